Source: an optimization exercise on an open RTL-to-GDS flow (aim: small area and a short achievable clock period). Production flows keep margins and buffers that such runs may drop.
At most, simulation tests tie the RTL to the original design; equivalence was not proved.
Order is by start time. A run may have started before the one above it ended, and the first run may already hold edits.
Not every run is shown, and edits may drop behaviour that the tests do not exercise.
No functional check of the RTL was part of runs 1 to 10, 12, 15, 21, 22, 24, 25 and 27 to 33.
The flow treats the clock pin as an ideal source, which a real chip does not have.

==> flow/design.v <==
module HA(
input IN1,
input IN2,
output cout,
output sum    
               );
assign sum = IN1^IN2;
assign cout= IN1&IN2;
endmodule
module N_bit_adder_no_carry (IN1,IN2,S);
	parameter N = 4;
	input [N-1:0] IN1,IN2;
	output [N-1:0] S;
	assign S = IN1 + IN2;
endmodule
module Vedic_2bit_Mul(
input            [1:0]A,
input            [1:0]B,
output           [3:0]Res
                     );
wire [2:0] And_out;
wire        c_ha_1;
assign Res[0]        = A[0]&B[0];
assign And_out[0]    = A[0]&B[1];
assign And_out[1]    = A[1]&B[0];
HA ha_1(.sum(Res[1]),.cout(c_ha_1),.IN1(And_out[0]),.IN2(And_out[1]));
assign And_out[2]    = A[1]&B[1];
HA ha_2(.sum(Res[2]),.cout(Res[3]),.IN1(c_ha_1),.IN2(And_out[2]));
endmodule
module vedic_adder (q0,q1,q2,q3,Q);
	parameter MUL_Size 			=  4; 						 
	parameter Small_Adder_Size  =  MUL_Size;				 
	parameter Big_Adder_Size 	=  MUL_Size + MUL_Size/2;    
	parameter Added_Zeros 		=  MUL_Size/2;
	parameter Mul_Output_Size   =  2*MUL_Size;
	input  [MUL_Size-1:0] 		   q0,q1,q2,q3;
	output [Mul_Output_Size-1:0]   Q;
	wire [Small_Adder_Size-1:0]   Small_Adder_Sum;
	wire [Big_Adder_Size-1:0]     Big_Adder_Sum;
	N_bit_adder_no_carry #(.N(Small_Adder_Size)) FBA (.IN1({{Added_Zeros{1'b0}},q0[MUL_Size-1:Added_Zeros]}),.IN2(q1),.S(Small_Adder_Sum));
	N_bit_adder_no_carry #(.N(Big_Adder_Size))   SBA_0 (.IN1({{Added_Zeros{1'b0}},q2}),.IN2({q3,{Added_Zeros{1'b0}}}),.S(Big_Adder_Sum));
	N_bit_adder_no_carry #(.N(Big_Adder_Size))   SBA_1 (.IN1({{Added_Zeros{1'b0}},Small_Adder_Sum}),.IN2(Big_Adder_Sum),.S(Q[Mul_Output_Size-1:Added_Zeros]));
	assign Q[Added_Zeros-1:0] = q0[Added_Zeros-1:0];
endmodule
module Vedic4x4_Top(
input         [3:0] A_2,
input         [3:0] B_2,
output        [7:0] Q
);
wire  [3:0]      WM1;
wire  [3:0]      WM2;
wire  [3:0]      WM3;
wire  [3:0]      WM4;
Vedic_2bit_Mul M1                  (.A(A_2[1:0]),.B(B_2[1:0]),.Res(WM1));
Vedic_2bit_Mul M2                  (.A(A_2[3:2]),.B(B_2[1:0]),.Res(WM2));
Vedic_2bit_Mul M3                  (.A(A_2[1:0]),.B(B_2[3:2]),.Res(WM3));
Vedic_2bit_Mul M4                  (.A(A_2[3:2]),.B(B_2[3:2]),.Res(WM4));
vedic_adder #(.MUL_Size(4))  VA     (.q0(WM1),.q1(WM2),.q2(WM3),.q3(WM4),.Q(Q));
endmodule
module Vedic8x8_Top(
input         [7:0] A_3,
input         [7:0] B_3,
output        [15:0] Q
);
wire  [7:0]      WM1;
wire  [7:0]      WM2;
wire  [7:0]      WM3;
wire  [7:0]      WM4;
Vedic4x4_Top M1                  (.A_2(A_3[3:0]),.B_2(B_3[3:0]),.Q(WM1));
Vedic4x4_Top M2                  (.A_2(A_3[7:4]),.B_2(B_3[3:0]),.Q(WM2));
Vedic4x4_Top M3                  (.A_2(A_3[3:0]),.B_2(B_3[7:4]),.Q(WM3));
Vedic4x4_Top M4                  (.A_2(A_3[7:4]),.B_2(B_3[7:4]),.Q(WM4));
vedic_adder #(.MUL_Size(8))  VA     (.q0(WM1),.q1(WM2),.q2(WM3),.q3(WM4),.Q(Q));
endmodule
module Vedic16x16_Top(
input         [15:0] A_4,
input         [15:0] B_4,
output        [31:0] Q
);
wire  [15:0]      WM1;
wire  [15:0]      WM2;
wire  [15:0]      WM3;
wire  [15:0]      WM4;
Vedic8x8_Top M1                  (.A_3(A_4[7:0]),.B_3(B_4[7:0]),.Q(WM1));
Vedic8x8_Top M2                  (.A_3(A_4[15:8]),.B_3(B_4[7:0]),.Q(WM2));
Vedic8x8_Top M3                  (.A_3(A_4[7:0]),.B_3(B_4[15:8]),.Q(WM3));
Vedic8x8_Top M4                  (.A_3(A_4[15:8]),.B_3(B_4[15:8]),.Q(WM4));
vedic_adder #(.MUL_Size(16))  VA     (.q0(WM1),.q1(WM2),.q2(WM3),.q3(WM4),.Q(Q));
endmodule
module Vedic(
input                clk,
input                rst,
input         [31:0] A_5,
input         [31:0] B_5,
output  reg [63:0] Q_REG
);
wire [63:0]  Q;
reg  [31:0] A_5_reg;
reg  [31:0] B_5_reg;
always@(posedge clk or negedge rst)
begin
      if(~rst)
	  begin
        Q_REG   <=0;
		A_5_reg <=0;
		B_5_reg <=0;
  end
		else
begin
		  Q_REG <=Q;
		A_5_reg <=A_5;
		B_5_reg <=B_5;
		end
end
wire  [31:0]      WM1;
wire  [31:0]      WM2;
wire  [31:0]      WM3;
wire  [31:0]      WM4;
Vedic16x16_Top M1                  (.A_4(A_5_reg[15:0]),.B_4(B_5_reg[15:0]),.Q(WM1));
Vedic16x16_Top M2                  (.A_4(A_5_reg[31:16]),.B_4(B_5_reg[15:0]),.Q(WM2));
Vedic16x16_Top M3                  (.A_4(A_5_reg[15:0]),.B_4(B_5_reg[31:16]),.Q(WM3));
Vedic16x16_Top M4                  (.A_4(A_5_reg[31:16]),.B_4(B_5_reg[31:16]),.Q(WM4));
vedic_adder #(.MUL_Size(32))  VA     (.q0(WM1),.q1(WM2),.q2(WM3),.q3(WM4),.Q(Q));
endmodule
==> flow/run.sh <==
#!/bin/bash
# synth_recipe.tcl (not shown) runs the flow's synth.tcl, then flattens the netlist and writes it again
# the make line also repeats each setting of config.mk as NAME=value (left out here)
make -C /OpenROAD-flow-scripts/flow DESIGN_CONFIG=/design/flow/config.mk WORK_HOME=/design/flow/orfs CLKGATE_MAP_FILE= SYNTH_SCRIPT=/design/flow/synth_recipe.tcl finish
==> flow/config.mk <==
export PLATFORM = sky130hd
export DESIGN_NAME = Vedic
export DESIGN_NICKNAME = Vedic
export VERILOG_FILES = /design/flow/design.v
export SDC_FILE = /design/flow/constraint.sdc
export NUM_CORES = 4
export LEC_CHECK = 0
export CAP_MARGIN = 20
export CORE_MARGIN = 2
export CORE_UTILIZATION = 40
export SLEW_MARGIN = 20
==> flow/constraint.sdc <==
create_clock -name core_clock -period 14.0 [get_ports {clk}]
set_input_delay 2.8000 -clock core_clock [delete_from_list [all_inputs] [get_ports {clk}]]
set_output_delay 2.8000 -clock core_clock [all_outputs]
set_load 0.01 [all_outputs]
==> results of run 1 <==
## timing repair
| item | 4_1_cts | 5_1_grt |
|---|---|---|
| setup buffers | 0 | 11 |
| hold buffers | 0 | 0 |
| endpoints found under the setup margin | 15 | 32 |
| pin swaps | 2 | 63 |
| resized for setup | 16 | 122 |
## cell type report
| class | instances | area [um2] |
|---|---|---|
| Inverter | 723 | 2710 |
| Clock buffer | 17 | 425 |
| Sequential cell | 128 | 3200 |
| Clock inverter | 15 | 178 |
| Fill cell | 13400 | 76500 |
| Timing Repair Buffer | 314 | 2710 |
| Antenna cell | 11 | 27.5 |
| Tap cell | 1794 | 2240 |
| Multi-Input combinational cell | 5174 | 49200 |
## cells by family after synthesis
group | after synthesis
compound gates | 976
xor+xnor | 745
fa+ha+maj | 1882
buf+inv | 922
flops | 128
mux | 2
simple gates | 1569
## per-layer routing
metal | vias to the layer above | share of wire
met3 | 120 | 0.027
met1 | 20200 | 0.46
met5 | - | 0.00013
li1 | 21000 | -
met4 | 2 | 0.020
met2 | 443 | 0.49
## placed cells by master, fill, tap and decap left out, drive strengths merged, types with 143 or more instances in the layout
cell type     n
a21o        310
a21oi       349
and2        978
buf         186
fa          410
ha         1472
inv         735
nand2       196
nor2        143
xnor2       557
xor2        188
## tightest hold or removal path, delay by kind of cell, from the launching register on
| kind | cells | cell delay [ps] |
|---|---|---|
| flip-flops | 1 | 400 |
| AND/OR/NAND/NOR | 1 | 150 |
| adder cells (fa/ha/maj) | 1 | 130 |
## worst min path at each step
stage           startpoint   endpoint  slack, ps  cells after the start
3_3_place_gp    B_5_reg[0]   Q_REG[0]        720                      2
3_5_place_dp   B_5_reg[16]  Q_REG[16]        710                      2
4_1_cts        B_5_reg[16]  Q_REG[16]        730                      2
6_report       B_5_reg[16]  Q_REG[16]        720                      2
2_1_floorplan   A_5_reg[0]   Q_REG[0]        510                      1
5_1_grt         B_5_reg[0]   Q_REG[0]        760                      2
## stage by stage
stage	instances	utilization	hold WS [ps]	worst slack, ps
after floorplan	6224	-	510	404
after global placement	8122	0.432	724	-51.8
after detailed placement	8122	0.432	706	-254
after CTS	8154	0.437	728	-1.40
after global routing	8167	0.442	756	-179
final	8176	0.442	721	504
==> impl.org, run 1 <==
** Yosys
- Post-Synth Simple-Gate Area :: 0.163
- In this run, distinct cell masters in the synthesized netlist total 74.
- Parity-gate share of the synthesized area counting xor and xnor cells :: 0.119
- Most frequent cell after synthesis :: sky130_fd_sc_hd__ha_1
- Synth Area in Compound Gates :: 0.114
- For this run, the number of Yosys warnings is 1.
- For this run, asynchronously set or reset flops after synthesis account for 1.00.
- After technology mapping, the gate count stands at ~6.2k.
- Mapped Area :: between 50000 and 60000 um2
- By area the synthesized netlist is led by sky130_fd_sc_hd__ha_1 33%, sky130_fd_sc_hd__fa_1 15%, sky130_fd_sc_hd__and2_1 11%.
- Cell taking the most area after synthesis :: sky130_fd_sc_hd__ha_1
- Dominant combinational cell family by area after synthesis :: adder cells
- The share of synthesized area in the top cell type comes to 0.334.
- Counting flops with a built-in enable in the synthesized netlist gives 0.
- Share of synthesized cell area in full adder, half adder and majority cells :: 0.483
- Dividing the synthesized area by the synthesized cell count gives between 8 and 9 um2.
- FF+latch count, synth :: 128
- Most frequent cells after synthesis :: 1472 x sky130_fd_sc_hd__ha_1, 978 x sky130_fd_sc_hd__and2_1, 723 x sky130_fd_sc_hd__inv_1
- In the synthesized netlist the dominant register cell turns out to be sky130_fd_sc_hd__dfrtp_1.
- Of the post-synthesis cell area, the part taken by muxes is 0.000363.
- The share of the Yosys chip area taken by registers is 0.0581.

** Min path
- In this run the worst hold path is classified as register to register.

** Setup path
- Launch point of the worst path :: A_5_reg[0]
- Among the stages of the critical path, the cell type that occurs most often is sky130_fd_sc_hd__ha_1.
- The worst register-to-register path ends at Q_REG[53].
- The most critical setup path has its endpoint at Q_REG[53].
- CP max stage delay :: around 580 ps
- For the worst setup path, the data required time is 14420 ps.
- Internal reg-to-reg setup slack :: 500 ps
- Endpoint kind of the worst setup timing path :: register
- The slowest stage of the critical path belongs to the cell sky130_fd_sc_hd__fa_2.
- The number of buffers and inverters on the critical path is 8.
- The critical path is of the register to register type.
- Cell depth of the worst flop-to-flop path :: 62
- Biggest fanout along the worst timing path :: 5
- Data on the critical path arrives at its endpoint at around 14000 ps.
- Crit. path cell count :: 62
- Critical Path Start Type :: register
- The worst register-to-register path begins at A_5_reg[0].
- In this design, the largest share of critical-path delay is due to adder cells.

** Clock network
- Clock network latency to the later pin of the worst-skew pair :: between 500 and 600 ps
- CTS saw 128 sinks.
- The clock passes through at most 2 buffers.
- The number of clock buffers added by TritonCTS is 17.
- Clock-pin slew was measured on the worst setup and hold paths at ~80 ps.
- CTS root buf :: sky130_fd_sc_hd__clkbuf_16
- The clock tree synthesis step divided the H-tree into 4 levels.
- TritonCTS built the clock tree.

** Route
- Total number of vias :: about 42k
- The routed design has 144000 um of wire.
- The pre-antenna-repair detailed-routing pass consisted of 5 iterations.
- Iteration-0 DRC Markers :: around 1.5k
- Vias per Instance :: around 5.1
- For this run, design rule violations remaining after detail routing come to 0.
- Drt wl/cell :: approximately 18 um
- Post-DRT Antenna Nets :: 0

** Global route
- Initial antenna violation count :: 10
- In the global route stage, overall resource usage came out at 0.207.
- Largest net degree at the start of global routing :: just under 60
- Met3 Track Usage GR :: 0.0215
- Fraction of met2 tracks used by global routing :: 0.371
- For this run, global-route usage on met1 was measured as 0.267.
- Wire length of the first global-routing pass :: 231000 um
- The layer flagged by global routing as most heavily used is met2.
- The via count of the first global-routing pass came to around 43k.
- Final global-route overflow total :: 0

** Finish
- Fraction of final layout cells with drive strength greater than 1 :: 0.0542
- From synthesis to final layout, the design area changed by 10.1%.
- Max FFs per register :: 64
- Final design area excluding fillers :: roughly 61000 um2
- The net count of the finished layout is just over 8k.

** Floorplanning
- Pin placement for this block handled 130 I/O pins.
- The total area inside the core boundary comes to between 100000 and 150000 um2.
- Total Die Area :: between 100000 and 150000 um2
- Horiz. Die Dim :: around 380 um
- The initial utilization of the core area, before any placement, comes to 0.402.
- In this run the core area contains 136 standard-cell rows.
- Measured along the y axis, the die boundary spans 375 um.

** Placement
- Count of buffers from port buffering :: roughly 130
- In this run the cell area measured after placement is just under 60000 um2.
- Final estimated routing congestion in global placement :: between 0.8 and 0.9
- Post-DP HPWL :: around 120000 um

** Timing
- Setup clock skew after layout :: 26.0 ps
- The hold violation count in the final report is 0.
- Final setup TNS :: 0 ps
- Worst slew margin relative to its limit :: 0.316
- The number of slew-limit violations in the final report was 0.
- Setup violations remaining at the end of the flow were counted as 0.
- In the finished design, the share of the clock period the worst path needs comes to 0.964.
- Actual slew at the worst max-slew pin :: just over 1000 ps
- The worst path needs around 13000 ps of the cycle, external delays included.
- Top achievable clock speed :: approximately 74 MHz

** Outcome
- The flow ran to the end and the layout has no timing, DRC or antenna violations.

** Job
- Count of maximum capacitance violations :: 0
Power of run 1 is not shown: default switching activity piles up to over one toggle a cycle in this logic, so the estimate is an artifact.
--- run 2: outline of the changes from run 1 ---
flow/design.v: 124 -> 5530 lines; modules unchanged: 0
  Vedic: edited, 35 -> 24 lines
  mul32: new, 5494 lines, shown in part
  fa1: new, 4 lines
  ha1: new, 4 lines
  hai1: new, 4 lines
  removed: HA, N_bit_adder_no_carry, Vedic_2bit_Mul, vedic_adder, Vedic4x4_Top, Vedic8x8_Top, Vedic16x16_Top
==> module Vedic as of run 2 <==
module Vedic(
  input             clk,
  input             rst,
  input      [31:0] A_5,
  input      [31:0] B_5,
  output reg [63:0] Q_REG
);
reg  [31:0] A_5_reg;
reg  [31:0] B_5_reg;
wire [63:0] Q;
always @(posedge clk or negedge rst)
begin
  if (~rst) begin
    Q_REG   <= 0;
    A_5_reg <= 0;
    B_5_reg <= 0;
  end else begin
    Q_REG   <= Q;
    A_5_reg <= A_5;
    B_5_reg <= B_5;
  end
end
mul32 u_mul (.a(A_5_reg), .b(B_5_reg), .Q(Q));
endmodule
==> module mul32 as of run 2, first 156 of 5494 lines <==
module mul32(
  input  [31:0] a,
  input  [31:0] b,
  output [63:0] Q
);
wire [63:0] X, Y, xt, yt, g, pr;
wire pp1;
wire pp2;
wire pp3;
wire pp4;
wire pp5;
wire pp6;
wire pp7;
wire pp8;
wire pp9;
wire pp10;
wire pp11;
wire pp12;
wire pp13;
wire pp14;
wire pp15;
wire pp16;
wire pp17;
wire pp18;
wire pp19;
wire pp20;
wire pp21;
wire pp22;
wire pp23;
wire pp24;
wire pp25;
wire pp26;
wire pp27;
wire pp28;
wire pp29;
wire pp30;
wire pp31;
wire pp32;
wire pp33;
wire pp34;
wire pp35;
wire pp36;
wire pp37;
wire pp38;
wire pp39;
wire pp40;
wire pp41;
wire pp42;
wire pp43;
wire pp44;
wire pp45;
wire pp46;
wire pp47;
wire pp48;
wire pp49;
wire pp50;
wire pp51;
wire pp52;
wire pp53;
wire pp54;
wire pp55;
wire pp56;
wire pp57;
wire pp58;
wire pp59;
wire pp60;
wire pp61;
wire pp62;
wire pp63;
wire pp64;
wire pp65;
wire pp66;
wire pp67;
wire pp68;
wire pp69;
wire pp70;
wire pp71;
wire pp72;
wire pp73;
wire pp74;
wire pp75;
wire pp76;
wire pp77;
wire pp78;
wire pp79;
wire pp80;
wire pp81;
wire pp82;
wire pp83;
wire pp84;
wire pp85;
wire pp86;
wire pp87;
wire pp88;
wire pp89;
wire pp90;
wire pp91;
wire pp92;
wire pp93;
wire pp94;
wire pp95;
wire pp96;
wire pp97;
wire pp98;
wire pp99;
wire pp100;
wire pp101;
wire pp102;
wire pp103;
wire pp104;
wire pp105;
wire pp106;
wire pp107;
wire pp108;
wire pp109;
wire pp110;
wire pp111;
wire pp112;
wire pp113;
wire pp114;
wire pp115;
wire pp116;
wire pp117;
wire pp118;
wire pp119;
wire pp120;
wire pp121;
wire pp122;
wire pp123;
wire pp124;
wire pp125;
wire pp126;
wire pp127;
wire pp128;
wire pp129;
wire pp130;
wire pp131;
wire pp132;
wire pp133;
wire pp134;
wire pp135;
wire pp136;
wire pp137;
wire pp138;
wire pp139;
wire pp140;
wire pp141;
wire pp142;
wire pp143;
wire pp144;
wire pp145;
wire pp146;
wire pp147;
wire pp148;
wire pp149;
wire pp150;
==> module fa1 as of run 2 <==
module fa1(input a, input b, input ci, output s, output co);
assign s = a ^ b ^ ci;
assign co = (a & b) | (a & ci) | (b & ci);
endmodule
==> module ha1 as of run 2 <==
module ha1(input a, input b, output s, output co);
assign s = a ^ b;
assign co = a & b;
endmodule
==> module hai1 as of run 2 <==
module hai1(input a, input b, output s, output co);
assign s = ~(a ^ b);
assign co = a | b;
endmodule
--- a/flow/config.mk
+++ b/flow/config.mk
@@ -9,3 +9,5 @@
 export CORE_MARGIN = 2
 export CORE_UTILIZATION = 40
 export SLEW_MARGIN = 20
+export SYNTH_HIERARCHICAL = 1
+export SYNTH_MINIMUM_KEEP_SIZE = 0
==> impl.org, run 2 <==
** Yosys
- Of the synthesized area, sequential elements account for 0.109.
- Average instance area after synthesis :: around 11 um2
- Ranked by instance count, the synthesized netlist is headed by 1053 x sky130_fd_sc_hd__nand2_1, 904 x sky130_fd_sc_hd__fa_1, 192 x sky130_fd_sc_hd__clkbuf_1.
- By instance count, the leading cell after synthesis is sky130_fd_sc_hd__nand2_1.
- Primary flip-flop cell chosen by synthesis mapping :: sky130_fd_sc_hd__dfrtp_1
- Counting flops and latches in the post-synthesis netlist gives approximately 130.
- Sorting the synthesized cells by area gives the leading types as sky130_fd_sc_hd__fa_1 62%, sky130_fd_sc_hd__nand2_1 13%, sky130_fd_sc_hd__dfrtp_1 11%.
- In this run, synthesis inferred 0 flip-flops with an integrated enable.
- The Yosys step of the flow raised 7 warnings.
- In this run the cell area of the synthesized design comes to around 29000 um2.
- For this run, asynchronously set or reset flops after synthesis account for 1.00.
- Post-synth top area share :: 0.616
- The cell count after synthesis came out at 2758.
- Synthesis instantiated 59 different standard cells from the library.
- Cell taking the most area after synthesis :: sky130_fd_sc_hd__fa_1

** Clock network
- In this run the clock root is driven by a sky130_fd_sc_hd__clkbuf_16.
- CTS built an H-tree with a depth of 4.
- CTS Sinks :: about 130
- After clock tree synthesis, the repair step resized 0 gates.
- Clock network latency to the later pin of the worst-skew pair :: about 510 ps
- Clock tree synthesis inserted a total of 17 buffers.
- Post-CTS repair timing setup buffer count :: 0
- Maximum clock path buffer count :: 2
- After clock tree synthesis, the clock-pin slew on the worst setup and hold paths is approximately 70 ps.
- TritonCTS built the clock tree.
- Buffers inserted to repair hold after CTS numbered 0.

** Global route
- Across every metal layer, demand over resource in global routing totals 0.271.
- Entering global routing, the biggest net connects 57 pins.
- Vias in the first global route :: approximately 25k
- Wire length of the first global-routing pass :: ~150000 um
- Final global-route overflow total :: 0
- Initial antenna violation count :: 2

** Setup path
- Data on the critical path is required at its endpoint by between 10000 and 15000 ps.
- Critical Path Start Type :: register
- Across all register-to-register paths, the minimum setup slack is 5900 ps.
- Launch point of the worst path :: A_5_reg[18]
- In this run the critical register-to-register path is launched from A_5_reg[18].
- Endpoint kind of the worst setup timing path :: register
- The worst setup path is of the register to register kind.
- Endpoint arrival time on the critical path :: approximately 8400 ps
- Along the worst path, the maximum fanout reaches 32.

** Placement
- During placement, the flow inserted port buffers numbering approximately 130.
- Final estimated routing congestion in global placement :: between 0.9 and 1
- Detailed placement finished with a half-perimeter wire length of between 60000 and 70000 um.

** Floorplanning
- Core Region :: approximately 73000 um2
- Floorplan row count :: a little under 100
- Total Die Area :: 75700 um2
- Die Y-Extent :: around 280 um
- For this configuration, the core starts out at a cell density of 0.404.
- Measured along the x axis, the die boundary spans 275 um.
- 130 I/O pins were placed.

** Timing
- Final setup violation count :: 0
- The number of slew-limit violations in the final report was 0.
- Static timing analysis puts the maximum clock frequency at roughly 120 MHz.
- Hold is met by a little under 900 ps.
- The clock period could shrink to about 8000 ps.
- The hold violation count in the final report is 0.
- Worst slew margin relative to its limit :: 0.252
- For the final database, setup skew stands at 25.4 ps.
- At the pin with the least slew margin, the transition time is about 1100 ps.
- For the final routed database, the setup TNS stands at 0 ps.
- Dividing the final minimum period by the clock period gives 0.579.
- Setup repair after global routing left no endpoint under its margin.

** Outcome
- The run finished with no timing, DRC or antenna violations.

** Finish
- Storage element area :: between 3000 and 4000 um2
- Nets :: 3828
- Multi-input gate area in the final layout :: between 20000 and 25000 um2
- The register with the most flip-flops in the layout has 64 of them.
- The repair_antennas step left the layout with diodes totalling 0.
- Relative to the synthesized area, the layout overhead comes to 9.32%.
- Highest-count cells in the layout ignoring fill and taps :: 1053 x sky130_fd_sc_hd__nand2_1, 904 x sky130_fd_sc_hd__fa_1, 141 x sky130_fd_sc_hd__inv_1
- Counting the fill cells in the layout gives between 6k and 7k.
- Leading cell type in the layout, fill and taps excluded :: sky130_fd_sc_hd__nand2_1
- Of the cells placed in the final design, the portion with a size suffix greater than 1 is 0.0450.

** Route
- Total number of vias :: ~22k
- For this block, the initial DRC count from the detailed router was approximately 2.2k.
- Vias per Instance :: ~5.8
- Dividing the detail-routed wire length by the instance count gives 26.4 um.
- The pre-antenna-repair detailed-routing pass consisted of 8 iterations.
- Detailed-route DRC error count :: 0
- Post-DRT Antenna Nets :: 0
- Wire length after detailed routing :: about 100000 um

** Min path
- Type of the tightest min-delay check :: register to register
- Worst hold path startpoint :: A_5_reg[0]

** Job
- The tool flagged a number of max-cap violations equal to 0.
run 2: cell types whose count changed after synthesis, sizes merged, moves of 494 or more:
cell / before / now
ha: 1472 / 93
and2: 978 / 5
nand2: 196 / 1053
inv: 723 / 141
xnor2: 557 / 27
fa: 410 / 904
run 2: routing by layer:
| layer | vias to the layer above | GRT usage | part of all wire |
|---|---|---|---|
| li1 | 8309 | - | - |
| met1 | 11400 | 0.345 | 0.37 |
| met2 | 1687 | 0.431 | 0.47 |
| met3 | 331 | 0.0758 | 0.12 |
| met4 | 4 | 0.128 | 0.049 |
| met5 | - | 0 | 0.00032 |
run 2: Yosys stat by module, one instance, submodules excluded:
module,times used,cells inside,area (um2),flip-flops and latches
Vedic,1,128,3200,128
fa1,899,1,20.0,0
hai1,31,5,27.5,0
mul32,1,1576,7350,0
run 2: worst paths after layout:
check | to | depth (start not counted)
min in group asynchronous | A_5_reg[3] | 1
worst min-delay path | Q_REG[0] | 2
worst min register to register | Q_REG[0] | 2
max in group asynchronous | B_5_reg[17] | 3
worst max register to register | Q_REG[46] | 17
worst max-delay path | Q_REG[46] | 17
run 2: cell families (layout without fill, tap and decap cells):
logic type	Yosys count	count (layout)	synth area share
buffers and inverters	335	355	0.0432
AOI/OAI and AO/OA	117	117	0.0277
adders and majority gates	997	997	0.655
and+or+nand+nor	1136	1136	0.151
DFF	128	128	0.109
xor gates and xnor gates	45	45	0.0137
run 2: layout make-up:
class	instances	share of cell area
clock buffers	19	0.0138
multi-input cells	2295	0.776
repair buffers	182	0.0526
well taps	959	0.0373
clock inverters	13	0.00397
inverters	141	0.0165
flip-flops and latches	128	0.100
run 2: worst max-delay path, stage by stage (launching register included):
cell,delay (ps)
sky130_fd_sc_hd__dfrtp_2,1110
sky130_fd_sc_hd__nand2_1,180
sky130_fd_sc_hd__fa_1,590
sky130_fd_sc_hd__fa_1,440
sky130_fd_sc_hd__fa_1,610
sky130_fd_sc_hd__fa_1,470
sky130_fd_sc_hd__fa_1,400
sky130_fd_sc_hd__fa_1,510
sky130_fd_sc_hd__fa_1,470
sky130_fd_sc_hd__ha_1,470
sky130_fd_sc_hd__and4_1,310
sky130_fd_sc_hd__and4_2,250
sky130_fd_sc_hd__o21a_1,600
sky130_fd_sc_hd__o21bai_1,200
sky130_fd_sc_hd__a21boi_0,480
sky130_fd_sc_hd__o21ai_1,180
sky130_fd_sc_hd__nor4b_1,200
sky130_fd_sc_hd__a311oi_1,420
run 2: metrics by stage:
| step | util | std cells | instance area (um2) | setup WS (ps) |
|---|---|---|---|---|
| after floorplan | - | 2758 | 29400 | 7680 |
| after global placement | 0.433 | 3705 | 31600 | 6080 |
| after detailed placement | 0.433 | 3705 | 31600 | 6120 |
| after CTS | 0.441 | 3737 | 32100 | 6060 |
| after global routing | 0.441 | 3737 | 32100 | 5650 |
| final | 0.441 | 3737 | 32100 | 5900 |
Power of run 2 is left out for the same reason.
==> run 3: changes to the inputs <==
==> flow/flow/run.sh (new file) <==
#!/bin/bash
# Standard ORFS layout (standard.sh), with the resizer's setup
# repair aiming at a slack margin of 7 ns below the 14 ns clock.
set -euo pipefail
bash standard.sh SETUP_SLACK_MARGIN=7 finish > make_finish.log 2>&1
==> flow/standard.sh (new file) <==
#!/bin/bash
# synth_recipe.tcl (not shown) runs the flow's synth.tcl, then flattens the netlist and writes it again
# the make line also repeats each setting of config.mk as NAME=value (left out here)
make -C /OpenROAD-flow-scripts/flow DESIGN_CONFIG=/design/flow/config.mk WORK_HOME=/design/flow/orfs CLKGATE_MAP_FILE= SYNTH_SCRIPT=/design/flow/synth_recipe.tcl "${@:-finish}"
removed: flow/run.sh
==> impl.org, run 3 <==
** Outcome
- Run status :: finished clean

** Route
- Summed over all layers, the routed wires come to ~120000 um.
- In the routed design, unresolved DRC markers number 0.
- First-pass DRT Iterations :: 8
- Total number of vias :: 23.9k
- Post-DRT Antenna Nets :: 0
- In this run, the number of DRC markers left after iteration 0 of detailed routing was approximately 3.1k.
- Drt wl/cell :: between 20 and 30 um
- Vias per Instance :: between 6 and 7

** Global route
- Met3 Track Usage GR :: 0.0932
- The global routing stage identified its most utilized layer as met2.
- Largest net degree at the start of global routing :: 57
- In the global route stage, met1 resource usage came out at 0.350.
- The number of antenna violations at the first check in global routing came to 5.
- The total overflow left after global routing is 0.
- Tot GR Track Use :: 0.281
- In the global route stage, met2 resource usage came out at 0.437.
- Vias in the first global route :: roughly 26k
- The first global-routing pass estimated around 160000 um of wire.

** Floorplanning
- Measured along the y axis, the die boundary spans about 280 um.
- Horiz. Die Dim :: approximately 280 um
- The initial utilization of the core area, before any placement, comes to 0.404.
- Floorplan row count :: 99
- I/O Pins :: 130
- Core Region :: between 70000 and 80000 um2
- Total Die Area :: approximately 76000 um2

** Finish
- In the final layout, the share of cells above drive strength 1 is 0.137.
- Layout Area Growth over Synthesis :: 21.7%
- Nets :: slightly above 4k
- The library cell used most frequently in the layout, excluding fill and tap cells, is sky130_fd_sc_hd__nand2_1.
- Final design area excluding fillers :: ~36000 um2
- The register with the most flip-flops in the layout has between 60 and 70 of them.
- Highest-count cells in the layout ignoring fill and taps :: 1053 x sky130_fd_sc_hd__nand2_1, 896 x sky130_fd_sc_hd__fa_1, 141 x sky130_fd_sc_hd__inv_1

** Setup path
- Cell depth of the worst flop-to-flop path :: 20
- Endpoint arrival time on the critical path :: about 7400 ps
- Across all register-to-register paths, the minimum setup slack is 7010 ps.
- The worst setup path is of the register to register kind.
- STA classifies the critical path endpoint as a register.
- Biggest fanout along the worst timing path :: 16
- Launch point of the worst path :: B_5_reg[3]
- The endpoint identified for the worst register-to-register timing path is Q_REG[52].
- Data required, critical path :: between 10000 and 15000 ps
- Critical Path Start Type :: register
- R2r startpoint :: B_5_reg[3]

** Yosys
- Most frequent cells after synthesis :: 1053 x sky130_fd_sc_hd__nand2_1, 904 x sky130_fd_sc_hd__fa_1, 192 x sky130_fd_sc_hd__clkbuf_1
- The synthesized design contains around 130 register bits.
- Summing every instance area after synthesis gives around 29000 um2.
- Ranked by total cell area, the synthesized netlist is headed by sky130_fd_sc_hd__fa_1 62%, sky130_fd_sc_hd__nand2_1 13%, sky130_fd_sc_hd__dfrtp_1 11%.
- Yosys mapped the design onto between 50 and 60 distinct sky130hd cell types.
- In the synthesized netlist the dominant register cell turns out to be sky130_fd_sc_hd__dfrtp_1.
- Counting flops with a built-in enable in the synthesized netlist gives 0.
- Most frequent cell after synthesis :: sky130_fd_sc_hd__nand2_1
- Synth warnings :: 7
- Summed over all instances, the cell type with the most area after synthesis is sky130_fd_sc_hd__fa_1.
- Async set or reset register ratio after synthesis :: 1.00
- Post-Synthesis Cells :: about 2.8k
- Post-synth top area share :: 0.616
- Average instance area after synthesis :: between 10 and 15 um2
- For this run, the register share of the synthesized area comes to 0.109.

** Placement
- After legalization and detailed placement, the total HPWL measured ~66000 um.
- Summing all placed instances gives a cell area of between 30000 and 40000 um2.
- Buffers placed on the I/O ports in this run total 129.
- At the end of routability-driven placement, the weighted congestion stood at approximately 0.92.

** Timing
- Final setup TNS :: 0 ps
- Setup violations remaining at the end of the flow were counted as 0.
- The number of slew-limit violations in the final report is 0.
- Setup clock skew after layout :: between 20 and 30 ps
- Final-layout worst hold slack :: roughly 850 ps
- Dividing the final minimum period by the clock period gives 0.500.
- Top achievable clock speed :: about 140 MHz
- Setup repair after global routing left no endpoint under its margin.
- The worst path needs 6990 ps of the cycle, external delays included.
- Actual slew at the worst max-slew pin :: 746 ps
- In this run the tightest slew margin relative to its limit is 0.497.
- The hold violation count in the final report was 0.

** Clock network
- In this run, post-CTS hold repair placed 0 buffers.
- Clock network latency to the later pin of the worst-skew pair :: about 500 ps
- After clock tree synthesis, the clock-pin slew on the worst setup and hold paths is 80 ps.
- TritonCTS built the clock tree.
- Number of clock buffers inserted by TritonCTS :: 17
- Maximum clock path buffer count :: 2
- Maximum level of the CTS H-tree :: 4
- The clock net in this run drives a total of between 100 and 150 sinks.
- The root buffer cell chosen for the clock tree is sky130_fd_sc_hd__clkbuf_16.

** Min path
- The startpoint identified for the worst hold timing path is B_5_reg[0].
- Destination of the worst hold path :: Q_REG[0]
- Type of the tightest min-delay check :: register to register
- The worst hold path passes through 2 cells.

** Job
- Max-cap violations in this run came to 0.
-- run 3: metal layers --
metal | routed length, um | vias up
met2 | 50800 | 2367
li1 | - | 8736
met1 | 39600 | 12200
met3 | 18000 | 615
met5 | 15 | -
met4 | 8710 | 2
-- run 3: metrics by stage --
stage	utilization	setup slack (ps)	instances
3_3_place_gp	0.433	6080	3705
5_1_grt	0.491	6940	3940
3_5_place_dp	0.433	6120	3705
2_1_floorplan	-	7680	2758
6_report	0.491	7010	3941
4_1_cts	0.455	6990	3781
-- run 3: modules after synthesis (local to each module, per instance) --
module	cells	times used
fa1	1	899
hai1	5	31
mul32	1576	1
Vedic	128	1
-- run 3: final cells by class --
| cell class | count | area, um2 |
|---|---|---|
| diodes | 1 | 2.50 |
| clock buffers | 19 | 443 |
| clock inverters | 13 | 128 |
| fillers | 6350 | 37000 |
| inverters | 141 | 529 |
| multi-input cells | 2295 | 25100 |
| flip-flops and latches | 128 | 3310 |
| well taps | 959 | 1200 |
| repair buffers | 385 | 5030 |
-- run 3: how the worst max path moves through the flow --
stage	end	slack, ps	depth (start not counted)
after floorplan	Q_REG[37]	7680	19
after global placement	Q_REG[52]	6080	18
after detailed placement	Q_REG[52]	6120	18
after CTS	Q_REG[52]	6990	20
after global routing	Q_REG[52]	6940	20
final	Q_REG[52]	7010	20
-- run 3: critical path, stage by stage, from the launching register on --
cell and delay [ps]:
sky130_fd_sc_hd__dfrtp_2 440, sky130_fd_sc_hd__buf_12 210, sky130_fd_sc_hd__nand2_1 110, sky130_fd_sc_hd__fa_1 560, sky130_fd_sc_hd__fa_1 460, sky130_fd_sc_hd__fa_1 590
sky130_fd_sc_hd__fa_1 470, sky130_fd_sc_hd__fa_1 410, sky130_fd_sc_hd__fa_1 470, sky130_fd_sc_hd__fa_1 630, sky130_fd_sc_hd__ha_4 260, sky130_fd_sc_hd__a21o_1 180
sky130_fd_sc_hd__a211o_1 300, sky130_fd_sc_hd__o221ai_2 210, sky130_fd_sc_hd__nand3_4 280, sky130_fd_sc_hd__buf_4 240, sky130_fd_sc_hd__o21ai_2 310, sky130_fd_sc_hd__a21boi_2 150
sky130_fd_sc_hd__a31o_2 280, sky130_fd_sc_hd__a21oi_1 170, sky130_fd_sc_hd__xor2_1 170
-- run 3: cells by family after synthesis --
kind of cell / after synthesis / share of synthesized area
flops: 128 / 0.109
simple gates: 1136 / 0.151
buf+inv: 335 / 0.0432
compound gates: 117 / 0.0277
fa+ha+maj: 997 / 0.655
xor+xnor: 45 / 0.0137
-- run 3: timing repair --
action / CTS / global route
gates cloned: 0 / 45
setup buffers: 44 / 114
pin swaps: 4 / 15
resized for setup: 121 / 160
endpoints found under the setup margin: 31 / 26
Power of run 3 is left out for the same reason.
==> run 4: changes to the inputs <==
==> flow/flow/run.sh (replaced) <==
#!/bin/bash
# Standard ORFS layout (standard.sh), with the resizer's setup
# repair aiming at a slack margin of 8 ns below the 14 ns clock.
set -euo pipefail
bash standard.sh SETUP_SLACK_MARGIN=8 finish > make_finish.log 2>&1
==> impl.org, run 4 <==
** Yosys
- Among all cell types in the netlist, the one instantiated most often is sky130_fd_sc_hd__nand2_1.
- Synth warnings :: 7
- In the synthesized netlist the async set-or-reset flop fraction comes to 1.00.
- Post-synth top area share :: 0.616
- Post-Synthesis Cells :: 2758
- After synthesis the netlist holds a flip-flop and latch count of between 100 and 150.
- For this run, the leading register cell type out of synthesis is sky130_fd_sc_hd__dfrtp_1.
- Number of different library cells in the post-synthesis netlist :: 59
- Mapped Area :: 29400 um2
- Largest cells by area after synthesis :: sky130_fd_sc_hd__fa_1 62%, sky130_fd_sc_hd__nand2_1 13%, sky130_fd_sc_hd__dfrtp_1 11%
- Cell taking the most area after synthesis :: sky130_fd_sc_hd__fa_1
- Averaged over all synthesized cells, the footprint is between 10 and 15 um2.
- Share of synthesized area occupied by flip-flops and latches :: 0.109
- The commonest cells after synthesis are 1053 x sky130_fd_sc_hd__nand2_1, 904 x sky130_fd_sc_hd__fa_1, 192 x sky130_fd_sc_hd__clkbuf_1.
- Count of flip-flops with a built-in enable after synthesis :: 0

** Clock network
- Clock edge transition at the registers on the reported setup and hold paths :: about 80 ps
- The clock net in this run drives a total of around 130 sinks.
- In this run, CTS created clock tree buffers numbering 17.
- CTS root buf :: sky130_fd_sc_hd__clkbuf_16
- Maximum clock path buffer count :: 2
- Clock network latency to the later pin of the worst-skew pair :: about 520 ps
- TritonCTS clock tree :: yes
- The H-tree was split into 4 levels.

** Global route
- Initial antenna violation count :: 9
- The first global-routing pass estimated ~170000 um of wire.
- Entering global routing, the biggest net connects 52 pins.
- In the global route stage, overall resource usage came out at 0.320.
- Final global-route overflow total :: 0
- The via count of the first global-routing pass was between 20k and 30k.

** Finish
- Layout Area Growth over Synthesis :: 28.7%
- Leading cell type in the layout, fill and taps excluded :: sky130_fd_sc_hd__nand2_1
- Layout filler cell count :: between 6k and 7k
- Of the cells placed in the final design, the portion with a size suffix greater than 1 is 0.204.
- Highest-count cells in the layout ignoring fill and taps :: 1042 x sky130_fd_sc_hd__nand2_1, 839 x sky130_fd_sc_hd__fa_1, 201 x sky130_fd_sc_hd__buf_4
- Storage element area :: between 3000 and 4000 um2
- Nets :: just over 4k
- The register with the most flip-flops in the layout has 64 of them.
- Multi-input gate area in the final layout :: 25900 um2

** Route
- Wire length after detailed routing :: about 120000 um
- After detailed routing, the number of vias per cell comes to roughly 6.0.
- Total number of vias :: roughly 24k
- After detailed routing, the wire length on met1 is about 40000 um.
- Wire segments on met3 add up to about 17000 um in the final route.
- In this run, the number of DRC markers left after iteration 0 of detailed routing was ~3.2k.
- First-pass DRT Iterations :: 7
- The count of nets left with antenna violations once routing finished came out at 0.
- Drt wl/cell :: 29.3 um
- Top layer in use :: met5
- For this run, design rule violations remaining after detail routing come to 0.
- Summed over all nets, wire length on met2 after detailed routing comes to between 50000 and 60000 um.

** Floorplanning
- Total Die Area :: approximately 76000 um2
- The total area inside the core boundary comes to 72800 um2.
- Horiz. Die Dim :: 275 um
- Floorplan row count :: a little under 100
- I/O Pins :: 130
- In this run the vertical extent of the chip is ~280 um.
- Initial core utilization :: 0.404

** Setup path
- The number of buffers and inverters on the critical path is 2.
- Traced cell by cell, the critical path runs through buf_12 -> nand2_1 -> fa_1 -> fa_1 -> fa_2 -> fa_1 -> fa_2 -> fa_1 -> fa_2 -> ha_4 -> a21o_4 -> a211o_1 -> o221ai_4 -> nand3_4 -> buf_12 -> o21a_1 -> o21a_4 -> o21ba_4 -> or3_4 -> xnor2_2.
- Endpoint kind of the worst setup timing path :: register
- Highest-delay cell along the critical path :: sky130_fd_sc_hd__fa_2
- In this run the critical register-to-register path is captured at Q_REG[37].
- CP max stage delay :: 660 ps
- The most critical setup path has its startpoint at B_5_reg[14].
- The critical path in this run is classified as register to register.
- Critical Path Start Type :: register
- Along the worst path, the maximum fanout reaches 14.
- Endpoint arrival time on the critical path :: around 7200 ps
- Data on the critical path is required at its endpoint by 14390 ps.
- Among cell families on the critical path, the largest total delay comes from adder cells.
- Measured in cells, the most critical reg-to-reg path has a length of 20.
- Internal reg-to-reg setup slack :: 7170 ps
- The most numerous cell type found on the critical path is sky130_fd_sc_hd__fa_1.
- R2r startpoint :: B_5_reg[14]

** Min path
- Destination of the worst hold path :: Q_REG[0]
- The worst hold path was traced through 2 stages.
- The path class of the tightest hold or removal check is register to register.
- Worst hold path startpoint :: B_5_reg[0]

** Placement
- Once detailed placement completed, the half-perimeter wirelength came to about 67000 um.
- Final estimated routing congestion in global placement :: between 0.8 and 0.9
- During placement, the flow inserted port buffers numbering approximately 130.

** Timing
- Worst slew margin relative to its limit :: 0.458
- Clock period minus worst slack :: about 6800 ps
- Top achievable clock speed :: between 100 and 150 MHz
- Post-route fraction of the period consumed by the critical path :: 0.488
- Across the routed clock network, the largest skew measured is around 27 ps.
- Actual slew at the worst max-slew pin :: slightly above 800 ps
- After routing, the total negative slack on setup checks comes to 0 ps.
- The number of slew-limit violations in the final report is 0.
- Setup violations remaining at the end of the flow were counted as 0.
- Setup repair after global routing could not meet its margin everywhere.
- Hold Fails Final Rpt :: 0

** Job
- Count of maximum capacitance violations :: 0

** Outcome
- The run finished with no timing, DRC or antenna violations.
[run 4: changes by cell type in the layout (fill, tap and decap cells not counted), moves of 11 or more]
cell,delta
sky130_fd_sc_hd__bufbuf_16,+32
sky130_fd_sc_hd__buf_4,+75
sky130_fd_sc_hd__nand2_1,-11
sky130_fd_sc_hd__fa_1,-57
sky130_fd_sc_hd__buf_12,+24
sky130_fd_sc_hd__ha_4,+15
sky130_fd_sc_hd__ha_1,-14
sky130_fd_sc_hd__fa_2,+57
sky130_fd_sc_hd__clkbuf_16,-42
[run 4: worst max-delay path by stage]
stage                            to  slack (ps)  cells after the start
after CTS                 Q_REG[37]        7300                     20
after global routing      Q_REG[62]        7100                     20
final                     Q_REG[37]        7170                     20
after floorplan           Q_REG[37]        7930                     19
after detailed placement  Q_REG[61]        6040                     19
after global placement    Q_REG[61]        6120                     19
[run 4: kinds of logic (layout without fill, tap and decap cells)]
| kind of cell | Yosys count | after routing | synth area share |
|---|---|---|---|
| xor+xnor | 45 | 45 | 0.0137 |
| compound gates | 117 | 117 | 0.0277 |
| buf+inv | 335 | 661 | 0.0432 |
| flops | 128 | 128 | 0.109 |
| simple gates | 1136 | 1136 | 0.151 |
| other cells | 0 | 3 | 0 |
| fa+ha+maj | 997 | 997 | 0.655 |
[run 4: what timing repair did]
item                                   CTS  global route
setup endpoints to repair               41            40
cloned                                  41             3
endpoints found under the hold margin    0             0
pin swaps                               62            76
buffers inserted                       197            54
hold buffers                             0             0
resized for setup                      328           137
[run 4: layer usage]
metal | track usage | vias up
met4 | 0.226 | 10
met2 | 0.475 | 2222
li1 | - | 8959
met3 | 0.142 | 668
met1 | 0.370 | 12500
met5 | 0.00689 | -
[run 4: per-module statistics from Yosys, one instance, submodules excluded]
module | flops+latches | cells inside | copies in the design
mul32 | 0 | 1576 | 1
fa1 | 0 | 1 | 899
Vedic | 128 | 128 | 1
hai1 | 0 | 5 | 31
[run 4: layout make-up]
cell class / instances / share of cell area
inverter: 141 / 0.0140
clock inverter: 12 / 0.00423
sequential: 128 / 0.0870
timing repair buffer: 488 / 0.166
multi-input combinational: 2295 / 0.686
antenna: 3 / 0.000198
tap: 959 / 0.0317
clock buffer: 20 / 0.0115
[run 4: metrics by stage]
stage          cell area (um2)  instances  setup WS (ps)  hold WS [ps]  utilization
6_report                 37800       4046           7170           830        0.520
5_1_grt                  37800       4043           7100           853        0.519
4_1_cts                  36800       3986           7300           844        0.505
3_5_place_dp             31700       3716           6040           885        0.436
3_3_place_gp             31700       3716           6120           875        0.436
2_1_floorplan            29800       2758           7930           510            -
[run 4: worst reg2reg max path: stages (launching register included)]
cell	delay, ps
sky130_fd_sc_hd__dfrtp_2	420
sky130_fd_sc_hd__buf_12	190
sky130_fd_sc_hd__nand2_1	120
sky130_fd_sc_hd__fa_1	470
sky130_fd_sc_hd__fa_1	520
sky130_fd_sc_hd__fa_2	650
sky130_fd_sc_hd__fa_1	470
sky130_fd_sc_hd__fa_2	380
sky130_fd_sc_hd__fa_1	490
sky130_fd_sc_hd__fa_2	660
sky130_fd_sc_hd__ha_4	240
sky130_fd_sc_hd__a21o_4	240
sky130_fd_sc_hd__a211o_1	270
sky130_fd_sc_hd__o221ai_4	190
sky130_fd_sc_hd__nand3_4	100
sky130_fd_sc_hd__buf_12	180
sky130_fd_sc_hd__o21a_1	200
sky130_fd_sc_hd__o21a_4	240
sky130_fd_sc_hd__o21ba_4	200
sky130_fd_sc_hd__or3_4	340
sky130_fd_sc_hd__xnor2_2	130
Power of run 4 is left out for the same reason.
==> run 5: changes to the inputs <==
--- a/flow/design.v
+++ b/flow/design.v
@@ -2977,36 +2977,36 @@
 wire P3877;
 wire G3878;
 wire G3879;
-wire G3880;
-wire P3881;
-wire G3882;
-wire P3883;
-wire G3884;
-wire P3885;
-wire G3886;
-wire P3887;
-wire G3888;
-wire P3889;
-wire G3890;
-wire P3891;
-wire G3892;
-wire P3893;
-wire G3894;
-wire P3895;
-wire G3896;
-wire P3897;
-wire G3898;
-wire P3899;
-wire G3900;
-wire P3901;
-wire G3902;
-wire P3903;
-wire G3904;
-wire P3905;
-wire G3906;
-wire P3907;
-wire G3908;
-wire P3909;
+wire P3880;
+wire G3881;
+wire P3882;
+wire G3883;
+wire P3884;
+wire G3885;
+wire P3886;
+wire G3887;
+wire P3888;
+wire G3889;
+wire P3890;
+wire G3891;
+wire P3892;
+wire G3893;
+wire P3894;
+wire G3895;
+wire P3896;
+wire G3897;
+wire P3898;
+wire G3899;
+wire P3900;
+wire G3901;
+wire P3902;
+wire G3903;
+wire P3904;
+wire G3905;
+wire P3906;
+wire G3907;
+wire P3908;
+wire G3909;
 wire G3910;
 wire P3911;
 wire G3912;
@@ -3022,217 +3022,73 @@
 wire G3922;
 wire P3923;
 wire G3924;
-wire P3925;
-wire G3926;
-wire P3927;
-wire G3928;
-wire P3929;
-wire G3930;
-wire P3931;
+wire G3925;
+wire P3926;
+wire G3927;
+wire P3928;
+wire G3929;
+wire P3930;
+wire G3931;
 wire G3932;
 wire P3933;
 wire G3934;
-wire P3935;
+wire G3935;
 wire G3936;
-wire P3937;
+wire G3937;
 wire G3938;
-wire P3939;
+wire G3939;
 wire G3940;
 wire G3941;
 wire G3942;
 wire G3943;
 wire G3944;
-wire P3945;
+wire G3945;
 wire G3946;
-wire P3947;
+wire G3947;
 wire G3948;
-wire P3949;
+wire G3949;
 wire G3950;
-wire P3951;
+wire G3951;
 wire G3952;
-wire P3953;
+wire G3953;
 wire G3954;
-wire P3955;
+wire G3955;
 wire G3956;
-wire P3957;
+wire G3957;
 wire G3958;
-wire P3959;
+wire G3959;
 wire G3960;
-wire P3961;
+wire G3961;
 wire G3962;
-wire P3963;
+wire G3963;
 wire G3964;
-wire P3965;
+wire G3965;
 wire G3966;
-wire P3967;
+wire G3967;
 wire G3968;
-wire P3969;
+wire G3969;
 wire G3970;
-wire P3971;
+wire G3971;
 wire G3972;
-wire P3973;
+wire G3973;
 wire G3974;
-wire P3975;
+wire G3975;
 wire G3976;
-wire P3977;
+wire G3977;
 wire G3978;
-wire P3979;
+wire G3979;
 wire G3980;
-wire P3981;
+wire G3981;
 wire G3982;
-wire P3983;
+wire G3983;
 wire G3984;
-wire P3985;
+wire G3985;
 wire G3986;
-wire P3987;
+wire G3987;
 wire G3988;
-wire P3989;
+wire G3989;
 wire G3990;
-wire P3991;
-wire G3992;
-wire P3993;
-wire G3994;
-wire P3995;
-wire G3996;
-wire P3997;
-wire G3998;
-wire P3999;
-wire G4000;
-wire G4001;
-wire G4002;
-wire G4003;
-wire G4004;
-wire G4005;
-wire G4006;
-wire G4007;
-wire G4008;
-wire P4009;
-wire G4010;
-wire P4011;
-wire G4012;
-wire P4013;
-wire G4014;
-wire P4015;
-wire G4016;
-wire P4017;
-wire G4018;
-wire P4019;
-wire G4020;
-wire P4021;
-wire G4022;
-wire P4023;
-wire G4024;
-wire P4025;
-wire G4026;
-wire P4027;
-wire G4028;
-wire P4029;
-wire G4030;
-wire P4031;
-wire G4032;
-wire P4033;
-wire G4034;
-wire P4035;
-wire G4036;
-wire P4037;
-wire G4038;
-wire P4039;
-wire G4040;
-wire P4041;
-wire G4042;
-wire P4043;
-wire G4044;
-wire P4045;
-wire G4046;
-wire P4047;
-wire G4048;
-wire P4049;
-wire G4050;
-wire P4051;
-wire G4052;
-wire P4053;
-wire G4054;
-wire P4055;
-wire G4056;
-wire G4057;
-wire G4058;
-wire G4059;
-wire G4060;
-wire G4061;
-wire G4062;
-wire G4063;
-wire G4064;
-wire G4065;
-wire G4066;
-wire G4067;
-wire G4068;
-wire G4069;
-wire G4070;
-wire G4071;
-wire G4072;
-wire P4073;
-wire G4074;
-wire P4075;
-wire G4076;
-wire P4077;
-wire G4078;
-wire P4079;
-wire G4080;
-wire P4081;
-wire G4082;
-wire P4083;
-wire G4084;
-wire P4085;
-wire G4086;
-wire P4087;
-wire G4088;
-wire P4089;
-wire G4090;
-wire P4091;
-wire G4092;
-wire P4093;
-wire G4094;
-wire P4095;
-wire G4096;
-wire P4097;
-wire G4098;
-wire P4099;
-wire G4100;
-wire P4101;
-wire G4102;
-wire P4103;
-wire G4104;
-wire G4105;
-wire G4106;
-wire G4107;
-wire G4108;
-wire G4109;
-wire G4110;
-wire G4111;
-wire G4112;
-wire G4113;
-wire G4114;
-wire G4115;
-wire G4116;
-wire G4117;
-wire G4118;
-wire G4119;
-wire G4120;
-wire G4121;
-wire G4122;
-wire G4123;
-wire G4124;
-wire G4125;
-wire G4126;
-wire G4127;
-wire G4128;
-wire G4129;
-wire G4130;
-wire G4131;
-wire G4132;
-wire G4133;
-wire G4134;
-wire G4135;
+wire G3991;
 assign pp1 = ~(a[0] & b[0]);
 assign pp2 = ~(a[0] & b[1]);
 assign pp3 = ~(a[0] & b[2]);
@@ -5256,265 +5112,121 @@
 assign P3875 = pr[61] & pr[60];
 assign G3876 = g[63] | (pr[63] & g[62]);
 assign P3877 = pr[63] & pr[62];
-assign G3878 = g[2] | (pr[2] & G3815);
-assign G3879 = G3816 | (P3817 & G3815);
-assign G3880 = g[6] | (pr[6] & G3818);
-assign P3881 = pr[6] & P3819;
-assign G3882 = G3820 | (P3821 & G3818);
-assign P3883 = P3821 & P3819;
-assign G3884 = g[10] | (pr[10] & G3822);
-assign P3885 = pr[10] & P3823;
-assign G3886 = G3824 | (P3825 & G3822);
-assign P3887 = P3825 & P3823;
-assign G3888 = g[14] | (pr[14] & G3826);
-assign P3889 = pr[14] & P3827;
-assign G3890 = G3828 | (P3829 & G3826);
-assign P3891 = P3829 & P3827;
-assign G3892 = g[18] | (pr[18] & G3830);
-assign P3893 = pr[18] & P3831;
-assign G3894 = G3832 | (P3833 & G3830);
-assign P3895 = P3833 & P3831;
-assign G3896 = g[22] | (pr[22] & G3834);
-assign P3897 = pr[22] & P3835;
-assign G3898 = G3836 | (P3837 & G3834);
-assign P3899 = P3837 & P3835;
-assign G3900 = g[26] | (pr[26] & G3838);
-assign P3901 = pr[26] & P3839;
-assign G3902 = G3840 | (P3841 & G3838);
-assign P3903 = P3841 & P3839;
-assign G3904 = g[30] | (pr[30] & G3842);
-assign P3905 = pr[30] & P3843;
-assign G3906 = G3844 | (P3845 & G3842);
-assign P3907 = P3845 & P3843;
-assign G3908 = g[34] | (pr[34] & G3846);
-assign P3909 = pr[34] & P3847;
-assign G3910 = G3848 | (P3849 & G3846);
-assign P3911 = P3849 & P3847;
-assign G3912 = g[38] | (pr[38] & G3850);
-assign P3913 = pr[38] & P3851;
-assign G3914 = G3852 | (P3853 & G3850);
-assign P3915 = P3853 & P3851;
-assign G3916 = g[42] | (pr[42] & G3854);
-assign P3917 = pr[42] & P3855;
-assign G3918 = G3856 | (P3857 & G3854);
-assign P3919 = P3857 & P3855;
-assign G3920 = g[46] | (pr[46] & G3858);
-assign P3921 = pr[46] & P3859;
-assign G3922 = G3860 | (P3861 & G3858);
-assign P3923 = P3861 & P3859;
-assign G3924 = g[50] | (pr[50] & G3862);
-assign P3925 = pr[50] & P3863;
-assign G3926 = G3864 | (P3865 & G3862);
-assign P3927 = P3865 & P3863;
-assign G3928 = g[54] | (pr[54] & G3866);
-assign P3929 = pr[54] & P3867;
-assign G3930 = G3868 | (P3869 & G3866);
-assign P3931 = P3869 & P3867;
-assign G3932 = g[58] | (pr[58] & G3870);
-assign P3933 = pr[58] & P3871;
-assign G3934 = G3872 | (P3873 & G3870);
-assign P3935 = P3873 & P3871;
-assign G3936 = g[62] | (pr[62] & G3874);
-assign P3937 = pr[62] & P3875;
-assign G3938 = G3876 | (P3877 & G3874);
-assign P3939 = P3877 & P3875;
-assign G3940 = g[4] | (pr[4] & G3879);
-assign G3941 = G3818 | (P3819 & G3879);
-assign G3942 = G3880 | (P3881 & G3879);
-assign G3943 = G3882 | (P3883 & G3879);
-assign G3944 = g[12] | (pr[12] & G3886);
-assign P3945 = pr[12] & P3887;
-assign G3946 = G3826 | (P3827 & G3886);
-assign P3947 = P3827 & P3887;
-assign G3948 = G3888 | (P3889 & G3886);
-assign P3949 = P3889 & P3887;
-assign G3950 = G3890 | (P3891 & G3886);
-assign P3951 = P3891 & P3887;
-assign G3952 = g[20] | (pr[20] & G3894);
-assign P3953 = pr[20] & P3895;
-assign G3954 = G3834 | (P3835 & G3894);
-assign P3955 = P3835 & P3895;
-assign G3956 = G3896 | (P3897 & G3894);
-assign P3957 = P3897 & P3895;
-assign G3958 = G3898 | (P3899 & G3894);
-assign P3959 = P3899 & P3895;
-assign G3960 = g[28] | (pr[28] & G3902);
-assign P3961 = pr[28] & P3903;
-assign G3962 = G3842 | (P3843 & G3902);
-assign P3963 = P3843 & P3903;
-assign G3964 = G3904 | (P3905 & G3902);
-assign P3965 = P3905 & P3903;
-assign G3966 = G3906 | (P3907 & G3902);
-assign P3967 = P3907 & P3903;
-assign G3968 = g[36] | (pr[36] & G3910);
-assign P3969 = pr[36] & P3911;
-assign G3970 = G3850 | (P3851 & G3910);
-assign P3971 = P3851 & P3911;
-assign G3972 = G3912 | (P3913 & G3910);
-assign P3973 = P3913 & P3911;
-assign G3974 = G3914 | (P3915 & G3910);
-assign P3975 = P3915 & P3911;
-assign G3976 = g[44] | (pr[44] & G3918);
-assign P3977 = pr[44] & P3919;
-assign G3978 = G3858 | (P3859 & G3918);
-assign P3979 = P3859 & P3919;
-assign G3980 = G3920 | (P3921 & G3918);
-assign P3981 = P3921 & P3919;
-assign G3982 = G3922 | (P3923 & G3918);
-assign P3983 = P3923 & P3919;
-assign G3984 = g[52] | (pr[52] & G3926);
-assign P3985 = pr[52] & P3927;
-assign G3986 = G3866 | (P3867 & G3926);
-assign P3987 = P3867 & P3927;
-assign G3988 = G3928 | (P3929 & G3926);
-assign P3989 = P3929 & P3927;
-assign G3990 = G3930 | (P3931 & G3926);
-assign P3991 = P3931 & P3927;
-assign G3992 = g[60] | (pr[60] & G3934);
-assign P3993 = pr[60] & P3935;
-assign G3994 = G3874 | (P3875 & G3934);
-assign P3995 = P3875 & P3935;
-assign G3996 = G3936 | (P3937 & G3934);
-assign P3997 = P3937 & P3935;
-assign G3998 = G3938 | (P3939 & G3934);
-assign P3999 = P3939 & P3935;
-assign G4000 = g[8] | (pr[8] & G3943);
-assign G4001 = G3822 | (P3823 & G3943);
-assign G4002 = G3884 | (P3885 & G3943);
-assign G4003 = G3886 | (P3887 & G3943);
-assign G4004 = G3944 | (P3945 & G3943);
-assign G4005 = G3946 | (P3947 & G3943);
-assign G4006 = G3948 | (P3949 & G3943);
-assign G4007 = G3950 | (P3951 & G3943);
-assign G4008 = g[24] | (pr[24] & G3958);
-assign P4009 = pr[24] & P3959;
-assign G4010 = G3838 | (P3839 & G3958);
-assign P4011 = P3839 & P3959;
-assign G4012 = G3900 | (P3901 & G3958);
-assign P4013 = P3901 & P3959;
-assign G4014 = G3902 | (P3903 & G3958);
-assign P4015 = P3903 & P3959;
-assign G4016 = G3960 | (P3961 & G3958);
-assign P4017 = P3961 & P3959;
-assign G4018 = G3962 | (P3963 & G3958);
-assign P4019 = P3963 & P3959;
-assign G4020 = G3964 | (P3965 & G3958);
-assign P4021 = P3965 & P3959;
-assign G4022 = G3966 | (P3967 & G3958);
-assign P4023 = P3967 & P3959;
-assign G4024 = g[40] | (pr[40] & G3974);
-assign P4025 = pr[40] & P3975;
-assign G4026 = G3854 | (P3855 & G3974);
-assign P4027 = P3855 & P3975;
-assign G4028 = G3916 | (P3917 & G3974);
-assign P4029 = P3917 & P3975;
-assign G4030 = G3918 | (P3919 & G3974);
-assign P4031 = P3919 & P3975;
-assign G4032 = G3976 | (P3977 & G3974);
-assign P4033 = P3977 & P3975;
-assign G4034 = G3978 | (P3979 & G3974);
-assign P4035 = P3979 & P3975;
-assign G4036 = G3980 | (P3981 & G3974);
-assign P4037 = P3981 & P3975;
-assign G4038 = G3982 | (P3983 & G3974);
-assign P4039 = P3983 & P3975;
-assign G4040 = g[56] | (pr[56] & G3990);
-assign P4041 = pr[56] & P3991;
-assign G4042 = G3870 | (P3871 & G3990);
-assign P4043 = P3871 & P3991;
-assign G4044 = G3932 | (P3933 & G3990);
-assign P4045 = P3933 & P3991;
-assign G4046 = G3934 | (P3935 & G3990);
-assign P4047 = P3935 & P3991;
-assign G4048 = G3992 | (P3993 & G3990);
-assign P4049 = P3993 & P3991;
-assign G4050 = G3994 | (P3995 & G3990);
-assign P4051 = P3995 & P3991;
-assign G4052 = G3996 | (P3997 & G3990);
-assign P4053 = P3997 & P3991;
-assign G4054 = G3998 | (P3999 & G3990);
-assign P4055 = P3999 & P3991;
-assign G4056 = g[16] | (pr[16] & G4007);
-assign G4057 = G3830 | (P3831 & G4007);
-assign G4058 = G3892 | (P3893 & G4007);
-assign G4059 = G3894 | (P3895 & G4007);
-assign G4060 = G3952 | (P3953 & G4007);
-assign G4061 = G3954 | (P3955 & G4007);
-assign G4062 = G3956 | (P3957 & G4007);
-assign G4063 = G3958 | (P3959 & G4007);
-assign G4064 = G4008 | (P4009 & G4007);
-assign G4065 = G4010 | (P4011 & G4007);
-assign G4066 = G4012 | (P4013 & G4007);
-assign G4067 = G4014 | (P4015 & G4007);
-assign G4068 = G4016 | (P4017 & G4007);
-assign G4069 = G4018 | (P4019 & G4007);
-assign G4070 = G4020 | (P4021 & G4007);
-assign G4071 = G4022 | (P4023 & G4007);
-assign G4072 = g[48] | (pr[48] & G4038);
-assign P4073 = pr[48] & P4039;
-assign G4074 = G3862 | (P3863 & G4038);
-assign P4075 = P3863 & P4039;
-assign G4076 = G3924 | (P3925 & G4038);
-assign P4077 = P3925 & P4039;
-assign G4078 = G3926 | (P3927 & G4038);
-assign P4079 = P3927 & P4039;
-assign G4080 = G3984 | (P3985 & G4038);
-assign P4081 = P3985 & P4039;
-assign G4082 = G3986 | (P3987 & G4038);
-assign P4083 = P3987 & P4039;
-assign G4084 = G3988 | (P3989 & G4038);
-assign P4085 = P3989 & P4039;
-assign G4086 = G3990 | (P3991 & G4038);
-assign P4087 = P3991 & P4039;
-assign G4088 = G4040 | (P4041 & G4038);
-assign P4089 = P4041 & P4039;
-assign G4090 = G4042 | (P4043 & G4038);
-assign P4091 = P4043 & P4039;
-assign G4092 = G4044 | (P4045 & G4038);
-assign P4093 = P4045 & P4039;
-assign G4094 = G4046 | (P4047 & G4038);
-assign P4095 = P4047 & P4039;
-assign G4096 = G4048 | (P4049 & G4038);
-assign P4097 = P4049 & P4039;
-assign G4098 = G4050 | (P4051 & G4038);
-assign P4099 = P4051 & P4039;
-assign G4100 = G4052 | (P4053 & G4038);
-assign P4101 = P4053 & P4039;
-assign G4102 = G4054 | (P4055 & G4038);
-assign P4103 = P4055 & P4039;
-assign G4104 = g[32] | (pr[32] & G4071);
-assign G4105 = G3846 | (P3847 & G4071);
-assign G4106 = G3908 | (P3909 & G4071);
-assign G4107 = G3910 | (P3911 & G4071);
-assign G4108 = G3968 | (P3969 & G4071);
-assign G4109 = G3970 | (P3971 & G4071);
-assign G4110 = G3972 | (P3973 & G4071);
-assign G4111 = G3974 | (P3975 & G4071);
-assign G4112 = G4024 | (P4025 & G4071);
-assign G4113 = G4026 | (P4027 & G4071);
-assign G4114 = G4028 | (P4029 & G4071);
-assign G4115 = G4030 | (P4031 & G4071);
-assign G4116 = G4032 | (P4033 & G4071);
-assign G4117 = G4034 | (P4035 & G4071);
-assign G4118 = G4036 | (P4037 & G4071);
-assign G4119 = G4038 | (P4039 & G4071);
-assign G4120 = G4072 | (P4073 & G4071);
-assign G4121 = G4074 | (P4075 & G4071);
-assign G4122 = G4076 | (P4077 & G4071);
-assign G4123 = G4078 | (P4079 & G4071);
-assign G4124 = G4080 | (P4081 & G4071);
-assign G4125 = G4082 | (P4083 & G4071);
-assign G4126 = G4084 | (P4085 & G4071);
-assign G4127 = G4086 | (P4087 & G4071);
-assign G4128 = G4088 | (P4089 & G4071);
-assign G4129 = G4090 | (P4091 & G4071);
-assign G4130 = G4092 | (P4093 & G4071);
-assign G4131 = G4094 | (P4095 & G4071);
-assign G4132 = G4096 | (P4097 & G4071);
-assign G4133 = G4098 | (P4099 & G4071);
-assign G4134 = G4100 | (P4101 & G4071);
-assign G4135 = G4102 | (P4103 & G4071);
-assign Q = {~(pr[63] ^ G4134), ~(pr[62] ^ G4133), ~(pr[61] ^ G4132), ~(pr[60] ^ G4131), ~(pr[59] ^ G4130), ~(pr[58] ^ G4129), ~(pr[57] ^ G4128), ~(pr[56] ^ G4127), ~(pr[55] ^ G4126), ~(pr[54] ^ G4125), ~(pr[53] ^ G4124), ~(pr[52] ^ G4123), ~(pr[51] ^ G4122), ~(pr[50] ^ G4121), ~(pr[49] ^ G4120), ~(pr[48] ^ G4119), ~(pr[47] ^ G4118), ~(pr[46] ^ G4117), ~(pr[45] ^ G4116), ~(pr[44] ^ G4115), ~(pr[43] ^ G4114), ~(pr[42] ^ G4113), ~(pr[41] ^ G4112), ~(pr[40] ^ G4111), ~(pr[39] ^ G4110), ~(pr[38] ^ G4109), ~(pr[37] ^ G4108), ~(pr[36] ^ G4107), ~(pr[35] ^ G4106), ~(pr[34] ^ G4105), ~(pr[33] ^ G4104), ~(pr[32] ^ G4071), ~(pr[31] ^ G4070), ~(pr[30] ^ G4069), ~(pr[29] ^ G4068), ~(pr[28] ^ G4067), ~(pr[27] ^ G4066), ~(pr[26] ^ G4065), ~(pr[25] ^ G4064), ~(pr[24] ^ G4063), ~(pr[23] ^ G4062), ~(pr[22] ^ G4061), ~(pr[21] ^ G4060), ~(pr[20] ^ G4059), ~(pr[19] ^ G4058), ~(pr[18] ^ G4057), ~(pr[17] ^ G4056), ~(pr[16] ^ G4007), ~(pr[15] ^ G4006), ~(pr[14] ^ G4005), ~(pr[13] ^ G4004), ~(pr[12] ^ G4003), ~(pr[11] ^ G4002), ~(pr[10] ^ G4001), ~(pr[9] ^ G4000), ~(pr[8] ^ G3943), ~(pr[7] ^ G3942), ~(pr[6] ^ G3941), ~(pr[5] ^ G3940), ~(pr[4] ^ G3879), ~(pr[3] ^ G3878), ~(pr[2] ^ G3815), ~(pr[1] ^ (X[0] | Y[0])), pr[0]};
+assign G3878 = G3816 | (P3817 & G3815);
+assign G3879 = G3820 | (P3821 & G3818);
+assign P3880 = P3821 & P3819;
+assign G3881 = G3824 | (P3825 & G3822);
+assign P3882 = P3825 & P3823;
+assign G3883 = G3828 | (P3829 & G3826);
+assign P3884 = P3829 & P3827;
+assign G3885 = G3832 | (P3833 & G3830);
+assign P3886 = P3833 & P3831;
+assign G3887 = G3836 | (P3837 & G3834);
+assign P3888 = P3837 & P3835;
+assign G3889 = G3840 | (P3841 & G3838);
+assign P3890 = P3841 & P3839;
+assign G3891 = G3844 | (P3845 & G3842);
+assign P3892 = P3845 & P3843;
+assign G3893 = G3848 | (P3849 & G3846);
+assign P3894 = P3849 & P3847;
+assign G3895 = G3852 | (P3853 & G3850);
+assign P3896 = P3853 & P3851;
+assign G3897 = G3856 | (P3857 & G3854);
+assign P3898 = P3857 & P3855;
+assign G3899 = G3860 | (P3861 & G3858);
+assign P3900 = P3861 & P3859;
+assign G3901 = G3864 | (P3865 & G3862);
+assign P3902 = P3865 & P3863;
+assign G3903 = G3868 | (P3869 & G3866);
+assign P3904 = P3869 & P3867;
+assign G3905 = G3872 | (P3873 & G3870);
+assign P3906 = P3873 & P3871;
+assign G3907 = G3876 | (P3877 & G3874);
+assign P3908 = P3877 & P3875;
+assign G3909 = G3879 | (P3880 & G3878);
+assign G3910 = G3883 | (P3884 & G3881);
+assign P3911 = P3884 & P3882;
+assign G3912 = G3887 | (P3888 & G3885);
+assign P3913 = P3888 & P3886;
+assign G3914 = G3891 | (P3892 & G3889);
+assign P3915 = P3892 & P3890;
+assign G3916 = G3895 | (P3896 & G3893);
+assign P3917 = P3896 & P3894;
+assign G3918 = G3899 | (P3900 & G3897);
+assign P3919 = P3900 & P3898;
+assign G3920 = G3903 | (P3904 & G3901);
+assign P3921 = P3904 & P3902;
+assign G3922 = G3907 | (P3908 & G3905);
+assign P3923 = P3908 & P3906;
+assign G3924 = G3910 | (P3911 & G3909);
+assign G3925 = G3914 | (P3915 & G3912);
+assign P3926 = P3915 & P3913;
+assign G3927 = G3918 | (P3919 & G3916);
+assign P3928 = P3919 & P3917;
+assign G3929 = G3922 | (P3923 & G3920);
+assign P3930 = P3923 & P3921;
+assign G3931 = G3925 | (P3926 & G3924);
+assign G3932 = G3929 | (P3930 & G3927);
+assign P3933 = P3930 & P3928;
+assign G3934 = G3932 | (P3933 & G3931);
+assign G3935 = G3927 | (P3928 & G3931);
+assign G3936 = G3912 | (P3913 & G3924);
+assign G3937 = G3916 | (P3917 & G3931);
+assign G3938 = G3920 | (P3921 & G3935);
+assign G3939 = G3881 | (P3882 & G3909);
+assign G3940 = G3885 | (P3886 & G3924);
+assign G3941 = G3889 | (P3890 & G3936);
+assign G3942 = G3893 | (P3894 & G3931);
+assign G3943 = G3897 | (P3898 & G3937);
+assign G3944 = G3901 | (P3902 & G3935);
+assign G3945 = G3905 | (P3906 & G3938);
+assign G3946 = G3818 | (P3819 & G3878);
+assign G3947 = G3822 | (P3823 & G3909);
+assign G3948 = G3826 | (P3827 & G3939);
+assign G3949 = G3830 | (P3831 & G3924);
+assign G3950 = G3834 | (P3835 & G3940);
+assign G3951 = G3838 | (P3839 & G3936);
+assign G3952 = G3842 | (P3843 & G3941);
+assign G3953 = G3846 | (P3847 & G3931);
+assign G3954 = G3850 | (P3851 & G3942);
+assign G3955 = G3854 | (P3855 & G3937);
+assign G3956 = G3858 | (P3859 & G3943);
+assign G3957 = G3862 | (P3863 & G3935);
+assign G3958 = G3866 | (P3867 & G3944);
+assign G3959 = G3870 | (P3871 & G3938);
+assign G3960 = G3874 | (P3875 & G3945);
+assign G3961 = g[2] | (pr[2] & G3815);
+assign G3962 = g[4] | (pr[4] & G3878);
+assign G3963 = g[6] | (pr[6] & G3946);
+assign G3964 = g[8] | (pr[8] & G3909);
+assign G3965 = g[10] | (pr[10] & G3947);
+assign G3966 = g[12] | (pr[12] & G3939);
+assign G3967 = g[14] | (pr[14] & G3948);
+assign G3968 = g[16] | (pr[16] & G3924);
+assign G3969 = g[18] | (pr[18] & G3949);
+assign G3970 = g[20] | (pr[20] & G3940);
+assign G3971 = g[22] | (pr[22] & G3950);
+assign G3972 = g[24] | (pr[24] & G3936);
+assign G3973 = g[26] | (pr[26] & G3951);
+assign G3974 = g[28] | (pr[28] & G3941);
+assign G3975 = g[30] | (pr[30] & G3952);
+assign G3976 = g[32] | (pr[32] & G3931);
+assign G3977 = g[34] | (pr[34] & G3953);
+assign G3978 = g[36] | (pr[36] & G3942);
+assign G3979 = g[38] | (pr[38] & G3954);
+assign G3980 = g[40] | (pr[40] & G3937);
+assign G3981 = g[42] | (pr[42] & G3955);
+assign G3982 = g[44] | (pr[44] & G3943);
+assign G3983 = g[46] | (pr[46] & G3956);
+assign G3984 = g[48] | (pr[48] & G3935);
+assign G3985 = g[50] | (pr[50] & G3957);
+assign G3986 = g[52] | (pr[52] & G3944);
+assign G3987 = g[54] | (pr[54] & G3958);
+assign G3988 = g[56] | (pr[56] & G3938);
+assign G3989 = g[58] | (pr[58] & G3959);
+assign G3990 = g[60] | (pr[60] & G3945);
+assign G3991 = g[62] | (pr[62] & G3960);
+assign Q = {~(pr[63] ^ G3991), ~(pr[62] ^ G3960), ~(pr[61] ^ G3990), ~(pr[60] ^ G3945), ~(pr[59] ^ G3989), ~(pr[58] ^ G3959), ~(pr[57] ^ G3988), ~(pr[56] ^ G3938), ~(pr[55] ^ G3987), ~(pr[54] ^ G3958), ~(pr[53] ^ G3986), ~(pr[52] ^ G3944), ~(pr[51] ^ G3985), ~(pr[50] ^ G3957), ~(pr[49] ^ G3984), ~(pr[48] ^ G3935), ~(pr[47] ^ G3983), ~(pr[46] ^ G3956), ~(pr[45] ^ G3982), ~(pr[44] ^ G3943), ~(pr[43] ^ G3981), ~(pr[42] ^ G3955), ~(pr[41] ^ G3980), ~(pr[40] ^ G3937), ~(pr[39] ^ G3979), ~(pr[38] ^ G3954), ~(pr[37] ^ G3978), ~(pr[36] ^ G3942), ~(pr[35] ^ G3977), ~(pr[34] ^ G3953), ~(pr[33] ^ G3976), ~(pr[32] ^ G3931), ~(pr[31] ^ G3975), ~(pr[30] ^ G3952), ~(pr[29] ^ G3974), ~(pr[28] ^ G3941), ~(pr[27] ^ G3973), ~(pr[26] ^ G3951), ~(pr[25] ^ G3972), ~(pr[24] ^ G3936), ~(pr[23] ^ G3971), ~(pr[22] ^ G3950), ~(pr[21] ^ G3970), ~(pr[20] ^ G3940), ~(pr[19] ^ G3969), ~(pr[18] ^ G3949), ~(pr[17] ^ G3968), ~(pr[16] ^ G3924), ~(pr[15] ^ G3967), ~(pr[14] ^ G3948), ~(pr[13] ^ G3966), ~(pr[12] ^ G3939), ~(pr[11] ^ G3965), ~(pr[10] ^ G3947), ~(pr[9] ^ G3964), ~(pr[8] ^ G3909), ~(pr[7] ^ G3963), ~(pr[6] ^ G3946), ~(pr[5] ^ G3962), ~(pr[4] ^ G3878), ~(pr[3] ^ G3961), ~(pr[2] ^ G3815), ~(pr[1] ^ (X[0] | Y[0])), pr[0]};
 endmodule
 module fa1(input a, input b, input ci, output s, output co);
 assign s = a ^ b ^ ci;
@@ -5524,6 +5236,9 @@
 assign s = a ^ b;
 assign co = a & b;
 endmodule
+module bsel(input one, input two, input neg, input x1, input x0, output p);
+assign p = ((one & x1) | (two & x0)) ^ neg;
+endmodule
 module hai1(input a, input b, output s, output co);
 assign s = ~(a ^ b);
 assign co = a | b;
==> flow/run.sh (new file) <==
#!/bin/bash
# synth_recipe.tcl (not shown) runs the flow's synth.tcl, then flattens the netlist and writes it again
# the make line also repeats each setting of config.mk as NAME=value (left out here)
make -C /OpenROAD-flow-scripts/flow DESIGN_CONFIG=/design/flow/config.mk WORK_HOME=/design/flow/orfs CLKGATE_MAP_FILE= SYNTH_SCRIPT=/design/flow/synth_recipe.tcl finish
removed: flow/flow/run.sh
removed: flow/standard.sh
==> impl.org, run 5 <==
** Finish
- The layout has just under 7k filler cells.
- Leaving out fill and tap cells, the most frequent cells in the layout are 1044 x sky130_fd_sc_hd__nand2_1, 930 x sky130_fd_sc_hd__fa_1, 181 x sky130_fd_sc_hd__inv_1.
- Count of inserted antenna diode cells :: 0
- Fraction of final layout cells with drive strength greater than 1 :: 0.0424
- Max FFs per register :: 64
- Leading cell type in the layout, fill and taps excluded :: sky130_fd_sc_hd__nand2_1
- Compared with the post-synthesis result, the final layout area differs by 9.39%.
- Nets :: 3810

** Timing
- Setup repair after global routing left no endpoint under its margin.
- Top achievable clock speed :: 124 MHz
- In the finished design, the share of the clock period the worst path needs comes to 0.577.
- Worst slew margin relative to its limit :: 0.228
- For the final database, setup skew stands at roughly 27 ps.
- Setup violations remaining at the end of the flow were counted as 0.
- In the final timing run, aggregate negative setup slack is 0 ps.
- Count of final max-slew check failures :: 0
- Actual slew at the worst max-slew pin :: approximately 1100 ps
- The hold violation count in the final report was 0.
- Clock period minus worst slack :: ~8000 ps

** Yosys
- Post-synth top area share :: 0.635
- Most frequent cell after synthesis :: sky130_fd_sc_hd__nand2_1
- Most frequent cells after synthesis :: 1044 x sky130_fd_sc_hd__nand2_1, 930 x sky130_fd_sc_hd__fa_1, 192 x sky130_fd_sc_hd__clkbuf_1
- Async set or reset register ratio after synthesis :: 1.00
- The cell count after synthesis came out at about 2.7k.
- Largest cells by area after synthesis :: sky130_fd_sc_hd__fa_1 63%, sky130_fd_sc_hd__nand2_1 13%, sky130_fd_sc_hd__dfrtp_1 11%
- Number of different library cells in the post-synthesis netlist :: between 40 and 50
- Share of synthesized area occupied by flip-flops and latches :: 0.109
- FF+latch count, synth :: 128
- Cell taking the most area after synthesis :: sky130_fd_sc_hd__fa_1
- A synthesized cell averages approximately 11 um2.
- Among all flip-flop cells after synthesis, the most frequent one is sky130_fd_sc_hd__dfrtp_1.
- Mapped Area :: 29300 um2
- In this run, synthesis inferred 0 flip-flops with an integrated enable.
- The Yosys step of the flow raised 7 warnings.

** Setup path
- The worst setup path is launched from a register.
- Critical setup path kind :: register to register
- In this run the critical register-to-register path is captured at Q_REG[62].
- The setup check on the worst reg-to-reg path leaves a slack of 5920 ps.
- Endpoint kind of the worst setup timing path :: register
- The most critical setup path has its startpoint at A_5_reg[8].
- Data on the critical path arrives at its endpoint at 8540 ps.
- R2r startpoint :: A_5_reg[8]
- For the worst setup path, the data required time is around 14000 ps.
- Of all nets on the critical path, the largest fanout is 17.
- The most critical setup path has its endpoint at Q_REG[62].
- Measured in cells, the most critical reg-to-reg path has a length of 21.

** Min path
- The tightest min-delay check is of the register to register type.

** Route
- For this run, design rule violations remaining after detail routing come to 0.
- First-pass DRT Iterations :: 6
- In the routed layout, each cell is associated on average with a via count of 5.71.
- In the final routed layout, each cell accounts on average for approximately 26 um.
- For this block, the via count after detailed routing is ~21k.
- After detailed routing, the total wire length is 96400 um.
- After the first detailed-routing iteration, the DRC count stood at 2073.
- Post-DRT Antenna Nets :: 0

** Floorplanning
- The floorplan step defined a core boundary enclosing roughly 73000 um2.
- Total Die Area :: between 70000 and 80000 um2
- For this design the top-level I/O count stands at 130.
- Die Y-Extent :: ~270 um
- Horiz. Die Dim :: roughly 270 um
- The floorplan has 99 rows.
- For this configuration, the core starts out at a cell density of 0.403.

** Clock network
- Post-CTS repair timing setup buffer count :: 0
- No sink is reached through more buffers than the 2 on the longest clock path.
- Clock edge transition at the registers on the reported setup and hold paths :: about 90 ps
- The tree is rooted in a sky130_fd_sc_hd__clkbuf_16.
- TritonCTS clock tree :: yes
- The later pin in the worst-skew pair is clocked with a latency of between 500 and 600 ps.
- The number of hold buffers added after CTS was 0.
- The number of clock buffers added by TritonCTS is 17.
- For this design, the sink count on the clock tree is around 130.
- Maximum level of the CTS H-tree :: 4
- Once the clock tree was built, the resizer swapped 0 gates to a different size.

** Global route
- In the global route stage, overall resource usage came out at 0.268.
- Final global-route overflow total :: 0
- Wire length of the first global-routing pass :: between 100000 and 150000 um
- Vias in the first global route :: roughly 25k
- Entering global routing, the biggest net connects 75 pins.
- The number of antenna violations at the first check in global routing was 0.

** Outcome
- The flow ran to the end and the layout has no timing, DRC or antenna violations.

** Placement
- Final estimated routing congestion in global placement :: 0.915
- Post-DP HPWL :: about 66000 um
- In this run the tool buffered the top-level ports with roughly 130 buffer cells.

** Job
- Count of maximum capacitance violations :: 0
run 5: critical path: stages (launching register included):
cell and delay (ps):
sky130_fd_sc_hd__dfrtp_1 780, sky130_fd_sc_hd__buf_4 390, sky130_fd_sc_hd__nand2_1 120, sky130_fd_sc_hd__fa_1 440, sky130_fd_sc_hd__fa_1 460, sky130_fd_sc_hd__fa_1 460, sky130_fd_sc_hd__fa_1 520, sky130_fd_sc_hd__fa_1 430
sky130_fd_sc_hd__fa_1 390, sky130_fd_sc_hd__fa_1 510, sky130_fd_sc_hd__fa_1 440, sky130_fd_sc_hd__ha_1 380, sky130_fd_sc_hd__nand2_1 90, sky130_fd_sc_hd__nor3_1 880, sky130_fd_sc_hd__nand3_1 190, sky130_fd_sc_hd__inv_1 130
sky130_fd_sc_hd__o211ai_1 110, sky130_fd_sc_hd__a31oi_1 310, sky130_fd_sc_hd__nor4_1 110, sky130_fd_sc_hd__o31ai_1 330, sky130_fd_sc_hd__fa_1 460, sky130_fd_sc_hd__inv_1 60
run 5: cell families (layout without fill, tap and decap cells):
group / after synthesis / in the layout / synth area share
flops: 128 / 128 / 0.109
simple gates: 1083 / 1083 / 0.141
buf+inv: 373 / 389 / 0.0477
xor+xnor: 30 / 30 / 0.00896
compound gates: 83 / 83 / 0.0187
fa+ha+maj: 1022 / 1022 / 0.674
run 5: worst min path at each step:
stage,start,end,cells past startpoint
final,A_5_reg[0],Q_REG[0],2
after global routing,A_5_reg[0],Q_REG[0],2
after CTS,A_5_reg[0],Q_REG[0],2
after detailed placement,A_5_reg[0],Q_REG[0],2
after global placement,A_5_reg[0],Q_REG[0],2
after floorplan,A_5_reg[0],Q_REG[0],1
run 5: per-layer routing:
layer  wire, um  part of all wire  track usage
met5          0                 0            0
met4       4600             0.048        0.123
met3      11400              0.12       0.0779
met2      45800              0.47        0.431
met1      34600              0.36        0.337
run 5: area by class of cell:
cell class	count	area [um2]	area share
multi-input cells	2218	24700	0.771
flip-flops and latches	128	3230	0.101
repair buffers	176	1650	0.0513
well taps	959	1200	0.0374
inverters	181	679	0.0212
clock buffers	17	425	0.0133
clock inverters	15	169	0.00526
run 5: stage by stage:
stage                     cells  hold slack [ps]  instance area [um2]   util  setup WS (ps)
after CTS                  3694              874                32100  0.440           6040
after detailed placement   3662              865                31500  0.432           6090
final                      3694              876                32100  0.440           5920
after global routing       3694              901                32100  0.440           5720
after floorplan            2719              507                29300      -           7660
after global placement     3662              872                31500  0.432           6190
run 5: per-module statistics from Yosys, one instance, submodules excluded:
module,area (um2),flip-flops and latches,cells,copies in the design
fa1,20.0,0,1,899
Vedic,3200,128,128,1
hai1,27.5,0,5,31
mul32,7280,0,1537,1
Power of run 5 is left out for the same reason.
## Run 6: large edit since run 5, in outline
flow/design.v: 5245 -> 3519 lines; modules unchanged: 5
  mul32: edited, 5206 -> 3480 lines, shown in part
==> module mul32 as of run 6, first 151 of 3480 lines <==
module mul32(
  input  [31:0] a,
  input  [31:0] b,
  output [63:0] Q
);
wire [63:0] X, Y, xt, yt, g, pr;
wire one1;
wire two2;
wire neg3;
wire bp4;
wire bp5;
wire bp7;
wire bp9;
wire bp11;
wire bp13;
wire bp15;
wire bp17;
wire bp19;
wire bp21;
wire bp23;
wire bp25;
wire bp27;
wire bp29;
wire bp31;
wire bp33;
wire bp35;
wire bp37;
wire bp39;
wire bp41;
wire bp43;
wire bp45;
wire bp47;
wire bp49;
wire bp51;
wire bp53;
wire bp55;
wire bp57;
wire bp59;
wire bp61;
wire bp63;
wire bp65;
wire bp67;
wire sn68;
wire one69;
wire two70;
wire neg71;
wire bp72;
wire bp73;
wire bp75;
wire bp77;
wire bp79;
wire bp81;
wire bp83;
wire bp85;
wire bp87;
wire bp89;
wire bp91;
wire bp93;
wire bp95;
wire bp97;
wire bp99;
wire bp101;
wire bp103;
wire bp105;
wire bp107;
wire bp109;
wire bp111;
wire bp113;
wire bp115;
wire bp117;
wire bp119;
wire bp121;
wire bp123;
wire bp125;
wire bp127;
wire bp129;
wire bp131;
wire bp133;
wire bp135;
wire sn136;
wire one137;
wire two138;
wire neg139;
wire bp140;
wire bp141;
wire bp143;
wire bp145;
wire bp147;
wire bp149;
wire bp151;
wire bp153;
wire bp155;
wire bp157;
wire bp159;
wire bp161;
wire bp163;
wire bp165;
wire bp167;
wire bp169;
wire bp171;
wire bp173;
wire bp175;
wire bp177;
wire bp179;
wire bp181;
wire bp183;
wire bp185;
wire bp187;
wire bp189;
wire bp191;
wire bp193;
wire bp195;
wire bp197;
wire bp199;
wire bp201;
wire bp203;
wire sn204;
wire one205;
wire two206;
wire neg207;
wire bp208;
wire bp209;
wire bp211;
wire bp213;
wire bp215;
wire bp217;
wire bp219;
wire bp221;
wire bp223;
wire bp225;
wire bp227;
wire bp229;
wire bp231;
wire bp233;
wire bp235;
wire bp237;
wire bp239;
wire bp241;
wire bp243;
wire bp245;
wire bp247;
wire bp249;
wire bp251;
wire bp253;
wire bp255;
wire bp257;
wire bp259;
wire bp261;
wire bp263;
wire bp265;
wire bp267;
--- a/flow/config.mk
+++ b/flow/config.mk
@@ -5,6 +5,7 @@
 export SDC_FILE = /design/flow/constraint.sdc
 export NUM_CORES = 4
 export LEC_CHECK = 0
+export ABC_AREA = 1
 export CAP_MARGIN = 20
 export CORE_MARGIN = 2
 export CORE_UTILIZATION = 40
==> impl.org, run 6 <==
** Yosys
- The cell count after synthesis came out at between 5k and 6k.
- Async set or reset register ratio after synthesis :: 1.00
- FF+latch count, synth :: 128
- In this run, distinct cell masters in the synthesized netlist total 32.
- Mapped Area :: about 32000 um2
- Of the synthesized area, sequential elements account for 0.101.
- Primary flip-flop cell chosen by synthesis mapping :: sky130_fd_sc_hd__dfrtp_1
- Count of flip-flops with a built-in enable after synthesis :: 0
- Synth warnings :: 7
- The synthesized design spends more area on one cell type than any other, namely sky130_fd_sc_hd__nand2_1.
- The share of synthesized area in the top cell type comes to 0.333.
- Yosys attributes the largest share of cell area to sky130_fd_sc_hd__nand2_1 33%, sky130_fd_sc_hd__fa_1 31%, sky130_fd_sc_hd__dfrtp_1 10%.
- Most frequent cell after synthesis :: sky130_fd_sc_hd__nand2_1
- By count the netlist is led by 2821 x sky130_fd_sc_hd__nand2_1, 680 x sky130_fd_sc_hd__inv_1, 547 x sky130_fd_sc_hd__nand3_1.
- After synthesis, the mean cell area works out to 6.27 um2.

** Floorplanning
- Row generation in the floorplan step produced just over 100 rows.
- Total Die Area :: just over 80000 um2
- Die Y-Extent :: ~290 um
- The initial utilization of the core area, before any placement, comes to 0.404.
- The die is 286 um wide.
- For this design the top-level I/O count stands at 130.
- Core Region :: between 70000 and 80000 um2

** Setup path
- Data on the critical path is required at its endpoint by approximately 14000 ps.
- The critical path is of the register to register type.
- Critical Path Start Type :: register
- Of all nets on the critical path, the largest fanout is 67.
- Endpoint kind of the worst setup timing path :: register
- Endpoint arrival time on the critical path :: between 8000 and 9000 ps
- Internal reg-to-reg setup slack :: 6340 ps

** Global route
- Largest net degree at the start of global routing :: 70
- The first global-routing pass estimated about 190000 um of wire.
- For this run, the total global-route usage over all layers was measured as 0.308.
- For this run the aggregate overflow at the end of global routing stands at 0.
- The via count of the first global-routing pass came to approximately 33k.
- Initial antenna violation count :: 2

** Finish
- Nets :: around 6k
- The library cells used most frequently in the layout, excluding fill and tap cells, are 2821 x sky130_fd_sc_hd__nand2_1, 680 x sky130_fd_sc_hd__inv_1, 547 x sky130_fd_sc_hd__nand3_1.
- Leaving out fill and tap cells, the most frequent cell in the layout is sky130_fd_sc_hd__nand2_1.
- Fraction of final layout cells with drive strength greater than 1 :: 0.0399
- Max FFs per register :: 64
- Relative to the synthesized area, the layout overhead comes to 12.3%.

** Timing
- Headroom to the max-slew limit came out at 0.297.
- Post-route fraction of the period consumed by the critical path :: 0.547
- Setup clock skew after layout :: between 20 and 25 ps
- For this run, the top clock speed supported by timing is about 130 MHz.
- For the pin with the worst max-slew slack, the measured transition is 1050 ps.
- Clock period minus worst slack :: about 7700 ps
- The number of slew-limit violations in the final report came to 0.
- Final setup TNS :: 0 ps
- Unrepaired setup endpoints after global routing :: false
- Hold Fails Final Rpt :: 0
- In the post-route analysis, the smallest setup slack over all paths is roughly 6300 ps.
- Final setup violation count :: 0

** Route
- The routed layout has between 30k and 40k vias.
- Post-DRT Antenna Nets :: 0
- Iteration-0 DRC Markers :: around 3k
- In the routed design, unresolved DRC markers number 0.
- Drt wl/cell :: between 15 and 20 um
- First-pass DRT Iterations :: 9
- After detailed routing, the number of vias per cell comes to 5.27.
- After detailed routing, the total wire length is around 120000 um.

** Clock network
- TritonCTS built the clock tree.
- Clock network latency to the later pin of the worst-skew pair :: approximately 500 ps
- The H-tree generated during clock tree synthesis spans 4 levels.
- Post-CTS timing repair inserted 0 buffers for setup.
- TritonCTS created 17 clock buffers.
- CTS root buf :: sky130_fd_sc_hd__clkbuf_16
- Number of buffers inserted by hold repair at cts :: 0
- After clock tree synthesis, the clock-pin slew on the worst setup and hold paths is about 70 ps.
- Clock tree synthesis found a total of around 130 sinks.
- Post-CTS repair changed the size of 0 cells.
- Maximum clock path buffer count :: 2

** Min path
- In this run the worst hold path is classified as register to register.

** Placement
- After legalization and detailed placement, the total HPWL measured between 80000 and 90000 um.
- Pre-CTS setup slack :: 6470 ps
- Count of buffers from port buffering :: about 130
- Final estimated routing congestion in global placement :: just under 0.9

** Job
- Across the run, the number of max-cap violations was 0.

** Outcome
- The run finished with no timing, DRC or antenna violations.
==> run 6: changes by cell type in the layout (fill, tap and decap cells not counted), sizes merged, moves of 36 or more <==
cell,change
buf,+36
nand3,+546
inv,+510
nor2,+78
fa,-445
nand2,+1794
==> run 6: path summary, 6_finish.rpt <==
| check | from | endpoint | cells after the start |
|---|---|---|---|
| max | B_5_reg[9] | Q_REG[55] | 23 |
| min | B_5_reg[30] | Q_REG[63] | 8 |
| max reg2reg | B_5_reg[9] | Q_REG[55] | 23 |
| min reg2reg | B_5_reg[30] | Q_REG[63] | 8 |
| max in group asynchronous | rst | B_5_reg[31] | 2 |
| min in group asynchronous | rst | Q_REG[16] | 1 |
==> run 6: final cells by class <==
class,instances,area (um2)
antenna,1,2.50
tap,1050,1310
fill,8246,43100
inverter,689,2590
sequential,128,3230
multi-input combinational,4254,26100
clock inverter,12,134
timing repair buffer,212,1920
clock buffer,20,467
==> run 6: worst max-delay path: stages, from the launching register on <==
cell and delay [ps]:
sky130_fd_sc_hd__dfrtp_2 340, sky130_fd_sc_hd__buf_4 650, sky130_fd_sc_hd__nor2_1 170, sky130_fd_sc_hd__nor2_2 780, sky130_fd_sc_hd__buf_4 490, sky130_fd_sc_hd__nand2_1 120
sky130_fd_sc_hd__nand3_1 120, sky130_fd_sc_hd__nand2_1 100, sky130_fd_sc_hd__fa_1 490, sky130_fd_sc_hd__fa_1 590, sky130_fd_sc_hd__fa_1 460, sky130_fd_sc_hd__fa_1 420
sky130_fd_sc_hd__fa_1 510, sky130_fd_sc_hd__fa_1 410, sky130_fd_sc_hd__ha_1 370, sky130_fd_sc_hd__nand2_1 90, sky130_fd_sc_hd__inv_2 60, sky130_fd_sc_hd__nand2_1 110
sky130_fd_sc_hd__nor2_1 420, sky130_fd_sc_hd__nand4_4 310, sky130_fd_sc_hd__nor3_1 220, sky130_fd_sc_hd__nand2_1 90, sky130_fd_sc_hd__nand3_1 120, sky130_fd_sc_hd__nand2_1 60
==> run 6: Yosys stat by module (local to each module, per instance) <==
module  cells  area, um2  copies in the design
mul32     949       4810                     1
Vedic     128       3200                     1
bsel        7       27.5                   496
fa1         1       20.0                   480
ha1         1       12.5                    44
==> run 6: cell families (layout without fill, tap and decap cells) <==
logic type,Yosys count,after routing,share of synthesized area
fa+ha+maj,592,592,0.347
compound gates,121,121,0.0217
flops,128,128,0.101
simple gates,3492,3492,0.437
other cells,1,15,0.000118
buf+inv,704,933,0.0840
xor+xnor,35,35,0.00963
==> run 6: metal layers <==
metal / track usage / routed length, um
met5: 0 / 13
met4: 0.134 / 5730
met3: 0.0427 / 9690
met2: 0.517 / 57900
met1: 0.395 / 50000
==> run 6: per-stage QoR <==
step	cell area, um2	std cells	utilization	hold slack, ps
finish	35700	6366	0.453	1000
global route	35700	6365	0.453	1100
CTS	35700	6365	0.453	1010
detailed placement	35100	6333	0.446	1020
global placement	35100	6333	0.446	1000
floorplan	31900	5086	-	888
Power of run 6 is left out for the same reason.
==> run 7: changes to the inputs <==
==> flow/design.v: back to that of run 5 <==
==> flow/flow/run.sh (new file) <==
#!/bin/bash
# Standard ORFS layout (standard.sh); the port buffers are buf_1.
set -euo pipefail
bash standard.sh "BUFFER_PORTS_ARGS=-buffer_cell sky130_fd_sc_hd__buf_1" finish > make_finish.log 2>&1
==> flow/standard.sh (new file) <==
#!/bin/bash
# synth_recipe.tcl (not shown) runs the flow's synth.tcl, then flattens the netlist and writes it again
# the make line also repeats each setting of config.mk as NAME=value (left out here)
make -C /OpenROAD-flow-scripts/flow DESIGN_CONFIG=/design/flow/config.mk WORK_HOME=/design/flow/orfs CLKGATE_MAP_FILE= SYNTH_SCRIPT=/design/flow/synth_recipe.tcl "${@:-finish}"
--- a/flow/config.mk
+++ b/flow/config.mk
@@ -5,7 +5,6 @@
 export SDC_FILE = /design/flow/constraint.sdc
 export NUM_CORES = 4
 export LEC_CHECK = 0
-export ABC_AREA = 1
 export CAP_MARGIN = 20
 export CORE_MARGIN = 2
 export CORE_UTILIZATION = 40
removed: flow/run.sh
==> impl.org, run 7 <==
** Outcome
- Run status :: finished clean

** Route
- First-pass DRT Iterations :: 6
- Wire length after detailed routing :: between 90000 and 100000 um
- Vias per Instance :: 5.72
- Detailed-route DRC error count :: 0
- The detailed router placed around 21k vias in this run.
- Drt wl/cell :: 25.7 um
- Post-DRT Antenna Nets :: 0
- The detailed router finished its first iteration with 1949 violations.

** Placement
- Input and output buffers added on the ports amount to approximately 130.
- After legalization and detailed placement, the total HPWL measured around 64000 um.
- Final estimated routing congestion in global placement :: just under 0.9

** Clock network
- After clock tree synthesis, the setup repair step added 0 buffers.
- Clock tree synthesis found a total of around 130 sinks.
- In this run the clock root is driven by a sky130_fd_sc_hd__clkbuf_16.
- Clock latency on the worst-skew pair, taken at its later pin, is about 520 ps.
- Count of cells resized by post-cts repair :: 0
- The clock tree synthesis step divided the H-tree into 4 levels.
- Maximum clock path buffer count :: 2
- In this run, CTS created clock tree buffers numbering 17.
- Clock-pin slew was measured on the worst setup and hold paths at 90 ps.
- TritonCTS clock tree :: yes
- Number of buffers inserted by hold repair at cts :: 0

** Timing
- Final setup violation count :: 0
- Between clock sinks in the finished design, the worst skew comes to slightly above 30 ps.
- Measured against its own limit, the worst slew margin works out to 0.286.
- Top achievable clock speed :: roughly 120 MHz
- The hold violation count in the final report was 0.
- Actual slew at the worst max-slew pin :: about 1100 ps
- Post-route fraction of the period consumed by the critical path :: 0.575
- Unrepaired setup endpoints after global routing :: false
- Clock period minus worst slack :: 8050 ps
- For the final routed database, the setup TNS stands at 0 ps.
- The number of slew-limit violations in the final report was 0.

** Floorplanning
- Horiz. Die Dim :: between 200 and 300 um
- Total Die Area :: 75500 um2
- In this run the core area contains 99 standard-cell rows.
- 130 I/O pins were placed.
- Measured along the y axis, the die boundary spans 275 um.
- Core Region :: 72800 um2
- The initial utilization of the core area, before any placement, comes to 0.403.

** Finish
- In the final layout, the multi-input gates occupy approximately 25000 um2.
- Fraction of final layout cells with drive strength greater than 1 :: 0.0418
- Relative to the synthesized area, the layout overhead comes to 6.53%.
- Layout filler cell count :: 6822
- Leading cell type in the layout, fill and taps excluded :: sky130_fd_sc_hd__nand2_1
- Count of inserted antenna diode cells :: 0
- At the end of the flow, the number of nets in the layout was around 3.8k.
- Max FFs per register :: 64
- Summing all flip-flop and latch instances after layout gives around 3200 um2.
- Highest-count cells in the layout ignoring fill and taps :: 1044 x sky130_fd_sc_hd__nand2_1, 930 x sky130_fd_sc_hd__fa_1, 181 x sky130_fd_sc_hd__inv_1

** Yosys
- Most frequent cell after synthesis :: sky130_fd_sc_hd__nand2_1
- Synthesis inferred roughly 130 register bits.
- Share of synthesized area occupied by flip-flops and latches :: 0.109
- Average instance area after synthesis :: approximately 11 um2
- Post-Synthesis Cells :: approximately 2.7k
- Sorting the synthesized cells by how often they occur yields 1044 x sky130_fd_sc_hd__nand2_1, 930 x sky130_fd_sc_hd__fa_1, 192 x sky130_fd_sc_hd__clkbuf_1.
- After synthesis, the netlist uses 42 different library cells.
- Of the post-synthesis cell area, the dominant cell type holds 0.635.
- Yosys mapped a number of flops with a built-in enable equal to 0.
- After synthesis the cells add up to 29300 um2.
- Async set or reset register ratio after synthesis :: 1.00
- Synth warnings :: 7
- For this run, the leading register cell type out of synthesis is sky130_fd_sc_hd__dfrtp_1.
- Largest cells by area after synthesis :: sky130_fd_sc_hd__fa_1 63%, sky130_fd_sc_hd__nand2_1 13%, sky130_fd_sc_hd__dfrtp_1 11%
- Cell taking the most area after synthesis :: sky130_fd_sc_hd__fa_1

** Min path
- The worst hold path passes through 2 cells.
- The worst hold path belongs to the class register to register.
- Worst hold path startpoint :: A_5_reg[0]

** Global route
- For this run the aggregate overflow at the end of global routing stands at 0.
- Entering global routing, the biggest net connects between 50 and 60 pins.
- The first global-routing pass estimated 147000 um of wire.
- Tot GR Track Use :: 0.264
- The via count of the first global-routing pass was 24.8k.
- Initial antenna violation count :: 0

** Setup path
- Data on the critical path arrives at its endpoint at 8450 ps.
- Internal reg-to-reg setup slack :: roughly 6000 ps
- Data on the critical path is required at its endpoint by between 10000 and 15000 ps.
- Along the worst path, the maximum fanout reaches 18.
- Endpoint kind of the worst setup timing path :: register
- Critical Path Start Type :: register
- The startpoint identified for the worst register-to-register timing path is A_5_reg[9].
- The worst setup path is of the register to register kind.
- Tracing the worst setup path back leads to its startpoint at A_5_reg[9].
- Cell depth of the worst flop-to-flop path :: 23

** Job
- Count of maximum capacitance violations :: 0
run 7: cell types whose count changed after synthesis, sizes merged, moves of 6 or more:
cell and change:
a21o +6, inv -508, nor2 -78, xor2 -15
nand3 -546, fa +445, o21ai -28, nor3 -11
a21oi -27, xnor2 +10, nand2 -1794, ha -15
clkbuf +183, buf -6
run 7: per-module statistics from Yosys (local to each module, per instance):
| module | flip-flops and latches | cell area [um2] | cells | copies in the design |
|---|---|---|---|---|
| fa1 | 0 | 20.0 | 1 | 899 |
| Vedic | 128 | 3200 | 128 | 1 |
| hai1 | 0 | 27.5 | 5 | 31 |
| mul32 | 0 | 7280 | 1537 | 1 |
run 7: worst paths after layout:
check | end
min | Q_REG[0]
max | Q_REG[61]
min in group asynchronous | Q_REG[33]
max reg2reg | Q_REG[61]
min reg2reg | Q_REG[0]
max in group asynchronous | B_5_reg[11]
run 7: metrics by stage:
step                 util  setup WS, ps  cell area [um2]  hold slack [ps]  std cells
detailed placement  0.421          6130            30600              860       3655
global route        0.429          5770            31200              890       3687
finish              0.429          5950            31200              873       3687
CTS                 0.429          6090            31200              870       3687
global placement    0.421          6230            30600              856       3655
floorplan               -          7660            29300              507       2719
run 7: cell type report:
| type | instances | share of cell area |
|---|---|---|
| inverter | 181 | 0.0217 |
| timing repair buffer | 169 | 0.0252 |
| clock buffer | 18 | 0.0141 |
| tap | 959 | 0.0384 |
| clock inverter | 14 | 0.00549 |
| multi-input combinational | 2218 | 0.791 |
| sequential | 128 | 0.104 |
run 7: kinds of logic (layout without fill, tap and decap cells):
group / count (synthesis) / after routing / share of synthesized area
XOR/XNOR: 30 / 30 / 0.00896
AO/OA/AOI/OAI: 83 / 83 / 0.0187
adder cells (fa/ha/maj): 1022 / 1022 / 0.674
flip-flops: 128 / 128 / 0.109
AND/OR/NAND/NOR: 1083 / 1083 / 0.141
buffers and inverters: 373 / 382 / 0.0477
run 7: worst max-delay path: stages, from the launching register on:
cell	delay, ps
sky130_fd_sc_hd__dfrtp_1	820
sky130_fd_sc_hd__buf_4	430
sky130_fd_sc_hd__nand2_1	90
sky130_fd_sc_hd__inv_1	80
sky130_fd_sc_hd__ha_1	190
sky130_fd_sc_hd__inv_1	70
sky130_fd_sc_hd__fa_1	490
sky130_fd_sc_hd__fa_1	440
sky130_fd_sc_hd__fa_1	540
sky130_fd_sc_hd__fa_1	430
sky130_fd_sc_hd__fa_1	390
sky130_fd_sc_hd__fa_1	500
sky130_fd_sc_hd__fa_1	420
sky130_fd_sc_hd__ha_1	390
sky130_fd_sc_hd__a21oi_1	370
sky130_fd_sc_hd__nor2_1	100
sky130_fd_sc_hd__o211ai_1	220
sky130_fd_sc_hd__nand4b_1	360
sky130_fd_sc_hd__a21oi_1	360
sky130_fd_sc_hd__a31oi_1	240
sky130_fd_sc_hd__nor4_1	310
sky130_fd_sc_hd__nor2_1	130
sky130_fd_sc_hd__fa_1	390
sky130_fd_sc_hd__xnor2_1	140
run 7: routing by layer:
| metal | vias to the layer above | global-route usage | wire length, um |
|---|---|---|---|
| met3 | 352 | 0.0722 | 11000 |
| met4 | 0 | 0.135 | 4930 |
| met2 | 1507 | 0.418 | 44300 |
| met5 | - | 0 | 0 |
| li1 | 8032 | - | - |
| met1 | 11200 | 0.336 | 34600 |
Power of run 7 is left out for the same reason.
==> run 8: changes to the inputs <==
==> flow/design.v: back to that of run 6 <==
==> flow/run.sh (new file) <==
#!/bin/bash
# synth_recipe.tcl (not shown) runs the flow's synth.tcl, then flattens the netlist and writes it again
# the make line also repeats each setting of config.mk as NAME=value (left out here)
make -C /OpenROAD-flow-scripts/flow DESIGN_CONFIG=/design/flow/config.mk WORK_HOME=/design/flow/orfs CLKGATE_MAP_FILE= SYNTH_SCRIPT=/design/flow/synth_recipe.tcl finish
removed: flow/flow/run.sh
removed: flow/standard.sh
==> impl.org, run 8 <==
** Outcome
- The flow ran to the end and the layout has no timing, DRC or antenna violations.

** Setup path
- The most numerous cell type found on the critical path is sky130_fd_sc_hd__fa_1.
- The slowest stage of the critical path is the sky130_fd_sc_hd__a211oi_1 cell.
- Endpoint kind of the worst setup timing path :: register
- Endpoint arrival time on the critical path :: 8990 ps
- CP max stage delay :: around 870 ps
- In this run the worst path has a maximum fanout of 39.
- The signal on the critical path passes through buf_4 -> inv_1 -> nand3_1 -> o21ai_4 -> buf_4 -> a22oi_2 -> xnor2_1 -> fa_1 -> fa_1 -> fa_1 -> fa_1 -> fa_1 -> fa_1 -> ha_1 -> nand4_1 -> nor2_1 -> nand3_1 -> o211ai_1 -> o211ai_1 -> a211oi_1 -> o211ai_1 -> and2_4 -> o311ai_4.
- Critical setup path kind :: register to register
- Data required, critical path :: ~14000 ps
- The worst setup path is launched from a register.

** Finish
- The filler cells instantiated in the layout total between 6k and 7k.
- Highest-count cells in the layout ignoring fill and taps :: 540 x sky130_fd_sc_hd__xnor2_1, 496 x sky130_fd_sc_hd__a22oi_2, 485 x sky130_fd_sc_hd__fa_1
- Nets :: between 3k and 4k
- Leaving out fill and tap cells, the most frequent cell in the layout is sky130_fd_sc_hd__xnor2_1.
- The register with the most flip-flops in the layout has 64 of them.
- The count of cells in the finished layout, fillers not included, comes to roughly 3.4k.
- The number of antenna diodes in the final layout is 0.
- Fraction of final layout cells with drive strength greater than 1 :: 0.288
- Layout Area Growth over Synthesis :: 15.0%

** Route
- In the final routed layout, each cell accounts on average for ~29 um.
- Wires add up to ~97000 um.
- First-pass DRT Iterations :: 5
- The first routing iteration left between 1.5k and 2k violations.
- Total number of vias :: approximately 21k
- Detailed-route DRC error count :: 0
- Vias per Instance :: between 6 and 7
- The detail route stage leaves a number of antenna-violating nets equal to 0.

** Clock network
- Counting every sink on the clock net gives roughly 130.
- Clock latency on the worst-skew pair, taken at its later pin, is 530 ps.
- CTS root buf :: sky130_fd_sc_hd__clkbuf_16
- After clock tree synthesis, the setup repair step added 0 buffers.
- Count of cells resized by post-cts repair :: 0
- After clock tree synthesis, the clock-pin slew on the worst setup and hold paths is 70 ps.
- TritonCTS built the clock tree.
- Maximum clock path buffer count :: 2
- Buffers inserted to repair hold after CTS numbered 0.
- Clock tree synthesis inserted a total of 17 buffers.
- Maximum level of the CTS H-tree :: 4

** Timing
- Post-route fraction of the period consumed by the critical path :: 0.613
- Setup violations remaining at the end of the flow were counted as 0.
- Static timing analysis puts the maximum clock frequency at ~120 MHz.
- Hold timing on the final database bottoms out at a slack of between 1000 and 1500 ps.
- Clock period minus worst slack :: 8580 ps
- Unrepaired setup endpoints after global routing :: false
- The hold violation count in the final report came to 0.
- Adding up every negative setup slack in the final design gives 0 ps.
- The number of slew-limit violations in the final report came to 0.
- In this run the tightest slew margin relative to its limit is 0.344.
- Actual slew at the worst max-slew pin :: around 980 ps
- Setup clock skew after layout :: between 20 and 30 ps

** Placement
- Post-DP HPWL :: about 62000 um
- Cells after DPL :: ~3.3k
- Count of buffers from port buffering :: about 130
- Final estimated routing congestion in global placement :: around 0.9

** Yosys
- Average instance area after synthesis :: between 10 and 15 um2
- Dominant combinational cell family by area after synthesis :: adder cells
- By instance count, the leading cell after synthesis is sky130_fd_sc_hd__xnor2_1.
- Of the total synthesized cell area, the portion taken by XOR and XNOR cells is 0.181.
- Number of different library cells in the post-synthesis netlist :: 53
- Post-Synth Simple-Gate Area :: 0.0402
- Synth Area in Compound Gates :: 0.257
- After synthesis the cells add up to approximately 28000 um2.
- Synthesis produced a netlist whose cell count is around 2.2k.
- Count of flip-flops with a built-in enable after synthesis :: 0
- Share of synthesized cell area in full adder, half adder and majority cells :: 0.398
- Primary flip-flop cell chosen by synthesis mapping :: sky130_fd_sc_hd__dfrtp_1
- Share of synthesized area occupied by flip-flops and latches :: 0.115
- Mux share of post-synthesis cell area :: 0.000720
- After synthesis, the share of flip-flops with an asynchronous set or reset is 1.00.
- Synth warnings :: 7
- Largest cells by area after synthesis :: sky130_fd_sc_hd__fa_1 35%, sky130_fd_sc_hd__a22oi_2 22%, sky130_fd_sc_hd__xnor2_1 17%
- The share of synthesized area in the top cell type comes to 0.349.
- FF+latch count, synth :: approximately 130
- Most frequent cells after synthesis :: 540 x sky130_fd_sc_hd__xnor2_1, 496 x sky130_fd_sc_hd__a22oi_2, 485 x sky130_fd_sc_hd__fa_1
- Cell taking the most area after synthesis :: sky130_fd_sc_hd__fa_1

** Global route
- Entering global routing, the biggest net connects between 70 and 80 pins.
- After global routing the overflow that remains totals 0.
- The via count of the first global-routing pass is around 23k.
- The number of antenna violations at the first check in global routing was 0.
- Wire length of the first global-routing pass :: 146000 um
- In the global route stage, overall resource usage came out at 0.278.

** Min path
- Type of the tightest min-delay check :: register to register

** Job
- Across the run, the number of max-cap violations was 0.

** Floorplanning
- Initial core utilization :: 0.405
- Horiz. Die Dim :: 268 um
- Row generation in the floorplan step produced 96 rows.
- During I/O placement, the number of pins put on the boundary was 130.
- The die is 268 um tall.
- The die covers 71600 um2.
- After floorplanning, the core was sized to cover 68700 um2.
run 8: layer usage:
metal | up-vias | global-route usage | share of wire
met1 | 11000 | 0.344 | 0.39
met2 | 984 | 0.468 | 0.49
li1 | 8363 | - | -
met5 | - | 0 | 0
met4 | 0 | 0.122 | 0.042
met3 | 219 | 0.0565 | 0.076
run 8: path summary, 6_finish.rpt:
kind | start | endpoint | slack [ps] | cells after the start
worst max-delay path | B_5_reg[3] | Q_REG[62] | 5420 | 23
worst min-delay path | A_5_reg[0] | Q_REG[0] | 1040 | 4
worst max register to register | B_5_reg[3] | Q_REG[62] | 5420 | 23
worst min register to register | A_5_reg[0] | Q_REG[0] | 1040 | 4
max in group asynchronous | rst | A_5_reg[25] | 10300 | 2
min in group asynchronous | rst | Q_REG[5] | 2320 | 1
run 8: metrics by stage:
step,worst slack [ps],utilization,area [um2]
after global routing,5260,0.465,32000
after CTS,5530,0.465,32000
after detailed placement,5580,0.456,31300
after floorplan,4250,-,27800
after global placement,5650,0.455,31300
final,5420,0.465,32000
run 8: cells by family (layout without fill, tap and decap cells):
family,count (synthesis),after routing
XOR/XNOR,573,573
other,1,14
buffers and inverters,58,271
multiplexers,2,2
flip-flops,128,128
AO/OA/AOI/OAI,638,638
AND/OR/NAND/NOR,214,214
adder cells (fa/ha/maj),592,592
run 8: modules after synthesis (local to each module, per instance):
module / cells inside / flip-flops and latches / copies in the design / area, um2
Vedic: 128 / 128 / 1 / 3200
bsel: 2 / 0 / 496 / 21.3
fa1: 1 / 0 / 480 / 20.0
ha1: 1 / 0 / 44 / 12.5
mul32: 562 / 0 / 1 / 3880
run 8: cell type report:
class | instances | area [um2] | area share
inverters | 32 | 120 | 0.00376
clock inverters | 14 | 214 | 0.00669
flip-flops and latches | 128 | 3270 | 0.102
clock buffers | 18 | 439 | 0.0137
multi-input cells | 2033 | 24900 | 0.778
well taps | 931 | 1160 | 0.0364
repair buffers | 207 | 1890 | 0.0591
run 8: critical path: cells and delay by family (launching register included):
family                     cells  cell delay [ps]
AOI/OAI and AO/OA              7             2600
xor gates and xnor gates       1              160
adders and majority gates      7             3210
buffers and inverters          3             1250
DFF                            1              340
and+or+nand+nor                5              850
Power of run 8 is left out for the same reason.
==> run 9: changes to the inputs <==
==> flow/design.v: back to that of run 5 <==
==> flow/flow/run.sh (new file) <==
#!/bin/bash
# Standard ORFS layout (standard.sh); the port buffers are buf_1, and
# the resizer's setup repair aims at 7.5 ns of slack on the 14 ns clock,
# working on the worst paths only (TNS_END_PERCENT=0).
set -euo pipefail
bash standard.sh "BUFFER_PORTS_ARGS=-buffer_cell sky130_fd_sc_hd__buf_1" SETUP_SLACK_MARGIN=7.5 TNS_END_PERCENT=0 finish > make_finish.log 2>&1
==> flow/standard.sh (new file) <==
#!/bin/bash
# synth_recipe.tcl (not shown) runs the flow's synth.tcl, then flattens the netlist and writes it again
# the make line also repeats each setting of config.mk as NAME=value (left out here)
make -C /OpenROAD-flow-scripts/flow DESIGN_CONFIG=/design/flow/config.mk WORK_HOME=/design/flow/orfs CLKGATE_MAP_FILE= SYNTH_SCRIPT=/design/flow/synth_recipe.tcl "${@:-finish}"
removed: flow/run.sh
==> impl.org, run 9 <==
** Finish
- In the final layout, the share of cells above drive strength 1 is 0.118.
- Leading cell type in the layout, fill and taps excluded :: sky130_fd_sc_hd__nand2_1
- Compared with the post-synthesis result, the final layout area differs by 18.3%.
- Highest-count cells in the layout ignoring fill and taps :: 1043 x sky130_fd_sc_hd__nand2_1, 919 x sky130_fd_sc_hd__fa_1, 181 x sky130_fd_sc_hd__inv_1
- After the last flow step, the layout net total stands at about 4.0k.
- Max FFs per register :: 64

** Yosys
- Primary flip-flop cell chosen by synthesis mapping :: sky130_fd_sc_hd__dfrtp_1
- Count of flip-flops with a built-in enable after synthesis :: 0
- Dominant combinational cell family by area after synthesis :: adder cells
- Largest cells by area after synthesis :: sky130_fd_sc_hd__fa_1 63%, sky130_fd_sc_hd__nand2_1 13%, sky130_fd_sc_hd__dfrtp_1 11%
- The most common cell in the synthesized netlist is sky130_fd_sc_hd__nand2_1.
- Of the total synthesized cell area, the portion taken by AND, OR, NAND and NOR gates is 0.141.
- Of the total synthesized cell area, the portion taken by full adders, half adders and majority gates is 0.674.
- Synth Area in Compound Gates :: 0.0187
- The share of the Yosys chip area taken by registers is 0.109.
- Average instance area after synthesis :: around 11 um2
- Post-Synthesis Cells :: 2719
- Number of different library cells in the post-synthesis netlist :: 42
- During synthesis, Yosys emitted a total of 7 warnings.
- Counting flops with an async set or reset pin after synthesis yields a share of 1.00.
- Of the total synthesized cell area, the portion taken by XOR and XNOR cells is 0.00896.
- Most frequent cells after synthesis :: 1044 x sky130_fd_sc_hd__nand2_1, 930 x sky130_fd_sc_hd__fa_1, 192 x sky130_fd_sc_hd__clkbuf_1
- Counting flops and latches in the post-synthesis netlist gives between 100 and 150.
- Post-synth top area share :: 0.635
- Mapped Area :: between 20000 and 30000 um2
- Cell taking the most area after synthesis :: sky130_fd_sc_hd__fa_1
- Mux share of post-synthesis cell area :: 0

** Clock network
- The later pin in the worst-skew pair is clocked with a latency of roughly 520 ps.
- CTS Sinks :: roughly 130
- CTS root buf :: sky130_fd_sc_hd__clkbuf_16
- Clock edge transition at the registers on the reported setup and hold paths :: ~70 ps
- Maximum clock path buffer count :: 2
- The H-tree was split into 4 levels.
- TritonCTS clock tree :: yes
- The number of hold buffers added after CTS was 0.
- Clock tree synthesis inserted a total of 17 buffers.

** Global route
- In the global route stage, met3 resource usage came out at 0.111.
- For met2 alone, demand over resource in global routing was 0.460.
- Vias in the first global route :: about 26k
- The total overflow left after global routing is 0.
- For this run, global-route usage on met1 was measured as 0.358.
- Entering global routing, the biggest net connects 58 pins.
- The first global-routing pass estimated 162000 um of wire.
- Tot GR Track Use :: 0.298
- Global-route layer with the greatest usage :: met2
- Initial antenna violation count :: 6

** Timing
- Post-route fraction of the period consumed by the critical path :: 0.485
- Final setup violation count :: 0
- Summed over all failing endpoints, the final setup total negative slack is 0 ps.
- Unrepaired setup endpoints after global routing :: true
- Actual slew at the worst max-slew pin :: between 800 and 900 ps
- Worst slew margin relative to its limit :: 0.436
- The number of slew-limit violations in the final report was 0.
- Clock period minus worst slack :: 6790 ps
- Hold Fails Final Rpt :: 0
- Top achievable clock speed :: between 100 and 150 MHz
- Setup clock skew after layout :: 30.9 ps

** Placement
- Count of buffers from port buffering :: roughly 130
- Post-DP HPWL :: between 60000 and 70000 um
- Final estimated routing congestion in global placement :: just under 0.9

** Min path
- Type of the tightest min-delay check :: register to register

** Route
- Iteration-0 DRC Markers :: between 2k and 3k
- Wire length after detailed routing :: between 100000 and 150000 um
- After detailed routing, the average wire length per cell comes to 27.9 um.
- The routed layout has roughly 23k vias.
- For this run, design rule violations remaining after detail routing come to 0.
- The first detailed-routing pass took 6 iterations.
- Vias per Instance :: about 5.9
- The detail route stage leaves a number of antenna-violating nets equal to 0.

** Setup path
- Biggest fanout along the worst timing path :: 15
- At the worst endpoint, the required time is 14400 ps.
- Endpoint kind of the worst setup timing path :: register
- Critical Path Start Type :: register
- Endpoint arrival time on the critical path :: between 7000 and 8000 ps
- Critical setup path kind :: register to register

** Floorplanning
- From bottom edge to top edge, the die measures approximately 270 um.
- The die covers about 76000 um2.
- The initial utilization of the core area, before any placement, comes to 0.403.
- Core Region :: between 70000 and 80000 um2
- I/O Pins :: 130
- Floorplan row count :: between 90 and 100
- Measured along the x axis, the die boundary spans 275 um.

** Outcome
- The run finished with no timing, DRC or antenna violations.

** Job
- Max-cap violations in this run came to 0.
-- run 9: through the flow --
| stage | cells | hold WS, ps | cell area, um2 | util | worst slack, ps |
|---|---|---|---|---|---|
| after CTS | 3843 | 821 | 34400 | 0.472 | 7260 |
| after global routing | 3857 | 832 | 34700 | 0.476 | 7060 |
| after detailed placement | 3655 | 860 | 30600 | 0.421 | 6130 |
| after floorplan | 2719 | 507 | 29300 | - | 7660 |
| after global placement | 3655 | 856 | 30600 | 0.421 | 6230 |
| final | 3858 | 810 | 34700 | 0.476 | 7210 |
-- run 9: cells by family (layout without fill, tap and decap cells) --
group | count (synthesis) | in the layout
compound gates | 83 | 83
buf+inv | 373 | 552
other cells | 0 | 1
fa+ha+maj | 1022 | 1022
flops | 128 | 128
simple gates | 1083 | 1083
xor+xnor | 30 | 30
-- run 9: final timing paths --
| check | startpoint | end | slack [ps] | cells after the start |
|---|---|---|---|---|
| max in group asynchronous | rst | B_5_reg[19] | 10600 | 2 |
| min in group asynchronous | rst | Q_REG[33] | 2170 | 1 |
| worst max register to register | B_5_reg[19] | Q_REG[62] | 7210 | 21 |
| worst min register to register | B_5_reg[0] | Q_REG[0] | 810 | 2 |
| worst min-delay path | B_5_reg[0] | Q_REG[0] | 810 | 2 |
| worst max-delay path | B_5_reg[19] | Q_REG[62] | 7210 | 21 |
-- run 9: timing repair --
| item | CTS | global route |
|---|---|---|
| cloned | 16 | 1 |
| buffers inserted | 140 | 13 |
| pin swaps | 17 | 25 |
| gates resized for setup | 181 | 29 |
| setup endpoints to repair | 40 | 35 |
-- run 9: layer usage --
metal  share of wire  routed length, um
met5         0.00086                 93
met4           0.067               7240
met3            0.14              15100
met2            0.45              48800
met1            0.34              36600
-- run 9: modules after synthesis, one instance, submodules excluded --
module	flip-flops and latches	area (um2)	times used	cells
Vedic	128	3200	1	128
mul32	0	7280	1	1537
hai1	0	27.5	31	5
fa1	0	20.0	899	1
-- run 9: area by class of cell --
class                      instances  area (um2)
clock buffer                      18         439
timing repair buffer             339        3810
multi-input combinational       2218       25100
tap                              959        1200
inverter                         181         679
fill                            6470       38100
sequential                       128        3330
clock inverter                    14         171
antenna                            1        2.50
-- run 9: critical path: stages (launching register included) --
cell and delay (ps):
sky130_fd_sc_hd__dfrtp_4 560, sky130_fd_sc_hd__buf_16 200, sky130_fd_sc_hd__nand2_1 90, sky130_fd_sc_hd__fa_1 570, sky130_fd_sc_hd__fa_1 490, sky130_fd_sc_hd__fa_1 470, sky130_fd_sc_hd__fa_1 520, sky130_fd_sc_hd__fa_1 440
sky130_fd_sc_hd__fa_1 550, sky130_fd_sc_hd__fa_1 480, sky130_fd_sc_hd__ha_1 330, sky130_fd_sc_hd__nand2_2 120, sky130_fd_sc_hd__nor2_1 50, sky130_fd_sc_hd__o211ai_1 200, sky130_fd_sc_hd__nand4b_1 120, sky130_fd_sc_hd__buf_4 190
sky130_fd_sc_hd__a21oi_4 210, sky130_fd_sc_hd__a31oi_4 170, sky130_fd_sc_hd__nor4_4 260, sky130_fd_sc_hd__o31ai_2 110, sky130_fd_sc_hd__fa_1 480, sky130_fd_sc_hd__inv_1 40
Power of run 9 is left out for the same reason.
==> run 10: changes to the inputs <==
==> flow/flow/run.sh (replaced) <==
#!/bin/bash
# Standard ORFS layout (standard.sh); the port buffers are buf_1, and
# the resizer's setup repair aims at 8.5 ns of slack on the 14 ns clock,
# working on the worst paths only (TNS_END_PERCENT=0).
set -euo pipefail
bash standard.sh "BUFFER_PORTS_ARGS=-buffer_cell sky130_fd_sc_hd__buf_1" SETUP_SLACK_MARGIN=8.5 TNS_END_PERCENT=0 finish > make_finish.log 2>&1
==> impl.org, run 10 <==
** Outcome
- The run finished with no timing, DRC or antenna violations.

** Setup path
- Biggest fanout along the worst timing path :: 11
- For the worst setup path, the data required time is 14390 ps.
- The worst setup path is launched from a register.
- Launch point of the worst path :: A_5_reg[8]
- Endpoint kind of the worst setup timing path :: register
- R2r startpoint :: A_5_reg[8]
- At the worst endpoint, the arrival time is just over 7000 ps.
- Critical setup path kind :: register to register

** Route
- Met3 wire len :: between 15000 and 20000 um
- Total number of vias :: about 24k
- Detailed-route DRC error count :: 0
- Vias per Instance :: 5.96
- Iteration-0 DRC Markers :: ~2.8k
- Met2 routed wirelength :: around 50000 um
- The final layout contains routed wiring with a total length of roughly 110000 um.
- Once detail routing completed, the nets flagged for antenna violations numbered 0.
- In this run the top signal layer used is met5.
- After detailed routing, the average wire length per cell comes to 28.6 um.
- First-pass DRT Iterations :: 14
- After detailed routing, the wire length on met1 is 37500 um.

** Yosys
- The share of synthesized area in the top cell type comes to 0.635.
- Number of different library cells in the post-synthesis netlist :: 42
- Mapped Area :: 29300 um2
- Primary flip-flop cell chosen by synthesis mapping :: sky130_fd_sc_hd__dfrtp_1
- Among all cell types in the netlist, the one instantiated most often is sky130_fd_sc_hd__nand2_1.
- FF+latch count, synth :: 128
- Synth warnings :: 7
- Sorting the synthesized cells by area gives the leading types as sky130_fd_sc_hd__fa_1 63%, sky130_fd_sc_hd__nand2_1 13%, sky130_fd_sc_hd__dfrtp_1 11%.
- Post-Synthesis Cells :: around 2.7k
- Counting flops with a built-in enable in the synthesized netlist gives 0.
- sky130_fd_sc_hd__fa_1 takes more of the synthesized area than any other cell.
- Of the synthesized area, sequential elements account for 0.109.
- A synthesized cell averages between 10 and 15 um2.
- After synthesis, the share of flip-flops with an asynchronous set or reset is 1.00.
- Counting instances in the post-synthesis netlist gives the leading cell types as 1044 x sky130_fd_sc_hd__nand2_1, 930 x sky130_fd_sc_hd__fa_1, 192 x sky130_fd_sc_hd__clkbuf_1.

** Timing
- Setup slack closes at just over 7000 ps.
- For the pin with the worst max-slew slack, the measured transition is approximately 810 ps.
- The worst path in the final design needs a cycle of around 6800 ps, including I/O delays and setup.
- Worst slew margin relative to its limit :: 0.461
- Setup total negative slack on the finished layout was measured at 0 ps.
- Of the available clock period, the critical path in the final layout requires 0.484.
- Final-layout worst hold slack :: about 850 ps
- Setup violations remaining at the end of the flow were counted as 0.
- Clock skew on the completed layout was measured at 25.7 ps.
- Setup repair after global routing could not meet its margin everywhere.
- Hold Fails Final Rpt :: 0
- Top achievable clock speed :: 148 MHz
- Count of final max-slew check failures :: 0

** Global route
- Final global-route overflow total :: 0
- Initial antenna violation count :: 3
- Across every metal layer, demand over resource in global routing totals 0.308.
- The first global-routing pass estimated between 150000 and 200000 um of wire.
- The via count of the first global-routing pass came to between 20k and 30k.
- Largest net degree at the start of global routing :: between 50 and 60

** Finish
- The register with the most flip-flops in the layout has 64 of them.
- At the end of the flow, the number of nets in the layout was roughly 4.1k.
- Fraction of final layout cells with drive strength greater than 1 :: 0.170
- Highest-count cells in the layout ignoring fill and taps :: 1035 x sky130_fd_sc_hd__nand2_1, 867 x sky130_fd_sc_hd__fa_1, 180 x sky130_fd_sc_hd__inv_1
- Once layout is complete, the utilization of the core stands at 0.494.
- Leading cell type in the layout, fill and taps excluded :: sky130_fd_sc_hd__nand2_1
- Layout Area Growth over Synthesis :: 22.8%

** Clock network
- Clock latency on the worst-skew pair, taken at its later pin, is 510 ps.
- Clock edge transition at the registers on the reported setup and hold paths :: roughly 70 ps
- TritonCTS clock tree :: yes
- The clock passes through at most 2 buffers.
- CTS saw about 130 sinks.
- CTS root buf :: sky130_fd_sc_hd__clkbuf_16
- TritonCTS created 17 clock buffers.
- The H-tree was split into 4 levels.
- Hold repair after CTS inserted 0 buffers.

** Placement
- Pre-CTS setup slack :: 6420 ps
- Count of buffers from port buffering :: ~130
- The congestion estimate from routability-driven global placement came to 0.881.
- Detailed placement ended at an HPWL of 63000 um.

** Min path
- The startpoint identified for the worst hold timing path is B_5_reg[0].
- Type of the tightest min-delay check :: register to register

** Floorplanning
- Total Die Area :: 75500 um2
- Die Y-Extent :: between 200 and 300 um
- Core Region :: roughly 73000 um2
- In this run the horizontal extent of the chip is ~270 um.
- Floorplan row count :: 99
- Initial core utilization :: 0.403
- 130 I/O pins were placed.

** Job
- Across the run, the number of max-cap violations was 0.
[run 10: cell counts after synthesis]
No cell type changed its count.
[run 10: timing repair]
item | CTS | global route
endpoints found under the hold margin | 0 | 0
buffers inserted | 202 | 15
endpoints found under the setup margin | 47 | 48
pin swaps | 70 | 27
gates cloned | 31 | 2
resized for setup | 288 | 19
[run 10: worst max-delay path, stage by stage, from the launching register on]
cell and delay, ps:
sky130_fd_sc_hd__dfrtp_2 440, sky130_fd_sc_hd__buf_12 140, sky130_fd_sc_hd__buf_12 140, sky130_fd_sc_hd__nand2_1 90, sky130_fd_sc_hd__fa_1 590, sky130_fd_sc_hd__fa_1 440
sky130_fd_sc_hd__fa_1 470, sky130_fd_sc_hd__fa_1 540, sky130_fd_sc_hd__fa_2 400, sky130_fd_sc_hd__fa_1 510, sky130_fd_sc_hd__fa_2 660, sky130_fd_sc_hd__ha_4 240
sky130_fd_sc_hd__a21oi_2 130, sky130_fd_sc_hd__o21ai_2 100, sky130_fd_sc_hd__nor2_4 180, sky130_fd_sc_hd__nand2_4 90, sky130_fd_sc_hd__o211ai_1 390, sky130_fd_sc_hd__a31oi_2 190
sky130_fd_sc_hd__nor4_4 280, sky130_fd_sc_hd__o31ai_2 90, sky130_fd_sc_hd__fa_1 500, sky130_fd_sc_hd__inv_1 40
[run 10: metal layers]
metal,vias to the layer above,global-route usage
met4,8,0.201
met1,12200,0.365
met2,2159,0.463
met5,-,0
met3,631,0.130
li1,8571,-
[run 10: final timing paths]
check	endpoint	slack, ps	depth (start not counted)
max	Q_REG[62]	7230	21
max in group asynchronous	B_5_reg[17]	10580	2
max reg2reg	Q_REG[62]	7230	21
min	Q_REG[0]	850	2
min in group asynchronous	Q_REG[6]	2210	1
min reg2reg	Q_REG[0]	850	2
[run 10: layout make-up]
type | instances | area [um2]
diodes | 4 | 10.0
well taps | 959 | 1200
clock inverters | 14 | 171
fillers | 6336 | 36800
flip-flops and latches | 128 | 3330
inverters | 181 | 679
multi-input cells | 2218 | 25300
repair buffers | 424 | 4900
clock buffers | 18 | 439
[run 10: logic make-up after synthesis]
family                     Yosys count  share of synthesized area
xor gates and xnor gates            30                    0.00896
adders and majority gates         1022                      0.674
AOI/OAI and AO/OA                   83                     0.0187
DFF                                128                      0.109
and+or+nand+nor                   1083                      0.141
buffers and inverters              373                     0.0477
[run 10: Yosys stat by module, one instance, submodules excluded]
module / cells / area (um2) / times used / flip-flops and latches
Vedic: 128 / 3200 / 1 / 128
mul32: 1537 / 7280 / 1 / 0
fa1: 1 / 20.0 / 899 / 0
hai1: 5 / 27.5 / 31 / 0
[run 10: per-stage QoR]
stage | instances | area, um2
after global placement | 3660 | 30700
after floorplan | 2719 | 29600
after global routing | 3943 | 36000
after CTS | 3925 | 35700
final | 3946 | 36000
after detailed placement | 3660 | 30700
Power of run 10 is left out for the same reason.
==> run 11: too many edits to list; what changed since run 10 <==
flow/design.v: 5245 -> 3252 lines; modules unchanged: 5
  mul32: edited, 5206 -> 3192 lines, shown in part
  pc_aoi21: new, 3 lines
  pc_oai21: new, 3 lines
  pc_nand2: new, 3 lines
  pc_nor2: new, 3 lines
  pc_inv: new, 3 lines
  pc_xor2: new, 3 lines
  pc_xnor2: new, 3 lines
==> module mul32 as of run 11, first 117 of 3192 lines <==
module mul32(
  input  [31:0] a,
  input  [31:0] b,
  output [63:0] Q
);
wire [63:0] X, Y, xt, yt, g, pr;
wire one1;
wire two2;
wire neg3;
wire bp4;
wire bp5;
wire bp7;
wire bp9;
wire bp11;
wire bp13;
wire bp15;
wire bp17;
wire bp19;
wire bp21;
wire bp23;
wire bp25;
wire bp27;
wire bp29;
wire bp31;
wire bp33;
wire bp35;
wire bp37;
wire bp39;
wire bp41;
wire bp43;
wire bp45;
wire bp47;
wire bp49;
wire bp51;
wire bp53;
wire bp55;
wire bp57;
wire bp59;
wire bp61;
wire bp63;
wire bp65;
wire bp67;
wire sn68;
wire one69;
wire two70;
wire neg71;
wire bp72;
wire bp73;
wire bp75;
wire bp77;
wire bp79;
wire bp81;
wire bp83;
wire bp85;
wire bp87;
wire bp89;
wire bp91;
wire bp93;
wire bp95;
wire bp97;
wire bp99;
wire bp101;
wire bp103;
wire bp105;
wire bp107;
wire bp109;
wire bp111;
wire bp113;
wire bp115;
wire bp117;
wire bp119;
wire bp121;
wire bp123;
wire bp125;
wire bp127;
wire bp129;
wire bp131;
wire bp133;
wire bp135;
wire sn136;
wire one137;
wire two138;
wire neg139;
wire bp140;
wire bp141;
wire bp143;
wire bp145;
wire bp147;
wire bp149;
wire bp151;
wire bp153;
wire bp155;
wire bp157;
wire bp159;
wire bp161;
wire bp163;
wire bp165;
wire bp167;
wire bp169;
wire bp171;
wire bp173;
wire bp175;
wire bp177;
wire bp179;
wire bp181;
wire bp183;
wire bp185;
wire bp187;
wire bp189;
wire bp191;
wire bp193;
wire bp195;
wire bp197;
wire bp199;
wire bp201;
wire bp203;
wire sn204;
==> module pc_aoi21 as of run 11 <==
module pc_aoi21(input a1, input a2, input b1, output y);
assign y = ~((a1 & a2) | b1);
endmodule
==> module pc_oai21 as of run 11 <==
module pc_oai21(input a1, input a2, input b1, output y);
assign y = ~((a1 | a2) & b1);
endmodule
==> module pc_nand2 as of run 11 <==
module pc_nand2(input a, input b, output y);
assign y = ~(a & b);
endmodule
==> module pc_nor2 as of run 11 <==
module pc_nor2(input a, input b, output y);
assign y = ~(a | b);
endmodule
==> module pc_inv as of run 11 <==
module pc_inv(input a, output y);
assign y = ~a;
endmodule
==> module pc_xor2 as of run 11 <==
module pc_xor2(input a, input b, output y);
assign y = a ^ b;
endmodule
==> module pc_xnor2 as of run 11 <==
module pc_xnor2(input a, input b, output y);
assign y = ~(a ^ b);
endmodule
==> flow/flow/run.sh (replaced) <==
#!/bin/bash
# The standard layout (standard.sh, unchanged synthesis) with three changes:
#  - the port buffers are buf_1 (ORFS picks a larger delay buffer by default);
#  - after floorplan, ABC's buffers are removed and every combinational cell
#    is set to its smallest size (flow/downsize.tcl);
#  - the resizer's setup repair aims at 7.5 ns of slack on the 14 ns clock,
#    working on the worst paths (TNS_END_PERCENT=0), so it sizes up only
#    the cells that the critical paths need.
# The make output goes to make_finish.log; each ORFS step keeps its own log
# under orfs/logs.
set -euo pipefail
HERE=$(pwd)
bash standard.sh \
  "BUFFER_PORTS_ARGS=-buffer_cell sky130_fd_sc_hd__buf_1" \
  REMOVE_ABC_BUFFERS=1 \
  POST_FLOORPLAN_TCL=$HERE/flow/downsize.tcl \
  SETUP_SLACK_MARGIN=7.5 TNS_END_PERCENT=0 \
  finish > make_finish.log 2>&1
==> flow/flow/downsize.tcl (new file) <==
# Set every combinational cell to the smallest-area cell of the same function
# (same footprint family, e.g. a22oi_2 -> a22oi_1); the timing repair that
# follows sizes up only what the clock period needs.  Registers, clock cells,
# tie cells, tap cells and port buffers are left alone.
set ds_count 0
set ds_saved 0.0
foreach inst [get_cells *] {
  set ref [get_full_name [get_lib_cells -of_objects $inst]]
  set cell [get_property [get_lib_cells -of_objects $inst] name]
  if { ![regexp {^(sky130_fd_sc_hd__)([a-z0-9]+)_([0-9]+)$} $cell -> pre base drive] } { continue }
  if { [regexp {^(df|dl|sdf|edf|clk|conb|tap|fill|decap|diode|buf$|probe|lpflow)} $base] } { continue }
  set name [get_full_name $inst]
  if { [regexp {^(input|output)[0-9]+$} $name] } { continue }
  set best $cell
  set best_area [get_property [get_lib_cells $cell] area]
  foreach d {0 1 2} {
    set cand "${pre}${base}_$d"
    if { $cand eq $cell } { continue }
    set lc [get_lib_cells -quiet $cand]
    if { $lc eq "" } { continue }
    if { [get_property $lc dont_use] } { continue }
    set a [get_property $lc area]
    if { $a < $best_area } { set best $cand; set best_area $a }
  }
  if { $best ne $cell } {
    set ds_saved [expr { $ds_saved + [get_property [get_lib_cells $cell] area] - $best_area }]
    replace_cell $name $best
    incr ds_count
  }
}
puts "downsize: $ds_count cells set to their smallest size, [format %.1f $ds_saved] um2 saved"
==> impl.org, run 11 <==
** Timing
- Final setup violation count :: 0
- Worst path setup slack after routing :: 7130 ps
- The number of slew-limit violations in the final report was 0.
- Counting I/O delays and the setup requirement, the final critical path takes between 6000 and 7000 ps.
- Headroom to the max-slew limit came out at 0.230.
- Unrepaired setup endpoints after global routing :: true
- Actual slew at the worst max-slew pin :: between 1000 and 1500 ps
- Post-route fraction of the period consumed by the critical path :: 0.491
- Setup clock skew after layout :: roughly 27 ps
- Hold Fails Final Rpt :: 0
- For the final routed database, the setup TNS stands at 0 ps.
- Final-layout worst hold slack :: about 990 ps
- Top achievable clock speed :: roughly 150 MHz

** Global route
- Fraction of met2 tracks used by global routing :: 0.451
- The via count of the first global-routing pass came to roughly 24k.
- Global-route layer with the greatest usage :: met2
- GRT met1 Usage :: 0.360
- The first global-routing pass estimated about 150000 um of wire.
- After global routing the overflow that remains totals 0.
- Entering global routing, the biggest net connects 53 pins.
- Initial antenna violation count :: 0
- Met3 Track Usage GR :: 0.101
- Tot GR Track Use :: 0.295

** Floorplanning
- In this run the standard cell core region covers approximately 69000 um2.
- The die covers 71500 um2.
- Initial core utilization :: 0.404
- After floorplanning, the core was divided into between 90 and 100 placement rows.
- The die is around 270 um wide.
- Die Y-Extent :: approximately 270 um
- I/O Pins :: 130

** Setup path
- The worst setup path is of the register to register kind.
- Launch point of the worst path :: B_5_reg[6]
- At the worst endpoint, the required time is ~14000 ps.
- Internal reg-to-reg setup slack :: between 7000 and 8000 ps
- Endpoint of the lowest-slack register-to-register path :: Q_REG[47]
- The worst setup path is captured at a register.
- Endpoint arrival time on the critical path :: 7250 ps
- Cell depth of the worst flop-to-flop path :: 23
- Endpoint of the worst setup timing path :: Q_REG[47]
- STA classifies the critical path startpoint as a register.
- Along the worst path, the maximum fanout reaches 13.
- R2r startpoint :: B_5_reg[6]

** Route
- In the routed layout, each cell is associated on average with a via count of roughly 6.4.
- Wire length after detailed routing :: roughly 110000 um
- Detailed-route DRC error count :: 0
- The first detailed-routing pass ran for 7 iterations.
- In this run the remaining antenna-violating nets after routing total 0.
- For this block, the initial DRC count from the detailed router was about 2.9k.
- Total number of vias :: between 20k and 25k
- In the final routed layout, each cell accounts on average for a little over 30 um.

** Yosys
- Yosys instantiated no cell more often than sky130_fd_sc_hd__xnor2_1.
- The share of synthesized area in the top cell type comes to 0.369.
- Synth warnings :: 7
- Of the synthesized area, sequential elements account for 0.115.
- The commonest cells after synthesis are 521 x sky130_fd_sc_hd__xnor2_1, 511 x sky130_fd_sc_hd__fa_1, 496 x sky130_fd_sc_hd__a22oi_2.
- Largest cells by area after synthesis :: sky130_fd_sc_hd__fa_1 37%, sky130_fd_sc_hd__a22oi_2 22%, sky130_fd_sc_hd__xnor2_1 16%
- Async set or reset register ratio after synthesis :: 1.00
- In this run, synthesis produced a sequential element count of between 100 and 150.
- Synthesis produced a netlist whose cell count is between 2k and 2.5k.
- The synthesized design spends more area on one cell type than any other, namely sky130_fd_sc_hd__fa_1.
- The synthesized netlist occupies a cell area of about 28000 um2.
- In the synthesized netlist the dominant register cell turns out to be sky130_fd_sc_hd__dfrtp_1.
- In this run, synthesis inferred 0 flip-flops with an integrated enable.
- Counting distinct cell types in the post-synthesis netlist gives 37.
- In this run the mean area of a mapped cell was 12.9 um2.

** Finish
- Leaving out fill and tap cells, the most frequent cell in the layout is sky130_fd_sc_hd__xnor2_1.
- Layout Area Growth over Synthesis :: 14.2%
- The final layout contains around 3.2k nets.
- 0 antenna diodes ended up in the layout.
- Final core utilization :: 0.462
- In the final layout, the share of cells above drive strength 1 is 0.174.
- The top cell types in the final layout, fill and taps aside, are 518 x sky130_fd_sc_hd__xnor2_1, 482 x sky130_fd_sc_hd__a22oi_1, 470 x sky130_fd_sc_hd__fa_1.
- The register with the most flip-flops in the layout has 64 of them.

** Min path
- Type of the tightest min-delay check :: register to register

** Clock network
- The clock tree synthesis step divided the H-tree into 4 levels.
- Clock tree synthesis inserted a total of 17 buffers.
- After clock tree synthesis, the clock-pin slew on the worst setup and hold paths is around 80 ps.
- The tree is rooted in a sky130_fd_sc_hd__clkbuf_16.
- CTS Sinks :: 128
- Maximum clock path buffer count :: 2
- Clock network latency to the later pin of the worst-skew pair :: approximately 500 ps
- TritonCTS clock tree :: yes

** Placement
- Detailed placement finished with a half-perimeter wire length of 57500 um.
- Before CTS, the worst setup slack after placement is slightly above 5000 ps.
- Final estimated routing congestion in global placement :: roughly 0.91
- Buffers placed on the I/O ports in this run total between 100 and 150.

** Job
- Count of maximum capacitance violations :: 0

** Outcome
- The run finished with no timing, DRC or antenna violations.
## run 11: layout make-up
type	count	area, um2
timing repair buffer	346	3800
multi-input combinational	1967	22700
clock buffer	17	425
tap	931	1160
clock inverter	15	150
inverter	48	225
sequential	128	3250
fill	6114	36900
## run 11: through the flow
stage | cell area [um2] | cells
global route | 31700 | 3452
detailed placement | 27600 | 3277
CTS | 31000 | 3422
global placement | 27600 | 3277
finish | 31700 | 3452
floorplan | 27700 | 2143
## run 11: critical path: stages (launching register included)
cell and delay, ps:
sky130_fd_sc_hd__dfrtp_2 490, sky130_fd_sc_hd__nand2b_1 210, sky130_fd_sc_hd__o21ai_4 200, sky130_fd_sc_hd__buf_12 170
sky130_fd_sc_hd__a22oi_1 90, sky130_fd_sc_hd__xnor2_1 270, sky130_fd_sc_hd__fa_1 490, sky130_fd_sc_hd__fa_1 560
sky130_fd_sc_hd__fa_1 460, sky130_fd_sc_hd__fa_2 370, sky130_fd_sc_hd__fa_1 490, sky130_fd_sc_hd__fa_2 660
sky130_fd_sc_hd__ha_4 230, sky130_fd_sc_hd__a21oi_1 130, sky130_fd_sc_hd__o21ai_0 130, sky130_fd_sc_hd__nor2_1 150
sky130_fd_sc_hd__nand2_2 140, sky130_fd_sc_hd__o21ai_4 260, sky130_fd_sc_hd__o21ai_4 140, sky130_fd_sc_hd__buf_4 160
sky130_fd_sc_hd__a21o_1 180, sky130_fd_sc_hd__a21o_1 190, sky130_fd_sc_hd__fa_1 370, sky130_fd_sc_hd__xor2_1 170
## run 11: repair_timing
| item | CTS | global route |
|---|---|---|
| gates cloned | 35 | 8 |
| hold buffers | 0 | 0 |
| hold endpoints to repair | 0 | 0 |
| gates resized for setup | 226 | 73 |
| pin swaps | 59 | 51 |
| setup endpoints to repair | 43 | 38 |
| setup buffers | 78 | 22 |
## run 11: logic make-up (layout without fill, tap and decap cells)
logic type / after synthesis / in the layout / share of synthesized area
AOI/OAI and AO/OA: 630 / 630 / 0.254
adders and majority gates: 617 / 617 / 0.417
xor gates and xnor gates: 559 / 559 / 0.176
and+or+nand+nor: 147 / 147 / 0.0281
DFF: 128 / 128 / 0.115
buffers and inverters: 71 / 426 / 0.00961
other: 1 / 14 / 0.000135
## run 11: how the worst min path moves through the flow
stage / startpoint / end / slack (ps) / depth (start not counted)
2_1_floorplan: B_5_reg[30] / Q_REG[62] / 1000 / 4
3_3_place_gp: B_5_reg[0] / Q_REG[0] / 980 / 4
3_5_place_dp: B_5_reg[0] / Q_REG[0] / 960 / 4
4_1_cts: B_5_reg[0] / Q_REG[0] / 970 / 4
5_1_grt: B_5_reg[0] / Q_REG[0] / 1030 / 4
6_report: B_5_reg[0] / Q_REG[0] / 990 / 4
## run 11: layer usage
metal / part of all wire / up-vias
met2: 0.44 / 1930
met4: 0.074 / 0
met1: 0.35 / 11300
met5: 0 / -
met3: 0.14 / 565
li1: - / 8438
## run 11: per-module statistics from Yosys (local to each module, per instance)
module / area, um2 / times used / flip-flops and latches
fa1: 20.0 / 480 / 0
bsel: 21.3 / 496 / 0
Vedic: 3200 / 1 / 128
ha1: 12.5 / 44 / 0
mul32: 3830 / 1 / 0
Power of run 11 is left out for the same reason.
==> run 12: changes to the inputs <==
==> flow/design.v: back to that of run 5 <==
==> flow/flow/run.sh (replaced) <==
#!/bin/bash
set -euo pipefail
HERE=$(pwd)
export SKEW_CELLS="dlygate4sd3_1 dlygate4sd3_1"
bash standard.sh \
  "BUFFER_PORTS_ARGS=-buffer_cell sky130_fd_sc_hd__buf_1" \
  REMOVE_ABC_BUFFERS=1 \
  POST_FLOORPLAN_TCL=$HERE/flow/downsize.tcl \
  POST_CTS_TCL=$HERE/flow/skew.tcl \
  SETUP_SLACK_MARGIN=8.5 TNS_END_PERCENT=0 \
  finish > make_finish.log 2>&1
==> flow/flow/skew.tcl (new file) <==
set skew_cells [expr { [info exists ::env(SKEW_CELLS)] ? $::env(SKEW_CELLS) : "dlygate4sd3_1 dlygate4sd3_1" }]
set skew_n [llength $skew_cells]
set skew_buf sky130_fd_sc_hd__clkbuf_4
set block [ord::get_db_block]
set groups [dict create]
foreach inst [$block getInsts] {
  if { ![string match "Q_REG*" [$inst getName]] } { continue }
  set it [$inst findITerm CLK]
  set net [$it getNet]
  dict lappend groups [$net getName] $inst
}
set k 0
dict for {netname insts} $groups {
  # centroid of the group
  set sx 0; set sy 0
  set pins {}
  foreach inst $insts {
    set bb [$inst getBBox]
    set sx [expr { $sx + ([$bb xMin] + [$bb xMax]) / 2 }]
    set sy [expr { $sy + ([$bb yMin] + [$bb yMax]) / 2 }]
    lappend pins [get_pins -of_objects [get_cells [$inst getName]] -filter "name == CLK"]
  }
  set n [llength $insts]
  set dbu [$block getDbUnitsPerMicron]
  set cx [expr { double($sx) / $n / $dbu }]
  set cy [expr { double($sy) / $n / $dbu }]
  set b [insert_buffer -buffer_cell $skew_buf -net [get_nets $netname] -load_pins $pins \
           -location [list $cx $cy] -buffer_name skewbuf_$k -net_name skewnet_${k}_0]
  set load [get_pins [get_full_name $b]/A]
  for {set i 1} {$i <= $skew_n} {incr i} {
    set d [insert_buffer -buffer_cell sky130_fd_sc_hd__[lindex $skew_cells [expr { $i - 1 }]] -net [get_nets $netname] -load_pins $load \
             -location [list $cx $cy] -buffer_name skewdly_${k}_$i -net_name skewnet_${k}_$i]
    set load [get_pins [get_full_name $d]/A]
  }
  incr k
}
puts "skew: delayed the clock of [dict size $groups] Q_REG groups by $skew_cells"
foreach net [$block getNets] {
  if { [string match "skewnet_*" [$net getName]] } { $net setSigType CLOCK }
}
detailed_placement
estimate_parasitics -placement
==> impl.org, run 12 <==
** Global route
- The first global-routing pass estimated about 160000 um of wire.
- Tot GR Track Use :: 0.292
- The via count of the first global-routing pass was roughly 26k.
- Entering global routing, the biggest net connects between 60 and 70 pins.
- The number of antenna violations at the first check in global routing was 2.
- Final global-route overflow total :: 0

** Route
- The first detailed-routing pass ran for 6 iterations.
- Drt wl/cell :: 28.2 um
- Total number of vias :: 23.3k
- Post-DRT Antenna Nets :: 0
- Iteration-0 DRC Markers :: slightly above 3k
- The final layout contains routed wiring with a total length of 111000 um.
- For this run, design rule violations remaining after detail routing come to 0.
- Using the TritonRoute via totals, the vias-per-cell ratio works out to roughly 5.9.

** Yosys
- Most frequent cell after synthesis :: sky130_fd_sc_hd__nand2_1
- Count of flip-flops with a built-in enable after synthesis :: 0
- Share of synthesized cell area in full adder, half adder and majority cells :: 0.674
- A synthesized cell averages roughly 11 um2.
- After synthesis the cells add up to slightly below 30000 um2.
- Of the total synthesized cell area, the portion taken by XOR and XNOR cells is 0.00896.
- After technology mapping, the gate count stands at around 2.7k.
- The portion of synthesized area spent on multiplexers is 0.
- The most used flip-flop cell after synthesis is sky130_fd_sc_hd__dfrtp_1.
- Most frequent cells after synthesis :: 1044 x sky130_fd_sc_hd__nand2_1, 930 x sky130_fd_sc_hd__fa_1, 192 x sky130_fd_sc_hd__clkbuf_1
- Async set or reset register ratio after synthesis :: 1.00
- The Yosys step of the flow raised 7 warnings.
- Dominant combinational cell family by area after synthesis :: adder cells
- For this run, the register share of the synthesized area comes to 0.109.
- Counting flops and latches in the post-synthesis netlist gives around 130.
- The area fraction in compound gates after synthesis was 0.0187.
- Largest cells by area after synthesis :: sky130_fd_sc_hd__fa_1 63%, sky130_fd_sc_hd__nand2_1 13%, sky130_fd_sc_hd__dfrtp_1 11%
- The synthesized design spends more area on one cell type than any other, namely sky130_fd_sc_hd__fa_1.
- Of the total synthesized cell area, the portion taken by AND, OR, NAND and NOR gates is 0.141.
- Number of different library cells in the post-synthesis netlist :: between 40 and 50
- The share of synthesized area in the top cell type comes to 0.635.

** Timing
- Setup clock skew after layout :: 1310 ps
- Final setup TNS :: 0 ps
- The number of slew-limit violations in the final report is 0.
- At the pin with the least slew margin, the transition time is roughly 1000 ps.
- Top achievable clock speed :: roughly 180 MHz
- Post-route fraction of the period consumed by the critical path :: 0.402
- Setup violations remaining at the end of the flow were counted as 0.
- Unrepaired setup endpoints after global routing :: true
- Worst slew margin relative to its limit :: 0.342
- The clock period could shrink to about 5600 ps.
- Final-layout worst hold slack :: -34.4 ps
- The hold violation count in the final report was 3.

** Placement
- Input and output buffers added on the ports amount to between 100 and 150.
- Final estimated routing congestion in global placement :: ~0.9
- Post-DP HPWL :: ~63000 um

** Finish
- Leading cell type in the layout, fill and taps excluded :: sky130_fd_sc_hd__nand2_1
- In the final layout, the share of cells above drive strength 1 is 0.133.
- Relative to the synthesized area, the layout overhead comes to 20.7%.
- In the final design database the tool counted approximately 4.1k nets.
- Highest-count cells in the layout ignoring fill and taps :: 1039 x sky130_fd_sc_hd__nand2_1, 904 x sky130_fd_sc_hd__fa_1, 181 x sky130_fd_sc_hd__inv_1
- The register with the most flip-flops in the layout has 64 of them.

** Setup path
- Along the worst path, the maximum fanout reaches 6.
- The largest single stage delay on the critical path is 670 ps.
- Highest-delay cell along the critical path :: sky130_fd_sc_hd__fa_2
- Critical setup path kind :: register to register
- Internal reg-to-reg setup slack :: around 8400 ps
- Endpoint kind of the worst setup timing path :: register
- Data on the critical path arrives at its endpoint at roughly 7300 ps.
- The critical path goes through buf_12 -> nand2_1 -> fa_1 -> fa_1 -> fa_1 -> fa_1 -> fa_2 -> fa_1 -> fa_2 -> ha_4 -> a21oi_1 -> o21ai_1 -> nor2_2 -> nand2_4 -> o21ai_4 -> buf_4 -> o21bai_4 -> a21o_1 -> a21o_1 -> fa_1 -> inv_1.
- Critical Path Start Type :: register
- Worst path most repeated cell :: sky130_fd_sc_hd__fa_1
- The number of cells on the worst reg-to-reg path is 21.
- Data required, critical path :: around 16000 ps

** Clock network
- After clock tree synthesis, the clock-pin slew on the worst setup and hold paths is ~70 ps.
- Clock network latency to the later pin of the worst-skew pair :: 1790 ps
- TritonCTS clock tree :: yes
- CTS Sinks :: 128

** Floorplanning
- Total Die Area :: roughly 76000 um2
- For this design the top-level I/O count stands at 130.
- Floorplan row count :: 99
- For this configuration, the core starts out at a cell density of 0.403.
- The die is ~270 um tall.
- The region available for standard cell placement spans between 70000 and 80000 um2.
- Horiz. Die Dim :: 275 um

** Job
- Across the run, the number of max-cap violations was 0.

** Outcome
- The layout checks failed on negative hold slack.
- Run status :: complete, but fails checks

** Min path
- Type of the tightest min-delay check :: register to register
- Counting instances, the worst hold path has a depth of 5.
[run 12: final timing paths]
kind / from / end
max in group asynchronous: rst / A_5_reg[21]
min reg2reg: A_5_reg[30] / Q_REG[62]
max: A_5_reg[21] / Q_REG[46]
min in group asynchronous: rst / Q_REG[2]
max reg2reg: A_5_reg[21] / Q_REG[46]
min: A_5_reg[30] / Q_REG[62]
[run 12: through the flow]
step / setup slack (ps) / area, um2 / utilization / std cells
2_1_floorplan: 7460 / 28600 / - / 2527
3_3_place_gp: 5220 / 30700 / 0.421 / 3672
3_5_place_dp: 5420 / 30700 / 0.422 / 3673
5_1_grt: 8230 / 35400 / 0.486 / 3936
6_report: 8370 / 35400 / 0.486 / 3940
[run 12: critical path, delay by kind of cell (launching register included)]
kind            cells  cell delay (ps)
fa+ha+maj           9             4350
compound gates      6             1030
flops               1              530
simple gates        3              450
buf+inv             3              360
[run 12: per-layer routing]
metal | up-vias | track usage | part of all wire
li1 | 8555 | - | -
met1 | 12100 | 0.347 | 0.33
met2 | 2110 | 0.462 | 0.45
met4 | 2 | 0.173 | 0.072
met5 | - | 0 | 0.000081
met3 | 560 | 0.102 | 0.14
[run 12: kinds of logic (layout without fill, tap and decap cells)]
kind of cell | Yosys count | in the layout
AOI/OAI and AO/OA | 83 | 83
xor gates and xnor gates | 30 | 30
adders and majority gates | 1022 | 1022
buffers and inverters | 373 | 631
DFF | 128 | 128
other | 0 | 4
and+or+nand+nor | 1083 | 1083
[run 12: final cells by class, clock buffers not listed]
type / instances / area (um2)
Fill cell: 6406 / 37400
Tap cell: 959 / 1200
Antenna cell: 4 / 10.0
Timing Repair Buffer: 373 / 4190
Inverter: 181 / 679
Sequential cell: 128 / 3280
Clock inverter: 15 / 154
Multi-Input combinational cell: 2218 / 25000
[run 12: modules after synthesis (local to each module, per instance)]
| module | area, um2 | cells inside | copies in the design |
|---|---|---|---|
| hai1 | 27.5 | 5 | 31 |
| Vedic | 3200 | 128 | 1 |
| mul32 | 7280 | 1537 | 1 |
| fa1 | 20.0 | 1 | 899 |
Power of run 12 is left out for the same reason.
==> run 13: changes to the inputs <==
==> flow/design.v: back to that of run 11 <==
==> flow/flow/run.sh (replaced) <==
#!/bin/bash
set -euo pipefail
HERE=$(pwd)
export SKEW_CELLS="dlygate4sd3_1 dlygate4sd3_1 clkdlybuf4s25_1"
bash standard.sh \
  "BUFFER_PORTS_ARGS=-buffer_cell sky130_fd_sc_hd__buf_1" \
  REMOVE_ABC_BUFFERS=1 \
  POST_FLOORPLAN_TCL=$HERE/flow/downsize.tcl \
  POST_CTS_TCL=$HERE/flow/skew.tcl \
  SETUP_SLACK_MARGIN=8.7 TNS_END_PERCENT=0 HOLD_SLACK_MARGIN=0.15 \
  finish > make_finish.log 2>&1
--- a/flow/flow/skew.tcl
+++ b/flow/flow/skew.tcl
@@ -1,4 +1,4 @@
-set skew_cells [expr { [info exists ::env(SKEW_CELLS)] ? $::env(SKEW_CELLS) : "dlygate4sd3_1 dlygate4sd3_1" }]
+set skew_cells [expr { [info exists ::env(SKEW_CELLS)] ? $::env(SKEW_CELLS) : "dlygate4sd3_1 dlygate4sd3_1 clkdlybuf4s25_1" }]
 set skew_n [llength $skew_cells]
 set skew_buf sky130_fd_sc_hd__clkbuf_4
 set block [ord::get_db_block]
==> impl.org, run 13 <==
** Global route
- The number of antenna violations at the first check in global routing came to 0.
- Final global-route overflow total :: 0
- The via count of the first global-routing pass is roughly 25k.
- Across every metal layer, demand over resource in global routing totals 0.298.
- Largest net degree at the start of global routing :: 53
- The first global-routing pass estimated ~160000 um of wire.

** Yosys
- During synthesis, Yosys emitted a total of 7 warnings.
- Mapped Area :: about 28000 um2
- In the synthesized netlist the async set-or-reset flop fraction comes to 1.00.
- Post-synth top area share :: 0.369
- Count of flip-flops with a built-in enable after synthesis :: 0
- Primary flip-flop cell chosen by synthesis mapping :: sky130_fd_sc_hd__dfrtp_1
- Most frequent cells after synthesis :: 521 x sky130_fd_sc_hd__xnor2_1, 511 x sky130_fd_sc_hd__fa_1, 496 x sky130_fd_sc_hd__a22oi_2
- Synthesis handed over a netlist of roughly 2.2k instances.
- Average instance area after synthesis :: 12.9 um2
- Share of synthesized area occupied by flip-flops and latches :: 0.115
- Of all cell types, the one taking the most synthesized area is sky130_fd_sc_hd__fa_1.
- The most common cell in the synthesized netlist is sky130_fd_sc_hd__xnor2_1.
- Sorting the synthesized cells by area gives the leading types as sky130_fd_sc_hd__fa_1 37%, sky130_fd_sc_hd__a22oi_2 22%, sky130_fd_sc_hd__xnor2_1 16%.
- After synthesis the netlist holds a flip-flop and latch count of between 100 and 150.
- Number of different library cells in the post-synthesis netlist :: 37

** Route
- First-pass DRT Iterations :: 8
- Iteration-0 DRC Markers :: around 3.3k
- Across all layers, the routed design uses about 23k vias.
- For this block, the routed nets add up to approximately 110000 um of wire.
- After detailed routing, the average wire length per cell comes to roughly 30 um.
- Vias per Instance :: roughly 6.4
- Once detail routing completed, the nets flagged for antenna violations numbered 0.
- Detailed-route DRC error count :: 0

** Floorplanning
- The die covers between 70000 and 80000 um2.
- From left edge to right edge, the die measures between 200 and 300 um.
- Floorplan row count :: 96
- During I/O placement, the number of pins put on the boundary was 130.
- Core Region :: about 69000 um2
- Initial core utilization :: 0.404
- The die is approximately 270 um tall.

** Setup path
- Worst path most repeated cell :: sky130_fd_sc_hd__fa_2
- STA classifies the critical path endpoint as a register.
- Critical setup path kind :: register to register
- Critical Path Start Type :: register
- For the worst setup path, the data required time is roughly 16000 ps.
- R2r startpoint :: B_5_reg[11]
- Highest-delay cell along the critical path :: sky130_fd_sc_hd__fa_2
- Biggest fanout along the worst timing path :: 10
- In this design, the stage delay of the slowest critical-path cell is approximately 570 ps.
- The most critical setup path has its startpoint at B_5_reg[11].
- Critical-path cell list :: buf_12 -> buf_16 -> xor2_4 -> buf_12 -> buf_6 -> a22oi_2 -> xnor2_2 -> fa_2 -> fa_1 -> fa_2 -> fa_2 -> fa_2 -> fa_2 -> ha_4 -> a21oi_4 -> o21ai_1 -> a22oi_2 -> a21oi_4 -> nor4bb_2 -> a21oi_2 -> a21boi_2 -> o21ai_1 -> fa_1 -> xnor2_1
- Endpoint arrival time on the critical path :: 7250 ps

** Timing
- Final setup violation count :: 0
- Hold is met by roughly 120 ps.
- Setup repair after global routing could not meet its margin everywhere.
- Actual slew at the worst max-slew pin :: ~1100 ps
- Hold Fails Final Rpt :: 0
- The clock period could shrink to approximately 5400 ps.
- Final setup TNS :: 0 ps
- In the finished design, the share of the clock period the worst path needs comes to 0.388.
- Timing would allow up to roughly 180 MHz.
- The number of slew-limit violations in the final report is 0.
- On the final layout, the worst clock skew is approximately 1500 ps.
- Measured against its own limit, the worst slew margin works out to 0.234.

** Finish
- Final design area excluding fillers :: roughly 32000 um2
- For this run, the post-layout net count is about 3.3k.
- The register with the most flip-flops in the layout has 64 of them.
- Leading cell type in the layout, fill and taps excluded :: sky130_fd_sc_hd__xnor2_1
- The repair_antennas step left the layout with diodes totalling 0.
- Fraction of final layout cells with drive strength greater than 1 :: 0.154
- Layout Area Growth over Synthesis :: 16.2%
- Highest-count cells in the layout ignoring fill and taps :: 518 x sky130_fd_sc_hd__xnor2_1, 490 x sky130_fd_sc_hd__a22oi_1, 483 x sky130_fd_sc_hd__fa_1

** Job
- Count of maximum capacitance violations :: 0

** Clock network
- Counting every sink on the clock net gives roughly 130.
- Clock network latency to the later pin of the worst-skew pair :: around 2000 ps
- After clock tree synthesis, the clock-pin slew on the worst setup and hold paths is around 70 ps.
- TritonCTS clock tree :: yes

** Min path
- The worst hold path begins at B_5_reg[22].
- Type of the tightest min-delay check :: register to register

** Placement
- During placement, the flow inserted port buffers numbering approximately 130.
- Final estimated routing congestion in global placement :: slightly above 0.9
- Post-DP HPWL :: between 50000 and 60000 um
- Summing all placed instances gives a cell area of 27600 um2.

** Outcome
- The flow ran to the end and the layout has no timing, DRC or antenna violations.
==> run 13: cell count changes in the layout (fill, tap and decap cells not counted), sizes merged, moves of 15 or more <==
| cell | before | now |
|---|---|---|
| a22oi | 0 | 497 |
| and2 | 5 | 35 |
| buf | 327 | 286 |
| clkdlybuf4s25 | 0 | 16 |
| dlygate4sd3 | 39 | 75 |
| fa | 930 | 511 |
| inv | 187 | 46 |
| nand2 | 1045 | 38 |
| nand2b | 2 | 17 |
| nand3 | 1 | 16 |
| o21ai | 17 | 34 |
| o22ai | 0 | 16 |
| xnor2 | 15 | 521 |
| xor2 | 15 | 38 |
==> run 13: cell type report, clock buffers not listed <==
type / instances / area (um2)
Fill cell: 6100 / 36300
Multi-Input combinational cell: 1967 / 22500
Timing Repair Buffer: 368 / 3930
Sequential cell: 128 / 3240
Tap cell: 931 / 1160
Inverter: 48 / 218
Clock inverter: 15 / 150
==> run 13: path summary, 6_finish.rpt <==
check                              endpoint  slack [ps]  depth (start not counted)
worst max register to register    Q_REG[63]        8570                         24
worst max-delay path              Q_REG[63]        8570                         24
worst min-delay path              Q_REG[54]         120                          6
min in group asynchronous         Q_REG[30]         840                          1
max in group asynchronous       B_5_reg[10]        9910                          3
worst min register to register    Q_REG[54]         120                          6
==> run 13: cell families (layout without fill, tap and decap cells) <==
| kind of cell | count (synthesis) | in the layout | synth area share |
|---|---|---|---|
| flops | 128 | 128 | 0.115 |
| buf+inv | 71 | 512 | 0.00961 |
| compound gates | 630 | 630 | 0.254 |
| xor+xnor | 559 | 559 | 0.176 |
| fa+ha+maj | 617 | 617 | 0.417 |
| simple gates | 147 | 147 | 0.0281 |
| other cells | 1 | 14 | 0.000135 |
==> run 13: critical path, delay by kind of cell, from the launching register on <==
family	cells	cell delay [ps]
AND/OR/NAND/NOR	1	320
adder cells (fa/ha/maj)	8	3550
AO/OA/AOI/OAI	8	1200
flip-flops	1	430
XOR/XNOR	3	540
buffers and inverters	4	670
==> run 13: stage by stage <==
stage	cells	worst slack [ps]	util
2_1_floorplan	2143	4210	-
6_report	3538	8570	0.470
3_3_place_gp	3277	5270	0.402
5_1_grt	3538	8490	0.470
3_5_place_dp	3277	5190	0.402
==> run 13: per-layer routing <==
layer	global-route usage	wire (um)
met5	0	0
met4	0.183	6950
met3	0.106	14500
met2	0.454	47000
met1	0.361	37500
==> run 13: Yosys stat by module (local to each module, per instance) <==
| module | cell area (um2) | times used |
|---|---|---|
| mul32 | 3830 | 1 |
| Vedic | 3200 | 1 |
| bsel | 21.3 | 496 |
| fa1 | 20.0 | 480 |
| ha1 | 12.5 | 44 |
Power of run 13 is left out for the same reason.
==> run 14: changes to the inputs <==
==> flow/flow/run.sh (replaced) <==
#!/bin/bash
# The standard layout (standard.sh, unchanged synthesis) with these changes:
#  - the port buffers are buf_1 (ORFS picks a larger delay buffer by default);
#  - after floorplan, ABC's buffers are removed and every combinational cell
#    is set to its smallest size (flow/downsize.tcl);
#  - CTS's setup repair runs after that skew (in flow/skew.tcl), and it and
#    the later repairs aim at 8.6 ns of setup slack on the 14 ns clock,
#    working on the worst paths (TNS_END_PERCENT=0), so they size up only
#    the cells that the critical paths need; the hold repair fixes the short
#    paths into Q_REG that the skew leaves too fast, with 0.15 ns to spare.
# The make output goes to make_finish.log; each ORFS step keeps its own log
# under orfs/logs.
set -euo pipefail
HERE=$(pwd)
export SKEW_CELLS="dlygate4sd3_1 dlygate4sd3_1 clkdlybuf4s25_1"
bash standard.sh \
  "BUFFER_PORTS_ARGS=-buffer_cell sky130_fd_sc_hd__buf_1" \
  REMOVE_ABC_BUFFERS=1 \
  POST_FLOORPLAN_TCL=$HERE/flow/downsize.tcl \
  POST_CTS_TCL=$HERE/flow/skew.tcl \
  SETUP_SLACK_MARGIN=8.6 TNS_END_PERCENT=0 HOLD_SLACK_MARGIN=0.15 SKIP_CTS_REPAIR_TIMING=1 \
  finish > make_finish.log 2>&1
--- a/flow/flow/skew.tcl
+++ b/flow/flow/skew.tcl
@@ -40,3 +40,13 @@
 }
 detailed_placement
 estimate_parasitics -placement
+
+# With SKIP_CTS_REPAIR_TIMING set, the setup repair that CTS would have run
+# before this hook runs here instead, after the skew, so that it sees the
+# clock the layout will have.
+if { [info exists ::env(SKIP_CTS_REPAIR_TIMING)] && $::env(SKIP_CTS_REPAIR_TIMING) } {
+  repair_timing_helper -setup
+  detailed_placement
+  check_placement -verbose
+  estimate_parasitics -placement
+}
==> impl.org, run 14 <==
** Placement
- OpenSTA, run right after detailed placement, puts the worst setup slack at 5190 ps.
- Post-DP HPWL :: 57500 um
- Count of buffers from port buffering :: between 100 and 150
- The number of placed instances, taps included, is around 3.3k.
- Routability-driven placement finished with a final weighted congestion of ~0.91.

** Timing
- In the finished design, the share of the clock period the worst path needs comes to 0.389.
- On the final layout, the worst clock skew is 1550 ps.
- Setup repair after global routing could not meet its margin everywhere.
- Top achievable clock speed :: between 150 and 200 MHz
- Final setup TNS :: 0 ps
- Worst path setup slack after routing :: around 8600 ps
- The routed design could run at a clock period as short as approximately 5400 ps.
- The number of slew-limit violations in the final report was 0.
- Actual slew at the worst max-slew pin :: about 1100 ps
- Setup violations remaining at the end of the flow were counted as 0.
- Measured against its own limit, the worst slew margin works out to 0.236.
- Hold Fails Final Rpt :: 0
- Final hold analysis gives a worst-case slack of about 120 ps.

** Finish
- In the final layout, the share of cells above drive strength 1 is 0.118.
- Relative to the synthesized area, the layout overhead comes to 11.8%.
- Nets :: 3217
- Count of inserted antenna diode cells :: 0
- Max FFs per register :: 64
- Once layout is complete, the cells apart from fillers number around 3.5k.
- Layout filler cell count :: slightly above 6k
- Highest-count cells in the layout ignoring fill and taps :: 518 x sky130_fd_sc_hd__xnor2_1, 511 x sky130_fd_sc_hd__fa_1, 493 x sky130_fd_sc_hd__a22oi_1
- Leaving out fill and tap cells, the most frequent cell in the layout is sky130_fd_sc_hd__xnor2_1.

** Setup path
- The critical path ends at Q_REG[61].
- In this design, the largest share of critical-path delay is due to adder cells.
- On the worst path, the slowest cell contributes a delay of roughly 540 ps.
- Internal reg-to-reg setup slack :: 8560 ps
- Along the worst path, the maximum fanout reaches 12.
- The worst setup path is launched from a register.
- The worst register-to-register path has a depth of 25.
- Endpoint arrival time on the critical path :: ~7300 ps
- Highest-delay cell along the critical path :: sky130_fd_sc_hd__a221oi_2
- The worst setup path is of the register to register kind.
- Data on the critical path is required at its endpoint by 15820 ps.
- By instance count, the cell type seen most on the critical path is sky130_fd_sc_hd__fa_1.
- Launch point of the worst path :: B_5_reg[11]
- STA classifies the critical path endpoint as a register.
- Endpoint of the lowest-slack register-to-register path :: Q_REG[61]
- The critical path runs through a total of 25 cells.
- Total buffers and inverters traversed by the critical path :: 6
- In this run the critical register-to-register path is launched from B_5_reg[11].

** Yosys
- Mapped Area :: between 20000 and 30000 um2
- FF+latch count, synth :: approximately 130
- For this run, the register share of the synthesized area comes to 0.115.
- Number of different library cells in the post-synthesis netlist :: 37
- Most frequent cell after synthesis :: sky130_fd_sc_hd__xnor2_1
- By count the netlist is led by 521 x sky130_fd_sc_hd__xnor2_1, 511 x sky130_fd_sc_hd__fa_1, 496 x sky130_fd_sc_hd__a22oi_2.
- Yosys printed 7 warnings.
- Of the post-synthesis cell area, the dominant cell type holds 0.369.
- Cell taking the most area after synthesis :: sky130_fd_sc_hd__fa_1
- The most used flip-flop cell after synthesis is sky130_fd_sc_hd__dfrtp_1.
- By area the synthesized netlist is led by sky130_fd_sc_hd__fa_1 37%, sky130_fd_sc_hd__a22oi_2 22%, sky130_fd_sc_hd__xnor2_1 16%.
- Count of flip-flops with a built-in enable after synthesis :: 0
- Async set or reset register ratio after synthesis :: 1.00
- In the synthesized netlist, the number of instances is between 2k and 2.5k.
- After synthesis, the mean cell area works out to around 13 um2.

** Floorplanning
- The die covers between 70000 and 80000 um2.
- The initial utilization of the core area, before any placement, comes to 0.404.
- Core Region :: 68600 um2
- In this run the vertical extent of the chip is 267 um.
- between 100 and 150 I/O pins were placed.
- The die is 267 um wide.
- Floorplan row count :: between 90 and 100

** Route
- After detailed routing, the number of remaining DRC violations is 0.
- In the routed layout, each cell is associated on average with a via count of approximately 6.3.
- The detail route stage leaves a number of antenna-violating nets equal to 0.
- Dividing the detail-routed wire length by the instance count gives approximately 29 um.
- Iteration-0 DRC Markers :: 2630
- Wire length after detailed routing :: between 100000 and 150000 um
- The first detailed-routing pass ran for 8 iterations.
- The routed layout has 21.9k vias.

** Outcome
- Run status :: finished clean

** Global route
- The total overflow left after global routing is 0.
- The first global-routing pass estimated around 150000 um of wire.
- Tot GR Track Use :: 0.279
- Vias in the first global route :: 23.9k
- Largest net degree at the start of global routing :: 53
- The number of antenna violations at the first check in global routing came to 1.

** Clock network
- The clock net in this run drives a total of roughly 130 sinks.
- TritonCTS clock tree :: yes
- Clock network latency to the later pin of the worst-skew pair :: 2020 ps
- Clock edge transition at the registers on the reported setup and hold paths :: roughly 70 ps

** Job
- Count of maximum capacitance violations :: 0

** Min path
- The worst hold path belongs to the class register to register.
-- run 14: cell counts after synthesis --
No cell type changed its count.
-- run 14: cell type report, clock buffers not listed --
cell class                      instances  area [um2]  share of cell area
Multi-Input combinational cell       1967       22300               0.719
Sequential cell                       128        3240               0.104
Timing Repair Buffer                  308        2910              0.0939
Tap cell                              931        1160              0.0376
Inverter                               48         218             0.00702
Clock inverter                         15         150             0.00484
-- run 14: worst min-delay path by stage --
stage / from / endpoint / slack (ps) / cells past startpoint
6_report: B_5_reg[1] / Q_REG[10] / 120 / 5
5_1_grt: B_5_reg[21] / Q_REG[54] / 170 / 6
2_1_floorplan: B_5_reg[30] / Q_REG[62] / 1000 / 4
3_5_place_dp: B_5_reg[0] / Q_REG[0] / 960 / 4
3_3_place_gp: B_5_reg[0] / Q_REG[0] / 980 / 4
-- run 14: per-module statistics from Yosys, one instance, submodules excluded --
| module | cells | copies in the design | area, um2 | flip-flops and latches |
|---|---|---|---|---|
| Vedic | 128 | 1 | 3200 | 128 |
| bsel | 2 | 496 | 21.3 | 0 |
| fa1 | 1 | 480 | 20.0 | 0 |
| ha1 | 1 | 44 | 12.5 | 0 |
| mul32 | 509 | 1 | 3830 | 0 |
-- run 14: per-layer routing --
metal / vias up / wire (um) / GRT usage
met5: - / 68 / 0
met4: 4 / 5810 / 0.153
met1: 11300 / 37100 / 0.348
met2: 1679 / 45400 / 0.434
li1: 8489 / - / -
met3: 436 / 12600 / 0.0826
-- run 14: kinds of logic after synthesis --
logic type / Yosys count / share of synthesized area
buf+inv: 71 / 0.00961
compound gates: 630 / 0.254
simple gates: 147 / 0.0281
fa+ha+maj: 617 / 0.417
other cells: 1 / 0.000135
flops: 128 / 0.115
xor+xnor: 559 / 0.176
-- run 14: metrics by stage --
step	area [um2]	utilization
after global placement	27600	0.402
final	31000	0.452
after global routing	31000	0.452
after floorplan	27700	-
after detailed placement	27600	0.402
-- run 14: worst reg2reg max path, stage by stage, from the launching register on --
cell	delay, ps
sky130_fd_sc_hd__dfrtp_2	430
sky130_fd_sc_hd__buf_12	150
sky130_fd_sc_hd__buf_16	160
sky130_fd_sc_hd__clkinvlp_4	120
sky130_fd_sc_hd__nand3_2	110
sky130_fd_sc_hd__o21ai_4	110
sky130_fd_sc_hd__buf_4	240
sky130_fd_sc_hd__a22oi_1	120
sky130_fd_sc_hd__xnor2_1	350
sky130_fd_sc_hd__ha_1	310
sky130_fd_sc_hd__fa_1	470
sky130_fd_sc_hd__fa_1	460
sky130_fd_sc_hd__fa_1	510
sky130_fd_sc_hd__fa_1	420
sky130_fd_sc_hd__ha_1	330
sky130_fd_sc_hd__a21oi_1	220
sky130_fd_sc_hd__o21bai_1	110
sky130_fd_sc_hd__a221oi_2	540
sky130_fd_sc_hd__nand2_2	230
sky130_fd_sc_hd__o211ai_1	260
sky130_fd_sc_hd__buf_4	200
sky130_fd_sc_hd__a21oi_2	80
sky130_fd_sc_hd__a21boi_2	230
sky130_fd_sc_hd__inv_1	80
sky130_fd_sc_hd__fa_1	370
sky130_fd_sc_hd__xor2_1	170
Power of run 14 is left out for the same reason.
==> run 15: too many edits to list; what changed since run 14 <==
flow/design.v: 3252 -> 3215 lines; modules unchanged: 11
  Vedic: edited, 24 -> 80 lines, not shown
  mul32: edited, 3192 -> 3099 lines, shown in part
==> module mul32, changes in run 15, first 136 of 3776 lines <==
@@ -1,50 +1,50 @@
 module mul32(
   input  [31:0] a,
-  input  [31:0] b,
+  input  [15:0] one,
+  input  [15:0] two,
+  input  [15:0] neg,
+  input         b31,
   output [63:0] Q
 );
 wire [63:0] X, Y, xt, yt, g, pr;
-wire one1;
-wire two2;
-wire neg3;
+wire bp1;
+wire bp2;
 wire bp4;
-wire bp5;
-wire bp7;
-wire bp9;
-wire bp11;
-wire bp13;
-wire bp15;
-wire bp17;
-wire bp19;
-wire bp21;
-wire bp23;
-wire bp25;
-wire bp27;
-wire bp29;
-wire bp31;
-wire bp33;
-wire bp35;
-wire bp37;
-wire bp39;
-wire bp41;
-wire bp43;
-wire bp45;
-wire bp47;
-wire bp49;
-wire bp51;
-wire bp53;
-wire bp55;
-wire bp57;
-wire bp59;
-wire bp61;
-wire bp63;
-wire bp65;
+wire bp6;
+wire bp8;
+wire bp10;
+wire bp12;
+wire bp14;
+wire bp16;
+wire bp18;
+wire bp20;
+wire bp22;
+wire bp24;
+wire bp26;
+wire bp28;
+wire bp30;
+wire bp32;
+wire bp34;
+wire bp36;
+wire bp38;
+wire bp40;
+wire bp42;
+wire bp44;
+wire bp46;
+wire bp48;
+wire bp50;
+wire bp52;
+wire bp54;
+wire bp56;
+wire bp58;
+wire bp60;
+wire bp62;
+wire bp64;
+wire sn65;
+wire bp66;
 wire bp67;
-wire sn68;
-wire one69;
-wire two70;
-wire neg71;
-wire bp72;
+wire bp69;
+wire bp71;
 wire bp73;
 wire bp75;
 wire bp77;
@@ -74,51 +74,48 @@
 wire bp125;
 wire bp127;
 wire bp129;
+wire sn130;
 wire bp131;
-wire bp133;
-wire bp135;
-wire sn136;
-wire one137;
-wire two138;
-wire neg139;
+wire bp132;
+wire bp134;
+wire bp136;
+wire bp138;
 wire bp140;
-wire bp141;
-wire bp143;
-wire bp145;
-wire bp147;
-wire bp149;
-wire bp151;
-wire bp153;
-wire bp155;
-wire bp157;
-wire bp159;
-wire bp161;
-wire bp163;
-wire bp165;
-wire bp167;
-wire bp169;
-wire bp171;
-wire bp173;
-wire bp175;
-wire bp177;
-wire bp179;
-wire bp181;
-wire bp183;
-wire bp185;
-wire bp187;
-wire bp189;
-wire bp191;
-wire bp193;
-wire bp195;
--- a/flow/flow/run.sh
+++ b/flow/flow/run.sh
@@ -7,7 +7,7 @@
 #    the later repairs aim at 8.6 ns of setup slack on the 14 ns clock,
 #    working on the worst paths (TNS_END_PERCENT=0), so they size up only
 #    the cells that the critical paths need; the hold repair fixes the short
-#    paths into Q_REG that the skew leaves too fast, with 0.15 ns to spare.
+#    paths into Q_REG that the skew leaves too fast, with 0.1 ns to spare.
 # The make output goes to make_finish.log; each ORFS step keeps its own log
 # under orfs/logs.
 set -euo pipefail
@@ -18,5 +18,5 @@
   REMOVE_ABC_BUFFERS=1 \
   POST_FLOORPLAN_TCL=$HERE/flow/downsize.tcl \
   POST_CTS_TCL=$HERE/flow/skew.tcl \
-  SETUP_SLACK_MARGIN=8.6 TNS_END_PERCENT=0 HOLD_SLACK_MARGIN=0.15 SKIP_CTS_REPAIR_TIMING=1 \
+  SETUP_SLACK_MARGIN=8.6 TNS_END_PERCENT=0 HOLD_SLACK_MARGIN=0.1 SKIP_CTS_REPAIR_TIMING=1 \
   finish > make_finish.log 2>&1
--- a/flow/flow/skew.tcl
+++ b/flow/flow/skew.tcl
@@ -24,9 +24,23 @@
   set dbu [$block getDbUnitsPerMicron]
   set cx [expr { double($sx) / $n / $dbu }]
   set cy [expr { double($sy) / $n / $dbu }]
-  set b [insert_buffer -buffer_cell $skew_buf -net [get_nets $netname] -load_pins $pins \
-           -location [list $cx $cy] -buffer_name skewbuf_$k -net_name skewnet_${k}_0]
-  set load [get_pins [get_full_name $b]/A]
+  set order [lsort -real -index 0 [lmap inst $insts p $pins {
+    set bb [$inst getBBox]
+    list [expr { ([$bb xMin] + [$bb xMax]) / 2.0 }] $p [expr { ([$bb yMin] + [$bb yMax]) / 2.0 }]
+  }]]
+  set nchunk [expr { ($n + 3) / 4 }]
+  set load {}
+  for {set c 0} {$c < $nchunk} {incr c} {
+    set lo [expr { $c * $n / $nchunk }]
+    set hi [expr { ($c + 1) * $n / $nchunk - 1 }]
+    set chunk [lrange $order $lo $hi]
+    set cp [lmap e $chunk { lindex $e 1 }]
+    set bx [expr { [tcl::mathop::+ {*}[lmap e $chunk { lindex $e 0 }]] / [llength $chunk] / $dbu }]
+    set by [expr { [tcl::mathop::+ {*}[lmap e $chunk { lindex $e 2 }]] / [llength $chunk] / $dbu }]
+    set b [insert_buffer -buffer_cell $skew_buf -net [get_nets $netname] -load_pins $cp \
+             -location [list $bx $by] -buffer_name skewbuf_${k}_$c -net_name skewnet_${k}_0_$c]
+    lappend load [get_pins [get_full_name $b]/A]
+  }
   for {set i 1} {$i <= $skew_n} {incr i} {
     set d [insert_buffer -buffer_cell sky130_fd_sc_hd__[lindex $skew_cells [expr { $i - 1 }]] -net [get_nets $netname] -load_pins $load \
              -location [list $cx $cy] -buffer_name skewdly_${k}_$i -net_name skewnet_${k}_$i]
==> impl.org, run 15 <==
** Setup path
- Endpoint arrival time on the critical path :: approximately 7600 ps
- At the worst endpoint, the required time is about 16000 ps.
- Counting cells, the worst reg-to-reg path comes to 19.
- Endpoint of the lowest-slack register-to-register path :: Q_REG[61]
- Critical setup path kind :: register to register
- Endpoint kind of the worst setup timing path :: register
- Biggest fanout along the worst timing path :: 32
- The startpoint identified for the worst register-to-register timing path is one_reg[7].
- Internal reg-to-reg setup slack :: 8320 ps
- STA classifies the critical path startpoint as a register.

** Global route
- Global-route layer with the greatest usage :: met2
- Entering global routing, the biggest net connects 75 pins.
- For this run the aggregate overflow at the end of global routing stands at 0.
- For met1 alone, demand over resource in global routing was 0.336.
- Fraction of met2 tracks used by global routing :: 0.427
- Initial antenna violation count :: 5
- Met3 Track Usage GR :: 0.0651
- In the global route stage, overall resource usage came out at 0.267.
- Wire length of the first global-routing pass :: around 140000 um
- Vias in the first global route :: 23.7k

** Route
- The first detailed-routing pass ran for 9 iterations.
- Total number of vias :: 21.0k
- Dividing the detail-routed wire length by the instance count gives 27.8 um.
- Iteration-0 DRC Markers :: roughly 2.6k
- The count of nets left with antenna violations once routing finished came out at 0.
- Detailed-route DRC error count :: 0
- Vias per Instance :: between 6 and 7
- Wire length after detailed routing :: roughly 95000 um

** Yosys
- FF+latch count, synth :: 144
- Most frequent cell after synthesis :: sky130_fd_sc_hd__xnor2_1
- The area fraction in compound gates after synthesis is 0.245.
- Post-synth top area share :: 0.365
- Synth warnings :: 7
- In the post-synthesis netlist, the biggest area contributors are sky130_fd_sc_hd__fa_1 36%, sky130_fd_sc_hd__a22oi_2 22%, sky130_fd_sc_hd__xnor2_1 17%.
- Of all cell types, the one taking the most synthesized area is sky130_fd_sc_hd__fa_1.
- Number of different library cells in the post-synthesis netlist :: between 40 and 50
- Post-Synth Simple-Gate Area :: 0.0285
- Of the total synthesized cell area, the portion taken by full adders, half adders and majority gates is 0.412.
- The portion of synthesized area spent on multiplexers is 0.
- For this run, the leading register cell type out of synthesis is sky130_fd_sc_hd__dfrtp_1.
- Share of synthesized area occupied by flip-flops and latches :: 0.128
- In this run, synthesis inferred 0 flip-flops with an integrated enable.
- After synthesis, the most frequently instantiated cells are 536 x sky130_fd_sc_hd__xnor2_1, 511 x sky130_fd_sc_hd__fa_1, 496 x sky130_fd_sc_hd__a22oi_2.
- Of the total synthesized cell area, the portion taken by XOR and XNOR cells is 0.179.
- Async set or reset register ratio after synthesis :: 1.00
- Mapped Area :: around 28000 um2
- Average instance area after synthesis :: about 13 um2
- After synthesis, the largest family of logic cells by area is adder cells.
- After technology mapping, the gate count stands at approximately 2.1k.

** Floorplanning
- For this configuration, the core starts out at a cell density of 0.402.
- Horiz. Die Dim :: ~270 um
- I/O Pins :: 130
- The die covers ~72000 um2.
- The floorplan step defined a core boundary enclosing 69800 um2.
- The die is around 270 um tall.
- After floorplanning, the core was divided into a little under 100 placement rows.

** Finish
- The register with the most flip-flops in the layout has 64 of them.
- The repair_antennas step left the layout with diodes totalling 0.
- Nets :: 3153
- Leaving out fill and tap cells, the most frequent cells in the layout are 536 x sky130_fd_sc_hd__xnor2_1, 511 x sky130_fd_sc_hd__fa_1, 496 x sky130_fd_sc_hd__a22oi_1.
- Layout Area Growth over Synthesis :: 4.81%
- Fraction of final layout cells with drive strength greater than 1 :: 0.0649
- Leading cell type in the layout, fill and taps excluded :: sky130_fd_sc_hd__xnor2_1

** Min path
- Destination of the worst hold path :: Q_REG[7]
- Count of cells along the worst hold path :: 6
- Type of the tightest min-delay check :: register to register
- Worst hold path startpoint :: neg_reg[2]

** Timing
- Actual slew at the worst max-slew pin :: roughly 970 ps
- Setup violations remaining at the end of the flow were counted as 0.
- Setup repair after global routing could not meet its margin everywhere.
- Setup total negative slack on the finished layout was measured at 0 ps.
- In this run the tightest slew margin relative to its limit is 0.350.
- The hold violation count in the final report came to 0.
- Clock period minus worst slack :: 5680 ps
- Dividing the final minimum period by the clock period gives 0.405.
- The number of slew-limit violations in the final report was 0.
- Setup clock skew after layout :: 1700 ps
- Based on the critical path, the design can be clocked at up to about 180 MHz.

** Placement
- Final estimated routing congestion in global placement :: 0.938
- Post-DP HPWL :: roughly 58000 um
- During placement, the flow inserted port buffers numbering between 100 and 150.

** Clock network
- Clock edge transition at the registers on the reported setup and hold paths :: 60 ps
- CTS Sinks :: between 100 and 150
- Clock latency on the worst-skew pair, taken at its later pin, is about 2200 ps.
- TritonCTS clock tree :: yes

** Outcome
- Run status :: finished clean

** Job
- Max-cap violations in this run came to 0.
-- run 15: cell count changes after synthesis, sizes merged, moves of 5 or more --
| cell | delta |
|---|---|
| clkbuf | -16 |
| o22ai | -16 |
| dfrtp | +16 |
| nand3b | +16 |
| nand3 | -12 |
| a21oi | -13 |
| nand2 | +19 |
| nor2b | -14 |
| nor2 | -5 |
| xnor2 | +15 |
-- run 15: how the worst max path moves through the flow --
stage	from	to	slack [ps]	cells after the start
global route	A_5_reg[23]	Q_REG[55]	8330	20
global placement	A_5_reg[12]	Q_REG[55]	6570	19
detailed placement	A_5_reg[12]	Q_REG[55]	6570	19
floorplan	neg_reg[15]	Q_REG[59]	7150	17
finish	one_reg[7]	Q_REG[61]	8320	19
-- run 15: stage by stage --
stage / util / worst slack (ps) / hold WS, ps / instances / cell area [um2]
2_1_floorplan: - / 7150 / 1120 / 2143 / 28100
3_3_place_gp: 0.398 / 6570 / 974 / 3288 / 27800
3_5_place_dp: 0.398 / 6570 / 997 / 3288 / 27800
5_1_grt: 0.421 / 8330 / 101 / 3422 / 29400
6_report: 0.421 / 8320 / 67.4 / 3422 / 29400
-- run 15: kinds of logic after synthesis --
kind of cell / Yosys count
AND/OR/NAND/NOR: 151
adder cells (fa/ha/maj): 617
buffers and inverters: 51
flip-flops: 144
other: 1
AO/OA/AOI/OAI: 598
XOR/XNOR: 575
-- run 15: final cells by class, clock buffers not listed --
class                           count  area (um2)
Inverter                           44         165
Multi-Input combinational cell   1955       21800
Timing Repair Buffer              247        1560
Fill cell                        6561       40400
Tap cell                          940        1180
Clock inverter                     11         110
Sequential cell                   144        3640
-- run 15: critical path, stage by stage, from the launching register on --
cell                       delay (ps)
sky130_fd_sc_hd__dfrtp_2          930
sky130_fd_sc_hd__a22oi_1          230
sky130_fd_sc_hd__xnor2_1          230
sky130_fd_sc_hd__fa_1             480
sky130_fd_sc_hd__fa_1             590
sky130_fd_sc_hd__fa_1             450
sky130_fd_sc_hd__fa_1             400
sky130_fd_sc_hd__fa_1             510
sky130_fd_sc_hd__fa_1             440
sky130_fd_sc_hd__ha_1             340
sky130_fd_sc_hd__a21oi_1          260
sky130_fd_sc_hd__o21ai_0          170
sky130_fd_sc_hd__a21oi_1          310
sky130_fd_sc_hd__o21ai_0          300
sky130_fd_sc_hd__a311oi_1         340
sky130_fd_sc_hd__a21oi_1          150
sky130_fd_sc_hd__a31oi_1          240
sky130_fd_sc_hd__nand2b_1         110
sky130_fd_sc_hd__fa_1             390
sky130_fd_sc_hd__xor2_1           170
-- run 15: layer usage --
| metal | share of wire | up-vias | wire length, um |
|---|---|---|---|
| li1 | - | 8295 | - |
| met1 | 0.38 | 10800 | 35900 |
| met2 | 0.46 | 1556 | 44100 |
| met3 | 0.11 | 343 | 10300 |
| met4 | 0.049 | 4 | 4670 |
| met5 | 0.00027 | - | 26 |
-- run 15: per-module statistics from Yosys, one instance, submodules excluded --
module	flops+latches	copies in the design
mul32	0	1
bsel	0	496
ha1	0	44
Vedic	144	1
fa1	0	480
Power of run 15 is left out for the same reason.
==> run 16: changes to the inputs <==
--- a/flow/design.v
+++ b/flow/design.v
@@ -1714,182 +1714,261 @@
 wire s2644;
 wire c2645;
 wire G2647;
-wire G2648;
-wire P2649;
-wire G2650;
+wire G2649;
 wire P2651;
-wire G2652;
-wire P2653;
-wire G2654;
+wire G2653;
 wire P2655;
-wire G2656;
-wire P2657;
-wire G2658;
+wire G2657;
 wire P2659;
-wire G2660;
-wire P2661;
-wire G2662;
+wire G2661;
 wire P2663;
-wire G2664;
-wire P2665;
-wire G2666;
+wire G2665;
 wire P2667;
-wire G2668;
-wire P2669;
-wire G2670;
+wire G2669;
 wire P2671;
-wire G2672;
-wire P2673;
-wire G2674;
+wire G2673;
 wire P2675;
-wire G2676;
-wire P2677;
-wire G2678;
+wire G2677;
 wire P2679;
-wire G2680;
-wire P2681;
-wire G2682;
+wire G2681;
 wire P2683;
-wire G2684;
-wire P2685;
-wire G2686;
+wire G2685;
 wire P2687;
-wire G2688;
-wire P2689;
-wire G2690;
+wire G2689;
 wire P2691;
-wire G2692;
-wire P2693;
-wire G2694;
+wire G2693;
 wire P2695;
-wire G2696;
-wire P2697;
-wire G2698;
+wire G2697;
 wire P2699;
-wire G2700;
-wire P2701;
-wire G2702;
+wire G2701;
 wire P2703;
-wire G2704;
-wire P2705;
-wire G2706;
+wire G2705;
 wire P2707;
-wire G2708;
-wire P2709;
-wire G2710;
-wire G2711;
-wire P2712;
+wire G2709;
+wire P2711;
 wire G2713;
-wire P2714;
-wire G2715;
-wire P2716;
+wire P2715;
 wire G2717;
-wire P2718;
-wire G2719;
-wire P2720;
+wire P2719;
 wire G2721;
-wire P2722;
-wire G2723;
-wire P2724;
+wire P2723;
 wire G2725;
-wire P2726;
-wire G2727;
-wire P2728;
+wire P2727;
 wire G2729;
-wire P2730;
-wire G2731;
-wire P2732;
+wire P2731;
 wire G2733;
-wire P2734;
-wire G2735;
-wire P2736;
+wire P2735;
 wire G2737;
-wire P2738;
-wire G2739;
-wire P2740;
+wire P2739;
 wire G2741;
-wire G2742;
 wire P2743;
-wire G2744;
-wire P2745;
-wire G2746;
+wire G2745;
 wire P2747;
-wire G2748;
-wire P2749;
-wire G2750;
+wire G2749;
 wire P2751;
-wire G2752;
-wire P2753;
-wire G2754;
+wire G2753;
 wire P2755;
-wire G2756;
 wire G2757;
-wire P2758;
-wire G2759;
-wire P2760;
+wire P2759;
 wire G2761;
-wire P2762;
-wire G2763;
-wire G2764;
-wire P2765;
-wire G2766;
-wire G2767;
-wire G2768;
+wire P2763;
+wire G2765;
+wire P2767;
 wire G2769;
-wire G2770;
-wire G2771;
-wire G2772;
+wire P2771;
 wire G2773;
-wire G2774;
 wire G2775;
-wire G2776;
-wire G2777;
-wire G2778;
+wire P2777;
 wire G2779;
-wire G2780;
-wire G2781;
-wire G2782;
+wire P2781;
 wire G2783;
-wire G2784;
-wire G2785;
-wire G2786;
+wire P2785;
 wire G2787;
-wire G2788;
-wire G2789;
-wire G2790;
+wire P2789;
 wire G2791;
-wire G2792;
-wire G2793;
-wire G2794;
+wire P2793;
 wire G2795;
-wire G2796;
-wire G2797;
-wire G2798;
+wire P2797;
 wire G2799;
-wire G2800;
-wire G2801;
-wire G2802;
+wire P2801;
 wire G2803;
-wire G2804;
-wire G2805;
-wire G2806;
+wire P2805;
 wire G2807;
-wire G2808;
-wire G2809;
-wire G2810;
+wire P2809;
 wire G2811;
-wire G2812;
-wire G2813;
-wire G2814;
+wire P2813;
 wire G2815;
-wire G2816;
-wire G2817;
-wire G2818;
+wire P2817;
 wire G2819;
-wire G2820;
-wire G2821;
-wire G2822;
+wire P2821;
 wire G2823;
+wire P2825;
+wire G2827;
+wire P2829;
+wire G2831;
+wire P2833;
+wire G2835;
+wire G2837;
+wire P2839;
+wire G2841;
+wire P2843;
+wire G2845;
+wire P2847;
+wire G2849;
+wire P2851;
+wire G2853;
+wire P2855;
+wire G2857;
+wire P2859;
+wire G2861;
+wire P2863;
+wire G2865;
+wire G2867;
+wire P2869;
+wire G2871;
+wire P2873;
+wire G2875;
+wire P2877;
+wire G2879;
+wire G2881;
+wire P2883;
+wire G2885;
+wire n2887;
+wire G2889;
+wire n2891;
+wire G2893;
+wire G2895;
+wire G2897;
+wire n2899;
+wire G2901;
+wire G2903;
+wire G2905;
+wire G2907;
+wire G2909;
+wire n2911;
+wire G2913;
+wire G2915;
+wire n2917;
+wire G2919;
+wire G2921;
+wire G2923;
+wire G2925;
+wire G2927;
+wire n2929;
+wire G2931;
+wire G2933;
+wire G2935;
+wire G2937;
+wire n2939;
+wire G2941;
+wire G2943;
+wire G2945;
+wire G2947;
+wire n2949;
+wire G2951;
+wire G2953;
+wire n2955;
+wire G2957;
+wire G2959;
+wire G2961;
+wire G2963;
+wire G2965;
+wire n2967;
+wire G2969;
+wire G2971;
+wire G2973;
+wire G2975;
+wire n2977;
+wire G2979;
+wire G2981;
+wire G2983;
+wire G2985;
+wire n2987;
+wire G2989;
+wire G2991;
+wire G2993;
+wire G2995;
+wire n2997;
+wire G2999;
+wire G3001;
+wire G3003;
+wire G3005;
+wire n3007;
+wire G3009;
+wire G3011;
+wire G3013;
+wire G3015;
+wire n3017;
+wire G3019;
+wire G3021;
+wire G3023;
+wire G3025;
+wire n3027;
+wire G3029;
+wire G3031;
+wire q3033;
+wire q3035;
+wire q3037;
+wire q3039;
+wire q3041;
+wire q3043;
+wire q3045;
+wire q3047;
+wire q3049;
+wire q3051;
+wire q3053;
+wire q3055;
+wire q3057;
+wire q3059;
+wire q3061;
+wire q3063;
+wire q3065;
+wire q3067;
+wire q3069;
+wire q3071;
+wire q3073;
+wire q3075;
+wire q3077;
+wire q3079;
+wire q3081;
+wire q3083;
+wire q3085;
+wire q3087;
+wire q3089;
+wire q3091;
+wire q3093;
+wire q3095;
+wire q3097;
+wire q3099;
+wire q3101;
+wire q3103;
+wire q3105;
+wire q3107;
+wire q3109;
+wire q3111;
+wire q3113;
+wire q3115;
+wire q3117;
+wire q3119;
+wire q3121;
+wire q3123;
+wire q3125;
+wire q3127;
+wire q3129;
+wire q3131;
+wire q3133;
+wire q3135;
+wire q3137;
+wire q3139;
+wire q3141;
+wire q3143;
+wire q3145;
+wire q3147;
+wire q3149;
+wire q3151;
+wire q3153;
+wire q3155;
+wire q3157;
 assign bp1 = ((one[0] & a[0])) ^ neg[0];
 bsel u3 (.one(one[0]), .two(two[0]), .neg(neg[0]), .x1(a[1]), .x0(a[0]), .p(bp2));
 bsel u5 (.one(one[0]), .two(two[0]), .neg(neg[0]), .x1(a[2]), .x0(a[1]), .p(bp4));
@@ -2998,184 +3077,263 @@
 assign yt = Y;
 assign g = xt & yt;
 assign pr = xt ^ yt;
-assign G2647 = g[1] | (pr[1] & g[0]);
-assign G2648 = g[3] | (pr[3] & g[2]);
-assign P2649 = pr[3] & pr[2];
-assign G2650 = g[5] | (pr[5] & g[4]);
-assign P2651 = pr[5] & pr[4];
-assign G2652 = g[7] | (pr[7] & g[6]);
-assign P2653 = pr[7] & pr[6];
-assign G2654 = g[9] | (pr[9] & g[8]);
-assign P2655 = pr[9] & pr[8];
-assign G2656 = g[11] | (pr[11] & g[10]);
-assign P2657 = pr[11] & pr[10];
-assign G2658 = g[13] | (pr[13] & g[12]);
-assign P2659 = pr[13] & pr[12];
-assign G2660 = g[15] | (pr[15] & g[14]);
-assign P2661 = pr[15] & pr[14];
-assign G2662 = g[17] | (pr[17] & g[16]);
-assign P2663 = pr[17] & pr[16];
-assign G2664 = g[19] | (pr[19] & g[18]);
-assign P2665 = pr[19] & pr[18];
-assign G2666 = g[21] | (pr[21] & g[20]);
-assign P2667 = pr[21] & pr[20];
-assign G2668 = g[23] | (pr[23] & g[22]);
-assign P2669 = pr[23] & pr[22];
-assign G2670 = g[25] | (pr[25] & g[24]);
-assign P2671 = pr[25] & pr[24];
-assign G2672 = g[27] | (pr[27] & g[26]);
-assign P2673 = pr[27] & pr[26];
-assign G2674 = g[29] | (pr[29] & g[28]);
-assign P2675 = pr[29] & pr[28];
-assign G2676 = g[31] | (pr[31] & g[30]);
-assign P2677 = pr[31] & pr[30];
-assign G2678 = g[33] | (pr[33] & g[32]);
-assign P2679 = pr[33] & pr[32];
-assign G2680 = g[35] | (pr[35] & g[34]);
-assign P2681 = pr[35] & pr[34];
-assign G2682 = g[37] | (pr[37] & g[36]);
-assign P2683 = pr[37] & pr[36];
-assign G2684 = g[39] | (pr[39] & g[38]);
-assign P2685 = pr[39] & pr[38];
-assign G2686 = g[41] | (pr[41] & g[40]);
-assign P2687 = pr[41] & pr[40];
-assign G2688 = g[43] | (pr[43] & g[42]);
-assign P2689 = pr[43] & pr[42];
-assign G2690 = g[45] | (pr[45] & g[44]);
-assign P2691 = pr[45] & pr[44];
-assign G2692 = g[47] | (pr[47] & g[46]);
-assign P2693 = pr[47] & pr[46];
-assign G2694 = g[49] | (pr[49] & g[48]);
-assign P2695 = pr[49] & pr[48];
-assign G2696 = g[51] | (pr[51] & g[50]);
-assign P2697 = pr[51] & pr[50];
-assign G2698 = g[53] | (pr[53] & g[52]);
-assign P2699 = pr[53] & pr[52];
-assign G2700 = g[55] | (pr[55] & g[54]);
-assign P2701 = pr[55] & pr[54];
-assign G2702 = g[57] | (pr[57] & g[56]);
-assign P2703 = pr[57] & pr[56];
-assign G2704 = g[59] | (pr[59] & g[58]);
-assign P2705 = pr[59] & pr[58];
-assign G2706 = g[61] | (pr[61] & g[60]);
-assign P2707 = pr[61] & pr[60];
-assign G2708 = g[63] | (pr[63] & g[62]);
-assign P2709 = pr[63] & pr[62];
-assign G2710 = G2648 | (P2649 & G2647);
-assign G2711 = G2652 | (P2653 & G2650);
-assign P2712 = P2653 & P2651;
-assign G2713 = G2656 | (P2657 & G2654);
-assign P2714 = P2657 & P2655;
-assign G2715 = G2660 | (P2661 & G2658);
-assign P2716 = P2661 & P2659;
-assign G2717 = G2664 | (P2665 & G2662);
-assign P2718 = P2665 & P2663;
-assign G2719 = G2668 | (P2669 & G2666);
-assign P2720 = P2669 & P2667;
-assign G2721 = G2672 | (P2673 & G2670);
-assign P2722 = P2673 & P2671;
-assign G2723 = G2676 | (P2677 & G2674);
-assign P2724 = P2677 & P2675;
-assign G2725 = G2680 | (P2681 & G2678);
-assign P2726 = P2681 & P2679;
-assign G2727 = G2684 | (P2685 & G2682);
-assign P2728 = P2685 & P2683;
-assign G2729 = G2688 | (P2689 & G2686);
-assign P2730 = P2689 & P2687;
-assign G2731 = G2692 | (P2693 & G2690);
-assign P2732 = P2693 & P2691;
-assign G2733 = G2696 | (P2697 & G2694);
-assign P2734 = P2697 & P2695;
-assign G2735 = G2700 | (P2701 & G2698);
-assign P2736 = P2701 & P2699;
-assign G2737 = G2704 | (P2705 & G2702);
-assign P2738 = P2705 & P2703;
-assign G2739 = G2708 | (P2709 & G2706);
-assign P2740 = P2709 & P2707;
-assign G2741 = G2711 | (P2712 & G2710);
-assign G2742 = G2715 | (P2716 & G2713);
-assign P2743 = P2716 & P2714;
-assign G2744 = G2719 | (P2720 & G2717);
-assign P2745 = P2720 & P2718;
-assign G2746 = G2723 | (P2724 & G2721);
-assign P2747 = P2724 & P2722;
-assign G2748 = G2727 | (P2728 & G2725);
-assign P2749 = P2728 & P2726;
-assign G2750 = G2731 | (P2732 & G2729);
-assign P2751 = P2732 & P2730;
-assign G2752 = G2735 | (P2736 & G2733);
-assign P2753 = P2736 & P2734;
-assign G2754 = G2739 | (P2740 & G2737);
-assign P2755 = P2740 & P2738;
-assign G2756 = G2742 | (P2743 & G2741);
-assign G2757 = G2746 | (P2747 & G2744);
-assign P2758 = P2747 & P2745;
-assign G2759 = G2750 | (P2751 & G2748);
-assign P2760 = P2751 & P2749;
-assign G2761 = G2754 | (P2755 & G2752);
-assign P2762 = P2755 & P2753;
-assign G2763 = G2757 | (P2758 & G2756);
-assign G2764 = G2761 | (P2762 & G2759);
-assign P2765 = P2762 & P2760;
-assign G2766 = G2764 | (P2765 & G2763);
-assign G2767 = G2759 | (P2760 & G2763);
-assign G2768 = G2744 | (P2745 & G2756);
-assign G2769 = G2748 | (P2749 & G2763);
-assign G2770 = G2752 | (P2753 & G2767);
-assign G2771 = G2713 | (P2714 & G2741);
-assign G2772 = G2717 | (P2718 & G2756);
-assign G2773 = G2721 | (P2722 & G2768);
-assign G2774 = G2725 | (P2726 & G2763);
-assign G2775 = G2729 | (P2730 & G2769);
-assign G2776 = G2733 | (P2734 & G2767);
-assign G2777 = G2737 | (P2738 & G2770);
-assign G2778 = G2650 | (P2651 & G2710);
-assign G2779 = G2654 | (P2655 & G2741);
-assign G2780 = G2658 | (P2659 & G2771);
-assign G2781 = G2662 | (P2663 & G2756);
-assign G2782 = G2666 | (P2667 & G2772);
-assign G2783 = G2670 | (P2671 & G2768);
-assign G2784 = G2674 | (P2675 & G2773);
-assign G2785 = G2678 | (P2679 & G2763);
-assign G2786 = G2682 | (P2683 & G2774);
-assign G2787 = G2686 | (P2687 & G2769);
-assign G2788 = G2690 | (P2691 & G2775);
-assign G2789 = G2694 | (P2695 & G2767);
-assign G2790 = G2698 | (P2699 & G2776);
-assign G2791 = G2702 | (P2703 & G2770);
-assign G2792 = G2706 | (P2707 & G2777);
-assign G2793 = g[2] | (pr[2] & G2647);
-assign G2794 = g[4] | (pr[4] & G2710);
-assign G2795 = g[6] | (pr[6] & G2778);
-assign G2796 = g[8] | (pr[8] & G2741);
-assign G2797 = g[10] | (pr[10] & G2779);
-assign G2798 = g[12] | (pr[12] & G2771);
-assign G2799 = g[14] | (pr[14] & G2780);
-assign G2800 = g[16] | (pr[16] & G2756);
-assign G2801 = g[18] | (pr[18] & G2781);
-assign G2802 = g[20] | (pr[20] & G2772);
-assign G2803 = g[22] | (pr[22] & G2782);
-assign G2804 = g[24] | (pr[24] & G2768);
-assign G2805 = g[26] | (pr[26] & G2783);
-assign G2806 = g[28] | (pr[28] & G2773);
-assign G2807 = g[30] | (pr[30] & G2784);
-assign G2808 = g[32] | (pr[32] & G2763);
-assign G2809 = g[34] | (pr[34] & G2785);
-assign G2810 = g[36] | (pr[36] & G2774);
-assign G2811 = g[38] | (pr[38] & G2786);
-assign G2812 = g[40] | (pr[40] & G2769);
-assign G2813 = g[42] | (pr[42] & G2787);
-assign G2814 = g[44] | (pr[44] & G2775);
-assign G2815 = g[46] | (pr[46] & G2788);
-assign G2816 = g[48] | (pr[48] & G2767);
-assign G2817 = g[50] | (pr[50] & G2789);
-assign G2818 = g[52] | (pr[52] & G2776);
-assign G2819 = g[54] | (pr[54] & G2790);
-assign G2820 = g[56] | (pr[56] & G2770);
-assign G2821 = g[58] | (pr[58] & G2791);
-assign G2822 = g[60] | (pr[60] & G2777);
-assign G2823 = g[62] | (pr[62] & G2792);
-assign Q = {(pr[63] ^ G2823), (pr[62] ^ G2792), (pr[61] ^ G2822), (pr[60] ^ G2777), (pr[59] ^ G2821), (pr[58] ^ G2791), (pr[57] ^ G2820), (pr[56] ^ G2770), (pr[55] ^ G2819), (pr[54] ^ G2790), (pr[53] ^ G2818), (pr[52] ^ G2776), (pr[51] ^ G2817), (pr[50] ^ G2789), (pr[49] ^ G2816), (pr[48] ^ G2767), (pr[47] ^ G2815), (pr[46] ^ G2788), (pr[45] ^ G2814), (pr[44] ^ G2775), (pr[43] ^ G2813), (pr[42] ^ G2787), (pr[41] ^ G2812), (pr[40] ^ G2769), (pr[39] ^ G2811), (pr[38] ^ G2786), (pr[37] ^ G2810), (pr[36] ^ G2774), (pr[35] ^ G2809), (pr[34] ^ G2785), (pr[33] ^ G2808), (pr[32] ^ G2763), (pr[31] ^ G2807), (pr[30] ^ G2784), (pr[29] ^ G2806), (pr[28] ^ G2773), (pr[27] ^ G2805), (pr[26] ^ G2783), (pr[25] ^ G2804), (pr[24] ^ G2768), (pr[23] ^ G2803), (pr[22] ^ G2782), (pr[21] ^ G2802), (pr[20] ^ G2772), (pr[19] ^ G2801), (pr[18] ^ G2781), (pr[17] ^ G2800), (pr[16] ^ G2756), (pr[15] ^ G2799), (pr[14] ^ G2780), (pr[13] ^ G2798), (pr[12] ^ G2771), (pr[11] ^ G2797), (pr[10] ^ G2779), (pr[9] ^ G2796), (pr[8] ^ G2741), (pr[7] ^ G2795), (pr[6] ^ G2778), (pr[5] ^ G2794), (pr[4] ^ G2710), (pr[3] ^ G2793), (pr[2] ^ G2647), (pr[1] ^ g[0]), pr[0]};
+pc_aoi21 u2648 (.a1(pr[1]), .a2(g[0]), .b1(g[1]), .y(G2647));
+pc_aoi21 u2650 (.a1(pr[3]), .a2(g[2]), .b1(g[3]), .y(G2649));
+pc_nand2 u2652 (.a(pr[3]), .b(pr[2]), .y(P2651));
+pc_aoi21 u2654 (.a1(pr[5]), .a2(g[4]), .b1(g[5]), .y(G2653));
+pc_nand2 u2656 (.a(pr[5]), .b(pr[4]), .y(P2655));
+pc_aoi21 u2658 (.a1(pr[7]), .a2(g[6]), .b1(g[7]), .y(G2657));
+pc_nand2 u2660 (.a(pr[7]), .b(pr[6]), .y(P2659));
+pc_aoi21 u2662 (.a1(pr[9]), .a2(g[8]), .b1(g[9]), .y(G2661));
+pc_nand2 u2664 (.a(pr[9]), .b(pr[8]), .y(P2663));
+pc_aoi21 u2666 (.a1(pr[11]), .a2(g[10]), .b1(g[11]), .y(G2665));
+pc_nand2 u2668 (.a(pr[11]), .b(pr[10]), .y(P2667));
+pc_aoi21 u2670 (.a1(pr[13]), .a2(g[12]), .b1(g[13]), .y(G2669));
+pc_nand2 u2672 (.a(pr[13]), .b(pr[12]), .y(P2671));
+pc_aoi21 u2674 (.a1(pr[15]), .a2(g[14]), .b1(g[15]), .y(G2673));
+pc_nand2 u2676 (.a(pr[15]), .b(pr[14]), .y(P2675));
+pc_aoi21 u2678 (.a1(pr[17]), .a2(g[16]), .b1(g[17]), .y(G2677));
+pc_nand2 u2680 (.a(pr[17]), .b(pr[16]), .y(P2679));
+pc_aoi21 u2682 (.a1(pr[19]), .a2(g[18]), .b1(g[19]), .y(G2681));
+pc_nand2 u2684 (.a(pr[19]), .b(pr[18]), .y(P2683));
+pc_aoi21 u2686 (.a1(pr[21]), .a2(g[20]), .b1(g[21]), .y(G2685));
+pc_nand2 u2688 (.a(pr[21]), .b(pr[20]), .y(P2687));
+pc_aoi21 u2690 (.a1(pr[23]), .a2(g[22]), .b1(g[23]), .y(G2689));
+pc_nand2 u2692 (.a(pr[23]), .b(pr[22]), .y(P2691));
+pc_aoi21 u2694 (.a1(pr[25]), .a2(g[24]), .b1(g[25]), .y(G2693));
+pc_nand2 u2696 (.a(pr[25]), .b(pr[24]), .y(P2695));
+pc_aoi21 u2698 (.a1(pr[27]), .a2(g[26]), .b1(g[27]), .y(G2697));
+pc_nand2 u2700 (.a(pr[27]), .b(pr[26]), .y(P2699));
+pc_aoi21 u2702 (.a1(pr[29]), .a2(g[28]), .b1(g[29]), .y(G2701));
+pc_nand2 u2704 (.a(pr[29]), .b(pr[28]), .y(P2703));
+pc_aoi21 u2706 (.a1(pr[31]), .a2(g[30]), .b1(g[31]), .y(G2705));
+pc_nand2 u2708 (.a(pr[31]), .b(pr[30]), .y(P2707));
+pc_aoi21 u2710 (.a1(pr[33]), .a2(g[32]), .b1(g[33]), .y(G2709));
+pc_nand2 u2712 (.a(pr[33]), .b(pr[32]), .y(P2711));
+pc_aoi21 u2714 (.a1(pr[35]), .a2(g[34]), .b1(g[35]), .y(G2713));
+pc_nand2 u2716 (.a(pr[35]), .b(pr[34]), .y(P2715));
+pc_aoi21 u2718 (.a1(pr[37]), .a2(g[36]), .b1(g[37]), .y(G2717));
+pc_nand2 u2720 (.a(pr[37]), .b(pr[36]), .y(P2719));
+pc_aoi21 u2722 (.a1(pr[39]), .a2(g[38]), .b1(g[39]), .y(G2721));
+pc_nand2 u2724 (.a(pr[39]), .b(pr[38]), .y(P2723));
+pc_aoi21 u2726 (.a1(pr[41]), .a2(g[40]), .b1(g[41]), .y(G2725));
+pc_nand2 u2728 (.a(pr[41]), .b(pr[40]), .y(P2727));
+pc_aoi21 u2730 (.a1(pr[43]), .a2(g[42]), .b1(g[43]), .y(G2729));
+pc_nand2 u2732 (.a(pr[43]), .b(pr[42]), .y(P2731));
+pc_aoi21 u2734 (.a1(pr[45]), .a2(g[44]), .b1(g[45]), .y(G2733));
+pc_nand2 u2736 (.a(pr[45]), .b(pr[44]), .y(P2735));
+pc_aoi21 u2738 (.a1(pr[47]), .a2(g[46]), .b1(g[47]), .y(G2737));
+pc_nand2 u2740 (.a(pr[47]), .b(pr[46]), .y(P2739));
+pc_aoi21 u2742 (.a1(pr[49]), .a2(g[48]), .b1(g[49]), .y(G2741));
+pc_nand2 u2744 (.a(pr[49]), .b(pr[48]), .y(P2743));
+pc_aoi21 u2746 (.a1(pr[51]), .a2(g[50]), .b1(g[51]), .y(G2745));
+pc_nand2 u2748 (.a(pr[51]), .b(pr[50]), .y(P2747));
+pc_aoi21 u2750 (.a1(pr[53]), .a2(g[52]), .b1(g[53]), .y(G2749));
+pc_nand2 u2752 (.a(pr[53]), .b(pr[52]), .y(P2751));
+pc_aoi21 u2754 (.a1(pr[55]), .a2(g[54]), .b1(g[55]), .y(G2753));
+pc_nand2 u2756 (.a(pr[55]), .b(pr[54]), .y(P2755));
+pc_aoi21 u2758 (.a1(pr[57]), .a2(g[56]), .b1(g[57]), .y(G2757));
+pc_nand2 u2760 (.a(pr[57]), .b(pr[56]), .y(P2759));
+pc_aoi21 u2762 (.a1(pr[59]), .a2(g[58]), .b1(g[59]), .y(G2761));
+pc_nand2 u2764 (.a(pr[59]), .b(pr[58]), .y(P2763));
+pc_aoi21 u2766 (.a1(pr[61]), .a2(g[60]), .b1(g[61]), .y(G2765));
+pc_nand2 u2768 (.a(pr[61]), .b(pr[60]), .y(P2767));
+pc_aoi21 u2770 (.a1(pr[63]), .a2(g[62]), .b1(g[63]), .y(G2769));
+pc_nand2 u2772 (.a(pr[63]), .b(pr[62]), .y(P2771));
+pc_oai21 u2774 (.a1(P2651), .a2(G2647), .b1(G2649), .y(G2773));
+pc_oai21 u2776 (.a1(P2659), .a2(G2653), .b1(G2657), .y(G2775));
+pc_nor2 u2778 (.a(P2659), .b(P2655), .y(P2777));
+pc_oai21 u2780 (.a1(P2667), .a2(G2661), .b1(G2665), .y(G2779));
+pc_nor2 u2782 (.a(P2667), .b(P2663), .y(P2781));
+pc_oai21 u2784 (.a1(P2675), .a2(G2669), .b1(G2673), .y(G2783));
+pc_nor2 u2786 (.a(P2675), .b(P2671), .y(P2785));
+pc_oai21 u2788 (.a1(P2683), .a2(G2677), .b1(G2681), .y(G2787));
+pc_nor2 u2790 (.a(P2683), .b(P2679), .y(P2789));
+pc_oai21 u2792 (.a1(P2691), .a2(G2685), .b1(G2689), .y(G2791));
+pc_nor2 u2794 (.a(P2691), .b(P2687), .y(P2793));
+pc_oai21 u2796 (.a1(P2699), .a2(G2693), .b1(G2697), .y(G2795));
+pc_nor2 u2798 (.a(P2699), .b(P2695), .y(P2797));
+pc_oai21 u2800 (.a1(P2707), .a2(G2701), .b1(G2705), .y(G2799));
+pc_nor2 u2802 (.a(P2707), .b(P2703), .y(P2801));
+pc_oai21 u2804 (.a1(P2715), .a2(G2709), .b1(G2713), .y(G2803));
+pc_nor2 u2806 (.a(P2715), .b(P2711), .y(P2805));
+pc_oai21 u2808 (.a1(P2723), .a2(G2717), .b1(G2721), .y(G2807));
+pc_nor2 u2810 (.a(P2723), .b(P2719), .y(P2809));
+pc_oai21 u2812 (.a1(P2731), .a2(G2725), .b1(G2729), .y(G2811));
+pc_nor2 u2814 (.a(P2731), .b(P2727), .y(P2813));
+pc_oai21 u2816 (.a1(P2739), .a2(G2733), .b1(G2737), .y(G2815));
+pc_nor2 u2818 (.a(P2739), .b(P2735), .y(P2817));
+pc_oai21 u2820 (.a1(P2747), .a2(G2741), .b1(G2745), .y(G2819));
+pc_nor2 u2822 (.a(P2747), .b(P2743), .y(P2821));
+pc_oai21 u2824 (.a1(P2755), .a2(G2749), .b1(G2753), .y(G2823));
+pc_nor2 u2826 (.a(P2755), .b(P2751), .y(P2825));
+pc_oai21 u2828 (.a1(P2763), .a2(G2757), .b1(G2761), .y(G2827));
+pc_nor2 u2830 (.a(P2763), .b(P2759), .y(P2829));
+pc_oai21 u2832 (.a1(P2771), .a2(G2765), .b1(G2769), .y(G2831));
+pc_nor2 u2834 (.a(P2771), .b(P2767), .y(P2833));
+pc_aoi21 u2836 (.a1(P2777), .a2(G2773), .b1(G2775), .y(G2835));
+pc_aoi21 u2838 (.a1(P2785), .a2(G2779), .b1(G2783), .y(G2837));
+pc_nand2 u2840 (.a(P2785), .b(P2781), .y(P2839));
+pc_aoi21 u2842 (.a1(P2793), .a2(G2787), .b1(G2791), .y(G2841));
+pc_nand2 u2844 (.a(P2793), .b(P2789), .y(P2843));
+pc_aoi21 u2846 (.a1(P2801), .a2(G2795), .b1(G2799), .y(G2845));
+pc_nand2 u2848 (.a(P2801), .b(P2797), .y(P2847));
+pc_aoi21 u2850 (.a1(P2809), .a2(G2803), .b1(G2807), .y(G2849));
+pc_nand2 u2852 (.a(P2809), .b(P2805), .y(P2851));
+pc_aoi21 u2854 (.a1(P2817), .a2(G2811), .b1(G2815), .y(G2853));
+pc_nand2 u2856 (.a(P2817), .b(P2813), .y(P2855));
+pc_aoi21 u2858 (.a1(P2825), .a2(G2819), .b1(G2823), .y(G2857));
+pc_nand2 u2860 (.a(P2825), .b(P2821), .y(P2859));
+pc_aoi21 u2862 (.a1(P2833), .a2(G2827), .b1(G2831), .y(G2861));
+pc_nand2 u2864 (.a(P2833), .b(P2829), .y(P2863));
+pc_oai21 u2866 (.a1(P2839), .a2(G2835), .b1(G2837), .y(G2865));
+pc_oai21 u2868 (.a1(P2847), .a2(G2841), .b1(G2845), .y(G2867));
+pc_nor2 u2870 (.a(P2847), .b(P2843), .y(P2869));
+pc_oai21 u2872 (.a1(P2855), .a2(G2849), .b1(G2853), .y(G2871));
+pc_nor2 u2874 (.a(P2855), .b(P2851), .y(P2873));
+pc_oai21 u2876 (.a1(P2863), .a2(G2857), .b1(G2861), .y(G2875));
+pc_nor2 u2878 (.a(P2863), .b(P2859), .y(P2877));
+pc_aoi21 u2880 (.a1(P2869), .a2(G2865), .b1(G2867), .y(G2879));
+pc_aoi21 u2882 (.a1(P2877), .a2(G2871), .b1(G2875), .y(G2881));
+pc_nand2 u2884 (.a(P2877), .b(P2873), .y(P2883));
+pc_oai21 u2886 (.a1(P2883), .a2(G2879), .b1(G2881), .y(G2885));
+pc_inv u2888 (.a(G2879), .y(n2887));
+pc_aoi21 u2890 (.a1(P2873), .a2(n2887), .b1(G2871), .y(G2889));
+pc_inv u2892 (.a(G2865), .y(n2891));
+pc_oai21 u2894 (.a1(P2843), .a2(n2891), .b1(G2841), .y(G2893));
+pc_oai21 u2896 (.a1(P2851), .a2(G2879), .b1(G2849), .y(G2895));
+pc_oai21 u2898 (.a1(P2859), .a2(G2889), .b1(G2857), .y(G2897));
+pc_inv u2900 (.a(G2835), .y(n2899));
+pc_aoi21 u2902 (.a1(P2781), .a2(n2899), .b1(G2779), .y(G2901));
+pc_aoi21 u2904 (.a1(P2789), .a2(G2865), .b1(G2787), .y(G2903));
+pc_aoi21 u2906 (.a1(P2797), .a2(G2893), .b1(G2795), .y(G2905));
+pc_aoi21 u2908 (.a1(P2805), .a2(n2887), .b1(G2803), .y(G2907));
+pc_aoi21 u2910 (.a1(P2813), .a2(G2895), .b1(G2811), .y(G2909));
+pc_inv u2912 (.a(G2889), .y(n2911));
+pc_aoi21 u2914 (.a1(P2821), .a2(n2911), .b1(G2819), .y(G2913));
+pc_aoi21 u2916 (.a1(P2829), .a2(G2897), .b1(G2827), .y(G2915));
+pc_inv u2918 (.a(G2773), .y(n2917));
+pc_oai21 u2920 (.a1(P2655), .a2(n2917), .b1(G2653), .y(G2919));
+pc_oai21 u2922 (.a1(P2663), .a2(G2835), .b1(G2661), .y(G2921));
+pc_oai21 u2924 (.a1(P2671), .a2(G2901), .b1(G2669), .y(G2923));
+pc_oai21 u2926 (.a1(P2679), .a2(n2891), .b1(G2677), .y(G2925));
+pc_oai21 u2928 (.a1(P2687), .a2(G2903), .b1(G2685), .y(G2927));
+pc_inv u2930 (.a(G2893), .y(n2929));
+pc_oai21 u2932 (.a1(P2695), .a2(n2929), .b1(G2693), .y(G2931));
+pc_oai21 u2934 (.a1(P2703), .a2(G2905), .b1(G2701), .y(G2933));
+pc_oai21 u2936 (.a1(P2711), .a2(G2879), .b1(G2709), .y(G2935));
+pc_oai21 u2938 (.a1(P2719), .a2(G2907), .b1(G2717), .y(G2937));
+pc_inv u2940 (.a(G2895), .y(n2939));
+pc_oai21 u2942 (.a1(P2727), .a2(n2939), .b1(G2725), .y(G2941));
+pc_oai21 u2944 (.a1(P2735), .a2(G2909), .b1(G2733), .y(G2943));
+pc_oai21 u2946 (.a1(P2743), .a2(G2889), .b1(G2741), .y(G2945));
+pc_oai21 u2948 (.a1(P2751), .a2(G2913), .b1(G2749), .y(G2947));
+pc_inv u2950 (.a(G2897), .y(n2949));
+pc_oai21 u2952 (.a1(P2759), .a2(n2949), .b1(G2757), .y(G2951));
+pc_oai21 u2954 (.a1(P2767), .a2(G2915), .b1(G2765), .y(G2953));
+pc_inv u2956 (.a(G2647), .y(n2955));
+pc_aoi21 u2958 (.a1(pr[2]), .a2(n2955), .b1(g[2]), .y(G2957));
+pc_aoi21 u2960 (.a1(pr[4]), .a2(G2773), .b1(g[4]), .y(G2959));
+pc_aoi21 u2962 (.a1(pr[6]), .a2(G2919), .b1(g[6]), .y(G2961));
+pc_aoi21 u2964 (.a1(pr[8]), .a2(n2899), .b1(g[8]), .y(G2963));
+pc_aoi21 u2966 (.a1(pr[10]), .a2(G2921), .b1(g[10]), .y(G2965));
+pc_inv u2968 (.a(G2901), .y(n2967));
+pc_aoi21 u2970 (.a1(pr[12]), .a2(n2967), .b1(g[12]), .y(G2969));
+pc_aoi21 u2972 (.a1(pr[14]), .a2(G2923), .b1(g[14]), .y(G2971));
+pc_aoi21 u2974 (.a1(pr[16]), .a2(G2865), .b1(g[16]), .y(G2973));
+pc_aoi21 u2976 (.a1(pr[18]), .a2(G2925), .b1(g[18]), .y(G2975));
+pc_inv u2978 (.a(G2903), .y(n2977));
+pc_aoi21 u2980 (.a1(pr[20]), .a2(n2977), .b1(g[20]), .y(G2979));
+pc_aoi21 u2982 (.a1(pr[22]), .a2(G2927), .b1(g[22]), .y(G2981));
+pc_aoi21 u2984 (.a1(pr[24]), .a2(G2893), .b1(g[24]), .y(G2983));
+pc_aoi21 u2986 (.a1(pr[26]), .a2(G2931), .b1(g[26]), .y(G2985));
+pc_inv u2988 (.a(G2905), .y(n2987));
+pc_aoi21 u2990 (.a1(pr[28]), .a2(n2987), .b1(g[28]), .y(G2989));
+pc_aoi21 u2992 (.a1(pr[30]), .a2(G2933), .b1(g[30]), .y(G2991));
+pc_aoi21 u2994 (.a1(pr[32]), .a2(n2887), .b1(g[32]), .y(G2993));
+pc_aoi21 u2996 (.a1(pr[34]), .a2(G2935), .b1(g[34]), .y(G2995));
+pc_inv u2998 (.a(G2907), .y(n2997));
+pc_aoi21 u3000 (.a1(pr[36]), .a2(n2997), .b1(g[36]), .y(G2999));
+pc_aoi21 u3002 (.a1(pr[38]), .a2(G2937), .b1(g[38]), .y(G3001));
+pc_aoi21 u3004 (.a1(pr[40]), .a2(G2895), .b1(g[40]), .y(G3003));
+pc_aoi21 u3006 (.a1(pr[42]), .a2(G2941), .b1(g[42]), .y(G3005));
+pc_inv u3008 (.a(G2909), .y(n3007));
+pc_aoi21 u3010 (.a1(pr[44]), .a2(n3007), .b1(g[44]), .y(G3009));
+pc_aoi21 u3012 (.a1(pr[46]), .a2(G2943), .b1(g[46]), .y(G3011));
+pc_aoi21 u3014 (.a1(pr[48]), .a2(n2911), .b1(g[48]), .y(G3013));
+pc_aoi21 u3016 (.a1(pr[50]), .a2(G2945), .b1(g[50]), .y(G3015));
+pc_inv u3018 (.a(G2913), .y(n3017));
+pc_aoi21 u3020 (.a1(pr[52]), .a2(n3017), .b1(g[52]), .y(G3019));
+pc_aoi21 u3022 (.a1(pr[54]), .a2(G2947), .b1(g[54]), .y(G3021));
+pc_aoi21 u3024 (.a1(pr[56]), .a2(G2897), .b1(g[56]), .y(G3023));
+pc_aoi21 u3026 (.a1(pr[58]), .a2(G2951), .b1(g[58]), .y(G3025));
+pc_inv u3028 (.a(G2915), .y(n3027));
+pc_aoi21 u3030 (.a1(pr[60]), .a2(n3027), .b1(g[60]), .y(G3029));
+pc_aoi21 u3032 (.a1(pr[62]), .a2(G2953), .b1(g[62]), .y(G3031));
+pc_xor2 u3034 (.a(pr[1]), .b(g[0]), .y(q3033));
+pc_xnor2 u3036 (.a(pr[2]), .b(G2647), .y(q3035));
+pc_xnor2 u3038 (.a(pr[3]), .b(G2957), .y(q3037));
+pc_xor2 u3040 (.a(pr[4]), .b(G2773), .y(q3039));
+pc_xnor2 u3042 (.a(pr[5]), .b(G2959), .y(q3041));
+pc_xor2 u3044 (.a(pr[6]), .b(G2919), .y(q3043));
+pc_xnor2 u3046 (.a(pr[7]), .b(G2961), .y(q3045));
+pc_xnor2 u3048 (.a(pr[8]), .b(G2835), .y(q3047));
+pc_xnor2 u3050 (.a(pr[9]), .b(G2963), .y(q3049));
+pc_xor2 u3052 (.a(pr[10]), .b(G2921), .y(q3051));
+pc_xnor2 u3054 (.a(pr[11]), .b(G2965), .y(q3053));
+pc_xnor2 u3056 (.a(pr[12]), .b(G2901), .y(q3055));
+pc_xnor2 u3058 (.a(pr[13]), .b(G2969), .y(q3057));
+pc_xor2 u3060 (.a(pr[14]), .b(G2923), .y(q3059));
+pc_xnor2 u3062 (.a(pr[15]), .b(G2971), .y(q3061));
+pc_xor2 u3064 (.a(pr[16]), .b(G2865), .y(q3063));
+pc_xnor2 u3066 (.a(pr[17]), .b(G2973), .y(q3065));
+pc_xor2 u3068 (.a(pr[18]), .b(G2925), .y(q3067));
+pc_xnor2 u3070 (.a(pr[19]), .b(G2975), .y(q3069));
+pc_xnor2 u3072 (.a(pr[20]), .b(G2903), .y(q3071));
+pc_xnor2 u3074 (.a(pr[21]), .b(G2979), .y(q3073));
+pc_xor2 u3076 (.a(pr[22]), .b(G2927), .y(q3075));
+pc_xnor2 u3078 (.a(pr[23]), .b(G2981), .y(q3077));
+pc_xor2 u3080 (.a(pr[24]), .b(G2893), .y(q3079));
+pc_xnor2 u3082 (.a(pr[25]), .b(G2983), .y(q3081));
+pc_xor2 u3084 (.a(pr[26]), .b(G2931), .y(q3083));
+pc_xnor2 u3086 (.a(pr[27]), .b(G2985), .y(q3085));
+pc_xnor2 u3088 (.a(pr[28]), .b(G2905), .y(q3087));
+pc_xnor2 u3090 (.a(pr[29]), .b(G2989), .y(q3089));
+pc_xor2 u3092 (.a(pr[30]), .b(G2933), .y(q3091));
+pc_xnor2 u3094 (.a(pr[31]), .b(G2991), .y(q3093));
+pc_xnor2 u3096 (.a(pr[32]), .b(G2879), .y(q3095));
+pc_xnor2 u3098 (.a(pr[33]), .b(G2993), .y(q3097));
+pc_xor2 u3100 (.a(pr[34]), .b(G2935), .y(q3099));
+pc_xnor2 u3102 (.a(pr[35]), .b(G2995), .y(q3101));
+pc_xnor2 u3104 (.a(pr[36]), .b(G2907), .y(q3103));
+pc_xnor2 u3106 (.a(pr[37]), .b(G2999), .y(q3105));
+pc_xor2 u3108 (.a(pr[38]), .b(G2937), .y(q3107));
+pc_xnor2 u3110 (.a(pr[39]), .b(G3001), .y(q3109));
+pc_xor2 u3112 (.a(pr[40]), .b(G2895), .y(q3111));
+pc_xnor2 u3114 (.a(pr[41]), .b(G3003), .y(q3113));
+pc_xor2 u3116 (.a(pr[42]), .b(G2941), .y(q3115));
+pc_xnor2 u3118 (.a(pr[43]), .b(G3005), .y(q3117));
+pc_xnor2 u3120 (.a(pr[44]), .b(G2909), .y(q3119));
+pc_xnor2 u3122 (.a(pr[45]), .b(G3009), .y(q3121));
+pc_xor2 u3124 (.a(pr[46]), .b(G2943), .y(q3123));
+pc_xnor2 u3126 (.a(pr[47]), .b(G3011), .y(q3125));
+pc_xnor2 u3128 (.a(pr[48]), .b(G2889), .y(q3127));
+pc_xnor2 u3130 (.a(pr[49]), .b(G3013), .y(q3129));
+pc_xor2 u3132 (.a(pr[50]), .b(G2945), .y(q3131));
+pc_xnor2 u3134 (.a(pr[51]), .b(G3015), .y(q3133));
+pc_xnor2 u3136 (.a(pr[52]), .b(G2913), .y(q3135));
+pc_xnor2 u3138 (.a(pr[53]), .b(G3019), .y(q3137));
+pc_xor2 u3140 (.a(pr[54]), .b(G2947), .y(q3139));
+pc_xnor2 u3142 (.a(pr[55]), .b(G3021), .y(q3141));
+pc_xor2 u3144 (.a(pr[56]), .b(G2897), .y(q3143));
+pc_xnor2 u3146 (.a(pr[57]), .b(G3023), .y(q3145));
+pc_xor2 u3148 (.a(pr[58]), .b(G2951), .y(q3147));
+pc_xnor2 u3150 (.a(pr[59]), .b(G3025), .y(q3149));
+pc_xnor2 u3152 (.a(pr[60]), .b(G2915), .y(q3151));
+pc_xnor2 u3154 (.a(pr[61]), .b(G3029), .y(q3153));
+pc_xor2 u3156 (.a(pr[62]), .b(G2953), .y(q3155));
+pc_xnor2 u3158 (.a(pr[63]), .b(G3031), .y(q3157));
+assign Q = {q3157, q3155, q3153, q3151, q3149, q3147, q3145, q3143, q3141, q3139, q3137, q3135, q3133, q3131, q3129, q3127, q3125, q3123, q3121, q3119, q3117, q3115, q3113, q3111, q3109, q3107, q3105, q3103, q3101, q3099, q3097, q3095, q3093, q3091, q3089, q3087, q3085, q3083, q3081, q3079, q3077, q3075, q3073, q3071, q3069, q3067, q3065, q3063, q3061, q3059, q3057, q3055, q3053, q3051, q3049, q3047, q3045, q3043, q3041, q3039, q3037, q3035, q3033, pr[0]};
 endmodule
 module fa1(input a, input b, input ci, output s, output co);
 assign s = a ^ b ^ ci;
==> flow/flow/run.sh (replaced) <==
#!/bin/bash
# The standard layout (standard.sh, unchanged synthesis) with these changes:
#  - the port buffers are buf_1 (ORFS picks a larger delay buffer by default);
#  - after floorplan, ABC's buffers are removed and every combinational cell
#    is set to its smallest size (flow/downsize.tcl);
#  - CTS's setup repair runs after that skew (in flow/skew.tcl), and it and
#    the later repairs aim at 8.75 ns of setup slack on the 14 ns clock,
#    working on the worst paths (TNS_END_PERCENT=0), so they size up only
#    the cells that the critical paths need; the hold repair fixes the short
#    paths into Q_REG that the skew leaves too fast, with 0.1 ns to spare.
# The make output goes to make_finish.log; each ORFS step keeps its own log
# under orfs/logs.
set -euo pipefail
HERE=$(pwd)
export SKEW_CELLS="dlygate4sd3_1 dlygate4sd3_1 clkdlybuf4s15_1"
bash standard.sh \
  "BUFFER_PORTS_ARGS=-buffer_cell sky130_fd_sc_hd__buf_1" \
  REMOVE_ABC_BUFFERS=1 \
  POST_FLOORPLAN_TCL=$HERE/flow/downsize.tcl \
  POST_CTS_TCL=$HERE/flow/skew.tcl \
  SETUP_SLACK_MARGIN=8.75 TNS_END_PERCENT=0 HOLD_SLACK_MARGIN=0.1 SKIP_CTS_REPAIR_TIMING=1 \
  finish > make_finish.log 2>&1
--- a/flow/flow/skew.tcl
+++ b/flow/flow/skew.tcl
@@ -1,10 +1,17 @@
-set skew_cells [expr { [info exists ::env(SKEW_CELLS)] ? $::env(SKEW_CELLS) : "dlygate4sd3_1 dlygate4sd3_1 clkdlybuf4s25_1" }]
+set skew_cells [expr { [info exists ::env(SKEW_CELLS)] ? $::env(SKEW_CELLS) : "dlygate4sd3_1 dlygate4sd3_1 clkdlybuf4s15_1" }]
 set skew_n [llength $skew_cells]
 set skew_buf sky130_fd_sc_hd__clkbuf_4
 set block [ord::get_db_block]
 set groups [dict create]
+estimate_parasitics -placement
+set skew_thr [expr { [info exists ::env(SETUP_SLACK_MARGIN)] ? $::env(SETUP_SLACK_MARGIN) : 1e9 }]
+set skew_skipped 0
 foreach inst [$block getInsts] {
   if { ![string match "Q_REG*" [$inst getName]] } { continue }
+  if { [get_property [get_pins -of_objects [get_cells [$inst getName]] -filter "name == D"] slack_max] >= $skew_thr } {
+    incr skew_skipped
+    continue
+  }
   set it [$inst findITerm CLK]
   set net [$it getNet]
   dict lappend groups [$net getName] $inst
@@ -48,7 +55,7 @@
   }
   incr k
 }
-puts "skew: delayed the clock of [dict size $groups] Q_REG groups by $skew_cells"
+puts "skew: delayed the clock of [dict size $groups] Q_REG groups by $skew_cells; $skew_skipped Q_REG flip-flops left as they were"
 foreach net [$block getNets] {
   if { [string match "skewnet_*" [$net getName]] } { $net setSigType CLOCK }
 }
==> impl.org, run 16 <==
** Yosys
- Mapped Area :: roughly 29000 um2
- The commonest cells after synthesis are 561 x sky130_fd_sc_hd__xnor2_1, 496 x sky130_fd_sc_hd__a22oi_2, 480 x sky130_fd_sc_hd__fa_1.
- During synthesis, Yosys emitted a total of 7 warnings.
- Ranked by total cell area, the synthesized netlist is headed by sky130_fd_sc_hd__fa_1 34%, sky130_fd_sc_hd__a22oi_2 22%, sky130_fd_sc_hd__xnor2_1 17%.
- sky130_fd_sc_hd__fa_1 takes more of the synthesized area than any other cell.
- The share of synthesized area in the top cell type comes to 0.337.
- Of the synthesized area, sequential elements account for 0.126.
- Synthesis inferred 144 register bits.
- Synthesis handed over a netlist of roughly 2.2k instances.
- Number of different library cells in the post-synthesis netlist :: 25
- Most frequent cell after synthesis :: sky130_fd_sc_hd__xnor2_1
- Primary flip-flop cell chosen by synthesis mapping :: sky130_fd_sc_hd__dfrtp_1
- Async set or reset register ratio after synthesis :: 1.00
- Count of flip-flops with a built-in enable after synthesis :: 0
- Average instance area after synthesis :: between 10 and 15 um2

** Finish
- Layout Area Growth over Synthesis :: 0.338%
- Final design area excluding fillers :: 28600 um2
- Fraction of final layout cells with drive strength greater than 1 :: 0.0630
- The register with the most flip-flops in the layout has between 60 and 70 of them.
- The layout has between 6k and 7k filler cells.
- For this run, the share of the core covered by cells in the final layout is 0.407.
- 0 antenna diodes ended up in the layout.
- Nets :: 3084
- The library cell used most frequently in the layout, excluding fill and tap cells, is sky130_fd_sc_hd__xnor2_1.
- Leaving out fill and tap cells, the most frequent cells in the layout are 570 x sky130_fd_sc_hd__xnor2_1, 496 x sky130_fd_sc_hd__a22oi_1, 480 x sky130_fd_sc_hd__fa_1.

** Clock network
- Clock edge transition at the registers on the reported setup and hold paths :: roughly 90 ps
- TritonCTS built the clock tree.
- For the worst-skew pair, the clock arrives at the later sink with an insertion delay of approximately 1900 ps.
- CTS Sinks :: between 100 and 150

** Route
- For this run, design rule violations remaining after detail routing come to 0.
- Total number of vias :: 20.6k
- Wire length after detailed routing :: 89800 um
- Dividing the detail-routed via count by the number of cells gives a little over 6.
- In the final routed layout, each cell accounts on average for approximately 27 um.
- In this run the remaining antenna-violating nets after routing total 0.
- After the first detailed-routing iteration, the DRC count stood at 2223.
- First-pass DRT Iterations :: 8

** Timing
- Worst path setup slack after routing :: approximately 8700 ps
- At the pin with the least slew margin, the transition time is ~940 ps.
- Setup clock skew after layout :: between 1000 and 1500 ps
- The routed design could run at a clock period as short as 5340 ps.
- The hold violation count in the final report is 0.
- The number of slew-limit violations in the final report was 0.
- In the finished design, the share of the clock period the worst path needs comes to 0.381.
- Setup violations remaining at the end of the flow were counted as 0.
- Worst slew margin relative to its limit :: 0.372
- Top achievable clock speed :: between 150 and 200 MHz
- After routing, the total negative slack on setup checks comes to 0 ps.
- Unrepaired setup endpoints after global routing :: true

** Global route
- Initial antenna violation count :: 0
- Wire length of the first global-routing pass :: ~140000 um
- Largest net degree at the start of global routing :: between 70 and 80
- Tot GR Track Use :: 0.248
- Final global-route overflow total :: 0
- Vias in the first global route :: 23.2k

** Floorplanning
- Horiz. Die Dim :: roughly 270 um
- Die Y-Extent :: around 270 um
- After floorplanning, the core was sized to cover 70300 um2.
- Initial core utilization :: 0.406
- Floorplan row count :: a little under 100
- 130 I/O pins were placed.
- The die covers roughly 73000 um2.

** Setup path
- Endpoint kind of the worst setup timing path :: output pin
- Highest-delay cell along the critical path :: sky130_fd_sc_hd__dfrtp_1
- On the worst path, the slowest cell contributes a delay of 430 ps.
- Endpoint arrival time on the critical path :: around 2500 ps
- Biggest fanout along the worst timing path :: 1
- Traced cell by cell, the critical path runs through buf_2.
- Critical setup path kind :: register to output pin
- Counting both buffers and inverters, the worst setup path holds a total of 1.
- Among cell families on the critical path, the largest total delay comes from flip-flops.
- For the worst setup path, the data required time is about 11000 ps.
- Critical Path Start Type :: register

** Placement
- Area after DPL :: roughly 27000 um2
- Post-DP HPWL :: between 50000 and 60000 um
- At the end of routability-driven placement, the weighted congestion stood at roughly 0.9.
- Timing analysis after detailed placement gives a worst setup slack of around 6500 ps.
- Count of buffers from port buffering :: around 130

** Outcome
- The flow ran to the end and the layout has no timing, DRC or antenna violations.

** Job
- Count of maximum capacitance violations :: 0

** Min path
- Type of the tightest min-delay check :: register to register
==> run 16: Yosys stat by module (local to each module, per instance) <==
| module | copies in the design | cell area [um2] |
|---|---|---|
| ha1 | 44 | 12.5 |
| pc_oai21 | 36 | 5.00 |
| pc_nor2 | 16 | 3.75 |
| pc_inv | 16 | 3.75 |
| fa1 | 480 | 20.0 |
| Vedic | 1 | 4020 |
| pc_nand2 | 36 | 3.75 |
| mul32 | 1 | 2110 |
| bsel | 496 | 21.3 |
| pc_aoi21 | 78 | 8.76 |
| pc_xor2 | 21 | 8.76 |
| pc_xnor2 | 42 | 8.76 |
==> run 16: stage by stage <==
step	hold slack, ps	std cells
final	52.3	3385
after detailed placement	947	3305
after floorplan	1120	2156
after global routing	123	3385
after global placement	935	3305
==> run 16: layer usage <==
| metal | part of all wire | GRT usage |
|---|---|---|
| met5 | 0 | 0 |
| met3 | 0.10 | 0.0627 |
| met2 | 0.47 | 0.397 |
| met4 | 0.046 | 0.130 |
| met1 | 0.38 | 0.309 |
==> run 16: final timing paths <==
| check | start | end | slack, ps | cells past startpoint |
|---|---|---|---|---|
| max | Q_REG[47] | Q_REG[47] | 8660 | 1 |
| min | A_5_reg[30] | Q_REG[62] | 50 | 6 |
| max reg2reg | A_5_reg[18] | Q_REG[63] | 8840 | 21 |
| min reg2reg | A_5_reg[30] | Q_REG[62] | 50 | 6 |
| max in group asynchronous | rst | neg_reg[15] | 10210 | 2 |
| min in group asynchronous | rst | Q_REG[35] | 1450 | 2 |
==> run 16: logic make-up after synthesis <==
logic type,count (synthesis),share of synthesized area
buffers and inverters,103,0.0236
AO/OA/AOI/OAI,625,0.251
AND/OR/NAND/NOR,147,0.0267
flip-flops,144,0.126
XOR/XNOR,607,0.189
other,2,0.000263
adder cells (fa/ha/maj),586,0.384
==> run 16: area by class of cell, clock buffers not listed <==
| type | instances | area, um2 | share of cell area |
|---|---|---|---|
| clock inverters | 12 | 186 | 0.00652 |
| flip-flops and latches | 144 | 3640 | 0.127 |
| well taps | 940 | 1180 | 0.0411 |
| repair buffers | 214 | 1220 | 0.0427 |
| multi-input cells | 1980 | 21400 | 0.749 |
| inverters | 32 | 120 | 0.00420 |
Power of run 16 is left out for the same reason.
==> run 17: changes to the inputs <==
==> flow/flow/run.sh (replaced) <==
#!/bin/bash
# The standard layout (standard.sh, unchanged synthesis) with these changes:
#  - the port buffers are buf_1 (ORFS picks a larger delay buffer by default);
#  - after floorplan, ABC's buffers are removed and every combinational cell
#    is set to its smallest size (flow/downsize.tcl);
#  - CTS's setup repair runs after that skew (in flow/skew.tcl), and it and
#    the later repairs aim at 8.6 ns of setup slack on the 14 ns clock,
#    working on the worst paths (TNS_END_PERCENT=0), so they size up only
#    the cells that the critical paths need; the hold repair fixes the short
#    paths into Q_REG that the skew leaves too fast, with 0.1 ns to spare.
# The make output goes to make_finish.log; each ORFS step keeps its own log
# under orfs/logs.
set -euo pipefail
HERE=$(pwd)
export SKEW_CELLS="dlygate4sd3_1 dlygate4sd3_1 clkdlybuf4s25_1"
bash standard.sh \
  "BUFFER_PORTS_ARGS=-buffer_cell sky130_fd_sc_hd__buf_1" \
  REMOVE_ABC_BUFFERS=1 \
  POST_FLOORPLAN_TCL=$HERE/flow/downsize.tcl \
  POST_CTS_TCL=$HERE/flow/skew.tcl \
  SETUP_SLACK_MARGIN=8.6 TNS_END_PERCENT=0 HOLD_SLACK_MARGIN=0.1 SKIP_CTS_REPAIR_TIMING=1 \
  finish > make_finish.log 2>&1
--- a/flow/flow/skew.tcl
+++ b/flow/flow/skew.tcl
@@ -1,17 +1,10 @@
-set skew_cells [expr { [info exists ::env(SKEW_CELLS)] ? $::env(SKEW_CELLS) : "dlygate4sd3_1 dlygate4sd3_1 clkdlybuf4s15_1" }]
+set skew_cells [expr { [info exists ::env(SKEW_CELLS)] ? $::env(SKEW_CELLS) : "dlygate4sd3_1 dlygate4sd3_1 clkdlybuf4s25_1" }]
 set skew_n [llength $skew_cells]
 set skew_buf sky130_fd_sc_hd__clkbuf_4
 set block [ord::get_db_block]
 set groups [dict create]
-estimate_parasitics -placement
-set skew_thr [expr { [info exists ::env(SETUP_SLACK_MARGIN)] ? $::env(SETUP_SLACK_MARGIN) : 1e9 }]
-set skew_skipped 0
 foreach inst [$block getInsts] {
   if { ![string match "Q_REG*" [$inst getName]] } { continue }
-  if { [get_property [get_pins -of_objects [get_cells [$inst getName]] -filter "name == D"] slack_max] >= $skew_thr } {
-    incr skew_skipped
-    continue
-  }
   set it [$inst findITerm CLK]
   set net [$it getNet]
   dict lappend groups [$net getName] $inst
@@ -55,7 +48,7 @@
   }
   incr k
 }
-puts "skew: delayed the clock of [dict size $groups] Q_REG groups by $skew_cells; $skew_skipped Q_REG flip-flops left as they were"
+puts "skew: delayed the clock of [dict size $groups] Q_REG groups by $skew_cells"
 foreach net [$block getNets] {
   if { [string match "skewnet_*" [$net getName]] } { $net setSigType CLOCK }
 }
==> impl.org, run 17 <==
** Placement
- Count of buffers from port buffering :: approximately 130
- Area after DPL :: 27400 um2
- Final estimated routing congestion in global placement :: 0.922
- The wire-length estimate of the detail-placed layout is between 50000 and 60000 um.

** Yosys
- The synthesized design contains 0 enable-type register cells.
- Share of synthesized area occupied by flip-flops and latches :: 0.126
- Post-Synth Simple-Gate Area :: 0.0267
- The synthesized netlist occupies a cell area of roughly 29000 um2.
- Mux share of post-synthesis cell area :: 0
- After synthesis, the largest family of logic cells by area is adder cells.
- Most frequent cell after synthesis :: sky130_fd_sc_hd__xnor2_1
- Async set or reset register ratio after synthesis :: 1.00
- Synthesis produced around 2.2k cells.
- Primary flip-flop cell chosen by synthesis mapping :: sky130_fd_sc_hd__dfrtp_1
- Sorting the synthesized cells by area gives the leading types as sky130_fd_sc_hd__fa_1 34%, sky130_fd_sc_hd__a22oi_2 22%, sky130_fd_sc_hd__xnor2_1 17%.
- After synthesis, the netlist uses 25 different library cells.
- Of the total synthesized cell area, the portion taken by full adders, half adders and majority gates is 0.384.
- Post-synth top area share :: 0.337
- Average instance area after synthesis :: 12.9 um2
- Most frequent cells after synthesis :: 561 x sky130_fd_sc_hd__xnor2_1, 496 x sky130_fd_sc_hd__a22oi_2, 480 x sky130_fd_sc_hd__fa_1
- FF+latch count, synth :: ~140
- Parity-gate share of the synthesized area counting xor and xnor cells :: 0.189
- The area fraction in compound gates after synthesis was 0.251.
- Cell taking the most area after synthesis :: sky130_fd_sc_hd__fa_1
- Yosys printed 7 warnings.

** Clock network
- The clock reaches the later pin of the worst-skew pair after approximately 2100 ps.
- CTS Sinks :: between 100 and 150
- After clock tree synthesis, the clock-pin slew on the worst setup and hold paths is 90 ps.
- TritonCTS built the clock tree.

** Setup path
- Together, buffers and inverters on the worst path number 1.
- Endpoint arrival time on the critical path :: about 2600 ps
- Cell class contributing the biggest share of worst-path delay :: flip-flops
- The worst setup path is captured at an output pin.
- Highest-delay cell along the critical path :: sky130_fd_sc_hd__dfrtp_1
- Across all register-to-register paths, the minimum setup slack is roughly 8800 ps.
- Critical-path cell list :: buf_1
- The critical path in this run is classified as register to output pin.
- STA classifies the critical path startpoint as a register.
- Biggest fanout along the worst timing path :: 1
- CP max stage delay :: roughly 340 ps
- At the worst endpoint, the required time is between 10000 and 15000 ps.

** Global route
- In the global route stage, overall resource usage came out at 0.249.
- Wire length of the first global-routing pass :: 139000 um
- Vias in the first global route :: between 20k and 25k
- Entering global routing, the biggest net connects 71 pins.
- The total overflow left after global routing is 0.
- The number of antenna violations at the first check in global routing is 0.

** Route
- Drt wl/cell :: 26.6 um
- The routed design has 91200 um of wire.
- Vias per Instance :: 6.07
- First-pass DRT Iterations :: 7
- The count of nets left with antenna violations once routing finished came out at 0.
- Detailed-route DRC error count :: 0
- Iteration-0 DRC Markers :: about 2.2k
- Detailed routing inserted a total of roughly 21k vias.

** Floorplanning
- I/O Pins :: 130
- Floorplan row count :: 97
- Measured along the y axis, the die boundary spans around 270 um.
- The core region is roughly 70000 um2.
- The die covers between 70000 and 80000 um2.
- Horiz. Die Dim :: roughly 270 um
- The initial utilization of the core area, before any placement, comes to 0.406.

** Finish
- Of the cells placed in the final design, the portion with a size suffix greater than 1 is 0.0622.
- Leading cell type in the layout, fill and taps excluded :: sky130_fd_sc_hd__xnor2_1
- 0 antenna diodes ended up in the layout.
- Summing all non-filler instances in the final layout gives an area of between 20000 and 30000 um2.
- For this run, the post-layout net count is roughly 3.1k.
- Highest-count cells in the layout ignoring fill and taps :: 570 x sky130_fd_sc_hd__xnor2_1, 496 x sky130_fd_sc_hd__a22oi_1, 480 x sky130_fd_sc_hd__fa_1
- Max FFs per register :: between 60 and 70
- Counting the fill cells in the layout gives roughly 6.6k.
- Relative to the synthesized area, the layout overhead comes to 1.80%.

** Timing
- The hold violation count in the final report came to 0.
- The clock arrives with 1640 ps of skew.
- Worst slew margin relative to its limit :: 0.362
- Setup violations remaining at the end of the flow were counted as 0.
- Setup total negative slack on the finished layout was measured at 0 ps.
- For the pin with the worst max-slew slack, the measured transition is around 960 ps.
- Top achievable clock speed :: around 180 MHz
- Clock period minus worst slack :: approximately 5400 ps
- Setup repair after global routing could not meet its margin everywhere.
- Count of final max-slew check failures :: 0
- Post-route fraction of the period consumed by the critical path :: 0.389
- Final-layout worst hold slack :: 46.9 ps

** Job
- Count of maximum capacitance violations :: 0

** Outcome
- Run status :: finished clean

** Min path
- Type of the tightest min-delay check :: register to register
-- run 17: per-stage QoR --
stage                     cells   util  setup WS, ps
after detailed placement   3305  0.390          6530
after floorplan            2156      -          7390
after global routing       3433  0.413          8500
after global placement     3305  0.390          6560
final                      3433  0.413          8560
-- run 17: path summary, 6_finish.rpt --
| check | from | end | cells after the start |
|---|---|---|---|
| setup / recovery | Q_REG[39] | Q_REG[39] | 1 |
| hold / removal | neg_reg[15] | Q_REG[58] | 5 |
| setup reg to reg | A_5_reg[21] | Q_REG[63] | 22 |
| hold reg to reg | neg_reg[15] | Q_REG[58] | 5 |
| max in group asynchronous | rst | neg_reg[15] | 2 |
| min in group asynchronous | rst | Q_REG[0] | 1 |
-- run 17: cell families (layout without fill, tap and decap cells) --
logic type	after synthesis	count (layout)
compound gates	625	625
xor+xnor	607	607
fa+ha+maj	586	586
buf+inv	103	369
flops	144	144
other cells	2	15
simple gates	147	147
-- run 17: layout make-up, clock buffers not listed --
| type | instances | area, um2 | area share |
|---|---|---|---|
| tap | 940 | 1180 | 0.0405 |
| clock inverter | 12 | 186 | 0.00642 |
| sequential | 144 | 3640 | 0.125 |
| inverter | 32 | 120 | 0.00414 |
| timing repair buffer | 246 | 1500 | 0.0516 |
| multi-input combinational | 1980 | 21400 | 0.738 |
-- run 17: Yosys stat by module (local to each module, per instance) --
module	times used	area [um2]	cells	flops+latches
ha1	44	12.5	1	0
Vedic	1	4020	205	144
mul32	1	2110	248	0
pc_xnor2	42	8.76	1	0
bsel	496	21.3	2	0
pc_oai21	36	5.00	1	0
pc_inv	16	3.75	1	0
pc_aoi21	78	8.76	1	0
pc_xor2	21	8.76	1	0
pc_nand2	36	3.75	1	0
fa1	480	20.0	1	0
pc_nor2	16	3.75	1	0
-- run 17: metal layers --
| layer | track usage | wire (um) | vias to the layer above |
|---|---|---|---|
| li1 | - | - | 8337 |
| met2 | 0.400 | 42900 | 1430 |
| met1 | 0.308 | 34700 | 10700 |
| met5 | 0 | 0 | - |
| met4 | 0.130 | 4350 | 0 |
| met3 | 0.0645 | 9280 | 345 |
Power of run 17 is left out for the same reason.
==> run 18: changes to the inputs <==
==> flow/flow/run.sh (replaced) <==
#!/bin/bash
# The standard layout (standard.sh, unchanged synthesis) with these changes:
#  - the port buffers are buf_1 (ORFS picks a larger delay buffer by default);
#  - after floorplan, ABC's buffers are removed and every combinational cell
#    is set to its smallest size (flow/downsize.tcl);
#  - CTS's setup repair runs after that skew (in flow/skew.tcl), and it and
#    the later repairs aim at 8.75 ns of setup slack on the 14 ns clock,
#    working on the worst paths (TNS_END_PERCENT=0), so they size up only
#    the cells that the critical paths need; the hold repair fixes the short
#    paths into Q_REG that the skew leaves too fast, with 0.1 ns to spare.
# The make output goes to make_finish.log; each ORFS step keeps its own log
# under orfs/logs.
set -euo pipefail
HERE=$(pwd)
export SKEW_CELLS="dlygate4sd3_1 dlygate4sd3_1"
bash standard.sh \
  "BUFFER_PORTS_ARGS=-buffer_cell sky130_fd_sc_hd__buf_1" \
  REMOVE_ABC_BUFFERS=1 \
  POST_FLOORPLAN_TCL=$HERE/flow/downsize.tcl \
  POST_CTS_TCL=$HERE/flow/skew.tcl \
  SETUP_SLACK_MARGIN=8.75 TNS_END_PERCENT=0 HOLD_SLACK_MARGIN=0.1 SKIP_CTS_REPAIR_TIMING=1 \
  finish > make_finish.log 2>&1
--- a/flow/flow/skew.tcl
+++ b/flow/flow/skew.tcl
@@ -1,10 +1,17 @@
-set skew_cells [expr { [info exists ::env(SKEW_CELLS)] ? $::env(SKEW_CELLS) : "dlygate4sd3_1 dlygate4sd3_1 clkdlybuf4s25_1" }]
+set skew_cells [expr { [info exists ::env(SKEW_CELLS)] ? $::env(SKEW_CELLS) : "dlygate4sd3_1 dlygate4sd3_1" }]
 set skew_n [llength $skew_cells]
 set skew_buf sky130_fd_sc_hd__clkbuf_4
 set block [ord::get_db_block]
 set groups [dict create]
+estimate_parasitics -placement
+set skew_thr [expr { [info exists ::env(SETUP_SLACK_MARGIN)] ? $::env(SETUP_SLACK_MARGIN) : 1e9 }]
+set skew_skipped 0
 foreach inst [$block getInsts] {
   if { ![string match "Q_REG*" [$inst getName]] } { continue }
+  if { [get_property [get_pins -of_objects [get_cells [$inst getName]] -filter "name == D"] slack_max] >= $skew_thr } {
+    incr skew_skipped
+    continue
+  }
   set it [$inst findITerm CLK]
   set net [$it getNet]
   dict lappend groups [$net getName] $inst
@@ -48,7 +55,7 @@
   }
   incr k
 }
-puts "skew: delayed the clock of [dict size $groups] Q_REG groups by $skew_cells"
+puts "skew: delayed the clock of [dict size $groups] Q_REG groups by $skew_cells; $skew_skipped Q_REG flip-flops left as they were"
 foreach net [$block getNets] {
   if { [string match "skewnet_*" [$net getName]] } { $net setSigType CLOCK }
 }
--- a/flow/config.mk
+++ b/flow/config.mk
@@ -7,7 +7,8 @@
 export LEC_CHECK = 0
 export CAP_MARGIN = 20
 export CORE_MARGIN = 2
-export CORE_UTILIZATION = 40
+export CORE_UTILIZATION = 65
+export PLACE_DENSITY = 0.75
 export SLEW_MARGIN = 20
 export SYNTH_HIERARCHICAL = 1
 export SYNTH_MINIMUM_KEEP_SIZE = 0
==> impl.org, run 18 <==
** Outcome
- Run status :: finished clean

** Yosys
- FF+latch count, synth :: around 140
- Post-synth top area share :: 0.337
- Share of synthesized area occupied by flip-flops and latches :: 0.126
- Synth warnings :: 7
- Mapped Area :: 28500 um2
- Share of synthesized cell area in full adder, half adder and majority cells :: 0.384
- The commonest cells after synthesis are 561 x sky130_fd_sc_hd__xnor2_1, 496 x sky130_fd_sc_hd__a22oi_2, 480 x sky130_fd_sc_hd__fa_1.
- Cell taking the most area after synthesis :: sky130_fd_sc_hd__fa_1
- The synthesized design contains 0 enable-type register cells.
- Parity-gate share of the synthesized area counting xor and xnor cells :: 0.189
- Synth Area in Compound Gates :: 0.251
- Number of different library cells in the post-synthesis netlist :: 25
- Most frequent cell after synthesis :: sky130_fd_sc_hd__xnor2_1
- By area, the combinational part of the netlist is dominated by adder cells.
- Of the total synthesized cell area, the portion taken by AND, OR, NAND and NOR gates is 0.0267.
- Synthesis produced a netlist whose cell count is 2214.
- Primary flip-flop cell chosen by synthesis mapping :: sky130_fd_sc_hd__dfrtp_1
- Largest cells by area after synthesis :: sky130_fd_sc_hd__fa_1 34%, sky130_fd_sc_hd__a22oi_2 22%, sky130_fd_sc_hd__xnor2_1 17%
- Of the post-synthesis cell area, the part taken by muxes is 0.
- Async set or reset register ratio after synthesis :: 1.00
- A synthesized cell averages about 13 um2.

** Clock network
- The tree built by TritonCTS fans out to 144 sinks.
- TritonCTS built the clock tree.
- Clock edge transition at the registers on the reported setup and hold paths :: 70 ps
- Clock latency on the worst-skew pair, taken at its later pin, is 1850 ps.

** Finish
- Leaving out fill and tap cells, the most frequent cells in the layout are 569 x sky130_fd_sc_hd__xnor2_1, 494 x sky130_fd_sc_hd__a22oi_1, 480 x sky130_fd_sc_hd__fa_1.
- Leaving out fill and tap cells, the most frequent cell in the layout is sky130_fd_sc_hd__xnor2_1.
- In the final layout, the share of cells above drive strength 1 is 0.0652.
- The register with the most flip-flops in the layout has 64 of them.
- Layout Area Growth over Synthesis :: -1.22%
- At the end of the flow, the number of nets in the layout was 3077.
- Leaving out filler cells and counting taps, the final layout contains between 3k and 4k.

** Route
- Post-DRT Antenna Nets :: 0
- The first detailed-routing pass ran for 7 iterations.
- In this run, the number of DRC markers left after iteration 0 of detailed routing was 2486.
- Summed over all layers, the routed wires come to 81400 um.
- Across all layers, the routed design uses 20.7k vias.
- After detailed routing, the average wire length per cell comes to 26.9 um.
- In the routed layout, each cell is associated on average with a via count of 6.85.
- In the routed design, unresolved DRC markers number 0.

** Timing
- Top achievable clock speed :: 188 MHz
- Measured against its own limit, the worst slew margin works out to 0.369.
- Hold is met by between 150 and 200 ps.
- Setup clock skew after layout :: about 1400 ps
- For the final routed database, the setup TNS stands at 0 ps.
- Counting I/O delays and the setup requirement, the final critical path takes 5320 ps.
- Hold Fails Final Rpt :: 0
- Post-route fraction of the period consumed by the critical path :: 0.380
- Setup violations remaining at the end of the flow were counted as 0.
- Actual slew at the worst max-slew pin :: 946 ps
- Unrepaired setup endpoints after global routing :: true
- The number of slew-limit violations in the final report came to 0.

** Setup path
- STA classifies the critical path endpoint as a register.
- The critical path is of the register to register type.
- STA classifies the critical path startpoint as a register.
- Endpoint arrival time on the critical path :: approximately 6900 ps
- R2r startpoint :: two_reg[10]
- Biggest fanout along the worst timing path :: 32
- The most critical setup path has its startpoint at two_reg[10].
- Counting cells, the worst reg-to-reg path comes to 18.
- At the worst endpoint, the required time is about 16000 ps.

** Global route
- For this run the aggregate overflow at the end of global routing stands at 0.
- Across every metal layer, demand over resource in global routing totals 0.373.
- Entering global routing, the biggest net connects 79 pins.
- Wire length of the first global-routing pass :: between 100000 and 150000 um
- Initial antenna violation count :: 3
- Vias in the first global route :: roughly 23k

** Floorplanning
- For this configuration, the core starts out at a cell density of 0.660.
- Core Region :: 43200 um2
- Horiz. Die Dim :: about 210 um
- Total Die Area :: between 40000 and 50000 um2
- In this run the core area contains 76 standard-cell rows.
- Die Y-Extent :: between 200 and 250 um
- 130 I/O pins were placed.

** Placement
- Post-DP HPWL :: 52400 um
- Count of buffers from port buffering :: roughly 130
- Once placement completed, the tool counted placed cells totaling between 2k and 3k.
- Final estimated routing congestion in global placement :: ~0.9

** Min path
- The worst hold path was traced through 6 stages.
- In this run the most critical hold path is launched from two_reg[15].
- Type of the tightest min-delay check :: register to register

** Job
- Max-cap violations in this run came to 0.
[run 18: kinds of logic after synthesis]
| kind of cell | count (synthesis) |
|---|---|
| and+or+nand+nor | 147 |
| adders and majority gates | 586 |
| other | 2 |
| buffers and inverters | 103 |
| xor gates and xnor gates | 607 |
| DFF | 144 |
| AOI/OAI and AO/OA | 625 |
[run 18: per-module statistics from Yosys (local to each module, per instance)]
| module | copies in the design | cells | flip-flops and latches | area (um2) |
|---|---|---|---|---|
| Vedic | 1 | 205 | 144 | 4020 |
| pc_aoi21 | 78 | 1 | 0 | 8.76 |
| pc_xnor2 | 42 | 1 | 0 | 8.76 |
| bsel | 496 | 2 | 0 | 21.3 |
| pc_oai21 | 36 | 1 | 0 | 5.00 |
| pc_inv | 16 | 1 | 0 | 3.75 |
| mul32 | 1 | 248 | 0 | 2110 |
| pc_nor2 | 16 | 1 | 0 | 3.75 |
| pc_nand2 | 36 | 1 | 0 | 3.75 |
| ha1 | 44 | 1 | 0 | 12.5 |
| fa1 | 480 | 1 | 0 | 20.0 |
| pc_xor2 | 21 | 1 | 0 | 8.76 |
[run 18: critical path, stage by stage, from the launching register on]
cell and delay, ps:
sky130_fd_sc_hd__dfrtp_1 340, sky130_fd_sc_hd__buf_4 420, sky130_fd_sc_hd__a22oi_1 160, sky130_fd_sc_hd__xnor2_1 170, sky130_fd_sc_hd__fa_1 500, sky130_fd_sc_hd__fa_1 610
sky130_fd_sc_hd__fa_1 450, sky130_fd_sc_hd__fa_1 400, sky130_fd_sc_hd__fa_1 530, sky130_fd_sc_hd__fa_1 440, sky130_fd_sc_hd__ha_1 370, sky130_fd_sc_hd__nand2_1 90
sky130_fd_sc_hd__nor2_1 350, sky130_fd_sc_hd__nand2_1 180, sky130_fd_sc_hd__o21ai_2 390, sky130_fd_sc_hd__inv_1 80, sky130_fd_sc_hd__o21ai_1 210, sky130_fd_sc_hd__a21oi_1 190
sky130_fd_sc_hd__xnor2_1 440
[run 18: per-stage QoR]
step | util | worst slack, ps | instance area, um2
after floorplan | - | 7390 | 28000
after global placement | 0.625 | 7020 | 27000
after detailed placement | 0.625 | 6850 | 27000
after global routing | 0.652 | 8700 | 28200
final | 0.652 | 8680 | 28200
[run 18: worst paths after layout]
path | slack (ps) | endpoint
min | 170 | Q_REG[62]
max | 8680 | Q_REG[43]
max in group asynchronous | 9910 | neg_reg[12]
min in group asynchronous | 1220 | Q_REG[49]
max reg2reg | 8680 | Q_REG[43]
min reg2reg | 170 | Q_REG[62]
[run 18: cell type report, clock buffers not listed]
class                   instances  area [um2]
clock inverters                15         171
repair buffers                216        1320
fillers                      3319       15000
well taps                     585         732
inverters                      32         120
flip-flops and latches        144        3620
diodes                          2        5.00
multi-input cells            1980       21500
[run 18: per-layer routing]
metal / vias to the layer above / track usage / share of wire
met5: - / 0 / 0.00014
met4: 2 / 0.252 / 0.066
met3: 426 / 0.0924 / 0.11
met2: 1654 / 0.589 / 0.47
met1: 10400 / 0.455 / 0.35
li1: 8235 / - / -
Power of run 18 is left out for the same reason.
==> run 19: changes to the inputs <==
==> flow/flow/run.sh (replaced) <==
#!/bin/bash
# The standard layout (standard.sh, unchanged synthesis) with these changes:
#  - the port buffers are buf_1 (ORFS picks a larger delay buffer by default);
#  - after floorplan, ABC's buffers are removed and every combinational cell
#    is set to its smallest size (flow/downsize.tcl);
#  - CTS's setup repair runs after that skew (in flow/skew.tcl), and it and
#    the later repairs aim at 9.0 ns of setup slack on the 14 ns clock,
#    working on the worst paths (TNS_END_PERCENT=0), so they size up only
#    the cells that the critical paths need; the hold repair fixes the short
#    paths into Q_REG that the skew leaves too fast, with 0.1 ns to spare.
# The make output goes to make_finish.log; each ORFS step keeps its own log
# under orfs/logs.
set -euo pipefail
HERE=$(pwd)
export SKEW_CELLS="dlygate4sd3_1 clkdlybuf4s50_1"
bash standard.sh \
  "BUFFER_PORTS_ARGS=-buffer_cell sky130_fd_sc_hd__buf_1" \
  REMOVE_ABC_BUFFERS=1 \
  POST_FLOORPLAN_TCL=$HERE/flow/downsize.tcl \
  POST_CTS_TCL=$HERE/flow/skew.tcl \
  SETUP_SLACK_MARGIN=9.0 TNS_END_PERCENT=0 HOLD_SLACK_MARGIN=0.1 SKIP_CTS_REPAIR_TIMING=1 \
  finish > make_finish.log 2>&1
--- a/flow/flow/skew.tcl
+++ b/flow/flow/skew.tcl
@@ -1,4 +1,4 @@
-set skew_cells [expr { [info exists ::env(SKEW_CELLS)] ? $::env(SKEW_CELLS) : "dlygate4sd3_1 dlygate4sd3_1" }]
+set skew_cells [expr { [info exists ::env(SKEW_CELLS)] ? $::env(SKEW_CELLS) : "dlygate4sd3_1 clkdlybuf4s50_1" }]
 set skew_n [llength $skew_cells]
 set skew_buf sky130_fd_sc_hd__clkbuf_4
 set block [ord::get_db_block]
--- a/flow/config.mk
+++ b/flow/config.mk
@@ -7,8 +7,7 @@
 export LEC_CHECK = 0
 export CAP_MARGIN = 20
 export CORE_MARGIN = 2
-export CORE_UTILIZATION = 65
-export PLACE_DENSITY = 0.75
+export CORE_UTILIZATION = 40
 export SLEW_MARGIN = 20
 export SYNTH_HIERARCHICAL = 1
 export SYNTH_MINIMUM_KEEP_SIZE = 0
==> impl.org, run 19 <==
** Outcome
- Run status :: finished clean

** Yosys
- Post-Synthesis Cells :: between 2k and 2.5k
- Most frequent cell after synthesis :: sky130_fd_sc_hd__xnor2_1
- Share of synthesized area occupied by flip-flops and latches :: 0.126
- Count of flip-flops with a built-in enable after synthesis :: 0
- Async set or reset register ratio after synthesis :: 1.00
- The mapped netlist covers between 20000 and 30000 um2.
- Among all flip-flop cells after synthesis, the most frequent one is sky130_fd_sc_hd__dfrtp_1.
- Synth warnings :: 7
- A synthesized cell averages about 13 um2.
- In the synthesized netlist, the cells that appear most often are 561 x sky130_fd_sc_hd__xnor2_1, 496 x sky130_fd_sc_hd__a22oi_2, 480 x sky130_fd_sc_hd__fa_1.
- Cell taking the most area after synthesis :: sky130_fd_sc_hd__fa_1
- Number of different library cells in the post-synthesis netlist :: 25
- Post-synth top area share :: 0.337
- The synthesized design contains about 140 register bits.
- Largest cells by area after synthesis :: sky130_fd_sc_hd__fa_1 34%, sky130_fd_sc_hd__a22oi_2 22%, sky130_fd_sc_hd__xnor2_1 17%

** Route
- In this run the remaining antenna-violating nets after routing total 0.
- Total number of vias :: 20.6k
- Dividing the detail-routed wire length by the instance count gives roughly 27 um.
- For this block, the initial DRC count from the detailed router was ~2.3k.
- Detailed-route DRC error count :: 0
- Vias per Instance :: a little over 6
- First-pass DRT Iterations :: 7
- For this block, the routed nets add up to roughly 90000 um of wire.

** Placement
- Area after DPL :: ~27000 um2
- Count of buffers from port buffering :: about 130
- Post-DP HPWL :: around 55000 um
- The congestion estimate from routability-driven global placement came to slightly above 0.9.

** Setup path
- Biggest fanout along the worst timing path :: 1
- Critical setup path kind :: register to output pin
- Cell class contributing the biggest share of worst-path delay :: flip-flops
- In this run the number of cells on the critical path is 1.
- Critical-path cell list :: buf_2
- Total buffers and inverters traversed by the critical path :: 1
- CP max stage delay :: ~440 ps
- Cell depth of the worst flop-to-flop path :: 20
- Highest-delay cell along the critical path :: sky130_fd_sc_hd__dfrtp_1
- The worst setup path is captured at an output pin.
- Data required, critical path :: between 10000 and 15000 ps
- Critical Path Start Type :: register
- Data on the critical path arrives at its endpoint at roughly 2300 ps.

** Timing
- For this run, the top clock speed supported by timing is between 150 and 200 MHz.
- Count of final max-slew check failures :: 0
- Clock period minus worst slack :: 5100 ps
- Unrepaired setup endpoints after global routing :: true
- Final setup violation count :: 0
- Final setup TNS :: 0 ps
- On the final layout, the worst hold slack is roughly 120 ps.
- Actual slew at the worst max-slew pin :: ~950 ps
- Of the available clock period, the critical path in the final layout requires 0.364.
- Worst slew margin relative to its limit :: 0.367
- Setup clock skew after layout :: between 1000 and 1500 ps
- The hold violation count in the final report was 0.

** Floorplanning
- The floorplan step defined a core boundary enclosing between 70000 and 80000 um2.
- During I/O placement, the number of pins put on the boundary was 130.
- The die covers about 73000 um2.
- Initial core utilization :: 0.406
- Floorplan row count :: 97
- Die Y-Extent :: 271 um
- From left edge to right edge, the die measures ~270 um.

** Global route
- Largest net degree at the start of global routing :: approximately 70
- Global routing finished with a remaining overflow of 0.
- Initial antenna violation count :: 0
- Wire length of the first global-routing pass :: ~140000 um
- The via count of the first global-routing pass is 23.2k.
- Tot GR Track Use :: 0.248

** Finish
- 0 antenna diodes ended up in the layout.
- Final core utilization :: 0.408
- The top cell types in the final layout, fill and taps aside, are 570 x sky130_fd_sc_hd__xnor2_1, 496 x sky130_fd_sc_hd__a22oi_1, 480 x sky130_fd_sc_hd__fa_1.
- After the last flow step, the layout net total stands at a little over 3k.
- Layout Area Growth over Synthesis :: 0.465%
- The register with the most flip-flops in the layout has 64 of them.
- Leading cell type in the layout, fill and taps excluded :: sky130_fd_sc_hd__xnor2_1
- Final design area excluding fillers :: roughly 29000 um2
- In the final layout, the share of cells above drive strength 1 is 0.0664.

** Job
- Count of maximum capacitance violations :: 0

** Min path
- Type of the tightest min-delay check :: register to register
- The worst hold path passes through 6 cells.

** Clock network
- Clock-pin slew was measured on the worst setup and hold paths at approximately 90 ps.
- TritonCTS clock tree :: yes
- CTS Sinks :: around 140
- For the worst-skew pair, the clock arrives at the later sink with an insertion delay of around 1700 ps.
run 19: final cells by class, clock buffers not listed:
cell class / count / area, um2
fillers: 6654 / 41600
multi-input cells: 1980 / 21400
flip-flops and latches: 144 / 3640
repair buffers: 214 / 1310
well taps: 940 / 1180
clock inverters: 12 / 186
inverters: 32 / 120
run 19: final timing paths:
path	start	to	slack (ps)
max	Q_REG[47]	Q_REG[47]	8900
min	A_5_reg[31]	Q_REG[63]	120
max reg2reg	neg_reg[9]	Q_REG[55]	8910
min reg2reg	A_5_reg[31]	Q_REG[63]	120
max in group asynchronous	rst	neg_reg[15]	10210
min in group asynchronous	rst	Q_REG[26]	1700
run 19: per-module statistics from Yosys, one instance, submodules excluded, excerpt:
module    times used  flip-flops and latches  cell area [um2]  cells inside
ha1               44                       0             12.5             1
pc_xnor2          42                       0             8.76             1
pc_xor2           21                       0             8.76             1
bsel             496                       0             21.3             2
mul32              1                       0             2110           248
pc_oai21          36                       0             5.00             1
pc_nor2           16                       0             3.75             1
pc_inv            16                       0             3.75             1
run 19: metal layers:
metal  part of all wire  vias to the layer above  global-route usage
li1                   -                     8227                   -
met1               0.38                    10600               0.311
met2               0.47                     1416               0.397
met3               0.10                      313              0.0607
met4              0.047                        0               0.129
met5                  0                        -                   0
run 19: per-stage QoR:
stage          instances  setup slack (ps)
3_5_place_dp        3305              6530
5_1_grt             3378              8740
2_1_floorplan       2156              7390
3_3_place_gp        3305              6560
6_report            3378              8900
run 19: logic make-up (layout without fill, tap and decap cells):
logic type / after synthesis / count (layout) / share of synthesized area
DFF: 144 / 144 / 0.126
other: 2 / 15 / 0.000263
xor gates and xnor gates: 607 / 607 / 0.189
buffers and inverters: 103 / 314 / 0.0236
and+or+nand+nor: 147 / 147 / 0.0267
AOI/OAI and AO/OA: 625 / 625 / 0.251
adders and majority gates: 586 / 586 / 0.384
Power of run 19 is left out for the same reason.
==> run 20: changes to the inputs <==
==> flow/flow/run.sh (replaced) <==
#!/bin/bash
# The standard layout (standard.sh, unchanged synthesis) with these changes:
#  - the port buffers are buf_1 (ORFS picks a larger delay buffer by default);
#  - after floorplan, ABC's buffers are removed and every combinational cell
#    is set to its smallest size (flow/downsize.tcl);
#  - CTS's setup repair runs after that skew (in flow/skew.tcl), and it and
#    the later repairs aim at 8.75 ns of setup slack on the 14 ns clock,
#    working on the worst paths (TNS_END_PERCENT=0), so they size up only
#    the cells that the critical paths need; the hold repair fixes the short
#    paths into Q_REG that the skew leaves too fast, with 0.1 ns to spare.
# The make output goes to make_finish.log; each ORFS step keeps its own log
# under orfs/logs.
set -euo pipefail
HERE=$(pwd)
export SKEW_CELLS="dlygate4sd3_1 dlygate4sd3_1"
bash standard.sh \
  "BUFFER_PORTS_ARGS=-buffer_cell sky130_fd_sc_hd__buf_1" \
  REMOVE_ABC_BUFFERS=1 \
  POST_FLOORPLAN_TCL=$HERE/flow/downsize.tcl \
  POST_CTS_TCL=$HERE/flow/skew.tcl \
  SETUP_SLACK_MARGIN=8.75 TNS_END_PERCENT=0 HOLD_SLACK_MARGIN=0.1 SKIP_CTS_REPAIR_TIMING=1 \
  finish > make_finish.log 2>&1
--- a/flow/flow/skew.tcl
+++ b/flow/flow/skew.tcl
@@ -1,4 +1,4 @@
-set skew_cells [expr { [info exists ::env(SKEW_CELLS)] ? $::env(SKEW_CELLS) : "dlygate4sd3_1 clkdlybuf4s50_1" }]
+set skew_cells [expr { [info exists ::env(SKEW_CELLS)] ? $::env(SKEW_CELLS) : "dlygate4sd3_1 dlygate4sd3_1" }]
 set skew_n [llength $skew_cells]
 set skew_buf sky130_fd_sc_hd__clkbuf_4
 set block [ord::get_db_block]
==> impl.org, run 20 <==
** Timing
- Clock skew on the completed layout was measured at between 1000 and 1500 ps.
- The hold violation count in the final report came to 0.
- Setup total negative slack on the finished layout was measured at 0 ps.
- For this run, the top clock speed supported by timing is a little under 200 MHz.
- Post-route fraction of the period consumed by the critical path :: 0.370
- Worst slew margin relative to its limit :: 0.363
- Clock period minus worst slack :: roughly 5200 ps
- Actual slew at the worst max-slew pin :: around 950 ps
- Unrepaired setup endpoints after global routing :: false
- Final setup violation count :: 0
- The number of slew-limit violations in the final report came to 0.

** Yosys
- Synth warnings :: 7
- After synthesis, the mean cell area works out to roughly 13 um2.
- Primary flip-flop cell chosen by synthesis mapping :: sky130_fd_sc_hd__dfrtp_1
- Most frequent cells after synthesis :: 561 x sky130_fd_sc_hd__xnor2_1, 496 x sky130_fd_sc_hd__a22oi_2, 480 x sky130_fd_sc_hd__fa_1
- sky130_fd_sc_hd__xnor2_1 is the most common cell in the netlist.
- Largest cells by area after synthesis :: sky130_fd_sc_hd__fa_1 34%, sky130_fd_sc_hd__a22oi_2 22%, sky130_fd_sc_hd__xnor2_1 17%
- Of the post-synthesis cell area, the dominant cell type holds 0.337.
- Cell taking the most area after synthesis :: sky130_fd_sc_hd__fa_1
- After technology mapping, the gate count stands at ~2.2k.
- FF+latch count, synth :: between 100 and 150
- Mapped Area :: roughly 29000 um2
- Of all flip-flops after synthesis, the portion carrying an async set or reset was 1.00.
- For this run, the register share of the synthesized area comes to 0.126.
- Yosys mapped a number of flops with a built-in enable equal to 0.
- The synthesized netlist contains 25 unique library cells.

** Floorplanning
- Die Y-Extent :: 271 um
- Total Die Area :: ~73000 um2
- The initial utilization of the core area, before any placement, comes to 0.406.
- After floorplanning, the core was divided into 97 placement rows.
- The region available for standard cell placement spans about 70000 um2.
- Horiz. Die Dim :: 271 um
- During I/O placement, the number of pins put on the boundary was 130.

** Finish
- Fraction of final layout cells with drive strength greater than 1 :: 0.0637
- The register with the most flip-flops in the layout has 64 of them.
- Leading cell type in the layout, fill and taps excluded :: sky130_fd_sc_hd__xnor2_1
- The net count of the finished layout is 3074.
- Layout filler cell count :: between 6k and 7k
- From synthesis to final layout, the design area changed by 0.430%.
- The library cells used most frequently in the layout, excluding fill and tap cells, are 570 x sky130_fd_sc_hd__xnor2_1, 495 x sky130_fd_sc_hd__a22oi_1, 480 x sky130_fd_sc_hd__fa_1.
- 0 antenna diodes ended up in the layout.

** Setup path
- Cell class contributing the biggest share of worst-path delay :: flip-flops
- The slowest stage of the critical path is the sky130_fd_sc_hd__dfrtp_1 cell.
- Data on the critical path arrives at its endpoint at 2380 ps.
- STA classifies the critical path endpoint as an output pin.
- Along the worst path, the maximum fanout reaches 1.
- On the worst path, the slowest cell contributes a delay of between 400 and 500 ps.
- The worst setup path is launched from a register.
- Critical setup path kind :: register to output pin
- Data on the critical path is required at its endpoint by 11200 ps.
- Critical-path cell list :: buf_1
- Total buffers and inverters traversed by the critical path :: 1

** Placement
- Buffers placed on the I/O ports in this run total roughly 130.
- Routability-driven placement finished with a final weighted congestion of 0.922.
- Summed over all nets, the half-perimeter wirelength after detailed placement is between 50000 and 60000 um.

** Route
- Drt wl/cell :: between 20 and 30 um
- The first detailed-routing pass ran for 6 iterations.
- For this block, the routed nets add up to 89800 um of wire.
- The detailed router finished its first iteration with roughly 2.3k violations.
- Total number of vias :: between 20k and 25k
- Post-DRT Antenna Nets :: 0
- Vias per Instance :: between 6 and 7
- Detailed-route DRC error count :: 0

** Clock network
- TritonCTS clock tree :: yes
- The clock reaches the later pin of the worst-skew pair after 1760 ps.
- After clock tree synthesis, the clock-pin slew on the worst setup and hold paths is about 60 ps.
- CTS Sinks :: 144

** Outcome
- Run status :: finished clean

** Global route
- Wire length of the first global-routing pass :: 138000 um
- Tot GR Track Use :: 0.247
- Entering global routing, the biggest net connects 71 pins.
- The via count of the first global-routing pass was ~23k.
- Initial antenna violation count :: 0
- Final global-route overflow total :: 0

** Min path
- Type of the tightest min-delay check :: register to register

** Job
- The tool flagged a number of max-cap violations equal to 0.
[run 20: path summary, 6_finish.rpt]
kind / from / end / slack, ps / cells past startpoint
max: Q_REG[46] / Q_REG[46] / 8820 / 1
min: two_reg[15] / Q_REG[63] / 100 / 6
max reg2reg: neg_reg[6] / Q_REG[55] / 8940 / 22
min reg2reg: two_reg[15] / Q_REG[63] / 100 / 6
max in group asynchronous: rst / neg_reg[15] / 10200 / 2
min in group asynchronous: rst / Q_REG[26] / 1640 / 2
[run 20: kinds of logic after synthesis]
logic type	share of synthesized area
AO/OA/AOI/OAI	0.251
adder cells (fa/ha/maj)	0.384
flip-flops	0.126
AND/OR/NAND/NOR	0.0267
other	0.000263
buffers and inverters	0.0236
XOR/XNOR	0.189
[run 20: layer usage]
metal | vias up | global-route usage | share of wire
li1 | 8223 | - | -
met1 | 10600 | 0.309 | 0.38
met2 | 1445 | 0.397 | 0.47
met3 | 326 | 0.0603 | 0.10
met4 | 0 | 0.131 | 0.050
met5 | - | 0 | 0
[run 20: layout make-up, clock buffers not listed]
| cell class | count | area [um2] | share of cell area |
|---|---|---|---|
| flip-flops and latches | 144 | 3640 | 0.127 |
| clock inverters | 12 | 186 | 0.00651 |
| multi-input cells | 1980 | 21500 | 0.749 |
| repair buffers | 214 | 1330 | 0.0463 |
| well taps | 940 | 1180 | 0.0411 |
| inverters | 32 | 120 | 0.00420 |
[run 20: per-stage QoR]
stage	instance area (um2)	hold slack [ps]	util	std cells	worst slack [ps]
2_1_floorplan	28000	1120	-	2156	7390
3_5_place_dp	27400	947	0.390	3305	6530
3_3_place_gp	27400	935	0.390	3305	6560
5_1_grt	28600	139	0.407	3375	8740
6_report	28600	95.8	0.407	3375	8820
[run 20: modules after synthesis (local to each module, per instance), excerpt]
module    cell area (um2)  flip-flops and latches
pc_nor2              3.75                       0
mul32                2110                       0
fa1                  20.0                       0
pc_inv               3.75                       0
Vedic                4020                     144
pc_xnor2             8.76                       0
pc_aoi21             8.76                       0
pc_xor2              8.76                       0
pc_oai21             5.00                       0
bsel                 21.3                       0
ha1                  12.5                       0
Power of run 20 is left out for the same reason.
--- run 21: outline of the changes from run 20 ---
flow/design.v: 3373 -> 3763 lines; modules unchanged: 12
  mul32: edited, 3257 -> 3647 lines, shown in part
==> module mul32, changes in run 21, first 137 of 1121 lines <==
@@ -1696,199 +1696,394 @@
 wire P2767;
 wire G2769;
 wire P2771;
-wire G2773;
+wire n2773;
 wire G2775;
-wire P2777;
-wire G2779;
-wire P2781;
-wire G2783;
+wire G2777;
+wire n2779;
+wire G2781;
+wire n2783;
 wire P2785;
 wire G2787;
 wire P2789;
-wire G2791;
-wire P2793;
-wire G2795;
+wire n2791;
+wire G2793;
+wire n2795;
 wire P2797;
 wire G2799;
 wire P2801;
-wire G2803;
-wire P2805;
-wire G2807;
+wire n2803;
+wire G2805;
+wire n2807;
 wire P2809;
 wire G2811;
 wire P2813;
-wire G2815;
-wire P2817;
-wire G2819;
+wire n2815;
+wire G2817;
+wire n2819;
 wire P2821;
 wire G2823;
 wire P2825;
-wire G2827;
-wire P2829;
-wire G2831;
+wire n2827;
+wire G2829;
+wire n2831;
 wire P2833;
 wire G2835;
-wire G2837;
-wire P2839;
+wire P2837;
+wire n2839;
 wire G2841;
-wire P2843;
-wire G2845;
-wire P2847;
-wire G2849;
-wire P2851;
+wire n2843;
+wire P2845;
+wire G2847;
+wire P2849;
+wire n2851;
 wire G2853;
-wire P2855;
-wire G2857;
-wire P2859;
-wire G2861;
-wire P2863;
+wire n2855;
+wire P2857;
+wire G2859;
+wire P2861;
+wire n2863;
 wire G2865;
-wire G2867;
+wire n2867;
 wire P2869;
 wire G2871;
 wire P2873;
-wire G2875;
-wire P2877;
-wire G2879;
-wire G2881;
-wire P2883;
-wire G2885;
+wire n2875;
+wire G2877;
+wire n2879;
+wire P2881;
+wire G2883;
+wire P2885;
 wire n2887;
 wire G2889;
 wire n2891;
-wire G2893;
+wire P2893;
 wire G2895;
-wire G2897;
+wire P2897;
 wire n2899;
 wire G2901;
-wire G2903;
-wire G2905;
+wire n2903;
+wire P2905;
 wire G2907;
-wire G2909;
+wire P2909;
 wire n2911;
 wire G2913;
-wire G2915;
-wire n2917;
+wire n2915;
+wire P2917;
 wire G2919;
-wire G2921;
-wire G2923;
+wire P2921;
+wire n2923;
 wire G2925;
-wire G2927;
-wire n2929;
+wire n2927;
+wire P2929;
 wire G2931;
-wire G2933;
-wire G2935;
+wire P2933;
+wire n2935;
 wire G2937;
 wire n2939;
==> impl.org, run 21 <==
** Global route
- The number of antenna violations at the first check in global routing came to 0.
- Wire length of the first global-routing pass :: around 140000 um
- Entering global routing, the biggest net connects 65 pins.
- Vias in the first global route :: 23.3k
- Across every metal layer, demand over resource in global routing totals 0.249.
- Global routing finished with a remaining overflow of 0.

** Setup path
- Walking the worst path, the cells encountered are buf_1.
- On the critical path, the stage with the largest delay is an instance of sky130_fd_sc_hd__dfrtp_2.
- Critical setup path kind :: register to output pin
- For the worst setup path, the data required time is about 11000 ps.
- Total buffers and inverters traversed by the critical path :: 1
- The worst setup path is launched from a register.
- Endpoint arrival time on the critical path :: 2450 ps
- Endpoint kind of the worst setup timing path :: output pin
- Grouping stages by cell kind, the critical path spends the most delay in flip-flops.
- Biggest fanout along the worst timing path :: 1
- The largest single stage delay on the critical path is approximately 450 ps.

** Clock network
- Clock network latency to the later pin of the worst-skew pair :: 1860 ps
- CTS saw around 140 sinks.
- After clock tree synthesis, the clock-pin slew on the worst setup and hold paths is around 60 ps.
- TritonCTS built the clock tree.

** Timing
- For the final database, setup skew stands at 1380 ps.
- Setup repair after global routing could not meet its margin everywhere.
- The hold violation count in the final report came to 0.
- Post-route fraction of the period consumed by the critical path :: 0.375
- Clock period minus worst slack :: approximately 5300 ps
- Setup violations remaining at the end of the flow were counted as 0.
- After routing, the total negative slack on setup checks comes to 0 ps.
- Setup slack closes at ~9000 ps.
- Top achievable clock speed :: 190 MHz
- For the pin with the worst max-slew slack, the measured transition is 950 ps.
- In this run the tightest slew margin relative to its limit is 0.367.
- Count of final max-slew check failures :: 0

** Floorplanning
- Floorplan row count :: a little under 100
- Horiz. Die Dim :: approximately 280 um
- Core Region :: between 70000 and 80000 um2
- Initial core utilization :: 0.404
- The floorplan step defined a die boundary enclosing 75900 um2.
- The die is roughly 280 um tall.
- I/O Pins :: 130

** Finish
- From synthesis to final layout, the design area changed by -1.24%.
- Leaving out fill and tap cells, the most frequent cell in the layout is sky130_fd_sc_hd__xnor2_1.
- After routing the design area is 29100 um2.
- Highest-count cells in the layout ignoring fill and taps :: 550 x sky130_fd_sc_hd__xnor2_1, 496 x sky130_fd_sc_hd__a22oi_1, 480 x sky130_fd_sc_hd__fa_1
- The repair_antennas step left the layout with diodes totalling 0.
- The register with the most flip-flops in the layout has 64 of them.
- The final layout contains roughly 3.3k nets.
- Fraction of final layout cells with drive strength greater than 1 :: 0.0576

** Outcome
- The run finished with no timing, DRC or antenna violations.

** Route
- Wire length after detailed routing :: slightly above 90000 um
- Once detail routing completed, the nets flagged for antenna violations numbered 0.
- Drt wl/cell :: 25.9 um
- Iteration-0 DRC Markers :: ~2.4k
- First-pass DRT Iterations :: 7
- The final route contains around 22k vias.
- Using the TritonRoute via totals, the vias-per-cell ratio works out to about 6.0.
- After detailed routing, the number of remaining DRC violations is 0.

** Placement
- Final estimated routing congestion in global placement :: between 0.9 and 1
- Port buffering added around 130 buffers.
- Post-DP HPWL :: ~60000 um
- Pre-CTS setup slack :: 7320 ps
- Once placement finished, the instance area stood at ~28000 um2.

** Yosys
- FF+latch count, synth :: roughly 140
- Largest cells by area after synthesis :: sky130_fd_sc_hd__fa_1 33%, sky130_fd_sc_hd__a22oi_2 21%, sky130_fd_sc_hd__xnor2_1 16%
- Share of synthesized area occupied by flip-flops and latches :: 0.122
- In the synthesized netlist, the cells that appear most often are 541 x sky130_fd_sc_hd__xnor2_1, 496 x sky130_fd_sc_hd__a22oi_2, 480 x sky130_fd_sc_hd__fa_1.
- In this run the cell area of the synthesized design comes to roughly 29000 um2.
- The largest total area in the synthesized netlist belongs to sky130_fd_sc_hd__fa_1.
- Average instance area after synthesis :: approximately 12 um2
- For this run, asynchronously set or reset flops after synthesis account for 1.00.
- Synth warnings :: 7
- The synthesized netlist contains 25 unique library cells.
- Primary flip-flop cell chosen by synthesis mapping :: sky130_fd_sc_hd__dfrtp_1
- Most frequent cell after synthesis :: sky130_fd_sc_hd__xnor2_1
- Synthesis produced a netlist whose cell count is about 2.4k.
- Count of flip-flops with a built-in enable after synthesis :: 0
- The share of synthesized area in the top cell type comes to 0.326.

** Job
- Count of maximum capacitance violations :: 0

** Min path
- The worst hold path belongs to the class register to register.
==> run 21: cells by family after synthesis <==
| logic type | count (synthesis) | synth area share |
|---|---|---|
| simple gates | 219 | 0.0350 |
| other cells | 2 | 0.000255 |
| fa+ha+maj | 586 | 0.371 |
| compound gates | 697 | 0.259 |
| xor+xnor | 607 | 0.183 |
| flops | 144 | 0.122 |
| buf+inv | 154 | 0.0293 |
==> run 21: metrics by stage <==
step | instances | util | hold slack, ps
floorplan | 2351 | - | 1120
global route | 3580 | 0.399 | 177
global placement | 3524 | 0.388 | 923
detailed placement | 3524 | 0.388 | 943
finish | 3580 | 0.399 | 131
==> run 21: final cells by class, clock buffers not listed <==
| type | count | area (um2) |
|---|---|---|
| fillers | 7054 | 43900 |
| repair buffers | 214 | 1130 |
| clock inverters | 12 | 133 |
| multi-input cells | 2124 | 22000 |
| flip-flops and latches | 144 | 3630 |
| well taps | 959 | 1200 |
| inverters | 83 | 312 |
==> run 21: final timing paths <==
path                            slack (ps)          end  cells after the start         from
worst max-delay path                  8750    Q_REG[48]                      1    Q_REG[48]
worst min-delay path                   130    Q_REG[63]                      6  A_5_reg[31]
worst max register to register        8760    Q_REG[55]                     16   neg_reg[3]
worst min register to register         130    Q_REG[63]                      6  A_5_reg[31]
max in group asynchronous            10370  one_reg[14]                      2          rst
min in group asynchronous              940    Q_REG[40]                      1          rst
==> run 21: Yosys stat by module, one instance, submodules excluded, a selection <==
module | flops+latches | cells | area (um2) | copies in the design
pc_xnor2 | 0 | 1 | 8.76 | 22
pc_xor2 | 0 | 1 | 8.76 | 41
ha1 | 0 | 1 | 12.5 | 44
pc_oai21 | 0 | 1 | 5.00 | 71
mul32 | 0 | 248 | 2110 | 1
Vedic | 144 | 205 | 4020 | 1
bsel | 0 | 2 | 21.3 | 496
pc_nor2 | 0 | 1 | 3.75 | 31
==> run 21: layer usage <==
| layer | global-route usage | part of all wire | up-vias |
|---|---|---|---|
| met5 | 0 | 0 | - |
| met2 | 0.404 | 0.48 | 1323 |
| met3 | 0.0538 | 0.087 | 271 |
| met4 | 0.125 | 0.046 | 0 |
| li1 | - | - | 8807 |
| met1 | 0.313 | 0.38 | 11100 |
Power of run 21 is left out for the same reason.
==> run 22: too many edits to list; what changed since run 21 <==
flow/design.v: 3763 -> 3380 lines; modules unchanged: 11
  Vedic: edited, 80 -> 83 lines
  mul32: edited, 3647 -> 3258 lines, shown in part
  bseln: new, 3 lines
==> module Vedic, changes in run 22 <==
@@ -7,6 +7,7 @@
 );
 reg  [31:0] A_5_reg;
 reg  [15:0] one_reg, two_reg, neg_reg;
+reg  [15:0] negn_reg;
 reg         b31_reg;
 wire [15:0] one_d, two_d, neg_d;
 wire [63:0] Q;
@@ -66,6 +67,7 @@
     one_reg <= 0;
     two_reg <= 0;
     neg_reg <= 0;
+    negn_reg <= 16'hffff;
     b31_reg <= 0;
   end else begin
     Q_REG   <= Q;
@@ -73,8 +75,9 @@
     one_reg <= one_d;
     two_reg <= two_d;
     neg_reg <= neg_d;
+    negn_reg <= ~neg_d;
     b31_reg <= B_5[31];
   end
 end
-mul32 u_mul (.a(A_5_reg), .one(one_reg), .two(two_reg), .neg(neg_reg), .b31(b31_reg), .Q(Q));
+mul32 u_mul (.a(A_5_reg), .one(one_reg), .two(two_reg), .neg(neg_reg), .negn(negn_reg), .b31(b31_reg), .Q(Q));
 endmodule
==> module mul32, changes in run 22, first 133 of 1785 lines <==
@@ -3,6 +3,7 @@
   input  [15:0] one,
   input  [15:0] two,
   input  [15:0] neg,
+  input  [15:0] negn,
   input         b31,
   output [63:0] Q
 );
@@ -1696,394 +1697,199 @@
 wire P2767;
 wire G2769;
 wire P2771;
-wire n2773;
+wire G2773;
 wire G2775;
-wire G2777;
-wire n2779;
-wire G2781;
-wire n2783;
+wire P2777;
+wire G2779;
+wire P2781;
+wire G2783;
 wire P2785;
 wire G2787;
 wire P2789;
-wire n2791;
-wire G2793;
-wire n2795;
+wire G2791;
+wire P2793;
+wire G2795;
 wire P2797;
 wire G2799;
 wire P2801;
-wire n2803;
-wire G2805;
-wire n2807;
+wire G2803;
+wire P2805;
+wire G2807;
 wire P2809;
 wire G2811;
 wire P2813;
-wire n2815;
-wire G2817;
-wire n2819;
+wire G2815;
+wire P2817;
+wire G2819;
 wire P2821;
 wire G2823;
 wire P2825;
-wire n2827;
-wire G2829;
-wire n2831;
+wire G2827;
+wire P2829;
+wire G2831;
 wire P2833;
 wire G2835;
-wire P2837;
-wire n2839;
+wire G2837;
+wire P2839;
 wire G2841;
-wire n2843;
-wire P2845;
-wire G2847;
-wire P2849;
-wire n2851;
+wire P2843;
+wire G2845;
+wire P2847;
+wire G2849;
+wire P2851;
 wire G2853;
-wire n2855;
-wire P2857;
-wire G2859;
-wire P2861;
-wire n2863;
+wire P2855;
+wire G2857;
+wire P2859;
+wire G2861;
+wire P2863;
 wire G2865;
-wire n2867;
+wire G2867;
 wire P2869;
 wire G2871;
 wire P2873;
-wire n2875;
-wire G2877;
-wire n2879;
-wire P2881;
-wire G2883;
-wire P2885;
+wire G2875;
+wire P2877;
+wire G2879;
+wire G2881;
+wire P2883;
+wire G2885;
 wire n2887;
 wire G2889;
 wire n2891;
-wire P2893;
+wire G2893;
 wire G2895;
-wire P2897;
+wire G2897;
 wire n2899;
 wire G2901;
-wire n2903;
-wire P2905;
+wire G2903;
+wire G2905;
 wire G2907;
-wire P2909;
+wire G2909;
 wire n2911;
 wire G2913;
-wire n2915;
-wire P2917;
+wire G2915;
+wire n2917;
 wire G2919;
-wire P2921;
-wire n2923;
+wire G2921;
+wire G2923;
==> module bseln as of run 22 <==
module bseln(input one, input two, input negn, input x1, input x0, output p);
assign p = ~(((one & x1) | (two & x0)) ^ negn);
endmodule
==> impl.org, run 22 <==
** Min path
- Type of the tightest min-delay check :: register to register

** Setup path
- The worst setup path is captured at a register.
- The number of buffers and inverters on the critical path is 3.
- Highest-delay cell along the critical path :: sky130_fd_sc_hd__fa_1
- CP max stage delay :: 570 ps
- Grouping stages by cell kind, the critical path spends the most delay in adder cells.
- Biggest fanout along the worst timing path :: 33
- Critical-path cell list :: buf_4 -> a22oi_1 -> xor2_1 -> fa_1 -> fa_1 -> fa_1 -> fa_1 -> fa_1 -> fa_1 -> ha_1 -> a21oi_1 -> o21ai_1 -> a21oi_1 -> o21ai_1 -> a21oi_4 -> inv_1 -> a21oi_4 -> inv_1 -> a21oi_1 -> o21ai_1 -> a21oi_1 -> xnor2_1
- Critical Path Start Type :: register
- The critical path is of the register to register type.
- Data required, critical path :: 15620 ps
- Worst path most repeated cell :: sky130_fd_sc_hd__fa_1
- Endpoint arrival time on the critical path :: between 6000 and 7000 ps

** Route
- The count of nets left with antenna violations once routing finished came out at 0.
- Iteration-0 DRC Markers :: ~2.4k
- In the routed layout, each cell is associated on average with a via count of approximately 6.0.
- First-pass DRT Iterations :: 7
- For this block, the routed nets add up to around 88000 um of wire.
- Detailed-route DRC error count :: 0
- Met2 routed wirelength :: between 40000 and 50000 um
- Top layer in use :: met5
- M1 wire length :: about 33000 um
- Dividing the detail-routed wire length by the instance count gives around 26 um.
- In the detailed route, the total length drawn on met3 is ~9200 um.
- Detailed routing inserted a total of 20.3k vias.

** Timing
- Setup violations remaining at the end of the flow were counted as 0.
- Unrepaired setup endpoints after global routing :: true
- The worst pin sits at a relative slew slack of 0.306.
- Clock period minus worst slack :: between 5000 and 6000 ps
- Final setup TNS :: 0 ps
- Actual slew at the worst max-slew pin :: ~1000 ps
- Setup clock skew after layout :: between 1000 and 1500 ps
- Dividing the final minimum period by the clock period gives 0.380.
- The hold violation count in the final report is 0.
- Worst path setup slack after routing :: ~8700 ps
- Final hold analysis gives a worst-case slack of ~63 ps.
- Derived from the worst setup path, the maximum achievable clock frequency is about 190 MHz.
- Count of final max-slew check failures :: 0

** Global route
- Largest net degree at the start of global routing :: approximately 60
- The via count of the first global-routing pass was about 22k.
- Final global-route overflow total :: 0
- The first global-routing pass estimated about 140000 um of wire.
- Tot GR Track Use :: 0.242
- Initial antenna violation count :: 0

** Finish
- From synthesis to final layout, the design area changed by -0.472%.
- In the final design database the tool counted approximately 3k nets.
- The top cell types in the final layout, fill and taps aside, are 496 x sky130_fd_sc_hd__a22oi_1, 480 x sky130_fd_sc_hd__fa_1, 315 x sky130_fd_sc_hd__xnor2_1.
- Count of inserted antenna diode cells :: 0
- Fraction of final layout cells with drive strength greater than 1 :: 0.0639
- Max FFs per register :: between 60 and 70
- Final core utilization :: 0.402
- The library cell used most frequently in the layout, excluding fill and tap cells, is sky130_fd_sc_hd__a22oi_1.

** Yosys
- Share of synthesized area occupied by flip-flops and latches :: 0.139
- Count of flip-flops with a built-in enable after synthesis :: 0
- FF+latch count, synth :: 160
- Synth warnings :: 7
- Most frequent cell after synthesis :: sky130_fd_sc_hd__a22oi_2
- Post-Synthesis Cells :: between 2k and 2.5k
- In this run the mean area of a mapped cell was between 10 and 15 um2.
- Cell taking the most area after synthesis :: sky130_fd_sc_hd__fa_1
- The share of synthesized area in the top cell type comes to 0.333.
- In the synthesized netlist the async set-or-reset flop fraction comes to 1.00.
- After synthesis the cells add up to 28900 um2.
- In the post-synthesis netlist, the biggest area contributors are sky130_fd_sc_hd__fa_1 33%, sky130_fd_sc_hd__a22oi_2 21%, sky130_fd_sc_hd__dfrtp_1 12%.
- The synthesized netlist contains 27 unique library cells.
- The commonest cells after synthesis are 496 x sky130_fd_sc_hd__a22oi_2, 480 x sky130_fd_sc_hd__fa_1, 315 x sky130_fd_sc_hd__xnor2_1.
- Primary flip-flop cell chosen by synthesis mapping :: sky130_fd_sc_hd__dfrtp_1

** Clock network
- CTS Sinks :: 160
- Clock latency on the worst-skew pair, taken at its later pin, is between 1500 and 2000 ps.
- Clock edge transition at the registers on the reported setup and hold paths :: around 70 ps
- TritonCTS built the clock tree.

** Outcome
- Run status :: finished clean

** Floorplanning
- Floorplan row count :: between 90 and 100
- Horiz. Die Dim :: roughly 270 um
- Core Region :: between 70000 and 80000 um2
- During I/O placement, the number of pins put on the boundary was 130.
- The die covers between 70000 and 80000 um2.
- Initial core utilization :: 0.404
- Measured along the y axis, the die boundary spans approximately 270 um.

** Job
- The tool flagged a number of max-cap violations equal to 0.

** Placement
- OpenSTA, run right after detailed placement, puts the worst setup slack at between 6000 and 7000 ps.
- During placement, the flow inserted port buffers numbering 129.
- Detailed placement finished with a half-perimeter wire length of around 59000 um.
- Final estimated routing congestion in global placement :: just over 0.9
==> run 22: cell types whose count changed after synthesis, moves of 14 or more <==
cell                      change
sky130_fd_sc_hd__a21oi_2     -37
sky130_fd_sc_hd__dfstp_2     +16
sky130_fd_sc_hd__inv_1       -50
sky130_fd_sc_hd__nand2_1     -44
sky130_fd_sc_hd__nor2_1      -14
sky130_fd_sc_hd__o21ai_1     -50
sky130_fd_sc_hd__xnor2_1    -226
sky130_fd_sc_hd__xor2_1     +227
==> run 22: worst paths after layout <==
check | start | end | slack (ps) | depth (start not counted)
worst max-delay path | A_5_reg[26] | Q_REG[55] | 8680 | 22
worst min-delay path | negn_reg[15] | Q_REG[62] | 60 | 4
worst max register to register | A_5_reg[26] | Q_REG[55] | 8680 | 22
worst min register to register | negn_reg[15] | Q_REG[62] | 60 | 4
max in group asynchronous | rst | one_reg[13] | 10340 | 2
min in group asynchronous | rst | Q_REG[35] | 1120 | 1
==> run 22: Yosys stat by module, one instance, submodules excluded, a selection <==
| module | times used | flip-flops and latches | cell area (um2) | cells inside |
|---|---|---|---|---|
| bseln | 240 | 0 | 21.3 | 2 |
| fa1 | 480 | 0 | 20.0 | 1 |
| ha1 | 44 | 0 | 12.5 | 1 |
| mul32 | 1 | 0 | 2040 | 233 |
| pc_aoi21 | 78 | 0 | 8.76 | 1 |
| pc_inv | 16 | 0 | 3.75 | 1 |
| pc_nand2 | 36 | 0 | 3.75 | 1 |
| pc_nor2 | 16 | 0 | 3.75 | 1 |
| pc_oai21 | 36 | 0 | 5.00 | 1 |
| pc_xnor2 | 42 | 0 | 8.76 | 1 |
| pc_xor2 | 21 | 0 | 8.76 | 1 |
==> run 22: metal layers <==
layer | track usage | vias to the layer above
met3 | 0.0670 | 282
met2 | 0.392 | 1314
li1 | - | 8245
met1 | 0.302 | 10500
met4 | 0.107 | 2
met5 | 0.00578 | -
==> run 22: worst min-delay path: stages, from the launching register on <==
cell and delay, ps:
sky130_fd_sc_hd__dfstp_2 530, sky130_fd_sc_hd__xor2_1 300, sky130_fd_sc_hd__fa_1 220, sky130_fd_sc_hd__ha_1 160
sky130_fd_sc_hd__xor2_1 70
==> run 22: layout make-up, clock buffers not listed <==
type	count	area [um2]
tap	950	1190
sequential	160	4050
timing repair buffer	210	1120
clock inverter	13	169
multi-input combinational	1980	21400
inverter	33	124
fill	6913	42700
==> run 22: kinds of logic (layout without fill, tap and decap cells) <==
family	after synthesis	in the layout	share of synthesized area
flip-flops	160	160	0.139
buffers and inverters	104	302	0.0233
XOR/XNOR	607	607	0.186
AND/OR/NAND/NOR	147	147	0.0246
AO/OA/AOI/OAI	625	625	0.248
adder cells (fa/ha/maj)	586	586	0.379
other	2	15	0.000260
==> run 22: metrics by stage <==
stage / instance area [um2] / instances
finish: 28800 / 3392
floorplan: 28400 / 2173
global placement: 27800 / 3332
detailed placement: 27800 / 3332
global route: 28800 / 3392
Power of run 22 is left out for the same reason.
==> run 23: changes to the inputs <==
==> flow/design.v: back to that of run 16 <==
==> flow/flow/run.sh (replaced) <==
#!/bin/bash
# The standard layout (standard.sh, unchanged synthesis) with these changes:
#  - the port buffers are buf_1 (ORFS picks a larger delay buffer by default);
#  - after floorplan, ABC's buffers are removed and every combinational cell
#    is set to its smallest size (flow/downsize.tcl);
#  - CTS's setup repair runs after that skew (in flow/skew.tcl), and it and
#    the later repairs aim at 9.25 ns of setup slack on the 14 ns clock,
#    working on the worst paths (TNS_END_PERCENT=0), so they size up only
#    the cells that the critical paths need; the hold repair fixes the short
#    paths into Q_REG that the skew leaves too fast, with 0.1 ns to spare.
# The make output goes to make_finish.log; each ORFS step keeps its own log
# under orfs/logs.
set -euo pipefail
HERE=$(pwd)
export SKEW_CELLS="dlygate4sd3_1 clkdlybuf4s25_1"
bash standard.sh \
  "BUFFER_PORTS_ARGS=-buffer_cell sky130_fd_sc_hd__buf_1" \
  REMOVE_ABC_BUFFERS=1 \
  POST_FLOORPLAN_TCL=$HERE/flow/downsize.tcl \
  POST_CTS_TCL=$HERE/flow/skew.tcl \
  SETUP_SLACK_MARGIN=9.25 TNS_END_PERCENT=0 HOLD_SLACK_MARGIN=0.1 SKIP_CTS_REPAIR_TIMING=1 \
  finish > make_finish.log 2>&1
--- a/flow/flow/skew.tcl
+++ b/flow/flow/skew.tcl
@@ -1,4 +1,4 @@
-set skew_cells [expr { [info exists ::env(SKEW_CELLS)] ? $::env(SKEW_CELLS) : "dlygate4sd3_1 dlygate4sd3_1" }]
+set skew_cells [expr { [info exists ::env(SKEW_CELLS)] ? $::env(SKEW_CELLS) : "dlygate4sd3_1 clkdlybuf4s25_1" }]
 set skew_n [llength $skew_cells]
 set skew_buf sky130_fd_sc_hd__clkbuf_4
 set block [ord::get_db_block]
==> impl.org, run 23 <==
** Outcome
- The run finished with no timing, DRC or antenna violations.

** Setup path
- Of all nets on the critical path, the largest fanout is 32.
- Internal reg-to-reg setup slack :: 9040 ps
- At the worst endpoint, the required time is about 15000 ps.
- The setup path with the least slack is of type register to register.
- STA classifies the critical path endpoint as a register.
- The most critical setup path has its endpoint at Q_REG[53].
- In this design, the largest share of critical-path delay is due to adder cells.
- Worst path most repeated cell :: sky130_fd_sc_hd__fa_1
- The number of buffers and inverters on the critical path is 7.
- The critical path starts at one_reg[3].
- The startpoint identified for the worst register-to-register timing path is one_reg[3].
- In this design, the stage delay of the slowest critical-path cell is a little under 600 ps.
- Data arrives at the worst endpoint at 6330 ps.
- The slowest stage of the critical path belongs to the cell sky130_fd_sc_hd__fa_1.
- The number of cells on the worst reg-to-reg path is 25.
- Critical Path Start Type :: register
- Endpoint of the lowest-slack register-to-register path :: Q_REG[53]
- In this run the number of cells on the critical path is 25.

** Yosys
- In this run, synthesis produced a sequential element count of approximately 140.
- Share of synthesized area occupied by flip-flops and latches :: 0.126
- Post-Synthesis Cells :: roughly 2.2k
- Among all cell types in the netlist, the one instantiated most often is sky130_fd_sc_hd__xnor2_1.
- For this run, the number of Yosys warnings is 7.
- Primary flip-flop cell chosen by synthesis mapping :: sky130_fd_sc_hd__dfrtp_1
- Most frequent cells after synthesis :: 561 x sky130_fd_sc_hd__xnor2_1, 496 x sky130_fd_sc_hd__a22oi_2, 480 x sky130_fd_sc_hd__fa_1
- Yosys attributes the largest share of cell area to sky130_fd_sc_hd__fa_1 34%, sky130_fd_sc_hd__a22oi_2 22%, sky130_fd_sc_hd__xnor2_1 17%.
- Count of flip-flops with a built-in enable after synthesis :: 0
- Post-synth top area share :: 0.337
- Number of different library cells in the post-synthesis netlist :: 25
- Average instance area after synthesis :: between 10 and 15 um2
- The mapped netlist covers between 20000 and 30000 um2.
- sky130_fd_sc_hd__fa_1 takes more of the synthesized area than any other cell.
- Async set or reset register ratio after synthesis :: 1.00

** Clock network
- Clock tree synthesis found a total of about 140 sinks.
- Clock edge transition at the registers on the reported setup and hold paths :: about 60 ps
- Clock network latency to the later pin of the worst-skew pair :: ~1500 ps
- TritonCTS built the clock tree.

** Finish
- The register with the most flip-flops in the layout has 64 of them.
- Nets :: about 3.1k
- Fill cells in the final layout number 6505.
- Compared with the post-synthesis result, the final layout area differs by 5.75%.
- Fraction of final layout cells with drive strength greater than 1 :: 0.116
- Number of standard cells in the layout, taps in and fillers out :: ~3.4k
- Leading cell type in the layout, fill and taps excluded :: sky130_fd_sc_hd__xnor2_1
- In the layout the commonest cells are 566 x sky130_fd_sc_hd__xnor2_1, 475 x sky130_fd_sc_hd__a22oi_1, 471 x sky130_fd_sc_hd__fa_1.
- Final core utilization :: 0.429

** Timing
- In the finished design, the share of the clock period the worst path needs comes to 0.354.
- Setup repair after global routing could not meet its margin everywhere.
- Setup violations remaining at the end of the flow were counted as 0.
- Clock skew on the completed layout was measured at 995 ps.
- Hold Fails Final Rpt :: 0
- Actual slew at the worst max-slew pin :: around 950 ps
- Clock period minus worst slack :: ~5000 ps
- Top achievable clock speed :: 202 MHz
- After routing, the total negative slack on setup checks comes to 0 ps.
- Setup slack closes at roughly 9000 ps.
- The number of slew-limit violations in the final report was 0.
- Worst slew margin relative to its limit :: 0.364

** Global route
- Initial antenna violation count :: 1
- The via count of the first global-routing pass came to ~23k.
- Entering global routing, the biggest net connects 71 pins.
- Final global-route overflow total :: 0
- Wire length of the first global-routing pass :: approximately 140000 um
- Tot GR Track Use :: 0.255

** Placement
- Final estimated routing congestion in global placement :: just over 0.9
- Cells after DPL :: 3305
- Before CTS, the worst setup slack after placement is roughly 6500 ps.
- Post-DP HPWL :: roughly 55000 um
- Count of buffers from port buffering :: roughly 130

** Floorplanning
- From bottom edge to top edge, the die measures 271 um.
- Core Region :: 70300 um2
- Horiz. Die Dim :: around 270 um
- Initial core utilization :: 0.406
- The initialized floorplan defines 97 standard-cell rows.
- Total Die Area :: between 70000 and 80000 um2
- 130 I/O pins were placed.

** Route
- The final layout contains routed wiring with a total length of between 90000 and 100000 um.
- Before antenna repair, the detailed router went through 6 iterations.
- Using the TritonRoute via totals, the vias-per-cell ratio works out to between 6 and 7.
- Detailed-route DRC error count :: 0
- Iteration-0 DRC Markers :: 2518
- After detailed routing, the average wire length per cell comes to between 20 and 30 um.
- Once detail routing completed, the nets flagged for antenna violations numbered 0.
- Detailed routing inserted a total of ~21k vias.

** Min path
- The worst hold path belongs to the class register to register.

** Job
- Across the run, the number of max-cap violations was 0.
[run 23: cell types whose count changed after synthesis, sizes merged, moves of 13 or more]
cell,previous run,this run
xnor2,315,570
xor2,292,37
dfstp,16,0
nand2,81,68
nand3b,2,15
o21ai,38,51
o22ai,13,0
[run 23: cells by family after synthesis]
group                    count (synthesis)  synth area share
AND/OR/NAND/NOR                        147            0.0267
buffers and inverters                  103            0.0236
XOR/XNOR                               607             0.189
other                                    2          0.000263
adder cells (fa/ha/maj)                586             0.384
flip-flops                             144             0.126
AO/OA/AOI/OAI                          625             0.251
[run 23: layer usage]
| metal | up-vias | global-route usage | wire length, um |
|---|---|---|---|
| li1 | 8342 | - | - |
| met1 | 10800 | 0.314 | 34900 |
| met2 | 1443 | 0.403 | 43400 |
| met3 | 349 | 0.0685 | 10000 |
| met4 | 2 | 0.150 | 5110 |
| met5 | - | 0 | 20 |
[run 23: cell type report, clock buffers not listed]
class / instances / area, um2 / share of cell area
inverters: 32 / 120 / 0.00398
repair buffers: 266 / 2420 / 0.0804
multi-input cells: 1980 / 21800 / 0.724
clock inverters: 12 / 186 / 0.00618
diodes: 1 / 2.50 / 0.0000830
well taps: 940 / 1180 / 0.0390
flip-flops and latches: 144 / 3650 / 0.121
[run 23: worst min-delay path by stage]
stage / from / to / cells after the start / slack, ps
finish: A_5_reg[31] / Q_REG[63] / 5 / 310
global route: A_5_reg[31] / Q_REG[63] / 5 / 320
detailed placement: one_reg[0] / Q_REG[0] / 4 / 950
global placement: one_reg[0] / Q_REG[0] / 4 / 930
floorplan: A_5_reg[0] / Q_REG[0] / 3 / 1120
[run 23: worst min-delay path: stages, from the launching register on]
cell	delay, ps
sky130_fd_sc_hd__dfrtp_1	380
sky130_fd_sc_hd__buf_12	240
sky130_fd_sc_hd__and2_1	190
sky130_fd_sc_hd__fa_1	190
sky130_fd_sc_hd__xor2_1	90
sky130_fd_sc_hd__xnor2_1	120
[run 23: stage by stage]
stage	hold WS [ps]	area (um2)
2_1_floorplan	1120	28000
6_report	309	30100
3_5_place_dp	947	27400
5_1_grt	317	30100
3_3_place_gp	935	27400
[run 23: per-module statistics from Yosys (local to each module, per instance), excerpt]
module | area (um2) | times used | flops+latches
pc_aoi21 | 8.76 | 78 | 0
pc_inv | 3.75 | 16 | 0
pc_oai21 | 5.00 | 36 | 0
Vedic | 4020 | 1 | 144
mul32 | 2110 | 1 | 0
pc_xnor2 | 8.76 | 42 | 0
bsel | 21.3 | 496 | 0
pc_xor2 | 8.76 | 21 | 0
ha1 | 12.5 | 44 | 0
Power of run 23 is left out for the same reason.
==> run 24: changes to the inputs <==
--- a/flow/design.v
+++ b/flow/design.v
@@ -1808,21 +1808,21 @@
 wire G2831;
 wire P2833;
 wire G2835;
-wire G2837;
-wire P2839;
-wire G2841;
-wire P2843;
-wire G2845;
-wire P2847;
-wire G2849;
-wire P2851;
-wire G2853;
-wire P2855;
-wire G2857;
-wire P2859;
-wire G2861;
-wire P2863;
-wire G2865;
+wire P2837;
+wire G2839;
+wire P2841;
+wire G2843;
+wire P2845;
+wire G2847;
+wire P2849;
+wire G2851;
+wire P2853;
+wire G2855;
+wire P2857;
+wire G2859;
+wire P2861;
+wire G2863;
+wire P2865;
 wire G2867;
 wire P2869;
 wire G2871;
@@ -1830,145 +1830,289 @@
 wire G2875;
 wire P2877;
 wire G2879;
-wire G2881;
-wire P2883;
-wire G2885;
-wire n2887;
-wire G2889;
-wire n2891;
-wire G2893;
-wire G2895;
+wire P2881;
+wire G2883;
+wire P2885;
+wire G2887;
+wire P2889;
+wire G2891;
+wire P2893;
+wire n2895;
 wire G2897;
-wire n2899;
+wire G2899;
 wire G2901;
-wire G2903;
+wire P2903;
 wire G2905;
-wire G2907;
+wire P2907;
 wire G2909;
-wire n2911;
+wire P2911;
 wire G2913;
-wire G2915;
-wire n2917;
-wire G2919;
+wire P2915;
+wire G2917;
+wire P2919;
 wire G2921;
-wire G2923;
+wire P2923;
 wire G2925;
-wire G2927;
-wire n2929;
-wire G2931;
+wire P2927;
+wire G2929;
+wire P2931;
 wire G2933;
-wire G2935;
+wire P2935;
 wire G2937;
-wire n2939;
+wire P2939;
 wire G2941;
-wire G2943;
+wire P2943;
 wire G2945;
-wire G2947;
-wire n2949;
-wire G2951;
+wire P2947;
+wire G2949;
+wire P2951;
 wire G2953;
-wire n2955;
+wire P2955;
 wire G2957;
-wire G2959;
+wire P2959;
 wire G2961;
-wire G2963;
+wire P2963;
 wire G2965;
-wire n2967;
+wire P2967;
 wire G2969;
-wire G2971;
+wire P2971;
 wire G2973;
-wire G2975;
-wire n2977;
-wire G2979;
+wire P2975;
+wire G2977;
+wire P2979;
 wire G2981;
-wire G2983;
+wire P2983;
 wire G2985;
-wire n2987;
+wire P2987;
 wire G2989;
-wire G2991;
+wire P2991;
 wire G2993;
-wire G2995;
-wire n2997;
-wire G2999;
+wire P2995;
+wire G2997;
+wire P2999;
 wire G3001;
-wire G3003;
+wire P3003;
 wire G3005;
-wire n3007;
+wire P3007;
 wire G3009;
-wire G3011;
+wire P3011;
 wire G3013;
-wire G3015;
-wire n3017;
+wire n3015;
+wire G3017;
 wire G3019;
 wire G3021;
 wire G3023;
-wire G3025;
-wire n3027;
-wire G3029;
+wire P3025;
+wire G3027;
+wire P3029;
 wire G3031;
-wire q3033;
-wire q3035;
-wire q3037;
-wire q3039;
-wire q3041;
-wire q3043;
-wire q3045;
-wire q3047;
-wire q3049;
-wire q3051;
-wire q3053;
-wire q3055;
-wire q3057;
-wire q3059;
-wire q3061;
-wire q3063;
-wire q3065;
-wire q3067;
-wire q3069;
-wire q3071;
-wire q3073;
-wire q3075;
-wire q3077;
-wire q3079;
-wire q3081;
-wire q3083;
-wire q3085;
-wire q3087;
-wire q3089;
-wire q3091;
-wire q3093;
-wire q3095;
-wire q3097;
-wire q3099;
-wire q3101;
-wire q3103;
-wire q3105;
-wire q3107;
-wire q3109;
-wire q3111;
-wire q3113;
-wire q3115;
-wire q3117;
-wire q3119;
-wire q3121;
-wire q3123;
-wire q3125;
-wire q3127;
-wire q3129;
-wire q3131;
-wire q3133;
-wire q3135;
-wire q3137;
-wire q3139;
-wire q3141;
-wire q3143;
-wire q3145;
-wire q3147;
-wire q3149;
-wire q3151;
-wire q3153;
-wire q3155;
-wire q3157;
+wire P3033;
+wire G3035;
+wire P3037;
+wire G3039;
+wire P3041;
+wire G3043;
+wire P3045;
+wire G3047;
+wire P3049;
+wire G3051;
+wire P3053;
+wire G3055;
+wire P3057;
+wire G3059;
+wire P3061;
+wire G3063;
+wire P3065;
+wire G3067;
+wire P3069;
+wire G3071;
+wire P3073;
+wire G3075;
+wire P3077;
+wire G3079;
+wire P3081;
+wire G3083;
+wire P3085;
+wire G3087;
+wire P3089;
+wire G3091;
+wire P3093;
+wire G3095;
+wire P3097;
+wire G3099;
+wire P3101;
+wire G3103;
+wire P3105;
+wire G3107;
+wire P3109;
+wire G3111;
+wire P3113;
+wire G3115;
+wire P3117;
+wire G3119;
+wire G3121;
+wire n3123;
+wire G3125;
+wire n3127;
+wire G3129;
+wire G3131;
+wire G3133;
+wire G3135;
+wire G3137;
+wire G3139;
+wire P3141;
+wire G3143;
+wire P3145;
+wire G3147;
+wire P3149;
+wire G3151;
+wire P3153;
+wire G3155;
+wire P3157;
+wire G3159;
+wire P3161;
+wire G3163;
+wire P3165;
+wire G3167;
+wire P3169;
+wire G3171;
+wire P3173;
+wire G3175;
+wire P3177;
+wire G3179;
+wire P3181;
+wire G3183;
+wire P3185;
+wire G3187;
+wire P3189;
+wire G3191;
+wire P3193;
+wire G3195;
+wire P3197;
+wire G3199;
+wire P3201;
+wire G3203;
+wire G3205;
+wire G3207;
+wire G3209;
+wire n3211;
+wire G3213;
+wire n3215;
+wire G3217;
+wire n3219;
+wire G3221;
+wire n3223;
+wire G3225;
+wire G3227;
+wire G3229;
+wire G3231;
+wire G3233;
+wire G3235;
+wire G3237;
+wire G3239;
+wire G3241;
+wire G3243;
+wire G3245;
+wire G3247;
+wire G3249;
+wire G3251;
+wire G3253;
+wire G3255;
+wire G3257;
+wire n3259;
+wire G3261;
+wire n3263;
+wire G3265;
+wire n3267;
+wire G3269;
+wire n3271;
+wire G3273;
+wire n3275;
+wire G3277;
+wire n3279;
+wire G3281;
+wire n3283;
+wire G3285;
+wire n3287;
+wire G3289;
+wire G3291;
+wire G3293;
+wire G3295;
+wire G3297;
+wire G3299;
+wire G3301;
+wire G3303;
+wire G3305;
+wire G3307;
+wire G3309;
+wire G3311;
+wire G3313;
+wire G3315;
+wire G3317;
+wire G3319;
+wire q3321;
+wire q3323;
+wire q3325;
+wire q3327;
+wire q3329;
+wire q3331;
+wire q3333;
+wire q3335;
+wire q3337;
+wire q3339;
+wire q3341;
+wire q3343;
+wire q3345;
+wire q3347;
+wire q3349;
+wire q3351;
+wire q3353;
+wire q3355;
+wire q3357;
+wire q3359;
+wire q3361;
+wire q3363;
+wire q3365;
+wire q3367;
+wire q3369;
+wire q3371;
+wire q3373;
+wire q3375;
+wire q3377;
+wire q3379;
+wire q3381;
+wire q3383;
+wire q3385;
+wire q3387;
+wire q3389;
+wire q3391;
+wire q3393;
+wire q3395;
+wire q3397;
+wire q3399;
+wire q3401;
+wire q3403;
+wire q3405;
+wire q3407;
+wire q3409;
+wire q3411;
+wire q3413;
+wire q3415;
+wire q3417;
+wire q3419;
+wire q3421;
+wire q3423;
+wire q3425;
+wire q3427;
+wire q3429;
+wire q3431;
+wire q3433;
+wire q3435;
+wire q3437;
+wire q3439;
+wire q3441;
+wire q3443;
+wire q3445;
 assign bp1 = ((one[0] & a[0])) ^ neg[0];
 bsel u3 (.one(one[0]), .two(two[0]), .neg(neg[0]), .x1(a[1]), .x0(a[0]), .p(bp2));
 bsel u5 (.one(one[0]), .two(two[0]), .neg(neg[0]), .x1(a[2]), .x0(a[1]), .p(bp4));
@@ -3141,199 +3285,343 @@
 pc_aoi21 u2770 (.a1(pr[63]), .a2(g[62]), .b1(g[63]), .y(G2769));
 pc_nand2 u2772 (.a(pr[63]), .b(pr[62]), .y(P2771));
 pc_oai21 u2774 (.a1(P2651), .a2(G2647), .b1(G2649), .y(G2773));
-pc_oai21 u2776 (.a1(P2659), .a2(G2653), .b1(G2657), .y(G2775));
-pc_nor2 u2778 (.a(P2659), .b(P2655), .y(P2777));
-pc_oai21 u2780 (.a1(P2667), .a2(G2661), .b1(G2665), .y(G2779));
-pc_nor2 u2782 (.a(P2667), .b(P2663), .y(P2781));
-pc_oai21 u2784 (.a1(P2675), .a2(G2669), .b1(G2673), .y(G2783));
-pc_nor2 u2786 (.a(P2675), .b(P2671), .y(P2785));
-pc_oai21 u2788 (.a1(P2683), .a2(G2677), .b1(G2681), .y(G2787));
-pc_nor2 u2790 (.a(P2683), .b(P2679), .y(P2789));
-pc_oai21 u2792 (.a1(P2691), .a2(G2685), .b1(G2689), .y(G2791));
-pc_nor2 u2794 (.a(P2691), .b(P2687), .y(P2793));
-pc_oai21 u2796 (.a1(P2699), .a2(G2693), .b1(G2697), .y(G2795));
-pc_nor2 u2798 (.a(P2699), .b(P2695), .y(P2797));
-pc_oai21 u2800 (.a1(P2707), .a2(G2701), .b1(G2705), .y(G2799));
-pc_nor2 u2802 (.a(P2707), .b(P2703), .y(P2801));
-pc_oai21 u2804 (.a1(P2715), .a2(G2709), .b1(G2713), .y(G2803));
-pc_nor2 u2806 (.a(P2715), .b(P2711), .y(P2805));
-pc_oai21 u2808 (.a1(P2723), .a2(G2717), .b1(G2721), .y(G2807));
-pc_nor2 u2810 (.a(P2723), .b(P2719), .y(P2809));
-pc_oai21 u2812 (.a1(P2731), .a2(G2725), .b1(G2729), .y(G2811));
-pc_nor2 u2814 (.a(P2731), .b(P2727), .y(P2813));
-pc_oai21 u2816 (.a1(P2739), .a2(G2733), .b1(G2737), .y(G2815));
-pc_nor2 u2818 (.a(P2739), .b(P2735), .y(P2817));
-pc_oai21 u2820 (.a1(P2747), .a2(G2741), .b1(G2745), .y(G2819));
-pc_nor2 u2822 (.a(P2747), .b(P2743), .y(P2821));
-pc_oai21 u2824 (.a1(P2755), .a2(G2749), .b1(G2753), .y(G2823));
-pc_nor2 u2826 (.a(P2755), .b(P2751), .y(P2825));
-pc_oai21 u2828 (.a1(P2763), .a2(G2757), .b1(G2761), .y(G2827));
-pc_nor2 u2830 (.a(P2763), .b(P2759), .y(P2829));
-pc_oai21 u2832 (.a1(P2771), .a2(G2765), .b1(G2769), .y(G2831));
-pc_nor2 u2834 (.a(P2771), .b(P2767), .y(P2833));
-pc_aoi21 u2836 (.a1(P2777), .a2(G2773), .b1(G2775), .y(G2835));
-pc_aoi21 u2838 (.a1(P2785), .a2(G2779), .b1(G2783), .y(G2837));
-pc_nand2 u2840 (.a(P2785), .b(P2781), .y(P2839));
-pc_aoi21 u2842 (.a1(P2793), .a2(G2787), .b1(G2791), .y(G2841));
-pc_nand2 u2844 (.a(P2793), .b(P2789), .y(P2843));
-pc_aoi21 u2846 (.a1(P2801), .a2(G2795), .b1(G2799), .y(G2845));
-pc_nand2 u2848 (.a(P2801), .b(P2797), .y(P2847));
-pc_aoi21 u2850 (.a1(P2809), .a2(G2803), .b1(G2807), .y(G2849));
-pc_nand2 u2852 (.a(P2809), .b(P2805), .y(P2851));
-pc_aoi21 u2854 (.a1(P2817), .a2(G2811), .b1(G2815), .y(G2853));
-pc_nand2 u2856 (.a(P2817), .b(P2813), .y(P2855));
-pc_aoi21 u2858 (.a1(P2825), .a2(G2819), .b1(G2823), .y(G2857));
-pc_nand2 u2860 (.a(P2825), .b(P2821), .y(P2859));
-pc_aoi21 u2862 (.a1(P2833), .a2(G2827), .b1(G2831), .y(G2861));
-pc_nand2 u2864 (.a(P2833), .b(P2829), .y(P2863));
-pc_oai21 u2866 (.a1(P2839), .a2(G2835), .b1(G2837), .y(G2865));
-pc_oai21 u2868 (.a1(P2847), .a2(G2841), .b1(G2845), .y(G2867));
-pc_nor2 u2870 (.a(P2847), .b(P2843), .y(P2869));
-pc_oai21 u2872 (.a1(P2855), .a2(G2849), .b1(G2853), .y(G2871));
-pc_nor2 u2874 (.a(P2855), .b(P2851), .y(P2873));
-pc_oai21 u2876 (.a1(P2863), .a2(G2857), .b1(G2861), .y(G2875));
-pc_nor2 u2878 (.a(P2863), .b(P2859), .y(P2877));
-pc_aoi21 u2880 (.a1(P2869), .a2(G2865), .b1(G2867), .y(G2879));
-pc_aoi21 u2882 (.a1(P2877), .a2(G2871), .b1(G2875), .y(G2881));
-pc_nand2 u2884 (.a(P2877), .b(P2873), .y(P2883));
-pc_oai21 u2886 (.a1(P2883), .a2(G2879), .b1(G2881), .y(G2885));
-pc_inv u2888 (.a(G2879), .y(n2887));
-pc_aoi21 u2890 (.a1(P2873), .a2(n2887), .b1(G2871), .y(G2889));
-pc_inv u2892 (.a(G2865), .y(n2891));
-pc_oai21 u2894 (.a1(P2843), .a2(n2891), .b1(G2841), .y(G2893));
-pc_oai21 u2896 (.a1(P2851), .a2(G2879), .b1(G2849), .y(G2895));
-pc_oai21 u2898 (.a1(P2859), .a2(G2889), .b1(G2857), .y(G2897));
-pc_inv u2900 (.a(G2835), .y(n2899));
-pc_aoi21 u2902 (.a1(P2781), .a2(n2899), .b1(G2779), .y(G2901));
-pc_aoi21 u2904 (.a1(P2789), .a2(G2865), .b1(G2787), .y(G2903));
-pc_aoi21 u2906 (.a1(P2797), .a2(G2893), .b1(G2795), .y(G2905));
-pc_aoi21 u2908 (.a1(P2805), .a2(n2887), .b1(G2803), .y(G2907));
-pc_aoi21 u2910 (.a1(P2813), .a2(G2895), .b1(G2811), .y(G2909));
-pc_inv u2912 (.a(G2889), .y(n2911));
-pc_aoi21 u2914 (.a1(P2821), .a2(n2911), .b1(G2819), .y(G2913));
-pc_aoi21 u2916 (.a1(P2829), .a2(G2897), .b1(G2827), .y(G2915));
-pc_inv u2918 (.a(G2773), .y(n2917));
-pc_oai21 u2920 (.a1(P2655), .a2(n2917), .b1(G2653), .y(G2919));
-pc_oai21 u2922 (.a1(P2663), .a2(G2835), .b1(G2661), .y(G2921));
-pc_oai21 u2924 (.a1(P2671), .a2(G2901), .b1(G2669), .y(G2923));
-pc_oai21 u2926 (.a1(P2679), .a2(n2891), .b1(G2677), .y(G2925));
-pc_oai21 u2928 (.a1(P2687), .a2(G2903), .b1(G2685), .y(G2927));
-pc_inv u2930 (.a(G2893), .y(n2929));
-pc_oai21 u2932 (.a1(P2695), .a2(n2929), .b1(G2693), .y(G2931));
-pc_oai21 u2934 (.a1(P2703), .a2(G2905), .b1(G2701), .y(G2933));
-pc_oai21 u2936 (.a1(P2711), .a2(G2879), .b1(G2709), .y(G2935));
-pc_oai21 u2938 (.a1(P2719), .a2(G2907), .b1(G2717), .y(G2937));
-pc_inv u2940 (.a(G2895), .y(n2939));
-pc_oai21 u2942 (.a1(P2727), .a2(n2939), .b1(G2725), .y(G2941));
-pc_oai21 u2944 (.a1(P2735), .a2(G2909), .b1(G2733), .y(G2943));
-pc_oai21 u2946 (.a1(P2743), .a2(G2889), .b1(G2741), .y(G2945));
-pc_oai21 u2948 (.a1(P2751), .a2(G2913), .b1(G2749), .y(G2947));
-pc_inv u2950 (.a(G2897), .y(n2949));
-pc_oai21 u2952 (.a1(P2759), .a2(n2949), .b1(G2757), .y(G2951));
-pc_oai21 u2954 (.a1(P2767), .a2(G2915), .b1(G2765), .y(G2953));
-pc_inv u2956 (.a(G2647), .y(n2955));
-pc_aoi21 u2958 (.a1(pr[2]), .a2(n2955), .b1(g[2]), .y(G2957));
-pc_aoi21 u2960 (.a1(pr[4]), .a2(G2773), .b1(g[4]), .y(G2959));
-pc_aoi21 u2962 (.a1(pr[6]), .a2(G2919), .b1(g[6]), .y(G2961));
-pc_aoi21 u2964 (.a1(pr[8]), .a2(n2899), .b1(g[8]), .y(G2963));
-pc_aoi21 u2966 (.a1(pr[10]), .a2(G2921), .b1(g[10]), .y(G2965));
-pc_inv u2968 (.a(G2901), .y(n2967));
-pc_aoi21 u2970 (.a1(pr[12]), .a2(n2967), .b1(g[12]), .y(G2969));
-pc_aoi21 u2972 (.a1(pr[14]), .a2(G2923), .b1(g[14]), .y(G2971));
-pc_aoi21 u2974 (.a1(pr[16]), .a2(G2865), .b1(g[16]), .y(G2973));
-pc_aoi21 u2976 (.a1(pr[18]), .a2(G2925), .b1(g[18]), .y(G2975));
-pc_inv u2978 (.a(G2903), .y(n2977));
-pc_aoi21 u2980 (.a1(pr[20]), .a2(n2977), .b1(g[20]), .y(G2979));
-pc_aoi21 u2982 (.a1(pr[22]), .a2(G2927), .b1(g[22]), .y(G2981));
-pc_aoi21 u2984 (.a1(pr[24]), .a2(G2893), .b1(g[24]), .y(G2983));
-pc_aoi21 u2986 (.a1(pr[26]), .a2(G2931), .b1(g[26]), .y(G2985));
-pc_inv u2988 (.a(G2905), .y(n2987));
-pc_aoi21 u2990 (.a1(pr[28]), .a2(n2987), .b1(g[28]), .y(G2989));
-pc_aoi21 u2992 (.a1(pr[30]), .a2(G2933), .b1(g[30]), .y(G2991));
-pc_aoi21 u2994 (.a1(pr[32]), .a2(n2887), .b1(g[32]), .y(G2993));
-pc_aoi21 u2996 (.a1(pr[34]), .a2(G2935), .b1(g[34]), .y(G2995));
-pc_inv u2998 (.a(G2907), .y(n2997));
-pc_aoi21 u3000 (.a1(pr[36]), .a2(n2997), .b1(g[36]), .y(G2999));
-pc_aoi21 u3002 (.a1(pr[38]), .a2(G2937), .b1(g[38]), .y(G3001));
-pc_aoi21 u3004 (.a1(pr[40]), .a2(G2895), .b1(g[40]), .y(G3003));
-pc_aoi21 u3006 (.a1(pr[42]), .a2(G2941), .b1(g[42]), .y(G3005));
-pc_inv u3008 (.a(G2909), .y(n3007));
-pc_aoi21 u3010 (.a1(pr[44]), .a2(n3007), .b1(g[44]), .y(G3009));
-pc_aoi21 u3012 (.a1(pr[46]), .a2(G2943), .b1(g[46]), .y(G3011));
-pc_aoi21 u3014 (.a1(pr[48]), .a2(n2911), .b1(g[48]), .y(G3013));
-pc_aoi21 u3016 (.a1(pr[50]), .a2(G2945), .b1(g[50]), .y(G3015));
-pc_inv u3018 (.a(G2913), .y(n3017));
-pc_aoi21 u3020 (.a1(pr[52]), .a2(n3017), .b1(g[52]), .y(G3019));
-pc_aoi21 u3022 (.a1(pr[54]), .a2(G2947), .b1(g[54]), .y(G3021));
-pc_aoi21 u3024 (.a1(pr[56]), .a2(G2897), .b1(g[56]), .y(G3023));
-pc_aoi21 u3026 (.a1(pr[58]), .a2(G2951), .b1(g[58]), .y(G3025));
-pc_inv u3028 (.a(G2915), .y(n3027));
-pc_aoi21 u3030 (.a1(pr[60]), .a2(n3027), .b1(g[60]), .y(G3029));
-pc_aoi21 u3032 (.a1(pr[62]), .a2(G2953), .b1(g[62]), .y(G3031));
-pc_xor2 u3034 (.a(pr[1]), .b(g[0]), .y(q3033));
-pc_xnor2 u3036 (.a(pr[2]), .b(G2647), .y(q3035));
-pc_xnor2 u3038 (.a(pr[3]), .b(G2957), .y(q3037));
-pc_xor2 u3040 (.a(pr[4]), .b(G2773), .y(q3039));
-pc_xnor2 u3042 (.a(pr[5]), .b(G2959), .y(q3041));
-pc_xor2 u3044 (.a(pr[6]), .b(G2919), .y(q3043));
-pc_xnor2 u3046 (.a(pr[7]), .b(G2961), .y(q3045));
-pc_xnor2 u3048 (.a(pr[8]), .b(G2835), .y(q3047));
-pc_xnor2 u3050 (.a(pr[9]), .b(G2963), .y(q3049));
-pc_xor2 u3052 (.a(pr[10]), .b(G2921), .y(q3051));
-pc_xnor2 u3054 (.a(pr[11]), .b(G2965), .y(q3053));
-pc_xnor2 u3056 (.a(pr[12]), .b(G2901), .y(q3055));
-pc_xnor2 u3058 (.a(pr[13]), .b(G2969), .y(q3057));
-pc_xor2 u3060 (.a(pr[14]), .b(G2923), .y(q3059));
-pc_xnor2 u3062 (.a(pr[15]), .b(G2971), .y(q3061));
-pc_xor2 u3064 (.a(pr[16]), .b(G2865), .y(q3063));
-pc_xnor2 u3066 (.a(pr[17]), .b(G2973), .y(q3065));
-pc_xor2 u3068 (.a(pr[18]), .b(G2925), .y(q3067));
-pc_xnor2 u3070 (.a(pr[19]), .b(G2975), .y(q3069));
-pc_xnor2 u3072 (.a(pr[20]), .b(G2903), .y(q3071));
-pc_xnor2 u3074 (.a(pr[21]), .b(G2979), .y(q3073));
-pc_xor2 u3076 (.a(pr[22]), .b(G2927), .y(q3075));
-pc_xnor2 u3078 (.a(pr[23]), .b(G2981), .y(q3077));
-pc_xor2 u3080 (.a(pr[24]), .b(G2893), .y(q3079));
-pc_xnor2 u3082 (.a(pr[25]), .b(G2983), .y(q3081));
-pc_xor2 u3084 (.a(pr[26]), .b(G2931), .y(q3083));
-pc_xnor2 u3086 (.a(pr[27]), .b(G2985), .y(q3085));
-pc_xnor2 u3088 (.a(pr[28]), .b(G2905), .y(q3087));
-pc_xnor2 u3090 (.a(pr[29]), .b(G2989), .y(q3089));
-pc_xor2 u3092 (.a(pr[30]), .b(G2933), .y(q3091));
-pc_xnor2 u3094 (.a(pr[31]), .b(G2991), .y(q3093));
-pc_xnor2 u3096 (.a(pr[32]), .b(G2879), .y(q3095));
-pc_xnor2 u3098 (.a(pr[33]), .b(G2993), .y(q3097));
-pc_xor2 u3100 (.a(pr[34]), .b(G2935), .y(q3099));
-pc_xnor2 u3102 (.a(pr[35]), .b(G2995), .y(q3101));
-pc_xnor2 u3104 (.a(pr[36]), .b(G2907), .y(q3103));
-pc_xnor2 u3106 (.a(pr[37]), .b(G2999), .y(q3105));
-pc_xor2 u3108 (.a(pr[38]), .b(G2937), .y(q3107));
-pc_xnor2 u3110 (.a(pr[39]), .b(G3001), .y(q3109));
-pc_xor2 u3112 (.a(pr[40]), .b(G2895), .y(q3111));
-pc_xnor2 u3114 (.a(pr[41]), .b(G3003), .y(q3113));
-pc_xor2 u3116 (.a(pr[42]), .b(G2941), .y(q3115));
-pc_xnor2 u3118 (.a(pr[43]), .b(G3005), .y(q3117));
-pc_xnor2 u3120 (.a(pr[44]), .b(G2909), .y(q3119));
-pc_xnor2 u3122 (.a(pr[45]), .b(G3009), .y(q3121));
-pc_xor2 u3124 (.a(pr[46]), .b(G2943), .y(q3123));
-pc_xnor2 u3126 (.a(pr[47]), .b(G3011), .y(q3125));
-pc_xnor2 u3128 (.a(pr[48]), .b(G2889), .y(q3127));
-pc_xnor2 u3130 (.a(pr[49]), .b(G3013), .y(q3129));
-pc_xor2 u3132 (.a(pr[50]), .b(G2945), .y(q3131));
-pc_xnor2 u3134 (.a(pr[51]), .b(G3015), .y(q3133));
-pc_xnor2 u3136 (.a(pr[52]), .b(G2913), .y(q3135));
-pc_xnor2 u3138 (.a(pr[53]), .b(G3019), .y(q3137));
-pc_xor2 u3140 (.a(pr[54]), .b(G2947), .y(q3139));
-pc_xnor2 u3142 (.a(pr[55]), .b(G3021), .y(q3141));
-pc_xor2 u3144 (.a(pr[56]), .b(G2897), .y(q3143));
-pc_xnor2 u3146 (.a(pr[57]), .b(G3023), .y(q3145));
-pc_xor2 u3148 (.a(pr[58]), .b(G2951), .y(q3147));
-pc_xnor2 u3150 (.a(pr[59]), .b(G3025), .y(q3149));
-pc_xnor2 u3152 (.a(pr[60]), .b(G2915), .y(q3151));
-pc_xnor2 u3154 (.a(pr[61]), .b(G3029), .y(q3153));
-pc_xor2 u3156 (.a(pr[62]), .b(G2953), .y(q3155));
-pc_xnor2 u3158 (.a(pr[63]), .b(G3031), .y(q3157));
-assign Q = {q3157, q3155, q3153, q3151, q3149, q3147, q3145, q3143, q3141, q3139, q3137, q3135, q3133, q3131, q3129, q3127, q3125, q3123, q3121, q3119, q3117, q3115, q3113, q3111, q3109, q3107, q3105, q3103, q3101, q3099, q3097, q3095, q3093, q3091, q3089, q3087, q3085, q3083, q3081, q3079, q3077, q3075, q3073, q3071, q3069, q3067, q3065, q3063, q3061, q3059, q3057, q3055, q3053, q3051, q3049, q3047, q3045, q3043, q3041, q3039, q3037, q3035, q3033, pr[0]};
+pc_oai21 u2776 (.a1(P2655), .a2(G2649), .b1(G2653), .y(G2775));
+pc_nor2 u2778 (.a(P2655), .b(P2651), .y(P2777));
+pc_oai21 u2780 (.a1(P2659), .a2(G2653), .b1(G2657), .y(G2779));
+pc_nor2 u2782 (.a(P2659), .b(P2655), .y(P2781));
+pc_oai21 u2784 (.a1(P2663), .a2(G2657), .b1(G2661), .y(G2783));
+pc_nor2 u2786 (.a(P2663), .b(P2659), .y(P2785));
+pc_oai21 u2788 (.a1(P2667), .a2(G2661), .b1(G2665), .y(G2787));
+pc_nor2 u2790 (.a(P2667), .b(P2663), .y(P2789));
+pc_oai21 u2792 (.a1(P2671), .a2(G2665), .b1(G2669), .y(G2791));
+pc_nor2 u2794 (.a(P2671), .b(P2667), .y(P2793));
+pc_oai21 u2796 (.a1(P2675), .a2(G2669), .b1(G2673), .y(G2795));
+pc_nor2 u2798 (.a(P2675), .b(P2671), .y(P2797));
+pc_oai21 u2800 (.a1(P2679), .a2(G2673), .b1(G2677), .y(G2799));
+pc_nor2 u2802 (.a(P2679), .b(P2675), .y(P2801));
+pc_oai21 u2804 (.a1(P2683), .a2(G2677), .b1(G2681), .y(G2803));
+pc_nor2 u2806 (.a(P2683), .b(P2679), .y(P2805));
+pc_oai21 u2808 (.a1(P2687), .a2(G2681), .b1(G2685), .y(G2807));
+pc_nor2 u2810 (.a(P2687), .b(P2683), .y(P2809));
+pc_oai21 u2812 (.a1(P2691), .a2(G2685), .b1(G2689), .y(G2811));
+pc_nor2 u2814 (.a(P2691), .b(P2687), .y(P2813));
+pc_oai21 u2816 (.a1(P2695), .a2(G2689), .b1(G2693), .y(G2815));
+pc_nor2 u2818 (.a(P2695), .b(P2691), .y(P2817));
+pc_oai21 u2820 (.a1(P2699), .a2(G2693), .b1(G2697), .y(G2819));
+pc_nor2 u2822 (.a(P2699), .b(P2695), .y(P2821));
+pc_oai21 u2824 (.a1(P2703), .a2(G2697), .b1(G2701), .y(G2823));
+pc_nor2 u2826 (.a(P2703), .b(P2699), .y(P2825));
+pc_oai21 u2828 (.a1(P2707), .a2(G2701), .b1(G2705), .y(G2827));
+pc_nor2 u2830 (.a(P2707), .b(P2703), .y(P2829));
+pc_oai21 u2832 (.a1(P2711), .a2(G2705), .b1(G2709), .y(G2831));
+pc_nor2 u2834 (.a(P2711), .b(P2707), .y(P2833));
+pc_oai21 u2836 (.a1(P2715), .a2(G2709), .b1(G2713), .y(G2835));
+pc_nor2 u2838 (.a(P2715), .b(P2711), .y(P2837));
+pc_oai21 u2840 (.a1(P2719), .a2(G2713), .b1(G2717), .y(G2839));
+pc_nor2 u2842 (.a(P2719), .b(P2715), .y(P2841));
+pc_oai21 u2844 (.a1(P2723), .a2(G2717), .b1(G2721), .y(G2843));
+pc_nor2 u2846 (.a(P2723), .b(P2719), .y(P2845));
+pc_oai21 u2848 (.a1(P2727), .a2(G2721), .b1(G2725), .y(G2847));
+pc_nor2 u2850 (.a(P2727), .b(P2723), .y(P2849));
+pc_oai21 u2852 (.a1(P2731), .a2(G2725), .b1(G2729), .y(G2851));
+pc_nor2 u2854 (.a(P2731), .b(P2727), .y(P2853));
+pc_oai21 u2856 (.a1(P2735), .a2(G2729), .b1(G2733), .y(G2855));
+pc_nor2 u2858 (.a(P2735), .b(P2731), .y(P2857));
+pc_oai21 u2860 (.a1(P2739), .a2(G2733), .b1(G2737), .y(G2859));
+pc_nor2 u2862 (.a(P2739), .b(P2735), .y(P2861));
+pc_oai21 u2864 (.a1(P2743), .a2(G2737), .b1(G2741), .y(G2863));
+pc_nor2 u2866 (.a(P2743), .b(P2739), .y(P2865));
+pc_oai21 u2868 (.a1(P2747), .a2(G2741), .b1(G2745), .y(G2867));
+pc_nor2 u2870 (.a(P2747), .b(P2743), .y(P2869));
+pc_oai21 u2872 (.a1(P2751), .a2(G2745), .b1(G2749), .y(G2871));
+pc_nor2 u2874 (.a(P2751), .b(P2747), .y(P2873));
+pc_oai21 u2876 (.a1(P2755), .a2(G2749), .b1(G2753), .y(G2875));
+pc_nor2 u2878 (.a(P2755), .b(P2751), .y(P2877));
+pc_oai21 u2880 (.a1(P2759), .a2(G2753), .b1(G2757), .y(G2879));
+pc_nor2 u2882 (.a(P2759), .b(P2755), .y(P2881));
+pc_oai21 u2884 (.a1(P2763), .a2(G2757), .b1(G2761), .y(G2883));
+pc_nor2 u2886 (.a(P2763), .b(P2759), .y(P2885));
+pc_oai21 u2888 (.a1(P2767), .a2(G2761), .b1(G2765), .y(G2887));
+pc_nor2 u2890 (.a(P2767), .b(P2763), .y(P2889));
+pc_oai21 u2892 (.a1(P2771), .a2(G2765), .b1(G2769), .y(G2891));
+pc_nor2 u2894 (.a(P2771), .b(P2767), .y(P2893));
+pc_inv u2896 (.a(G2647), .y(n2895));
+pc_aoi21 u2898 (.a1(P2777), .a2(n2895), .b1(G2775), .y(G2897));
+pc_aoi21 u2900 (.a1(P2781), .a2(G2773), .b1(G2779), .y(G2899));
+pc_aoi21 u2902 (.a1(P2785), .a2(G2775), .b1(G2783), .y(G2901));
+pc_nand2 u2904 (.a(P2785), .b(P2777), .y(P2903));
+pc_aoi21 u2906 (.a1(P2789), .a2(G2779), .b1(G2787), .y(G2905));
+pc_nand2 u2908 (.a(P2789), .b(P2781), .y(P2907));
+pc_aoi21 u2910 (.a1(P2793), .a2(G2783), .b1(G2791), .y(G2909));
+pc_nand2 u2912 (.a(P2793), .b(P2785), .y(P2911));
+pc_aoi21 u2914 (.a1(P2797), .a2(G2787), .b1(G2795), .y(G2913));
+pc_nand2 u2916 (.a(P2797), .b(P2789), .y(P2915));
+pc_aoi21 u2918 (.a1(P2801), .a2(G2791), .b1(G2799), .y(G2917));
+pc_nand2 u2920 (.a(P2801), .b(P2793), .y(P2919));
+pc_aoi21 u2922 (.a1(P2805), .a2(G2795), .b1(G2803), .y(G2921));
+pc_nand2 u2924 (.a(P2805), .b(P2797), .y(P2923));
+pc_aoi21 u2926 (.a1(P2809), .a2(G2799), .b1(G2807), .y(G2925));
+pc_nand2 u2928 (.a(P2809), .b(P2801), .y(P2927));
+pc_aoi21 u2930 (.a1(P2813), .a2(G2803), .b1(G2811), .y(G2929));
+pc_nand2 u2932 (.a(P2813), .b(P2805), .y(P2931));
+pc_aoi21 u2934 (.a1(P2817), .a2(G2807), .b1(G2815), .y(G2933));
+pc_nand2 u2936 (.a(P2817), .b(P2809), .y(P2935));
+pc_aoi21 u2938 (.a1(P2821), .a2(G2811), .b1(G2819), .y(G2937));
+pc_nand2 u2940 (.a(P2821), .b(P2813), .y(P2939));
+pc_aoi21 u2942 (.a1(P2825), .a2(G2815), .b1(G2823), .y(G2941));
+pc_nand2 u2944 (.a(P2825), .b(P2817), .y(P2943));
+pc_aoi21 u2946 (.a1(P2829), .a2(G2819), .b1(G2827), .y(G2945));
+pc_nand2 u2948 (.a(P2829), .b(P2821), .y(P2947));
+pc_aoi21 u2950 (.a1(P2833), .a2(G2823), .b1(G2831), .y(G2949));
+pc_nand2 u2952 (.a(P2833), .b(P2825), .y(P2951));
+pc_aoi21 u2954 (.a1(P2837), .a2(G2827), .b1(G2835), .y(G2953));
+pc_nand2 u2956 (.a(P2837), .b(P2829), .y(P2955));
+pc_aoi21 u2958 (.a1(P2841), .a2(G2831), .b1(G2839), .y(G2957));
+pc_nand2 u2960 (.a(P2841), .b(P2833), .y(P2959));
+pc_aoi21 u2962 (.a1(P2845), .a2(G2835), .b1(G2843), .y(G2961));
+pc_nand2 u2964 (.a(P2845), .b(P2837), .y(P2963));
+pc_aoi21 u2966 (.a1(P2849), .a2(G2839), .b1(G2847), .y(G2965));
+pc_nand2 u2968 (.a(P2849), .b(P2841), .y(P2967));
+pc_aoi21 u2970 (.a1(P2853), .a2(G2843), .b1(G2851), .y(G2969));
+pc_nand2 u2972 (.a(P2853), .b(P2845), .y(P2971));
+pc_aoi21 u2974 (.a1(P2857), .a2(G2847), .b1(G2855), .y(G2973));
+pc_nand2 u2976 (.a(P2857), .b(P2849), .y(P2975));
+pc_aoi21 u2978 (.a1(P2861), .a2(G2851), .b1(G2859), .y(G2977));
+pc_nand2 u2980 (.a(P2861), .b(P2853), .y(P2979));
+pc_aoi21 u2982 (.a1(P2865), .a2(G2855), .b1(G2863), .y(G2981));
+pc_nand2 u2984 (.a(P2865), .b(P2857), .y(P2983));
+pc_aoi21 u2986 (.a1(P2869), .a2(G2859), .b1(G2867), .y(G2985));
+pc_nand2 u2988 (.a(P2869), .b(P2861), .y(P2987));
+pc_aoi21 u2990 (.a1(P2873), .a2(G2863), .b1(G2871), .y(G2989));
+pc_nand2 u2992 (.a(P2873), .b(P2865), .y(P2991));
+pc_aoi21 u2994 (.a1(P2877), .a2(G2867), .b1(G2875), .y(G2993));
+pc_nand2 u2996 (.a(P2877), .b(P2869), .y(P2995));
+pc_aoi21 u2998 (.a1(P2881), .a2(G2871), .b1(G2879), .y(G2997));
+pc_nand2 u3000 (.a(P2881), .b(P2873), .y(P2999));
+pc_aoi21 u3002 (.a1(P2885), .a2(G2875), .b1(G2883), .y(G3001));
+pc_nand2 u3004 (.a(P2885), .b(P2877), .y(P3003));
+pc_aoi21 u3006 (.a1(P2889), .a2(G2879), .b1(G2887), .y(G3005));
+pc_nand2 u3008 (.a(P2889), .b(P2881), .y(P3007));
+pc_aoi21 u3010 (.a1(P2893), .a2(G2883), .b1(G2891), .y(G3009));
+pc_nand2 u3012 (.a(P2893), .b(P2885), .y(P3011));
+pc_oai21 u3014 (.a1(P2903), .a2(G2647), .b1(G2901), .y(G3013));
+pc_inv u3016 (.a(G2773), .y(n3015));
+pc_oai21 u3018 (.a1(P2907), .a2(n3015), .b1(G2905), .y(G3017));
+pc_oai21 u3020 (.a1(P2911), .a2(G2897), .b1(G2909), .y(G3019));
+pc_oai21 u3022 (.a1(P2915), .a2(G2899), .b1(G2913), .y(G3021));
+pc_oai21 u3024 (.a1(P2919), .a2(G2901), .b1(G2917), .y(G3023));
+pc_nor2 u3026 (.a(P2919), .b(P2903), .y(P3025));
+pc_oai21 u3028 (.a1(P2923), .a2(G2905), .b1(G2921), .y(G3027));
+pc_nor2 u3030 (.a(P2923), .b(P2907), .y(P3029));
+pc_oai21 u3032 (.a1(P2927), .a2(G2909), .b1(G2925), .y(G3031));
+pc_nor2 u3034 (.a(P2927), .b(P2911), .y(P3033));
+pc_oai21 u3036 (.a1(P2931), .a2(G2913), .b1(G2929), .y(G3035));
+pc_nor2 u3038 (.a(P2931), .b(P2915), .y(P3037));
+pc_oai21 u3040 (.a1(P2935), .a2(G2917), .b1(G2933), .y(G3039));
+pc_nor2 u3042 (.a(P2935), .b(P2919), .y(P3041));
+pc_oai21 u3044 (.a1(P2939), .a2(G2921), .b1(G2937), .y(G3043));
+pc_nor2 u3046 (.a(P2939), .b(P2923), .y(P3045));
+pc_oai21 u3048 (.a1(P2943), .a2(G2925), .b1(G2941), .y(G3047));
+pc_nor2 u3050 (.a(P2943), .b(P2927), .y(P3049));
+pc_oai21 u3052 (.a1(P2947), .a2(G2929), .b1(G2945), .y(G3051));
+pc_nor2 u3054 (.a(P2947), .b(P2931), .y(P3053));
+pc_oai21 u3056 (.a1(P2951), .a2(G2933), .b1(G2949), .y(G3055));
+pc_nor2 u3058 (.a(P2951), .b(P2935), .y(P3057));
+pc_oai21 u3060 (.a1(P2955), .a2(G2937), .b1(G2953), .y(G3059));
+pc_nor2 u3062 (.a(P2955), .b(P2939), .y(P3061));
+pc_oai21 u3064 (.a1(P2959), .a2(G2941), .b1(G2957), .y(G3063));
+pc_nor2 u3066 (.a(P2959), .b(P2943), .y(P3065));
+pc_oai21 u3068 (.a1(P2963), .a2(G2945), .b1(G2961), .y(G3067));
+pc_nor2 u3070 (.a(P2963), .b(P2947), .y(P3069));
+pc_oai21 u3072 (.a1(P2967), .a2(G2949), .b1(G2965), .y(G3071));
+pc_nor2 u3074 (.a(P2967), .b(P2951), .y(P3073));
+pc_oai21 u3076 (.a1(P2971), .a2(G2953), .b1(G2969), .y(G3075));
+pc_nor2 u3078 (.a(P2971), .b(P2955), .y(P3077));
+pc_oai21 u3080 (.a1(P2975), .a2(G2957), .b1(G2973), .y(G3079));
+pc_nor2 u3082 (.a(P2975), .b(P2959), .y(P3081));
+pc_oai21 u3084 (.a1(P2979), .a2(G2961), .b1(G2977), .y(G3083));
+pc_nor2 u3086 (.a(P2979), .b(P2963), .y(P3085));
+pc_oai21 u3088 (.a1(P2983), .a2(G2965), .b1(G2981), .y(G3087));
+pc_nor2 u3090 (.a(P2983), .b(P2967), .y(P3089));
+pc_oai21 u3092 (.a1(P2987), .a2(G2969), .b1(G2985), .y(G3091));
+pc_nor2 u3094 (.a(P2987), .b(P2971), .y(P3093));
+pc_oai21 u3096 (.a1(P2991), .a2(G2973), .b1(G2989), .y(G3095));
+pc_nor2 u3098 (.a(P2991), .b(P2975), .y(P3097));
+pc_oai21 u3100 (.a1(P2995), .a2(G2977), .b1(G2993), .y(G3099));
+pc_nor2 u3102 (.a(P2995), .b(P2979), .y(P3101));
+pc_oai21 u3104 (.a1(P2999), .a2(G2981), .b1(G2997), .y(G3103));
+pc_nor2 u3106 (.a(P2999), .b(P2983), .y(P3105));
+pc_oai21 u3108 (.a1(P3003), .a2(G2985), .b1(G3001), .y(G3107));
+pc_nor2 u3110 (.a(P3003), .b(P2987), .y(P3109));
+pc_oai21 u3112 (.a1(P3007), .a2(G2989), .b1(G3005), .y(G3111));
+pc_nor2 u3114 (.a(P3007), .b(P2991), .y(P3113));
+pc_oai21 u3116 (.a1(P3011), .a2(G2993), .b1(G3009), .y(G3115));
+pc_nor2 u3118 (.a(P3011), .b(P2995), .y(P3117));
+pc_aoi21 u3120 (.a1(P3025), .a2(n2895), .b1(G3023), .y(G3119));
+pc_aoi21 u3122 (.a1(P3029), .a2(G2773), .b1(G3027), .y(G3121));
+pc_inv u3124 (.a(G2897), .y(n3123));
+pc_aoi21 u3126 (.a1(P3033), .a2(n3123), .b1(G3031), .y(G3125));
+pc_inv u3128 (.a(G2899), .y(n3127));
+pc_aoi21 u3130 (.a1(P3037), .a2(n3127), .b1(G3035), .y(G3129));
+pc_aoi21 u3132 (.a1(P3041), .a2(G3013), .b1(G3039), .y(G3131));
+pc_aoi21 u3134 (.a1(P3045), .a2(G3017), .b1(G3043), .y(G3133));
+pc_aoi21 u3136 (.a1(P3049), .a2(G3019), .b1(G3047), .y(G3135));
+pc_aoi21 u3138 (.a1(P3053), .a2(G3021), .b1(G3051), .y(G3137));
+pc_aoi21 u3140 (.a1(P3057), .a2(G3023), .b1(G3055), .y(G3139));
+pc_nand2 u3142 (.a(P3057), .b(P3025), .y(P3141));
+pc_aoi21 u3144 (.a1(P3061), .a2(G3027), .b1(G3059), .y(G3143));
+pc_nand2 u3146 (.a(P3061), .b(P3029), .y(P3145));
+pc_aoi21 u3148 (.a1(P3065), .a2(G3031), .b1(G3063), .y(G3147));
+pc_nand2 u3150 (.a(P3065), .b(P3033), .y(P3149));
+pc_aoi21 u3152 (.a1(P3069), .a2(G3035), .b1(G3067), .y(G3151));
+pc_nand2 u3154 (.a(P3069), .b(P3037), .y(P3153));
+pc_aoi21 u3156 (.a1(P3073), .a2(G3039), .b1(G3071), .y(G3155));
+pc_nand2 u3158 (.a(P3073), .b(P3041), .y(P3157));
+pc_aoi21 u3160 (.a1(P3077), .a2(G3043), .b1(G3075), .y(G3159));
+pc_nand2 u3162 (.a(P3077), .b(P3045), .y(P3161));
+pc_aoi21 u3164 (.a1(P3081), .a2(G3047), .b1(G3079), .y(G3163));
+pc_nand2 u3166 (.a(P3081), .b(P3049), .y(P3165));
+pc_aoi21 u3168 (.a1(P3085), .a2(G3051), .b1(G3083), .y(G3167));
+pc_nand2 u3170 (.a(P3085), .b(P3053), .y(P3169));
+pc_aoi21 u3172 (.a1(P3089), .a2(G3055), .b1(G3087), .y(G3171));
+pc_nand2 u3174 (.a(P3089), .b(P3057), .y(P3173));
+pc_aoi21 u3176 (.a1(P3093), .a2(G3059), .b1(G3091), .y(G3175));
+pc_nand2 u3178 (.a(P3093), .b(P3061), .y(P3177));
+pc_aoi21 u3180 (.a1(P3097), .a2(G3063), .b1(G3095), .y(G3179));
+pc_nand2 u3182 (.a(P3097), .b(P3065), .y(P3181));
+pc_aoi21 u3184 (.a1(P3101), .a2(G3067), .b1(G3099), .y(G3183));
+pc_nand2 u3186 (.a(P3101), .b(P3069), .y(P3185));
+pc_aoi21 u3188 (.a1(P3105), .a2(G3071), .b1(G3103), .y(G3187));
+pc_nand2 u3190 (.a(P3105), .b(P3073), .y(P3189));
+pc_aoi21 u3192 (.a1(P3109), .a2(G3075), .b1(G3107), .y(G3191));
+pc_nand2 u3194 (.a(P3109), .b(P3077), .y(P3193));
+pc_aoi21 u3196 (.a1(P3113), .a2(G3079), .b1(G3111), .y(G3195));
+pc_nand2 u3198 (.a(P3113), .b(P3081), .y(P3197));
+pc_aoi21 u3200 (.a1(P3117), .a2(G3083), .b1(G3115), .y(G3199));
+pc_nand2 u3202 (.a(P3117), .b(P3085), .y(P3201));
+pc_oai21 u3204 (.a1(P3141), .a2(G2647), .b1(G3139), .y(G3203));
+pc_oai21 u3206 (.a1(P3145), .a2(n3015), .b1(G3143), .y(G3205));
+pc_oai21 u3208 (.a1(P3149), .a2(G2897), .b1(G3147), .y(G3207));
+pc_oai21 u3210 (.a1(P3153), .a2(G2899), .b1(G3151), .y(G3209));
+pc_inv u3212 (.a(G3013), .y(n3211));
+pc_oai21 u3214 (.a1(P3157), .a2(n3211), .b1(G3155), .y(G3213));
+pc_inv u3216 (.a(G3017), .y(n3215));
+pc_oai21 u3218 (.a1(P3161), .a2(n3215), .b1(G3159), .y(G3217));
+pc_inv u3220 (.a(G3019), .y(n3219));
+pc_oai21 u3222 (.a1(P3165), .a2(n3219), .b1(G3163), .y(G3221));
+pc_inv u3224 (.a(G3021), .y(n3223));
+pc_oai21 u3226 (.a1(P3169), .a2(n3223), .b1(G3167), .y(G3225));
+pc_oai21 u3228 (.a1(P3173), .a2(G3119), .b1(G3171), .y(G3227));
+pc_oai21 u3230 (.a1(P3177), .a2(G3121), .b1(G3175), .y(G3229));
+pc_oai21 u3232 (.a1(P3181), .a2(G3125), .b1(G3179), .y(G3231));
+pc_oai21 u3234 (.a1(P3185), .a2(G3129), .b1(G3183), .y(G3233));
+pc_oai21 u3236 (.a1(P3189), .a2(G3131), .b1(G3187), .y(G3235));
+pc_oai21 u3238 (.a1(P3193), .a2(G3133), .b1(G3191), .y(G3237));
+pc_oai21 u3240 (.a1(P3197), .a2(G3135), .b1(G3195), .y(G3239));
+pc_oai21 u3242 (.a1(P3201), .a2(G3137), .b1(G3199), .y(G3241));
+pc_aoi21 u3244 (.a1(pr[2]), .a2(n2895), .b1(g[2]), .y(G3243));
+pc_aoi21 u3246 (.a1(pr[4]), .a2(G2773), .b1(g[4]), .y(G3245));
+pc_aoi21 u3248 (.a1(pr[6]), .a2(n3123), .b1(g[6]), .y(G3247));
+pc_aoi21 u3250 (.a1(pr[8]), .a2(n3127), .b1(g[8]), .y(G3249));
+pc_aoi21 u3252 (.a1(pr[10]), .a2(G3013), .b1(g[10]), .y(G3251));
+pc_aoi21 u3254 (.a1(pr[12]), .a2(G3017), .b1(g[12]), .y(G3253));
+pc_aoi21 u3256 (.a1(pr[14]), .a2(G3019), .b1(g[14]), .y(G3255));
+pc_aoi21 u3258 (.a1(pr[16]), .a2(G3021), .b1(g[16]), .y(G3257));
+pc_inv u3260 (.a(G3119), .y(n3259));
+pc_aoi21 u3262 (.a1(pr[18]), .a2(n3259), .b1(g[18]), .y(G3261));
+pc_inv u3264 (.a(G3121), .y(n3263));
+pc_aoi21 u3266 (.a1(pr[20]), .a2(n3263), .b1(g[20]), .y(G3265));
+pc_inv u3268 (.a(G3125), .y(n3267));
+pc_aoi21 u3270 (.a1(pr[22]), .a2(n3267), .b1(g[22]), .y(G3269));
+pc_inv u3272 (.a(G3129), .y(n3271));
+pc_aoi21 u3274 (.a1(pr[24]), .a2(n3271), .b1(g[24]), .y(G3273));
+pc_inv u3276 (.a(G3131), .y(n3275));
+pc_aoi21 u3278 (.a1(pr[26]), .a2(n3275), .b1(g[26]), .y(G3277));
+pc_inv u3280 (.a(G3133), .y(n3279));
+pc_aoi21 u3282 (.a1(pr[28]), .a2(n3279), .b1(g[28]), .y(G3281));
+pc_inv u3284 (.a(G3135), .y(n3283));
+pc_aoi21 u3286 (.a1(pr[30]), .a2(n3283), .b1(g[30]), .y(G3285));
+pc_inv u3288 (.a(G3137), .y(n3287));
+pc_aoi21 u3290 (.a1(pr[32]), .a2(n3287), .b1(g[32]), .y(G3289));
+pc_aoi21 u3292 (.a1(pr[34]), .a2(G3203), .b1(g[34]), .y(G3291));
+pc_aoi21 u3294 (.a1(pr[36]), .a2(G3205), .b1(g[36]), .y(G3293));
+pc_aoi21 u3296 (.a1(pr[38]), .a2(G3207), .b1(g[38]), .y(G3295));
+pc_aoi21 u3298 (.a1(pr[40]), .a2(G3209), .b1(g[40]), .y(G3297));
+pc_aoi21 u3300 (.a1(pr[42]), .a2(G3213), .b1(g[42]), .y(G3299));
+pc_aoi21 u3302 (.a1(pr[44]), .a2(G3217), .b1(g[44]), .y(G3301));
+pc_aoi21 u3304 (.a1(pr[46]), .a2(G3221), .b1(g[46]), .y(G3303));
+pc_aoi21 u3306 (.a1(pr[48]), .a2(G3225), .b1(g[48]), .y(G3305));
+pc_aoi21 u3308 (.a1(pr[50]), .a2(G3227), .b1(g[50]), .y(G3307));
+pc_aoi21 u3310 (.a1(pr[52]), .a2(G3229), .b1(g[52]), .y(G3309));
+pc_aoi21 u3312 (.a1(pr[54]), .a2(G3231), .b1(g[54]), .y(G3311));
+pc_aoi21 u3314 (.a1(pr[56]), .a2(G3233), .b1(g[56]), .y(G3313));
+pc_aoi21 u3316 (.a1(pr[58]), .a2(G3235), .b1(g[58]), .y(G3315));
+pc_aoi21 u3318 (.a1(pr[60]), .a2(G3237), .b1(g[60]), .y(G3317));
+pc_aoi21 u3320 (.a1(pr[62]), .a2(G3239), .b1(g[62]), .y(G3319));
+pc_xor2 u3322 (.a(pr[1]), .b(g[0]), .y(q3321));
+pc_xnor2 u3324 (.a(pr[2]), .b(G2647), .y(q3323));
+pc_xnor2 u3326 (.a(pr[3]), .b(G3243), .y(q3325));
+pc_xor2 u3328 (.a(pr[4]), .b(G2773), .y(q3327));
+pc_xnor2 u3330 (.a(pr[5]), .b(G3245), .y(q3329));
+pc_xnor2 u3332 (.a(pr[6]), .b(G2897), .y(q3331));
+pc_xnor2 u3334 (.a(pr[7]), .b(G3247), .y(q3333));
+pc_xnor2 u3336 (.a(pr[8]), .b(G2899), .y(q3335));
+pc_xnor2 u3338 (.a(pr[9]), .b(G3249), .y(q3337));
+pc_xor2 u3340 (.a(pr[10]), .b(G3013), .y(q3339));
+pc_xnor2 u3342 (.a(pr[11]), .b(G3251), .y(q3341));
+pc_xor2 u3344 (.a(pr[12]), .b(G3017), .y(q3343));
+pc_xnor2 u3346 (.a(pr[13]), .b(G3253), .y(q3345));
+pc_xor2 u3348 (.a(pr[14]), .b(G3019), .y(q3347));
+pc_xnor2 u3350 (.a(pr[15]), .b(G3255), .y(q3349));
+pc_xor2 u3352 (.a(pr[16]), .b(G3021), .y(q3351));
+pc_xnor2 u3354 (.a(pr[17]), .b(G3257), .y(q3353));
+pc_xnor2 u3356 (.a(pr[18]), .b(G3119), .y(q3355));
+pc_xnor2 u3358 (.a(pr[19]), .b(G3261), .y(q3357));
+pc_xnor2 u3360 (.a(pr[20]), .b(G3121), .y(q3359));
+pc_xnor2 u3362 (.a(pr[21]), .b(G3265), .y(q3361));
+pc_xnor2 u3364 (.a(pr[22]), .b(G3125), .y(q3363));
+pc_xnor2 u3366 (.a(pr[23]), .b(G3269), .y(q3365));
+pc_xnor2 u3368 (.a(pr[24]), .b(G3129), .y(q3367));
+pc_xnor2 u3370 (.a(pr[25]), .b(G3273), .y(q3369));
+pc_xnor2 u3372 (.a(pr[26]), .b(G3131), .y(q3371));
+pc_xnor2 u3374 (.a(pr[27]), .b(G3277), .y(q3373));
+pc_xnor2 u3376 (.a(pr[28]), .b(G3133), .y(q3375));
+pc_xnor2 u3378 (.a(pr[29]), .b(G3281), .y(q3377));
+pc_xnor2 u3380 (.a(pr[30]), .b(G3135), .y(q3379));
+pc_xnor2 u3382 (.a(pr[31]), .b(G3285), .y(q3381));
+pc_xnor2 u3384 (.a(pr[32]), .b(G3137), .y(q3383));
+pc_xnor2 u3386 (.a(pr[33]), .b(G3289), .y(q3385));
+pc_xor2 u3388 (.a(pr[34]), .b(G3203), .y(q3387));
+pc_xnor2 u3390 (.a(pr[35]), .b(G3291), .y(q3389));
+pc_xor2 u3392 (.a(pr[36]), .b(G3205), .y(q3391));
+pc_xnor2 u3394 (.a(pr[37]), .b(G3293), .y(q3393));
+pc_xor2 u3396 (.a(pr[38]), .b(G3207), .y(q3395));
+pc_xnor2 u3398 (.a(pr[39]), .b(G3295), .y(q3397));
+pc_xor2 u3400 (.a(pr[40]), .b(G3209), .y(q3399));
+pc_xnor2 u3402 (.a(pr[41]), .b(G3297), .y(q3401));
+pc_xor2 u3404 (.a(pr[42]), .b(G3213), .y(q3403));
+pc_xnor2 u3406 (.a(pr[43]), .b(G3299), .y(q3405));
+pc_xor2 u3408 (.a(pr[44]), .b(G3217), .y(q3407));
+pc_xnor2 u3410 (.a(pr[45]), .b(G3301), .y(q3409));
+pc_xor2 u3412 (.a(pr[46]), .b(G3221), .y(q3411));
+pc_xnor2 u3414 (.a(pr[47]), .b(G3303), .y(q3413));
+pc_xor2 u3416 (.a(pr[48]), .b(G3225), .y(q3415));
+pc_xnor2 u3418 (.a(pr[49]), .b(G3305), .y(q3417));
+pc_xor2 u3420 (.a(pr[50]), .b(G3227), .y(q3419));
+pc_xnor2 u3422 (.a(pr[51]), .b(G3307), .y(q3421));
+pc_xor2 u3424 (.a(pr[52]), .b(G3229), .y(q3423));
+pc_xnor2 u3426 (.a(pr[53]), .b(G3309), .y(q3425));
+pc_xor2 u3428 (.a(pr[54]), .b(G3231), .y(q3427));
+pc_xnor2 u3430 (.a(pr[55]), .b(G3311), .y(q3429));
+pc_xor2 u3432 (.a(pr[56]), .b(G3233), .y(q3431));
+pc_xnor2 u3434 (.a(pr[57]), .b(G3313), .y(q3433));
+pc_xor2 u3436 (.a(pr[58]), .b(G3235), .y(q3435));
+pc_xnor2 u3438 (.a(pr[59]), .b(G3315), .y(q3437));
+pc_xor2 u3440 (.a(pr[60]), .b(G3237), .y(q3439));
+pc_xnor2 u3442 (.a(pr[61]), .b(G3317), .y(q3441));
+pc_xor2 u3444 (.a(pr[62]), .b(G3239), .y(q3443));
+pc_xnor2 u3446 (.a(pr[63]), .b(G3319), .y(q3445));
+assign Q = {q3445, q3443, q3441, q3439, q3437, q3435, q3433, q3431, q3429, q3427, q3425, q3423, q3421, q3419, q3417, q3415, q3413, q3411, q3409, q3407, q3405, q3403, q3401, q3399, q3397, q3395, q3393, q3391, q3389, q3387, q3385, q3383, q3381, q3379, q3377, q3375, q3373, q3371, q3369, q3367, q3365, q3363, q3361, q3359, q3357, q3355, q3353, q3351, q3349, q3347, q3345, q3343, q3341, q3339, q3337, q3335, q3333, q3331, q3329, q3327, q3325, q3323, q3321, pr[0]};
 endmodule
 module fa1(input a, input b, input ci, output s, output co);
 assign s = a ^ b ^ ci;
==> flow/flow/run.sh (replaced) <==
#!/bin/bash
# The standard layout (standard.sh, unchanged synthesis) with these changes:
#  - the port buffers are buf_1 (ORFS picks a larger delay buffer by default);
#  - after floorplan, ABC's buffers are removed and every combinational cell
#    is set to its smallest size (flow/downsize.tcl);
#  - CTS's setup repair runs after that skew (in flow/skew.tcl), and it and
#    the later repairs aim at 8.75 ns of setup slack on the 14 ns clock,
#    working on the worst paths (TNS_END_PERCENT=0), so they size up only
#    the cells that the critical paths need; the hold repair fixes the short
#    paths into Q_REG that the skew leaves too fast, with 0.1 ns to spare.
# The make output goes to make_finish.log; each ORFS step keeps its own log
# under orfs/logs.
set -euo pipefail
HERE=$(pwd)
export SKEW_CELLS="dlygate4sd3_1 dlygate4sd3_1"
bash standard.sh \
  "BUFFER_PORTS_ARGS=-buffer_cell sky130_fd_sc_hd__buf_1" \
  REMOVE_ABC_BUFFERS=1 \
  POST_FLOORPLAN_TCL=$HERE/flow/downsize.tcl \
  POST_CTS_TCL=$HERE/flow/skew.tcl \
  SETUP_SLACK_MARGIN=8.75 TNS_END_PERCENT=0 HOLD_SLACK_MARGIN=0.1 SKIP_CTS_REPAIR_TIMING=1 \
  finish > make_finish.log 2>&1
--- a/flow/flow/skew.tcl
+++ b/flow/flow/skew.tcl
@@ -1,4 +1,4 @@
-set skew_cells [expr { [info exists ::env(SKEW_CELLS)] ? $::env(SKEW_CELLS) : "dlygate4sd3_1 clkdlybuf4s25_1" }]
+set skew_cells [expr { [info exists ::env(SKEW_CELLS)] ? $::env(SKEW_CELLS) : "dlygate4sd3_1 dlygate4sd3_1" }]
 set skew_n [llength $skew_cells]
 set skew_buf sky130_fd_sc_hd__clkbuf_4
 set block [ord::get_db_block]
==> impl.org, run 24 <==
** Finish
- Count of inserted antenna diode cells :: 0
- Max FFs per register :: 64
- Summing all multi-input logic gate instances after layout gives approximately 22000 um2.
- Highest-count cells in the layout ignoring fill and taps :: 570 x sky130_fd_sc_hd__xnor2_1, 496 x sky130_fd_sc_hd__a22oi_1, 480 x sky130_fd_sc_hd__fa_1
- Once layout is complete, the utilization of the core stands at 0.398.
- Final design area excluding fillers :: a little under 30000 um2
- The area growth from synthesis to layout is -1.05%.
- Fraction of final layout cells with drive strength greater than 1 :: 0.0615
- The net count of the finished layout is 3209.
- Storage element area :: approximately 3700 um2
- Layout filler cell count :: roughly 7.1k
- Leaving out fill and tap cells, the most frequent cell in the layout is sky130_fd_sc_hd__xnor2_1.

** Floorplanning
- Floorplan row count :: 99
- Horiz. Die Dim :: ~270 um
- The initial utilization of the core area, before any placement, comes to 0.403.
- The die covers between 70000 and 80000 um2.
- Core Region :: between 70000 and 80000 um2
- I/O Pins :: 130
- The die is between 200 and 300 um tall.

** Yosys
- Post-synth top area share :: 0.328
- Async set or reset register ratio after synthesis :: 1.00
- Synthesis produced between 2k and 2.5k cells.
- During synthesis, Yosys emitted a total of 7 warnings.
- In this run the cell area of the synthesized design comes to 29300 um2.
- Each instance of the synthesized netlist takes up on average between 10 and 15 um2.
- Primary flip-flop cell chosen by synthesis mapping :: sky130_fd_sc_hd__dfrtp_1
- Cell taking the most area after synthesis :: sky130_fd_sc_hd__fa_1
- Counting flops and latches in the post-synthesis netlist gives ~140.
- Among all cell types in the netlist, the one instantiated most often is sky130_fd_sc_hd__xnor2_1.
- In this run, synthesis inferred 0 flip-flops with an integrated enable.
- After synthesis, the netlist uses 25 different library cells.
- In the post-synthesis netlist, the biggest area contributors are sky130_fd_sc_hd__fa_1 33%, sky130_fd_sc_hd__a22oi_2 21%, sky130_fd_sc_hd__xnor2_1 17%.
- The commonest cells after synthesis are 561 x sky130_fd_sc_hd__xnor2_1, 496 x sky130_fd_sc_hd__a22oi_2, 480 x sky130_fd_sc_hd__fa_1.
- Share of synthesized area occupied by flip-flops and latches :: 0.123

** Timing
- Count of final max-slew check failures :: 0
- Final setup TNS :: 0 ps
- For this run, the top clock speed supported by timing is between 150 and 200 MHz.
- Actual slew at the worst max-slew pin :: about 1000 ps
- Final setup violation count :: 0
- Worst slew margin relative to its limit :: 0.312
- Hold Fails Final Rpt :: 0
- In the post-route analysis, the smallest setup slack over all paths is 8420 ps.
- Setup repair after global routing could not meet its margin everywhere.
- Post-route fraction of the period consumed by the critical path :: 0.398
- Setup clock skew after layout :: ~1600 ps
- Clock period minus worst slack :: ~5600 ps

** Setup path
- Critical Path Start Type :: register
- Biggest fanout along the worst timing path :: 32
- STA puts the critical path data arrival time at a little over 7000 ps.
- Endpoint kind of the worst setup timing path :: register
- Data required, critical path :: about 16000 ps
- By startpoint and endpoint, the worst setup path is classified as register to register.

** Outcome
- The flow ran to the end and the layout has no timing, DRC or antenna violations.

** Route
- Total number of vias :: roughly 22k
- Drt wl/cell :: a little under 30 um
- Post-DRT Antenna Nets :: 0
- For this run, design rule violations remaining after detail routing come to 0.
- For this block, the initial DRC count from the detailed router was 2864.
- Wire length after detailed routing :: between 100000 and 150000 um
- First-pass DRT Iterations :: 7
- Vias per Instance :: 6.28

** Placement
- Count of buffers from port buffering :: 129
- Post-DP HPWL :: 66400 um
- At the end of routability-driven placement, the weighted congestion stood at 0.979.
- Once placement finished, the instance area stood at roughly 28000 um2.
- Pre-CTS setup slack :: roughly 7200 ps

** Clock network
- Clock edge transition at the registers on the reported setup and hold paths :: approximately 70 ps
- Clock tree synthesis found a total of 144 sinks.
- TritonCTS clock tree :: yes
- Clock network latency to the later pin of the worst-skew pair :: about 2100 ps

** Global route
- Vias in the first global route :: 24.5k
- The total overflow left after global routing is 0.
- Tot GR Track Use :: 0.281
- Entering global routing, the biggest net connects 69 pins.
- Initial antenna violation count :: 1
- The first global-routing pass estimated ~160000 um of wire.

** Job
- Count of maximum capacitance violations :: 0

** Min path
- The min-delay analysis places its worst path in the category register to register.
[run 24: changes by cell type in the layout (fill, tap and decap cells not counted), moves of 16 or more]
cell | before | now
sky130_fd_sc_hd__buf_6 | 16 | 0
sky130_fd_sc_hd__a22oi_2 | 21 | 0
sky130_fd_sc_hd__nand2_1 | 66 | 104
sky130_fd_sc_hd__nor2_1 | 11 | 52
sky130_fd_sc_hd__buf_12 | 36 | 0
sky130_fd_sc_hd__o21ai_1 | 41 | 87
sky130_fd_sc_hd__a22oi_1 | 475 | 496
sky130_fd_sc_hd__a21oi_1 | 62 | 112
[run 24: path summary, 6_finish.rpt]
| kind | startpoint | to | slack [ps] | depth (start not counted) |
|---|---|---|---|---|
| min in group asynchronous | rst | Q_REG[52] | 1030 | 1 |
| max in group asynchronous | rst | two_reg[4] | 10270 | 2 |
| worst min-delay path | A_5_reg[31] | Q_REG[62] | 70 | 6 |
| worst max register to register | two_reg[8] | Q_REG[45] | 8420 | 17 |
| worst min register to register | A_5_reg[31] | Q_REG[62] | 70 | 6 |
| worst max-delay path | two_reg[8] | Q_REG[45] | 8420 | 17 |
[run 24: per-module statistics from Yosys, one instance, submodules excluded, a selection]
module / flip-flops and latches / cells / area [um2] / copies in the design
ha1: 0 / 1 / 12.5 / 44
pc_xor2: 0 / 1 / 8.76 / 21
pc_oai21: 0 / 1 / 5.00 / 72
mul32: 0 / 248 / 2110 / 1
fa1: 0 / 1 / 20.0 / 480
pc_nor2: 0 / 1 / 3.75 / 52
pc_nand2: 0 / 1 / 3.75 / 72
pc_aoi21: 0 / 1 / 8.76 / 114
Vedic: 144 / 205 / 4020 / 1
pc_xnor2: 0 / 1 / 8.76 / 42
bsel: 0 / 2 / 21.3 / 496
[run 24: cell type report, clock buffers not listed]
cell class,instances,area share
Multi-Input combinational cell,2124,0.761
Tap cell,959,0.0414
Sequential cell,144,0.126
Clock inverter,14,0.00501
Timing Repair Buffer,200,0.0353
Inverter,32,0.00415
[run 24: layer usage]
layer	vias up	global-route usage	wire, um	part of all wire
met2	1719	0.442	48300	0.46
met4	2	0.165	6000	0.057
met1	11300	0.345	38400	0.37
met3	397	0.0804	12300	0.12
li1	8706	-	-	-
met5	-	0	9	0.000086
[run 24: critical path: stages (launching register included)]
cell                      delay [ps]
sky130_fd_sc_hd__dfrtp_2        1030
sky130_fd_sc_hd__a22oi_1         200
sky130_fd_sc_hd__xnor2_1         200
sky130_fd_sc_hd__fa_1            540
sky130_fd_sc_hd__fa_1            570
sky130_fd_sc_hd__fa_1            480
sky130_fd_sc_hd__fa_1            410
sky130_fd_sc_hd__fa_1            570
sky130_fd_sc_hd__fa_1            470
sky130_fd_sc_hd__ha_1            360
sky130_fd_sc_hd__nand2_1         120
sky130_fd_sc_hd__nor2_1          200
sky130_fd_sc_hd__nand2_1         160
sky130_fd_sc_hd__nor2_1          230
sky130_fd_sc_hd__nand2_1          80
sky130_fd_sc_hd__o21ai_1         550
sky130_fd_sc_hd__a21oi_1         160
sky130_fd_sc_hd__xnor2_1         330
[run 24: logic make-up (layout without fill, tap and decap cells)]
logic type      after synthesis  in the layout  share of synthesized area
other cells                   2             15                   0.000257
fa+ha+maj                   586            586                      0.374
flops                       144            144                      0.123
buf+inv                     103            302                     0.0230
simple gates                219            219                     0.0353
xor+xnor                    607            607                      0.184
compound gates              697            697                      0.261
[run 24: stage by stage]
step / hold slack [ps] / instances
after floorplan: 1120 / 2300
after global placement: 949 / 3459
after detailed placement: 964 / 3459
after global routing: 106 / 3529
final: 70.8 / 3529
Power of run 24 is left out for the same reason.
==> run 25: too many edits to list; what changed since run 24 <==
flow/design.v: 3661 -> 4177 lines; modules unchanged: 12
  mul32: edited, 3545 -> 4061 lines, shown in part
==> module mul32, changes in run 25, first 137 of 1870 lines <==
@@ -1697,130 +1697,130 @@
 wire G2769;
 wire P2771;
 wire G2773;
-wire G2775;
-wire P2777;
-wire G2779;
-wire P2781;
-wire G2783;
-wire P2785;
-wire G2787;
-wire P2789;
-wire G2791;
-wire P2793;
-wire G2795;
-wire P2797;
-wire G2799;
-wire P2801;
-wire G2803;
-wire P2805;
-wire G2807;
-wire P2809;
-wire G2811;
-wire P2813;
-wire G2815;
-wire P2817;
-wire G2819;
-wire P2821;
-wire G2823;
-wire P2825;
-wire G2827;
-wire P2829;
-wire G2831;
-wire P2833;
-wire G2835;
-wire P2837;
-wire G2839;
-wire P2841;
-wire G2843;
-wire P2845;
-wire G2847;
-wire P2849;
-wire G2851;
-wire P2853;
-wire G2855;
-wire P2857;
-wire G2859;
-wire P2861;
-wire G2863;
-wire P2865;
-wire G2867;
-wire P2869;
-wire G2871;
-wire P2873;
-wire G2875;
-wire P2877;
-wire G2879;
-wire P2881;
-wire G2883;
-wire P2885;
-wire G2887;
-wire P2889;
-wire G2891;
-wire P2893;
-wire n2895;
-wire G2897;
+wire P2775;
+wire G2777;
+wire P2779;
+wire G2781;
+wire P2783;
+wire G2785;
+wire P2787;
+wire G2789;
+wire P2791;
+wire G2793;
+wire P2795;
+wire G2797;
+wire P2799;
+wire G2801;
+wire P2803;
+wire G2805;
+wire P2807;
+wire G2809;
+wire P2811;
+wire G2813;
+wire P2815;
+wire G2817;
+wire P2819;
+wire G2821;
+wire P2823;
+wire G2825;
+wire P2827;
+wire G2829;
+wire P2831;
+wire G2833;
+wire P2835;
+wire G2837;
+wire P2839;
+wire G2841;
+wire P2843;
+wire G2845;
+wire P2847;
+wire G2849;
+wire P2851;
+wire G2853;
+wire P2855;
+wire G2857;
+wire P2859;
+wire G2861;
+wire P2863;
+wire G2865;
+wire P2867;
+wire G2869;
+wire P2871;
+wire G2873;
+wire P2875;
+wire G2877;
+wire P2879;
+wire G2881;
+wire P2883;
+wire G2885;
+wire P2887;
+wire G2889;
+wire P2891;
+wire G2893;
+wire P2895;
+wire n2897;
 wire G2899;
 wire G2901;
-wire P2903;
-wire G2905;
-wire P2907;
-wire G2909;
-wire P2911;
-wire G2913;
-wire P2915;
==> impl.org, run 25 <==
** Yosys
- Largest cells by area after synthesis :: sky130_fd_sc_hd__fa_1 31%, sky130_fd_sc_hd__a22oi_2 20%, sky130_fd_sc_hd__xnor2_1 15%
- Most frequent cells after synthesis :: 540 x sky130_fd_sc_hd__xnor2_1, 496 x sky130_fd_sc_hd__a22oi_2, 480 x sky130_fd_sc_hd__fa_1
- Of all flip-flops after synthesis, the portion carrying an async set or reset was 1.00.
- Post-Synthesis Cells :: about 2.6k
- Number of different library cells in the post-synthesis netlist :: 25
- The synthesized design spends more area on one cell type than any other, namely sky130_fd_sc_hd__fa_1.
- Of the post-synthesis cell area, the dominant cell type holds 0.314.
- Synthesis inferred around 140 register bits.
- Yosys printed 7 warnings.
- Average instance area after synthesis :: 11.7 um2
- Share of synthesized area occupied by flip-flops and latches :: 0.118
- Mapped Area :: 30600 um2
- Primary flip-flop cell chosen by synthesis mapping :: sky130_fd_sc_hd__dfrtp_1
- Count of flip-flops with a built-in enable after synthesis :: 0
- By instance count, the leading cell after synthesis is sky130_fd_sc_hd__xnor2_1.

** Timing
- Hold Fails Final Rpt :: 0
- Of the available clock period, the critical path in the final layout requires 0.379.
- Final hold analysis gives a worst-case slack of 160 ps.
- Final setup TNS :: 0 ps
- Actual slew at the worst max-slew pin :: 1040 ps
- The number of slew-limit violations in the final report is 0.
- Setup clock skew after layout :: 1410 ps
- Top achievable clock speed :: 189 MHz
- Setup repair after global routing could not meet its margin everywhere.
- The worst pin sits at a relative slew slack of 0.304.
- Clock period minus worst slack :: approximately 5300 ps
- Final setup violation count :: 0

** Setup path
- The most critical setup path has its startpoint at one_reg[7].
- Endpoint of the worst setup timing path :: Q_REG[43]
- Critical setup path kind :: register to register
- Data required, critical path :: 15580 ps
- Critical-path cell list :: a22oi_1 -> xnor2_1 -> fa_1 -> fa_1 -> fa_1 -> fa_1 -> fa_1 -> fa_1 -> ha_1 -> a21oi_1 -> o21ai_1 -> a21oi_1 -> o21ai_1 -> a21oi_1 -> o21ai_1 -> xor2_1
- STA puts the critical path data arrival time at about 6900 ps.
- Endpoint of the lowest-slack register-to-register path :: Q_REG[43]
- Critical Path Start Type :: register
- On the critical path, the stage with the largest delay is an instance of sky130_fd_sc_hd__dfrtp_2.
- On the worst path, the slowest cell contributes a delay of about 1000 ps.
- In this run the worst path has a maximum fanout of 32.
- R2r startpoint :: one_reg[7]
- Internal reg-to-reg setup slack :: just under 9000 ps
- In this design, the critical path's most frequently occurring cell is sky130_fd_sc_hd__fa_1.
- Cell depth of the worst flop-to-flop path :: 16
- Endpoint kind of the worst setup timing path :: register

** Finish
- The register with the most flip-flops in the layout has between 60 and 70 of them.
- Layout filler cell count :: approximately 7.6k
- Compared with the post-synthesis result, the final layout area differs by -2.06%.
- Count of inserted antenna diode cells :: 0
- Multi-input gate area in the final layout :: between 20000 and 25000 um2
- The top cell types in the final layout, fill and taps aside, are 549 x sky130_fd_sc_hd__xnor2_1, 496 x sky130_fd_sc_hd__a22oi_1, 480 x sky130_fd_sc_hd__fa_1.
- The library cell used most frequently in the layout, excluding fill and tap cells, is sky130_fd_sc_hd__xnor2_1.
- In the final layout, the share of cells above drive strength 1 is 0.0530.
- Storage element area :: 3660 um2
- Nets :: around 3.5k

** Global route
- Tot GR Track Use :: 0.271
- Entering global routing, the biggest net connects 57 pins.
- The first global-routing pass estimated 159000 um of wire.
- The via count of the first global-routing pass was approximately 25k.
- Final global-route overflow total :: 0
- The number of antenna violations at the first check in global routing was 1.

** Outcome
- The run finished with no timing, DRC or antenna violations.

** Clock network
- Clock-pin slew was measured on the worst setup and hold paths at around 70 ps.
- TritonCTS clock tree :: yes
- The clock reaches the later pin of the worst-skew pair after 1870 ps.
- CTS Sinks :: approximately 140

** Floorplanning
- Horiz. Die Dim :: ~280 um
- The floorplan step defined a die boundary enclosing 78700 um2.
- In this run the core area contains between 100 and 150 standard-cell rows.
- Initial core utilization :: 0.404
- The core region is 75800 um2.
- The die is roughly 280 um tall.
- I/O Pins :: between 100 and 150

** Route
- Iteration-0 DRC Markers :: roughly 2.8k
- For this run, the detailed router's first-pass iteration total came to 6.
- After detailed routing, the number of remaining DRC violations is 0.
- Once detail routing completed, the nets flagged for antenna violations numbered 0.
- After detailed routing, the number of vias per cell comes to 6.18.
- For this block, the via count after detailed routing is around 23k.
- Drt wl/cell :: about 28 um
- For this block, the routed nets add up to 106000 um of wire.

** Job
- The tool flagged a number of max-cap violations equal to 0.

** Placement
- Count of buffers from port buffering :: about 130
- Final estimated routing congestion in global placement :: around 1
- Summed over all nets, the half-perimeter wirelength after detailed placement is between 60000 and 70000 um.

** Min path
- Type of the tightest min-delay check :: register to register
==> run 25: cell types whose count changed after synthesis, sizes merged <==
cell / change
o21ai: +75
nor2: +54
nand2: +75
a21oi: +54
xnor2: -21
xor2: +21
==> run 25: worst min-delay path by stage <==
stage	startpoint	end	slack (ps)	cells after the start
after detailed placement	A_5_reg[0]	Q_REG[0]	1000	4
after floorplan	A_5_reg[0]	Q_REG[0]	1120	3
final	two_reg[15]	Q_REG[62]	160	6
after global placement	A_5_reg[0]	Q_REG[0]	980	4
after global routing	two_reg[15]	Q_REG[62]	170	6
==> run 25: metal layers <==
layer,global-route usage,share of wire
met1,0.357,0.40
met2,0.421,0.45
met3,0.0688,0.11
met4,0.117,0.040
met5,0,0.00012
==> run 25: worst max-delay path: cells and delay by family (launching register included) <==
| family | cells | cell delay, ps |
|---|---|---|
| xor gates and xnor gates | 2 | 580 |
| DFF | 1 | 1040 |
| AOI/OAI and AO/OA | 7 | 1460 |
| adders and majority gates | 7 | 3310 |
==> run 25: final cells by class, clock buffers not listed <==
type | count | share of cell area
Multi-Input combinational cell | 2383 | 0.773
Sequential cell | 144 | 0.122
Tap cell | 978 | 0.0408
Timing Repair Buffer | 190 | 0.0316
Clock inverter | 14 | 0.00488
Inverter | 32 | 0.00401
==> run 25: cells by family after synthesis <==
family | share of synthesized area
XOR/XNOR | 0.176
AND/OR/NAND/NOR | 0.0495
flip-flops | 0.118
AO/OA/AOI/OAI | 0.277
buffers and inverters | 0.0220
adder cells (fa/ha/maj) | 0.357
other | 0.000245
==> run 25: stage by stage <==
stage,cells,utilization,area [um2],worst slack [ps]
6_report,3790,0.395,30000,8700
5_1_grt,3790,0.395,30000,8690
3_5_place_dp,3727,0.384,29100,7640
3_3_place_gp,3727,0.384,29100,7640
2_1_floorplan,2559,-,30100,7910
==> run 25: Yosys stat by module, one instance, submodules excluded, a selection <==
module	cells	cell area (um2)
pc_xnor2	1	8.76
fa1	1	20.0
Vedic	205	4020
pc_xor2	1	8.76
pc_aoi21	1	8.76
pc_nor2	1	3.75
pc_nand2	1	3.75
pc_inv	1	3.75
ha1	1	12.5
mul32	248	2110
pc_oai21	1	5.00
Power of run 25 is left out for the same reason.
==> run 26: changes to the inputs <==
==> flow/design.v: back to that of run 16 <==
--- a/flow/flow/run.sh
+++ b/flow/flow/run.sh
@@ -5,7 +5,7 @@
 #    is set to its smallest size (flow/downsize.tcl);
 #  - CTS's setup repair runs after that skew (in flow/skew.tcl), and it and
 #    the later repairs aim at 8.75 ns of setup slack on the 14 ns clock,
-#    working on the worst paths (TNS_END_PERCENT=0), so they size up only
+#    working on the worst paths (TNS_END_PERCENT=10), so they size up only
 #    the cells that the critical paths need; the hold repair fixes the short
 #    paths into Q_REG that the skew leaves too fast, with 0.1 ns to spare.
 # The make output goes to make_finish.log; each ORFS step keeps its own log
@@ -18,5 +18,5 @@
   REMOVE_ABC_BUFFERS=1 \
   POST_FLOORPLAN_TCL=$HERE/flow/downsize.tcl \
   POST_CTS_TCL=$HERE/flow/skew.tcl \
-  SETUP_SLACK_MARGIN=8.75 TNS_END_PERCENT=0 HOLD_SLACK_MARGIN=0.1 SKIP_CTS_REPAIR_TIMING=1 \
+  SETUP_SLACK_MARGIN=8.75 TNS_END_PERCENT=10 HOLD_SLACK_MARGIN=0.1 SKIP_CTS_REPAIR_TIMING=1 \
   finish > make_finish.log 2>&1
==> impl.org, run 26 <==
** Outcome
- Run status :: finished clean

** Timing
- After layout, the minimum clock period comes to between 5000 and 6000 ps.
- The number of slew-limit violations in the final report is 0.
- Top achievable clock speed :: 193 MHz
- Final setup TNS :: 0 ps
- Final-layout worst hold slack :: ~96 ps
- The hold violation count in the final report came to 0.
- In the finished design, the share of the clock period the worst path needs comes to 0.370.
- Worst slew margin relative to its limit :: 0.363
- Across all setup checks in the final design, the least slack found is around 8800 ps.
- Final setup violation count :: 0
- Actual slew at the worst max-slew pin :: 955 ps
- Setup clock skew after layout :: roughly 1300 ps
- Unrepaired setup endpoints after global routing :: false

** Setup path
- Critical setup path kind :: register to output pin
- Data on the critical path arrives at its endpoint at 2380 ps.
- Walking the worst path, the cells encountered are buf_1.
- On the critical path, the stage with the largest delay is an instance of sky130_fd_sc_hd__dfrtp_1.
- Together, buffers and inverters on the worst path number 1.
- CP max stage delay :: between 400 and 500 ps
- The cell family contributing the most delay on the critical path is flip-flops.
- Critical Path Start Type :: register
- For flop-to-flop paths, the worst setup slack is around 8900 ps.
- Data required, critical path :: between 10000 and 15000 ps
- Endpoint kind of the worst setup timing path :: output pin
- Biggest fanout along the worst timing path :: 1

** Clock network
- CTS Sinks :: roughly 140
- Clock edge transition at the registers on the reported setup and hold paths :: 60 ps
- Clock latency on the worst-skew pair, taken at its later pin, is 1760 ps.
- TritonCTS built the clock tree.

** Global route
- Initial antenna violation count :: 0
- Met3 Track Usage GR :: 0.0603
- Vias in the first global route :: 23.2k
- In the global route stage, overall resource usage came out at 0.247.
- Fraction of met2 tracks used by global routing :: 0.397
- The first global-routing pass estimated ~140000 um of wire.
- Final global-route overflow total :: 0
- Entering global routing, the biggest net connects 71 pins.
- Global-route layer with the greatest usage :: met2
- GRT met1 Usage :: 0.309

** Finish
- Count of inserted antenna diode cells :: 0
- Layout filler cell count :: 6655
- Max FFs per register :: 64
- Nets :: between 3k and 4k
- Final core utilization :: 0.407
- The area growth from synthesis to layout is 0.430%.
- The library cell used most frequently in the layout, excluding fill and tap cells, is sky130_fd_sc_hd__xnor2_1.
- The top cell types in the final layout, fill and taps aside, are 570 x sky130_fd_sc_hd__xnor2_1, 495 x sky130_fd_sc_hd__a22oi_1, 480 x sky130_fd_sc_hd__fa_1.
- Of the cells placed in the final design, the portion with a size suffix greater than 1 is 0.0637.

** Route
- First-pass DRT Iterations :: 6
- Summed over all layers, the routed wires come to 89800 um.
- Vias per Instance :: 6.10
- Iteration-0 DRC Markers :: between 2k and 2.5k
- Drt wl/cell :: 26.6 um
- Total number of vias :: approximately 21k
- The count of nets left with antenna violations once routing finished came out at 0.
- In the routed design, unresolved DRC markers number 0.

** Floorplanning
- Core Region :: about 70000 um2
- Initial core utilization :: 0.406
- Measured along the x axis, the die boundary spans roughly 270 um.
- The die covers between 70000 and 80000 um2.
- Row generation in the floorplan step produced 97 rows.
- Die Y-Extent :: roughly 270 um
- I/O Pins :: 130

** Yosys
- Largest cells by area after synthesis :: sky130_fd_sc_hd__fa_1 34%, sky130_fd_sc_hd__a22oi_2 22%, sky130_fd_sc_hd__xnor2_1 17%
- The cell area that synthesis handed to floorplanning was 28500 um2.
- After technology mapping, the gate count stands at around 2.2k.
- Most frequent cells after synthesis :: 561 x sky130_fd_sc_hd__xnor2_1, 496 x sky130_fd_sc_hd__a22oi_2, 480 x sky130_fd_sc_hd__fa_1
- A synthesized cell averages roughly 13 um2.
- The synthesized netlist contains 25 unique library cells.
- FF+latch count, synth :: 144
- Synth warnings :: 7
- Among all cell types in the netlist, the one instantiated most often is sky130_fd_sc_hd__xnor2_1.
- The biggest area contributor in the post-synthesis netlist is sky130_fd_sc_hd__fa_1.
- For this run, the leading register cell type out of synthesis is sky130_fd_sc_hd__dfrtp_1.
- Count of flip-flops with a built-in enable after synthesis :: 0
- Of the post-synthesis cell area, the dominant cell type holds 0.337.
- For this run, the register share of the synthesized area comes to 0.126.
- Async set or reset register ratio after synthesis :: 1.00

** Placement
- Pre-CTS setup slack :: about 6500 ps
- Once detailed placement completed, the half-perimeter wirelength came to between 50000 and 60000 um.
- Port buffering added 129 buffers.
- Routability-driven placement finished with a final weighted congestion of between 0.9 and 1.

** Job
- Count of maximum capacitance violations :: 0

** Min path
- Type of the tightest min-delay check :: register to register
==> run 26: cell types whose count changed in the layout (fill, tap and decap cells not counted), moves of 20 or more <==
cell,before,now
sky130_fd_sc_hd__nor2_1,106,16
sky130_fd_sc_hd__buf_6,0,36
sky130_fd_sc_hd__xnor2_1,549,570
sky130_fd_sc_hd__o21ai_1,162,50
sky130_fd_sc_hd__nand2_1,179,68
sky130_fd_sc_hd__xor2_1,58,37
sky130_fd_sc_hd__buf_4,61,41
sky130_fd_sc_hd__dfrtp_2,36,16
sky130_fd_sc_hd__a21oi_1,168,72
==> run 26: stage by stage <==
stage	cells	area [um2]
2_1_floorplan	2156	28000
3_3_place_gp	3305	27400
3_5_place_dp	3305	27400
5_1_grt	3375	28600
6_report	3375	28600
==> run 26: tightest hold or removal path: cells and delay by family (launching register included) <==
family,cells,cell delay (ps)
DFF,1,360
xor gates and xnor gates,3,360
buffers and inverters,1,270
adders and majority gates,1,190
and+or+nand+nor,1,140
==> run 26: worst paths after layout <==
kind,end,depth (start not counted),start
setup / recovery,Q_REG[46],1,Q_REG[46]
hold / removal,Q_REG[63],6,two_reg[15]
setup reg to reg,Q_REG[55],22,neg_reg[6]
hold reg to reg,Q_REG[63],6,two_reg[15]
max in group asynchronous,neg_reg[15],2,rst
min in group asynchronous,Q_REG[26],2,rst
==> run 26: area by class of cell, clock buffers not listed <==
cell class	count	area, um2	share of cell area
Tap cell	940	1180	0.0411
Timing Repair Buffer	214	1330	0.0463
Multi-Input combinational cell	1980	21500	0.749
Sequential cell	144	3640	0.127
Clock inverter	12	186	0.00651
Inverter	32	120	0.00420
==> run 26: logic make-up after synthesis <==
| family | share of synthesized area |
|---|---|
| other | 0.000263 |
| and+or+nand+nor | 0.0267 |
| adders and majority gates | 0.384 |
| xor gates and xnor gates | 0.189 |
| DFF | 0.126 |
| buffers and inverters | 0.0236 |
| AOI/OAI and AO/OA | 0.251 |
==> run 26: layer usage <==
layer / part of all wire / vias up / wire length [um]
met5: 0 / - / 0
met3: 0.10 / 326 / 9090
li1: - / 8223 / -
met1: 0.38 / 10600 / 34100
met4: 0.050 / 0 / 4470
met2: 0.47 / 1445 / 42100
==> run 26: per-module statistics from Yosys (local to each module, per instance) <==
module / copies in the design / area [um2] / cells / flops+latches
pc_nand2: 36 / 3.75 / 1 / 0
mul32: 1 / 2110 / 248 / 0
pc_nor2: 16 / 3.75 / 1 / 0
pc_oai21: 36 / 5.00 / 1 / 0
ha1: 44 / 12.5 / 1 / 0
pc_aoi21: 78 / 8.76 / 1 / 0
pc_inv: 16 / 3.75 / 1 / 0
bsel: 496 / 21.3 / 2 / 0
pc_xnor2: 42 / 8.76 / 1 / 0
Vedic: 1 / 4020 / 205 / 144
fa1: 480 / 20.0 / 1 / 0
pc_xor2: 21 / 8.76 / 1 / 0
Power of run 26 is left out for the same reason.
==> run 27: changes to the inputs <==
==> flow/design.v: back to that of run 24 <==
==> impl.org, run 27 <==
** Global route
- Global routing finished with a remaining overflow of 0.
- The first global-routing pass estimated about 160000 um of wire.
- Largest net degree at the start of global routing :: between 60 and 70
- For this run, the total global-route usage over all layers was measured as 0.281.
- Initial antenna violation count :: 1
- Vias in the first global route :: approximately 24k

** Yosys
- The synthesized netlist contains 25 unique library cells.
- After synthesis the cells add up to slightly below 30000 um2.
- FF+latch count, synth :: roughly 140
- Most frequent cells after synthesis :: 561 x sky130_fd_sc_hd__xnor2_1, 496 x sky130_fd_sc_hd__a22oi_2, 480 x sky130_fd_sc_hd__fa_1
- Yosys printed 7 warnings.
- Most frequent cell after synthesis :: sky130_fd_sc_hd__xnor2_1
- The share of the Yosys chip area taken by registers is 0.123.
- Count of flip-flops with a built-in enable after synthesis :: 0
- Post-Synthesis Cells :: 2358
- Cell taking the most area after synthesis :: sky130_fd_sc_hd__fa_1
- In the post-synthesis netlist, the biggest area contributors are sky130_fd_sc_hd__fa_1 33%, sky130_fd_sc_hd__a22oi_2 21%, sky130_fd_sc_hd__xnor2_1 17%.
- Async set or reset register ratio after synthesis :: 1.00
- Average instance area after synthesis :: around 12 um2
- Primary flip-flop cell chosen by synthesis mapping :: sky130_fd_sc_hd__dfrtp_1
- The share of synthesized area in the top cell type comes to 0.328.

** Setup path
- Highest-delay cell along the critical path :: sky130_fd_sc_hd__dfrtp_1
- The worst register-to-register path begins at A_5_reg[16].
- Endpoint arrival time on the critical path :: 2630 ps
- CP max stage delay :: between 400 and 500 ps
- Counting both buffers and inverters, the worst setup path holds a total of 1.
- The worst setup path is captured at an output pin.
- Data on the critical path is required at its endpoint by 11200 ps.
- In this design, the largest share of critical-path delay is due to flip-flops.
- Critical setup path kind :: register to output pin
- Critical Path Start Type :: register
- Biggest fanout along the worst timing path :: 1
- Tracing the worst setup path back leads to its startpoint at Q_REG[31].
- Walking the worst path, the cells encountered are buf_2.

** Clock network
- TritonCTS clock tree :: yes
- At the later pin of the worst-skew pair, clock insertion delay measures a little over 2000 ps.
- CTS Sinks :: 144
- After clock tree synthesis, the clock-pin slew on the worst setup and hold paths is ~100 ps.

** Finish
- Storage element area :: 3670 um2
- At the end of the flow, the number of nets in the layout was 3209.
- Counting the fill cells in the layout gives around 7k.
- The register with the most flip-flops in the layout has 64 of them.
- Fraction of final layout cells with drive strength greater than 1 :: 0.0623
- Leaving out fill and tap cells, the most frequent cell in the layout is sky130_fd_sc_hd__xnor2_1.
- Once layout is complete, the utilization of the core stands at 0.399.
- Number of standard cells in the layout, taps in and fillers out :: about 3.5k
- Relative to the synthesized area, the layout overhead comes to -0.863%.
- In the layout the commonest cells are 570 x sky130_fd_sc_hd__xnor2_1, 496 x sky130_fd_sc_hd__a22oi_1, 480 x sky130_fd_sc_hd__fa_1.
- Count of inserted antenna diode cells :: 0
- The multi-input combinational cells in the finished layout cover a total of roughly 22000 um2.

** Route
- Iteration-0 DRC Markers :: 2648
- For this run, design rule violations remaining after detail routing come to 0.
- After detailed routing, the number of vias per cell comes to around 6.3.
- In the final routed layout, each cell accounts on average for approximately 30 um.
- The detail route stage leaves a number of antenna-violating nets equal to 0.
- Wires add up to about 110000 um.
- Total number of vias :: around 22k
- The first detailed-routing pass took 7 iterations.

** Floorplanning
- The die covers ~75000 um2.
- Die Y-Extent :: around 270 um
- The floorplan step set the die width to about 270 um.
- For this configuration, the core starts out at a cell density of 0.403.
- In this run the core area contains between 90 and 100 standard-cell rows.
- Core Region :: 72700 um2
- For this design the top-level I/O count stands at 130.

** Timing
- Count of final max-slew check failures :: 0
- Setup repair after global routing could not meet its margin everywhere.
- Of the available clock period, the critical path in the final layout requires 0.388.
- For the pin with the worst max-slew slack, the measured transition is just over 1000 ps.
- Final setup TNS :: 0 ps
- Worst slew margin relative to its limit :: 0.316
- Setup violations remaining at the end of the flow were counted as 0.
- Based on the critical path, the design can be clocked at up to about 180 MHz.
- Hold Fails Final Rpt :: 0
- On the final layout, the worst clock skew is around 1600 ps.
- Counting I/O delays and the setup requirement, the final critical path takes between 5000 and 6000 ps.

** Min path
- Type of the tightest min-delay check :: register to register
- The worst hold path begins at A_5_reg[31].

** Placement
- During placement, the flow inserted port buffers numbering around 130.
- Once detailed placement completed, the half-perimeter wirelength came to ~66000 um.
- In this run, placement finished with an instance count of between 3k and 4k.
- At the end of routability-driven placement, the weighted congestion stood at about 0.98.

** Job
- Count of maximum capacitance violations :: 0

** Outcome
- The run finished with no timing, DRC or antenna violations.
## run 27: logic make-up after synthesis
logic type      share of synthesized area
compound gates                      0.261
xor+xnor                            0.184
fa+ha+maj                           0.374
simple gates                       0.0353
flops                               0.123
buf+inv                            0.0230
other cells                      0.000257
## run 27: metrics by stage
stage	hold WS (ps)	area (um2)	setup WS, ps
after global placement	949	28000	7180
after floorplan	1120	28800	7760
after detailed placement	964	28000	7230
after global routing	106	29000	8510
final	71.6	29000	8570
## run 27: worst paths after layout
path	to	slack (ps)	cells past startpoint
max	Q_REG[31]	8570	1
min	Q_REG[62]	70	6
max reg2reg	Q_REG[45]	8580	18
min reg2reg	Q_REG[62]	70	6
max in group asynchronous	two_reg[4]	10280	2
min in group asynchronous	Q_REG[49]	1030	1
## run 27: final cells by class, clock buffers not listed
cell class / count / area share
Sequential cell: 144 / 0.126
Tap cell: 959 / 0.0413
Clock inverter: 14 / 0.00500
Multi-Input combinational cell: 2124 / 0.760
Timing Repair Buffer: 200 / 0.0365
Inverter: 32 / 0.00414
## run 27: routing by layer
layer  vias to the layer above  wire, um  track usage
met5                         -         9            0
met4                         2      6030        0.165
met3                       396     12100       0.0804
met2                      1733     48400        0.442
met1                     11300     38800        0.345
li1                       8706         -            -
## run 27: Yosys stat by module (local to each module, per instance), a selection
module	times used	area, um2
pc_oai21	72	5.00
pc_xor2	21	8.76
mul32	1	2110
pc_nand2	72	3.75
Vedic	1	4020
pc_inv	16	3.75
ha1	44	12.5
pc_xnor2	42	8.76
bsel	496	21.3
pc_nor2	52	3.75
pc_aoi21	114	8.76
Power of run 27 is left out for the same reason.
==> run 28: too many edits to list; what changed since run 27 <==
flow/design.v: 3661 -> 4045 lines; modules unchanged: 12
  mul32: edited, 3545 -> 3929 lines, shown in part
==> module mul32, changes in run 28, first 137 of 2003 lines <==
@@ -1634,146 +1634,146 @@
 wire s2644;
 wire c2645;
 wire G2647;
-wire G2649;
-wire P2651;
+wire n2649;
+wire G2651;
 wire G2653;
 wire P2655;
 wire G2657;
-wire P2659;
+wire G2659;
 wire G2661;
 wire P2663;
-wire G2665;
-wire P2667;
+wire n2665;
+wire G2667;
 wire G2669;
 wire P2671;
 wire G2673;
-wire P2675;
-wire G2677;
-wire P2679;
+wire G2675;
+wire n2677;
+wire G2679;
 wire G2681;
 wire P2683;
 wire G2685;
-wire P2687;
+wire n2687;
 wire G2689;
-wire P2691;
-wire G2693;
-wire P2695;
+wire n2691;
+wire P2693;
+wire G2695;
 wire G2697;
-wire P2699;
+wire n2699;
 wire G2701;
-wire P2703;
-wire G2705;
-wire P2707;
-wire G2709;
-wire P2711;
-wire G2713;
+wire G2703;
+wire P2705;
+wire G2707;
+wire n2709;
+wire G2711;
+wire n2713;
 wire P2715;
 wire G2717;
-wire P2719;
-wire G2721;
-wire P2723;
-wire G2725;
-wire P2727;
-wire G2729;
-wire P2731;
+wire G2719;
+wire P2721;
+wire G2723;
+wire P2725;
+wire G2727;
+wire n2729;
+wire G2731;
 wire G2733;
 wire P2735;
 wire G2737;
-wire P2739;
+wire n2739;
 wire G2741;
-wire P2743;
-wire G2745;
-wire P2747;
+wire n2743;
+wire P2745;
+wire G2747;
 wire G2749;
 wire P2751;
 wire G2753;
 wire P2755;
 wire G2757;
-wire P2759;
-wire G2761;
-wire P2763;
-wire G2765;
-wire P2767;
+wire G2759;
+wire P2761;
+wire G2763;
+wire P2765;
+wire G2767;
 wire G2769;
 wire P2771;
-wire G2773;
-wire G2775;
-wire P2777;
-wire G2779;
-wire P2781;
+wire n2773;
+wire n2775;
+wire G2777;
+wire P2779;
+wire G2781;
 wire G2783;
 wire P2785;
-wire G2787;
-wire P2789;
+wire n2787;
+wire n2789;
 wire G2791;
 wire P2793;
 wire G2795;
-wire P2797;
-wire G2799;
-wire P2801;
-wire G2803;
-wire P2805;
-wire G2807;
-wire P2809;
+wire G2797;
+wire P2799;
+wire G2801;
+wire P2803;
+wire G2805;
+wire P2807;
+wire G2809;
 wire G2811;
 wire P2813;
 wire G2815;
==> impl.org, run 28 <==
** Outcome
- The flow ran to the end and the layout has no timing, DRC or antenna violations.

** Floorplanning
- The floorplan step defined a die boundary enclosing 77600 um2.
- I/O Pins :: between 100 and 150
- The initial utilization of the core area, before any placement, comes to 0.404.
- The floorplan step set the die height to roughly 280 um.
- Row generation in the floorplan step produced 100 rows.
- In this run the horizontal extent of the chip is 279 um.
- The floorplan step defined a core boundary enclosing between 70000 and 80000 um2.

** Job
- Count of maximum capacitance violations :: 0

** Finish
- Leaving out fill and tap cells, the most frequent cells in the layout are 562 x sky130_fd_sc_hd__xnor2_1, 496 x sky130_fd_sc_hd__a22oi_1, 480 x sky130_fd_sc_hd__fa_1.
- Fraction of final layout cells with drive strength greater than 1 :: 0.0593
- The register with the most flip-flops in the layout has 64 of them.
- The library cell used most frequently in the layout, excluding fill and tap cells, is sky130_fd_sc_hd__xnor2_1.
- Relative to the synthesized area, the layout overhead comes to -0.892%.
- The final layout contains about 3.4k nets.
- At the end of the flow the core is filled with cells to 0.401.
- Leaving out filler cells and counting taps, the final layout contains 3735.

** Timing
- Counting I/O delays and the setup requirement, the final critical path takes 5150 ps.
- Post-route fraction of the period consumed by the critical path :: 0.368
- The hold violation count in the final report is 0.
- Actual slew at the worst max-slew pin :: between 900 and 1000 ps
- Setup violations remaining at the end of the flow were counted as 0.
- Top achievable clock speed :: 194 MHz
- Count of final max-slew check failures :: 0
- Setup total negative slack on the finished layout was measured at 0 ps.
- Across the routed clock network, the largest skew measured is approximately 1400 ps.
- The worst pin sits at a relative slew slack of 0.394.
- Setup repair after global routing could not meet its margin everywhere.

** Setup path
- Critical Path Start Type :: register
- For this run, the slowest stage of the critical path takes ~320 ps.
- Data required, critical path :: around 11000 ps
- Together, buffers and inverters on the worst path number 1.
- Cell depth of the worst flop-to-flop path :: 16
- In this run the number of cells on the critical path is 1.
- Biggest fanout along the worst timing path :: 1
- The kind of cell with the highest combined delay along the critical path is flip-flops.
- STA classifies the critical path endpoint as an output pin.
- The critical path is of the register to output pin type.
- Data arrives at the worst endpoint at 2350 ps.
- The critical path goes through buf_1.
- Highest-delay cell along the critical path :: sky130_fd_sc_hd__dfrtp_1

** Placement
- After legalization and detailed placement, the total HPWL measured about 60000 um.
- Once placement completed, the tool counted placed cells totaling approximately 3.7k.
- Buffers placed on the I/O ports in this run total between 100 and 150.
- The congestion estimate from routability-driven global placement came to slightly above 0.9.

** Global route
- Wire length of the first global-routing pass :: roughly 140000 um
- Tot GR Track Use :: 0.245
- Largest net degree at the start of global routing :: 75
- Vias in the first global route :: between 20k and 25k
- The total overflow left after global routing is 0.
- The number of antenna violations at the first check in global routing came to 3.

** Route
- In the final routed layout, each cell accounts on average for roughly 25 um.
- First-pass DRT Iterations :: 8
- The routed layout has ~22k vias.
- Post-DRT Antenna Nets :: 0
- In the routed design, unresolved DRC markers number 0.
- Dividing the detail-routed via count by the number of cells gives approximately 6.
- After the first detailed-routing iteration, the DRC count stood at between 2k and 2.5k.
- The routed design has around 94000 um of wire.

** Yosys
- Most frequent cells after synthesis :: 553 x sky130_fd_sc_hd__xnor2_1, 496 x sky130_fd_sc_hd__a22oi_2, 480 x sky130_fd_sc_hd__fa_1
- Summed over all instances, the cell type with the most area after synthesis is sky130_fd_sc_hd__fa_1.
- Async set or reset register ratio after synthesis :: 1.00
- Post-Synthesis Cells :: 2536
- Largest cells by area after synthesis :: sky130_fd_sc_hd__fa_1 32%, sky130_fd_sc_hd__a22oi_2 21%, sky130_fd_sc_hd__xnor2_1 16%
- Dividing the synthesized area by the synthesized cell count gives between 10 and 15 um2.
- Primary flip-flop cell chosen by synthesis mapping :: sky130_fd_sc_hd__dfrtp_1
- Synth warnings :: 7
- Share of synthesized area occupied by flip-flops and latches :: 0.120
- The synthesized netlist occupies a cell area of about 30000 um2.
- Of the post-synthesis cell area, the dominant cell type holds 0.319.
- In this run, synthesis inferred 0 flip-flops with an integrated enable.
- Number of different library cells in the post-synthesis netlist :: 25
- Yosys instantiated no cell more often than sky130_fd_sc_hd__xnor2_1.
- FF+latch count, synth :: ~140

** Min path
- Count of cells along the worst hold path :: 6
- The tightest min-delay check is of the register to register type.

** Clock network
- After clock tree synthesis, the clock-pin slew on the worst setup and hold paths is approximately 70 ps.
- The tree built by TritonCTS fans out to between 100 and 150 sinks.
- TritonCTS clock tree :: yes
- At the later pin of the worst-skew pair, clock insertion delay measures around 1800 ps.
run 28: cell types whose count changed after synthesis, sizes merged:
| cell | previous run | this run |
|---|---|---|
| nand2 | 104 | 150 |
| xor2 | 37 | 45 |
| inv | 32 | 106 |
| xnor2 | 570 | 562 |
| nor2 | 52 | 58 |
| o21ai | 87 | 101 |
| a21oi | 114 | 152 |
run 28: final timing paths:
path | start | endpoint | slack [ps]
max | Q_REG[49] | Q_REG[49] | 8850
min in group asynchronous | rst | Q_REG[48] | 1440
min reg2reg | two_reg[15] | Q_REG[63] | 180
max reg2reg | neg_reg[7] | Q_REG[44] | 8860
min | two_reg[15] | Q_REG[63] | 180
max in group asynchronous | rst | neg_reg[9] | 10030
run 28: cell type report, clock buffers not listed:
class                   instances  area [um2]
fillers                      7371       44700
multi-input cells            2228       22500
flip-flops and latches        144        3630
well taps                     969        1210
repair buffers                218        1210
inverters                     106         402
clock inverters                15         170
repair inverters                1        7.51
diodes                          2        5.00
run 28: routing by layer:
metal	share of wire	global-route usage
met3	0.095	0.0533
met1	0.38	0.309
met2	0.48	0.404
met5	0	0
met4	0.039	0.108
run 28: stage by stage:
| stage | area [um2] | hold slack [ps] | setup slack (ps) |
|---|---|---|---|
| finish | 29900 | 176 | 8850 |
| detailed placement | 28900 | 985 | 7130 |
| floorplan | 29600 | 1120 | 7450 |
| global placement | 28900 | 962 | 7250 |
| global route | 29900 | 259 | 8720 |
run 28: modules after synthesis (local to each module, per instance), a selection:
module | flip-flops and latches | cells inside
ha1 | 0 | 1
pc_nand2 | 0 | 1
pc_aoi21 | 0 | 1
mul32 | 0 | 248
pc_oai21 | 0 | 1
pc_nor2 | 0 | 1
Vedic | 144 | 205
fa1 | 0 | 1
bsel | 0 | 2
pc_xnor2 | 0 | 1
pc_inv | 0 | 1
run 28: cells by family after synthesis:
| group | after synthesis | share of synthesized area |
|---|---|---|
| XOR/XNOR | 607 | 0.179 |
| AO/OA/AOI/OAI | 749 | 0.267 |
| adder cells (fa/ha/maj) | 586 | 0.363 |
| flip-flops | 144 | 0.120 |
| other | 2 | 0.000249 |
| buffers and inverters | 177 | 0.0315 |
| AND/OR/NAND/NOR | 271 | 0.0407 |
run 28: tightest hold or removal path, cell delays in order (launching register included):
cell	delay (ps)
sky130_fd_sc_hd__dfrtp_1	360
sky130_fd_sc_hd__buf_4	280
sky130_fd_sc_hd__nand2_1	140
sky130_fd_sc_hd__xnor2_1	150
sky130_fd_sc_hd__fa_1	190
sky130_fd_sc_hd__xor2_1	90
sky130_fd_sc_hd__xnor2_1	120
Power of run 28 is left out for the same reason.
==> run 29: changes to the inputs <==
==> flow/design.v: back to that of run 25 <==
==> impl.org, run 29 <==
** Setup path
- The critical path contains buffers and inverters numbering 0 combined.
- STA puts the critical path data arrival time at a little under 7000 ps.
- Worst path most repeated cell :: sky130_fd_sc_hd__fa_1
- Broken down by cell family, the worst path's largest delay share belongs to adder cells.
- Biggest fanout along the worst timing path :: 32
- STA classifies the critical path endpoint as a register.
- Data required, critical path :: 15580 ps
- CP max stage delay :: about 1000 ps
- Critical-path cell list :: a22oi_1 -> xnor2_1 -> fa_1 -> fa_1 -> fa_1 -> fa_1 -> fa_1 -> fa_1 -> ha_1 -> a21oi_1 -> o21ai_1 -> a21oi_1 -> o21ai_1 -> a21oi_1 -> o21ai_1 -> xor2_1
- Critical setup path kind :: register to register
- Critical Path Start Type :: register
- Among all stages on the critical path, the largest delay is contributed by sky130_fd_sc_hd__dfrtp_2.

** Floorplanning
- The core region is about 76000 um2.
- The floorplan step defined a die boundary enclosing between 70000 and 80000 um2.
- Horiz. Die Dim :: ~280 um
- The floorplan step set the die height to 281 um.
- I/O Pins :: between 100 and 150
- The initial utilization of the core area, before any placement, comes to 0.404.
- The floorplan has between 100 and 150 rows.

** Yosys
- After technology mapping, the gate count stands at 2616.
- Synth warnings :: 7
- Summed over all instances, the cell type with the most area after synthesis is sky130_fd_sc_hd__fa_1.
- Count of flip-flops with a built-in enable after synthesis :: 0
- The share of the Yosys chip area taken by registers is 0.118.
- The number of different library cells used by synthesis comes to 25.
- Post-synth top area share :: 0.314
- The most used flip-flop cell after synthesis is sky130_fd_sc_hd__dfrtp_1.
- FF+latch count, synth :: about 140
- Yosys instantiated no cell more often than sky130_fd_sc_hd__xnor2_1.
- Async set or reset register ratio after synthesis :: 1.00
- Mapped Area :: between 30000 and 40000 um2
- Most frequent cells after synthesis :: 540 x sky130_fd_sc_hd__xnor2_1, 496 x sky130_fd_sc_hd__a22oi_2, 480 x sky130_fd_sc_hd__fa_1
- Average instance area after synthesis :: around 12 um2
- Largest cells by area after synthesis :: sky130_fd_sc_hd__fa_1 31%, sky130_fd_sc_hd__a22oi_2 20%, sky130_fd_sc_hd__xnor2_1 15%

** Route
- In the routed design, unresolved DRC markers number 0.
- For this block, the routed nets add up to about 110000 um of wire.
- For this block, the via count after detailed routing is between 20k and 25k.
- Once detail routing completed, the nets flagged for antenna violations numbered 0.
- Drt wl/cell :: roughly 28 um
- Vias per Instance :: approximately 6.2
- First-pass DRT Iterations :: 6
- Iteration-0 DRC Markers :: approximately 2.8k

** Clock network
- TritonCTS built the clock tree.
- Clock edge transition at the registers on the reported setup and hold paths :: about 70 ps
- CTS Sinks :: 144
- At the later pin of the worst-skew pair, clock insertion delay measures ~1900 ps.

** Timing
- The smallest clock period supported by the final layout is computed as 5300 ps.
- Timing would allow up to 189 MHz.
- The number of slew-limit violations in the final report was 0.
- Of the available clock period, the critical path in the final layout requires 0.379.
- Final setup violation count :: 0
- Actual slew at the worst max-slew pin :: between 1000 and 1500 ps
- Setup repair after global routing could not meet its margin everywhere.
- Clock skew on the completed layout was measured at between 1000 and 1500 ps.
- Setup total negative slack on the finished layout was measured at 0 ps.
- The hold violation count in the final report is 0.
- In this run the tightest slew margin relative to its limit is 0.304.

** Global route
- Largest net degree at the start of global routing :: between 50 and 60
- The via count of the first global-routing pass was roughly 25k.
- After global routing the overflow that remains totals 0.
- Wire length of the first global-routing pass :: approximately 160000 um
- Tot GR Track Use :: 0.271
- Initial antenna violation count :: 1

** Finish
- Counting the fill cells in the layout gives roughly 7.6k.
- Leading cell type in the layout, fill and taps excluded :: sky130_fd_sc_hd__xnor2_1
- The register with the most flip-flops in the layout has 64 of them.
- Of the cells placed in the final design, the portion with a size suffix greater than 1 is 0.0530.
- Storage element area :: approximately 3700 um2
- Layout Area Growth over Synthesis :: -2.06%
- The number of antenna diodes in the final layout is 0.
- Multi-input gate area in the final layout :: approximately 23000 um2
- After the last flow step, the layout net total stands at roughly 3.5k.
- Highest-count cells in the layout ignoring fill and taps :: 549 x sky130_fd_sc_hd__xnor2_1, 496 x sky130_fd_sc_hd__a22oi_1, 480 x sky130_fd_sc_hd__fa_1

** Min path
- Type of the tightest min-delay check :: register to register

** Placement
- Count of buffers from port buffering :: 129
- The congestion estimate from routability-driven global placement came to between 1 and 1.5.
- Post-DP HPWL :: about 69000 um

** Job
- The tool flagged a number of max-cap violations equal to 0.

** Outcome
- The run finished with no timing, DRC or antenna violations.
-- run 29: area by class of cell, clock buffers not listed --
| class | count | share of cell area |
|---|---|---|
| multi-input combinational | 2383 | 0.773 |
| sequential | 144 | 0.122 |
| tap | 978 | 0.0408 |
| timing repair buffer | 190 | 0.0316 |
| clock inverter | 14 | 0.00488 |
| inverter | 32 | 0.00401 |
-- run 29: tightest hold or removal path, cell delays in order (launching register included) --
cell                      delay [ps]
sky130_fd_sc_hd__dfrtp_1         360
sky130_fd_sc_hd__buf_4           260
sky130_fd_sc_hd__nand2_1         140
sky130_fd_sc_hd__xnor2_1         160
sky130_fd_sc_hd__fa_1            180
sky130_fd_sc_hd__ha_1            170
sky130_fd_sc_hd__xor2_1           90
-- run 29: path summary, 6_finish.rpt --
kind                                    end  slack (ps)         from  cells past startpoint
worst max-delay path              Q_REG[43]        8700   one_reg[7]                     16
worst min-delay path              Q_REG[62]         160  two_reg[15]                      6
worst max register to register    Q_REG[43]        8700   one_reg[7]                     16
worst min register to register    Q_REG[62]         160  two_reg[15]                      6
max in group asynchronous       neg_reg[15]       10460          rst                      2
min in group asynchronous         Q_REG[30]        1040          rst                      1
-- run 29: cell families after synthesis --
group                    after synthesis  synth area share
buffers and inverters                103            0.0220
XOR/XNOR                             607             0.176
flip-flops                           144             0.118
other                                  2          0.000245
AND/OR/NAND/NOR                      348            0.0495
AO/OA/AOI/OAI                        826             0.277
adder cells (fa/ha/maj)              586             0.357
-- run 29: modules after synthesis (local to each module, per instance) --
| module | copies in the design | cells inside | cell area [um2] |
|---|---|---|---|
| Vedic | 1 | 205 | 4020 |
| pc_oai21 | 147 | 1 | 5.00 |
| pc_inv | 16 | 1 | 3.75 |
| fa1 | 480 | 1 | 20.0 |
| pc_nor2 | 106 | 1 | 3.75 |
| mul32 | 1 | 248 | 2110 |
| ha1 | 44 | 1 | 12.5 |
| pc_aoi21 | 168 | 1 | 8.76 |
| pc_xnor2 | 21 | 1 | 8.76 |
| pc_xor2 | 42 | 1 | 8.76 |
| bsel | 496 | 2 | 21.3 |
| pc_nand2 | 147 | 1 | 3.75 |
-- run 29: metal layers --
layer  part of all wire  global-route usage  up-vias  wire length (um)
li1                   -                   -     9592                 -
met3               0.11              0.0688      283             11700
met2               0.45               0.421     1606             47800
met1               0.40               0.357    11900             42400
met5            0.00012                   0        -                13
met4              0.040               0.117        2              4200
-- run 29: per-stage QoR --
| step | util | hold WS [ps] | worst slack [ps] | cells | area, um2 |
|---|---|---|---|---|---|
| 2_1_floorplan | - | 1120 | 7910 | 2559 | 30100 |
| 3_3_place_gp | 0.384 | 976 | 7640 | 3727 | 29100 |
| 3_5_place_dp | 0.384 | 999 | 7640 | 3727 | 29100 |
| 5_1_grt | 0.395 | 166 | 8690 | 3790 | 30000 |
| 6_report | 0.395 | 160 | 8700 | 3790 | 30000 |
Power of run 29 is left out for the same reason.
## Run 30: large edit since run 29, in outline
flow/design.v: 4177 -> 3372 lines; modules unchanged: 11
  Vedic: edited, 80 -> 79 lines
  mul32: edited, 4061 -> 3257 lines, shown in part
==> module Vedic, changes in run 30 <==
@@ -63,18 +63,17 @@
   if (~rst) begin
     Q_REG   <= 0;
     A_5_reg <= 0;
-    one_reg <= 0;
-    two_reg <= 0;
-    neg_reg <= 0;
-    b31_reg <= 0;
   end else begin
     Q_REG   <= Q;
     A_5_reg <= A_5;
-    one_reg <= one_d;
-    two_reg <= two_d;
-    neg_reg <= neg_d;
-    b31_reg <= B_5[31];
   end
+end
+always @(posedge clk)
+begin
+  one_reg <= one_d;
+  two_reg <= two_d;
+  neg_reg <= neg_d;
+  b31_reg <= B_5[31];
 end
 mul32 u_mul (.a(A_5_reg), .one(one_reg), .two(two_reg), .neg(neg_reg), .b31(b31_reg), .Q(Q));
 endmodule
==> module mul32, changes in run 30, first 136 of 1657 lines <==
@@ -1697,37 +1697,37 @@
 wire G2769;
 wire P2771;
 wire G2773;
-wire P2775;
-wire G2777;
-wire P2779;
-wire G2781;
-wire P2783;
-wire G2785;
-wire P2787;
-wire G2789;
-wire P2791;
-wire G2793;
-wire P2795;
-wire G2797;
-wire P2799;
-wire G2801;
-wire P2803;
-wire G2805;
-wire P2807;
-wire G2809;
-wire P2811;
-wire G2813;
-wire P2815;
-wire G2817;
-wire P2819;
-wire G2821;
-wire P2823;
-wire G2825;
-wire P2827;
-wire G2829;
-wire P2831;
-wire G2833;
-wire P2835;
+wire G2775;
+wire P2777;
+wire G2779;
+wire P2781;
+wire G2783;
+wire P2785;
+wire G2787;
+wire P2789;
+wire G2791;
+wire P2793;
+wire G2795;
+wire P2797;
+wire G2799;
+wire P2801;
+wire G2803;
+wire P2805;
+wire G2807;
+wire P2809;
+wire G2811;
+wire P2813;
+wire G2815;
+wire P2817;
+wire G2819;
+wire P2821;
+wire G2823;
+wire P2825;
+wire G2827;
+wire P2829;
+wire G2831;
+wire P2833;
+wire G2835;
 wire G2837;
 wire P2839;
 wire G2841;
@@ -1743,554 +1743,152 @@
 wire G2861;
 wire P2863;
 wire G2865;
-wire P2867;
-wire G2869;
-wire P2871;
-wire G2873;
-wire P2875;
-wire G2877;
-wire P2879;
+wire G2867;
+wire P2869;
+wire G2871;
+wire P2873;
+wire G2875;
+wire P2877;
+wire G2879;
 wire G2881;
 wire P2883;
 wire G2885;
-wire P2887;
+wire n2887;
 wire G2889;
-wire P2891;
+wire n2891;
 wire G2893;
-wire P2895;
-wire n2897;
-wire G2899;
+wire G2895;
+wire G2897;
+wire n2899;
 wire G2901;
 wire G2903;
-wire P2905;
+wire G2905;
 wire G2907;
-wire P2909;
-wire G2911;
-wire P2913;
+wire G2909;
+wire n2911;
+wire G2913;
 wire G2915;
-wire P2917;
+wire n2917;
 wire G2919;
-wire P2921;
+wire G2921;
 wire G2923;
-wire P2925;
+wire G2925;
 wire G2927;
-wire P2929;
+wire n2929;
 wire G2931;
-wire P2933;
+wire G2933;
 wire G2935;
-wire P2937;
-wire G2939;
-wire P2941;
+wire G2937;
+wire n2939;
+wire G2941;
 wire G2943;
--- a/flow/flow/run.sh
+++ b/flow/flow/run.sh
@@ -5,7 +5,7 @@
 #    is set to its smallest size (flow/downsize.tcl);
 #  - CTS's setup repair runs after that skew (in flow/skew.tcl), and it and
 #    the later repairs aim at 8.75 ns of setup slack on the 14 ns clock,
-#    working on the worst paths (TNS_END_PERCENT=10), so they size up only
+#    working on the worst paths (TNS_END_PERCENT=0), so they size up only
 #    the cells that the critical paths need; the hold repair fixes the short
 #    paths into Q_REG that the skew leaves too fast, with 0.1 ns to spare.
 # The make output goes to make_finish.log; each ORFS step keeps its own log
@@ -18,5 +18,5 @@
   REMOVE_ABC_BUFFERS=1 \
   POST_FLOORPLAN_TCL=$HERE/flow/downsize.tcl \
   POST_CTS_TCL=$HERE/flow/skew.tcl \
-  SETUP_SLACK_MARGIN=8.75 TNS_END_PERCENT=10 HOLD_SLACK_MARGIN=0.1 SKIP_CTS_REPAIR_TIMING=1 \
+  SETUP_SLACK_MARGIN=8.75 TNS_END_PERCENT=0 HOLD_SLACK_MARGIN=0.1 SKIP_CTS_REPAIR_TIMING=1 \
   finish > make_finish.log 2>&1
==> impl.org, run 30 <==
** Setup path
- Of all nets on the critical path, the largest fanout is 33.
- CP max stage delay :: about 650 ps
- Across all register-to-register paths, the minimum setup slack is ~8800 ps.
- The critical path goes through buf_4 -> a22oi_1 -> xnor2_1 -> fa_1 -> fa_1 -> fa_1 -> fa_1 -> fa_1 -> fa_1 -> ha_1 -> nand2_1 -> nor2_1 -> nand2_1 -> o21ai_1 -> a21oi_1 -> o21ai_1 -> xor2_1.
- For this design, the slowest cell found on the critical path is sky130_fd_sc_hd__o21ai_1.
- R2r startpoint :: A_5_reg[12]
- Measured in cells, the most critical reg-to-reg path has a length of 17.
- STA classifies the critical path startpoint as a register.
- Worst path most repeated cell :: sky130_fd_sc_hd__fa_1
- Endpoint kind of the worst setup timing path :: register
- Endpoint of the lowest-slack register-to-register path :: Q_REG[46]
- Critical setup path kind :: register to register
- Endpoint of the worst setup timing path :: Q_REG[46]
- Launch point of the worst path :: A_5_reg[12]
- Endpoint arrival time on the critical path :: 6890 ps
- Data required, critical path :: around 16000 ps

** Timing
- Post-route fraction of the period consumed by the critical path :: 0.374
- The clock arrives with about 1400 ps of skew.
- At the pin with the least slew margin, the transition time is between 900 and 1000 ps.
- Unrepaired setup endpoints after global routing :: true
- Setup violations remaining at the end of the flow were counted as 0.
- Clock period minus worst slack :: 5240 ps
- Hold Fails Final Rpt :: 0
- Count of final max-slew check failures :: 0
- The worst pin sits at a relative slew slack of 0.399.
- Top achievable clock speed :: between 150 and 200 MHz
- Final setup TNS :: 0 ps

** Yosys
- After synthesis, the mean cell area works out to roughly 13 um2.
- Most frequent cell after synthesis :: sky130_fd_sc_hd__xnor2_1
- The biggest area contributor in the post-synthesis netlist is sky130_fd_sc_hd__fa_1.
- Synth warnings :: 7
- Largest cells by area after synthesis :: sky130_fd_sc_hd__fa_1 34%, sky130_fd_sc_hd__a22oi_2 22%, sky130_fd_sc_hd__xnor2_1 17%
- In the synthesized netlist, the cells that appear most often are 561 x sky130_fd_sc_hd__xnor2_1, 496 x sky130_fd_sc_hd__a22oi_2, 480 x sky130_fd_sc_hd__fa_1.
- FF+latch count, synth :: roughly 140
- Post-Synthesis Cells :: ~2.2k
- Of all flip-flops after synthesis, the portion carrying an async set or reset was 0.667.
- Share of synthesized cell area in full adder, half adder and majority cells :: 0.387
- Post-synth top area share :: 0.340
- Measured against the total synthesized area, the mux share comes to 0.
- Mapped Area :: approximately 28000 um2
- For this run, the register share of the synthesized area comes to 0.119.
- The area fraction in compound gates after synthesis is 0.253.
- After synthesis, the netlist uses 26 different library cells.
- Of the total synthesized cell area, the portion taken by AND, OR, NAND and NOR gates is 0.0270.
- Of the total synthesized cell area, the portion taken by XOR and XNOR cells is 0.190.
- Count of flip-flops with a built-in enable after synthesis :: 0
- By area, the combinational part of the netlist is dominated by adder cells.
- In the synthesized netlist the dominant register cell turns out to be sky130_fd_sc_hd__dfrtp_1.

** Floorplanning
- 130 I/O pins were placed.
- Horiz. Die Dim :: 270 um
- Core Region :: 70000 um2
- The floorplan step defined a die boundary enclosing about 73000 um2.
- Die Y-Extent :: roughly 270 um
- Floorplan row count :: slightly below 100
- Initial core utilization :: 0.404

** Route
- Vias per Instance :: roughly 6.1
- The detailed router finished its first iteration with about 2.5k violations.
- Wire length after detailed routing :: approximately 90000 um
- Once detail routing completed, the nets flagged for antenna violations numbered 0.
- Dividing the detail-routed wire length by the instance count gives approximately 26 um.
- Total number of vias :: 20.5k
- Before antenna repair, the detailed router went through 8 iterations.
- In the routed design, unresolved DRC markers number 0.

** Finish
- Nets :: 3070
- The register with the most flip-flops in the layout has 64 of them.
- Compared with the post-synthesis result, the final layout area differs by -0.230%.
- Leading cell type in the layout, fill and taps excluded :: sky130_fd_sc_hd__xnor2_1
- Fraction of final layout cells with drive strength greater than 1 :: 0.0633
- Highest-count cells in the layout ignoring fill and taps :: 570 x sky130_fd_sc_hd__xnor2_1, 496 x sky130_fd_sc_hd__a22oi_1, 480 x sky130_fd_sc_hd__fa_1
- Final core utilization :: 0.403

** Clock network
- Clock network latency to the later pin of the worst-skew pair :: 1840 ps
- CTS Sinks :: roughly 140
- Clock-pin slew was measured on the worst setup and hold paths at 70 ps.
- TritonCTS clock tree :: yes

** Global route
- Entering global routing, the biggest net connects between 60 and 70 pins.
- Final global-route overflow total :: 0
- Wire length of the first global-routing pass :: ~140000 um
- The number of antenna violations at the first check in global routing was 1.
- Vias in the first global route :: roughly 23k
- Tot GR Track Use :: 0.244

** Placement
- Post-DP HPWL :: ~56000 um
- Count of buffers from port buffering :: approximately 130
- The congestion estimate from routability-driven global placement came to 0.930.

** Outcome
- Run status :: finished clean

** Job
- Across the run, the number of max-cap violations was 0.

** Min path
- Type of the tightest min-delay check :: register to register
-- run 30: how the worst min path moves through the flow --
stage               slack [ps]  cells after the start        start         to
detailed placement         890                      4   one_reg[0]   Q_REG[0]
finish                     130                      6  two_reg[15]  Q_REG[62]
global route               170                      6  two_reg[15]  Q_REG[63]
floorplan                 1120                      3   A_5_reg[0]   Q_REG[0]
global placement           870                      4   one_reg[0]   Q_REG[0]
-- run 30: cell type report, clock buffers not listed --
cell class	instances	area [um2]
Clock inverter	12	97.6
Inverter	32	120
Tap cell	940	1180
Multi-Input combinational cell	1980	21400
Timing Repair Buffer	206	1190
Sequential cell	144	3410
Antenna cell	1	2.50
Fill cell	6789	41800
-- run 30: Yosys stat by module (local to each module, per instance) --
module    times used  cell area, um2
pc_nand2          36            3.75
pc_xnor2          42            8.76
pc_nor2           16            3.75
Vedic              1            3780
bsel             496            21.3
ha1               44            12.5
pc_inv            16            3.75
pc_aoi21          78            8.76
mul32              1            2110
pc_oai21          36            5.00
fa1              480            20.0
pc_xor2           21            8.76
-- run 30: through the flow --
step	hold WS (ps)	instance area (um2)	setup WS, ps	instances
finish	128	28200	8760	3372
global route	175	28200	8640	3371
detailed placement	891	27100	6800	3300
global placement	872	27100	6810	3300
floorplan	1120	27800	7300	2156
-- run 30: cell families (layout without fill, tap and decap cells) --
kind of cell | count (synthesis) | count (layout)
compound gates | 625 | 625
xor+xnor | 607 | 607
fa+ha+maj | 586 | 586
simple gates | 147 | 147
flops | 144 | 144
buf+inv | 103 | 307
other cells | 2 | 16
-- run 30: critical path, delay by kind of cell (launching register included) --
family | cells | cell delay, ps
xor+xnor | 2 | 390
flops | 1 | 330
fa+ha+maj | 7 | 3200
compound gates | 4 | 1430
buf+inv | 1 | 460
simple gates | 3 | 570
-- run 30: metal layers --
layer  wire length (um)  vias to the layer above  track usage
li1                   -                     8207            -
met1              33000                    10500        0.295
met2              42400                     1460        0.409
met3               9290                      306       0.0621
met4               4100                        2        0.115
met5                  7                        -            0
Power of run 30 is left out for the same reason.
==> run 31: changes to the inputs <==
--- a/flow/design.v
+++ b/flow/design.v
@@ -2662,12 +2662,12 @@
 fa1 u1416 (.a(bp922), .b(bp983), .ci(c1148), .s(s1414), .co(c1415));
 fa1 u1419 (.a(c1151), .b(c1154), .ci(c1157), .s(s1417), .co(c1418));
 fa1 u1422 (.a(s1159), .b(s1162), .ci(s1165), .s(s1420), .co(c1421));
-fa1 u1425 (.a(s1171), .b(bp741), .ci(bp802), .s(s1423), .co(c1424));
-fa1 u1428 (.a(bp863), .b(bp924), .ci(bp985), .s(s1426), .co(c1427));
+fa1 u1425 (.a(bp741), .b(bp802), .ci(bp863), .s(s1423), .co(c1424));
+fa1 u1428 (.a(bp924), .b(bp985), .ci(s1171), .s(s1426), .co(c1427));
 fa1 u1431 (.a(c1160), .b(c1163), .ci(c1166), .s(s1429), .co(c1430));
 fa1 u1434 (.a(c1169), .b(s1174), .ci(s1177), .s(s1432), .co(c1433));
-fa1 u1437 (.a(c1172), .b(bp743), .ci(bp804), .s(s1435), .co(c1436));
-fa1 u1440 (.a(bp865), .b(bp926), .ci(bp987), .s(s1438), .co(c1439));
+fa1 u1437 (.a(bp743), .b(bp804), .ci(bp865), .s(s1435), .co(c1436));
+fa1 u1440 (.a(bp926), .b(bp987), .ci(c1172), .s(s1438), .co(c1439));
 fa1 u1443 (.a(s1192), .b(c1175), .ci(c1178), .s(s1441), .co(c1442));
 fa1 u1446 (.a(c1181), .b(s1183), .ci(s1186), .s(s1444), .co(c1445));
 fa1 u1449 (.a(bp684), .b(bp745), .ci(bp806), .s(s1447), .co(c1448));
@@ -2690,10 +2690,10 @@
 fa1 u1500 (.a(bp631), .b(bp692), .ci(bp753), .s(s1498), .co(c1499));
 fa1 u1503 (.a(bp814), .b(bp875), .ci(bp936), .s(s1501), .co(c1502));
 fa1 u1506 (.a(bp997), .b(c1223), .ci(c1220), .s(s1504), .co(c1505));
-fa1 u1509 (.a(s1228), .b(bp389), .ci(bp450), .s(s1507), .co(c1508));
-fa1 u1512 (.a(bp511), .b(bp572), .ci(bp633), .s(s1510), .co(c1511));
-fa1 u1515 (.a(bp694), .b(bp755), .ci(bp816), .s(s1513), .co(c1514));
-fa1 u1518 (.a(bp877), .b(bp938), .ci(bp999), .s(s1516), .co(c1517));
+fa1 u1509 (.a(bp389), .b(bp450), .ci(bp511), .s(s1507), .co(c1508));
+fa1 u1512 (.a(bp572), .b(bp633), .ci(bp694), .s(s1510), .co(c1511));
+fa1 u1515 (.a(bp755), .b(bp816), .ci(bp877), .s(s1513), .co(c1514));
+fa1 u1518 (.a(bp938), .b(bp999), .ci(s1228), .s(s1516), .co(c1517));
 fa1 u1521 (.a(sn390), .b(pp1052), .ci(c1229), .s(s1519), .co(c1520));
 fa1 u1524 (.a(bp452), .b(bp513), .ci(bp574), .s(s1522), .co(c1523));
 fa1 u1527 (.a(bp635), .b(bp696), .ci(bp757), .s(s1525), .co(c1526));
@@ -2783,11 +2783,11 @@
 fa1 u1779 (.a(c1400), .b(s1411), .ci(s1168), .s(s1777), .co(c1778));
 fa1 u1782 (.a(c1403), .b(c1406), .ci(c1409), .s(s1780), .co(c1781));
 fa1 u1785 (.a(s1414), .b(s1417), .ci(s1420), .s(s1783), .co(c1784));
-fa1 u1788 (.a(c1412), .b(s1423), .ci(s1426), .s(s1786), .co(c1787));
-fa1 u1791 (.a(s1180), .b(c1415), .ci(c1418), .s(s1789), .co(c1790));
+fa1 u1788 (.a(c1412), .b(s1423), .ci(s1180), .s(s1786), .co(c1787));
+fa1 u1791 (.a(s1426), .b(c1415), .ci(c1418), .s(s1789), .co(c1790));
 fa1 u1794 (.a(c1421), .b(s1429), .ci(s1432), .s(s1792), .co(c1793));
-fa1 u1797 (.a(c1424), .b(c1427), .ci(s1435), .s(s1795), .co(c1796));
-fa1 u1800 (.a(s1438), .b(s1189), .ci(c1430), .s(s1798), .co(c1799));
+fa1 u1797 (.a(c1424), .b(s1435), .ci(s1189), .s(s1795), .co(c1796));
+fa1 u1800 (.a(c1427), .b(s1438), .ci(c1430), .s(s1798), .co(c1799));
 fa1 u1803 (.a(c1433), .b(s1441), .ci(s1444), .s(s1801), .co(c1802));
 fa1 u1806 (.a(c1436), .b(c1439), .ci(s1447), .s(s1804), .co(c1805));
 fa1 u1809 (.a(s1450), .b(s1201), .ci(c1442), .s(s1807), .co(c1808));
@@ -2828,9 +2828,9 @@
 fa1 u1914 (.a(bp708), .b(bp769), .ci(bp830), .s(s1912), .co(c1913));
 fa1 u1917 (.a(bp891), .b(bp952), .ci(bp1013), .s(s1915), .co(c1916));
 fa1 u1920 (.a(c1571), .b(c1568), .ci(s1573), .s(s1918), .co(c1919));
-fa1 u1923 (.a(s1576), .b(bp649), .ci(bp710), .s(s1921), .co(c1922));
-fa1 u1926 (.a(bp771), .b(bp832), .ci(bp893), .s(s1924), .co(c1925));
-fa1 u1929 (.a(bp954), .b(bp1015), .ci(c1574), .s(s1927), .co(c1928));
+fa1 u1923 (.a(bp649), .b(bp710), .ci(bp771), .s(s1921), .co(c1922));
+fa1 u1926 (.a(bp832), .b(bp893), .ci(bp954), .s(s1924), .co(c1925));
+fa1 u1929 (.a(bp1015), .b(s1576), .ci(c1574), .s(s1927), .co(c1928));
 fa1 u1932 (.a(sn650), .b(pp1060), .ci(c1577), .s(s1930), .co(c1931));
 fa1 u1935 (.a(bp712), .b(bp773), .ci(bp834), .s(s1933), .co(c1934));
 fa1 u1938 (.a(bp895), .b(bp956), .ci(bp1017), .s(s1936), .co(c1937));
@@ -2899,8 +2899,8 @@
 fa1 u2127 (.a(c1766), .b(s1771), .ci(s1774), .s(s2125), .co(c2126));
 fa1 u2130 (.a(c1769), .b(s1777), .ci(c1772), .s(s2128), .co(c2129));
 fa1 u2133 (.a(c1775), .b(s1780), .ci(s1783), .s(s2131), .co(c2132));
-fa1 u2136 (.a(c1778), .b(s1786), .ci(s1789), .s(s2134), .co(c2135));
-fa1 u2139 (.a(c1781), .b(c1784), .ci(s1792), .s(s2137), .co(c2138));
+fa1 u2136 (.a(c1778), .b(s1786), .ci(c1781), .s(s2134), .co(c2135));
+fa1 u2139 (.a(s1789), .b(c1784), .ci(s1792), .s(s2137), .co(c2138));
 fa1 u2142 (.a(c1787), .b(s1795), .ci(c1790), .s(s2140), .co(c2141));
 fa1 u2145 (.a(s1798), .b(c1793), .ci(s1801), .s(s2143), .co(c2144));
 fa1 u2148 (.a(c1796), .b(s1804), .ci(c1799), .s(s2146), .co(c2147));
@@ -2914,7 +2914,7 @@
 fa1 u2172 (.a(c1832), .b(c1835), .ci(s1840), .s(s2170), .co(c2171));
 fa1 u2175 (.a(s1843), .b(c1838), .ci(s1846), .s(s2173), .co(c2174));
 fa1 u2178 (.a(c1841), .b(c1844), .ci(s1849), .s(s2176), .co(c2177));
-fa1 u2181 (.a(s1852), .b(s1855), .ci(c1847), .s(s2179), .co(c2180));
+fa1 u2181 (.a(s1852), .b(c1847), .ci(s1855), .s(s2179), .co(c2180));
 fa1 u2184 (.a(c1850), .b(c1853), .ci(s1858), .s(s2182), .co(c2183));
 fa1 u2187 (.a(s1861), .b(s1864), .ci(c1856), .s(s2185), .co(c2186));
 fa1 u2190 (.a(c1859), .b(c1862), .ci(s1867), .s(s2188), .co(c2189));
@@ -2941,8 +2941,8 @@
 fa1 u2253 (.a(c1949), .b(c1952), .ci(s1954), .s(s2251), .co(c2252));
 fa1 u2256 (.a(bp903), .b(bp964), .ci(bp1025), .s(s2254), .co(c2255));
 fa1 u2259 (.a(c1958), .b(c1955), .ci(s1960), .s(s2257), .co(c2258));
-fa1 u2262 (.a(s1963), .b(bp844), .ci(bp905), .s(s2260), .co(c2261));
-fa1 u2265 (.a(bp966), .b(bp1027), .ci(c1961), .s(s2263), .co(c2264));
+fa1 u2262 (.a(bp844), .b(bp905), .ci(bp966), .s(s2260), .co(c2261));
+fa1 u2265 (.a(bp1027), .b(s1963), .ci(c1961), .s(s2263), .co(c2264));
 fa1 u2268 (.a(sn845), .b(pp1066), .ci(c1964), .s(s2266), .co(c2267));
 fa1 u2271 (.a(bp907), .b(bp968), .ci(bp1029), .s(s2269), .co(c2270));
 fa1 u2274 (.a(1'b1), .b(pp1067), .ci(bp909), .s(s2272), .co(c2273));
@@ -2988,7 +2988,7 @@
 fa1 u2394 (.a(s2164), .b(c2159), .ci(c2162), .s(s2392), .co(c2393));
 fa1 u2397 (.a(c2165), .b(s2170), .ci(c2168), .s(s2395), .co(c2396));
 fa1 u2400 (.a(c2171), .b(s2176), .ci(c2174), .s(s2398), .co(c2399));
-fa1 u2403 (.a(c2177), .b(s2182), .ci(s2185), .s(s2401), .co(c2402));
+fa1 u2403 (.a(c2177), .b(s2182), .ci(c2180), .s(s2401), .co(c2402));
 fa1 u2406 (.a(c2183), .b(s2188), .ci(s2191), .s(s2404), .co(c2405));
 fa1 u2409 (.a(c2189), .b(s2194), .ci(c2192), .s(s2407), .co(c2408));
 fa1 u2412 (.a(c2195), .b(s2200), .ci(c2198), .s(s2410), .co(c2411));
@@ -2996,7 +2996,7 @@
 fa1 u2418 (.a(c2207), .b(s2212), .ci(c2210), .s(s2416), .co(c2417));
 fa1 u2421 (.a(s2218), .b(c2213), .ci(c2216), .s(s2419), .co(c2420));
 fa1 u2424 (.a(c2219), .b(s2224), .ci(c2222), .s(s2422), .co(c2423));
-fa1 u2427 (.a(c2225), .b(s2230), .ci(s2233), .s(s2425), .co(c2426));
+fa1 u2427 (.a(c2225), .b(s2230), .ci(c2228), .s(s2425), .co(c2426));
 fa1 u2430 (.a(c2231), .b(s2236), .ci(s2239), .s(s2428), .co(c2429));
 fa1 u2433 (.a(c2237), .b(c2240), .ci(s2242), .s(s2431), .co(c2432));
 fa1 u2436 (.a(c2243), .b(s2248), .ci(c2246), .s(s2434), .co(c2435));
@@ -3005,7 +3005,7 @@
 fa1 u2445 (.a(s2266), .b(c2261), .ci(s2269), .s(s2443), .co(c2444));
 fa1 u2448 (.a(c2267), .b(s2275), .ci(c2270), .s(s2446), .co(c2447));
 fa1 u2451 (.a(bp1033), .b(c2276), .ci(c2273), .s(s2449), .co(c2450));
-fa1 u2454 (.a(s2281), .b(bp974), .ci(bp1035), .s(s2452), .co(c2453));
+fa1 u2454 (.a(bp974), .b(bp1035), .ci(s2281), .s(s2452), .co(c2453));
 fa1 u2457 (.a(sn975), .b(pp1070), .ci(c2282), .s(s2455), .co(c2456));
 ha1 u2460 (.a(1'b1), .b(pp1071), .s(s2458), .co(c2459));
 ha1 u2463 (.a(neg[1]), .b(bp4), .s(s2461), .co(c2462));
@@ -3049,7 +3049,7 @@
 fa1 u2577 (.a(s2167), .b(c2390), .ci(s2392), .s(s2575), .co(c2576));
 fa1 u2580 (.a(s2173), .b(c2393), .ci(s2395), .s(s2578), .co(c2579));
 fa1 u2583 (.a(s2179), .b(c2396), .ci(s2398), .s(s2581), .co(c2582));
-fa1 u2586 (.a(c2180), .b(s2401), .ci(c2399), .s(s2584), .co(c2585));
+fa1 u2586 (.a(s2185), .b(c2399), .ci(s2401), .s(s2584), .co(c2585));
 fa1 u2589 (.a(c2186), .b(s2404), .ci(c2402), .s(s2587), .co(c2588));
 fa1 u2592 (.a(s2197), .b(c2405), .ci(s2407), .s(s2590), .co(c2591));
 fa1 u2595 (.a(s2203), .b(c2408), .ci(s2410), .s(s2593), .co(c2594));
@@ -3057,7 +3057,7 @@
 fa1 u2601 (.a(s2215), .b(c2414), .ci(s2416), .s(s2599), .co(c2600));
 fa1 u2604 (.a(s2221), .b(c2417), .ci(s2419), .s(s2602), .co(c2603));
 fa1 u2607 (.a(s2227), .b(c2420), .ci(s2422), .s(s2605), .co(c2606));
-fa1 u2610 (.a(c2228), .b(s2425), .ci(c2423), .s(s2608), .co(c2609));
+fa1 u2610 (.a(s2233), .b(c2423), .ci(s2425), .s(s2608), .co(c2609));
 fa1 u2613 (.a(c2234), .b(s2428), .ci(c2426), .s(s2611), .co(c2612));
 fa1 u2616 (.a(s2245), .b(c2429), .ci(s2431), .s(s2614), .co(c2615));
 fa1 u2619 (.a(s2251), .b(c2432), .ci(s2434), .s(s2617), .co(c2618));
@@ -3068,10 +3068,10 @@
 fa1 u2634 (.a(s2278), .b(c2447), .ci(s2449), .s(s2632), .co(c2633));
 fa1 u2637 (.a(c2279), .b(s2452), .ci(c2450), .s(s2635), .co(c2636));
 fa1 u2640 (.a(bp1037), .b(s2455), .ci(c2453), .s(s2638), .co(c2639));
-fa1 u2643 (.a(s2458), .b(bp1039), .ci(c2456), .s(s2641), .co(c2642));
+fa1 u2643 (.a(bp1039), .b(s2458), .ci(c2456), .s(s2641), .co(c2642));
 fa1 u2646 (.a(sn1040), .b(pp1072), .ci(c2459), .s(s2644), .co(c2645));
-assign X = {s2644, s2641, s2638, s2635, c2630, s2629, c2624, c2621, c2618, c2615, s2614, s2611, c2606, c2603, c2600, c2597, c2594, c2591, s2590, s2587, c2582, c2579, c2576, c2573, c2570, c2567, c2564, c2561, c2558, c2555, c2552, c2549, c2546, c2543, c2540, c2537, c2534, c2531, c2528, c2525, c2522, c2519, c2516, c2513, c2510, c2507, c2504, c2501, c2498, c2495, c2492, c2489, c2486, c2483, c2480, c2477, c2474, c2471, c2468, c2465, c2462, bp66, bp2, neg[0]};
-assign Y = {c2642, c2639, c2636, c2633, s2632, c2627, s2626, s2623, s2620, s2617, c2612, c2609, s2608, s2605, s2602, s2599, s2596, s2593, c2588, c2585, s2584, s2581, s2578, s2575, s2572, s2569, s2566, s2563, s2560, s2557, s2554, s2551, s2548, s2545, s2542, s2539, s2536, s2533, s2530, s2527, s2524, s2521, s2518, s2515, s2512, s2509, s2506, s2503, s2500, s2497, s2494, s2491, s2488, s2485, s2482, s2479, s2476, s2473, s2470, s2467, s2464, s2461, 1'b0, bp1};
+assign X = {s2644, s2641, s2638, c2633, c2630, s2629, c2624, c2621, c2618, c2615, s2614, c2609, c2606, c2603, c2600, c2597, c2594, c2591, s2590, c2585, c2582, c2579, c2576, c2573, c2570, c2567, c2564, c2561, c2558, c2555, c2552, c2549, c2546, c2543, c2540, c2537, c2534, c2531, c2528, c2525, c2522, c2519, c2516, c2513, c2510, c2507, c2504, c2501, c2498, c2495, c2492, c2489, c2486, c2483, c2480, c2477, c2474, c2471, c2468, c2465, c2462, bp66, bp2, neg[0]};
+assign Y = {c2642, c2639, c2636, s2635, s2632, c2627, s2626, s2623, s2620, s2617, c2612, s2611, s2608, s2605, s2602, s2599, s2596, s2593, c2588, s2587, s2584, s2581, s2578, s2575, s2572, s2569, s2566, s2563, s2560, s2557, s2554, s2551, s2548, s2545, s2542, s2539, s2536, s2533, s2530, s2527, s2524, s2521, s2518, s2515, s2512, s2509, s2506, s2503, s2500, s2497, s2494, s2491, s2488, s2485, s2482, s2479, s2476, s2473, s2470, s2467, s2464, s2461, 1'b0, bp1};
 assign xt = X;
 assign yt = Y;
 assign g = xt & yt;
==> impl.org, run 31 <==
** Yosys
- Post-Synthesis Cells :: 2214
- Synthesis instantiated 26 different standard cells from the library.
- In the synthesized netlist, the cells that appear most often are 561 x sky130_fd_sc_hd__xnor2_1, 496 x sky130_fd_sc_hd__a22oi_2, 480 x sky130_fd_sc_hd__fa_1.
- For this run, the number of Yosys warnings is 7.
- Count of flip-flops with a built-in enable after synthesis :: 0
- Most frequent cell after synthesis :: sky130_fd_sc_hd__xnor2_1
- Summed over all instances, the cell type with the most area after synthesis is sky130_fd_sc_hd__fa_1.
- FF+latch count, synth :: about 140
- Post-synth top area share :: 0.340
- Average instance area after synthesis :: between 10 and 15 um2
- Share of synthesized area occupied by flip-flops and latches :: 0.119
- Mapped Area :: 28300 um2
- Async set or reset register ratio after synthesis :: 0.667
- For this run, the leading register cell type out of synthesis is sky130_fd_sc_hd__dfrtp_1.
- Largest cells by area after synthesis :: sky130_fd_sc_hd__fa_1 34%, sky130_fd_sc_hd__a22oi_2 22%, sky130_fd_sc_hd__xnor2_1 17%

** Clock network
- TritonCTS clock tree :: yes
- Clock edge transition at the registers on the reported setup and hold paths :: 70 ps
- Counting every sink on the clock net gives about 140.
- The later pin in the worst-skew pair is clocked with a latency of approximately 1800 ps.

** Timing
- Unrepaired setup endpoints after global routing :: true
- At the pin with the least slew margin, the transition time is between 900 and 1000 ps.
- Final-layout worst hold slack :: around 64 ps
- Setup clock skew after layout :: approximately 1300 ps
- Post-route fraction of the period consumed by the critical path :: 0.371
- Top achievable clock speed :: 193 MHz
- Setup violations remaining at the end of the flow were counted as 0.
- Final setup TNS :: 0 ps
- The number of slew-limit violations in the final report was 0.
- The worst path in the final design needs a cycle of slightly above 5000 ps, including I/O delays and setup.
- Hold Fails Final Rpt :: 0
- Measured against its own limit, the worst slew margin works out to 0.382.

** Placement
- Final estimated routing congestion in global placement :: ~0.88
- The HPWL after detailed placement is about 56000 um.
- Count of buffers from port buffering :: around 130
- Area after DPL :: 27100 um2

** Setup path
- STA classifies the critical path startpoint as a register.
- The setup check on the worst reg-to-reg path leaves a slack of just under 9000 ps.
- Critical setup path kind :: register to register
- Biggest fanout along the worst timing path :: 17
- The worst setup path is captured at a register.
- Data arrives at the worst endpoint at between 6000 and 7000 ps.
- Data required, critical path :: 15660 ps

** Finish
- Fraction of final layout cells with drive strength greater than 1 :: 0.0649
- Nets :: 3072
- The register with the most flip-flops in the layout has 64 of them.
- The finished cells cover approximately 28000 um2.
- At the end of the flow the core is filled with cells to 0.404.
- Fill cells in the final layout number 6720.
- The area growth from synthesis to layout is -0.0397%.
- The number of antenna diodes in the final layout is 0.
- Highest-count cells in the layout ignoring fill and taps :: 570 x sky130_fd_sc_hd__xnor2_1, 496 x sky130_fd_sc_hd__a22oi_1, 480 x sky130_fd_sc_hd__fa_1
- The library cell used most frequently in the layout, excluding fill and tap cells, is sky130_fd_sc_hd__xnor2_1.

** Global route
- GRT met1 Usage :: 0.298
- For met2 alone, demand over resource in global routing was 0.391.
- Tot GR Track Use :: 0.240
- For met3 alone, demand over resource in global routing was 0.0581.
- The total overflow left after global routing is 0.
- The via count of the first global-routing pass is between 20k and 25k.
- Entering global routing, the biggest net connects 57 pins.
- Initial antenna violation count :: 0
- The first global-routing pass estimated ~130000 um of wire.
- met2 is the most crowded layer.

** Outcome
- The run finished with no timing, DRC or antenna violations.

** Floorplanning
- The initial utilization of the core area, before any placement, comes to 0.404.
- Horiz. Die Dim :: about 270 um
- Total Die Area :: approximately 73000 um2
- I/O Pins :: 130
- In this run the standard cell core region covers about 70000 um2.
- After floorplanning, the core was divided into 97 placement rows.
- Die Y-Extent :: between 200 and 300 um

** Job
- Across the run, the number of max-cap violations was 0.

** Route
- Vias per Instance :: 5.96
- Wire length after detailed routing :: around 86000 um
- First-pass DRT Iterations :: 7
- Once detail routing completed, the nets flagged for antenna violations numbered 0.
- For this block, the initial DRC count from the detailed router was 2135.
- Across all layers, the routed design uses 20.1k vias.
- In the routed design, unresolved DRC markers number 0.
- Drt wl/cell :: 25.6 um

** Min path
- In this run the worst hold path is classified as register to register.
run 31: per-module statistics from Yosys (local to each module, per instance), excerpt:
module	cells inside	copies in the design	flops+latches
pc_aoi21	1	78	0
ha1	1	44	0
pc_xnor2	1	42	0
pc_nor2	1	16	0
pc_oai21	1	36	0
pc_xor2	1	21	0
run 31: stage by stage:
step | setup slack (ps) | cells
2_1_floorplan | 7430 | 2156
3_3_place_gp | 6810 | 3300
3_5_place_dp | 6770 | 3300
5_1_grt | 8650 | 3373
6_report | 8810 | 3373
run 31: worst paths after layout:
check                             end        start  cells past startpoint
hold / removal              Q_REG[63]  A_5_reg[31]                      5
setup / recovery            Q_REG[55]  A_5_reg[13]                     20
hold reg to reg             Q_REG[63]  A_5_reg[31]                      5
setup reg to reg            Q_REG[55]  A_5_reg[13]                     20
max in group asynchronous  A_5_reg[5]          rst                      2
min in group asynchronous   Q_REG[33]          rst                      1
run 31: cells by family (layout without fill, tap and decap cells):
kind of cell,Yosys count,count (layout),share of synthesized area
AND/OR/NAND/NOR,147,147,0.0270
other,2,15,0.000266
XOR/XNOR,607,607,0.190
flip-flops,144,144,0.119
AO/OA/AOI/OAI,625,625,0.253
buffers and inverters,103,309,0.0238
adder cells (fa/ha/maj),586,586,0.387
run 31: cell type report, clock buffers not listed:
cell class              instances  area [um2]  area share
clock inverters                14         171     0.00607
inverters                      32         120     0.00425
multi-input cells            1980       21400       0.758
flip-flops and latches        144        3410       0.121
well taps                     940        1180      0.0416
repair buffers                207        1170      0.0413
run 31: worst max-delay path: stages, from the launching register on:
cell	delay, ps
sky130_fd_sc_hd__dfrtp_2	580
sky130_fd_sc_hd__buf_4	340
sky130_fd_sc_hd__a22oi_1	120
sky130_fd_sc_hd__xnor2_1	170
sky130_fd_sc_hd__fa_1	480
sky130_fd_sc_hd__fa_1	580
sky130_fd_sc_hd__fa_1	430
sky130_fd_sc_hd__fa_1	410
sky130_fd_sc_hd__fa_1	450
sky130_fd_sc_hd__fa_1	480
sky130_fd_sc_hd__ha_1	330
sky130_fd_sc_hd__a21oi_1	220
sky130_fd_sc_hd__o21ai_1	230
sky130_fd_sc_hd__a21oi_1	270
sky130_fd_sc_hd__o21ai_1	150
sky130_fd_sc_hd__a21oi_4	270
sky130_fd_sc_hd__inv_1	120
sky130_fd_sc_hd__a21oi_1	260
sky130_fd_sc_hd__o21ai_1	160
sky130_fd_sc_hd__a21oi_1	170
sky130_fd_sc_hd__xnor2_1	130
run 31: routing by layer:
metal,vias up,wire length [um]
met2,1293,40900
met1,10300,33100
met3,255,8350
li1,8219,-
met5,-,0
met4,0,3970
Power of run 31 is left out for the same reason.
==> run 32: changes to the inputs <==
==> flow/design.v: back to that of run 30 <==
--- a/flow/flow/run.sh
+++ b/flow/flow/run.sh
@@ -5,7 +5,7 @@
 #    is set to its smallest size (flow/downsize.tcl);
 #  - CTS's setup repair runs after that skew (in flow/skew.tcl), and it and
 #    the later repairs aim at 8.75 ns of setup slack on the 14 ns clock,
-#    working on the worst paths (TNS_END_PERCENT=0), so they size up only
+#    working on the worst paths (TNS_END_PERCENT=100), so they size up only
 #    the cells that the critical paths need; the hold repair fixes the short
 #    paths into Q_REG that the skew leaves too fast, with 0.1 ns to spare.
 # The make output goes to make_finish.log; each ORFS step keeps its own log
@@ -18,5 +18,5 @@
   REMOVE_ABC_BUFFERS=1 \
   POST_FLOORPLAN_TCL=$HERE/flow/downsize.tcl \
   POST_CTS_TCL=$HERE/flow/skew.tcl \
-  SETUP_SLACK_MARGIN=8.75 TNS_END_PERCENT=0 HOLD_SLACK_MARGIN=0.1 SKIP_CTS_REPAIR_TIMING=1 \
+  SETUP_SLACK_MARGIN=8.75 TNS_END_PERCENT=100 HOLD_SLACK_MARGIN=0.1 SKIP_CTS_REPAIR_TIMING=1 \
   finish > make_finish.log 2>&1
==> impl.org, run 32 <==
** Route
- Post-DRT Antenna Nets :: 0
- The first detailed-routing pass took 10 iterations.
- For this block, the initial DRC count from the detailed router was roughly 2.3k.
- Detailed-route DRC error count :: 0
- Dividing the detail-routed wire length by the instance count gives around 26 um.
- The routed layout has slightly above 20k vias.
- Met3 wire len :: approximately 9300 um
- Wire length after detailed routing :: 88800 um
- Vias per Instance :: slightly above 6
- Met2 routed wirelength :: about 42000 um
- The detailed router used layers up to and including met5.
- M1 wire length :: 32900 um

** Setup path
- In this run the critical register-to-register path is launched from A_5_reg[24].
- The worst setup path is captured at a register.
- Along the worst path, the maximum fanout reaches 33.
- Tracing the worst setup path back leads to its startpoint at A_5_reg[24].
- STA puts the critical path data required time at 15620 ps.
- Endpoint of the lowest-slack register-to-register path :: Q_REG[63]
- Internal reg-to-reg setup slack :: between 8000 and 9000 ps
- For the worst setup path, the data arrival time is between 6000 and 7000 ps.
- The number of cells on the worst reg-to-reg path is 22.
- In this run the worst setup path terminates at Q_REG[63].
- Critical Path Start Type :: register
- Critical setup path kind :: register to register

** Yosys
- Of the total synthesized cell area, the portion taken by AND, OR, NAND and NOR gates is 0.0270.
- Most frequent cells after synthesis :: 561 x sky130_fd_sc_hd__xnor2_1, 496 x sky130_fd_sc_hd__a22oi_2, 480 x sky130_fd_sc_hd__fa_1
- Average instance area after synthesis :: ~13 um2
- Largest cells by area after synthesis :: sky130_fd_sc_hd__fa_1 34%, sky130_fd_sc_hd__a22oi_2 22%, sky130_fd_sc_hd__xnor2_1 17%
- Synth Area in Compound Gates :: 0.253
- Summed over all instances, the cell type with the most area after synthesis is sky130_fd_sc_hd__fa_1.
- Post-Synthesis Cells :: 2214
- The synthesized design contains 0 enable-type register cells.
- Most frequent cell after synthesis :: sky130_fd_sc_hd__xnor2_1
- Parity-gate share of the synthesized area counting xor and xnor cells :: 0.190
- Share of synthesized cell area in full adder, half adder and majority cells :: 0.387
- Synthesis inferred 144 register bits.
- Of the post-synthesis cell area, the dominant cell type holds 0.340.
- After synthesis, the netlist uses 26 different library cells.
- Synth warnings :: 7
- Primary flip-flop cell chosen by synthesis mapping :: sky130_fd_sc_hd__dfrtp_1
- Dominant combinational cell family by area after synthesis :: adder cells
- Measured against the total synthesized area, the mux share comes to 0.
- After synthesis, the share of flip-flops with an asynchronous set or reset is 0.667.
- Share of synthesized area occupied by flip-flops and latches :: 0.119
- Mapped Area :: ~28000 um2

** Finish
- Highest-count cells in the layout ignoring fill and taps :: 570 x sky130_fd_sc_hd__xnor2_1, 495 x sky130_fd_sc_hd__a22oi_1, 480 x sky130_fd_sc_hd__fa_1
- Compared with the post-synthesis result, the final layout area differs by 0.0442%.
- Final core utilization :: 0.404
- In the final layout, the share of cells above drive strength 1 is 0.0678.
- The library cell used most frequently in the layout, excluding fill and tap cells, is sky130_fd_sc_hd__xnor2_1.
- The register with the most flip-flops in the layout has 64 of them.
- Nets :: a little over 3k

** Min path
- Counting instances, the worst hold path has a depth of 6.
- Type of the tightest min-delay check :: register to register

** Timing
- Setup violations remaining at the end of the flow were counted as 0.
- Hold Fails Final Rpt :: 0
- The number of slew-limit violations in the final report came to 0.
- The worst path in the final design needs a cycle of about 5200 ps, including I/O delays and setup.
- Clock skew on the completed layout was measured at ~1400 ps.
- Top achievable clock speed :: just under 200 MHz
- Setup repair after global routing could not meet its margin everywhere.
- For the pin with the worst max-slew slack, the measured transition is 910 ps.
- Measured against its own limit, the worst slew margin works out to 0.393.
- Summed over all failing endpoints, the final setup total negative slack is 0 ps.
- Dividing the final minimum period by the clock period gives 0.371.

** Clock network
- TritonCTS clock tree :: yes
- After clock tree synthesis, the clock-pin slew on the worst setup and hold paths is roughly 70 ps.
- CTS Sinks :: about 140
- Clock network latency to the later pin of the worst-skew pair :: ~1800 ps

** Placement
- Final estimated routing congestion in global placement :: about 0.93
- Count of buffers from port buffering :: 129
- Post-DP HPWL :: approximately 56000 um

** Floorplanning
- Die Y-Extent :: 270 um
- The region available for standard cell placement spans 70000 um2.
- In this run the horizontal extent of the chip is 270 um.
- The initial utilization of the core area, before any placement, comes to 0.404.
- Total Die Area :: roughly 73000 um2
- The floorplan has 97 rows.
- I/O Pins :: 130

** Global route
- The first global-routing pass estimated roughly 140000 um of wire.
- For this run the aggregate overflow at the end of global routing stands at 0.
- Vias in the first global route :: 23.0k
- Largest net degree at the start of global routing :: between 60 and 70
- Tot GR Track Use :: 0.244
- The number of antenna violations at the first check in global routing came to 1.

** Job
- Count of maximum capacitance violations :: 0

** Outcome
- Run status :: finished clean
==> run 32: cell counts after synthesis <==
No cell type changed its count.
==> run 32: worst min-delay path by stage <==
stage | start | to
final | two_reg[15] | Q_REG[62]
after global routing | A_5_reg[31] | Q_REG[63]
after detailed placement | one_reg[0] | Q_REG[0]
after global placement | one_reg[0] | Q_REG[0]
after floorplan | A_5_reg[0] | Q_REG[0]
==> run 32: cell families (layout without fill, tap and decap cells) <==
group / Yosys count / in the layout
AOI/OAI and AO/OA: 625 / 625
xor gates and xnor gates: 607 / 607
adders and majority gates: 586 / 586
buffers and inverters: 103 / 308
DFF: 144 / 144
other: 2 / 16
and+or+nand+nor: 147 / 147
==> run 32: through the flow <==
stage	hold slack, ps	instances	worst slack, ps	instance area (um2)
after floorplan	1120	2156	7300	27800
after global placement	872	3300	6810	27100
after detailed placement	891	3300	6800	27100
after global routing	162	3372	8700	28300
final	125	3373	8800	28300
==> run 32: metal layers <==
metal / vias up / GRT usage
li1: 8215 / -
met1: 10600 / 0.295
met2: 1488 / 0.409
met3: 307 / 0.0621
met4: 2 / 0.115
met5: - / 0
==> run 32: modules after synthesis (local to each module, per instance), a selection <==
module / cell area, um2 / times used / cells
Vedic: 3780 / 1 / 205
bsel: 21.3 / 496 / 2
ha1: 12.5 / 44 / 1
mul32: 2110 / 1 / 248
pc_aoi21: 8.76 / 78 / 1
pc_inv: 3.75 / 16 / 1
pc_nand2: 3.75 / 36 / 1
pc_nor2: 3.75 / 16 / 1
pc_oai21: 5.00 / 36 / 1
pc_xnor2: 8.76 / 42 / 1
pc_xor2: 8.76 / 21 / 1
==> run 32: worst max-delay path, stage by stage (launching register included) <==
cell	delay, ps
sky130_fd_sc_hd__dfrtp_1	340
sky130_fd_sc_hd__buf_6	320
sky130_fd_sc_hd__a22oi_1	170
sky130_fd_sc_hd__xnor2_1	270
sky130_fd_sc_hd__fa_1	490
sky130_fd_sc_hd__fa_1	550
sky130_fd_sc_hd__fa_1	440
sky130_fd_sc_hd__fa_1	400
sky130_fd_sc_hd__fa_1	520
sky130_fd_sc_hd__fa_1	430
sky130_fd_sc_hd__ha_1	350
sky130_fd_sc_hd__a21oi_1	170
sky130_fd_sc_hd__o21ai_1	80
sky130_fd_sc_hd__a21oi_1	110
sky130_fd_sc_hd__o21ai_1	90
sky130_fd_sc_hd__a21oi_2	250
sky130_fd_sc_hd__inv_1	170
sky130_fd_sc_hd__a21oi_4	270
sky130_fd_sc_hd__o21ai_2	160
sky130_fd_sc_hd__a21oi_2	250
sky130_fd_sc_hd__o21ai_1	140
sky130_fd_sc_hd__a21oi_1	170
sky130_fd_sc_hd__xnor2_1	140
==> run 32: final cells by class, clock buffers not listed <==
type / count / area, um2
flip-flops and latches: 144 / 3410
clock inverters: 12 / 97.6
repair buffers: 207 / 1250
multi-input cells: 1980 / 21500
fillers: 6771 / 41700
well taps: 940 / 1180
inverters: 32 / 120
diodes: 1 / 2.50
Power of run 32 is left out for the same reason.
==> run 33: changes to the inputs <==
--- a/flow/flow/run.sh
+++ b/flow/flow/run.sh
@@ -4,8 +4,8 @@
 #  - after floorplan, ABC's buffers are removed and every combinational cell
 #    is set to its smallest size (flow/downsize.tcl);
 #  - CTS's setup repair runs after that skew (in flow/skew.tcl), and it and
-#    the later repairs aim at 8.75 ns of setup slack on the 14 ns clock,
-#    working on the worst paths (TNS_END_PERCENT=100), so they size up only
+#    the later repairs aim at 8.7 ns of setup slack on the 14 ns clock,
+#    working on the worst paths (TNS_END_PERCENT=0), so they size up only
 #    the cells that the critical paths need; the hold repair fixes the short
 #    paths into Q_REG that the skew leaves too fast, with 0.1 ns to spare.
 # The make output goes to make_finish.log; each ORFS step keeps its own log
@@ -18,5 +18,5 @@
   REMOVE_ABC_BUFFERS=1 \
   POST_FLOORPLAN_TCL=$HERE/flow/downsize.tcl \
   POST_CTS_TCL=$HERE/flow/skew.tcl \
-  SETUP_SLACK_MARGIN=8.75 TNS_END_PERCENT=100 HOLD_SLACK_MARGIN=0.1 SKIP_CTS_REPAIR_TIMING=1 \
+  SETUP_SLACK_MARGIN=8.7 TNS_END_PERCENT=0 HOLD_SLACK_MARGIN=0.1 SKIP_CTS_REPAIR_TIMING=1 \
   finish > make_finish.log 2>&1
==> impl.org, run 33 <==
** Outcome
- The run finished with no timing, DRC or antenna violations.

** Setup path
- Launch point of the worst path :: neg_reg[1]
- Endpoint of the worst setup timing path :: Q_REG[46]
- Critical Path Start Type :: register
- Of all nets on the critical path, the largest fanout is 35.
- For the worst setup path, the data required time is roughly 16000 ps.
- By startpoint and endpoint, the worst setup path is classified as register to register.
- Internal reg-to-reg setup slack :: between 8000 and 9000 ps
- The endpoint identified for the worst register-to-register timing path is Q_REG[46].
- The worst setup path is captured at a register.
- Data arrives at the worst endpoint at 6920 ps.
- Cell depth of the worst flop-to-flop path :: 16
- R2r startpoint :: neg_reg[1]

** Finish
- Multi-input gate area in the final layout :: 21400 um2
- Layout Area Growth over Synthesis :: -0.230%
- Max FFs per register :: 64
- Layout filler cell count :: just under 7k
- Across the whole layout, storage elements account for between 3000 and 4000 um2.
- Of the cells placed in the final design, the portion with a size suffix greater than 1 is 0.0633.
- The library cells used most frequently in the layout, excluding fill and tap cells, are 570 x sky130_fd_sc_hd__xnor2_1, 496 x sky130_fd_sc_hd__a22oi_1, 480 x sky130_fd_sc_hd__fa_1.
- Leading cell type in the layout, fill and taps excluded :: sky130_fd_sc_hd__xnor2_1
- In the final design database the tool counted approximately 3k nets.

** Timing
- After layout, the minimum clock period comes to 5270 ps.
- Final setup TNS :: 0 ps
- Count of final max-slew check failures :: 0
- Post-route fraction of the period consumed by the critical path :: 0.376
- Actual slew at the worst max-slew pin :: about 930 ps
- Setup repair after global routing could not meet its margin everywhere.
- Final setup violation count :: 0
- Hold Fails Final Rpt :: 0
- Based on the critical path, the design can be clocked at up to 190 MHz.
- Setup clock skew after layout :: 1370 ps
- Worst slew margin relative to its limit :: 0.382

** Floorplanning
- Core Region :: between 70000 and 80000 um2
- The die covers 72800 um2.
- Floorplan row count :: between 90 and 100
- For this configuration, the core starts out at a cell density of 0.404.
- The die is about 270 um wide.
- 130 I/O pins were placed.
- Die Y-Extent :: approximately 270 um

** Yosys
- Post-synth top area share :: 0.340
- Ranked by total cell area, the synthesized netlist is headed by sky130_fd_sc_hd__fa_1 34%, sky130_fd_sc_hd__a22oi_2 22%, sky130_fd_sc_hd__xnor2_1 17%.
- The synthesized design contains ~140 register bits.
- The biggest area contributor in the post-synthesis netlist is sky130_fd_sc_hd__fa_1.
- Primary flip-flop cell chosen by synthesis mapping :: sky130_fd_sc_hd__dfrtp_1
- Post-Synthesis Cells :: around 2.2k
- The cell area that synthesis handed to floorplanning was roughly 28000 um2.
- Yosys instantiated no cell more often than sky130_fd_sc_hd__xnor2_1.
- Share of synthesized area occupied by flip-flops and latches :: 0.119
- For this run, the number of Yosys warnings is 7.
- Async set or reset register ratio after synthesis :: 0.667
- Synthesis instantiated 26 different standard cells from the library.
- Most frequent cells after synthesis :: 561 x sky130_fd_sc_hd__xnor2_1, 496 x sky130_fd_sc_hd__a22oi_2, 480 x sky130_fd_sc_hd__fa_1
- Count of flip-flops with a built-in enable after synthesis :: 0
- Average instance area after synthesis :: approximately 13 um2

** Route
- Before antenna repair, the detailed router went through 6 iterations.
- Vias per Instance :: 6.09
- Iteration-0 DRC Markers :: between 2k and 2.5k
- Drt wl/cell :: 26.4 um
- The routed layout has 20.5k vias.
- Detailed-route DRC error count :: 0
- Post-DRT Antenna Nets :: 0
- Summed over all layers, the routed wires come to 88900 um.

** Placement
- Count of buffers from port buffering :: about 130
- Routability-driven placement finished with a final weighted congestion of ~0.93.
- Post-DP HPWL :: 55800 um

** Global route
- Vias in the first global route :: around 23k
- Entering global routing, the biggest net connects between 60 and 70 pins.
- The total overflow left after global routing is 0.
- The number of antenna violations at the first check in global routing was 1.
- Wire length of the first global-routing pass :: about 140000 um
- Tot GR Track Use :: 0.244

** Clock network
- Clock latency on the worst-skew pair, taken at its later pin, is 1840 ps.
- TritonCTS built the clock tree.
- After clock tree synthesis, the clock-pin slew on the worst setup and hold paths is roughly 70 ps.
- The clock net in this run drives a total of 144 sinks.

** Min path
- Type of the tightest min-delay check :: register to register

** Job
- The tool flagged a number of max-cap violations equal to 0.
-- run 33: changes by cell type in the layout (fill, tap and decap cells not counted), moves of 2 or more --
cell | previous run | this run
sky130_fd_sc_hd__a21oi_1 | 72 | 74
sky130_fd_sc_hd__a21oi_2 | 5 | 3
sky130_fd_sc_hd__buf_1 | 122 | 128
sky130_fd_sc_hd__buf_4 | 38 | 44
sky130_fd_sc_hd__buf_6 | 34 | 32
sky130_fd_sc_hd__clkbuf_2 | 5 | 0
sky130_fd_sc_hd__clkbuf_8 | 4 | 1
-- run 33: metrics by stage --
stage	hold slack, ps	worst slack [ps]	util	instance area (um2)	instances
3_3_place_gp	872	6810	0.388	27100	3300
2_1_floorplan	1120	7300	-	27800	2156
6_report	123	8730	0.403	28200	3372
3_5_place_dp	891	6800	0.388	27100	3300
5_1_grt	175	8620	0.403	28200	3371
-- run 33: logic make-up (layout without fill, tap and decap cells) --
family | count (synthesis) | after routing | synth area share
buffers and inverters | 103 | 307 | 0.0238
XOR/XNOR | 607 | 607 | 0.190
other | 2 | 16 | 0.000266
AO/OA/AOI/OAI | 625 | 625 | 0.253
flip-flops | 144 | 144 | 0.119
AND/OR/NAND/NOR | 147 | 147 | 0.0270
adder cells (fa/ha/maj) | 586 | 586 | 0.387
-- run 33: worst max-delay path, cell delays in order, from the launching register on --
cell and delay [ps]:
sky130_fd_sc_hd__dfxtp_2 310, sky130_fd_sc_hd__buf_4 540, sky130_fd_sc_hd__inv_1 150, sky130_fd_sc_hd__fa_1 550, sky130_fd_sc_hd__fa_1 590, sky130_fd_sc_hd__fa_1 450, sky130_fd_sc_hd__fa_1 470, sky130_fd_sc_hd__fa_1 570
sky130_fd_sc_hd__fa_1 430, sky130_fd_sc_hd__ha_1 350, sky130_fd_sc_hd__nand2_1 80, sky130_fd_sc_hd__nor2_1 320, sky130_fd_sc_hd__nand2_1 130, sky130_fd_sc_hd__o21ai_1 680, sky130_fd_sc_hd__a21oi_1 300, sky130_fd_sc_hd__o21ai_1 270
sky130_fd_sc_hd__xor2_1 210
-- run 33: area by class of cell, clock buffers not listed --
cell class | count | area share
Tap cell | 940 | 0.0417
Clock inverter | 12 | 0.00346
Multi-Input combinational cell | 1980 | 0.760
Antenna cell | 1 | 0.0000887
Timing Repair Buffer | 206 | 0.0423
Inverter | 32 | 0.00426
Sequential cell | 144 | 0.121
-- run 33: worst min-delay path by stage --
stage / from / to / slack (ps) / cells after the start
after floorplan: A_5_reg[0] / Q_REG[0] / 1120 / 3
after global placement: one_reg[0] / Q_REG[0] / 870 / 4
after detailed placement: one_reg[0] / Q_REG[0] / 890 / 4
after global routing: two_reg[15] / Q_REG[63] / 170 / 6
final: two_reg[15] / Q_REG[62] / 120 / 6
-- run 33: layer usage --
layer  global-route usage  up-vias  routed length (um)
met1                0.295    10600               33300
met5                    0        -                   7
met2                0.408     1454               42500
li1                     -     8207                   -
met3               0.0621      284                9140
met4                0.117        2                4040
-- run 33: modules after synthesis, one instance, submodules excluded, excerpt --
module,times used,cells inside
fa1,480,1
bsel,496,2
ha1,44,1
pc_oai21,36,1
pc_aoi21,78,1
mul32,1,248
pc_nor2,16,1
pc_xnor2,42,1
pc_xor2,21,1
pc_nand2,36,1
Vedic,1,205
Power of run 33 is left out for the same reason.

what the ideal ports hide:
In the flow no input, the clock included, has a driving cell. The finished layouts below were timed again as built, in two steps.
Step 1 assumes that a clkbuf_16 drives the clock port and a buf_2 every other input.
Step 2, shift: input delay + t, output delay - t, t = (earliest + latest rising clock arrival at the registers) / 2. This alone moves slack from input paths to output paths.
Three values: no drivers, after step 1, after step 2; two values: the first two.
run | t, ns | setup WS [ns] | hold slack, ns | clock arrival spread, ns | cell pins on the clock port's net
run 1 | 0.630 | 0.504 / 0.504 / 0.504 | 0.721 / 0.721 / 0.721 | 0.027 / 0.028 | 1
run 2 | 0.555 | 5.895 / 5.895 / 5.895 | 0.874 / 0.874 / 0.874 | 0.027 / 0.026 | 1
run 3 | 0.561 | 7.007 / 7.007 / 7.007 | 0.850 / 0.850 / 0.850 | 0.028 / 0.028 | 1
run 4 | 0.570 | 7.174 / 7.174 / 7.174 | 0.830 / 0.830 / 0.830 | 0.027 / 0.027 | 1
run 5 | 0.572 | 5.915 / 5.915 / 5.915 | 0.876 / 0.876 / 0.876 | 0.027 / 0.027 | 1
run 6 | 0.561 | 6.339 / 6.339 / 6.339 | 1.004 / 1.004 / 1.004 | 0.024 / 0.024 | 1
run 7 | 0.574 | 5.945 / 5.945 / 5.945 | 0.873 / 0.873 / 0.873 | 0.030 / 0.031 | 1
run 8 | 0.583 | 5.418 / 5.418 / 5.418 | 1.036 / 1.036 / 1.036 | 0.028 / 0.028 | 1
run 9 | 0.577 | 7.208 / 7.208 / 7.208 | 0.810 / 0.810 / 0.810 | 0.031 / 0.031 | 1
run 10 | 0.562 | 7.228 / 7.228 / 7.228 | 0.854 / 0.854 / 0.854 | 0.026 / 0.026 | 1
run 11 | 0.554 | 7.130 / 7.130 / 7.130 | 0.987 / 0.987 / 0.987 | 0.027 / 0.027 | 1
run 12 | 1.201 | 8.372 / 8.372 / 8.372 | -0.034 / -0.034 / -0.034 | 1.314 / 1.314 | 1
run 13 | 1.315 | 8.570 / 8.535 / 8.570 | 0.121 / 0.121 / 0.121 | 1.548 / 1.548 | 1
run 14 | 1.310 | 8.556 / 8.521 / 8.556 | 0.118 / 0.118 / 0.118 | 1.548 / 1.549 | 1
run 15 | 1.382 | 8.324 / 8.324 / 8.250 | 0.067 / 0.067 / 0.067 | 1.697 / 1.697 | 1
run 16 | 1.268 | 8.663 / 8.603 / 8.838 | 0.052 / 0.052 / 0.052 | 1.460 / 1.461 | 1
run 17 | 1.347 | 8.560 / 8.503 / 8.812 | 0.047 / 0.047 / 0.047 | 1.637 / 1.637 | 1
run 18 | 1.219 | 8.683 / 8.683 / 8.683 | 0.165 / 0.165 / 0.165 | 1.386 / 1.386 | 1
run 19 | 1.145 | 8.902 / 8.845 / 8.911 | 0.120 / 0.120 / 0.120 | 1.220 / 1.220 | 1
run 20 | 1.179 | 8.821 / 8.762 / 8.940 | 0.096 / 0.096 / 0.096 | 1.287 / 1.286 | 1
run 21 | 1.227 | 8.746 / 8.684 / 8.758 | 0.131 / 0.131 / 0.131 | 1.382 / 1.382 | 1
run 22 | 1.190 | 8.676 / 8.676 / 8.676 | 0.063 / 0.063 / 0.063 | 1.285 / 1.285 | 1
run 23 | 1.034 | 9.042 / 9.042 / 9.042 | 0.309 / 0.309 / 0.309 | 0.995 / 0.995 | 1
run 24 | 1.335 | 8.425 / 8.425 / 8.425 | 0.071 / 0.071 / 0.071 | 1.574 / 1.573 | 1
run 25 | 1.228 | 8.699 / 8.699 / 8.699 | 0.160 / 0.160 / 0.160 | 1.413 / 1.414 | 1
run 26 | 1.179 | 8.821 / 8.762 / 8.940 | 0.096 / 0.096 / 0.096 | 1.287 / 1.286 | 1
run 27 | 1.330 | 8.569 / 8.502 / 8.582 | 0.072 / 0.072 / 0.072 | 1.564 / 1.564 | 1
run 28 | 1.227 | 8.850 / 8.785 / 8.842 | 0.176 / 0.176 / 0.176 | 1.350 / 1.350 | 1
run 29 | 1.228 | 8.699 / 8.699 / 8.699 | 0.160 / 0.160 / 0.160 | 1.413 / 1.414 | 1
run 30 | 1.214 | 8.761 / 8.744 / 8.761 | 0.128 / 0.128 / 0.128 | 1.364 / 1.364 | 1
run 31 | 1.198 | 8.808 / 8.794 / 8.808 | 0.064 / 0.064 / 0.064 | 1.328 / 1.327 | 1
run 32 | 1.212 | 8.801 / 8.746 / 8.801 | 0.125 / 0.125 / 0.125 | 1.357 / 1.357 | 1
run 33 | 1.217 | 8.730 / 8.730 / 8.730 | 0.123 / 0.123 / 0.123 | 1.369 / 1.368 | 1
In 22 of these runs the clock reaches the registers at very different times; t lies between them, and the last value is a rough guide only. For run 15, which loses most, drivers alone change the setup slack by 0.000 ns; drivers and shift together by -0.074 ns. Setup slack includes reset recovery checks.
